Background: an optimization exercise with open tools, aiming at small area and a short achievable clock period. Do not read the settings as production practice.
RTL that was checked went through simulation tests only; none was proved equivalent to the original.
Runs are listed by start time; runs that overlapped did not see each other's results, and the first one shown may already differ from the original design.
The series may have gaps, and a smaller design here may also do less where the tests do not look.
Only the layout flow was run in runs 2 to 5, 8 to 12, 16, 20, 21, 23 and 24; the RTL was not checked for function there.
No activity file was given, so power comes from the tool's default toggle rates.

File: flow/design.v
module float_adder(a,b,z);
input [31:0] a, b;
output  [31:0] z;
wire sign_a,sign_b;
wire [7:0] exp_a,exp_b;
wire [22:0] frac_a,frac_b;
assign sign_a = a[31];
assign sign_b = b[31];
assign exp_a = a[30:23];
assign exp_b = b[30:23];
 assign frac_a = a[22:0];
 assign frac_b = b[22:0];
 reg [7:0] smaller_exp;
 reg [23:0] norm_a, norm_b,final_a,final_b;
 reg [24:0] add_result;
 reg [7:0] final_exp;
 reg overflow;
 reg out_sign;
 assign z = {out_sign,final_exp,add_result[22:0]};
 always @(*)
 begin
         smaller_exp = (exp_a < exp_b) ? exp_a :  exp_b;
         norm_a = {1'b1,frac_a} >> (exp_b - smaller_exp);
         norm_b = {1'b1,frac_b} >> (exp_a - smaller_exp);
         final_a = (sign_a == 1) ? ~norm_a + 1 : norm_a;
         final_b = (sign_b == 1) ? ~norm_b + 1 : norm_b;
         add_result = final_a + final_b;
         final_exp= (exp_a > exp_b) ? exp_a : exp_b;	 
         overflow = (add_result[24] == 1'b1);
             if(overflow)
                out_sign = sign_a;
             else if (exp_a > exp_b)
                out_sign = sign_a;
             else if (exp_b > exp_a)
                 out_sign = sign_b;
            else 
                 out_sign = sign_a ^ sign_b ;
end
   endmodule
module fadd_top(clk, a, b, z);
input clk;
input [31:0] a, b;
output reg [31:0] z;
wire [31:0] sum;
float_adder u_add(.a(a), .b(b), .z(sum));
always @(posedge clk)
  z <= sum;
endmodule
File: flow/run.sh
#!/bin/bash
# synth_recipe.tcl (not shown) runs the flow's synth.tcl, then flattens the netlist and writes it again
# the make line also repeats each setting of config.mk as NAME=value (left out here)
make -C /OpenROAD-flow-scripts/flow DESIGN_CONFIG=/design/flow/config.mk WORK_HOME=/design/flow/orfs CLKGATE_MAP_FILE= SYNTH_SCRIPT=/design/flow/synth_recipe.tcl finish
File: flow/config.mk
export PLATFORM = sky130hd
export DESIGN_NAME = fadd_top
export DESIGN_NICKNAME = fadd_top
export VERILOG_FILES = /design/flow/design.v
export SDC_FILE = /design/flow/constraint.sdc
export NUM_CORES = 4
export LEC_CHECK = 0
export CAP_MARGIN = 20
export CORE_MARGIN = 2
export CORE_UTILIZATION = 40
export SLEW_MARGIN = 20
File: flow/constraint.sdc
create_clock -name core_clock -period 8.5 [get_ports {clk}]
set_input_delay 1.7000 -clock core_clock [delete_from_list [all_inputs] [get_ports {clk}]]
set_output_delay 1.7000 -clock core_clock [all_outputs]
set_load 0.01 [all_outputs]
==> metrics.log, run 1 <==
[metrics] total I/O pin count: 97
[metrics] critical path type: input pin to flip-flop
[metrics] result of the run: finished clean
[metrics] initial core utilization: 0.4092
[metrics] cell at the root of the clock tree: sky130_fd_sc_hd__clkbuf_16
[metrics] Core Region: 18,830 um2
[metrics] Via density: 5.794
[metrics] first-pass GRT wire length: 50,520 um
[metrics] maximum fanout along the worst path: 4
[metrics] synthesis-stage register bit count: 32
[metrics] chip width: 142.8 um
[metrics] cell type with the largest total area after synthesis: sky130_fd_sc_hd__dfxtp_1
[metrics] Mapped Nets: 1,211
[metrics] Hold Violations, Final: 0
[metrics] headroom to the max-slew limit: 0.5700
[metrics] dominant synthesized flop cell: sky130_fd_sc_hd__dfxtp_1
[metrics] placement-stage cell area: 11,580 um2
[metrics] area of all placed cells without fillers: 12,310 um2
[metrics] Die Y: 142.8 um
[metrics] share of the yosys chip area belonging to registers: 0.08313
[metrics] detailed placement HPWL: 25,610 um
[metrics] Yosys warning total: 2
[metrics] clock tree from TritonCTS: built
[metrics] Post-Synthesis Mean Instance Area: 6.987 um2
[metrics] number of slew-limit violations in the final report: 0
[metrics] die outline area: 20,390 um2
[metrics] leading registers by flop count: z x32
[metrics] maximum root-to-sink buffer count: 2
[metrics] Yosys cell types: 84
[metrics] slowest CP cell: sky130_fd_sc_hd__mux4_2
[metrics] critical path data required time: 8710 ps
[metrics] number of enable-type register cells in the synthesized netlist: 0
[metrics] DP Cell Count: 1,743
[metrics] cell types occupying the most area after synthesis: sky130_fd_sc_hd__dfxtp_1 8.3%, sky130_fd_sc_hd__ha_1 6.8%, sky130_fd_sc_hd__o21ai_0 6.4%
[metrics] number of nets in the layout: 1,618
[metrics] non-filler cells in the finished layout: 1,771
[metrics] post-synthesis instance area: 7706 um2
[metrics] fraction of registers with async set/reset: 0
[metrics] floorplan row count: 50
[metrics] final critical-path share of the clock period: 0.9697
[metrics] hold wc startpoint: b[25]
[metrics] most used standard cell by instance count after synthesis: sky130_fd_sc_hd__nand2_1
[metrics] total overflow reported by the global router: 0
[metrics] final setup fails: 0
[metrics] maximum achievable frequency: 121.3 MHz
[metrics] Sum Neg Setup Slack: 0 ps
[metrics] pin count of the biggest net entering global routing: 30
[metrics] worst hold path stage count: 3
[metrics] Hold/Removal Path Class: input pin to flip-flop
[metrics] standby leakage power: 5.405 nW
[metrics] total wire length after detailed routing: 31,980 um
[metrics] total routing usage reported by global routing: 0.3094
[metrics] flip-flop count of the largest register after layout: 32
[metrics] category of the worst setup path capture point: flip-flop
[metrics] Worst setup SP type: input pin
[metrics] Worst VDD drop: 0.0001224 V
[metrics] layout-stage area growth over the synthesis result: 59.73%
[metrics] worst slack at placement: -721.9 ps
[metrics] hold_buf cts: 0
[metrics] synthesized instance count: 1,103
[metrics] proportion of netlist area held by the largest area contributor: 0.08313
[metrics] H-Tree Depth: 2
[metrics] first element of the critical path: b[25]
[metrics] proportion of layout cells with a drive suffix above 1: 0.3441
[metrics] initial drt markers: 970
[metrics] number of remaining DRC errors: 0
[metrics] count of port buffers added during placement: 96
[metrics] via count of the first global-routing pass: 9,747
[metrics] worst hold slack: 1743 ps
[metrics] shortest period the worst path allows: 8242 ps
[metrics] antenna viol nets, final: 0
[metrics] routed wirelength normalized by instance count: 18.06 um
[metrics] maxcap violations: 0
[metrics] transition time at the pin with the least slew margin: 640.4 ps
[metrics] number of clock sinks: 32
[metrics] total vias in the final route: 10,261
[metrics] clock transition at the registers of the reported paths: 70 ps
[metrics] PnR worst setup slack: 257.9 ps
[metrics] first-pass detailed-route iteration total: 7
[metrics] largest register by flop count: z
[metrics] diode count: 0
[metrics] Worst EP arrival: 8450 ps
[metrics] routability-driven placement congestion ratio: 0.9849
[metrics] list of most frequent post-synthesis cells: 103 x sky130_fd_sc_hd__nand2_1, 99 x sky130_fd_sc_hd__o21ai_0, 98 x sky130_fd_sc_hd__nor2_1
[metrics] total CTS buffers: 5
[metrics] power per standard cell area: 268.9 nW/um2
[metrics] Critical Path Max Stage Delay: 550 ps
[metrics] initial antenna violation count: 1
-- final timing paths --
check                      endpoint  slack, ps
worst max-delay path  z[31]$_DFF_P_        260
worst min-delay path  z[25]$_DFF_P_       1740
-- stage by stage --
stage	util	power [mW]
3_5_place_dp	0.6148	2.844
5_1_grt	0.6537	3.566
4_1_cts	0.6342	3.147
6_report	0.6537	3.310
3_3_place_gp	0.6148	2.808
2_1_floorplan	-	1.636
-- power breakdown --
| group | switching, mW | total, mW | leakage [nW] | internal [mW] |
|---|---|---|---|---|
| registers | 0.0157 | 0.242 | 0.270 | 0.226 |
| clock network | 0.0789 | 0.196 | 0.0701 | 0.117 |
| logic | 1.37 | 2.87 | 5.07 | 1.51 |
-- worst max-delay path, delay by kind of cell --
kind | cells | cell delay (ps)
AO/OA/AOI/OAI | 18 | 3070
XOR/XNOR | 1 | 210
adder cells (fa/ha/maj) | 5 | 1210
buffers and inverters | 4 | 280
multiplexers | 1 | 550
AND/OR/NAND/NOR | 7 | 1410
-- cell families (layout without fill, tap and decap cells) --
kind of cell | Yosys count | count (layout) | synth area share
fa+ha+maj | 43 | 43 | 0.07079
simple gates | 366 | 366 | 0.2325
mux | 70 | 70 | 0.1150
flops | 32 | 32 | 0.08313
buf+inv | 102 | 510 | 0.05309
xor+xnor | 73 | 73 | 0.08394
compound gates | 417 | 417 | 0.3616
-- metal layers --
layer	vias up	wire length, um	track usage
li1	5033	-	-
met1	4722	14270	0.4295
met2	446	14460	0.5015
met3	60	2417	0.04359
met4	0	829	0.08442
met5	-	0	0
-- what timing repair did --
item | 4_1_cts | 5_1_grt
pin swaps | 16 | 41
endpoints found under the setup margin | 3 | 5
hold endpoints to repair | 0 | 0
resized for setup | 30 | 90
buffers inserted | 13 | 7
-- placed cells by master (no fill, tap or decap), drive strengths merged, types with 9 or more instances in the layout --
| cell | count |
|---|---|
| mux4 | 13 |
| o211ai | 16 |
| nand3 | 23 |
| nand2 | 104 |
| and3 | 15 |
| dfxtp | 32 |
| mux2 | 18 |
| a31oi | 18 |
| and2 | 13 |
| nor3 | 30 |
| o32ai | 9 |
| o31ai | 12 |
| a21oi | 67 |
| o22ai | 21 |
| mux2i | 39 |
| nor2 | 98 |
| inv | 36 |
| dlymetal6s2s | 15 |
| o2111ai | 9 |
| buf | 371 |
| a211oi | 27 |
| xor2 | 20 |
| a21boi | 13 |
| xnor2 | 53 |
| clkdlybuf4s50 | 79 |
| nand2b | 25 |
| nor2b | 18 |
| ha | 42 |
| o21ai | 111 |
| o21a | 15 |
-- cell type report --
type,instances,area [um2]
clock buffer,7,142.6
sequential,32,640.6
timing repair buffer,466,3822
inverter,36,142.6
multi-input combinational,969,7228
clock inverter,1,7.507
tap,260,325.3
fill,1727,6521
==> run 2, diff against run 1 <==
==> flow/design.v (replaced) <==
module fadd_align(a, b, x, y, cin, emax, sa, snov);
input [31:0] a, b;
output [23:0] x, y;
output cin;
output [7:0] emax;
output sa;      
output snov;    
wire [7:0] ea = a[30:23];
wire [7:0] eb = b[30:23];
wire [8:0] dab = {1'b0,ea} - {1'b0,eb};
wire b_gt = dab[8];                        
wire eq = (ea == eb);
wire [7:0] d = b_gt ? (eb - ea) : dab[7:0];
wire [22:0] fl = b_gt ? b[22:0] : a[22:0];
wire [22:0] fs = b_gt ? a[22:0] : b[22:0];
wire sl = b_gt ? b[31] : a[31];
wire ss = b_gt ? a[31] : b[31];
assign emax = b_gt ? eb : ea;
wire [23:0] S = {1'b1, fs} >> d;
wire szero = (d >= 8'd24);
assign cin = ss & ~szero;
wire [23:0] L = {1'b1, fl};
assign x = sl ? (~L + 24'd1) : L;
assign y = S ^ {24{cin}};
assign sa = a[31];
assign snov = eq ? (a[31] ^ b[31]) : sl;
endmodule
module fadd_sum(x, y, cin, emax, sa, snov, z);
input [23:0] x, y;
input cin;
input [7:0] emax;
input sa, snov;
output [31:0] z;
wire [25:0] t = {1'b0, x, cin} + {1'b0, y, cin};
wire [24:0] s = t[25:1];
assign z = {s[24] ? sa : snov, emax, s[22:0]};
endmodule
module fadd_top(clk, a, b, z);
input clk;
input [31:0] a, b;
output [31:0] z;
wire [23:0] x_d, y_d;
wire cin_d, sa_d, snov_d;
wire [7:0] emax_d;
reg [23:0] x_q, y_q;
reg cin_q, sa_q, snov_q;
reg [7:0] emax_q;
fadd_align u_align(.a(a), .b(b), .x(x_d), .y(y_d), .cin(cin_d), .emax(emax_d),
                   .sa(sa_d), .snov(snov_d));
always @(posedge clk) begin
  x_q <= x_d;
  y_q <= y_d;
  cin_q <= cin_d;
  emax_q <= emax_d;
  sa_q <= sa_d;
  snov_q <= snov_d;
end
fadd_sum u_sum(.x(x_q), .y(y_q), .cin(cin_q), .emax(emax_q), .sa(sa_q),
               .snov(snov_q), .z(z));
endmodule
==> run 2 against run 1 <==
Routed wire length fell by 47%. Synthesized cell count shrank 38%. Critical endpoint is now y_q[18]$_DFF_P_. Largest cell class unchanged. Final cell count down 47%. Still clean on timing, DRC and antenna. Sequential cell count increased by 27. Count of clock-buffer cells in the layout grew 3. Largest power group unchanged. Die area is 23% lower.
==> metrics.log, run 2 <==
[metrics] result of the run: finished clean
[metrics] Mapped Nets: 790
[metrics] first-pass GRT wire length: 26,880 um
[metrics] Sum Neg Setup Slack: 0 ps
[metrics] total routing usage reported by global routing: 0.2111
[metrics] most frequent standard cell in the layout excluding fill and tap cells: sky130_fd_sc_hd__clkdlybuf4s50_1
[metrics] sw frac: 0.4027
[metrics] category of the worst setup path capture point: flip-flop
[metrics] maximum root-to-sink buffer count: 2
[metrics] list of most frequent post-synthesis cells: 77 x sky130_fd_sc_hd__nand2_1, 59 x sky130_fd_sc_hd__dfxtp_1, 54 x sky130_fd_sc_hd__nor2_1
[metrics] initial core utilization: 0.4081
[metrics] standby leakage power: 3.000 nW
[metrics] critical path type: input pin to flip-flop
[metrics] total wire length after detailed routing: 16,860 um
[metrics] total overflow reported by the global router: 0
[metrics] pin count of the biggest net entering global routing: 65
[metrics] met3 global-route usage: 0.04407
[metrics] number of nets in the layout: 868
[metrics] combinational share of power: 0.592
[metrics] internal portion of total power: 1.007 mW
[metrics] Via density: 5.652
[metrics] number of slew-limit violations in the final report: 0
[metrics] peak-usage layer in the global routing report: met2
[metrics] share of power burned in registers: 0.213
[metrics] cell at the root of the clock tree: sky130_fd_sc_hd__clkbuf_16
[metrics] shortest period the worst path allows: 6312 ps
[metrics] post-cts sizing count: 0
[metrics] post-synthesis instance area: 5908 um2
[metrics] Clk network pwr share: 0.195
[metrics] Worst setup SP type: input pin
[metrics] synthesis-stage register bit count: 59
[metrics] total CTS buffers: 9
[metrics] diode count: 0
[metrics] most used standard cell by instance count after synthesis: sky130_fd_sc_hd__nand2_1
[metrics] fraction of registers with async set/reset: 0
[metrics] count of port buffers added during placement: 96
[metrics] Hold/Removal Path Class: input pin to flip-flop
[metrics] Yosys warning total: 1
[metrics] Critical Path Max Stage Delay: 700 ps
[metrics] share of the yosys chip area belonging to registers: 0.1999
[metrics] final setup fails: 0
[metrics] proportion of netlist area held by the largest area contributor: 0.1999
[metrics] proportion of layout cells with a drive suffix above 1: 0.07471
[metrics] dominant synthesized flop cell: sky130_fd_sc_hd__dfxtp_1
[metrics] number of clock sinks: 59
[metrics] total vias in the final route: 5,352
[metrics] Post CTS Setup Buffer Count: 0
[metrics] power per standard cell area: 236.6 nW/um2
[metrics] H-Tree Depth: 3
[metrics] clock transition at the registers of the reported paths: 50 ps
[metrics] synthesized instance count: 681
[metrics] total I/O pin count: 97
[metrics] final critical-path share of the clock period: 0.7426
[metrics] worst path cell trace: clkdlybuf4s50_1, inv_1, ha_1, nand4_1, a21o_1, nand2_2, buf_4, mux2i_1, xor2_1, o221ai_1, or3_1, clkinv_8, xnor2_1
[metrics] floorplan row count: 44
[metrics] headroom to the max-slew limit: 0.2915
[metrics] Core Region: 14,480 um2
[metrics] final design utilization: 0.4923
[metrics] net load switching power: 0.6792 mW
[metrics] Global Route met1 Usage: 0.2772
[metrics] cell type with the largest total area after synthesis: sky130_fd_sc_hd__dfxtp_1
[metrics] cell types occupying the most area after synthesis: sky130_fd_sc_hd__dfxtp_1 20%, sky130_fd_sc_hd__ha_1 8.7%, sky130_fd_sc_hd__mux2i_1 8.5%
[metrics] met2 usage: 0.3494
[metrics] transition time at the pin with the least slew margin: 1036 ps
[metrics] clock tree from TritonCTS: built
[metrics] routability-driven placement congestion ratio: 0.8738
[metrics] leading registers by flop count: x_q x24, y_q x24, emax_q x8
[metrics] routed wirelength normalized by instance count: 17.81 um
[metrics] highest-count cells in the layout ignoring fill and taps: 96 x sky130_fd_sc_hd__clkdlybuf4s50_1, 77 x sky130_fd_sc_hd__nand2_1, 59 x sky130_fd_sc_hd__dfxtp_1
[metrics] initial drt markers: 316
[metrics] Worst EP arrival: 6560 ps
[metrics] detailed placement HPWL: 13,350 um
[metrics] Worst VDD drop: 0.00007834 V
[metrics] slowest CP cell: sky130_fd_sc_hd__xor2_1
[metrics] maximum achievable frequency: 158.4 MHz
[metrics] chip width: 125.5 um
[metrics] maxcap violations: 0
[metrics] number of enable-type register cells in the synthesized netlist: 0
[metrics] critical path data required time: 8750 ps
[metrics] layout-stage area growth over the synthesis result: 20.65%
[metrics] Hold Violations, Final: 0
[metrics] RSZ-0062 raised after global routing: false
[metrics] antenna viol nets, final: 0
[metrics] via count of the first global-routing pass: 5,186
[metrics] Die Y: 125.5 um
[metrics] Yosys cell types: 75
[metrics] first-pass detailed-route iteration total: 4
[metrics] initial antenna violation count: 0
[metrics] Post-Synthesis Mean Instance Area: 8.676 um2
[metrics] maximum fanout along the worst path: 27
[metrics] die outline area: 15,760 um2
[metrics] number of remaining DRC errors: 0
[metrics] hold_buf cts: 0
==> run 2: per-layer routing <==
| metal | vias up | routed length, um |
|---|---|---|
| met1 | 2531 | 7727 |
| met5 | - | 0 |
| met4 | 0 | 370 |
| li1 | 2624 | - |
| met3 | 24 | 954 |
| met2 | 173 | 7810 |
==> run 2: path summary, 6_finish.rpt <==
check	start	endpoint	slack (ps)	depth (start not counted)
worst min-delay path	b[30]	emax_q[7]$_DFF_P_	1980	3
worst max-delay path	a[27]	y_q[18]$_DFF_P_	2190	13
==> run 2: cell families (layout without fill, tap and decap cells) <==
logic type	count (synthesis)	count (layout)	synth area share
AO/OA/AOI/OAI	149	149	0.1660
multiplexers	81	81	0.1946
adder cells (fa/ha/maj)	44	44	0.09699
buffers and inverters	62	144	0.06777
AND/OR/NAND/NOR	222	222	0.1741
flip-flops	59	59	0.1999
XOR/XNOR	64	64	0.1006
==> run 2: worst max-delay path, delay by kind of cell <==
family,cells,cell delay [ps]
simple gates,3,1280
buf+inv,4,1180
xor+xnor,2,850
compound gates,2,710
fa+ha+maj,1,460
mux,1,350
==> run 2: cell type report <==
| cell class | instances | area, um2 |
|---|---|---|
| fillers | 1397 | 7351 |
| multi-input cells | 560 | 4332 |
| flip-flops and latches | 59 | 1181 |
| repair buffers | 101 | 998.5 |
| clock buffers | 10 | 239.0 |
| well taps | 184 | 230.2 |
| inverters | 28 | 117.6 |
| clock inverters | 5 | 30.03 |
==> run 2: per-stage QoR <==
step / std cells / cell area [um2] / power (mW) / worst slack (ps) / hold slack (ps)
after floorplan: 681 / 5908 / 1.017 / 3331 / 1728
after global placement: 932 / 6854 / 1.344 / 1993 / 2301
after detailed placement: 932 / 6854 / 1.357 / 1894 / 2329
after CTS: 947 / 7123 / 1.693 / 2207 / 1977
after global routing: 947 / 7128 / 1.795 / 1882 / 2014
final: 947 / 7128 / 1.687 / 2188 / 1982
==> run 2: power by group through the flow <==
| stage | Sequential (mW) | Clock (mW) | Combinational [mW] |
|---|---|---|---|
| floorplan | 0.360 | 0 | 0.658 |
| finish | 0.359 | 0.329 | 0.998 |
| global route | 0.365 | 0.349 | 1.08 |
| CTS | 0.360 | 0.337 | 0.995 |
| detailed placement | 0.366 | 0 | 0.991 |
| global placement | 0.364 | 0 | 0.979 |
==> run 3, diff against run 2 <==
--- a/flow/config.mk
+++ b/flow/config.mk
@@ -9,3 +9,4 @@
 export CORE_MARGIN = 2
-export CORE_UTILIZATION = 40
+export CORE_UTILIZATION = 55
+export SETUP_SLACK_MARGIN = 4
 export SLEW_MARGIN = 20
==> run 3 against run 2 <==
Sequential share of layout area is 3.4 points lower. Routed wire length increased by 50%. Global-route usage increased by 14 points. Largest cell class unchanged. Still clean. Setup slack gained 1500 ps. Final cell count grew 9.0%. Clock power decreased by 3%. Critical endpoint is now z[21]. Power increased by 25%. Non-clock buffer count is 124 higher. Synthesized cell count did not move. Die area shrank 26%. Highest routed layer unchanged.
==> metrics.log, run 3 <==
[metrics] result of the run: finished clean
[metrics] Worst VDD drop: 0.0001506 V
[metrics] length of routed met2 wiring: 11,090 um
[metrics] total vias in the final route: 6,918
[metrics] placement-stage cell area: 6855 um2
[metrics] leading registers by flop count: x_q x24, y_q x24, emax_q x8
[metrics] Yosys cell types: 75
[metrics] chip width: 107.6 um
[metrics] Mapped Nets: 790
[metrics] via count of the first global-routing pass: 6,067
[metrics] floorplan row count: 37
[metrics] clock tree from TritonCTS: built
[metrics] highest-count cells in the layout ignoring fill and taps: 101 x sky130_fd_sc_hd__buf_4, 74 x sky130_fd_sc_hd__nand2_1, 63 x sky130_fd_sc_hd__clkdlybuf4s50_1
[metrics] share of the yosys chip area belonging to registers: 0.1999
[metrics] antenna viol nets, final: 0
[metrics] Top delay family on crit path: compound AO/OA/AOI/OAI gates
[metrics] die outline area: 11,590 um2
[metrics] Sum Neg Setup Slack: 0 ps
[metrics] Worst setup SP type: flip-flop
[metrics] clock transition at the registers of the reported paths: 80 ps
[metrics] number of buffers and inverters on the critical path: 3
[metrics] maximum fanout along the worst path: 2
[metrics] count of port buffers added during placement: 96
[metrics] number of nets in the layout: 999
[metrics] hold wc startpoint: b[28]
[metrics] Worst EP arrival: 3150 ps
[metrics] detailed placement HPWL: 12,750 um
[metrics] cell type with the largest total area after synthesis: sky130_fd_sc_hd__dfxtp_1
[metrics] standby leakage power: 3.769 nW
[metrics] H-Tree Depth: 3
[metrics] total overflow reported by the global router: 0
[metrics] routed wirelength normalized by instance count: 24.45 um
[metrics] cell at the root of the clock tree: sky130_fd_sc_hd__clkbuf_8
[metrics] final critical-path share of the clock period: 0.5704
[metrics] number of clock sinks: 59
[metrics] number of enable-type register cells in the synthesized netlist: 0
[metrics] transition time at the pin with the least slew margin: 872.0 ps
[metrics] proportion of netlist area held by the largest area contributor: 0.1999
[metrics] routability-driven placement congestion ratio: 0.9488
[metrics] Critical Path Max Stage Delay: 380 ps
[metrics] most used standard cell by instance count after synthesis: sky130_fd_sc_hd__nand2_1
[metrics] maximum achievable frequency: 206.3 MHz
[metrics] critical path data required time: 6800 ps
[metrics] fraction of registers with async set/reset: 0
[metrics] total wire length after detailed routing: 25,230 um
[metrics] first-pass GRT wire length: 31,880 um
[metrics] list of most frequent post-synthesis cells: 77 x sky130_fd_sc_hd__nand2_1, 59 x sky130_fd_sc_hd__dfxtp_1, 54 x sky130_fd_sc_hd__nor2_1
[metrics] hold_buf cts: 0
[metrics] total routing usage reported by global routing: 0.3541
[metrics] pin count of the biggest net entering global routing: 33
[metrics] total CTS buffers: 9
[metrics] post-synthesis instance area: 5908 um2
[metrics] first element of the critical path: x_q[0]$_DFF_P_
[metrics] synthesis-stage register bit count: 59
[metrics] Post-Synthesis Mean Instance Area: 8.676 um2
[metrics] maximum root-to-sink buffer count: 2
[metrics] dominant synthesized flop cell: sky130_fd_sc_hd__dfxtp_1
[metrics] number of remaining DRC errors: 0
[metrics] proportion of layout cells with a drive suffix above 1: 0.3899
[metrics] worst path cell trace: inv_2, fa_2, nor2b_1, o21ai_1, a21boi_1, o211ai_1, buf_4, a2111oi_4, nor3_2, o21a_1, o21bai_1, a21oi_2, xnor2_1, buf_2
[metrics] most frequent standard cell in the layout excluding fill and tap cells: sky130_fd_sc_hd__buf_4
[metrics] layout-stage area growth over the synthesis result: 52.52%
[metrics] initial antenna violation count: 0
[metrics] final setup fails: 0
[metrics] total I/O pin count: 97
[metrics] initial drt markers: 1,061
[metrics] critical path type: flip-flop to output pin
[metrics] overall power consumption: 2.108 mW
[metrics] cell types occupying the most area after synthesis: sky130_fd_sc_hd__dfxtp_1 20%, sky130_fd_sc_hd__ha_1 8.7%, sky130_fd_sc_hd__mux2i_1 8.5%
[metrics] RSZ-0062 raised after global routing: true
[metrics] initial core utilization: 0.5697
[metrics] area of all placed cells without fillers: 9011 um2
[metrics] Hold Violations, Final: 0
[metrics] synthesized instance count: 681
[metrics] power per standard cell area: 233.9 nW/um2
[metrics] Yosys warning total: 1
[metrics] worst hold slack: 1582 ps
[metrics] Via density: 6.703
[metrics] number of slew-limit violations in the final report: 0
[metrics] Hold/Removal Path Class: input pin to flip-flop
[metrics] maxcap violations: 0
[metrics] headroom to the max-slew limit: 0.4187
[metrics] first-pass detailed-route iteration total: 6
[metrics] Core Region: 10,370 um2
[metrics] DR top layer: met4
[metrics] DR WL met3: 2967 um
[metrics] category of the worst setup path capture point: output pin
[metrics] Die Y: 107.6 um
[metrics] slowest CP cell: sky130_fd_sc_hd__fa_2
[metrics] shortest period the worst path allows: 4848 ps
[metrics] routed metal-1 wire length: 8999 um
-- run 3: cell families after synthesis --
kind of cell	count (synthesis)	share of synthesized area
and+or+nand+nor	222	0.1741
AOI/OAI and AO/OA	149	0.1660
adders and majority gates	44	0.09699
xor gates and xnor gates	64	0.1006
DFF	59	0.1999
muxes	81	0.1946
buffers and inverters	62	0.06777
-- run 3: area by class of cell --
class	count	area, um2
Antenna cell	1	2.502
Multi-Input combinational cell	567	5218
Sequential cell	59	1191
Clock buffer	12	145.1
Inverter	28	132.6
Tap cell	136	170.2
Fill cell	511	1359
Timing Repair Buffer	225	2054
Clock inverter	4	97.59
-- run 3: routing by layer --
| layer | track usage | vias up |
|---|---|---|
| met5 | 0 | - |
| met4 | 0.1465 | 0 |
| met3 | 0.05145 | 215 |
| met2 | 0.5800 | 596 |
| met1 | 0.4670 | 3199 |
| li1 | - | 2908 |
-- run 3: stage by stage --
step | worst slack [ps] | cells | util
3_3_place_gp | 2032 | 884 | 0.6611
6_report | 3652 | 1032 | 0.8690
4_1_cts | 3658 | 984 | 0.7939
3_5_place_dp | 2010 | 884 | 0.6611
2_1_floorplan | 3947 | 681 | -
5_1_grt | 3513 | 1031 | 0.8687
-- run 3: tightest hold or removal path, cell delays in order --
cell,delay (ps)
sky130_fd_sc_hd__buf_6,90
sky130_fd_sc_hd__nand2_1,40
sky130_fd_sc_hd__o21ai_0,70
-- run 3: power by group --
part           internal [mW]  switching (mW)  total, mW
clock network          0.203           0.115      0.319
registers              0.339          0.0282      0.368
logic                  0.666           0.755       1.42
total                   1.21           0.899       2.11
-- run 3: timing repair --
| action | CTS | global route |
|---|---|---|
| pin swaps | 53 | 54 |
| gates cloned | 8 | 4 |
| buffers inserted | 76 | 43 |
| gates resized for setup | 182 | 138 |
| setup endpoints to repair | 66 | 52 |
-- run 3: path summary, 6_finish.rpt --
| path | to | slack, ps | cells after the start |
|---|---|---|---|
| worst max-delay path | z[21] | 3650 | 14 |
| worst min-delay path | emax_q[5]$_DFF_P_ | 1580 | 3 |
==> run 4, diff against run 3 <==
--- a/flow/config.mk
+++ b/flow/config.mk
@@ -10,3 +10,3 @@
 export CORE_UTILIZATION = 55
-export SETUP_SLACK_MARGIN = 4
+export SETUP_SLACK_MARGIN = 3
 export SLEW_MARGIN = 20
==> run 4 against run 3 <==
Clock power decreased by 21%. Final cell count decreased by 12%. Setup slack got worse by 530 ps. Global-route usage decreased by 5.6 points. Count of clock-buffer cells in the layout decreased by 3. Largest cell class unchanged. Routed wire length decreased by 31%. Area after synthesis unchanged. Fmax decreased by 9.8%.
==> metrics.log, run 4 <==
[metrics] result of the run: finished clean
[metrics] clock transition at the registers of the reported paths: 70 ps
[metrics] number of remaining DRC errors: 0
[metrics] synthesis-stage register bit count: 59
[metrics] number of clock sinks: 59
[metrics] Critical Path Max Stage Delay: 540 ps
[metrics] number of enable-type register cells in the synthesized netlist: 0
[metrics] Yosys warning total: 1
[metrics] Yosys cell types: 75
[metrics] maximum achievable frequency: 186.1 MHz
[metrics] number of nets in the layout: 881
[metrics] critical path data required time: 8720 ps
[metrics] total vias in the final route: 5,600
[metrics] highest-count cells in the layout ignoring fill and taps: 96 x sky130_fd_sc_hd__clkdlybuf4s50_1, 77 x sky130_fd_sc_hd__nand2_1, 59 x sky130_fd_sc_hd__dfxtp_1
[metrics] synthesized instance count: 681
[metrics] worst path cell trace: clkdlybuf4s50_1, ha_1, inv_1, fa_1, nand3_1, a21o_1, and2_4, mux2i_4, xor2_4, mux2i_1, o21ai_1, nand4_1, o221ai_1, mux2_1
[metrics] fraction of the mapped netlist area in compound gates: 0.1660
[metrics] Clk network pwr share: 0.151
[metrics] most used standard cell by instance count after synthesis: sky130_fd_sc_hd__nand2_1
[metrics] total overflow reported by the global router: 0
[metrics] layout-stage area growth over the synthesis result: 21.56%
[metrics] H-Tree Depth: 3
[metrics] list of most frequent post-synthesis cells: 77 x sky130_fd_sc_hd__nand2_1, 59 x sky130_fd_sc_hd__dfxtp_1, 54 x sky130_fd_sc_hd__nor2_1
[metrics] Worst VDD drop: 0.0001551 V
[metrics] initial core utilization: 0.5697
[metrics] floorplan row count: 37
[metrics] overall power consumption: 1.671 mW
[metrics] final design utilization: 0.6926
[metrics] headroom to the max-slew limit: 0.2585
[metrics] leading registers by flop count: x_q x24, y_q x24, emax_q x8
[metrics] chip width: 107.6 um
[metrics] sink of the worst hold path: emax_q[7]$_DFF_P_
[metrics] antenna viol nets, final: 0
[metrics] standby leakage power: 3.035 nW
[metrics] share of the yosys chip area belonging to registers: 0.1999
[metrics] critical path type: input pin to flip-flop
[metrics] number of slew-limit violations in the final report: 0
[metrics] cell at the root of the clock tree: sky130_fd_sc_hd__clkbuf_8
[metrics] diode count: 0
[metrics] hold_buf cts: 0
[metrics] detailed placement HPWL: 12,800 um
[metrics] Post-Synthesis Mean Instance Area: 8.676 um2
[metrics] die outline area: 11,590 um2
[metrics] total I/O pin count: 97
[metrics] cell type with the largest total area after synthesis: sky130_fd_sc_hd__dfxtp_1
[metrics] initial drt markers: 490
[metrics] sw frac: 0.4238
[metrics] fraction of registers with async set/reset: 0
[metrics] share of synthesized cell area in and, or, nand and nor gates: 0.1741
[metrics] post-synthesis share of cell area spent on xor and xnor gates: 0.1006
[metrics] routed wirelength normalized by instance count: 18.95 um
[metrics] category of the worst setup path capture point: flip-flop
[metrics] hold wc startpoint: b[30]
[metrics] Hold/Removal Path Class: input pin to flip-flop
[metrics] Mapped Nets: 790
[metrics] area share of fa/ha/maj cells after synthesis: 0.09699
[metrics] power per standard cell area: 232.6 nW/um2
[metrics] Worst EP arrival: 5600 ps
[metrics] share of power burned in registers: 0.214
[metrics] maximum fanout along the worst path: 14
[metrics] final critical-path share of the clock period: 0.6322
[metrics] proportion of netlist area held by the largest area contributor: 0.1999
[metrics] total wire length after detailed routing: 17,300 um
[metrics] largest family of logic cells by synthesized area: multiplexers
[metrics] routability-driven placement congestion ratio: 0.9194
[metrics] maximum root-to-sink buffer count: 2
[metrics] pin count of the biggest net entering global routing: 49
[metrics] worst hold path stage count: 3
[metrics] post-synthesis instance area: 5908 um2
[metrics] count of port buffers added during placement: 96
[metrics] Die Y: 107.6 um
[metrics] Hold Violations, Final: 0
[metrics] internal portion of total power: 0.9625 mW
[metrics] RSZ-0062 raised after global routing: false
[metrics] first-pass detailed-route iteration total: 7
[metrics] maxcap violations: 0
[metrics] clock tree from TritonCTS: built
[metrics] mux contribution to synthesized area: 0.1946
[metrics] shortest period the worst path allows: 5373 ps
[metrics] total CTS buffers: 9
[metrics] Worst setup SP type: input pin
[metrics] net load switching power: 0.7080 mW
[metrics] combinational share of power: 0.635
[metrics] Core Region: 10,370 um2
[metrics] proportion of layout cells with a drive suffix above 1: 0.1030
[metrics] Sum Neg Setup Slack: 0 ps
[metrics] slowest CP cell: sky130_fd_sc_hd__clkdlybuf4s50_1
[metrics] total routing usage reported by global routing: 0.2982
[metrics] final setup fails: 0
[metrics] most frequent standard cell in the layout excluding fill and tap cells: sky130_fd_sc_hd__clkdlybuf4s50_1
[metrics] first-pass GRT wire length: 26,850 um
[metrics] initial antenna violation count: 0
[metrics] transition time at the pin with the least slew margin: 1112 ps
[metrics] dominant synthesized flop cell: sky130_fd_sc_hd__dfxtp_1
[metrics] Via density: 6.134
[metrics] cell types occupying the most area after synthesis: sky130_fd_sc_hd__dfxtp_1 20%, sky130_fd_sc_hd__ha_1 8.7%, sky130_fd_sc_hd__mux2i_1 8.5%
[metrics] via count of the first global-routing pass: 5,216
run 4: cell counts after synthesis:
Identical to the previous run, type by type.
run 4: worst max-delay path: cells and delay by family:
| family | cells | cell delay [ps] |
|---|---|---|
| xor+xnor | 1 | 470 |
| buf+inv | 2 | 590 |
| compound gates | 3 | 780 |
| fa+ha+maj | 2 | 590 |
| simple gates | 3 | 540 |
| mux | 3 | 900 |
run 4: power by group through the flow:
stage	Combinational [mW]	Clock, mW	Sequential (mW)
6_report	1.06	0.252	0.358
5_1_grt	1.14	0.268	0.362
4_1_cts	1.03	0.257	0.358
3_5_place_dp	0.993	0	0.364
3_3_place_gp	0.977	0	0.362
2_1_floorplan	0.658	0	0.360
run 4: cell families (layout without fill, tap and decap cells):
kind of cell | after synthesis | in the layout
flops | 59 | 59
xor+xnor | 64 | 65
simple gates | 222 | 224
buf+inv | 62 | 154
fa+ha+maj | 44 | 44
mux | 81 | 82
compound gates | 149 | 149
run 4: layer usage:
layer  track usage  vias to the layer above  wire [um]
met4       0.09066                        0        352
met1        0.4044                     2646       7463
li1              -                     2651          -
met2        0.4852                      270       8053
met5             0                        -          0
met3       0.05145                       33       1432
run 4: final cells by class:
type                            count  area (um2)
Clock buffer                        9       123.9
Clock inverter                      7       68.82
Fill cell                         836        3188
Inverter                           28       117.6
Multi-Input combinational cell    564        4442
Sequential cell                    59        1181
Tap cell                          136       170.2
Timing Repair Buffer              110        1079
run 4: how the worst max path moves through the flow:
stage               start               to  slack (ps)  depth (start not counted)
floorplan           a[23]  x_q[18]$_DFF_P_        3330                         20
global placement    a[28]   y_q[1]$_DFF_P_        2170                         11
detailed placement  a[23]  y_q[21]$_DFF_P_        2050                         15
CTS                 a[27]   y_q[2]$_DFF_P_        3070                         14
global route        a[23]   y_q[1]$_DFF_P_        3040                         15
finish              b[23]   y_q[3]$_DFF_P_        3130                         14
run 4: what timing repair did:
action,CTS,global route
setup endpoints to repair,36,9
cloned,4,0
pin swaps,0,3
gates resized for setup,11,7
setup buffers,7,3
run 4: through the flow:
stage          cell area, um2  std cells  hold slack (ps)  setup slack, ps
2_1_floorplan            5908        681             1728             3331
3_3_place_gp             6787        883             2307             2173
3_5_place_dp             6787        883             2333             2052
4_1_cts                  7128        910             1967             3072
5_1_grt                  7182        913             1990             3036
6_report                 7182        913             1965             3127
==> run 5, diff against run 4 <==
==> flow/flow/run.sh (new file) <==
#!/bin/bash
# Standard ORFS layout (standard.sh), with the I/O port buffers made
# from small buf_2 cells instead of the default clkdlybuf4s50_1 delay cells.
set -euo pipefail
export BUFFER_PORTS_ARGS="-buffer_cell sky130_fd_sc_hd__buf_2"
bash standard.sh > standard_flow.log 2>&1
==> flow/standard.sh (new file) <==
#!/bin/bash
# synth_recipe.tcl (not shown) runs the flow's synth.tcl, then flattens the netlist and writes it again
# the make line also repeats each setting of config.mk as NAME=value (left out here)
make -C /OpenROAD-flow-scripts/flow DESIGN_CONFIG=/design/flow/config.mk WORK_HOME=/design/flow/orfs CLKGATE_MAP_FILE= SYNTH_SCRIPT=/design/flow/synth_recipe.tcl "${@:-finish}"
removed: flow/run.sh
==> run 5 against run 4 <==
Still clean on timing, DRC and antenna. Count of clock-buffer cells in the layout increased by 2. Sequential share of layout area increased by 1.5 points. Core utilization decreased by 5.9 points. Global-route usage decreased by 2.8 points. First-iteration DRC count increased by 13%. Final area decreased by 8.4%. Combinational power decreased by 14%. Via count decreased by 3.8%. Highest routed layer unchanged.
==> metrics.log, run 5 <==
[metrics] total wire length after detailed routing: 15,920 um
[metrics] number of nets in the layout: 868
[metrics] diode count: 0
[metrics] number of remaining DRC errors: 0
[metrics] headroom to the max-slew limit: 0.4247
[metrics] RSZ-0062 raised after global routing: false
[metrics] Hold/Removal Path Class: input pin to flip-flop
[metrics] post-synthesis instance area: 5908 um2
[metrics] total routing usage reported by global routing: 0.2704
[metrics] Hold Violations, Final: 0
[metrics] most frequent standard cell in the layout excluding fill and tap cells: sky130_fd_sc_hd__buf_2
[metrics] Die Y: 107.6 um
[metrics] worst hold path stage count: 1
[metrics] total vias in the final route: 5,387
[metrics] Worst setup SP type: input pin
[metrics] routability-driven placement congestion ratio: 0.9330
[metrics] DP Cell Count: 883
[metrics] synthesis-stage register bit count: 59
[metrics] via count of the first global-routing pass: 4,847
[metrics] non-filler cells in the finished layout: 900
[metrics] layout-stage area growth over the synthesis result: 11.29%
[metrics] cell at the root of the clock tree: sky130_fd_sc_hd__clkbuf_8
[metrics] Core Region: 10,370 um2
[metrics] chip width: 107.6 um
[metrics] floorplan row count: 37
[metrics] Yosys cell types: 75
[metrics] cell types occupying the most area after synthesis: sky130_fd_sc_hd__dfxtp_1 20%, sky130_fd_sc_hd__ha_1 8.7%, sky130_fd_sc_hd__mux2i_1 8.5%
[metrics] proportion of netlist area held by the largest area contributor: 0.1999
[metrics] area of combinational cells with multiple inputs: 4383 um2
[metrics] Worst EP arrival: 5510 ps
[metrics] maxcap violations: 0
[metrics] total CTS buffers: 9
[metrics] die outline area: 11,590 um2
[metrics] power per standard cell area: 235.4 nW/um2
[metrics] share of the yosys chip area belonging to registers: 0.1999
[metrics] worst slack at placement: 2341 ps
[metrics] final setup fails: 0
[metrics] Register Area: 1181 um2
[metrics] area of all placed cells without fillers: 6575 um2
[metrics] H-Tree Depth: 3
[metrics] peak-usage layer in the global routing report: met2
[metrics] transition time at the pin with the least slew margin: 844.9 ps
[metrics] Post-Synthesis Mean Instance Area: 8.676 um2
[metrics] list of most frequent post-synthesis cells: 77 x sky130_fd_sc_hd__nand2_1, 59 x sky130_fd_sc_hd__dfxtp_1, 54 x sky130_fd_sc_hd__nor2_1
[metrics] count of port buffers added during placement: 96
[metrics] number of clock sinks: 59
[metrics] Via density: 5.986
[metrics] maximum fanout along the worst path: 32
[metrics] initial antenna violation count: 0
[metrics] category of the worst setup path capture point: flip-flop
[metrics] shortest period the worst path allows: 5242 ps
[metrics] Post CTS Setup Buffer Count: 0
[metrics] Sum Neg Setup Slack: 0 ps
[metrics] highest-count cells in the layout ignoring fill and taps: 96 x sky130_fd_sc_hd__buf_2, 77 x sky130_fd_sc_hd__nand2_1, 59 x sky130_fd_sc_hd__dfxtp_1
[metrics] antenna viol nets, final: 0
[metrics] routed wirelength normalized by instance count: 17.68 um
[metrics] proportion of layout cells with a drive suffix above 1: 0.2068
[metrics] standby leakage power: 2.987 nW
[metrics] met2 usage: 0.4227
[metrics] hold_buf cts: 0
[metrics] Yosys warning total: 1
[metrics] result of the run: finished clean
[metrics] Fillers: 957
[metrics] synthesized instance count: 681
[metrics] critical path type: input pin to flip-flop
[metrics] final critical-path share of the clock period: 0.6167
[metrics] PnR worst setup slack: 3258 ps
[metrics] clock tree from TritonCTS: built
[metrics] most used standard cell by instance count after synthesis: sky130_fd_sc_hd__nand2_1
[metrics] critical path data required time: 8760 ps
[metrics] placement-stage cell area: 6311 um2
[metrics] number of slew-limit violations in the final report: 0
[metrics] maximum root-to-sink buffer count: 2
[metrics] met3 global-route usage: 0.04237
[metrics] dominant synthesized flop cell: sky130_fd_sc_hd__dfxtp_1
[metrics] pin count of the biggest net entering global routing: 65
[metrics] clock transition at the registers of the reported paths: 80 ps
[metrics] initial core utilization: 0.5697
[metrics] total overflow reported by the global router: 0
[metrics] leading registers by flop count: x_q x24, y_q x24, emax_q x8
[metrics] Global Route met1 Usage: 0.3876
[metrics] first-pass GRT wire length: 24,520 um
[metrics] number of enable-type register cells in the synthesized netlist: 0
[metrics] Mapped Nets: 790
[metrics] total I/O pin count: 97
[metrics] initial drt markers: 552
[metrics] fraction of registers with async set/reset: 0
[metrics] first-pass detailed-route iteration total: 7
[metrics] detailed placement HPWL: 12,400 um
[metrics] Worst VDD drop: 0.0001079 V
[metrics] maximum achievable frequency: 190.8 MHz
[metrics] cell type with the largest total area after synthesis: sky130_fd_sc_hd__dfxtp_1
## run 5: final timing paths
kind	start	end	slack, ps
worst min-delay path	a[31]	sa_q$_DFF_P_	1550
worst max-delay path	a[23]	y_q[12]$_DFF_P_	3260
## run 5: power by group
group	switching (mW)	total [mW]	internal (mW)
clock	0.115	0.279	0.164
sequential	0.0208	0.358	0.337
combinational	0.538	0.910	0.373
total	0.674	1.55	0.874
## run 5: logic make-up after synthesis
| kind of cell | synth area share |
|---|---|
| AND/OR/NAND/NOR | 0.1741 |
| AO/OA/AOI/OAI | 0.1660 |
| multiplexers | 0.1946 |
| XOR/XNOR | 0.1006 |
| buffers and inverters | 0.06777 |
| flip-flops | 0.1999 |
| adder cells (fa/ha/maj) | 0.09699 |
## run 5: repair_timing
item / 4_1_cts / 5_1_grt
pin swaps: 0 / 0
resized for setup: 4 / 5
setup endpoints to repair: 26 / 29
cloned: 0 / 1
## run 5: worst max-delay path, stage by stage
cell	delay (ps)
sky130_fd_sc_hd__buf_2	110
sky130_fd_sc_hd__inv_1	90
sky130_fd_sc_hd__ha_1	150
sky130_fd_sc_hd__inv_1	50
sky130_fd_sc_hd__fa_1	410
sky130_fd_sc_hd__nand3_1	120
sky130_fd_sc_hd__a21o_1	170
sky130_fd_sc_hd__and2_4	500
sky130_fd_sc_hd__mux2i_4	400
sky130_fd_sc_hd__xor2_4	620
sky130_fd_sc_hd__mux2i_1	200
sky130_fd_sc_hd__mux2i_1	360
sky130_fd_sc_hd__nand3_1	120
sky130_fd_sc_hd__a21oi_1	310
sky130_fd_sc_hd__xnor2_1	170
## run 5: stage by stage
stage	hold slack (ps)	power, mW	util
5_1_grt	1553	1.650	0.6340
3_3_place_gp	1899	1.237	0.6081
2_1_floorplan	1728	1.017	-
6_report	1548	1.548	0.6340
3_5_place_dp	1904	1.248	0.6086
4_1_cts	1540	1.533	0.6304
## run 5: final cells by class
cell class	instances	area share
timing repair buffer	100	0.07821
clock buffer	11	0.01998
clock inverter	5	0.01180
multi-input combinational	561	0.6666
sequential	59	0.1796
inverter	28	0.01789
tap	136	0.02588
## run 5: routing by layer
metal	part of all wire	wire, um
met1	0.47	7518
met2	0.44	7058
met5	0	0
met3	0.064	1026
met4	0.020	311
==> run 6, diff against run 5 <==
--- a/flow/design.v
+++ b/flow/design.v
@@ -37,2 +37,12 @@
 endmodule
+module float_adder(a, b, z);
+input [31:0] a, b;
+output [31:0] z;
+wire [23:0] x, y;
+wire cin, sa, snov;
+wire [7:0] emax;
+fadd_align u_align(.a(a), .b(b), .x(x), .y(y), .cin(cin), .emax(emax), .sa(sa),
+                   .snov(snov));
+fadd_sum u_sum(.x(x), .y(y), .cin(cin), .emax(emax), .sa(sa), .snov(snov), .z(z));
+endmodule
 module fadd_top(clk, a, b, z);
==> run 6 against run 5 <==
Die area stayed put. Synthesized cell count stayed put. Sequential power hardly changed. Final area stayed put.
==> metrics.log, run 6 <==
[metrics] met2 usage: 0.4227
[metrics] clock tree from TritonCTS: built
[metrics] fraction of registers with async set/reset: 0
[metrics] number of slew-limit violations in the final report: 0
[metrics] Post-Synthesis Mean Instance Area: 8.676 um2
[metrics] Yosys warning total: 1
[metrics] Core Region: 10,370 um2
[metrics] share of synthesized cell area in and, or, nand and nor gates: 0.1741
[metrics] met3 global-route usage: 0.04237
[metrics] routability-driven placement congestion ratio: 0.9330
[metrics] area of combinational cells with multiple inputs: 4383 um2
[metrics] total overflow reported by the global router: 0
[metrics] initial drt markers: 552
[metrics] shortest period the worst path allows: 5242 ps
[metrics] Hold/Removal Path Class: input pin to flip-flop
[metrics] first-pass detailed-route iteration total: 7
[metrics] total I/O pin count: 97
[metrics] dominant synthesized flop cell: sky130_fd_sc_hd__dfxtp_1
[metrics] Yosys cell types: 75
[metrics] count of port buffers added during placement: 96
[metrics] category of the worst setup path capture point: flip-flop
[metrics] Worst EP arrival: 5510 ps
[metrics] layout-stage area growth over the synthesis result: 11.29%
[metrics] maximum achievable frequency: 190.8 MHz
[metrics] Mapped Nets: 790
[metrics] antenna viol nets, final: 0
[metrics] result of the run: finished clean
[metrics] Fillers: 957
[metrics] floorplan row count: 37
[metrics] final critical-path share of the clock period: 0.6167
[metrics] fraction of the mapped netlist area in compound gates: 0.1660
[metrics] cell types occupying the most area after synthesis: sky130_fd_sc_hd__dfxtp_1 20%, sky130_fd_sc_hd__ha_1 8.7%, sky130_fd_sc_hd__mux2i_1 8.5%
[metrics] pin count of the biggest net entering global routing: 65
[metrics] Die Y: 107.6 um
[metrics] proportion of netlist area held by the largest area contributor: 0.1999
[metrics] Hold Violations, Final: 0
[metrics] post-synthesis instance area: 5908 um2
[metrics] headroom to the max-slew limit: 0.4247
[metrics] cell at the root of the clock tree: sky130_fd_sc_hd__clkbuf_8
[metrics] total vias in the final route: 5,387
[metrics] Sum Neg Setup Slack: 0 ps
[metrics] number of nets in the layout: 868
[metrics] initial core utilization: 0.5697
[metrics] detailed placement HPWL: 12,400 um
[metrics] RSZ-0062 raised after global routing: false
[metrics] leading registers by flop count: x_q x24, y_q x24, emax_q x8
[metrics] maxcap violations: 0
[metrics] cell type with the largest total area after synthesis: sky130_fd_sc_hd__dfxtp_1
[metrics] largest family of logic cells by synthesized area: multiplexers
[metrics] peak-usage layer in the global routing report: met2
[metrics] area share of fa/ha/maj cells after synthesis: 0.09699
[metrics] critical path type: input pin to flip-flop
[metrics] mux contribution to synthesized area: 0.1946
[metrics] routed wirelength normalized by instance count: 17.68 um
[metrics] hold_buf cts: 0
[metrics] maximum fanout along the worst path: 32
[metrics] first-pass GRT wire length: 24,520 um
[metrics] die outline area: 11,590 um2
[metrics] share of the yosys chip area belonging to registers: 0.1999
[metrics] post-synthesis share of cell area spent on xor and xnor gates: 0.1006
[metrics] total wire length after detailed routing: 15,920 um
[metrics] Worst VDD drop: 0.0001079 V
[metrics] transition time at the pin with the least slew margin: 844.9 ps
[metrics] maximum root-to-sink buffer count: 2
[metrics] via count of the first global-routing pass: 4,847
[metrics] H-Tree Depth: 3
[metrics] proportion of layout cells with a drive suffix above 1: 0.2068
[metrics] final setup fails: 0
[metrics] critical path data required time: 8760 ps
[metrics] Register Area: 1181 um2
[metrics] synthesis-stage register bit count: 59
[metrics] list of most frequent post-synthesis cells: 77 x sky130_fd_sc_hd__nand2_1, 59 x sky130_fd_sc_hd__dfxtp_1, 54 x sky130_fd_sc_hd__nor2_1
[metrics] standby leakage power: 2.987 nW
[metrics] initial antenna violation count: 0
[metrics] number of remaining DRC errors: 0
[metrics] overall power consumption: 1.548 mW
[metrics] highest-count cells in the layout ignoring fill and taps: 96 x sky130_fd_sc_hd__buf_2, 77 x sky130_fd_sc_hd__nand2_1, 59 x sky130_fd_sc_hd__dfxtp_1
[metrics] total routing usage reported by global routing: 0.2704
[metrics] synthesized instance count: 681
[metrics] power per standard cell area: 235.4 nW/um2
[metrics] Via density: 5.986
[metrics] most frequent standard cell in the layout excluding fill and tap cells: sky130_fd_sc_hd__buf_2
[metrics] number of clock sinks: 59
[metrics] number of enable-type register cells in the synthesized netlist: 0
[metrics] chip width: 107.6 um
[metrics] diode count: 0
[metrics] total CTS buffers: 9
[metrics] final design utilization: 0.6340
[metrics] Global Route met1 Usage: 0.3876
[metrics] Worst setup SP type: input pin
[metrics] most used standard cell by instance count after synthesis: sky130_fd_sc_hd__nand2_1
[metrics] clock transition at the registers of the reported paths: 80 ps
run 6: power breakdown:
part	internal [mW]	total, mW	switching [mW]
logic	0.373	0.910	0.538
clock network	0.164	0.279	0.115
registers	0.337	0.358	0.0208
total	0.874	1.55	0.674
run 6: worst paths after layout:
check             start         endpoint  slack (ps)  depth (start not counted)
hold / removal    a[31]     sa_q$_DFF_P_        1550                          1
setup / recovery  a[23]  y_q[12]$_DFF_P_        3260                         15
run 6: worst max-delay path, cell delays in order:
cell and delay (ps):
sky130_fd_sc_hd__buf_2 110, sky130_fd_sc_hd__inv_1 90, sky130_fd_sc_hd__ha_1 150, sky130_fd_sc_hd__inv_1 50, sky130_fd_sc_hd__fa_1 410, sky130_fd_sc_hd__nand3_1 120
sky130_fd_sc_hd__a21o_1 170, sky130_fd_sc_hd__and2_4 500, sky130_fd_sc_hd__mux2i_4 400, sky130_fd_sc_hd__xor2_4 620, sky130_fd_sc_hd__mux2i_1 200, sky130_fd_sc_hd__mux2i_1 360
sky130_fd_sc_hd__nand3_1 120, sky130_fd_sc_hd__a21oi_1 310, sky130_fd_sc_hd__xnor2_1 170
run 6: timing repair:
action                                  4_1_cts  5_1_grt
buffers inserted                              0        0
endpoints found under the setup margin       26       29
resized for setup                             4        5
gates cloned                                  0        1
run 6: area by class of cell:
cell class,instances,share of cell area
Sequential cell,59,0.1796
Clock buffer,11,0.01998
Clock inverter,5,0.01180
Tap cell,136,0.02588
Inverter,28,0.01789
Timing Repair Buffer,100,0.07821
Multi-Input combinational cell,561,0.6666
run 6: layer usage:
metal  part of all wire  wire length, um  up-vias
met5                  0                0        -
met4              0.020              311        0
met3              0.064             1026       20
met2               0.44             7058      200
met1               0.47             7518     2536
li1                   -                -     2631
run 6: logic make-up (layout without fill, tap and decap cells):
| family | Yosys count | after routing |
|---|---|---|
| buf+inv | 62 | 144 |
| flops | 59 | 59 |
| fa+ha+maj | 44 | 44 |
| xor+xnor | 64 | 64 |
| simple gates | 222 | 223 |
| compound gates | 149 | 149 |
| mux | 81 | 81 |
run 6: per-stage QoR:
| stage | hold WS, ps | setup slack, ps | std cells | cell area (um2) |
|---|---|---|---|---|
| 2_1_floorplan | 1728 | 3331 | 681 | 5908 |
| 3_3_place_gp | 1899 | 2185 | 883 | 6306 |
| 3_5_place_dp | 1904 | 2341 | 883 | 6311 |
| 4_1_cts | 1540 | 3020 | 899 | 6538 |
| 5_1_grt | 1553 | 3004 | 900 | 6575 |
| 6_report | 1548 | 3258 | 900 | 6575 |
==> run 7, diff against run 6 <==
--- a/flow/config.mk
+++ b/flow/config.mk
@@ -10,3 +10,3 @@
 export CORE_UTILIZATION = 55
-export SETUP_SLACK_MARGIN = 3
+export SETUP_SLACK_MARGIN = 3.5
 export SLEW_MARGIN = 20
==> run 7 against run 6 <==
Final cell count up 1.8%. Sequential power hardly changed. Power rose by 1.3%. Non-clock buffer count up 12. First-iteration DRC count down 1.6%. Critical path depth is 3 lower. Critical path type is now flip-flop to output pin.
==> metrics.log, run 7 <==
[metrics] result of the run: finished clean
[metrics] met2 usage: 0.4721
[metrics] Hold/Removal Path Class: input pin to flip-flop
[metrics] via count of the first global-routing pass: 5,153
[metrics] total vias in the final route: 5,564
[metrics] initial drt markers: 543
[metrics] total I/O pin count: 97
[metrics] Sum Neg Setup Slack: 0 ps
[metrics] Worst VDD drop: 0.0001193 V
[metrics] initial core utilization: 0.5697
[metrics] floorplan row count: 37
[metrics] RSZ-0062 raised after global routing: true
[metrics] peak-usage layer in the global routing report: met2
[metrics] Yosys warning total: 1
[metrics] worst slack at placement: 2334 ps
[metrics] first-pass GRT wire length: 26,300 um
[metrics] cell type with the largest total area after synthesis: sky130_fd_sc_hd__dfxtp_1
[metrics] net load switching power: 0.6969 mW
[metrics] cell types occupying the most area after synthesis: sky130_fd_sc_hd__dfxtp_1 20%, sky130_fd_sc_hd__ha_1 8.7%, sky130_fd_sc_hd__mux2i_1 8.5%
[metrics] number of remaining DRC errors: 0
[metrics] pin count of the biggest net entering global routing: 49
[metrics] share of power burned in registers: 0.230
[metrics] Clk network pwr share: 0.148
[metrics] maximum root-to-sink buffer count: 2
[metrics] shortest period the worst path allows: 4874 ps
[metrics] Fillers: 885
[metrics] Critical Path Max Stage Delay: 370 ps
[metrics] PnR worst setup slack: 3626 ps
[metrics] area of combinational cells with multiple inputs: 4548 um2
[metrics] total wire length after detailed routing: 16,690 um
[metrics] cell at the root of the clock tree: sky130_fd_sc_hd__clkbuf_8
[metrics] most used standard cell by instance count after synthesis: sky130_fd_sc_hd__nand2_1
[metrics] number of slew-limit violations in the final report: 0
[metrics] critical path data required time: 6800 ps
[metrics] fraction of registers with async set/reset: 0
[metrics] antenna viol nets, final: 0
[metrics] area of all placed cells without fillers: 6839 um2
[metrics] clock tree from TritonCTS: built
[metrics] placement-stage cell area: 6306 um2
[metrics] Yosys cell types: 75
[metrics] Post-Synthesis Mean Instance Area: 8.676 um2
[metrics] post-synthesis instance area: 5908 um2
[metrics] chip width: 107.6 um
[metrics] maxcap violations: 0
[metrics] maximum fanout along the worst path: 3
[metrics] internal portion of total power: 0.8715 mW
[metrics] Mapped Nets: 790
[metrics] synthesized instance count: 681
[metrics] die outline area: 11,590 um2
[metrics] slowest CP cell: sky130_fd_sc_hd__a2111oi_4
[metrics] count of port buffers added during placement: 96
[metrics] transition time at the pin with the least slew margin: 842.6 ps
[metrics] clock transition at the registers of the reported paths: 70 ps
[metrics] most frequent standard cell in the layout excluding fill and tap cells: sky130_fd_sc_hd__buf_2
[metrics] proportion of layout cells with a drive suffix above 1: 0.2478
[metrics] Die Y: 107.6 um
[metrics] first-pass detailed-route iteration total: 5
[metrics] total routing usage reported by global routing: 0.2914
[metrics] power per standard cell area: 229.3 nW/um2
[metrics] non-filler cells in the finished layout: 916
[metrics] overall power consumption: 1.568 mW
[metrics] headroom to the max-slew limit: 0.4342
[metrics] routability-driven placement congestion ratio: 0.8987
[metrics] number of nets in the layout: 883
[metrics] final critical-path share of the clock period: 0.5734
[metrics] worst path cell trace: ha_1, a21o_1, a21o_1, a2111oi_4, o211ai_1, a41oi_2, o21ai_2, a21oi_2, o21a_1, a21oi_2, mux2_2, buf_2
[metrics] Worst EP arrival: 3170 ps
[metrics] critical path type: flip-flop to output pin
[metrics] detailed placement HPWL: 12,480 um
[metrics] dominant synthesized flop cell: sky130_fd_sc_hd__dfxtp_1
[metrics] total overflow reported by the global router: 0
[metrics] sw frac: 0.4443
[metrics] combinational share of power: 0.621
[metrics] routed wirelength normalized by instance count: 18.22 um
[metrics] met3 global-route usage: 0.05327
[metrics] standby leakage power: 3.054 nW
[metrics] total CTS buffers: 9
[metrics] highest-count cells in the layout ignoring fill and taps: 96 x sky130_fd_sc_hd__buf_2, 77 x sky130_fd_sc_hd__nand2_1, 58 x sky130_fd_sc_hd__dfxtp_1
[metrics] final setup fails: 0
[metrics] Global Route met1 Usage: 0.3992
[metrics] Via density: 6.074
[metrics] H-Tree Depth: 3
[metrics] share of the yosys chip area belonging to registers: 0.1999
[metrics] synthesis-stage register bit count: 59
[metrics] DP Cell Count: 883
[metrics] leading registers by flop count: x_q x24, y_q x24, emax_q x8
[metrics] Register Area: 1182 um2
[metrics] Core Region: 10,370 um2
[metrics] layout-stage area growth over the synthesis result: 15.76%
[metrics] list of most frequent post-synthesis cells: 77 x sky130_fd_sc_hd__nand2_1, 59 x sky130_fd_sc_hd__dfxtp_1, 54 x sky130_fd_sc_hd__nor2_1
[metrics] Hold Violations, Final: 0
[metrics] maximum achievable frequency: 205.2 MHz
[metrics] initial antenna violation count: 1
[metrics] number of clock sinks: 59
[metrics] category of the worst setup path capture point: output pin
[metrics] number of enable-type register cells in the synthesized netlist: 0
[metrics] proportion of netlist area held by the largest area contributor: 0.1999
[metrics] Worst setup SP type: flip-flop
==> run 7: cell families (layout without fill, tap and decap cells) <==
family | count (synthesis) | in the layout | share of synthesized area
xor+xnor | 64 | 65 | 0.1006
buf+inv | 62 | 156 | 0.06777
simple gates | 222 | 224 | 0.1741
mux | 81 | 82 | 0.1946
flops | 59 | 59 | 0.1999
compound gates | 149 | 149 | 0.1660
fa+ha+maj | 44 | 44 | 0.09699
other cells | 0 | 1 | 0
==> run 7: per-layer routing <==
| layer | vias to the layer above | routed length, um |
|---|---|---|
| met5 | - | 0 |
| met4 | 0 | 255 |
| met3 | 24 | 1267 |
| met2 | 273 | 7699 |
| met1 | 2596 | 7470 |
| li1 | 2671 | - |
==> run 7: per-stage QoR <==
step	hold slack [ps]	utilization
final	1562	0.6595
after global routing	1549	0.6593
after CTS	1547	0.6410
after detailed placement	1908	0.6081
after global placement	1903	0.6081
after floorplan	1728	-
==> run 7: critical path: cells and delay by family (launching register included) <==
family	cells	cell delay, ps
adder cells (fa/ha/maj)	1	280
flip-flops	1	330
multiplexers	1	270
buffers and inverters	1	140
AO/OA/AOI/OAI	9	1840
==> run 7: final cells by class <==
| class | count | area share |
|---|---|---|
| flip-flops and latches | 59 | 0.1729 |
| inverters | 28 | 0.01720 |
| diodes | 1 | 0.0003659 |
| repair buffers | 112 | 0.09330 |
| well taps | 136 | 0.02488 |
| multi-input cells | 564 | 0.6650 |
| clock inverters | 4 | 0.003659 |
| clock buffers | 12 | 0.02269 |
==> run 7: power groups by stage <==
stage          sequential [mW]  clock, mW  combinational [mW]
3_5_place_dp             0.366          0               0.878
4_1_cts                  0.360      0.238               0.921
3_3_place_gp             0.363          0               0.870
5_1_grt                  0.367      0.247                1.06
6_report                 0.361      0.233               0.975
2_1_floorplan            0.360          0               0.659
==> run 7: worst paths after layout <==
path	start	end	slack [ps]	cells past startpoint
hold / removal	a[31]	sa_q$_DFF_P_	1560	1
setup / recovery	y_q[0]$_DFF_P_	z[31]	3630	12
==> run 7: repair_timing <==
action / CTS / global route
gates cloned: 4 / 0
buffers inserted: 2 / 10
pin swaps: 2 / 16
resized for setup: 17 / 21
hold buffers: 0 / 0
endpoints found under the setup margin: 40 / 32
==> run 8, diff against run 7 <==
--- a/flow/design.v
+++ b/flow/design.v
@@ -5,10 +5,24 @@
 output [7:0] emax;
-output sa;      
-output snov;    
+output sa;
+output snov;
 wire [7:0] ea = a[30:23];
 wire [7:0] eb = b[30:23];
-wire [8:0] dab = {1'b0,ea} - {1'b0,eb};
-wire b_gt = dab[8];                        
-wire eq = (ea == eb);
-wire [7:0] d = b_gt ? (eb - ea) : dab[7:0];
+wire [7:0] g0 = eb & ~ea;
+wire [7:0] e0 = ~(ea ^ eb);
+wire [3:0] g1, e1;
+wire [1:0] g2, e2;
+genvar i;
+generate for (i = 0; i < 4; i = i + 1) begin : c1
+  assign g1[i] = g0[2*i+1] | (e0[2*i+1] & g0[2*i]);
+  assign e1[i] = e0[2*i+1] & e0[2*i];
+end endgenerate
+generate for (i = 0; i < 2; i = i + 1) begin : c2
+  assign g2[i] = g1[2*i+1] | (e1[2*i+1] & g1[2*i]);
+  assign e2[i] = e1[2*i+1] & e1[2*i];
+end endgenerate
+wire b_gt = g2[1] | (e2[1] & g2[0]);
+wire eq = e2[1] & e2[0];
+wire [7:0] dab = ea - eb;
+wire [7:0] dba = eb - ea;
+wire [7:0] d = b_gt ? dba : dab;
 wire [22:0] fl = b_gt ? b[22:0] : a[22:0];
@@ -20,18 +34,106 @@
 wire szero = (d >= 8'd24);
-assign cin = ss & ~szero;
-wire [23:0] L = {1'b1, fl};
-assign x = sl ? (~L + 24'd1) : L;
-assign y = S ^ {24{cin}};
-assign sa = a[31];
+assign cin = ss;
+wire [22:0] orp;   
+assign orp[0] = fl[0];
+generate for (i = 1; i < 23; i = i + 1) begin : po
+  assign orp[i] = orp[i-1] | fl[i];
+end endgenerate
+assign x[0] = fl[0];
+assign x[22:1] = fl[22:1] ^ ({22{sl}} & orp[21:0]);
+assign x[23] = ~(sl & orp[22]);
+assign y = S ^ {24{ss}};
 assign snov = eq ? (a[31] ^ b[31]) : sl;
+assign sa = (szero & ss) ? snov : a[31];
 endmodule
 module fadd_sum(x, y, cin, emax, sa, snov, z);
-input [23:0] x, y;
-input cin;
-input [7:0] emax;
-input sa, snov;
-output [31:0] z;
-wire [25:0] t = {1'b0, x, cin} + {1'b0, y, cin};
-wire [24:0] s = t[25:1];
-assign z = {s[24] ? sa : snov, emax, s[22:0]};
+input [23:0] x, y; input cin; input [7:0] emax; input sa, snov; output [31:0] z;
+wire [24:0] g0, p0;
+assign g0 = {x & y, cin};
+assign p0 = {x ^ y, 1'b0};
+wire gg0 = g0[1] | (p0[1] & g0[0]);
+wire gg1 = g0[3] | (p0[3] & g0[2]);
+wire pp1 = p0[3] & p0[2];
+wire gg2 = g0[5] | (p0[5] & g0[4]);
+wire pp2 = p0[5] & p0[4];
+wire gg3 = g0[7] | (p0[7] & g0[6]);
+wire pp3 = p0[7] & p0[6];
+wire gg4 = g0[9] | (p0[9] & g0[8]);
+wire pp4 = p0[9] & p0[8];
+wire gg5 = g0[11] | (p0[11] & g0[10]);
+wire pp5 = p0[11] & p0[10];
+wire gg6 = g0[13] | (p0[13] & g0[12]);
+wire pp6 = p0[13] & p0[12];
+wire gg7 = g0[15] | (p0[15] & g0[14]);
+wire pp7 = p0[15] & p0[14];
+wire gg8 = g0[17] | (p0[17] & g0[16]);
+wire pp8 = p0[17] & p0[16];
+wire gg9 = g0[19] | (p0[19] & g0[18]);
+wire pp9 = p0[19] & p0[18];
+wire gg10 = g0[21] | (p0[21] & g0[20]);
+wire pp10 = p0[21] & p0[20];
+wire gg11 = g0[23] | (p0[23] & g0[22]);
+wire pp11 = p0[23] & p0[22];
+wire gg12 = gg1 | (pp1 & gg0);
+wire gg13 = gg3 | (pp3 & gg2);
+wire pp13 = pp3 & pp2;
+wire gg14 = gg5 | (pp5 & gg4);
+wire pp14 = pp5 & pp4;
+wire gg15 = gg7 | (pp7 & gg6);
+wire pp15 = pp7 & pp6;
+wire gg16 = gg9 | (pp9 & gg8);
+wire pp16 = pp9 & pp8;
+wire gg17 = gg11 | (pp11 & gg10);
+wire pp17 = pp11 & pp10;
+wire gg18 = gg13 | (pp13 & gg12);
+wire gg19 = gg15 | (pp15 & gg14);
+wire pp19 = pp15 & pp14;
+wire gg20 = gg17 | (pp17 & gg16);
+wire pp20 = pp17 & pp16;
+wire gg21 = gg19 | (pp19 & gg18);
+wire gg22 = gg20 | (pp20 & gg21);
+wire gg23 = gg14 | (pp14 & gg18);
+wire gg24 = gg16 | (pp16 & gg21);
+wire gg25 = gg2 | (pp2 & gg12);
+wire gg26 = gg4 | (pp4 & gg18);
+wire gg27 = gg6 | (pp6 & gg23);
+wire gg28 = gg8 | (pp8 & gg21);
+wire gg29 = gg10 | (pp10 & gg24);
+wire gg30 = g0[2] | (p0[2] & gg0);
+wire gg31 = g0[4] | (p0[4] & gg12);
+wire gg32 = g0[6] | (p0[6] & gg25);
+wire gg33 = g0[8] | (p0[8] & gg18);
+wire gg34 = g0[10] | (p0[10] & gg26);
+wire gg35 = g0[12] | (p0[12] & gg23);
+wire gg36 = g0[14] | (p0[14] & gg27);
+wire gg37 = g0[16] | (p0[16] & gg21);
+wire gg38 = g0[18] | (p0[18] & gg28);
+wire gg39 = g0[20] | (p0[20] & gg24);
+wire gg40 = g0[22] | (p0[22] & gg29);
+wire gg41 = g0[24] | (p0[24] & gg22);
+wire [22:0] s;
+assign s[0] = p0[1] ^ g0[0];
+assign s[1] = p0[2] ^ gg0;
+assign s[2] = p0[3] ^ gg30;
+assign s[3] = p0[4] ^ gg12;
+assign s[4] = p0[5] ^ gg31;
+assign s[5] = p0[6] ^ gg25;
+assign s[6] = p0[7] ^ gg32;
+assign s[7] = p0[8] ^ gg18;
+assign s[8] = p0[9] ^ gg33;
+assign s[9] = p0[10] ^ gg26;
+assign s[10] = p0[11] ^ gg34;
+assign s[11] = p0[12] ^ gg23;
+assign s[12] = p0[13] ^ gg35;
+assign s[13] = p0[14] ^ gg27;
+assign s[14] = p0[15] ^ gg36;
+assign s[15] = p0[16] ^ gg21;
+assign s[16] = p0[17] ^ gg37;
+assign s[17] = p0[18] ^ gg28;
+assign s[18] = p0[19] ^ gg38;
+assign s[19] = p0[20] ^ gg24;
+assign s[20] = p0[21] ^ gg39;
+assign s[21] = p0[22] ^ gg29;
+assign s[22] = p0[23] ^ gg40;
+wire s24 = gg41;
+assign z = {s24 ? sa : snov, emax, s};
 endmodule
==> run 8 against run 7 <==
Critical path type is now input pin to flip-flop. Synthesized cell count down 3.2%. Final area down 0.59%. Routed wire length down 1.7%. Final cell count down 2.8%. First-iteration DRC count down 26%. Sequential power about the same. Die area up 0.41%. Setup slack worse by 2.7 ps. Sequential cell count unchanged. Combinational power down 5.6%. Global-route usage down 0.17 points.
==> metrics.log, run 8 <==
[metrics] pin count of the biggest net entering global routing: 32
[metrics] number of slew-limit violations in the final report: 0
[metrics] Top delay family on crit path: compound AO/OA/AOI/OAI gates
[metrics] sw frac: 0.4436
[metrics] antenna viol nets, final: 0
[metrics] share of the yosys chip area belonging to registers: 0.1991
[metrics] number of enable-type register cells in the synthesized netlist: 0
[metrics] category of the worst setup path capture point: flip-flop
[metrics] H-Tree Depth: 3
[metrics] number of remaining DRC errors: 0
[metrics] Worst setup SP type: input pin
[metrics] routability-driven placement congestion ratio: 0.9825
[metrics] dominant synthesized flop cell: sky130_fd_sc_hd__dfxtp_1
[metrics] worst slack at placement: 2489 ps
[metrics] count of port buffers added during placement: 96
[metrics] power per standard cell area: 220.7 nW/um2
[metrics] internal portion of total power: 0.8348 mW
[metrics] number of nets in the layout: 868
[metrics] cell at the root of the clock tree: sky130_fd_sc_hd__clkbuf_8
[metrics] Worst VDD drop: 0.0001390 V
[metrics] Critical Path Max Stage Delay: 420 ps
[metrics] share of power burned in registers: 0.241
[metrics] routed wirelength normalized by instance count: 18.44 um
[metrics] cell types occupying the most area after synthesis: sky130_fd_sc_hd__dfxtp_1 20%, sky130_fd_sc_hd__mux2i_1 9.1%, sky130_fd_sc_hd__ha_1 8.2%
[metrics] Yosys warning total: 1
[metrics] maximum root-to-sink buffer count: 2
[metrics] Hold/Removal Path Class: input pin to flip-flop
[metrics] proportion of netlist area held by the largest area contributor: 0.1991
[metrics] Die Y: 107.9 um
[metrics] diode count: 0
[metrics] fraction of registers with async set/reset: 0
[metrics] total overflow reported by the global router: 0
[metrics] list of most frequent post-synthesis cells: 71 x sky130_fd_sc_hd__nand2_1, 59 x sky130_fd_sc_hd__dfxtp_1, 54 x sky130_fd_sc_hd__mux2i_1
[metrics] synthesized instance count: 659
[metrics] total routing usage reported by global routing: 0.2897
[metrics] headroom to the max-slew limit: 0.3826
[metrics] net load switching power: 0.6656 mW
[metrics] most frequent standard cell in the layout excluding fill and tap cells: sky130_fd_sc_hd__buf_2
[metrics] worst path cell trace: buf_2, inv_1, ha_1, and3_1, o21ai_2, o211a_4, buf_4, mux2i_4, xor2_2, buf_4, mux2_2, o31ai_1, o221ai_1, a311oi_1
[metrics] library cell appearing most often on the critical path: sky130_fd_sc_hd__buf_4
[metrics] Hold Violations, Final: 0
[metrics] first-pass GRT wire length: 26,080 um
[metrics] Mapped Nets: 777
[metrics] area of combinational cells with multiple inputs: 4551 um2
[metrics] transition time at the pin with the least slew margin: 925.1 ps
[metrics] Via density: 6.100
[metrics] maximum achievable frequency: 205.1 MHz
[metrics] Yosys cell types: 69
[metrics] Core Region: 10,420 um2
[metrics] total CTS buffers: 9
[metrics] total wire length after detailed routing: 16,420 um
[metrics] clock transition at the registers of the reported paths: 70 ps
[metrics] initial core utilization: 0.5696
[metrics] floorplan row count: 37
[metrics] standby leakage power: 3.093 nW
[metrics] layout-stage area growth over the synthesis result: 14.59%
[metrics] cell type with the largest total area after synthesis: sky130_fd_sc_hd__dfxtp_1
[metrics] Sum Neg Setup Slack: 0 ps
[metrics] slowest CP cell: sky130_fd_sc_hd__mux2_2
[metrics] final setup fails: 0
[metrics] worst hold slack: 1582 ps
[metrics] result of the run: finished clean
[metrics] maxcap violations: 0
[metrics] PnR worst setup slack: 3624 ps
[metrics] Clk network pwr share: 0.146
[metrics] combinational share of power: 0.613
[metrics] shortest period the worst path allows: 4876 ps
[metrics] number of clock sinks: 59
[metrics] total I/O pin count: 97
[metrics] die outline area: 11,630 um2
[metrics] detailed placement HPWL: 12,890 um
[metrics] highest-count cells in the layout ignoring fill and taps: 96 x sky130_fd_sc_hd__buf_2, 70 x sky130_fd_sc_hd__nand2_1, 59 x sky130_fd_sc_hd__dfxtp_1
[metrics] initial antenna violation count: 0
[metrics] first-pass detailed-route iteration total: 6
[metrics] initial drt markers: 404
[metrics] most used standard cell by instance count after synthesis: sky130_fd_sc_hd__nand2_1
[metrics] number of buffers and inverters on the critical path: 4
[metrics] final critical-path share of the clock period: 0.5737
[metrics] proportion of layout cells with a drive suffix above 1: 0.2507
[metrics] via count of the first global-routing pass: 5,165
[metrics] maximum fanout along the worst path: 25
[metrics] leading registers by flop count: x_q x24, y_q x24, emax_q x8
[metrics] critical path type: input pin to flip-flop
[metrics] critical path data required time: 8730 ps
[metrics] RSZ-0062 raised after global routing: true
[metrics] synthesis-stage register bit count: 59
[metrics] chip width: 107.9 um
[metrics] clock tree from TritonCTS: built
[metrics] Worst EP arrival: 5110 ps
[metrics] Register Area: 1181 um2
[metrics] Fillers: 889
[metrics] total vias in the final route: 5,429
[metrics] Post-Synthesis Mean Instance Area: 9.003 um2
[metrics] post-synthesis instance area: 5933 um2
run 8: changes by cell type after synthesis, sizes merged, moves of 6 or more:
| cell | delta |
|---|---|
| xnor2 | -7 |
| nand2 | -6 |
| nor2 | -8 |
| xor2 | +8 |
| fa | +11 |
| nor3 | -23 |
| o211ai | +6 |
| mux2i | +6 |
run 8: layout make-up:
type,instances,area share
clock buffers,13,0.02190
clock inverters,2,0.001840
inverters,31,0.01711
multi-input cells,536,0.6693
flip-flops and latches,59,0.1737
well taps,136,0.02503
repair buffers,113,0.09109
run 8: path summary, 6_finish.rpt:
path | startpoint | endpoint | slack (ps) | depth (start not counted)
setup / recovery | a[28] | y_q[0]$_DFF_P_ | 3620 | 14
hold / removal | a[29] | emax_q[6]$_DFF_P_ | 1580 | 3
run 8: cells by family (layout without fill, tap and decap cells):
logic type               Yosys count  after routing  share of synthesized area
adder cells (fa/ha/maj)           53             53                     0.1295
multiplexers                      90             90                     0.2128
buffers and inverters             65            159                    0.05652
AO/OA/AOI/OAI                    149            150                     0.1689
flip-flops                        59             59                     0.1991
AND/OR/NAND/NOR                  178            178                     0.1348
XOR/XNOR                          65             65                    0.09848
run 8: metal layers:
| metal | track usage | vias up | part of all wire |
|---|---|---|---|
| li1 | - | 2580 | - |
| met1 | 0.3874 | 2631 | 0.43 |
| met2 | 0.4843 | 190 | 0.48 |
| met3 | 0.04116 | 28 | 0.060 |
| met4 | 0.08883 | 0 | 0.022 |
| met5 | 0 | - | 0 |
run 8: what timing repair did:
action	CTS	global route
buffers inserted	1	7
pin swaps	4	9
endpoints found under the setup margin	46	30
gates cloned	1	0
hold buffers	0	0
resized for setup	9	21
run 8: tightest hold or removal path, stage by stage:
cell                      delay, ps
sky130_fd_sc_hd__buf_2          100
sky130_fd_sc_hd__nand2_1         40
sky130_fd_sc_hd__o21ai_0         50
run 8: per-stage QoR:
stage | total power [mW] | utilization | instance area (um2) | cells
global placement | 1.225 | 0.6199 | 6457 | 866
global route | 1.617 | 0.6527 | 6799 | 890
finish | 1.500 | 0.6527 | 6799 | 890
floorplan | 1.001 | - | 5933 | 659
detailed placement | 1.239 | 0.6199 | 6457 | 866
CTS | 1.472 | 0.6395 | 6661 | 883
run 8: power by group through the flow:
stage | Combinational, mW | Clock (mW) | Sequential, mW
after floorplan | 0.640 | 0 | 0.360
after global placement | 0.859 | 0 | 0.365
after detailed placement | 0.872 | 0 | 0.367
after CTS | 0.886 | 0.224 | 0.361
after global routing | 1.01 | 0.238 | 0.366
final | 0.920 | 0.220 | 0.361
==> run 9, diff against run 8 <==
--- a/flow/design.v
+++ b/flow/design.v
@@ -75,39 +75,63 @@
 wire pp11 = p0[23] & p0[22];
-wire gg12 = gg1 | (pp1 & gg0);
-wire gg13 = gg3 | (pp3 & gg2);
-wire pp13 = pp3 & pp2;
-wire gg14 = gg5 | (pp5 & gg4);
-wire pp14 = pp5 & pp4;
-wire gg15 = gg7 | (pp7 & gg6);
-wire pp15 = pp7 & pp6;
-wire gg16 = gg9 | (pp9 & gg8);
-wire pp16 = pp9 & pp8;
-wire gg17 = gg11 | (pp11 & gg10);
-wire pp17 = pp11 & pp10;
-wire gg18 = gg13 | (pp13 & gg12);
-wire gg19 = gg15 | (pp15 & gg14);
-wire pp19 = pp15 & pp14;
-wire gg20 = gg17 | (pp17 & gg16);
-wire pp20 = pp17 & pp16;
-wire gg21 = gg19 | (pp19 & gg18);
-wire gg22 = gg20 | (pp20 & gg21);
-wire gg23 = gg14 | (pp14 & gg18);
-wire gg24 = gg16 | (pp16 & gg21);
-wire gg25 = gg2 | (pp2 & gg12);
-wire gg26 = gg4 | (pp4 & gg18);
-wire gg27 = gg6 | (pp6 & gg23);
-wire gg28 = gg8 | (pp8 & gg21);
-wire gg29 = gg10 | (pp10 & gg24);
-wire gg30 = g0[2] | (p0[2] & gg0);
-wire gg31 = g0[4] | (p0[4] & gg12);
-wire gg32 = g0[6] | (p0[6] & gg25);
-wire gg33 = g0[8] | (p0[8] & gg18);
-wire gg34 = g0[10] | (p0[10] & gg26);
-wire gg35 = g0[12] | (p0[12] & gg23);
-wire gg36 = g0[14] | (p0[14] & gg27);
-wire gg37 = g0[16] | (p0[16] & gg21);
-wire gg38 = g0[18] | (p0[18] & gg28);
-wire gg39 = g0[20] | (p0[20] & gg24);
-wire gg40 = g0[22] | (p0[22] & gg29);
-wire gg41 = g0[24] | (p0[24] & gg22);
+wire gg12 = g0[2] | (p0[2] & gg0);
+wire gg13 = gg1 | (pp1 & gg0);
+wire gg14 = g0[6] | (p0[6] & gg2);
+wire pp14 = p0[6] & pp2;
+wire gg15 = gg3 | (pp3 & gg2);
+wire pp15 = pp3 & pp2;
+wire gg16 = g0[10] | (p0[10] & gg4);
+wire pp16 = p0[10] & pp4;
+wire gg17 = gg5 | (pp5 & gg4);
+wire pp17 = pp5 & pp4;
+wire gg18 = g0[14] | (p0[14] & gg6);
+wire pp18 = p0[14] & pp6;
+wire gg19 = gg7 | (pp7 & gg6);
+wire pp19 = pp7 & pp6;
+wire gg20 = g0[18] | (p0[18] & gg8);
+wire pp20 = p0[18] & pp8;
+wire gg21 = gg9 | (pp9 & gg8);
+wire pp21 = pp9 & pp8;
+wire gg22 = g0[22] | (p0[22] & gg10);
+wire pp22 = p0[22] & pp10;
+wire gg23 = gg11 | (pp11 & gg10);
+wire pp23 = pp11 & pp10;
+wire gg24 = g0[4] | (p0[4] & gg13);
+wire gg25 = gg2 | (pp2 & gg13);
+wire gg26 = gg14 | (pp14 & gg13);
+wire gg27 = gg15 | (pp15 & gg13);
+wire gg28 = g0[12] | (p0[12] & gg17);
+wire pp28 = p0[12] & pp17;
+wire gg29 = gg6 | (pp6 & gg17);
+wire pp29 = pp6 & pp17;
+wire gg30 = gg18 | (pp18 & gg17);
+wire pp30 = pp18 & pp17;
+wire gg31 = gg19 | (pp19 & gg17);
+wire pp31 = pp19 & pp17;
+wire gg32 = g0[20] | (p0[20] & gg21);
+wire pp32 = p0[20] & pp21;
+wire gg33 = gg10 | (pp10 & gg21);
+wire pp33 = pp10 & pp21;
+wire gg34 = gg22 | (pp22 & gg21);
+wire pp34 = pp22 & pp21;
+wire gg35 = gg23 | (pp23 & gg21);
+wire pp35 = pp23 & pp21;
+wire gg36 = g0[8] | (p0[8] & gg27);
+wire gg37 = gg4 | (pp4 & gg27);
+wire gg38 = gg16 | (pp16 & gg27);
+wire gg39 = gg17 | (pp17 & gg27);
+wire gg40 = gg28 | (pp28 & gg27);
+wire gg41 = gg29 | (pp29 & gg27);
+wire gg42 = gg30 | (pp30 & gg27);
+wire gg43 = gg31 | (pp31 & gg27);
+wire gg44 = g0[24] | (p0[24] & gg35);
+wire pp44 = p0[24] & pp35;
+wire gg45 = g0[16] | (p0[16] & gg43);
+wire gg46 = gg8 | (pp8 & gg43);
+wire gg47 = gg20 | (pp20 & gg43);
+wire gg48 = gg21 | (pp21 & gg43);
+wire gg49 = gg32 | (pp32 & gg43);
+wire gg50 = gg33 | (pp33 & gg43);
+wire gg51 = gg34 | (pp34 & gg43);
+wire gg52 = gg35 | (pp35 & gg43);
+wire gg53 = gg44 | (pp44 & gg43);
 wire [22:0] s;
@@ -115,24 +139,24 @@
 assign s[1] = p0[2] ^ gg0;
-assign s[2] = p0[3] ^ gg30;
-assign s[3] = p0[4] ^ gg12;
-assign s[4] = p0[5] ^ gg31;
+assign s[2] = p0[3] ^ gg12;
+assign s[3] = p0[4] ^ gg13;
+assign s[4] = p0[5] ^ gg24;
 assign s[5] = p0[6] ^ gg25;
-assign s[6] = p0[7] ^ gg32;
-assign s[7] = p0[8] ^ gg18;
-assign s[8] = p0[9] ^ gg33;
-assign s[9] = p0[10] ^ gg26;
-assign s[10] = p0[11] ^ gg34;
-assign s[11] = p0[12] ^ gg23;
-assign s[12] = p0[13] ^ gg35;
-assign s[13] = p0[14] ^ gg27;
-assign s[14] = p0[15] ^ gg36;
-assign s[15] = p0[16] ^ gg21;
-assign s[16] = p0[17] ^ gg37;
-assign s[17] = p0[18] ^ gg28;
-assign s[18] = p0[19] ^ gg38;
-assign s[19] = p0[20] ^ gg24;
-assign s[20] = p0[21] ^ gg39;
-assign s[21] = p0[22] ^ gg29;
-assign s[22] = p0[23] ^ gg40;
-wire s24 = gg41;
+assign s[6] = p0[7] ^ gg26;
+assign s[7] = p0[8] ^ gg27;
+assign s[8] = p0[9] ^ gg36;
+assign s[9] = p0[10] ^ gg37;
+assign s[10] = p0[11] ^ gg38;
+assign s[11] = p0[12] ^ gg39;
+assign s[12] = p0[13] ^ gg40;
+assign s[13] = p0[14] ^ gg41;
+assign s[14] = p0[15] ^ gg42;
+assign s[15] = p0[16] ^ gg43;
+assign s[16] = p0[17] ^ gg45;
+assign s[17] = p0[18] ^ gg46;
+assign s[18] = p0[19] ^ gg47;
+assign s[19] = p0[20] ^ gg48;
+assign s[20] = p0[21] ^ gg49;
+assign s[21] = p0[22] ^ gg50;
+assign s[22] = p0[23] ^ gg51;
+wire s24 = gg53;
 assign z = {s24 ? sa : snov, emax, s};
==> run 9 against run 8 <==
Still clean. Routed wire length is 3.9% lower. Sequential power is 2% lower. Area after synthesis is 4.2% lower. Final cell count is 0.22% lower. Combinational power is 2% lower. Sequential share of layout area is 0.21 points higher. Count of clock-buffer cells in the layout is 3 lower. Critical endpoint is now z[16]. Largest cell class unchanged.
==> metrics.log, run 9 <==
[metrics] first element of the critical path: y_q[1]$_DFF_P_
[metrics] initial antenna violation count: 0
[metrics] Fillers: 864
[metrics] transition time at the pin with the least slew margin: 767.3 ps
[metrics] clock transition at the registers of the reported paths: 70 ps
[metrics] result of the run: finished clean
[metrics] proportion of layout cells with a drive suffix above 1: 0.2513
[metrics] maximum achievable frequency: 205.7 MHz
[metrics] maximum fanout along the worst path: 3
[metrics] via count of the first global-routing pass: 4,916
[metrics] Core Region: 10,180 um2
[metrics] dominant synthesized flop cell: sky130_fd_sc_hd__dfxtp_1
[metrics] synthesized instance count: 651
[metrics] Hold/Removal Path Class: input pin to flip-flop
[metrics] H-Tree Depth: 3
[metrics] share of the yosys chip area belonging to registers: 0.2079
[metrics] area of combinational cells with multiple inputs: 4348 um2
[metrics] Die Y: 105.6 um
[metrics] Mapped Nets: 762
[metrics] Yosys warning total: 1
[metrics] highest-count cells in the layout ignoring fill and taps: 96 x sky130_fd_sc_hd__buf_2, 62 x sky130_fd_sc_hd__nand2_1, 59 x sky130_fd_sc_hd__dfxtp_1
[metrics] total CTS buffers: 9
[metrics] headroom to the max-slew limit: 0.4874
[metrics] Worst EP arrival: 3160 ps
[metrics] detailed placement HPWL: 11,820 um
[metrics] chip width: 105.6 um
[metrics] cell type with the largest total area after synthesis: sky130_fd_sc_hd__dfxtp_1
[metrics] maxcap violations: 0
[metrics] Via density: 6.050
[metrics] Yosys cell types: 65
[metrics] standby leakage power: 3.011 nW
[metrics] list of most frequent post-synthesis cells: 63 x sky130_fd_sc_hd__nand2_1, 59 x sky130_fd_sc_hd__dfxtp_1, 58 x sky130_fd_sc_hd__mux2i_1
[metrics] clock tree from TritonCTS: built
[metrics] Worst setup SP type: flip-flop
[metrics] first-pass detailed-route iteration total: 4
[metrics] Worst VDD drop: 0.0001246 V
[metrics] Post-Synthesis Mean Instance Area: 8.728 um2
[metrics] critical path type: flip-flop to output pin
[metrics] most used standard cell by instance count after synthesis: sky130_fd_sc_hd__nand2_1
[metrics] number of enable-type register cells in the synthesized netlist: 0
[metrics] floorplan row count: 37
[metrics] number of nets in the layout: 858
[metrics] total I/O pin count: 97
[metrics] die outline area: 11,160 um2
[metrics] RSZ-0062 raised after global routing: true
[metrics] most frequent standard cell in the layout excluding fill and tap cells: sky130_fd_sc_hd__buf_2
[metrics] cell types occupying the most area after synthesis: sky130_fd_sc_hd__dfxtp_1 21%, sky130_fd_sc_hd__mux2i_1 10%, sky130_fd_sc_hd__mux4_2 8.7%
[metrics] number of remaining DRC errors: 0
[metrics] layout-stage area growth over the synthesis result: 18.21%
[metrics] diode count: 0
[metrics] category of the worst setup path capture point: output pin
[metrics] leading registers by flop count: x_q x24, y_q x24, emax_q x8
[metrics] proportion of netlist area held by the largest area contributor: 0.2079
[metrics] total wire length after detailed routing: 15,780 um
[metrics] initial core utilization: 0.5579
[metrics] fraction of registers with async set/reset: 0
[metrics] final critical-path share of the clock period: 0.5718
[metrics] number of slew-limit violations in the final report: 0
[metrics] routability-driven placement congestion ratio: 0.9224
[metrics] total vias in the final route: 5,372
[metrics] Register Area: 1181 um2
[metrics] shortest period the worst path allows: 4861 ps
[metrics] antenna viol nets, final: 0
[metrics] critical path capture point: z[16]
[metrics] count of port buffers added during placement: 96
[metrics] cell at the root of the clock tree: sky130_fd_sc_hd__clkbuf_8
[metrics] Sum Neg Setup Slack: 0 ps
[metrics] final setup fails: 0
[metrics] routed wirelength normalized by instance count: 17.77 um
[metrics] synthesis-stage register bit count: 59
[metrics] number of clock sinks: 59
[metrics] total routing usage reported by global routing: 0.2830
[metrics] critical path data required time: 6800 ps
[metrics] first-pass GRT wire length: 24,870 um
[metrics] total overflow reported by the global router: 0
[metrics] power per standard cell area: 231.1 nW/um2
[metrics] initial drt markers: 351
[metrics] pin count of the biggest net entering global routing: 41
[metrics] maximum root-to-sink buffer count: 2
[metrics] worst hold slack: 1563 ps
[metrics] Hold Violations, Final: 0
[metrics] post-synthesis instance area: 5682 um2
## run 9: worst min path at each step
stage / slack (ps) / startpoint / depth (start not counted) / to
2_1_floorplan: 1810 / a[23] / 2 / emax_q[0]$_DFF_P_
3_3_place_gp: 1920 / b[30] / 3 / emax_q[7]$_DFF_P_
3_5_place_dp: 1930 / b[30] / 3 / emax_q[7]$_DFF_P_
4_1_cts: 1550 / a[25] / 3 / emax_q[2]$_DFF_P_
5_1_grt: 1580 / b[30] / 3 / emax_q[7]$_DFF_P_
6_report: 1560 / a[25] / 3 / emax_q[2]$_DFF_P_
## run 9: logic make-up after synthesis
logic type	Yosys count	share of synthesized area
AO/OA/AOI/OAI	145	0.1674
adder cells (fa/ha/maj)	46	0.1105
multiplexers	87	0.2041
XOR/XNOR	70	0.1105
flip-flops	59	0.2079
AND/OR/NAND/NOR	178	0.1453
buffers and inverters	66	0.05417
## run 9: repair_timing
action                     in CTS  in global routing
gates resized for setup         9                 15
gates cloned                    3                  0
hold buffers                    0                  0
pin swaps                       4                  6
buffers inserted                5                  7
setup endpoints to repair      35                 16
## run 9: area by class of cell
| cell class | instances | share of cell area |
|---|---|---|
| Timing Repair Buffer | 116 | 0.09985 |
| Inverter | 32 | 0.01788 |
| Tap cell | 136 | 0.02534 |
| Sequential cell | 59 | 0.1759 |
| Clock inverter | 6 | 0.01323 |
| Multi-Input combinational cell | 529 | 0.6474 |
| Clock buffer | 10 | 0.02049 |
## run 9: metal layers
metal | GRT usage | share of wire
met5 | 0 | 0
met2 | 0.4664 | 0.48
met1 | 0.3858 | 0.44
met4 | 0.06673 | 0.012
met3 | 0.05195 | 0.069
## run 9: worst max-delay path: stages (launching register included)
cell and delay, ps:
sky130_fd_sc_hd__dfxtp_1 400, sky130_fd_sc_hd__ha_1 250, sky130_fd_sc_hd__nor2b_1 120, sky130_fd_sc_hd__o21ai_1 170, sky130_fd_sc_hd__a21boi_1 110, sky130_fd_sc_hd__o211ai_1 390, sky130_fd_sc_hd__nand2_2 180, sky130_fd_sc_hd__a221oi_2 300
sky130_fd_sc_hd__inv_1 110, sky130_fd_sc_hd__fa_1 450, sky130_fd_sc_hd__xor2_1 180, sky130_fd_sc_hd__buf_2 150
## run 9: stage by stage
| stage | cells | worst slack, ps | power, mW | instance area [um2] | util |
|---|---|---|---|---|---|
| after global routing | 888 | 3435 | 1.655 | 6716 | 0.6595 |
| after global placement | 856 | 2703 | 1.187 | 6225 | 0.6112 |
| final | 888 | 3639 | 1.552 | 6716 | 0.6595 |
| after CTS | 881 | 3410 | 1.530 | 6608 | 0.6488 |
| after detailed placement | 857 | 2547 | 1.208 | 6252 | 0.6139 |
| after floorplan | 651 | 3980 | 0.9697 | 5682 | - |
## run 9: power by group
group	internal, mW	leakage, nW	switching [mW]
clock network	0.173	0.108	0.124
logic	0.387	2.41	0.514
registers	0.329	0.497	0.0250
==> run 10, diff against run 9 <==
--- a/flow/config.mk
+++ b/flow/config.mk
@@ -9,3 +9,3 @@
 export CORE_MARGIN = 2
-export CORE_UTILIZATION = 55
+export CORE_UTILIZATION = 70
 export SETUP_SLACK_MARGIN = 3.5
==> run 10 against run 9 <==
Power shrank 4.1%. Core utilization grew 18 points. Sequential power is essentially flat. Final cell count shrank 4.5%. Synthesized cell count is the same. Worst hold slack gained 2.9 ps. Sequential share of layout area grew 0.48 points. Critical path type is now input pin to flip-flop. Largest cell class unchanged. Largest power group unchanged.
==> metrics.log, run 10 <==
[metrics] number of enable-type register cells in the synthesized netlist: 0
[metrics] Hold/Removal Path Class: input pin to flip-flop
[metrics] number of remaining DRC errors: 0
[metrics] count of port buffers added during placement: 96
[metrics] via count of the first global-routing pass: 5,184
[metrics] area of all placed cells without fillers: 6539 um2
[metrics] result of the run: finished clean
[metrics] pin count of the biggest net entering global routing: 31
[metrics] clock transition at the registers of the reported paths: 70 ps
[metrics] cell type with the largest total area after synthesis: sky130_fd_sc_hd__dfxtp_1
[metrics] transition time at the pin with the least slew margin: 665.1 ps
[metrics] worst hold path stage count: 3
[metrics] total I/O pin count: 97
[metrics] fraction of registers with async set/reset: 0
[metrics] non-filler cells in the finished layout: 848
[metrics] antenna viol nets, final: 0
[metrics] clock tree from TritonCTS: built
[metrics] Worst setup SP type: input pin
[metrics] total vias in the final route: 5,630
[metrics] synthesis-stage register bit count: 59
[metrics] Worst EP arrival: 5110 ps
[metrics] synthesized instance count: 651
[metrics] proportion of netlist area held by the largest area contributor: 0.2079
[metrics] final setup fails: 0
[metrics] H-Tree Depth: 3
[metrics] routed wirelength normalized by instance count: 19.31 um
[metrics] headroom to the max-slew limit: 0.5544
[metrics] highest-count cells in the layout ignoring fill and taps: 96 x sky130_fd_sc_hd__buf_2, 62 x sky130_fd_sc_hd__nand2_1, 59 x sky130_fd_sc_hd__dfxtp_1
[metrics] maximum root-to-sink buffer count: 2
[metrics] Mapped Nets: 762
[metrics] Yosys cell types: 65
[metrics] Core Region: 7807 um2
[metrics] Fillers: 493
[metrics] DP Cell Count: 822
[metrics] maxcap violations: 0
[metrics] critical path data required time: 8720 ps
[metrics] final critical-path share of the clock period: 0.5750
[metrics] Worst VDD drop: 0.0001261 V
[metrics] most frequent standard cell in the layout excluding fill and tap cells: sky130_fd_sc_hd__buf_2
[metrics] Die Y: 94.09 um
[metrics] proportion of layout cells with a drive suffix above 1: 0.2440
[metrics] standby leakage power: 2.944 nW
[metrics] power per standard cell area: 227.7 nW/um2
[metrics] detailed placement HPWL: 12,310 um
[metrics] layout-stage area growth over the synthesis result: 15.08%
[metrics] Via density: 6.639
[metrics] Yosys warning total: 1
[metrics] RSZ-0062 raised after global routing: true
[metrics] hold_buf cts: 0
[metrics] cell types occupying the most area after synthesis: sky130_fd_sc_hd__dfxtp_1 21%, sky130_fd_sc_hd__mux2i_1 10%, sky130_fd_sc_hd__mux4_2 8.7%
[metrics] die outline area: 8853 um2
[metrics] maximum fanout along the worst path: 12
[metrics] cell at the root of the clock tree: sky130_fd_sc_hd__clkbuf_8
[metrics] routability-driven placement congestion ratio: 0.9585
[metrics] diode count: 0
[metrics] category of the worst setup path capture point: flip-flop
[metrics] total routing usage reported by global routing: 0.3723
[metrics] number of clock sinks: 59
[metrics] maximum achievable frequency: 204.6 MHz
[metrics] initial drt markers: 588
[metrics] Register Area: 1181 um2
[metrics] Hold Violations, Final: 0
[metrics] dominant synthesized flop cell: sky130_fd_sc_hd__dfxtp_1
[metrics] placement-stage cell area: 6175 um2
[metrics] worst slack at placement: 2516 ps
[metrics] share of the yosys chip area belonging to registers: 0.2079
[metrics] list of most frequent post-synthesis cells: 63 x sky130_fd_sc_hd__nand2_1, 59 x sky130_fd_sc_hd__dfxtp_1, 58 x sky130_fd_sc_hd__mux2i_1
[metrics] total wire length after detailed routing: 16,380 um
[metrics] initial antenna violation count: 1
[metrics] PnR worst setup slack: 3612 ps
[metrics] total overflow reported by the global router: 0
[metrics] leading registers by flop count: x_q x24, y_q x24, emax_q x8
[metrics] floorplan row count: 32
[metrics] post-synthesis instance area: 5682 um2
[metrics] number of nets in the layout: 852
[metrics] overall power consumption: 1.489 mW
[metrics] first-pass GRT wire length: 25,720 um
[metrics] Post-Synthesis Mean Instance Area: 8.728 um2
[metrics] most used standard cell by instance count after synthesis: sky130_fd_sc_hd__nand2_1
[metrics] initial core utilization: 0.7277
[metrics] first-pass detailed-route iteration total: 6
[metrics] area of combinational cells with multiple inputs: 4337 um2
[metrics] chip width: 94.09 um
[metrics] Sum Neg Setup Slack: 0 ps
[metrics] shortest period the worst path allows: 4888 ps
[metrics] total CTS buffers: 9
[metrics] critical path type: input pin to flip-flop
[metrics] number of slew-limit violations in the final report: 0
run 10: cell counts after synthesis:
Identical to the previous run, type by type.
run 10: path summary, 6_finish.rpt:
kind / startpoint / to / slack [ps]
worst max-delay path: a[24] / y_q[7]$_DFF_P_ / 3610
worst min-delay path: b[30] / emax_q[7]$_DFF_P_ / 1570
run 10: cell type report:
type | instances | area share
repair buffers | 110 | 0.09242
multi-input cells | 529 | 0.6632
flip-flops and latches | 59 | 0.1806
well taps | 102 | 0.01952
clock inverters | 7 | 0.006889
inverters | 32 | 0.01837
clock buffers | 9 | 0.01894
run 10: power breakdown:
| part | internal [mW] | leakage (nW) | switching (mW) |
|---|---|---|---|
| logic | 0.382 | 2.36 | 0.524 |
| clock network | 0.104 | 0.0887 | 0.123 |
| registers | 0.329 | 0.497 | 0.0261 |
| total | 0.816 | 2.94 | 0.673 |
run 10: timing repair:
action,CTS,global route
endpoints found under the setup margin,35,25
gates resized for setup,4,18
cloned,2,1
pin swaps,2,5
setup buffers,3,3
run 10: routing by layer:
layer | global-route usage | vias up | part of all wire
met5 | 0 | - | 0
met4 | 0.1256 | 0 | 0.037
met3 | 0.07303 | 69 | 0.092
met2 | 0.6232 | 360 | 0.48
met1 | 0.4811 | 2646 | 0.39
li1 | - | 2555 | -
run 10: kinds of logic after synthesis:
logic type	after synthesis	synth area share
mux	87	0.2041
compound gates	145	0.1674
fa+ha+maj	46	0.1105
xor+xnor	70	0.1105
simple gates	178	0.1453
buf+inv	66	0.05417
flops	59	0.2079
run 10: through the flow:
step                hold WS (ps)  utilization
finish                      1566       0.8375
global placement            1915       0.7909
detailed placement          1935       0.7909
CTS                         1564       0.8215
floorplan                   1809            -
global route                1591       0.8375
run 10: critical path: stages:
cell and delay, ps:
sky130_fd_sc_hd__buf_2 130, sky130_fd_sc_hd__inv_1 80, sky130_fd_sc_hd__ha_1 350, sky130_fd_sc_hd__a21oi_1 220, sky130_fd_sc_hd__o21a_1 330, sky130_fd_sc_hd__o211a_4 240, sky130_fd_sc_hd__mux2i_2 570, sky130_fd_sc_hd__xor2_4 460
sky130_fd_sc_hd__nand2_1 230, sky130_fd_sc_hd__or3_1 420, sky130_fd_sc_hd__a31oi_1 270, sky130_fd_sc_hd__xnor2_1 110
==> run 11, diff against run 10 <==
--- a/flow/config.mk
+++ b/flow/config.mk
@@ -9,4 +9,4 @@
 export CORE_MARGIN = 2
-export CORE_UTILIZATION = 70
-export SETUP_SLACK_MARGIN = 3.5
+export CORE_UTILIZATION = 55
+export SETUP_SLACK_MARGIN = 3.8
 export SLEW_MARGIN = 20
==> run 11 against run 10 <==
Still clean. Final cell count up 6.7%. Fmax up 3.6%. Final area up 7.5%. Sequential power about the same. First-iteration DRC count down 25%. Global-route usage down 8.4 points. Area after synthesis unchanged. Critical path type is now flip-flop to output pin. Highest routed layer unchanged.
==> metrics.log, run 11 <==
[metrics] initial core utilization: 0.5579
[metrics] worst slack at placement: 2547 ps
[metrics] clock tree from TritonCTS: built
[metrics] maximum root-to-sink buffer count: 2
[metrics] category of the worst setup path capture point: output pin
[metrics] slowest CP cell: sky130_fd_sc_hd__dfxtp_4
[metrics] layout-stage area growth over the synthesis result: 23.74%
[metrics] maximum achievable frequency: 211.9 MHz
[metrics] headroom to the max-slew limit: 0.5551
[metrics] Mapped Nets: 762
[metrics] standby leakage power: 3.130 nW
[metrics] critical path type: flip-flop to output pin
[metrics] Register Area: 1190 um2
[metrics] die outline area: 11,160 um2
[metrics] area of all placed cells without fillers: 7030 um2
[metrics] chip width: 105.6 um
[metrics] cell types occupying the most area after synthesis: sky130_fd_sc_hd__dfxtp_1 21%, sky130_fd_sc_hd__mux2i_1 10%, sky130_fd_sc_hd__mux4_2 8.7%
[metrics] routed wirelength normalized by instance count: 17.84 um
[metrics] total overflow reported by the global router: 0
[metrics] Sum Neg Setup Slack: 0 ps
[metrics] routability-driven placement congestion ratio: 0.9224
[metrics] worst path cell trace: ha_4, nor2b_4, o21ai_2, a21boi_2, o211ai_1, a211oi_2, o2111ai_1, nand3b_1, buf_6, a311o_1, o311ai_1, buf_2
[metrics] total wire length after detailed routing: 16,140 um
[metrics] Via density: 5.996
[metrics] number of clock sinks: 59
[metrics] share of the yosys chip area belonging to registers: 0.2079
[metrics] post-synthesis instance area: 5682 um2
[metrics] highest-count cells in the layout ignoring fill and taps: 94 x sky130_fd_sc_hd__buf_2, 62 x sky130_fd_sc_hd__nand2_1, 56 x sky130_fd_sc_hd__dfxtp_1
[metrics] total vias in the final route: 5,426
[metrics] most frequent standard cell in the layout excluding fill and tap cells: sky130_fd_sc_hd__buf_2
[metrics] via count of the first global-routing pass: 5,001
[metrics] area of combinational cells with multiple inputs: 4464 um2
[metrics] maxcap violations: 0
[metrics] Die Y: 105.6 um
[metrics] dominant synthesized flop cell: sky130_fd_sc_hd__dfxtp_1
[metrics] initial antenna violation count: 0
[metrics] Hold Violations, Final: 0
[metrics] Fillers: 810
[metrics] proportion of layout cells with a drive suffix above 1: 0.2991
[metrics] Core Region: 10,180 um2
[metrics] initial drt markers: 443
[metrics] Critical Path Max Stage Delay: 360 ps
[metrics] Worst VDD drop: 0.0001426 V
[metrics] number of enable-type register cells in the synthesized netlist: 0
[metrics] Hold/Removal Path Class: input pin to flip-flop
[metrics] pin count of the biggest net entering global routing: 41
[metrics] number of remaining DRC errors: 0
[metrics] non-filler cells in the finished layout: 905
[metrics] critical path data required time: 6800 ps
[metrics] cell at the root of the clock tree: sky130_fd_sc_hd__clkbuf_8
[metrics] Top delay family on crit path: compound AO/OA/AOI/OAI gates
[metrics] first element of the critical path: x_q[1]$_DFF_P_
[metrics] number of slew-limit violations in the final report: 0
[metrics] final critical-path share of the clock period: 0.5552
[metrics] number of buffers and inverters on the critical path: 2
[metrics] power per standard cell area: 236.5 nW/um2
[metrics] diode count: 0
[metrics] first-pass detailed-route iteration total: 5
[metrics] final setup fails: 0
[metrics] Yosys warning total: 1
[metrics] final design utilization: 0.6903
[metrics] RSZ-0062 raised after global routing: true
[metrics] fraction of registers with async set/reset: 0
[metrics] transition time at the pin with the least slew margin: 664.0 ps
[metrics] detailed placement HPWL: 11,820 um
[metrics] total CTS buffers: 9
[metrics] antenna viol nets, final: 0
[metrics] count of port buffers added during placement: 96
[metrics] maximum fanout along the worst path: 3
[metrics] most used standard cell by instance count after synthesis: sky130_fd_sc_hd__nand2_1
[metrics] synthesis-stage register bit count: 59
[metrics] PnR worst setup slack: 3780 ps
[metrics] Post-Synthesis Mean Instance Area: 8.728 um2
[metrics] Worst setup SP type: flip-flop
[metrics] list of most frequent post-synthesis cells: 63 x sky130_fd_sc_hd__nand2_1, 59 x sky130_fd_sc_hd__dfxtp_1, 58 x sky130_fd_sc_hd__mux2i_1
[metrics] hold wc startpoint: a[25]
[metrics] worst hold slack: 1561 ps
[metrics] number of nets in the layout: 875
[metrics] leading registers by flop count: x_q x24, y_q x24, emax_q x8
[metrics] cell type with the largest total area after synthesis: sky130_fd_sc_hd__dfxtp_1
[metrics] Yosys cell types: 65
[metrics] first-pass GRT wire length: 25,350 um
[metrics] total routing usage reported by global routing: 0.2882
[metrics] DP Cell Count: 857
[metrics] Worst EP arrival: 3020 ps
[metrics] result of the run: finished clean
[metrics] H-Tree Depth: 3
[metrics] placement-stage cell area: 6252 um2
[metrics] synthesized instance count: 651
[metrics] total I/O pin count: 97
[metrics] proportion of netlist area held by the largest area contributor: 0.2079
[metrics] shortest period the worst path allows: 4720 ps
[metrics] clock transition at the registers of the reported paths: 70 ps
[metrics] overall power consumption: 1.663 mW
[metrics] floorplan row count: 37
run 11: cell counts after synthesis:
No cell type changed its count.
run 11: logic make-up (layout without fill, tap and decap cells):
family / count (synthesis) / after routing / share of synthesized area
multiplexers: 87 / 87 / 0.2041
buffers and inverters: 66 / 181 / 0.05417
AND/OR/NAND/NOR: 178 / 178 / 0.1453
XOR/XNOR: 70 / 71 / 0.1105
adder cells (fa/ha/maj): 46 / 46 / 0.1105
flip-flops: 59 / 59 / 0.2079
AO/OA/AOI/OAI: 145 / 147 / 0.1674
run 11: where the power goes:
part | switching [mW] | total, mW | internal (mW)
combinational | 0.548 | 1.01 | 0.461
clock | 0.124 | 0.297 | 0.173
sequential | 0.0261 | 0.357 | 0.331
total | 0.698 | 1.66 | 0.965
run 11: cell type report:
class	instances	share of cell area
clock buffers	10	0.01958
flip-flops and latches	59	0.1692
well taps	136	0.02420
inverters	32	0.01708
clock inverters	6	0.01264
repair buffers	133	0.1223
multi-input cells	529	0.6350
run 11: routing by layer:
metal / share of wire / track usage
met5: 0 / 0
met4: 0.014 / 0.07801
met3: 0.061 / 0.05071
met2: 0.48 / 0.4737
met1: 0.44 / 0.3913
run 11: timing repair:
item	4_1_cts	5_1_grt
endpoints found under the hold margin	0	0
pin swaps	18	16
setup endpoints to repair	47	45
hold buffers	0	0
buffers inserted	18	10
resized for setup	35	33
gates cloned	3	1
run 11: final timing paths:
| kind | endpoint | cells after the start | slack (ps) |
|---|---|---|---|
| worst max-delay path | z[31] | 12 | 3780 |
| worst min-delay path | emax_q[2]$_DFF_P_ | 3 | 1560 |
==> run 12, diff against run 11 <==
--- a/flow/config.mk
+++ b/flow/config.mk
@@ -9,4 +9,4 @@
 export CORE_MARGIN = 2
-export CORE_UTILIZATION = 55
-export SETUP_SLACK_MARGIN = 3.8
+export CORE_UTILIZATION = 85
+export SETUP_SLACK_MARGIN = 3.5
 export SLEW_MARGIN = 20
==> run 12 against run 11 <==
The run now fails in 3_3_place_gp. Synthesized cell count unchanged. Area after synthesis unchanged.
==> metrics.log, run 12 <==
[metrics] fraction of registers with async set/reset: 0
[metrics] dominant synthesized flop cell: sky130_fd_sc_hd__dfxtp_1
[metrics] Die Y: 85.76 um
[metrics] first error: [ERROR GPL-0301] Utilization 100.210 % exceeds 100%.
[metrics] floorplan row count: 29
[metrics] synthesized instance count: 651
[metrics] count of port buffers added during placement: 96
[metrics] proportion of netlist area held by the largest area contributor: 0.2079
[metrics] chip width: 85.76 um
[metrics] number of enable-type register cells in the synthesized netlist: 0
[metrics] Yosys cell types: 65
[metrics] Post-Synthesis Mean Instance Area: 8.728 um2
[metrics] share of the yosys chip area belonging to registers: 0.2079
[metrics] list of most frequent post-synthesis cells: 63 x sky130_fd_sc_hd__nand2_1, 59 x sky130_fd_sc_hd__dfxtp_1, 58 x sky130_fd_sc_hd__mux2i_1
[metrics] cell type with the largest total area after synthesis: sky130_fd_sc_hd__dfxtp_1
[metrics] Yosys warning total: 1
[metrics] post-synthesis instance area: 5682 um2
[metrics] result of the run: did not finish
[metrics] cell types occupying the most area after synthesis: sky130_fd_sc_hd__dfxtp_1 21%, sky130_fd_sc_hd__mux2i_1 10%, sky130_fd_sc_hd__mux4_2 8.7%
[metrics] Mapped Nets: 762
[metrics] initial core utilization: 0.8847
[metrics] stage at which the flow ended: 3_3_place_gp
[metrics] most used standard cell by instance count after synthesis: sky130_fd_sc_hd__nand2_1
[metrics] synthesis-stage register bit count: 59
[metrics] total I/O pin count: 97
[run 12: cell counts after synthesis]
Identical to the previous run, type by type.
[run 12: logic make-up after synthesis]
kind of cell | count (synthesis) | synth area share
muxes | 87 | 0.2041
and+or+nand+nor | 178 | 0.1453
buffers and inverters | 66 | 0.05417
adders and majority gates | 46 | 0.1105
DFF | 59 | 0.2079
xor gates and xnor gates | 70 | 0.1105
AOI/OAI and AO/OA | 145 | 0.1674
==> run 13, diff against run 12 <==
--- a/flow/design.v
+++ b/flow/design.v
@@ -32,3 +32,10 @@
 assign emax = b_gt ? eb : ea;
-wire [23:0] S = {1'b1, fs} >> d;
+wire big = |d[7:5];
+wire [23:0] m0 = {1'b1, fs};
+wire [23:0] t0 = d[0] ? {1'd0, m0[23:1]} : m0;
+wire [23:0] t1 = d[1] ? {2'd0, t0[23:2]} : t0;
+wire [23:0] t2 = d[2] ? {4'd0, t1[23:4]} : t1;
+wire [23:0] t3 = d[3] ? {8'd0, t2[23:8]} : t2;
+wire [23:0] t4 = d[4] ? {16'd0, t3[23:16]} : t3;
+wire [23:0] S = big ? 24'd0 : t4;
 wire szero = (d >= 8'd24);
--- a/flow/config.mk
+++ b/flow/config.mk
@@ -9,3 +9,3 @@
 export CORE_MARGIN = 2
-export CORE_UTILIZATION = 85
+export CORE_UTILIZATION = 70
 export SETUP_SLACK_MARGIN = 3.5
==> run 13 against run 12 <==
Now clean on timing, DRC and antenna. Area after synthesis shrank 4.3%. Synthesized cell count fell by 5.7%.
==> metrics.log, run 13 <==
[metrics] total vias in the final route: 5,255
[metrics] leading registers by flop count: x_q x24, y_q x24, emax_q x8
[metrics] first-pass detailed-route iteration total: 6
[metrics] Register Area: 1181 um2
[metrics] list of most frequent post-synthesis cells: 61 x sky130_fd_sc_hd__nand2_1, 59 x sky130_fd_sc_hd__dfxtp_1, 56 x sky130_fd_sc_hd__mux2i_1
[metrics] synthesis-stage register bit count: 59
[metrics] PnR worst setup slack: 3519 ps
[metrics] floorplan row count: 32
[metrics] diode count: 0
[metrics] H-Tree Depth: 3
[metrics] category of the worst setup path capture point: flip-flop
[metrics] sw frac: 0.4332
[metrics] total CTS buffers: 9
[metrics] routability-driven placement congestion ratio: 0.9806
[metrics] number of slew-limit violations in the final report: 0
[metrics] dominant synthesized flop cell: sky130_fd_sc_hd__dfxtp_1
[metrics] initial antenna violation count: 0
[metrics] Mapped Nets: 725
[metrics] number of clock sinks: 59
[metrics] Sum Neg Setup Slack: 0 ps
[metrics] Fillers: 509
[metrics] Clk network pwr share: 0.174
[metrics] total routing usage reported by global routing: 0.3662
[metrics] standby leakage power: 2.851 nW
[metrics] number of remaining DRC errors: 0
[metrics] Yosys warning total: 1
[metrics] maxcap violations: 0
[metrics] detailed placement HPWL: 10,980 um
[metrics] Worst VDD drop: 0.0001434 V
[metrics] share of the yosys chip area belonging to registers: 0.2173
[metrics] total overflow reported by the global router: 0
[metrics] final design utilization: 0.8363
[metrics] total wire length after detailed routing: 15,420 um
[metrics] maximum root-to-sink buffer count: 2
[metrics] clock transition at the registers of the reported paths: 70 ps
[metrics] maximum achievable frequency: 200.8 MHz
[metrics] critical path type: input pin to flip-flop
[metrics] initial core utilization: 0.7145
[metrics] RSZ-0062 raised after global routing: true
[metrics] placement-stage cell area: 5944 um2
[metrics] worst hold path stage count: 3
[metrics] layout-stage area growth over the synthesis result: 17.06%
[metrics] result of the run: finished clean
[metrics] clock tree from TritonCTS: built
[metrics] most frequent standard cell in the layout excluding fill and tap cells: sky130_fd_sc_hd__buf_2
[metrics] Hold Violations, Final: 0
[metrics] number of nets in the layout: 816
[metrics] die outline area: 8485 um2
[metrics] cell type with the largest total area after synthesis: sky130_fd_sc_hd__dfxtp_1
[metrics] antenna viol nets, final: 0
[metrics] area of combinational cells with multiple inputs: 4175 um2
[metrics] maximum fanout along the worst path: 15
[metrics] transition time at the pin with the least slew margin: 953.5 ps
[metrics] total I/O pin count: 97
[metrics] Post-Synthesis Mean Instance Area: 8.852 um2
[metrics] power per standard cell area: 237.6 nW/um2
[metrics] Via density: 6.472
[metrics] most used standard cell by instance count after synthesis: sky130_fd_sc_hd__nand2_1
[metrics] critical path data required time: 8760 ps
[metrics] synthesized instance count: 614
[metrics] via count of the first global-routing pass: 5,120
[metrics] share of power burned in registers: 0.236
[metrics] combinational share of power: 0.590
[metrics] headroom to the max-slew limit: 0.3636
[metrics] first-pass GRT wire length: 24,500 um
[metrics] chip width: 92.12 um
[metrics] cell types occupying the most area after synthesis: sky130_fd_sc_hd__dfxtp_1 22%, sky130_fd_sc_hd__mux2i_1 10%, sky130_fd_sc_hd__mux4_2 9.9%
[metrics] worst slack at placement: 2521 ps
[metrics] internal portion of total power: 0.8568 mW
[metrics] final critical-path share of the clock period: 0.5860
[metrics] Yosys cell types: 55
[metrics] proportion of netlist area held by the largest area contributor: 0.2173
[metrics] Core Region: 7607 um2
[metrics] post-synthesis instance area: 5435 um2
[metrics] net load switching power: 0.6548 mW
[metrics] routed wirelength normalized by instance count: 18.99 um
[metrics] cell at the root of the clock tree: sky130_fd_sc_hd__clkbuf_8
[metrics] initial drt markers: 500
[metrics] highest-count cells in the layout ignoring fill and taps: 96 x sky130_fd_sc_hd__buf_2, 60 x sky130_fd_sc_hd__nand2_1, 59 x sky130_fd_sc_hd__dfxtp_1
[metrics] proportion of layout cells with a drive suffix above 1: 0.2592
[metrics] Hold/Removal Path Class: input pin to flip-flop
[metrics] final setup fails: 0
[metrics] pin count of the biggest net entering global routing: 26
[metrics] fraction of registers with async set/reset: 0
[metrics] area of all placed cells without fillers: 6362 um2
[metrics] Worst setup SP type: input pin
[metrics] Worst EP arrival: 5240 ps
[metrics] count of port buffers added during placement: 96
[metrics] number of enable-type register cells in the synthesized netlist: 0
[metrics] shortest period the worst path allows: 4981 ps
[metrics] Die Y: 92.12 um
[run 13: cell count changes after synthesis, moves of 5 or more]
cell | before | now
sky130_fd_sc_hd__nor3_1 | 26 | 16
sky130_fd_sc_hd__and2_1 | 6 | 0
sky130_fd_sc_hd__nor2b_1 | 3 | 9
sky130_fd_sc_hd__or3_1 | 3 | 9
sky130_fd_sc_hd__inv_1 | 32 | 27
[run 13: critical path, stage by stage]
cell	delay (ps)
sky130_fd_sc_hd__buf_2	130
sky130_fd_sc_hd__inv_1	90
sky130_fd_sc_hd__ha_1	350
sky130_fd_sc_hd__a21oi_1	350
sky130_fd_sc_hd__o21ai_4	150
sky130_fd_sc_hd__a21oi_4	290
sky130_fd_sc_hd__buf_4	220
sky130_fd_sc_hd__mux2i_4	610
sky130_fd_sc_hd__nand2b_1	210
sky130_fd_sc_hd__o21ai_0	210
sky130_fd_sc_hd__mux2i_1	360
sky130_fd_sc_hd__a32oi_1	110
sky130_fd_sc_hd__nor3_1	260
sky130_fd_sc_hd__xnor2_1	170
[run 13: repair_timing]
action                     4_1_cts  5_1_grt
setup endpoints to repair       48       30
pin swaps                        3        1
gates resized for setup         17        9
setup buffers                    3        4
hold endpoints to repair         0        0
hold buffers                     0        0
cloned                           3        0
[run 13: per-layer routing]
layer  up-vias  part of all wire  track usage
met5         -                 0            0
met4         0             0.025       0.1269
met3        42             0.090      0.07724
met2       342              0.50       0.6305
met1      2477              0.39       0.4560
li1       2394                 -            -
[run 13: kinds of logic after synthesis]
group,after synthesis,share of synthesized area
buffers and inverters,58,0.04972
AO/OA/AOI/OAI,125,0.1395
adder cells (fa/ha/maj),46,0.1156
multiplexers,86,0.2175
flip-flops,59,0.2173
XOR/XNOR,70,0.1142
AND/OR/NAND/NOR,170,0.1462
[run 13: layout make-up]
class / count / area share
inverters: 28 / 0.01652
flip-flops and latches: 59 / 0.1856
repair buffers: 107 / 0.09105
multi-input cells: 500 / 0.6562
well taps: 102 / 0.02006
clock buffers: 11 / 0.02222
clock inverters: 5 / 0.008260
[run 13: final timing paths]
| check | from | endpoint | slack (ps) |
|---|---|---|---|
| worst max-delay path | a[24] | y_q[1]$_DFF_P_ | 3520 |
| worst min-delay path | a[25] | emax_q[2]$_DFF_P_ | 1590 |
[run 13: power groups by stage]
stage	clock network (mW)	registers [mW]	logic, mW
detailed placement	0	0.362	0.824
global route	0.277	0.361	0.965
global placement	0	0.361	0.795
CTS	0.263	0.357	0.866
finish	0.262	0.357	0.893
floorplan	0	0.355	0.601
[run 13: per-stage QoR]
step | hold WS, ps | power (mW) | std cells
4_1_cts | 1579 | 1.486 | 808
3_3_place_gp | 1921 | 1.156 | 786
6_report | 1586 | 1.512 | 812
5_1_grt | 1583 | 1.603 | 812
3_5_place_dp | 1939 | 1.186 | 786
2_1_floorplan | 1799 | 0.9555 | 614
==> run 14, diff against run 13 <==
--- a/flow/config.mk
+++ b/flow/config.mk
@@ -9,3 +9,3 @@
 export CORE_MARGIN = 2
-export CORE_UTILIZATION = 70
+export CORE_UTILIZATION = 55
 export SETUP_SLACK_MARGIN = 3.5
==> run 14 against run 13 <==
Still clean on timing, DRC and antenna. Worst hold slack worse by 9.7 ps. Sequential share of layout area down 0.21 points. Setup slack better by 76 ps. Global-route usage shrank 9.0 points. Fmax grew 1.6%. Critical path depth shrank 2. Final cell count increased by 4.2%. Critical endpoint is now z[20]. Largest cell class unchanged.
==> metrics.log, run 14 <==
[metrics] count of port buffers added during placement: 96
[metrics] worst path cell trace: ha_4, nor2b_1, o21a_1, o21ai_2, a32oi_2, a211oi_2, nor3_4, or3_4, a211o_1, a21oi_2, xnor2_1, buf_2
[metrics] final design utilization: 0.6674
[metrics] initial core utilization: 0.5612
[metrics] maxcap violations: 0
[metrics] combinational share of power: 0.557
[metrics] leading registers by flop count: x_q x24, y_q x24, emax_q x8
[metrics] dominant synthesized flop cell: sky130_fd_sc_hd__dfxtp_1
[metrics] maximum root-to-sink buffer count: 2
[metrics] floorplan row count: 36
[metrics] Via density: 5.819
[metrics] maximum fanout along the worst path: 3
[metrics] antenna viol nets, final: 0
[metrics] Mapped Nets: 725
[metrics] highest-count cells in the layout ignoring fill and taps: 96 x sky130_fd_sc_hd__buf_2, 60 x sky130_fd_sc_hd__nand2_1, 57 x sky130_fd_sc_hd__dfxtp_1
[metrics] pin count of the biggest net entering global routing: 39
[metrics] proportion of netlist area held by the largest area contributor: 0.2173
[metrics] Post-Synthesis Mean Instance Area: 8.852 um2
[metrics] Clk network pwr share: 0.215
[metrics] Hold Violations, Final: 0
[metrics] diode count: 0
[metrics] PnR worst setup slack: 3595 ps
[metrics] list of most frequent post-synthesis cells: 61 x sky130_fd_sc_hd__nand2_1, 59 x sky130_fd_sc_hd__dfxtp_1, 56 x sky130_fd_sc_hd__mux2i_1
[metrics] Worst EP arrival: 3200 ps
[metrics] category of the worst setup path capture point: output pin
[metrics] routability-driven placement congestion ratio: 0.9462
[metrics] total CTS buffers: 9
[metrics] Yosys warning total: 1
[metrics] worst slack at placement: 2589 ps
[metrics] result of the run: finished clean
[metrics] transition time at the pin with the least slew margin: 985.5 ps
[metrics] routed wirelength normalized by instance count: 17.11 um
[metrics] critical path type: flip-flop to output pin
[metrics] final critical-path share of the clock period: 0.5770
[metrics] total overflow reported by the global router: 0
[metrics] first-pass detailed-route iteration total: 5
[metrics] slowest CP cell: sky130_fd_sc_hd__or3_4
[metrics] worst hold path stage count: 3
[metrics] number of enable-type register cells in the synthesized netlist: 0
[metrics] synthesized instance count: 614
[metrics] Hold/Removal Path Class: input pin to flip-flop
[metrics] total I/O pin count: 97
[metrics] RSZ-0062 raised after global routing: true
[metrics] most used standard cell by instance count after synthesis: sky130_fd_sc_hd__nand2_1
[metrics] standby leakage power: 2.895 nW
[metrics] most frequent standard cell in the layout excluding fill and tap cells: sky130_fd_sc_hd__buf_2
[metrics] headroom to the max-slew limit: 0.3423
[metrics] H-Tree Depth: 3
[metrics] shortest period the worst path allows: 4905 ps
[metrics] detailed placement HPWL: 10,810 um
[metrics] number of buffers and inverters on the critical path: 1
[metrics] Critical Path Max Stage Delay: 440 ps
[metrics] maximum achievable frequency: 203.9 MHz
[metrics] number of remaining DRC errors: 0
[metrics] number of clock sinks: 59
[metrics] internal portion of total power: 0.9358 mW
[metrics] number of nets in the layout: 819
[metrics] Worst VDD drop: 0.0001345 V
[metrics] DP Cell Count: 820
[metrics] critical path data required time: 6800 ps
[metrics] final setup fails: 0
[metrics] share of the yosys chip area belonging to registers: 0.2173
[metrics] fraction of registers with async set/reset: 0
[metrics] chip width: 103.4 um
[metrics] die outline area: 10,690 um2
[metrics] proportion of layout cells with a drive suffix above 1: 0.2623
[metrics] sw frac: 0.4044
[metrics] cell at the root of the clock tree: sky130_fd_sc_hd__clkbuf_8
[metrics] clock tree from TritonCTS: built
[metrics] Yosys cell types: 55
[metrics] synthesis-stage register bit count: 59
[metrics] first-pass GRT wire length: 22,460 um
[metrics] power per standard cell area: 243.1 nW/um2
[metrics] sink of the worst hold path: emax_q[7]$_DFF_P_
[metrics] net load switching power: 0.6353 mW
[metrics] hold wc startpoint: b[30]
[metrics] total routing usage reported by global routing: 0.2761
[metrics] total wire length after detailed routing: 14,480 um
[metrics] cell type with the largest total area after synthesis: sky130_fd_sc_hd__dfxtp_1
[metrics] layout-stage area growth over the synthesis result: 18.92%
[metrics] hold_buf cts: 0
[metrics] via count of the first global-routing pass: 4,608
[metrics] initial drt markers: 262
[metrics] Core Region: 9684 um2
[metrics] Top delay family on crit path: compound AO/OA/AOI/OAI gates
[metrics] cell types occupying the most area after synthesis: sky130_fd_sc_hd__dfxtp_1 22%, sky130_fd_sc_hd__mux2i_1 10%, sky130_fd_sc_hd__mux4_2 9.9%
[metrics] number of slew-limit violations in the final report: 0
[metrics] non-filler cells in the finished layout: 846
[metrics] Sum Neg Setup Slack: 0 ps
[metrics] Worst setup SP type: flip-flop
[metrics] initial antenna violation count: 0
[metrics] total vias in the final route: 4,923
[metrics] share of power burned in registers: 0.228
[metrics] clock transition at the registers of the reported paths: 70 ps
[metrics] post-synthesis instance area: 5435 um2
[metrics] Die Y: 103.4 um
## run 14: worst max-delay path by stage
stage / cells past startpoint / slack (ps) / startpoint / to
6_report: 12 / 3600 / y_q[1]$_DFF_P_ / z[20]
5_1_grt: 12 / 3460 / x_q[1]$_DFF_P_ / z[20]
2_1_floorplan: 15 / 4070 / a[28] / y_q[0]$_DFF_P_
4_1_cts: 12 / 3510 / y_q[1]$_DFF_P_ / z[20]
3_5_place_dp: 13 / 2590 / a[26] / y_q[4]$_DFF_P_
3_3_place_gp: 13 / 2610 / a[26] / y_q[4]$_DFF_P_
## run 14: power by group through the flow
stage | combinational (mW) | clock (mW) | sequential, mW
2_1_floorplan | 0.601 | 0 | 0.355
3_3_place_gp | 0.815 | 0 | 0.360
3_5_place_dp | 0.825 | 0 | 0.362
4_1_cts | 0.854 | 0.343 | 0.356
5_1_grt | 0.969 | 0.353 | 0.361
6_report | 0.876 | 0.338 | 0.357
## run 14: kinds of logic after synthesis
kind of cell / after synthesis / share of synthesized area
xor+xnor: 70 / 0.1142
fa+ha+maj: 46 / 0.1156
buf+inv: 58 / 0.04972
flops: 59 / 0.2173
mux: 86 / 0.2175
compound gates: 125 / 0.1395
simple gates: 170 / 0.1462
## run 14: per-stage QoR
| stage | hold WS (ps) | area [um2] | power (mW) |
|---|---|---|---|
| finish | 1577 | 6464 | 1.571 |
| global route | 1601 | 6464 | 1.684 |
| CTS | 1565 | 6376 | 1.553 |
| detailed placement | 1934 | 6006 | 1.186 |
| global placement | 1923 | 6006 | 1.175 |
| floorplan | 1799 | 5435 | 0.9555 |
## run 14: layout make-up
| cell class | count | area [um2] |
|---|---|---|
| multi-input combinational | 499 | 4136 |
| fill | 834 | 3221 |
| sequential | 59 | 1186 |
| timing repair buffer | 111 | 609.3 |
| tap | 133 | 166.4 |
| clock buffer | 12 | 165.2 |
| inverter | 28 | 105.1 |
| clock inverter | 4 | 95.09 |
## run 14: repair_timing
action | CTS | global route
setup endpoints to repair | 38 | 29
gates cloned | 2 | 0
buffers inserted | 5 | 2
gates resized for setup | 12 | 15
pin swaps | 3 | 11
## run 14: metal layers
metal / GRT usage / part of all wire / up-vias / wire (um)
li1: - / - / 2389 / -
met1: 0.3647 / 0.45 / 2332 / 6463
met2: 0.4610 / 0.47 / 182 / 6855
met3: 0.04099 / 0.063 / 20 / 913
met4: 0.09818 / 0.017 / 0 / 246
met5: 0 / 0 / - / 0
==> run 15, diff against run 14 <==
==> flow/flow/run.sh (replaced) <==
#!/bin/bash
# Standard ORFS layout (standard.sh), with the I/O port buffers made
# from small buf_1 cells instead of the default clkdlybuf4s50_1 delay cells.
set -euo pipefail
export BUFFER_PORTS_ARGS="-buffer_cell sky130_fd_sc_hd__buf_1"
bash standard.sh > standard_flow.log 2>&1
--- a/flow/config.mk
+++ b/flow/config.mk
@@ -9,3 +9,3 @@
 export CORE_MARGIN = 2
-export CORE_UTILIZATION = 55
+export CORE_UTILIZATION = 70
 export SETUP_SLACK_MARGIN = 3.5
==> run 15 against run 14 <==
Sequential share of layout area is 0.43 points higher. Setup slack better by 15 ps. Die area is 21% lower. Sequential power hardly changed. Highest routed layer unchanged. Via count is 6.2% higher. Worst hold slack better by 48 ps. Final cell count is 3.3% lower.
==> metrics.log, run 15 <==
[metrics] result of the run: finished clean
[metrics] hold wc startpoint: a[26]
[metrics] Post-Synthesis Mean Instance Area: 8.852 um2
[metrics] power per standard cell area: 236.4 nW/um2
[metrics] number of slew-limit violations in the final report: 0
[metrics] number of enable-type register cells in the synthesized netlist: 0
[metrics] critical path type: flip-flop to output pin
[metrics] floorplan row count: 32
[metrics] maximum achievable frequency: 204.5 MHz
[metrics] detailed placement HPWL: 10,580 um
[metrics] initial core utilization: 0.7145
[metrics] Worst setup SP type: flip-flop
[metrics] routed wirelength normalized by instance count: 19.07 um
[metrics] total CTS buffers: 9
[metrics] Sum Neg Setup Slack: 0 ps
[metrics] Hold Violations, Final: 0
[metrics] chip width: 92.12 um
[metrics] first-pass GRT wire length: 24,340 um
[metrics] number of clock sinks: 59
[metrics] Via density: 6.389
[metrics] clock transition at the registers of the reported paths: 80 ps
[metrics] total vias in the final route: 5,226
[metrics] standby leakage power: 2.617 nW
[metrics] die outline area: 8485 um2
[metrics] peak-usage layer in the global routing report: met2
[metrics] proportion of layout cells with a drive suffix above 1: 0.1341
[metrics] met3 global-route usage: 0.04191
[metrics] DP Cell Count: 786
[metrics] slowest CP cell: sky130_fd_sc_hd__fa_1
[metrics] initial antenna violation count: 0
[metrics] synthesized instance count: 614
[metrics] shortest period the worst path allows: 4890 ps
[metrics] RSZ-0062 raised after global routing: false
[metrics] dominant synthesized flop cell: sky130_fd_sc_hd__dfxtp_1
[metrics] total wire length after detailed routing: 15,600 um
[metrics] most frequent standard cell in the layout excluding fill and tap cells: sky130_fd_sc_hd__buf_1
[metrics] critical path data required time: 6800 ps
[metrics] initial drt markers: 422
[metrics] fraction of registers with async set/reset: 0
[metrics] antenna viol nets, final: 0
[metrics] first-pass detailed-route iteration total: 5
[metrics] maxcap violations: 0
[metrics] Fillers: 486
[metrics] Global Route met1 Usage: 0.4739
[metrics] maximum fanout along the worst path: 3
[metrics] final setup fails: 0
[metrics] final critical-path share of the clock period: 0.5753
[metrics] worst path cell trace: ha_1, nor2b_1, o21a_1, o21ai_2, a32oi_2, a211oi_2, nor3_2, or3_4, fa_1, xor2_1, buf_2
[metrics] number of nets in the layout: 822
[metrics] headroom to the max-slew limit: 0.4187
[metrics] Critical Path Max Stage Delay: 440 ps
[metrics] pin count of the biggest net entering global routing: 26
[metrics] list of most frequent post-synthesis cells: 61 x sky130_fd_sc_hd__nand2_1, 59 x sky130_fd_sc_hd__dfxtp_1, 56 x sky130_fd_sc_hd__mux2i_1
[metrics] transition time at the pin with the least slew margin: 870.9 ps
[metrics] proportion of netlist area held by the largest area contributor: 0.2173
[metrics] worst hold path stage count: 3
[metrics] synthesis-stage register bit count: 59
[metrics] maximum root-to-sink buffer count: 2
[metrics] count of port buffers added during placement: 96
[metrics] Hold/Removal Path Class: input pin to flip-flop
[metrics] category of the worst setup path capture point: output pin
[metrics] via count of the first global-routing pass: 5,023
[metrics] total routing usage reported by global routing: 0.3602
[metrics] Die Y: 92.12 um
[metrics] share of the yosys chip area belonging to registers: 0.2173
[metrics] highest-count cells in the layout ignoring fill and taps: 95 x sky130_fd_sc_hd__buf_1, 60 x sky130_fd_sc_hd__nand2_1, 59 x sky130_fd_sc_hd__dfxtp_1
[metrics] leading registers by flop count: x_q x24, y_q x24, emax_q x8
[metrics] cell at the root of the clock tree: sky130_fd_sc_hd__clkbuf_8
[metrics] post-synthesis instance area: 5435 um2
[metrics] diode count: 0
[metrics] Mapped Nets: 725
[metrics] layout-stage area growth over the synthesis result: 15.72%
[metrics] Worst VDD drop: 0.0001338 V
[metrics] routability-driven placement congestion ratio: 0.9248
[metrics] most used standard cell by instance count after synthesis: sky130_fd_sc_hd__nand2_1
[metrics] Yosys cell types: 55
[metrics] overall power consumption: 1.487 mW
[metrics] Core Region: 7607 um2
[metrics] sink of the worst hold path: emax_q[3]$_DFF_P_
[metrics] clock tree from TritonCTS: built
[metrics] total I/O pin count: 97
[metrics] total overflow reported by the global router: 0
[metrics] Yosys warning total: 1
[metrics] number of remaining DRC errors: 0
[metrics] cell type with the largest total area after synthesis: sky130_fd_sc_hd__dfxtp_1
[metrics] Worst EP arrival: 3190 ps
[metrics] non-filler cells in the finished layout: 818
[metrics] cell types occupying the most area after synthesis: sky130_fd_sc_hd__dfxtp_1 22%, sky130_fd_sc_hd__mux2i_1 10%, sky130_fd_sc_hd__mux4_2 9.9%
[metrics] met2 usage: 0.6189
[metrics] H-Tree Depth: 3
## run 15: layout make-up
cell class | count | area [um2] | share of cell area
timing repair buffer | 113 | 505.5 | 0.08037
inverter | 28 | 105.1 | 0.01671
tap | 102 | 127.6 | 0.02029
sequential | 59 | 1181 | 0.1878
clock buffer | 11 | 141.4 | 0.02248
multi-input combinational | 500 | 4177 | 0.6640
clock inverter | 5 | 52.55 | 0.008355
## run 15: cell families (layout without fill, tap and decap cells)
family,after synthesis,count (layout),share of synthesized area
buffers and inverters,58,157,0.04972
multiplexers,86,87,0.2175
AO/OA/AOI/OAI,125,127,0.1395
adder cells (fa/ha/maj),46,46,0.1156
AND/OR/NAND/NOR,170,170,0.1462
XOR/XNOR,70,70,0.1142
flip-flops,59,59,0.2173
## run 15: power breakdown
group          internal, mW  switching, mW  total [mW]
clock                 0.142          0.116       0.258
sequential            0.331         0.0253       0.356
combinational         0.363          0.510       0.873
total                 0.836          0.651        1.49
## run 15: worst max-delay path by stage
stage | from | endpoint | slack, ps | depth (start not counted)
2_1_floorplan | a[28] | y_q[0]$_DFF_P_ | 4070 | 15
3_3_place_gp | a[26] | y_q[0]$_DFF_P_ | 2630 | 13
3_5_place_dp | a[26] | x_q[20]$_DFF_P_ | 2480 | 13
4_1_cts | a[26] | y_q[21]$_DFF_P_ | 3360 | 13
5_1_grt | y_q[1]$_DFF_P_ | z[16] | 3490 | 11
6_report | y_q[1]$_DFF_P_ | z[16] | 3610 | 11
## run 15: through the flow
step	util	hold slack (ps)	worst slack (ps)	area (um2)
3_3_place_gp	0.7656	1944	2628	5824
4_1_cts	0.8102	1627	3358	6163
3_5_place_dp	0.7656	1971	2484	5824
2_1_floorplan	-	1799	4071	5435
5_1_grt	0.8268	1661	3486	6290
6_report	0.8268	1624	3610	6290
## run 15: per-layer routing
layer / part of all wire / up-vias / wire, um
met5: 0 / - / 0
met4: 0.023 / 0 / 365
met3: 0.070 / 39 / 1092
met2: 0.50 / 285 / 7839
met1: 0.40 / 2499 / 6299
li1: - / 2403 / -
## run 15: what timing repair did
| action | 4_1_cts | 5_1_grt |
|---|---|---|
| hold buffers | 0 | 0 |
| setup buffers | 6 | 7 |
| resized for setup | 16 | 16 |
| cloned | 3 | 0 |
| hold endpoints to repair | 0 | 0 |
| pin swaps | 4 | 3 |
| endpoints found under the setup margin | 49 | 39 |
## run 15: critical path: cells and delay by family (launching register included)
kind                       cells  cell delay [ps]
xor gates and xnor gates       1              160
adders and majority gates      2              740
AOI/OAI and AO/OA              4              790
DFF                            1              330
and+or+nand+nor                3              660
buffers and inverters          1              160
==> run 16, diff against run 15 <==
==> flow/design.v (replaced) <==
module fadd_align(a, b, x, y, cin, emax, sa, snov);
input [31:0] a, b;
output [23:0] x, y;
output cin;
output [7:0] emax;
output sa;
output snov;
wire [7:0] ea = a[30:23];
wire [7:0] eb = b[30:23];
wire [7:0] g0 = eb & ~ea;
wire [7:0] e0 = ~(ea ^ eb);
wire [3:0] g1, e1;
wire [1:0] g2, e2;
genvar i;
generate for (i = 0; i < 4; i = i + 1) begin : c1
  assign g1[i] = g0[2*i+1] | (e0[2*i+1] & g0[2*i]);
  assign e1[i] = e0[2*i+1] & e0[2*i];
end endgenerate
generate for (i = 0; i < 2; i = i + 1) begin : c2
  assign g2[i] = g1[2*i+1] | (e1[2*i+1] & g1[2*i]);
  assign e2[i] = e1[2*i+1] & e1[2*i];
end endgenerate
wire b_gt = g2[1] | (e2[1] & g2[0]);
wire eq = e2[1] & e2[0];
wire [7:0] dab = ea - eb;
wire [7:0] dba = eb - ea;
wire [7:0] d = b_gt ? dba : dab;
wire [22:0] fl = b_gt ? b[22:0] : a[22:0];
wire [22:0] fs = b_gt ? a[22:0] : b[22:0];
wire sl = b_gt ? b[31] : a[31];
wire ss = b_gt ? a[31] : b[31];
assign emax = b_gt ? eb : ea;
wire big = |d[7:5];
wire [23:0] m0 = {1'b1, fs};
wire [23:0] t0 = d[0] ? {1'd0, m0[23:1]} : m0;
wire [23:0] t1 = d[1] ? {2'd0, t0[23:2]} : t0;
wire [23:0] t2 = d[2] ? {4'd0, t1[23:4]} : t1;
wire [23:0] t3 = d[3] ? {8'd0, t2[23:8]} : t2;
wire [23:0] t4 = d[4] ? {16'd0, t3[23:16]} : t3;
wire [23:0] S = big ? 24'd0 : t4;
wire szero = (d >= 8'd24);
assign cin = ss;
wire [22:0] orp;   
assign orp[0] = fl[0];
generate for (i = 1; i < 23; i = i + 1) begin : po
  assign orp[i] = orp[i-1] | fl[i];
end endgenerate
assign x[0] = fl[0];
assign x[22:1] = fl[22:1] ^ ({22{sl}} & orp[21:0]);
assign x[23] = ~(sl & orp[22]);
assign y = S ^ {24{ss}};
assign snov = eq ? (a[31] ^ b[31]) : sl;
assign sa = (szero & ss) ? snov : a[31];
endmodule
module fadd_sum(x, y, cin, emax, sa, snov, z);
input [23:0] x, y; input cin; input [7:0] emax; input sa, snov; output [31:0] z;
wire [24:0] g0, p0;
assign g0 = {x & y, cin};
assign p0 = {x ^ y, 1'b0};
wire gg0 = g0[1] | (p0[1] & g0[0]);
wire gg1 = g0[2] | (p0[2] & g0[1]);
wire pp1 = p0[2] & p0[1];
wire gg2 = g0[3] | (p0[3] & g0[2]);
wire pp2 = p0[3] & p0[2];
wire gg3 = g0[4] | (p0[4] & g0[3]);
wire pp3 = p0[4] & p0[3];
wire gg4 = g0[5] | (p0[5] & g0[4]);
wire pp4 = p0[5] & p0[4];
wire gg5 = g0[6] | (p0[6] & g0[5]);
wire pp5 = p0[6] & p0[5];
wire gg6 = g0[7] | (p0[7] & g0[6]);
wire pp6 = p0[7] & p0[6];
wire gg7 = g0[8] | (p0[8] & g0[7]);
wire pp7 = p0[8] & p0[7];
wire gg8 = g0[9] | (p0[9] & g0[8]);
wire pp8 = p0[9] & p0[8];
wire gg9 = g0[10] | (p0[10] & g0[9]);
wire pp9 = p0[10] & p0[9];
wire gg10 = g0[11] | (p0[11] & g0[10]);
wire pp10 = p0[11] & p0[10];
wire gg11 = g0[12] | (p0[12] & g0[11]);
wire pp11 = p0[12] & p0[11];
wire gg12 = g0[13] | (p0[13] & g0[12]);
wire pp12 = p0[13] & p0[12];
wire gg13 = g0[14] | (p0[14] & g0[13]);
wire pp13 = p0[14] & p0[13];
wire gg14 = g0[15] | (p0[15] & g0[14]);
wire pp14 = p0[15] & p0[14];
wire gg15 = g0[16] | (p0[16] & g0[15]);
wire pp15 = p0[16] & p0[15];
wire gg16 = g0[17] | (p0[17] & g0[16]);
wire pp16 = p0[17] & p0[16];
wire gg17 = g0[18] | (p0[18] & g0[17]);
wire pp17 = p0[18] & p0[17];
wire gg18 = g0[19] | (p0[19] & g0[18]);
wire pp18 = p0[19] & p0[18];
wire gg19 = g0[20] | (p0[20] & g0[19]);
wire pp19 = p0[20] & p0[19];
wire gg20 = g0[21] | (p0[21] & g0[20]);
wire pp20 = p0[21] & p0[20];
wire gg21 = g0[22] | (p0[22] & g0[21]);
wire pp21 = p0[22] & p0[21];
wire gg22 = g0[23] | (p0[23] & g0[22]);
wire pp22 = p0[23] & p0[22];
wire gg23 = g0[24] | (p0[24] & g0[23]);
wire pp23 = p0[24] & p0[23];
wire gg24 = gg1 | (pp1 & g0[0]);
wire gg25 = gg2 | (pp2 & gg0);
wire gg26 = gg3 | (pp3 & gg1);
wire pp26 = pp3 & pp1;
wire gg27 = gg4 | (pp4 & gg2);
wire pp27 = pp4 & pp2;
wire gg28 = gg5 | (pp5 & gg3);
wire pp28 = pp5 & pp3;
wire gg29 = gg6 | (pp6 & gg4);
wire pp29 = pp6 & pp4;
wire gg30 = gg7 | (pp7 & gg5);
wire pp30 = pp7 & pp5;
wire gg31 = gg8 | (pp8 & gg6);
wire pp31 = pp8 & pp6;
wire gg32 = gg9 | (pp9 & gg7);
wire pp32 = pp9 & pp7;
wire gg33 = gg10 | (pp10 & gg8);
wire pp33 = pp10 & pp8;
wire gg34 = gg11 | (pp11 & gg9);
wire pp34 = pp11 & pp9;
wire gg35 = gg12 | (pp12 & gg10);
wire pp35 = pp12 & pp10;
wire gg36 = gg13 | (pp13 & gg11);
wire pp36 = pp13 & pp11;
wire gg37 = gg14 | (pp14 & gg12);
wire pp37 = pp14 & pp12;
wire gg38 = gg15 | (pp15 & gg13);
wire pp38 = pp15 & pp13;
wire gg39 = gg16 | (pp16 & gg14);
wire pp39 = pp16 & pp14;
wire gg40 = gg17 | (pp17 & gg15);
wire pp40 = pp17 & pp15;
wire gg41 = gg18 | (pp18 & gg16);
wire pp41 = pp18 & pp16;
wire gg42 = gg19 | (pp19 & gg17);
wire pp42 = pp19 & pp17;
wire gg43 = gg20 | (pp20 & gg18);
wire pp43 = pp20 & pp18;
wire gg44 = gg21 | (pp21 & gg19);
wire pp44 = pp21 & pp19;
wire gg45 = gg22 | (pp22 & gg20);
wire pp45 = pp22 & pp20;
wire gg46 = gg23 | (pp23 & gg21);
wire pp46 = pp23 & pp21;
wire gg47 = gg26 | (pp26 & g0[0]);
wire gg48 = gg27 | (pp27 & gg0);
wire gg49 = gg28 | (pp28 & gg24);
wire gg50 = gg29 | (pp29 & gg25);
wire gg51 = gg30 | (pp30 & gg26);
wire pp51 = pp30 & pp26;
wire gg52 = gg31 | (pp31 & gg27);
wire pp52 = pp31 & pp27;
wire gg53 = gg32 | (pp32 & gg28);
wire pp53 = pp32 & pp28;
wire gg54 = gg33 | (pp33 & gg29);
wire pp54 = pp33 & pp29;
wire gg55 = gg34 | (pp34 & gg30);
wire pp55 = pp34 & pp30;
wire gg56 = gg35 | (pp35 & gg31);
wire pp56 = pp35 & pp31;
wire gg57 = gg36 | (pp36 & gg32);
wire pp57 = pp36 & pp32;
wire gg58 = gg37 | (pp37 & gg33);
wire pp58 = pp37 & pp33;
wire gg59 = gg38 | (pp38 & gg34);
wire pp59 = pp38 & pp34;
wire gg60 = gg39 | (pp39 & gg35);
wire pp60 = pp39 & pp35;
wire gg61 = gg40 | (pp40 & gg36);
wire pp61 = pp40 & pp36;
wire gg62 = gg41 | (pp41 & gg37);
wire pp62 = pp41 & pp37;
wire gg63 = gg42 | (pp42 & gg38);
wire pp63 = pp42 & pp38;
wire gg64 = gg43 | (pp43 & gg39);
wire pp64 = pp43 & pp39;
wire gg65 = gg44 | (pp44 & gg40);
wire pp65 = pp44 & pp40;
wire gg66 = gg45 | (pp45 & gg41);
wire pp66 = pp45 & pp41;
wire gg67 = gg46 | (pp46 & gg42);
wire pp67 = pp46 & pp42;
wire gg68 = gg51 | (pp51 & g0[0]);
wire gg69 = gg52 | (pp52 & gg0);
wire gg70 = gg53 | (pp53 & gg24);
wire gg71 = gg54 | (pp54 & gg25);
wire gg72 = gg55 | (pp55 & gg47);
wire gg73 = gg56 | (pp56 & gg48);
wire gg74 = gg57 | (pp57 & gg49);
wire gg75 = gg58 | (pp58 & gg50);
wire gg76 = gg59 | (pp59 & gg51);
wire pp76 = pp59 & pp51;
wire gg77 = gg60 | (pp60 & gg52);
wire pp77 = pp60 & pp52;
wire gg78 = gg61 | (pp61 & gg53);
wire pp78 = pp61 & pp53;
wire gg79 = gg62 | (pp62 & gg54);
wire pp79 = pp62 & pp54;
wire gg80 = gg63 | (pp63 & gg55);
wire pp80 = pp63 & pp55;
wire gg81 = gg64 | (pp64 & gg56);
wire pp81 = pp64 & pp56;
wire gg82 = gg65 | (pp65 & gg57);
wire pp82 = pp65 & pp57;
wire gg83 = gg66 | (pp66 & gg58);
wire pp83 = pp66 & pp58;
wire gg84 = gg67 | (pp67 & gg59);
wire pp84 = pp67 & pp59;
wire gg85 = gg76 | (pp76 & g0[0]);
wire gg86 = gg77 | (pp77 & gg0);
wire gg87 = gg78 | (pp78 & gg24);
wire gg88 = gg79 | (pp79 & gg25);
wire gg89 = gg80 | (pp80 & gg47);
wire gg90 = gg81 | (pp81 & gg48);
wire gg91 = gg82 | (pp82 & gg49);
wire gg92 = gg83 | (pp83 & gg50);
wire gg93 = gg84 | (pp84 & gg68);
wire [22:0] s;
assign s[0] = p0[1] ^ g0[0];
assign s[1] = p0[2] ^ gg0;
assign s[2] = p0[3] ^ gg24;
assign s[3] = p0[4] ^ gg25;
assign s[4] = p0[5] ^ gg47;
assign s[5] = p0[6] ^ gg48;
assign s[6] = p0[7] ^ gg49;
assign s[7] = p0[8] ^ gg50;
assign s[8] = p0[9] ^ gg68;
assign s[9] = p0[10] ^ gg69;
assign s[10] = p0[11] ^ gg70;
assign s[11] = p0[12] ^ gg71;
assign s[12] = p0[13] ^ gg72;
assign s[13] = p0[14] ^ gg73;
assign s[14] = p0[15] ^ gg74;
assign s[15] = p0[16] ^ gg75;
assign s[16] = p0[17] ^ gg85;
assign s[17] = p0[18] ^ gg86;
assign s[18] = p0[19] ^ gg87;
assign s[19] = p0[20] ^ gg88;
assign s[20] = p0[21] ^ gg89;
assign s[21] = p0[22] ^ gg90;
assign s[22] = p0[23] ^ gg91;
wire s24 = gg93;
assign z = {s24 ? sa : snov, emax, s};
endmodule
module float_adder(a, b, z);
input [31:0] a, b;
output [31:0] z;
wire [23:0] x, y;
wire cin, sa, snov;
wire [7:0] emax;
fadd_align u_align(.a(a), .b(b), .x(x), .y(y), .cin(cin), .emax(emax), .sa(sa),
                   .snov(snov));
fadd_sum u_sum(.x(x), .y(y), .cin(cin), .emax(emax), .sa(sa), .snov(snov), .z(z));
endmodule
module fadd_top(clk, a, b, z);
input clk;
input [31:0] a, b;
output [31:0] z;
wire [23:0] x_d, y_d;
wire cin_d, sa_d, snov_d;
wire [7:0] emax_d;
reg [23:0] x_q, y_q;
reg cin_q, sa_q, snov_q;
reg [7:0] emax_q;
fadd_align u_align(.a(a), .b(b), .x(x_d), .y(y_d), .cin(cin_d), .emax(emax_d),
                   .sa(sa_d), .snov(snov_d));
always @(posedge clk) begin
  x_q <= x_d;
  y_q <= y_d;
  cin_q <= cin_d;
  emax_q <= emax_d;
  sa_q <= sa_d;
  snov_q <= snov_d;
end
fadd_sum u_sum(.x(x_q), .y(y_q), .cin(cin_q), .emax(emax_q), .sa(sa_q),
               .snov(snov_q), .z(z));
endmodule
--- a/flow/config.mk
+++ b/flow/config.mk
@@ -9,3 +9,3 @@
 export CORE_MARGIN = 2
-export CORE_UTILIZATION = 70
+export CORE_UTILIZATION = 55
 export SETUP_SLACK_MARGIN = 3.5
==> run 16 against run 15 <==
Final area rose by 8.2%. Largest power group unchanged. Highest routed layer unchanged. Combinational power rose by 13%. Fmax rose by 0.25%. Sequential power fell by 2%. Still clean on timing, DRC and antenna. Largest cell class unchanged. Via count rose by 4.1%.
==> metrics.log, run 16 <==
[metrics] combinational share of power: 0.608
[metrics] post-synthesis instance area: 6018 um2
[metrics] Yosys cell types: 68
[metrics] most used standard cell by instance count after synthesis: sky130_fd_sc_hd__nand2_1
[metrics] layout-stage area growth over the synthesis result: 13.04%
[metrics] non-filler cells in the finished layout: 925
[metrics] detailed placement HPWL: 12,610 um
[metrics] maximum achievable frequency: 205.0 MHz
[metrics] maximum fanout along the worst path: 4
[metrics] Mapped Nets: 799
[metrics] number of enable-type register cells in the synthesized netlist: 0
[metrics] final critical-path share of the clock period: 0.5739
[metrics] category of the worst setup path capture point: output pin
[metrics] leading registers by flop count: x_q x24, y_q x24, emax_q x8
[metrics] met3 global-route usage: 0.03195
[metrics] number of clock sinks: 59
[metrics] share of power burned in registers: 0.216
[metrics] net load switching power: 0.7096 mW
[metrics] clock transition at the registers of the reported paths: 70 ps
[metrics] result of the run: finished clean
[metrics] most frequent standard cell in the layout excluding fill and tap cells: sky130_fd_sc_hd__buf_1
[metrics] library cell appearing most often on the critical path: sky130_fd_sc_hd__a31oi_2
[metrics] Hold Violations, Final: 0
[metrics] pin count of the biggest net entering global routing: 32
[metrics] Worst VDD drop: 0.0001556 V
[metrics] critical path type: flip-flop to output pin
[metrics] fraction of registers with async set/reset: 0
[metrics] Yosys warning total: 1
[metrics] die outline area: 11,800 um2
[metrics] number of nets in the layout: 890
[metrics] proportion of layout cells with a drive suffix above 1: 0.1274
[metrics] Core Region: 10,750 um2
[metrics] Clk network pwr share: 0.176
[metrics] number of slew-limit violations in the final report: 0
[metrics] total routing usage reported by global routing: 0.2718
[metrics] list of most frequent post-synthesis cells: 69 x sky130_fd_sc_hd__nand2_1, 59 x sky130_fd_sc_hd__dfxtp_1, 56 x sky130_fd_sc_hd__xnor2_1
[metrics] maximum root-to-sink buffer count: 2
[metrics] total vias in the final route: 5,440
[metrics] transition time at the pin with the least slew margin: 896.6 ps
[metrics] synthesized instance count: 691
[metrics] critical path data required time: 6800 ps
[metrics] Top delay family on crit path: compound AO/OA/AOI/OAI gates
[metrics] proportion of netlist area held by the largest area contributor: 0.1963
[metrics] diode count: 0
[metrics] highest-count cells in the layout ignoring fill and taps: 96 x sky130_fd_sc_hd__buf_1, 69 x sky130_fd_sc_hd__nand2_1, 59 x sky130_fd_sc_hd__dfxtp_1
[metrics] floorplan row count: 38
[metrics] count of port buffers added during placement: 96
[metrics] shortest period the worst path allows: 4878 ps
[metrics] slowest CP cell: sky130_fd_sc_hd__mux2_2
[metrics] clock tree from TritonCTS: built
[metrics] routed wirelength normalized by instance count: 17.40 um
[metrics] Die Y: 108.6 um
[metrics] standby leakage power: 2.745 nW
[metrics] worst hold slack: 1571 ps
[metrics] Post-Synthesis Mean Instance Area: 8.710 um2
[metrics] Critical Path Max Stage Delay: 370 ps
[metrics] hold_buf cts: 0
[metrics] worst path cell trace: ha_1, a21o_1, a21oi_4, o21ai_0, a31oi_2, a2111o_1, a31oi_2, a211o_1, a21oi_2, mux2_2, buf_1
[metrics] first-pass GRT wire length: 24,860 um
[metrics] power per standard cell area: 237.9 nW/um2
[metrics] total CTS buffers: 9
[metrics] number of remaining DRC errors: 0
[metrics] number of buffers and inverters on the critical path: 1
[metrics] total I/O pin count: 97
[metrics] peak-usage layer in the global routing report: met2
[metrics] dominant synthesized flop cell: sky130_fd_sc_hd__dfxtp_1
[metrics] Fillers: 953
[metrics] headroom to the max-slew limit: 0.3980
[metrics] routability-driven placement congestion ratio: 0.9710
[metrics] H-Tree Depth: 3
[metrics] internal portion of total power: 0.9088 mW
[metrics] RSZ-0062 raised after global routing: true
[metrics] total wire length after detailed routing: 16,100 um
[metrics] Sum Neg Setup Slack: 0 ps
[metrics] met2 usage: 0.4661
[metrics] final setup fails: 0
[metrics] cell types occupying the most area after synthesis: sky130_fd_sc_hd__dfxtp_1 20%, sky130_fd_sc_hd__mux2i_1 9.1%, sky130_fd_sc_hd__ha_1 8.3%
[metrics] Worst setup SP type: flip-flop
[metrics] share of the yosys chip area belonging to registers: 0.1963
[metrics] total overflow reported by the global router: 0
[metrics] sw frac: 0.4385
[metrics] Worst EP arrival: 3180 ps
[metrics] initial antenna violation count: 0
[metrics] initial core utilization: 0.5601
[metrics] cell type with the largest total area after synthesis: sky130_fd_sc_hd__dfxtp_1
[metrics] maxcap violations: 0
[metrics] Via density: 5.881
[metrics] synthesis-stage register bit count: 59
[metrics] antenna viol nets, final: 0
[metrics] chip width: 108.6 um
[metrics] initial drt markers: 501
[metrics] Hold/Removal Path Class: input pin to flip-flop
[metrics] DP Cell Count: 903
[metrics] first-pass detailed-route iteration total: 5
[metrics] via count of the first global-routing pass: 5,031
[metrics] cell at the root of the clock tree: sky130_fd_sc_hd__clkbuf_8
[metrics] overall power consumption: 1.618 mW
[metrics] Global Route met1 Usage: 0.3513
run 16: cell count changes after synthesis, sizes merged, moves of 5 or more:
cell / change
a21oi: +5
nand2: +7
a31oi: +8
or3: -6
inv: +10
nand3: +10
o211ai: +9
nor3: +14
and2: +5
xor2: -7
xnor2: +8
run 16: logic make-up (layout without fill, tap and decap cells):
logic type / after synthesis / in the layout / synth area share
adders and majority gates: 43 / 43 / 0.09314
xor gates and xnor gates: 71 / 72 / 0.1046
DFF: 59 / 59 / 0.1963
and+or+nand+nor: 200 / 200 / 0.1672
muxes: 85 / 85 / 0.1925
buffers and inverters: 68 / 160 / 0.05842
AOI/OAI and AO/OA: 165 / 166 / 0.1879
run 16: cell type report:
| type | instances | area (um2) | share of cell area |
|---|---|---|---|
| clock inverters | 2 | 60.06 | 0.008828 |
| multi-input cells | 566 | 4614 | 0.6783 |
| flip-flops and latches | 59 | 1181 | 0.1736 |
| repair buffers | 109 | 478.0 | 0.07026 |
| inverters | 37 | 138.9 | 0.02042 |
| clock buffers | 12 | 155.1 | 0.02281 |
| well taps | 140 | 175.2 | 0.02575 |
run 16: power groups by stage:
stage / clock [mW] / combinational [mW] / sequential, mW
2_1_floorplan: 0 / 0.721 / 0.352
3_3_place_gp: 0 / 0.917 / 0.355
3_5_place_dp: 0 / 0.933 / 0.356
4_1_cts: 0.291 / 0.945 / 0.351
5_1_grt: 0.300 / 1.08 / 0.354
6_report: 0.285 / 0.983 / 0.350
run 16: per-layer routing:
layer  wire [um]  vias to the layer above
li1            -                     2690
met1        7177                     2545
met2        7794                      176
met3         711                       29
met4         413                        0
met5           0                        -
run 16: repair_timing:
action | CTS | global route
pin swaps | 1 | 5
buffers inserted | 0 | 6
resized for setup | 7 | 10
cloned | 1 | 1
hold endpoints to repair | 0 | 0
endpoints found under the setup margin | 33 | 35
run 16: per-stage QoR:
step | util | cell area [um2] | worst slack [ps]
floorplan | - | 6018 | 4169
finish | 0.6331 | 6803 | 3622
detailed placement | 0.5979 | 6425 | 2864
global route | 0.6331 | 6803 | 3408
global placement | 0.5979 | 6425 | 2967
CTS | 0.6223 | 6686 | 3506
run 16: final timing paths:
check | slack (ps) | startpoint | endpoint | depth (start not counted)
worst min-delay path | 1570 | b[30] | emax_q[7]$_DFF_P_ | 3
worst max-delay path | 3620 | y_q[0]$_DFF_P_ | z[31] | 11
==> run 17, diff against run 16 <==
==> flow/design.v: back to that of run 13 <==
==> run 17 against run 16 <==
Area after synthesis fell by 9.7%. Core utilization rose by 0.77 points. Die area fell by 9.3%. Final area fell by 8.8%. Sequential cell count did not move. Still clean. Critical path depth rose by 1. Setup slack got worse by 41 ps. Highest routed layer unchanged. Largest power group unchanged. Count of clock-buffer cells in the layout fell by 2.
==> metrics.log, run 17 <==
[metrics] final setup fails: 0
[metrics] maximum fanout along the worst path: 3
[metrics] synthesized instance count: 614
[metrics] non-filler cells in the finished layout: 838
[metrics] total overflow reported by the global router: 0
[metrics] number of nets in the layout: 812
[metrics] antenna viol nets, final: 0
[metrics] count of port buffers added during placement: 96
[metrics] initial antenna violation count: 0
[metrics] clock tree from TritonCTS: built
[metrics] most frequent standard cell in the layout excluding fill and tap cells: sky130_fd_sc_hd__buf_1
[metrics] critical path capture point: z[20]
[metrics] cell at the root of the clock tree: sky130_fd_sc_hd__clkbuf_8
[metrics] maximum root-to-sink buffer count: 2
[metrics] Core Region: 9684 um2
[metrics] die outline area: 10,690 um2
[metrics] critical path type: flip-flop to output pin
[metrics] diode count: 0
[metrics] RSZ-0062 raised after global routing: true
[metrics] proportion of netlist area held by the largest area contributor: 0.2173
[metrics] initial drt markers: 308
[metrics] synthesis-stage register bit count: 59
[metrics] total wire length after detailed routing: 14,050 um
[metrics] Post-Synthesis Mean Instance Area: 8.852 um2
[metrics] standby leakage power: 2.554 nW
[metrics] initial core utilization: 0.5612
[metrics] highest-count cells in the layout ignoring fill and taps: 94 x sky130_fd_sc_hd__buf_1, 60 x sky130_fd_sc_hd__nand2_1, 57 x sky130_fd_sc_hd__dfxtp_1
[metrics] first-pass detailed-route iteration total: 5
[metrics] number of enable-type register cells in the synthesized netlist: 0
[metrics] critical path data required time: 6800 ps
[metrics] internal portion of total power: 0.7906 mW
[metrics] list of most frequent post-synthesis cells: 61 x sky130_fd_sc_hd__nand2_1, 59 x sky130_fd_sc_hd__dfxtp_1, 56 x sky130_fd_sc_hd__mux2i_1
[metrics] floorplan row count: 36
[metrics] cell types occupying the most area after synthesis: sky130_fd_sc_hd__dfxtp_1 22%, sky130_fd_sc_hd__mux2i_1 10%, sky130_fd_sc_hd__mux4_2 9.9%
[metrics] total CTS buffers: 9
[metrics] proportion of layout cells with a drive suffix above 1: 0.1206
[metrics] Clk network pwr share: 0.157
[metrics] share of the yosys chip area belonging to registers: 0.2173
[metrics] number of remaining DRC errors: 0
[metrics] Hold/Removal Path Class: input pin to flip-flop
[metrics] leading registers by flop count: x_q x24, y_q x24, emax_q x8
[metrics] hold_buf cts: 0
[metrics] transition time at the pin with the least slew margin: 963.2 ps
[metrics] shortest period the worst path allows: 4919 ps
[metrics] maximum achievable frequency: 203.3 MHz
[metrics] most used standard cell by instance count after synthesis: sky130_fd_sc_hd__nand2_1
[metrics] sw frac: 0.4436
[metrics] Via density: 5.807
[metrics] Die Y: 103.4 um
[metrics] Sum Neg Setup Slack: 0 ps
[metrics] H-Tree Depth: 3
[metrics] Mapped Nets: 725
[metrics] layout-stage area growth over the synthesis result: 14.18%
[metrics] DP Cell Count: 819
[metrics] Worst setup SP type: flip-flop
[metrics] routed wirelength normalized by instance count: 16.77 um
[metrics] Worst VDD drop: 0.0001240 V
[metrics] routability-driven placement congestion ratio: 0.9079
[metrics] first element of the critical path: x_q[1]$_DFF_P_
[metrics] final critical-path share of the clock period: 0.5787
[metrics] Yosys warning total: 1
[metrics] fraction of registers with async set/reset: 0
[metrics] dominant synthesized flop cell: sky130_fd_sc_hd__dfxtp_1
[metrics] headroom to the max-slew limit: 0.3571
[metrics] result of the run: finished clean
[metrics] Worst EP arrival: 3220 ps
[metrics] total routing usage reported by global routing: 0.2688
[metrics] total vias in the final route: 4,866
[metrics] power per standard cell area: 229.0 nW/um2
[metrics] first-pass GRT wire length: 21,990 um
[metrics] chip width: 103.4 um
[metrics] cell type with the largest total area after synthesis: sky130_fd_sc_hd__dfxtp_1
[metrics] total I/O pin count: 97
[metrics] share of power burned in registers: 0.250
[metrics] via count of the first global-routing pass: 4,514
[metrics] post-synthesis instance area: 5435 um2
[metrics] net load switching power: 0.6304 mW
[metrics] number of clock sinks: 59
[metrics] Hold Violations, Final: 0
[metrics] clock transition at the registers of the reported paths: 70 ps
[metrics] category of the worst setup path capture point: output pin
[metrics] detailed placement HPWL: 10,620 um
[metrics] pin count of the biggest net entering global routing: 56
[metrics] combinational share of power: 0.593
[metrics] number of slew-limit violations in the final report: 0
[metrics] Yosys cell types: 55
[metrics] maxcap violations: 0
==> run 17: cell count changes after synthesis, sizes merged, moves of 8 or more <==
cell	delta
a31oi	-8
inv	-10
nand3	-10
nor3	-14
xnor2	-8
o211ai	-9
==> run 17: power groups by stage <==
stage	registers, mW	logic, mW	clock network, mW
6_report	0.355	0.843	0.223
5_1_grt	0.359	0.943	0.238
4_1_cts	0.354	0.820	0.227
3_5_place_dp	0.360	0.797	0
3_3_place_gp	0.359	0.786	0
2_1_floorplan	0.355	0.601	0
==> run 17: cell type report <==
cell class | instances | area, um2
Inverter | 28 | 105.1
Tap cell | 133 | 166.4
Clock inverter | 5 | 31.28
Clock buffer | 10 | 127.6
Timing Repair Buffer | 106 | 470.5
Sequential cell | 59 | 1186
Fill cell | 898 | 3478
Multi-Input combinational cell | 497 | 4119
==> run 17: cells by family (layout without fill, tap and decap cells) <==
kind of cell,Yosys count,count (layout),share of synthesized area
DFF,59,59,0.2173
muxes,86,86,0.2175
xor gates and xnor gates,70,70,0.1142
and+or+nand+nor,170,170,0.1462
adders and majority gates,46,46,0.1156
AOI/OAI and AO/OA,125,125,0.1395
buffers and inverters,58,149,0.04972
==> run 17: timing repair <==
action,CTS,global route
pin swaps,2,10
setup endpoints to repair,39,39
setup buffers,1,2
cloned,0,0
resized for setup,11,25
==> run 17: worst min path at each step <==
| stage | slack, ps | cells after the start | to | startpoint |
|---|---|---|---|---|
| floorplan | 1800 | 2 | x_q[0]$_DFF_P_ | a[0] |
| global placement | 1950 | 3 | emax_q[7]$_DFF_P_ | b[30] |
| detailed placement | 1940 | 3 | emax_q[7]$_DFF_P_ | b[30] |
| CTS | 1570 | 3 | emax_q[7]$_DFF_P_ | b[30] |
| global route | 1600 | 3 | emax_q[7]$_DFF_P_ | b[30] |
| finish | 1570 | 3 | emax_q[7]$_DFF_P_ | b[30] |
==> run 17: stage by stage <==
| step | instance area [um2] | setup slack [ps] | util | hold WS [ps] | power (mW) |
|---|---|---|---|---|---|
| floorplan | 5435 | 4071 | - | 1799 | 0.9555 |
| global placement | 5878 | 2923 | 0.6070 | 1946 | 1.145 |
| CTS | 6088 | 3490 | 0.6287 | 1565 | 1.401 |
| finish | 6206 | 3581 | 0.6408 | 1570 | 1.421 |
| detailed placement | 5878 | 2665 | 0.6070 | 1936 | 1.157 |
| global route | 6206 | 3460 | 0.6408 | 1597 | 1.540 |
==> run 17: critical path: stages, from the launching register on <==
cell and delay (ps):
sky130_fd_sc_hd__dfxtp_2 340, sky130_fd_sc_hd__ha_4 220, sky130_fd_sc_hd__nor2b_1 120, sky130_fd_sc_hd__o21a_1 200, sky130_fd_sc_hd__o21ai_2 180, sky130_fd_sc_hd__a32oi_2 160
sky130_fd_sc_hd__a211oi_2 340, sky130_fd_sc_hd__nor3_4 80, sky130_fd_sc_hd__or3_4 430, sky130_fd_sc_hd__a211o_1 330, sky130_fd_sc_hd__a21oi_2 150, sky130_fd_sc_hd__xnor2_1 140
sky130_fd_sc_hd__buf_2 160
==> run 17: routing by layer <==
layer | global-route usage | up-vias | share of wire
li1 | - | 2381 | -
met1 | 0.3541 | 2311 | 0.45
met3 | 0.04637 | 27 | 0.050
met5 | 0 | - | 0
met2 | 0.4417 | 147 | 0.48
met4 | 0.1022 | 0 | 0.023
==> run 18, diff against run 17 <==
--- a/flow/config.mk
+++ b/flow/config.mk
@@ -10,2 +10,4 @@
 export CORE_UTILIZATION = 55
+export CTS_BUF_LIST = sky130_fd_sc_hd__clkbuf_4
+export CTS_CLUSTER_SIZE = 30
 export SETUP_SLACK_MARGIN = 3.5
==> run 18 against run 17 <==
Sequential cell count stayed put. Fmax decreased by 1.8%. Sequential power about the same. Area after synthesis unchanged. Setup slack worse by 90 ps. Final cell count fell by 0.12%. Die area did not move. Critical path type unchanged. Worst hold slack got worse by 74 ps. Power down 2.8%. Combinational power up 1%. Via count fell by 0.99%.
==> metrics.log, run 18 <==
[metrics] share of power burned in registers: 0.257
[metrics] non-filler cells in the finished layout: 837
[metrics] transition time at the pin with the least slew margin: 998.5 ps
[metrics] chip width: 103.4 um
[metrics] floorplan row count: 36
[metrics] clock transition at the registers of the reported paths: 110 ps
[metrics] net load switching power: 0.6284 mW
[metrics] Hold Violations, Final: 0
[metrics] critical path data required time: 6800 ps
[metrics] Sum Neg Setup Slack: 0 ps
[metrics] fraction of registers with async set/reset: 0
[metrics] Fillers: 904
[metrics] initial antenna violation count: 0
[metrics] final critical-path share of the clock period: 0.5893
[metrics] result of the run: finished clean
[metrics] mux contribution to synthesized area: 0.2175
[metrics] Yosys cell types: 55
[metrics] worst hold slack: 1497 ps
[metrics] maximum fanout along the worst path: 3
[metrics] slowest CP cell: sky130_fd_sc_hd__or3_4
[metrics] number of nets in the layout: 811
[metrics] total I/O pin count: 97
[metrics] count of port buffers added during placement: 96
[metrics] Via density: 5.756
[metrics] Die Y: 103.4 um
[metrics] shortest period the worst path allows: 5009 ps
[metrics] share of the yosys chip area belonging to registers: 0.2173
[metrics] sw frac: 0.4547
[metrics] Clk network pwr share: 0.126
[metrics] routability-driven placement congestion ratio: 0.9079
[metrics] maximum root-to-sink buffer count: 2
[metrics] power per standard cell area: 224.1 nW/um2
[metrics] total vias in the final route: 4,818
[metrics] initial core utilization: 0.5612
[metrics] total routing usage reported by global routing: 0.2662
[metrics] Register Area: 1186 um2
[metrics] internal portion of total power: 0.7535 mW
[metrics] maxcap violations: 0
[metrics] list of most frequent post-synthesis cells: 61 x sky130_fd_sc_hd__nand2_1, 59 x sky130_fd_sc_hd__dfxtp_1, 56 x sky130_fd_sc_hd__mux2i_1
[metrics] worst path cell trace: ha_4, nor2b_1, o21a_1, o21ai_2, a32oi_2, a211oi_4, nor3_4, or3_4, a211o_1, a21oi_2, xnor2_1, buf_2
[metrics] Global Route met1 Usage: 0.3520
[metrics] DP Cell Count: 819
[metrics] area share of fa/ha/maj cells after synthesis: 0.1156
[metrics] maximum achievable frequency: 199.6 MHz
[metrics] area of combinational cells with multiple inputs: 4124 um2
[metrics] Worst EP arrival: 3310 ps
[metrics] Yosys warning total: 1
[metrics] highest-count cells in the layout ignoring fill and taps: 92 x sky130_fd_sc_hd__buf_1, 60 x sky130_fd_sc_hd__nand2_1, 57 x sky130_fd_sc_hd__dfxtp_1
[metrics] synthesis-stage register bit count: 59
[metrics] post-synthesis share of cell area spent on xor and xnor gates: 0.1142
[metrics] standby leakage power: 2.541 nW
[metrics] proportion of layout cells with a drive suffix above 1: 0.1222
[metrics] layout-stage area growth over the synthesis result: 13.44%
[metrics] peak-usage layer in the global routing report: met2
[metrics] cell types occupying the most area after synthesis: sky130_fd_sc_hd__dfxtp_1 22%, sky130_fd_sc_hd__mux2i_1 10%, sky130_fd_sc_hd__mux4_2 9.9%
[metrics] hold_buf cts: 0
[metrics] first-pass GRT wire length: 21,790 um
[metrics] RSZ-0062 raised after global routing: true
[metrics] total CTS buffers: 9
[metrics] cell at the root of the clock tree: sky130_fd_sc_hd__clkbuf_4
[metrics] total overflow reported by the global router: 0
[metrics] proportion of netlist area held by the largest area contributor: 0.2173
[metrics] Mapped Nets: 725
[metrics] pin count of the biggest net entering global routing: 56
[metrics] worst hold path stage count: 3
[metrics] diode count: 0
[metrics] total wire length after detailed routing: 14,070 um
[metrics] met2 usage: 0.4397
[metrics] number of clock sinks: 59
[metrics] H-Tree Depth: 3
[metrics] fraction of the mapped netlist area in compound gates: 0.1395
[metrics] first-pass detailed-route iteration total: 5
[metrics] headroom to the max-slew limit: 0.3336
[metrics] most used standard cell by instance count after synthesis: sky130_fd_sc_hd__nand2_1
[metrics] antenna viol nets, final: 0
[metrics] clock tree from TritonCTS: built
[metrics] Worst setup SP type: flip-flop
[metrics] critical path type: flip-flop to output pin
[metrics] Critical Path Max Stage Delay: 430 ps
[metrics] routed wirelength normalized by instance count: 16.81 um
[metrics] die outline area: 10,690 um2
[metrics] overall power consumption: 1.382 mW
[metrics] category of the worst setup path capture point: output pin
[metrics] synthesized instance count: 614
[metrics] via count of the first global-routing pass: 4,488
[metrics] most frequent standard cell in the layout excluding fill and tap cells: sky130_fd_sc_hd__buf_1
[metrics] number of remaining DRC errors: 0
[metrics] number of enable-type register cells in the synthesized netlist: 0
[metrics] met3 global-route usage: 0.04368
[metrics] number of slew-limit violations in the final report: 0
[metrics] final design utilization: 0.6367
[metrics] Worst VDD drop: 0.0001205 V
[metrics] post-synthesis instance area: 5435 um2
[metrics] leading registers by flop count: x_q x24, y_q x24, emax_q x8
[metrics] Hold/Removal Path Class: input pin to flip-flop
[metrics] share of synthesized cell area in and, or, nand and nor gates: 0.1462
[metrics] largest family of logic cells by synthesized area: multiplexers
[metrics] Post-Synthesis Mean Instance Area: 8.852 um2
[metrics] initial drt markers: 231
[metrics] Core Region: 9684 um2
[metrics] cell type with the largest total area after synthesis: sky130_fd_sc_hd__dfxtp_1
[metrics] combinational share of power: 0.617
[metrics] dominant synthesized flop cell: sky130_fd_sc_hd__dfxtp_1
[metrics] detailed placement HPWL: 10,620 um
[metrics] final setup fails: 0
## run 18: cell counts after synthesis
Identical to the previous run, type by type.
## run 18: worst paths after layout
kind	startpoint	to	slack, ps
worst max-delay path	x_q[1]$_DFF_P_	z[20]	3490
worst min-delay path	b[30]	emax_q[7]$_DFF_P_	1500
## run 18: area by class of cell
cell class,count,area share
clock buffer,10,0.01218
clock inverter,5,0.005073
inverter,28,0.01705
multi-input combinational,497,0.6688
sequential,59,0.1924
tap,133,0.02699
timing repair buffer,105,0.07752
## run 18: worst max-delay path: cells and delay by family (launching register included)
kind | cells | cell delay [ps]
AOI/OAI and AO/OA | 6 | 1340
and+or+nand+nor | 3 | 660
DFF | 1 | 350
adders and majority gates | 1 | 220
buffers and inverters | 1 | 160
xor gates and xnor gates | 1 | 140
## run 18: stage by stage
stage	worst slack (ps)	instance area [um2]
global placement	2923	5878
CTS	3444	6038
floorplan	4071	5435
detailed placement	2665	5878
finish	3491	6166
global route	3359	6166
## run 18: kinds of logic after synthesis
family	count (synthesis)
AOI/OAI and AO/OA	125
xor gates and xnor gates	70
adders and majority gates	46
and+or+nand+nor	170
DFF	59
buffers and inverters	58
muxes	86
## run 18: power by group through the flow
stage	combinational (mW)	sequential, mW	clock (mW)
6_report	0.853	0.355	0.174
5_1_grt	0.952	0.359	0.189
4_1_cts	0.822	0.354	0.180
3_5_place_dp	0.797	0.360	0
3_3_place_gp	0.786	0.359	0
2_1_floorplan	0.601	0.355	0
## run 18: per-layer routing
metal,vias to the layer above,wire length (um)
li1,2372,-
met1,2276,6397
met2,147,6660
met3,23,705
met4,0,304
met5,-,0
## run 18: timing repair
action	in CTS	in global routing
pin swaps	4	11
resized for setup	13	25
buffers inserted	1	1
setup endpoints to repair	19	38
==> run 19, diff against run 18 <==
--- a/flow/config.mk
+++ b/flow/config.mk
@@ -10,5 +10,3 @@
 export CORE_UTILIZATION = 55
-export CTS_BUF_LIST = sky130_fd_sc_hd__clkbuf_4
-export CTS_CLUSTER_SIZE = 30
-export SETUP_SLACK_MARGIN = 3.5
+export SETUP_SLACK_MARGIN = 3.8
 export SLEW_MARGIN = 20
==> run 19 against run 18 <==
Critical path type unchanged. Sequential power is essentially flat. Global-route usage increased by 1.2 points. Combinational power rose by 5.7%. Die area is the same. Sequential cell count stayed put. Via count up 2.9%. Power up 7.1%. Sequential share of layout area decreased by 0.86 points. Worst hold slack better by 80 ps. First-iteration DRC count increased by 26%. Still clean. Core utilization rose by 3.1 points. Critical path depth did not move.
==> metrics.log, run 19 <==
[metrics] category of the worst setup path capture point: output pin
[metrics] shortest period the worst path allows: 4841 ps
[metrics] placement-stage cell area: 5878 um2
[metrics] Hold/Removal Path Class: input pin to flip-flop
[metrics] most used standard cell by instance count after synthesis: sky130_fd_sc_hd__nand2_1
[metrics] Sum Neg Setup Slack: 0 ps
[metrics] leading registers by flop count: x_q x24, y_q x24, emax_q x8
[metrics] transition time at the pin with the least slew margin: 1006 ps
[metrics] total I/O pin count: 97
[metrics] maximum achievable frequency: 206.6 MHz
[metrics] Worst VDD drop: 0.0001253 V
[metrics] Core Region: 9684 um2
[metrics] Worst setup SP type: flip-flop
[metrics] Register Area: 1189 um2
[metrics] synthesized instance count: 614
[metrics] Post-Synthesis Mean Instance Area: 8.852 um2
[metrics] cell at the root of the clock tree: sky130_fd_sc_hd__clkbuf_8
[metrics] critical path data required time: 6800 ps
[metrics] result of the run: finished clean
[metrics] number of slew-limit violations in the final report: 0
[metrics] final design utilization: 0.6678
[metrics] critical path type: flip-flop to output pin
[metrics] Mapped Nets: 725
[metrics] routability-driven placement congestion ratio: 0.9079
[metrics] chip width: 103.4 um
[metrics] DP Cell Count: 819
[metrics] H-Tree Depth: 3
[metrics] Fillers: 860
[metrics] headroom to the max-slew limit: 0.3287
[metrics] highest-count cells in the layout ignoring fill and taps: 88 x sky130_fd_sc_hd__buf_1, 60 x sky130_fd_sc_hd__nand2_1, 55 x sky130_fd_sc_hd__dfxtp_1
[metrics] Top delay family on crit path: compound AO/OA/AOI/OAI gates
[metrics] area of all placed cells without fillers: 6467 um2
[metrics] initial antenna violation count: 0
[metrics] overall power consumption: 1.481 mW
[metrics] total wire length after detailed routing: 15,080 um
[metrics] sink of the worst hold path: emax_q[7]$_DFF_P_
[metrics] non-filler cells in the finished layout: 847
[metrics] number of clock sinks: 59
[metrics] antenna viol nets, final: 0
[metrics] first-pass GRT wire length: 22,760 um
[metrics] worst slack at placement: 2665 ps
[metrics] power per standard cell area: 228.9 nW/um2
[metrics] proportion of layout cells with a drive suffix above 1: 0.1639
[metrics] count of port buffers added during placement: 96
[metrics] PnR worst setup slack: 3659 ps
[metrics] maximum root-to-sink buffer count: 2
[metrics] clock tree from TritonCTS: built
[metrics] worst path cell trace: ha_4, nor2b_1, o21a_1, o21ai_2, a32oi_2, a211oi_2, nor3_2, or3_4, a211o_1, a21oi_2, xnor2_1, buf_2
[metrics] Hold Violations, Final: 0
[metrics] cell types occupying the most area after synthesis: sky130_fd_sc_hd__dfxtp_1 22%, sky130_fd_sc_hd__mux2i_1 10%, sky130_fd_sc_hd__mux4_2 9.9%
[metrics] detailed placement HPWL: 10,620 um
[metrics] via count of the first global-routing pass: 4,597
[metrics] total vias in the final route: 4,960
[metrics] hold wc startpoint: b[30]
[metrics] die outline area: 10,690 um2
[metrics] maxcap violations: 0
[metrics] first-pass detailed-route iteration total: 4
[metrics] layout-stage area growth over the synthesis result: 18.99%
[metrics] number of remaining DRC errors: 0
[metrics] total CTS buffers: 9
[metrics] worst hold slack: 1576 ps
[metrics] Yosys cell types: 55
[metrics] synthesis-stage register bit count: 59
[metrics] final critical-path share of the clock period: 0.5695
[metrics] maximum fanout along the worst path: 3
[metrics] RSZ-0062 raised after global routing: true
[metrics] floorplan row count: 36
[metrics] Worst EP arrival: 3140 ps
[metrics] Yosys warning total: 1
[metrics] fraction of registers with async set/reset: 0
[metrics] Critical Path Max Stage Delay: 410 ps
[metrics] dominant synthesized flop cell: sky130_fd_sc_hd__dfxtp_1
[metrics] final setup fails: 0
[metrics] clock transition at the registers of the reported paths: 70 ps
[metrics] routed wirelength normalized by instance count: 17.81 um
[metrics] standby leakage power: 2.653 nW
[metrics] most frequent standard cell in the layout excluding fill and tap cells: sky130_fd_sc_hd__buf_1
[metrics] proportion of netlist area held by the largest area contributor: 0.2173
[metrics] pin count of the biggest net entering global routing: 38
[metrics] initial drt markers: 290
[metrics] slowest CP cell: sky130_fd_sc_hd__or3_4
[metrics] Via density: 5.856
[metrics] number of nets in the layout: 821
[metrics] total overflow reported by the global router: 0
[metrics] hold_buf cts: 0
[metrics] cell type with the largest total area after synthesis: sky130_fd_sc_hd__dfxtp_1
[metrics] initial core utilization: 0.5612
[metrics] worst hold path stage count: 3
[metrics] diode count: 0
[metrics] number of buffers and inverters on the critical path: 1
[metrics] post-synthesis instance area: 5435 um2
[metrics] share of the yosys chip area belonging to registers: 0.2173
[metrics] total routing usage reported by global routing: 0.2778
[metrics] area of combinational cells with multiple inputs: 4225 um2
[metrics] Die Y: 103.4 um
[metrics] number of enable-type register cells in the synthesized netlist: 0
[metrics] list of most frequent post-synthesis cells: 61 x sky130_fd_sc_hd__nand2_1, 59 x sky130_fd_sc_hd__dfxtp_1, 56 x sky130_fd_sc_hd__mux2i_1
## run 19: cell counts after synthesis
Identical to the previous run, type by type.
## run 19: worst max-delay path by stage
stage / start / endpoint / slack (ps) / cells after the start
after floorplan: a[28] / y_q[0]$_DFF_P_ / 4070 / 15
after global placement: a[24] / x_q[20]$_DFF_P_ / 2920 / 14
after detailed placement: a[24] / x_q[20]$_DFF_P_ / 2660 / 14
after CTS: y_q[1]$_DFF_P_ / z[31] / 3560 / 13
after global routing: x_q[1]$_DFF_P_ / z[31] / 3520 / 13
final: x_q[1]$_DFF_P_ / z[20] / 3660 / 12
## run 19: cells by family (layout without fill, tap and decap cells)
family | Yosys count | after routing | share of synthesized area
muxes | 86 | 87 | 0.2175
and+or+nand+nor | 170 | 170 | 0.1462
buffers and inverters | 58 | 157 | 0.04972
AOI/OAI and AO/OA | 125 | 125 | 0.1395
adders and majority gates | 46 | 46 | 0.1156
DFF | 59 | 59 | 0.2173
xor gates and xnor gates | 70 | 70 | 0.1142
## run 19: cell type report
cell class,instances,share of cell area
clock buffer,10,0.01973
timing repair buffer,114,0.09634
sequential,59,0.1838
inverter,28,0.01625
clock inverter,5,0.004837
multi-input combinational,498,0.6533
tap,133,0.02573
## run 19: metal layers
layer  share of wire  global-route usage
met4           0.021             0.09615
met1            0.45              0.3714
met2            0.47              0.4625
met5               0                   0
met3           0.060             0.03763
## run 19: what timing repair did
item                                    CTS  global route
endpoints found under the setup margin   51            34
cloned                                    2             2
gates resized for setup                  38            28
setup buffers                             5             4
pin swaps                                 8            14
## run 19: where the power goes
group | internal (mW) | switching [mW] | leakage, nW
sequential | 0.332 | 0.0238 | 0.498
clock | 0.103 | 0.120 | 0.0819
combinational | 0.395 | 0.508 | 2.07
## run 19: tightest hold or removal path, cell delays in order
cell and delay [ps]:
sky130_fd_sc_hd__buf_1 90, sky130_fd_sc_hd__nand2_1 50, sky130_fd_sc_hd__o21ai_0 60
==> run 20, diff against run 19 <==
--- a/flow/design.v
+++ b/flow/design.v
@@ -1,4 +1,5 @@
-module fadd_align(a, b, x, y, cin, emax, sa, snov);
+module fadd_align(a, b, x, p, cin, emax, sa, snov);
 input [31:0] a, b;
-output [23:0] x, y;
+output [23:0] x;
+output [23:0] p;    
 output cin;
@@ -50,3 +51,3 @@
 assign x[23] = ~(sl & orp[22]);
-assign y = S ^ {24{ss}};
+assign p = S ^ x ^ {24{ss}};
 assign snov = eq ? (a[31] ^ b[31]) : sl;
@@ -54,7 +55,7 @@
 endmodule
-module fadd_sum(x, y, cin, emax, sa, snov, z);
-input [23:0] x, y; input cin; input [7:0] emax; input sa, snov; output [31:0] z;
+module fadd_sum(x, p, cin, emax, sa, snov, z);
+input [23:0] x, p; input cin; input [7:0] emax; input sa, snov; output [31:0] z;
 wire [24:0] g0, p0;
-assign g0 = {x & y, cin};
-assign p0 = {x ^ y, 1'b0};
+assign g0 = {x & ~p, cin};
+assign p0 = {p, 1'b0};
 wire gg0 = g0[1] | (p0[1] & g0[0]);
@@ -173,8 +174,8 @@
 output [31:0] z;
-wire [23:0] x, y;
+wire [23:0] x, p;
 wire cin, sa, snov;
 wire [7:0] emax;
-fadd_align u_align(.a(a), .b(b), .x(x), .y(y), .cin(cin), .emax(emax), .sa(sa),
+fadd_align u_align(.a(a), .b(b), .x(x), .p(p), .cin(cin), .emax(emax), .sa(sa),
                    .snov(snov));
-fadd_sum u_sum(.x(x), .y(y), .cin(cin), .emax(emax), .sa(sa), .snov(snov), .z(z));
+fadd_sum u_sum(.x(x), .p(p), .cin(cin), .emax(emax), .sa(sa), .snov(snov), .z(z));
 endmodule
@@ -184,9 +185,9 @@
 output [31:0] z;
-wire [23:0] x_d, y_d;
+wire [23:0] x_d, p_d;
 wire cin_d, sa_d, snov_d;
 wire [7:0] emax_d;
-reg [23:0] x_q, y_q;
+reg [23:0] x_q, p_q;
 reg cin_q, sa_q, snov_q;
 reg [7:0] emax_q;
-fadd_align u_align(.a(a), .b(b), .x(x_d), .y(y_d), .cin(cin_d), .emax(emax_d),
+fadd_align u_align(.a(a), .b(b), .x(x_d), .p(p_d), .cin(cin_d), .emax(emax_d),
                    .sa(sa_d), .snov(snov_d));
@@ -194,3 +195,3 @@
   x_q <= x_d;
-  y_q <= y_d;
+  p_q <= p_d;
   cin_q <= cin_d;
@@ -200,3 +201,3 @@
 end
-fadd_sum u_sum(.x(x_q), .y(y_q), .cin(cin_q), .emax(emax_q), .sa(sa_q),
+fadd_sum u_sum(.x(x_q), .p(p_q), .cin(cin_q), .emax(emax_q), .sa(sa_q),
                .snov(snov_q), .z(z));
--- a/flow/config.mk
+++ b/flow/config.mk
@@ -9,4 +9,4 @@
 export CORE_MARGIN = 2
-export CORE_UTILIZATION = 55
-export SETUP_SLACK_MARGIN = 3.8
+export CORE_UTILIZATION = 70
+export SETUP_SLACK_MARGIN = 3.5
 export SLEW_MARGIN = 20
==> run 20 against run 19 <==
Critical path type is now input pin to flip-flop. Core utilization increased by 14 points. Critical path depth rose by 1. Final cell count down 0.24%.
==> metrics.log, run 20 <==
[metrics] result of the run: finished clean
[metrics] routed wirelength normalized by instance count: 22.25 um
[metrics] initial antenna violation count: 0
[metrics] slowest CP cell: sky130_fd_sc_hd__mux4_2
[metrics] share of the yosys chip area belonging to registers: 0.1997
[metrics] Sum Neg Setup Slack: 0 ps
[metrics] pin count of the biggest net entering global routing: 34
[metrics] net load switching power: 0.8003 mW
[metrics] routability-driven placement congestion ratio: 0.9814
[metrics] RSZ-0062 raised after global routing: true
[metrics] clock transition at the registers of the reported paths: 70 ps
[metrics] maximum achievable frequency: 203.8 MHz
[metrics] via count of the first global-routing pass: 5,600
[metrics] count of port buffers added during placement: 96
[metrics] total routing usage reported by global routing: 0.4033
[metrics] DP Cell Count: 822
[metrics] worst hold path stage count: 3
[metrics] initial core utilization: 0.7200
[metrics] internal portion of total power: 0.9027 mW
[metrics] cell at the root of the clock tree: sky130_fd_sc_hd__clkbuf_8
[metrics] Mapped Nets: 732
[metrics] Post-Synthesis Mean Instance Area: 9.115 um2
[metrics] standby leakage power: 2.690 nW
[metrics] hold_buf cts: 0
[metrics] library cell appearing most often on the critical path: sky130_fd_sc_hd__mux2i_1
[metrics] most used standard cell by instance count after synthesis: sky130_fd_sc_hd__nand2_1
[metrics] initial drt markers: 856
[metrics] total I/O pin count: 97
[metrics] maximum root-to-sink buffer count: 2
[metrics] critical path data required time: 8770 ps
[metrics] total wire length after detailed routing: 18,810 um
[metrics] Hold/Removal Path Class: input pin to flip-flop
[metrics] synthesis-stage register bit count: 59
[metrics] Core Region: 8217 um2
[metrics] maximum fanout along the worst path: 17
[metrics] Yosys cell types: 80
[metrics] cell type with the largest total area after synthesis: sky130_fd_sc_hd__dfxtp_1
[metrics] total vias in the final route: 5,873
[metrics] non-filler cells in the finished layout: 845
[metrics] antenna viol nets, final: 0
[metrics] Critical Path Max Stage Delay: 540 ps
[metrics] Die Y: 95.93 um
[metrics] Yosys warning total: 1
[metrics] combinational share of power: 0.590
[metrics] Worst VDD drop: 0.0001119 V
[metrics] Hold Violations, Final: 0
[metrics] first-pass detailed-route iteration total: 6
[metrics] final critical-path share of the clock period: 0.5773
[metrics] post-synthesis instance area: 5916 um2
[metrics] number of nets in the layout: 818
[metrics] proportion of layout cells with a drive suffix above 1: 0.1486
[metrics] highest-count cells in the layout ignoring fill and taps: 96 x sky130_fd_sc_hd__buf_1, 69 x sky130_fd_sc_hd__nand2_1, 65 x sky130_fd_sc_hd__mux2i_1
[metrics] sw frac: 0.4699
[metrics] power per standard cell area: 256.8 nW/um2
[metrics] maxcap violations: 0
[metrics] shortest period the worst path allows: 4907 ps
[metrics] number of enable-type register cells in the synthesized netlist: 0
[metrics] Via density: 6.950
[metrics] synthesized instance count: 649
[metrics] transition time at the pin with the least slew margin: 1039 ps
[metrics] number of gates on the worst path with buffers counted: 13
[metrics] cell types occupying the most area after synthesis: sky130_fd_sc_hd__dfxtp_1 20%, sky130_fd_sc_hd__mux2i_1 11%, sky130_fd_sc_hd__xnor2_1 8.6%
[metrics] fraction of registers with async set/reset: 0
[metrics] Worst setup SP type: input pin
[metrics] critical path type: input pin to flip-flop
[metrics] leading registers by flop count: p_q x24, x_q x24, emax_q x8
[metrics] number of buffers and inverters on the critical path: 3
[metrics] floorplan row count: 33
[metrics] total overflow reported by the global router: 0
[metrics] share of power burned in registers: 0.250
[metrics] die outline area: 9203 um2
[metrics] list of most frequent post-synthesis cells: 69 x sky130_fd_sc_hd__nand2_1, 67 x sky130_fd_sc_hd__mux2i_1, 59 x sky130_fd_sc_hd__dfxtp_1
[metrics] proportion of netlist area held by the largest area contributor: 0.1997
[metrics] H-Tree Depth: 3
[metrics] number of remaining DRC errors: 0
[metrics] diode count: 0
[metrics] first-pass GRT wire length: 28,190 um
[metrics] dominant synthesized flop cell: sky130_fd_sc_hd__dfxtp_1
[metrics] final setup fails: 0
[metrics] number of slew-limit violations in the final report: 0
[metrics] total CTS buffers: 9
[metrics] Top delay family on crit path: multiplexers
[metrics] worst path cell trace: buf_1, inv_1, ha_1, a21o_1, a21o_2, a21oi_4, buf_12, mux4_2, mux2i_1, mux2i_1, a2bb2oi_1, nor3_2, xnor2_1
[metrics] most frequent standard cell in the layout excluding fill and tap cells: sky130_fd_sc_hd__buf_1
[metrics] Clk network pwr share: 0.160
[metrics] category of the worst setup path capture point: flip-flop
[metrics] layout-stage area growth over the synthesis result: 12.10%
[metrics] headroom to the max-slew limit: 0.3074
[metrics] number of clock sinks: 59
[metrics] Worst EP arrival: 5170 ps
[metrics] clock tree from TritonCTS: built
[metrics] chip width: 95.93 um
[metrics] detailed placement HPWL: 13,040 um
-- run 20: cell families after synthesis --
kind of cell	after synthesis	share of synthesized area
and+or+nand+nor	164	0.1423
AOI/OAI and AO/OA	154	0.1965
xor gates and xnor gates	96	0.1552
muxes	95	0.2102
buffers and inverters	63	0.05542
DFF	59	0.1997
adders and majority gates	18	0.04061
-- run 20: layout make-up --
cell class	instances	area (um2)
clock buffer	10	137.6
clock inverter	6	65.06
fill	515	1585
inverter	28	105.1
multi-input combinational	527	4487
sequential	59	1181
tap	105	131.4
timing repair buffer	110	524.3
-- run 20: timing repair --
item                                    in CTS  in global routing
gates resized for setup                      5                 14
setup buffers                                4                  1
endpoints found under the setup margin      25                 11
gates cloned                                 1                  1
pin swaps                                    2                  2
-- run 20: per-stage QoR --
stage	util	total power, mW	area [um2]	hold slack (ps)	worst slack (ps)
2_1_floorplan	-	1.116	5916	1809	3886
3_3_place_gp	0.7591	1.310	6237	1925	2803
3_5_place_dp	0.7591	1.351	6237	1939	2621
4_1_cts	0.7946	1.650	6529	1571	3557
5_1_grt	0.8071	1.805	6631	1601	3471
6_report	0.8071	1.703	6631	1582	3593
-- run 20: path summary, 6_finish.rpt --
path,from,endpoint,slack (ps)
hold / removal,b[30],emax_q[7]$_DFF_P_,1580
setup / recovery,a[24],p_q[12]$_DFF_P_,3590
-- run 20: layer usage --
layer,up-vias,global-route usage,share of wire
met4,0,0.2095,0.055
met1,2718,0.4534,0.35
met3,125,0.1323,0.11
li1,2555,-,-
met5,-,0,0
met2,475,0.6801,0.48
-- run 20: power by group through the flow --
stage          Combinational [mW]  Sequential, mW  Clock, mW
2_1_floorplan               0.706           0.410          0
3_3_place_gp                0.891           0.419          0
3_5_place_dp                0.925           0.426          0
4_1_cts                     0.957           0.422      0.271
5_1_grt                      1.09           0.434      0.284
6_report                     1.01           0.425      0.273
-- run 20: tightest hold or removal path: cells and delay by family --
family | cells | cell delay (ps)
simple gates | 1 | 50
buf+inv | 1 | 100
compound gates | 1 | 60
==> run 21, diff against run 20 <==
--- a/flow/config.mk
+++ b/flow/config.mk
@@ -9,3 +9,3 @@
 export CORE_MARGIN = 2
-export CORE_UTILIZATION = 70
+export CORE_UTILIZATION = 55
 export SETUP_SLACK_MARGIN = 3.5
==> run 21 against run 20 <==
Non-clock buffer count is the same. Still clean. Critical endpoint is now p_q[0]$_DFF_P_. Routed wire length shrank 12%. Via count shrank 9.3%. Highest routed layer unchanged. Largest cell class unchanged. Setup slack gained 75 ps. Sequential power shrank 2%.
==> metrics.log, run 21 <==
[metrics] via count of the first global-routing pass: 5,104
[metrics] proportion of layout cells with a drive suffix above 1: 0.1536
[metrics] total routing usage reported by global routing: 0.2858
[metrics] fraction of registers with async set/reset: 0
[metrics] hold wc startpoint: b[30]
[metrics] count of port buffers added during placement: 96
[metrics] cell type with the largest total area after synthesis: sky130_fd_sc_hd__dfxtp_1
[metrics] met2 usage: 0.4915
[metrics] Critical Path Max Stage Delay: 420 ps
[metrics] post-synthesis instance area: 5916 um2
[metrics] final setup fails: 0
[metrics] first-pass GRT wire length: 25,670 um
[metrics] final design utilization: 0.6431
[metrics] Worst setup SP type: input pin
[metrics] die outline area: 11,600 um2
[metrics] internal portion of total power: 0.8799 mW
[metrics] largest family of logic cells by synthesized area: multiplexers
[metrics] clock tree from TritonCTS: built
[metrics] maximum root-to-sink buffer count: 2
[metrics] synthesis-stage register bit count: 59
[metrics] Top delay family on crit path: compound AO/OA/AOI/OAI gates
[metrics] antenna viol nets, final: 0
[metrics] peak-usage layer in the global routing report: met2
[metrics] net load switching power: 0.7303 mW
[metrics] number of nets in the layout: 820
[metrics] number of enable-type register cells in the synthesized netlist: 0
[metrics] Yosys warning total: 1
[metrics] area of all placed cells without fillers: 6669 um2
[metrics] share of synthesized cell area in and, or, nand and nor gates: 0.1423
[metrics] transition time at the pin with the least slew margin: 1018 ps
[metrics] maximum achievable frequency: 206.9 MHz
[metrics] Mapped Nets: 732
[metrics] total wire length after detailed routing: 16,480 um
[metrics] most frequent standard cell in the layout excluding fill and tap cells: sky130_fd_sc_hd__buf_1
[metrics] combinational share of power: 0.594
[metrics] Worst EP arrival: 5060 ps
[metrics] Core Region: 10,370 um2
[metrics] share of power burned in registers: 0.259
[metrics] area of combinational cells with multiple inputs: 4521 um2
[metrics] sink of the worst hold path: emax_q[7]$_DFF_P_
[metrics] detailed placement HPWL: 12,580 um
[metrics] number of buffers and inverters on the critical path: 4
[metrics] cell types occupying the most area after synthesis: sky130_fd_sc_hd__dfxtp_1 20%, sky130_fd_sc_hd__mux2i_1 11%, sky130_fd_sc_hd__xnor2_1 8.6%
[metrics] initial antenna violation count: 0
[metrics] area share of fa/ha/maj cells after synthesis: 0.04061
[metrics] shortest period the worst path allows: 4832 ps
[metrics] first-pass detailed-route iteration total: 5
[metrics] worst path cell trace: buf_1, inv_1, ha_1, and2_1, a21oi_4, o21ai_4, buf_6, mux2i_4, xor2_2, buf_4, nand2_1, o22a_1, a211oi_2, xnor2_1
[metrics] Sum Neg Setup Slack: 0 ps
[metrics] fraction of the mapped netlist area in compound gates: 0.1965
[metrics] PnR worst setup slack: 3668 ps
[metrics] leading registers by flop count: p_q x24, x_q x24, emax_q x8
[metrics] chip width: 107.7 um
[metrics] overall power consumption: 1.610 mW
[metrics] mux contribution to synthesized area: 0.2102
[metrics] Clk network pwr share: 0.147
[metrics] Die Y: 107.7 um
[metrics] proportion of netlist area held by the largest area contributor: 0.1997
[metrics] number of gates on the worst path with buffers counted: 14
[metrics] headroom to the max-slew limit: 0.3212
[metrics] pin count of the biggest net entering global routing: 48
[metrics] maximum fanout along the worst path: 27
[metrics] critical path data required time: 8730 ps
[metrics] Post-Synthesis Mean Instance Area: 9.115 um2
[metrics] maxcap violations: 0
[metrics] Fillers: 921
[metrics] cell at the root of the clock tree: sky130_fd_sc_hd__clkbuf_8
[metrics] Via density: 6.069
[metrics] total I/O pin count: 97
[metrics] RSZ-0062 raised after global routing: false
[metrics] highest-count cells in the layout ignoring fill and taps: 95 x sky130_fd_sc_hd__buf_1, 69 x sky130_fd_sc_hd__nand2_1, 64 x sky130_fd_sc_hd__mux2i_1
[metrics] category of the worst setup path capture point: flip-flop
[metrics] sw frac: 0.4535
[metrics] share of the yosys chip area belonging to registers: 0.1997
[metrics] Yosys cell types: 80
[metrics] floorplan row count: 37
[metrics] layout-stage area growth over the synthesis result: 12.73%
[metrics] total vias in the final route: 5,329
[metrics] diode count: 0
[metrics] post-synthesis share of cell area spent on xor and xnor gates: 0.1552
[metrics] H-Tree Depth: 3
[metrics] initial drt markers: 355
[metrics] dominant synthesized flop cell: sky130_fd_sc_hd__dfxtp_1
[metrics] critical path type: input pin to flip-flop
[metrics] power per standard cell area: 241.4 nW/um2
[metrics] worst hold path stage count: 3
[metrics] met3 global-route usage: 0.06114
[metrics] most used standard cell by instance count after synthesis: sky130_fd_sc_hd__nand2_1
[metrics] number of remaining DRC errors: 0
[metrics] worst slack at placement: 2656 ps
[metrics] initial core utilization: 0.5705
[metrics] list of most frequent post-synthesis cells: 69 x sky130_fd_sc_hd__nand2_1, 67 x sky130_fd_sc_hd__mux2i_1, 59 x sky130_fd_sc_hd__dfxtp_1
[metrics] Hold/Removal Path Class: input pin to flip-flop
[metrics] final critical-path share of the clock period: 0.5685
[metrics] synthesized instance count: 649
[metrics] clock transition at the registers of the reported paths: 70 ps
[metrics] Worst VDD drop: 0.0001397 V
[metrics] routability-driven placement congestion ratio: 0.9367
[metrics] number of clock sinks: 59
[metrics] Hold Violations, Final: 0
[metrics] slowest CP cell: sky130_fd_sc_hd__ha_1
[metrics] routed wirelength normalized by instance count: 18.77 um
[metrics] Register Area: 1181 um2
[metrics] total overflow reported by the global router: 0
[metrics] standby leakage power: 2.668 nW
[metrics] result of the run: finished clean
[metrics] number of slew-limit violations in the final report: 0
[metrics] first element of the critical path: a[25]
[metrics] total CTS buffers: 9
[metrics] Global Route met1 Usage: 0.3549
[metrics] placement-stage cell area: 6289 um2
[run 21: cells by family (layout without fill, tap and decap cells)]
logic type,count (synthesis),count (layout)
buffers and inverters,63,154
AND/OR/NAND/NOR,164,164
AO/OA/AOI/OAI,154,155
XOR/XNOR,96,96
flip-flops,59,59
multiplexers,95,96
adder cells (fa/ha/maj),18,18
[run 21: repair_timing]
action	4_1_cts	5_1_grt
gates cloned	1	2
hold buffers	0	0
gates resized for setup	5	17
buffers inserted	5	1
setup endpoints to repair	25	17
pin swaps	2	1
[run 21: tightest hold or removal path: stages]
cell                      delay, ps
sky130_fd_sc_hd__buf_1           90
sky130_fd_sc_hd__nand2_1         50
sky130_fd_sc_hd__o21ai_0         60
[run 21: layout make-up]
type	instances	share of cell area
sequential	59	0.1771
multi-input combinational	529	0.6779
clock inverter	4	0.003752
inverter	28	0.01576
timing repair buffer	110	0.07674
tap	136	0.02552
clock buffer	12	0.02326
[run 21: worst max-delay path by stage]
stage	end	slack, ps
final	p_q[0]$_DFF_P_	3670
after floorplan	p_q[11]$_DFF_P_	3890
after detailed placement	p_q[22]$_DFF_P_	2660
after global routing	p_q[0]$_DFF_P_	3510
after CTS	p_q[22]$_DFF_P_	3460
after global placement	p_q[22]$_DFF_P_	2710
[run 21: metrics by stage]
step           hold slack, ps  instances
2_1_floorplan            1809        649
6_report                 1577        878
3_5_place_dp             1946        853
4_1_cts                  1561        875
5_1_grt                  1638        878
3_3_place_gp             1928        853
[run 21: power by group through the flow]
| stage | Combinational, mW | Sequential [mW] | Clock (mW) |
|---|---|---|---|
| 2_1_floorplan | 0.706 | 0.410 | 0 |
| 3_3_place_gp | 0.905 | 0.419 | 0 |
| 3_5_place_dp | 0.916 | 0.423 | 0 |
| 4_1_cts | 0.930 | 0.417 | 0.244 |
| 5_1_grt | 1.05 | 0.427 | 0.257 |
| 6_report | 0.957 | 0.418 | 0.236 |
[run 21: per-layer routing]
| layer | vias to the layer above | wire [um] |
|---|---|---|
| li1 | 2563 | - |
| met1 | 2539 | 6989 |
| met2 | 199 | 8126 |
| met3 | 28 | 998 |
| met4 | 0 | 363 |
| met5 | - | 0 |
==> run 22, diff against run 21 <==
--- a/flow/design.v
+++ b/flow/design.v
@@ -1,5 +1,4 @@
-module fadd_align(a, b, x, p, cin, emax, sa, snov);
+module fadd_align(a, b, x, y, cin, emax, sa, snov);
 input [31:0] a, b;
-output [23:0] x;
-output [23:0] p;    
+output [23:0] x, y;
 output cin;
@@ -51,3 +50,3 @@
 assign x[23] = ~(sl & orp[22]);
-assign p = S ^ x ^ {24{ss}};
+assign y = S ^ {24{ss}};
 assign snov = eq ? (a[31] ^ b[31]) : sl;
@@ -55,7 +54,7 @@
 endmodule
-module fadd_sum(x, p, cin, emax, sa, snov, z);
-input [23:0] x, p; input cin; input [7:0] emax; input sa, snov; output [31:0] z;
+module fadd_sum(x, y, cin, emax, sa, snov, z);
+input [23:0] x, y; input cin; input [7:0] emax; input sa, snov; output [31:0] z;
 wire [24:0] g0, p0;
-assign g0 = {x & ~p, cin};
-assign p0 = {p, 1'b0};
+assign g0 = {x & y, cin};
+assign p0 = {x ^ y, 1'b0};
 wire gg0 = g0[1] | (p0[1] & g0[0]);
@@ -174,8 +173,8 @@
 output [31:0] z;
-wire [23:0] x, p;
+wire [23:0] x, y;
 wire cin, sa, snov;
 wire [7:0] emax;
-fadd_align u_align(.a(a), .b(b), .x(x), .p(p), .cin(cin), .emax(emax), .sa(sa),
+fadd_align u_align(.a(a), .b(b), .x(x), .y(y), .cin(cin), .emax(emax), .sa(sa),
                    .snov(snov));
-fadd_sum u_sum(.x(x), .p(p), .cin(cin), .emax(emax), .sa(sa), .snov(snov), .z(z));
+fadd_sum u_sum(.x(x), .y(y), .cin(cin), .emax(emax), .sa(sa), .snov(snov), .z(z));
 endmodule
@@ -185,9 +184,9 @@
 output [31:0] z;
-wire [23:0] x_d, p_d;
+wire [23:0] x_d, y_d;
 wire cin_d, sa_d, snov_d;
 wire [7:0] emax_d;
-reg [23:0] x_q, p_q;
+reg [23:0] x_q, y_q;
 reg cin_q, sa_q, snov_q;
 reg [7:0] emax_q;
-fadd_align u_align(.a(a), .b(b), .x(x_d), .p(p_d), .cin(cin_d), .emax(emax_d),
+fadd_align u_align(.a(a), .b(b), .x(x_d), .y(y_d), .cin(cin_d), .emax(emax_d),
                    .sa(sa_d), .snov(snov_d));
@@ -195,3 +194,3 @@
   x_q <= x_d;
-  p_q <= p_d;
+  y_q <= y_d;
   cin_q <= cin_d;
@@ -201,3 +200,3 @@
 end
-fadd_sum u_sum(.x(x_q), .p(p_q), .cin(cin_q), .emax(emax_q), .sa(sa_q),
+fadd_sum u_sum(.x(x_q), .y(y_q), .cin(cin_q), .emax(emax_q), .sa(sa_q),
                .snov(snov_q), .z(z));
--- a/flow/config.mk
+++ b/flow/config.mk
@@ -7,2 +7,3 @@
 export LEC_CHECK = 0
+export ABC_AREA = 1
 export CAP_MARGIN = 20
==> run 22 against run 21 <==
Sequential power fell by 12%. Critical path depth up 2. Final area fell by 5.9%. Setup slack lost 27 ps. Via count rose by 2.1%. Count of clock-buffer cells in the layout shrank 1. Combinational power is 0.4% lower. Largest power group unchanged.
==> metrics.log, run 22 <==
[metrics] result of the run: finished clean
[metrics] library cell appearing most often on the critical path: sky130_fd_sc_hd__nand2_2
[metrics] maximum fanout along the worst path: 8
[metrics] Post-Synthesis Mean Instance Area: 6.764 um2
[metrics] final critical-path share of the clock period: 0.5717
[metrics] most frequent standard cell in the layout excluding fill and tap cells: sky130_fd_sc_hd__nand2_1
[metrics] hold_buf cts: 0
[metrics] sw frac: 0.4622
[metrics] highest-count cells in the layout ignoring fill and taps: 213 x sky130_fd_sc_hd__nand2_1, 94 x sky130_fd_sc_hd__buf_1, 89 x sky130_fd_sc_hd__inv_1
[metrics] number of nets in the layout: 1,006
[metrics] Hold Violations, Final: 0
[metrics] proportion of layout cells with a drive suffix above 1: 0.1167
[metrics] Fillers: 913
[metrics] maxcap violations: 0
[metrics] first element of the critical path: y_q[2]$_DFF_P_
[metrics] pin count of the biggest net entering global routing: 104
[metrics] share of power burned in registers: 0.230
[metrics] Worst VDD drop: 0.0001624 V
[metrics] floorplan row count: 36
[metrics] via count of the first global-routing pass: 4,842
[metrics] H-Tree Depth: 3
[metrics] number of slew-limit violations in the final report: 0
[metrics] routability-driven placement congestion ratio: 0.9524
[metrics] worst path cell trace: ha_4, a21oi_2, nand2_2, nand3_2, nand2_2, a21oi_4, o21bai_4, a21boi_2, o21bai_2, a21oi_2, nor2_1, nand3_1, nand2_2, a21o_4, fa_2, buf_6
[metrics] Clk network pwr share: 0.171
[metrics] maximum root-to-sink buffer count: 2
[metrics] area of all placed cells without fillers: 6277 um2
[metrics] Hold/Removal Path Class: input pin to flip-flop
[metrics] synthesized instance count: 795
[metrics] post-synthesis instance area: 5378 um2
[metrics] list of most frequent post-synthesis cells: 216 x sky130_fd_sc_hd__nand2_1, 93 x sky130_fd_sc_hd__inv_1, 80 x sky130_fd_sc_hd__o21ai_0
[metrics] number of clock sinks: 59
[metrics] Yosys warning total: 1
[metrics] Worst setup SP type: flip-flop
[metrics] Sum Neg Setup Slack: 0 ps
[metrics] clock tree from TritonCTS: built
[metrics] category of the worst setup path capture point: output pin
[metrics] Yosys cell types: 44
[metrics] proportion of netlist area held by the largest area contributor: 0.2196
[metrics] total CTS buffers: 9
[metrics] internal portion of total power: 0.8552 mW
[metrics] die outline area: 10,580 um2
[metrics] total routing usage reported by global routing: 0.2834
[metrics] placement-stage cell area: 5768 um2
[metrics] most used standard cell by instance count after synthesis: sky130_fd_sc_hd__nand2_1
[metrics] leading registers by flop count: x_q x24, y_q x24, emax_q x8
[metrics] layout-stage area growth over the synthesis result: 16.73%
[metrics] total vias in the final route: 5,440
[metrics] routed wirelength normalized by instance count: 15.13 um
[metrics] total I/O pin count: 97
[metrics] slowest CP cell: sky130_fd_sc_hd__fa_2
[metrics] number of remaining DRC errors: 0
[metrics] cell types occupying the most area after synthesis: sky130_fd_sc_hd__dfxtp_1 22%, sky130_fd_sc_hd__nand2_1 15%, sky130_fd_sc_hd__ha_1 9.1%
[metrics] headroom to the max-slew limit: 0.5151
[metrics] cell type with the largest total area after synthesis: sky130_fd_sc_hd__dfxtp_1
[metrics] count of port buffers added during placement: 96
[metrics] RSZ-0062 raised after global routing: false
[metrics] Via density: 5.266
[metrics] Mapped Nets: 906
[metrics] area of combinational cells with multiple inputs: 3797 um2
[metrics] final design utilization: 0.6512
[metrics] Core Region: 9639 um2
[metrics] initial drt markers: 241
[metrics] Top delay family on crit path: compound AO/OA/AOI/OAI gates
[metrics] Register Area: 1187 um2
[metrics] total overflow reported by the global router: 0
[metrics] Worst EP arrival: 3160 ps
[metrics] combinational share of power: 0.599
[metrics] cell at the root of the clock tree: sky130_fd_sc_hd__clkbuf_8
[metrics] number of enable-type register cells in the synthesized netlist: 0
[metrics] dominant synthesized flop cell: sky130_fd_sc_hd__dfxtp_1
[metrics] power per standard cell area: 253.3 nW/um2
[metrics] net load switching power: 0.7349 mW
[metrics] Critical Path Max Stage Delay: 580 ps
[metrics] final setup fails: 0
[metrics] detailed placement HPWL: 12,040 um
[metrics] antenna viol nets, final: 0
[metrics] standby leakage power: 2.933 nW
[metrics] worst hold slack: 1602 ps
[metrics] clock transition at the registers of the reported paths: 60 ps
[metrics] initial core utilization: 0.5579
[metrics] hold wc startpoint: b[30]
[metrics] total wire length after detailed routing: 15,630 um
[metrics] initial antenna violation count: 0
[metrics] share of the yosys chip area belonging to registers: 0.2196
[metrics] maximum achievable frequency: 205.8 MHz
[metrics] critical path data required time: 6800 ps
[metrics] shortest period the worst path allows: 4860 ps
[metrics] Die Y: 102.9 um
[metrics] synthesis-stage register bit count: 59
[metrics] chip width: 102.9 um
[metrics] critical path type: flip-flop to output pin
[metrics] diode count: 0
[metrics] transition time at the pin with the least slew margin: 724.6 ps
[metrics] first-pass GRT wire length: 23,050 um
[metrics] fraction of registers with async set/reset: 0
[metrics] first-pass detailed-route iteration total: 5
[metrics] number of buffers and inverters on the critical path: 1
## run 22: cell count changes in the layout (fill, tap and decap cells not counted), sizes merged, moves of 12 or more
cell and delta:
nand2 +161, inv +68, mux2i -60, o21ai +60
xnor2 -43, nand3 +24, ha +23, mux4 -22
nor2 +22, xor2 +17, nor3 -14, a211oi -12
## run 22: logic make-up after synthesis
kind of cell	count (synthesis)	share of synthesized area
AOI/OAI and AO/OA	150	0.1598
xor gates and xnor gates	66	0.1089
adders and majority gates	46	0.1168
buffers and inverters	131	0.1007
DFF	59	0.2196
muxes	8	0.01489
and+or+nand+nor	335	0.2792
## run 22: path summary, 6_finish.rpt
check | endpoint | slack [ps] | depth (start not counted)
max | z[15] | 3640 | 16
min | emax_q[7]$_DFF_P_ | 1600 | 3
## run 22: power groups by stage
stage,Combinational (mW),Clock [mW],Sequential [mW]
after floorplan,0.616,0,0.363
after global placement,0.812,0,0.366
after detailed placement,0.830,0,0.369
after CTS,0.880,0.276,0.364
after global routing,1.08,0.288,0.370
final,0.953,0.271,0.366
## run 22: timing repair
action	CTS	global route
endpoints found under the setup margin	44	41
cloned	0	3
hold endpoints to repair	0	0
setup buffers	9	9
pin swaps	6	15
gates resized for setup	15	22
## run 22: metal layers
layer	vias up	share of wire	global-route usage
met5	-	0	0
met4	0	0.024	0.1002
li1	2768	-	-
met3	28	0.069	0.05288
met2	206	0.47	0.4580
met1	2438	0.44	0.3789
## run 22: stage by stage
step / power [mW] / cells / setup slack (ps)
floorplan: 0.9786 / 795 / 3776
global placement: 1.178 / 996 / 2782
detailed placement: 1.198 / 996 / 2622
CTS: 1.521 / 1021 / 3524
global route: 1.734 / 1033 / 3464
finish: 1.590 / 1033 / 3640
## run 22: area by class of cell
cell class | instances | share of cell area
clock buffers | 11 | 0.02093
repair buffers | 119 | 0.08631
well taps | 133 | 0.02651
multi-input cells | 608 | 0.6049
flip-flops and latches | 59 | 0.1892
clock inverters | 5 | 0.01236
inverters | 98 | 0.05980
==> run 23, diff against run 22 <==
--- a/flow/design.v
+++ b/flow/design.v
@@ -33,4 +33,6 @@
 wire big = |d[7:5];
-wire [23:0] m0 = {1'b1, fs};
-wire [23:0] t0 = d[0] ? {1'd0, m0[23:1]} : m0;
+wire d0 = ea[0] ^ eb[0];
+wire [23:0] ma0 = d0 ? {1'b0, 1'b1, a[22:1]} : {1'b1, a[22:0]};
+wire [23:0] mb0 = d0 ? {1'b0, 1'b1, b[22:1]} : {1'b1, b[22:0]};
+wire [23:0] t0 = b_gt ? ma0 : mb0;
 wire [23:0] t1 = d[1] ? {2'd0, t0[23:2]} : t0;
==> run 23 against run 22 <==
Core utilization decreased by 0.49 points. Clock power decreased by 13%. Sequential share of layout area decreased by 0.30 points. Final area increased by 1.1%. Via count increased by 0.20%. Power decreased by 2.7%. First-iteration DRC count increased by 41%. Count of clock-buffer cells in the layout increased by 1. Die area increased by 3.8%. Global-route usage decreased by 2.7 points.
==> metrics.log, run 23 <==
[metrics] result of the run: finished clean
[metrics] maximum fanout along the worst path: 8
[metrics] Yosys cell types: 41
[metrics] chip width: 104.8 um
[metrics] first-pass GRT wire length: 22,970 um
[metrics] diode count: 0
[metrics] synthesis-stage register bit count: 59
[metrics] routability-driven placement congestion ratio: 0.9998
[metrics] Mapped Nets: 934
[metrics] Worst setup SP type: flip-flop
[metrics] H-Tree Depth: 3
[metrics] hold wc startpoint: b[25]
[metrics] detailed placement HPWL: 11,140 um
[metrics] count of port buffers added during placement: 96
[metrics] most used standard cell by instance count after synthesis: sky130_fd_sc_hd__nand2_1
[metrics] RSZ-0062 raised after global routing: true
[metrics] maxcap violations: 0
[metrics] dominant synthesized flop cell: sky130_fd_sc_hd__dfxtp_1
[metrics] hold_buf cts: 0
[metrics] initial core utilization: 0.5693
[metrics] total routing usage reported by global routing: 0.2562
[metrics] proportion of netlist area held by the largest area contributor: 0.2113
[metrics] clock tree from TritonCTS: built
[metrics] Hold Violations, Final: 0
[metrics] antenna viol nets, final: 0
[metrics] number of remaining DRC errors: 0
[metrics] total I/O pin count: 97
[metrics] Worst EP arrival: 3110 ps
[metrics] critical path type: flip-flop to output pin
[metrics] shortest period the worst path allows: 4808 ps
[metrics] highest-count cells in the layout ignoring fill and taps: 205 x sky130_fd_sc_hd__nand2_1, 94 x sky130_fd_sc_hd__buf_1, 93 x sky130_fd_sc_hd__inv_1
[metrics] total wire length after detailed routing: 14,380 um
[metrics] initial antenna violation count: 0
[metrics] first-pass detailed-route iteration total: 5
[metrics] pin count of the biggest net entering global routing: 113
[metrics] share of the yosys chip area belonging to registers: 0.2113
[metrics] layout-stage area growth over the synthesis result: 13.52%
[metrics] fraction of registers with async set/reset: 0
[metrics] Hold/Removal Path Class: input pin to flip-flop
[metrics] maximum achievable frequency: 208.0 MHz
[metrics] post-synthesis instance area: 5590 um2
[metrics] final critical-path share of the clock period: 0.5656
[metrics] maximum root-to-sink buffer count: 2
[metrics] power per standard cell area: 243.9 nW/um2
[metrics] number of nets in the layout: 1,020
[metrics] Die Y: 104.8 um
[metrics] headroom to the max-slew limit: 0.4755
[metrics] routed wirelength normalized by instance count: 13.73 um
[metrics] transition time at the pin with the least slew margin: 785.8 ps
[metrics] total CTS buffers: 9
[metrics] number of slew-limit violations in the final report: 0
[metrics] Core Region: 9819 um2
[metrics] most frequent standard cell in the layout excluding fill and tap cells: sky130_fd_sc_hd__nand2_1
[metrics] total vias in the final route: 5,451
[metrics] final setup fails: 0
[metrics] standby leakage power: 2.904 nW
[metrics] cell types occupying the most area after synthesis: sky130_fd_sc_hd__dfxtp_1 21%, sky130_fd_sc_hd__nand2_1 14%, sky130_fd_sc_hd__ha_1 8.7%
[metrics] number of clock sinks: 59
[metrics] die outline area: 10,990 um2
[metrics] synthesized instance count: 823
[metrics] leading registers by flop count: x_q x24, y_q x24, emax_q x8
[metrics] cell at the root of the clock tree: sky130_fd_sc_hd__clkbuf_8
[metrics] Worst VDD drop: 0.0001496 V
[metrics] Fillers: 945
[metrics] initial drt markers: 339
[metrics] via count of the first global-routing pass: 4,889
[metrics] total overflow reported by the global router: 0
[metrics] first element of the critical path: x_q[0]$_DFF_P_
[metrics] list of most frequent post-synthesis cells: 208 x sky130_fd_sc_hd__nand2_1, 94 x sky130_fd_sc_hd__inv_1, 80 x sky130_fd_sc_hd__o21ai_0
[metrics] number of enable-type register cells in the synthesized netlist: 0
[metrics] critical path data required time: 6800 ps
[metrics] cell type with the largest total area after synthesis: sky130_fd_sc_hd__dfxtp_1
[metrics] Post-Synthesis Mean Instance Area: 6.793 um2
[metrics] Yosys warning total: 1
[metrics] Via density: 5.206
[metrics] proportion of layout cells with a drive suffix above 1: 0.1105
[metrics] clock transition at the registers of the reported paths: 80 ps
[metrics] final design utilization: 0.6463
[metrics] category of the worst setup path capture point: output pin
[metrics] floorplan row count: 36
[metrics] Sum Neg Setup Slack: 0 ps
[run 23: cell types whose count changed after synthesis, moves of 6 or more]
cell,delta
sky130_fd_sc_hd__nand3_1,-6
sky130_fd_sc_hd__or2_2,+10
sky130_fd_sc_hd__o211ai_1,+28
sky130_fd_sc_hd__nand2_1,-8
sky130_fd_sc_hd__nor3_1,-8
[run 23: cell type report]
type	instances	area [um2]	share of cell area
clock buffers	12	155.1	0.02445
clock inverters	4	25.02	0.003943
inverters	100	375.4	0.05915
multi-input cells	626	3946	0.6218
flip-flops and latches	59	1181	0.1861
well taps	133	166.4	0.02622
repair buffers	113	496.7	0.07827
[run 23: routing by layer]
metal	vias up	share of wire	global-route usage
met3	13	0.046	0.03930
li1	2848	-	-
met4	0	0.010	0.05524
met2	142	0.45	0.4114
met5	-	0	0
met1	2448	0.49	0.3629
[run 23: through the flow]
step	worst slack [ps]	hold slack [ps]	total power [mW]	std cells	area (um2)
global route	3447	1649	1.675	1047	6346
floorplan	3776	1813	1.004	823	5590
finish	3692	1617	1.548	1047	6346
CTS	3435	1599	1.487	1037	6187
global placement	2885	1963	1.196	1017	5934
detailed placement	2743	1973	1.214	1017	5934
[run 23: cells by family after synthesis]
logic type	count (synthesis)	share of synthesized area
adders and majority gates	46	0.1124
and+or+nand+nor	326	0.2637
AOI/OAI and AO/OA	178	0.1878
muxes	8	0.01432
buffers and inverters	140	0.1072
xor gates and xnor gates	66	0.1034
DFF	59	0.2113
[run 23: repair_timing]
action	in CTS	in global routing
endpoints found under the setup margin	29	39
gates resized for setup	13	16
pin swaps	6	14
buffers inserted	4	8
gates cloned	0	2
[run 23: final timing paths]
| kind | to | slack [ps] | cells after the start |
|---|---|---|---|
| min | emax_q[2]$_DFF_P_ | 1620 | 3 |
| max | z[15] | 3690 | 18 |
[run 23: critical path, stage by stage (launching register included)]
cell,delay (ps)
sky130_fd_sc_hd__dfxtp_1,310
sky130_fd_sc_hd__inv_1,50
sky130_fd_sc_hd__fa_2,380
sky130_fd_sc_hd__inv_2,60
sky130_fd_sc_hd__nand3_1,70
sky130_fd_sc_hd__nand2_2,90
sky130_fd_sc_hd__nand3_2,60
sky130_fd_sc_hd__nand2_2,110
sky130_fd_sc_hd__a21oi_4,70
sky130_fd_sc_hd__o21bai_4,130
sky130_fd_sc_hd__a21boi_2,80
sky130_fd_sc_hd__o21bai_2,180
sky130_fd_sc_hd__a21oi_2,80
sky130_fd_sc_hd__nor2_2,150
sky130_fd_sc_hd__nand3_2,90
sky130_fd_sc_hd__nand2_2,80
sky130_fd_sc_hd__a21o_4,170
sky130_fd_sc_hd__fa_2,450
sky130_fd_sc_hd__buf_6,130
[run 23: power breakdown]
part           leakage [nW]  switching [mW]  internal (mW)
registers             0.497          0.0264          0.340
logic                  2.32           0.589          0.356
clock network        0.0884           0.115          0.121
total                  2.90           0.731          0.817
==> run 24, diff against run 23 <==
--- a/flow/config.mk
+++ b/flow/config.mk
@@ -7,3 +7,2 @@
 export LEC_CHECK = 0
-export ABC_AREA = 1
 export CAP_MARGIN = 20
==> run 24 against run 23 <==
Fmax shrank 4.6%. Largest power group unchanged. Critical path type unchanged. Routed wire length grew 6.4%. Die area grew 0.52%.
==> metrics.log, run 24 <==
[metrics] category of the worst setup path capture point: output pin
[metrics] H-Tree Depth: 3
[metrics] cell type with the largest total area after synthesis: sky130_fd_sc_hd__dfxtp_1
[metrics] number of buffers and inverters on the critical path: 2
[metrics] pin count of the biggest net entering global routing: 36
[metrics] critical path type: flip-flop to output pin
[metrics] Yosys cell types: 67
[metrics] shortest period the worst path allows: 5038 ps
[metrics] synthesis-stage register bit count: 59
[metrics] routability-driven placement congestion ratio: 0.9430
[metrics] proportion of netlist area held by the largest area contributor: 0.2102
[metrics] Mapped Nets: 745
[metrics] list of most frequent post-synthesis cells: 67 x sky130_fd_sc_hd__nand2_1, 59 x sky130_fd_sc_hd__dfxtp_1, 51 x sky130_fd_sc_hd__mux2i_1
[metrics] Post-Synthesis Mean Instance Area: 8.865 um2
[metrics] cell types occupying the most area after synthesis: sky130_fd_sc_hd__dfxtp_1 21%, sky130_fd_sc_hd__mux4_2 9.2%, sky130_fd_sc_hd__mux2i_1 9.1%
[metrics] slowest CP cell: sky130_fd_sc_hd__a2111oi_4
[metrics] headroom to the max-slew limit: 0.4124
[metrics] initial core utilization: 0.5698
[metrics] worst hold path stage count: 3
[metrics] share of the yosys chip area belonging to registers: 0.2102
[metrics] via count of the first global-routing pass: 4,989
[metrics] result of the run: finished clean
[metrics] initial drt markers: 334
[metrics] worst path cell trace: inv_2, fa_2, nor2b_2, o21ai_2, a2111oi_4, o2111ai_2, and3_4, nor4b_4, o21ai_1, a21oi_2, mux2_4, buf_6
[metrics] Worst EP arrival: 3340 ps
[metrics] total I/O pin count: 97
[metrics] Top delay family on crit path: compound AO/OA/AOI/OAI gates
[metrics] number of slew-limit violations in the final report: 0
[metrics] worst hold slack: 1569 ps
[metrics] total CTS buffers: 9
[metrics] count of port buffers added during placement: 96
[metrics] clock tree from TritonCTS: built
[metrics] Via density: 5.998
[metrics] number of enable-type register cells in the synthesized netlist: 0
[metrics] proportion of layout cells with a drive suffix above 1: 0.1374
[metrics] maxcap violations: 0
[metrics] post-synthesis instance area: 5620 um2
[metrics] Yosys warning total: 1
[metrics] hold_buf cts: 0
[metrics] hold wc startpoint: b[30]
[metrics] most used standard cell by instance count after synthesis: sky130_fd_sc_hd__nand2_1
[metrics] total routing usage reported by global routing: 0.2793
[metrics] layout-stage area growth over the synthesis result: 14.92%
[metrics] Hold/Removal Path Class: input pin to flip-flop
[metrics] number of remaining DRC errors: 0
[metrics] number of clock sinks: 59
[metrics] floorplan row count: 36
[metrics] power per standard cell area: 232.2 nW/um2
[metrics] initial antenna violation count: 0
[metrics] maximum fanout along the worst path: 2
[metrics] most frequent standard cell in the layout excluding fill and tap cells: sky130_fd_sc_hd__buf_1
[metrics] clock transition at the registers of the reported paths: 90 ps
[metrics] die outline area: 11,040 um2
[metrics] chip width: 105.1 um
[metrics] synthesized instance count: 634
[metrics] first-pass detailed-route iteration total: 5
[metrics] Hold Violations, Final: 0
[metrics] detailed placement HPWL: 11,750 um
[metrics] highest-count cells in the layout ignoring fill and taps: 95 x sky130_fd_sc_hd__buf_1, 67 x sky130_fd_sc_hd__nand2_1, 58 x sky130_fd_sc_hd__dfxtp_1
[metrics] final critical-path share of the clock period: 0.5927
[metrics] transition time at the pin with the least slew margin: 875.1 ps
[metrics] maximum root-to-sink buffer count: 2
[metrics] total vias in the final route: 5,164
[metrics] leading registers by flop count: x_q x24, y_q x24, emax_q x8
[metrics] Worst VDD drop: 0.0001555 V
[metrics] routed wirelength normalized by instance count: 17.77 um
[metrics] standby leakage power: 2.712 nW
[metrics] fraction of registers with async set/reset: 0
[metrics] total overflow reported by the global router: 0
[metrics] sink of the worst hold path: emax_q[7]$_DFF_P_
[metrics] final setup fails: 0
[metrics] Sum Neg Setup Slack: 0 ps
[metrics] Critical Path Max Stage Delay: 420 ps
[metrics] maximum achievable frequency: 198.5 MHz
[metrics] first-pass GRT wire length: 24,390 um
[metrics] dominant synthesized flop cell: sky130_fd_sc_hd__dfxtp_1
[metrics] critical path data required time: 6800 ps
[metrics] number of nets in the layout: 834
[metrics] cell at the root of the clock tree: sky130_fd_sc_hd__clkbuf_8
[metrics] diode count: 0
[metrics] Die Y: 105.1 um
[metrics] Core Region: 9864 um2
[metrics] RSZ-0062 raised after global routing: true
[metrics] antenna viol nets, final: 0
[metrics] total wire length after detailed routing: 15,300 um
[metrics] Worst setup SP type: flip-flop
run 24: cell count changes after synthesis, moves of 28 or more:
cell	previous run	this run
sky130_fd_sc_hd__xnor2_1	13	44
sky130_fd_sc_hd__mux2i_1	8	51
sky130_fd_sc_hd__o21ai_0	80	30
sky130_fd_sc_hd__inv_1	94	32
sky130_fd_sc_hd__o211ai_1	44	8
sky130_fd_sc_hd__nand2_1	208	67
sky130_fd_sc_hd__xor2_1	53	25
run 24: per-stage QoR:
step	cell area, um2	cells	total power [mW]	setup slack [ps]	util
finish	6459	861	1.500	3462	0.6547
global route	6459	861	1.608	3335	0.6547
CTS	6382	861	1.483	3469	0.6470
detailed placement	6060	840	1.202	2242	0.6143
global placement	6060	840	1.189	2394	0.6143
floorplan	5620	634	0.9842	3670	-
run 24: how the worst max path moves through the flow:
stage | depth (start not counted) | from | slack, ps | to
after CTS | 12 | cin_q$_DFF_P_ | 3470 | z[31]
after global routing | 12 | x_q[0]$_DFF_P_ | 3330 | z[31]
final | 12 | x_q[0]$_DFF_P_ | 3460 | z[31]
after detailed placement | 13 | a[24] | 2240 | y_q[19]$_DFF_P_
after global placement | 13 | a[28] | 2390 | y_q[11]$_DFF_P_
after floorplan | 13 | a[28] | 3670 | y_q[9]$_DFF_P_
run 24: cell type report:
| cell class | instances | area [um2] |
|---|---|---|
| Multi-Input combinational cell | 513 | 4319 |
| Fill cell | 839 | 3406 |
| Sequential cell | 59 | 1182 |
| Timing Repair Buffer | 107 | 478.0 |
| Tap cell | 133 | 166.4 |
| Clock buffer | 11 | 151.4 |
| Inverter | 33 | 123.9 |
| Clock inverter | 5 | 37.54 |
run 24: metal layers:
metal  vias up  share of wire  track usage
met2       171           0.48       0.4694
met5         -              0            0
met3        23          0.051      0.03681
met4         0          0.019      0.09048
met1      2480           0.45       0.3711
li1       2490              -            -
run 24: kinds of logic (layout without fill, tap and decap cells):
family | after synthesis | after routing | share of synthesized area
fa+ha+maj | 46 | 46 | 0.1118
flops | 59 | 59 | 0.2102
mux | 83 | 83 | 0.2017
buf+inv | 63 | 156 | 0.04853
simple gates | 167 | 167 | 0.1418
xor+xnor | 69 | 69 | 0.1075
compound gates | 147 | 148 | 0.1785
run 24: power by group:
part	total (mW)	internal (mW)	switching, mW
Clock	0.248	0.122	0.126
Combinational	0.893	0.361	0.532
Sequential	0.359	0.332	0.0264
Total	1.50	0.815	0.685
run 24: timing repair:
item	CTS	global route
buffers inserted	4	0
gates cloned	1	0
pin swaps	5	7
setup endpoints to repair	36	18
resized for setup	20	21
==> run 25, diff against run 24 <==
--- a/flow/design.v
+++ b/flow/design.v
@@ -33,6 +33,4 @@
 wire big = |d[7:5];
-wire d0 = ea[0] ^ eb[0];
-wire [23:0] ma0 = d0 ? {1'b0, 1'b1, a[22:1]} : {1'b1, a[22:0]};
-wire [23:0] mb0 = d0 ? {1'b0, 1'b1, b[22:1]} : {1'b1, b[22:0]};
-wire [23:0] t0 = b_gt ? ma0 : mb0;
+wire [23:0] m0 = {1'b1, fs};
+wire [23:0] t0 = d[0] ? {1'd0, m0[23:1]} : m0;
 wire [23:0] t1 = d[1] ? {2'd0, t0[23:2]} : t0;
--- a/flow/config.mk
+++ b/flow/config.mk
@@ -7,2 +7,3 @@
 export LEC_CHECK = 0
+export ABC_AREA = 1
 export CAP_MARGIN = 20
@@ -10,2 +11,4 @@
 export CORE_UTILIZATION = 55
+export CTS_BUF_LIST = sky130_fd_sc_hd__clkbuf_4
+export CTS_CLUSTER_SIZE = 30
 export SETUP_SLACK_MARGIN = 3.5
==> run 25 against run 24 <==
Still clean. Area after synthesis fell by 4.3%. First-iteration DRC count fell by 29%. Global-route usage rose by 0.62 points. Sequential cell count did not move. Routed wire length rose by 2.8%. Worst hold slack got worse by 38 ps. Final area fell by 2.4%. Core utilization fell by 0.080 points. Final cell count rose by 21%. Sequential share of layout area rose by 0.55 points. Via count rose by 6.2%. Critical path type unchanged. Largest power group unchanged.
==> metrics.log, run 25 <==
[metrics] worst path cell trace: inv_2, fa_2, inv_2, nand3_2, nand2_2, nand3_2, nand2_2, a21oi_4, o21bai_4, a21boi_2, o21bai_2, a21oi_2, nor2_1, nand3_1, nand2_2, a21o_4, fa_2, buf_6
[metrics] shortest period the worst path allows: 4953 ps
[metrics] first-pass GRT wire length: 23,220 um
[metrics] power per standard cell area: 254.9 nW/um2
[metrics] Yosys cell types: 44
[metrics] category of the worst setup path capture point: output pin
[metrics] pin count of the biggest net entering global routing: 104
[metrics] clock tree from TritonCTS: built
[metrics] mux contribution to synthesized area: 0.01489
[metrics] Worst EP arrival: 3250 ps
[metrics] floorplan row count: 36
[metrics] area of combinational cells with multiple inputs: 3795 um2
[metrics] worst hold slack: 1531 ps
[metrics] antenna viol nets, final: 0
[metrics] number of enable-type register cells in the synthesized netlist: 0
[metrics] maximum root-to-sink buffer count: 2
[metrics] number of remaining DRC errors: 0
[metrics] cell type with the largest total area after synthesis: sky130_fd_sc_hd__dfxtp_1
[metrics] Worst setup SP type: flip-flop
[metrics] share of the yosys chip area belonging to registers: 0.2196
[metrics] chip width: 102.9 um
[metrics] critical path type: flip-flop to output pin
[metrics] total overflow reported by the global router: 0
[metrics] Yosys warning total: 1
[metrics] headroom to the max-slew limit: 0.2948
[metrics] cell at the root of the clock tree: sky130_fd_sc_hd__clkbuf_4
[metrics] initial core utilization: 0.5579
[metrics] area share of fa/ha/maj cells after synthesis: 0.1168
[metrics] die outline area: 10,580 um2
[metrics] list of most frequent post-synthesis cells: 216 x sky130_fd_sc_hd__nand2_1, 93 x sky130_fd_sc_hd__inv_1, 80 x sky130_fd_sc_hd__o21ai_0
[metrics] number of nets in the layout: 1,016
[metrics] share of synthesized cell area in and, or, nand and nor gates: 0.2792
[metrics] number of slew-limit violations in the final report: 0
[metrics] leading registers by flop count: x_q x24, y_q x24, emax_q x8
[metrics] fraction of registers with async set/reset: 0
[metrics] Mapped Nets: 906
[metrics] sink of the worst hold path: emax_q[7]$_DFF_P_
[metrics] via count of the first global-routing pass: 4,867
[metrics] hold_buf cts: 0
[metrics] slowest CP cell: sky130_fd_sc_hd__fa_2
[metrics] final setup fails: 0
[metrics] most used standard cell by instance count after synthesis: sky130_fd_sc_hd__nand2_1
[metrics] routed wirelength normalized by instance count: 15.08 um
[metrics] clock transition at the registers of the reported paths: 90 ps
[metrics] Sum Neg Setup Slack: 0 ps
[metrics] Post-Synthesis Mean Instance Area: 6.764 um2
[metrics] Die Y: 102.9 um
[metrics] first-pass detailed-route iteration total: 5
[metrics] number of clock sinks: 59
[metrics] Via density: 5.257
[metrics] hold wc startpoint: b[30]
[metrics] initial drt markers: 237
[metrics] Critical Path Max Stage Delay: 450 ps
[metrics] detailed placement HPWL: 12,040 um
[metrics] post-synthesis share of cell area spent on xor and xnor gates: 0.1089
[metrics] dominant synthesized flop cell: sky130_fd_sc_hd__dfxtp_1
[metrics] Hold Violations, Final: 0
[metrics] total CTS buffers: 9
[metrics] maxcap violations: 0
[metrics] standby leakage power: 2.978 nW
[metrics] initial antenna violation count: 0
[metrics] proportion of layout cells with a drive suffix above 1: 0.1352
[metrics] post-synthesis instance area: 5378 um2
[metrics] Hold/Removal Path Class: input pin to flip-flop
[metrics] cell types occupying the most area after synthesis: sky130_fd_sc_hd__dfxtp_1 22%, sky130_fd_sc_hd__nand2_1 15%, sky130_fd_sc_hd__ha_1 9.1%
[metrics] Register Area: 1189 um2
[metrics] proportion of netlist area held by the largest area contributor: 0.2196
[metrics] Core Region: 9639 um2
[metrics] routability-driven placement congestion ratio: 0.9524
[metrics] largest family of logic cells by synthesized area: simple AND/OR/NAND/NOR gates
[metrics] final critical-path share of the clock period: 0.5827
[metrics] most frequent standard cell in the layout excluding fill and tap cells: sky130_fd_sc_hd__nand2_1
[metrics] count of port buffers added during placement: 96
[metrics] highest-count cells in the layout ignoring fill and taps: 213 x sky130_fd_sc_hd__nand2_1, 90 x sky130_fd_sc_hd__inv_1, 90 x sky130_fd_sc_hd__buf_1
[metrics] transition time at the pin with the least slew margin: 1058 ps
[metrics] total I/O pin count: 97
[metrics] H-Tree Depth: 3
[metrics] synthesized instance count: 795
[metrics] RSZ-0062 raised after global routing: true
[metrics] diode count: 0
[metrics] Fillers: 910
[metrics] total vias in the final route: 5,483
[metrics] synthesis-stage register bit count: 59
[metrics] maximum fanout along the worst path: 8
[metrics] total routing usage reported by global routing: 0.2855
[metrics] Worst VDD drop: 0.0001874 V
[metrics] worst hold path stage count: 3
[metrics] library cell appearing most often on the critical path: sky130_fd_sc_hd__nand2_2
[metrics] result of the run: finished clean
[metrics] total wire length after detailed routing: 15,730 um
[metrics] critical path data required time: 6800 ps
[metrics] layout-stage area growth over the synthesis result: 17.22%
[metrics] fraction of the mapped netlist area in compound gates: 0.1598
[metrics] maximum achievable frequency: 201.9 MHz
## run 25: worst max path at each step
stage,start,end,slack (ps),cells past startpoint
2_1_floorplan,y_q[2]$_DFF_P_,z[16],3780,17
5_1_grt,y_q[0]$_DFF_P_,z[15],3370,18
6_report,x_q[0]$_DFF_P_,z[15],3550,18
4_1_cts,cin_q$_DFF_P_,z[15],3460,18
3_3_place_gp,a[24],y_q[15]$_DFF_P_,2780,19
3_5_place_dp,a[24],y_q[15]$_DFF_P_,2620,19
## run 25: routing by layer
| metal | up-vias | wire, um | track usage |
|---|---|---|---|
| li1 | 2788 | - | - |
| met5 | - | 0 | 0 |
| met1 | 2451 | 6813 | 0.3814 |
| met4 | 0 | 304 | 0.09211 |
| met2 | 218 | 7448 | 0.4630 |
| met3 | 26 | 1159 | 0.05763 |
## run 25: through the flow
stage | instance area (um2) | worst slack [ps] | util | power, mW | std cells
finish | 6304 | 3547 | 0.6539 | 1.606 | 1043
global route | 6304 | 3367 | 0.6539 | 1.753 | 1043
CTS | 6122 | 3461 | 0.6351 | 1.516 | 1029
detailed placement | 5768 | 2622 | 0.5984 | 1.198 | 996
global placement | 5768 | 2782 | 0.5984 | 1.178 | 996
floorplan | 5378 | 3776 | - | 0.9786 | 795
## run 25: repair_timing
action	4_1_cts	5_1_grt
gates cloned	0	3
gates resized for setup	17	25
pin swaps	6	20
setup buffers	17	11
setup endpoints to repair	43	45
## run 25: area by class of cell
| cell class | count | share of cell area |
|---|---|---|
| Multi-Input combinational cell | 608 | 0.6020 |
| Sequential cell | 59 | 0.1886 |
| Timing Repair Buffer | 129 | 0.09865 |
| Inverter | 98 | 0.05895 |
| Tap cell | 133 | 0.02640 |
| Clock buffer | 11 | 0.01310 |
| Clock inverter | 5 | 0.01231 |
## run 25: power breakdown
group / internal (mW) / switching (mW)
logic: 0.400 / 0.613
registers: 0.338 / 0.0288
clock network: 0.125 / 0.101
## run 25: kinds of logic (layout without fill, tap and decap cells)
group | after synthesis | in the layout
adder cells (fa/ha/maj) | 46 | 46
multiplexers | 8 | 8
AND/OR/NAND/NOR | 335 | 338
XOR/XNOR | 66 | 66
buffers and inverters | 131 | 243
AO/OA/AOI/OAI | 150 | 150
flip-flops | 59 | 59
## run 25: worst max-delay path: cells and delay by family, from the launching register on
kind	cells	cell delay (ps)
simple gates	7	670
buf+inv	3	260
compound gates	6	760
fa+ha+maj	2	830
flops	1	340
==> run 26, diff against run 25 <==
--- a/flow/config.mk
+++ b/flow/config.mk
@@ -10,6 +10,4 @@
 export CORE_MARGIN = 2
-export CORE_UTILIZATION = 55
-export CTS_BUF_LIST = sky130_fd_sc_hd__clkbuf_4
-export CTS_CLUSTER_SIZE = 30
-export SETUP_SLACK_MARGIN = 3.5
+export CORE_UTILIZATION = 60
+export SETUP_SLACK_MARGIN = 3.6
 export SLEW_MARGIN = 20
==> run 26 against run 25 <==
Still clean. Sequential power hardly changed. First-iteration DRC count is 66% higher. Final cell count decreased by 3.3%. Core utilization up 7.1 points. Sequential share of layout area fell by 0.092 points. Critical endpoint unchanged.
==> metrics.log, run 26 <==
[metrics] result of the run: finished clean
[metrics] first-pass GRT wire length: 23,920 um
[metrics] floorplan row count: 34
[metrics] H-Tree Depth: 3
[metrics] category of the worst setup path capture point: output pin
[metrics] total I/O pin count: 97
[metrics] total routing usage reported by global routing: 0.3061
[metrics] PnR worst setup slack: 3723 ps
[metrics] transition time at the pin with the least slew margin: 1038 ps
[metrics] synthesis-stage register bit count: 59
[metrics] antenna viol nets, final: 0
[metrics] total CTS buffers: 9
[metrics] Hold/Removal Path Class: input pin to flip-flop
[metrics] worst slack at placement: 2399 ps
[metrics] number of nets in the layout: 1,007
[metrics] final critical-path share of the clock period: 0.5620
[metrics] Hold Violations, Final: 0
[metrics] standby leakage power: 2.970 nW
[metrics] overall power consumption: 1.602 mW
[metrics] clock tree from TritonCTS: built
[metrics] number of slew-limit violations in the final report: 0
[metrics] initial drt markers: 394
[metrics] highest-count cells in the layout ignoring fill and taps: 212 x sky130_fd_sc_hd__nand2_1, 91 x sky130_fd_sc_hd__inv_1, 90 x sky130_fd_sc_hd__buf_1
[metrics] chip width: 98.67 um
[metrics] die outline area: 9736 um2
[metrics] total vias in the final route: 5,573
[metrics] total wire length after detailed routing: 15,030 um
[metrics] number of clock sinks: 59
[metrics] DP Cell Count: 969
[metrics] critical path data required time: 6800 ps
[metrics] Fillers: 757
[metrics] Sum Neg Setup Slack: 0 ps
[metrics] final design utilization: 0.7248
[metrics] dominant synthesized flop cell: sky130_fd_sc_hd__dfxtp_1
[metrics] leading registers by flop count: x_q x24, y_q x24, emax_q x8
[metrics] initial core utilization: 0.6166
[metrics] Worst setup SP type: flip-flop
[metrics] maximum achievable frequency: 209.3 MHz
[metrics] via count of the first global-routing pass: 5,053
[metrics] maximum fanout along the worst path: 2
[metrics] Yosys warning total: 1
[metrics] cell types occupying the most area after synthesis: sky130_fd_sc_hd__dfxtp_1 22%, sky130_fd_sc_hd__nand2_1 15%, sky130_fd_sc_hd__ha_1 9.1%
[metrics] layout-stage area growth over the synthesis result: 17.54%
[metrics] first-pass detailed-route iteration total: 5
[metrics] post-synthesis instance area: 5378 um2
[metrics] power per standard cell area: 253.4 nW/um2
[metrics] total overflow reported by the global router: 0
[metrics] share of the yosys chip area belonging to registers: 0.2196
[metrics] most used standard cell by instance count after synthesis: sky130_fd_sc_hd__nand2_1
[metrics] maximum root-to-sink buffer count: 2
[metrics] critical path type: flip-flop to output pin
[metrics] proportion of layout cells with a drive suffix above 1: 0.1265
[metrics] proportion of netlist area held by the largest area contributor: 0.2196
[metrics] Worst EP arrival: 3080 ps
[metrics] Die Y: 98.67 um
[metrics] detailed placement HPWL: 11,240 um
[metrics] diode count: 0
[metrics] non-filler cells in the finished layout: 1,009
[metrics] RSZ-0062 raised after global routing: true
[metrics] number of enable-type register cells in the synthesized netlist: 0
[metrics] routed wirelength normalized by instance count: 14.89 um
[metrics] clock transition at the registers of the reported paths: 70 ps
[metrics] Worst VDD drop: 0.0001405 V
[metrics] Yosys cell types: 44
[metrics] maxcap violations: 0
[metrics] most frequent standard cell in the layout excluding fill and tap cells: sky130_fd_sc_hd__nand2_1
[metrics] synthesized instance count: 795
[metrics] count of port buffers added during placement: 96
[metrics] headroom to the max-slew limit: 0.3080
[metrics] Post-Synthesis Mean Instance Area: 6.764 um2
[metrics] initial antenna violation count: 0
[metrics] list of most frequent post-synthesis cells: 216 x sky130_fd_sc_hd__nand2_1, 93 x sky130_fd_sc_hd__inv_1, 80 x sky130_fd_sc_hd__o21ai_0
[metrics] routability-driven placement congestion ratio: 0.9257
[metrics] cell at the root of the clock tree: sky130_fd_sc_hd__clkbuf_8
[metrics] Via density: 5.523
[metrics] Mapped Nets: 906
[metrics] final setup fails: 0
[metrics] number of remaining DRC errors: 0
[metrics] cell type with the largest total area after synthesis: sky130_fd_sc_hd__dfxtp_1
[metrics] pin count of the biggest net entering global routing: 52
[metrics] shortest period the worst path allows: 4777 ps
[metrics] Core Region: 8721 um2
[metrics] fraction of registers with async set/reset: 0
run 26: through the flow:
stage | hold WS, ps | instance area (um2)
after CTS | 1614 | 6142
after floorplan | 1803 | 5378
after global routing | 1647 | 6321
final | 1621 | 6321
after detailed placement | 1965 | 5722
after global placement | 1955 | 5722
run 26: critical path, stage by stage, from the launching register on:
cell and delay [ps]:
sky130_fd_sc_hd__dfxtp_2 330, sky130_fd_sc_hd__ha_1 300, sky130_fd_sc_hd__nand3_1 110, sky130_fd_sc_hd__nand2_2 80, sky130_fd_sc_hd__nand3_2 70, sky130_fd_sc_hd__nand2_2 60
sky130_fd_sc_hd__a21oi_2 160, sky130_fd_sc_hd__o21bai_2 90, sky130_fd_sc_hd__a21boi_2 180, sky130_fd_sc_hd__o21bai_2 90, sky130_fd_sc_hd__a21oi_2 180, sky130_fd_sc_hd__nor2_2 80
sky130_fd_sc_hd__nand3_2 60, sky130_fd_sc_hd__nand2_2 60, sky130_fd_sc_hd__a21o_4 230, sky130_fd_sc_hd__fa_2 570, sky130_fd_sc_hd__buf_6 100
run 26: area by class of cell:
type | instances | area, um2 | share of cell area
sequential | 59 | 1186 | 0.1876
timing repair buffer | 119 | 578.1 | 0.09145
timing repair inverter | 1 | 5.005 | 0.0007918
clock inverter | 4 | 72.57 | 0.01148
clock buffer | 12 | 155.1 | 0.02454
inverter | 98 | 371.6 | 0.05879
tap | 108 | 135.1 | 0.02138
multi-input combinational | 608 | 3817 | 0.6039
run 26: final timing paths:
kind              depth (start not counted)      startpoint  slack, ps                end
hold / removal                            3           b[30]       1620  emax_q[7]$_DFF_P_
setup / recovery                         16  y_q[1]$_DFF_P_       3720              z[15]
run 26: layer usage:
metal	global-route usage	vias to the layer above	wire (um)
met5	0	-	0
met4	0.08641	0	249
met3	0.03262	21	885
met2	0.5186	230	7250
met1	0.4160	2543	6641
li1	-	2779	-
run 26: where the power goes:
group	switching, mW	internal, mW
registers	0.0275	0.338
logic	0.583	0.361
clock network	0.111	0.181
total	0.722	0.879
run 26: timing repair:
| item | in CTS | in global routing |
|---|---|---|
| gates cloned | 2 | 2 |
| hold buffers | 0 | 0 |
| pin swaps | 11 | 15 |
| gates resized for setup | 23 | 21 |
| buffers inserted | 9 | 11 |
| setup endpoints to repair | 47 | 39 |
run 26: kinds of logic (layout without fill, tap and decap cells):
| group | Yosys count | in the layout | synth area share |
|---|---|---|---|
| simple gates | 335 | 338 | 0.2792 |
| xor+xnor | 66 | 66 | 0.1089 |
| flops | 59 | 59 | 0.2196 |
| compound gates | 150 | 150 | 0.1598 |
| buf+inv | 131 | 234 | 0.1007 |
| fa+ha+maj | 46 | 46 | 0.1168 |
| mux | 8 | 8 | 0.01489 |
==> run 27, diff against run 26 <==
--- a/flow/config.mk
+++ b/flow/config.mk
@@ -11,3 +11,3 @@
 export CORE_UTILIZATION = 60
-export SETUP_SLACK_MARGIN = 3.6
+export SETUP_SLACK_MARGIN = 3.7
 export SLEW_MARGIN = 20
==> run 27 against run 26 <==
Still clean. Synthesized cell count is the same. Core utilization rose by 2.8 points. Fmax increased by 0.25%. Critical path type unchanged. Largest cell class unchanged. Largest power group unchanged. Highest routed layer unchanged.
==> metrics.log, run 27 <==
[metrics] Hold Violations, Final: 0
[metrics] most used standard cell by instance count after synthesis: sky130_fd_sc_hd__nand2_1
[metrics] number of clock sinks: 59
[metrics] initial antenna violation count: 0
[metrics] count of port buffers added during placement: 96
[metrics] cell types occupying the most area after synthesis: sky130_fd_sc_hd__dfxtp_1 22%, sky130_fd_sc_hd__nand2_1 15%, sky130_fd_sc_hd__ha_1 9.1%
[metrics] power per standard cell area: 258.6 nW/um2
[metrics] Worst setup SP type: flip-flop
[metrics] chip width: 98.67 um
[metrics] total vias in the final route: 5,651
[metrics] post-synthesis instance area: 5378 um2
[metrics] headroom to the max-slew limit: 0.3103
[metrics] Worst VDD drop: 0.0001413 V
[metrics] clock tree from TritonCTS: built
[metrics] initial drt markers: 374
[metrics] Yosys cell types: 44
[metrics] first-pass GRT wire length: 24,630 um
[metrics] initial core utilization: 0.6166
[metrics] number of nets in the layout: 1,023
[metrics] total wire length after detailed routing: 15,750 um
[metrics] diode count: 0
[metrics] Via density: 5.513
[metrics] category of the worst setup path capture point: output pin
[metrics] clock transition at the registers of the reported paths: 70 ps
[metrics] maximum achievable frequency: 209.9 MHz
[metrics] RSZ-0062 raised after global routing: true
[metrics] total I/O pin count: 97
[metrics] Register Area: 1189 um2
[metrics] area of combinational cells with multiple inputs: 3943 um2
[metrics] via count of the first global-routing pass: 5,205
[metrics] routability-driven placement congestion ratio: 0.9257
[metrics] critical path data required time: 6800 ps
[metrics] number of enable-type register cells in the synthesized netlist: 0
[metrics] number of remaining DRC errors: 0
[metrics] most frequent standard cell in the layout excluding fill and tap cells: sky130_fd_sc_hd__nand2_1
[metrics] detailed placement HPWL: 11,240 um
[metrics] proportion of netlist area held by the largest area contributor: 0.2196
[metrics] leading registers by flop count: x_q x24, y_q x24, emax_q x8
[metrics] Post-Synthesis Mean Instance Area: 6.764 um2
[metrics] result of the run: finished clean
[metrics] list of most frequent post-synthesis cells: 216 x sky130_fd_sc_hd__nand2_1, 93 x sky130_fd_sc_hd__inv_1, 80 x sky130_fd_sc_hd__o21ai_0
[metrics] standby leakage power: 3.086 nW
[metrics] Yosys warning total: 1
[metrics] Worst EP arrival: 3070 ps
[metrics] maxcap violations: 0
[metrics] fraction of registers with async set/reset: 0
[metrics] cell type with the largest total area after synthesis: sky130_fd_sc_hd__dfxtp_1
[metrics] share of the yosys chip area belonging to registers: 0.2196
[metrics] Mapped Nets: 906
[metrics] synthesized instance count: 795
[metrics] final design utilization: 0.7524
[metrics] Hold/Removal Path Class: input pin to flip-flop
[metrics] antenna viol nets, final: 0
[metrics] synthesis-stage register bit count: 59
[metrics] Sum Neg Setup Slack: 0 ps
[metrics] maximum fanout along the worst path: 3
[metrics] maximum root-to-sink buffer count: 2
[metrics] die outline area: 9736 um2
[metrics] total routing usage reported by global routing: 0.3155
[metrics] Core Region: 8721 um2
[metrics] Fillers: 690
[metrics] pin count of the biggest net entering global routing: 52
[metrics] transition time at the pin with the least slew margin: 1034 ps
[metrics] shortest period the worst path allows: 4765 ps
[metrics] first-pass detailed-route iteration total: 5
[metrics] Die Y: 98.67 um
[metrics] final setup fails: 0
[metrics] dominant synthesized flop cell: sky130_fd_sc_hd__dfxtp_1
[metrics] total overflow reported by the global router: 0
[metrics] routed wirelength normalized by instance count: 15.37 um
[metrics] final critical-path share of the clock period: 0.5606
[metrics] proportion of layout cells with a drive suffix above 1: 0.1658
[metrics] floorplan row count: 34
[metrics] number of slew-limit violations in the final report: 0
[metrics] H-Tree Depth: 3
[metrics] critical path type: flip-flop to output pin
[metrics] layout-stage area growth over the synthesis result: 22.01%
[metrics] cell at the root of the clock tree: sky130_fd_sc_hd__clkbuf_8
[metrics] total CTS buffers: 9
[metrics] highest-count cells in the layout ignoring fill and taps: 206 x sky130_fd_sc_hd__nand2_1, 88 x sky130_fd_sc_hd__inv_1, 86 x sky130_fd_sc_hd__buf_1
## run 27: stage by stage
stage | hold WS, ps | power, mW | setup WS (ps) | area, um2 | std cells
floorplan | 1803 | 0.9786 | 3776 | 5378 | 795
global placement | 1955 | 1.160 | 2583 | 5722 | 969
detailed placement | 1965 | 1.180 | 2399 | 5722 | 969
CTS | 1614 | 1.594 | 3675 | 6254 | 1010
global route | 1647 | 1.823 | 3565 | 6561 | 1025
finish | 1619 | 1.697 | 3735 | 6561 | 1025
## run 27: worst paths after layout
path                  depth (start not counted)  slack, ps      startpoint           endpoint
worst min-delay path                          3       1620           b[30]  emax_q[7]$_DFF_P_
worst max-delay path                         17       3730  x_q[2]$_DFF_P_              z[16]
## run 27: area by class of cell
cell class                      count  area share
Clock buffer                       12     0.02365
Timing Repair inverter              1   0.0007628
Inverter                           98     0.05664
Timing Repair Buffer              133      0.1053
Clock inverter                      4     0.01106
Tap cell                          108     0.02060
Sequential cell                    59      0.1812
Multi-Input combinational cell    610      0.6009
## run 27: cell families (layout without fill, tap and decap cells)
| group | after synthesis | after routing | synth area share |
|---|---|---|---|
| AND/OR/NAND/NOR | 335 | 340 | 0.2792 |
| AO/OA/AOI/OAI | 150 | 150 | 0.1598 |
| buffers and inverters | 131 | 248 | 0.1007 |
| XOR/XNOR | 66 | 66 | 0.1089 |
| flip-flops | 59 | 59 | 0.2196 |
| adder cells (fa/ha/maj) | 46 | 46 | 0.1168 |
| multiplexers | 8 | 8 | 0.01489 |
## run 27: power by group
part	leakage, nW	internal [mW]	switching [mW]
Sequential	0.497	0.338	0.0278
Clock	0.113	0.181	0.110
Combinational	2.48	0.415	0.624
Total	3.09	0.934	0.762
## run 27: routing by layer
layer  vias to the layer above  global-route usage  part of all wire
met1                      2583              0.4228              0.44
met5                         -                   0                 0
li1                       2812                   -                 -
met2                       226              0.5406              0.48
met3                        30             0.03546             0.058
met4                         0             0.08851             0.020
## run 27: worst max-delay path: stages, from the launching register on
cell,delay (ps)
sky130_fd_sc_hd__dfxtp_2,340
sky130_fd_sc_hd__ha_4,250
sky130_fd_sc_hd__a21oi_2,140
sky130_fd_sc_hd__nand2_2,80
sky130_fd_sc_hd__nand3_2,60
sky130_fd_sc_hd__nand2_2,50
sky130_fd_sc_hd__a21oi_2,150
sky130_fd_sc_hd__o21bai_2,90
sky130_fd_sc_hd__a21boi_2,190
sky130_fd_sc_hd__o21bai_2,100
sky130_fd_sc_hd__a21oi_2,180
sky130_fd_sc_hd__nor2_2,70
sky130_fd_sc_hd__nand3_2,60
sky130_fd_sc_hd__nand2_2,60
sky130_fd_sc_hd__a21o_4,220
sky130_fd_sc_hd__fa_2,340
sky130_fd_sc_hd__xor2_1,160
sky130_fd_sc_hd__buf_2,160
## run 27: repair_timing
item                                    in CTS  in global routing
hold buffers                                 0                  0
buffers inserted                            22                 12
resized for setup                           24                 59
endpoints found under the setup margin      49                 44
gates cloned                                 3                  3
pin swaps                                   16                 18
==> run 28, diff against run 27 <==
--- a/flow/config.mk
+++ b/flow/config.mk
@@ -11,3 +11,4 @@
 export CORE_UTILIZATION = 60
-export SETUP_SLACK_MARGIN = 3.7
+export GPL_TIMING_DRIVEN = 0
+export SETUP_SLACK_MARGIN = 3.6
 export SLEW_MARGIN = 20
==> run 28 against run 27 <==
Critical endpoint unchanged. Combinational power barely moved. First-iteration DRC count rose by 17%. Count of clock-buffer cells in the layout did not move. Largest power group unchanged. Worst hold slack got worse by 18 ps. Area after synthesis did not move.
==> metrics.log, run 28 <==
[metrics] Hold Violations, Final: 0
[metrics] standby leakage power: 3.016 nW
[metrics] Sum Neg Setup Slack: 0 ps
[metrics] dominant synthesized flop cell: sky130_fd_sc_hd__dfxtp_1
[metrics] category of the worst setup path capture point: output pin
[metrics] Fillers: 702
[metrics] Core Region: 8721 um2
[metrics] maxcap violations: 0
[metrics] via count of the first global-routing pass: 5,624
[metrics] initial antenna violation count: 0
[metrics] final setup fails: 0
[metrics] total routing usage reported by global routing: 0.3565
[metrics] Worst setup SP type: flip-flop
[metrics] most used standard cell by instance count after synthesis: sky130_fd_sc_hd__nand2_1
[metrics] cell types occupying the most area after synthesis: sky130_fd_sc_hd__dfxtp_1 22%, sky130_fd_sc_hd__nand2_1 15%, sky130_fd_sc_hd__ha_1 9.1%
[metrics] number of slew-limit violations in the final report: 0
[metrics] Yosys warning total: 1
[metrics] worst path cell trace: ha_4, a21oi_2, nand2_2, nand3_2, nand2_2, a21oi_4, o21bai_4, a21boi_2, o21bai_2, a21oi_2, nor2_2, nand3_2, nand2_2, a21o_1, buf_6, fa_2, xor2_1, buf_2
[metrics] pin count of the biggest net entering global routing: 11
[metrics] count of port buffers added during placement: 96
[metrics] die outline area: 9736 um2
[metrics] slowest CP cell: sky130_fd_sc_hd__fa_2
[metrics] maximum root-to-sink buffer count: 2
[metrics] final critical-path share of the clock period: 0.5968
[metrics] total overflow reported by the global router: 0
[metrics] library cell appearing most often on the critical path: sky130_fd_sc_hd__nand2_2
[metrics] shortest period the worst path allows: 5072 ps
[metrics] RSZ-0062 raised after global routing: true
[metrics] critical path type: flip-flop to output pin
[metrics] synthesized instance count: 795
[metrics] clock transition at the registers of the reported paths: 70 ps
[metrics] result of the run: finished clean
[metrics] list of most frequent post-synthesis cells: 216 x sky130_fd_sc_hd__nand2_1, 93 x sky130_fd_sc_hd__inv_1, 80 x sky130_fd_sc_hd__o21ai_0
[metrics] Hold/Removal Path Class: input pin to flip-flop
[metrics] routed wirelength normalized by instance count: 18.51 um
[metrics] number of remaining DRC errors: 0
[metrics] first-pass detailed-route iteration total: 7
[metrics] maximum achievable frequency: 197.1 MHz
[metrics] Die Y: 98.67 um
[metrics] number of enable-type register cells in the synthesized netlist: 0
[metrics] overall power consumption: 1.716 mW
[metrics] number of nets in the layout: 1,030
[metrics] chip width: 98.67 um
[metrics] total I/O pin count: 97
[metrics] antenna viol nets, final: 0
[metrics] fraction of registers with async set/reset: 0
[metrics] Critical Path Max Stage Delay: 360 ps
[metrics] transition time at the pin with the least slew margin: 797.2 ps
[metrics] Post-Synthesis Mean Instance Area: 6.764 um2
[metrics] total wire length after detailed routing: 19,100 um
[metrics] share of the yosys chip area belonging to registers: 0.2196
[metrics] maximum fanout along the worst path: 7
[metrics] hold_buf cts: 0
[metrics] clock tree from TritonCTS: built
[metrics] leading registers by flop count: x_q x24, y_q x24, emax_q x8
[metrics] Via density: 5.857
[metrics] layout-stage area growth over the synthesis result: 18.52%
[metrics] Worst VDD drop: 0.0001495 V
[metrics] Worst EP arrival: 3370 ps
[metrics] Mapped Nets: 906
[metrics] highest-count cells in the layout ignoring fill and taps: 211 x sky130_fd_sc_hd__nand2_1, 90 x sky130_fd_sc_hd__buf_1, 88 x sky130_fd_sc_hd__inv_1
[metrics] first-pass GRT wire length: 27,420 um
[metrics] synthesis-stage register bit count: 59
[metrics] total CTS buffers: 9
[metrics] floorplan row count: 34
[metrics] post-synthesis instance area: 5378 um2
[metrics] cell at the root of the clock tree: sky130_fd_sc_hd__clkbuf_8
[metrics] cell type with the largest total area after synthesis: sky130_fd_sc_hd__dfxtp_1
[metrics] power per standard cell area: 269.2 nW/um2
[metrics] routability-driven placement congestion ratio: 0.9496
[metrics] initial core utilization: 0.6166
[metrics] Yosys cell types: 44
[metrics] detailed placement HPWL: 13,310 um
[metrics] total vias in the final route: 6,044
[metrics] proportion of layout cells with a drive suffix above 1: 0.1418
[metrics] diode count: 0
[metrics] most frequent standard cell in the layout excluding fill and tap cells: sky130_fd_sc_hd__nand2_1
[metrics] headroom to the max-slew limit: 0.4629
[metrics] initial drt markers: 437
[metrics] proportion of netlist area held by the largest area contributor: 0.2196
[metrics] H-Tree Depth: 3
[metrics] number of clock sinks: 59
[metrics] critical path data required time: 6800 ps
==> run 28: cell counts after synthesis <==
No cell type changed its count.
==> run 28: layer usage <==
layer | vias up | GRT usage | part of all wire
li1 | 2816 | - | -
met1 | 2756 | 0.4351 | 0.39
met2 | 377 | 0.6342 | 0.47
met3 | 95 | 0.04965 | 0.080
met4 | 0 | 0.1380 | 0.059
met5 | - | 0 | 0
==> run 28: area by class of cell <==
class | count | area [um2] | area share
flip-flops and latches | 59 | 1189 | 0.1865
multi-input cells | 605 | 3774 | 0.5921
well taps | 108 | 135.1 | 0.02120
plain buffers | 33 | 185.2 | 0.02905
clock inverters | 4 | 47.55 | 0.007460
clock buffers | 12 | 165.2 | 0.02591
repair buffers | 113 | 506.7 | 0.07951
inverters | 98 | 371.6 | 0.05830
==> run 28: power by group <==
part | switching [mW] | internal, mW | leakage [nW]
Clock | 0.118 | 0.158 | 0.108
Sequential | 0.0316 | 0.338 | 0.497
Combinational | 0.681 | 0.389 | 2.41
Total | 0.830 | 0.886 | 3.02
==> run 28: kinds of logic (layout without fill, tap and decap cells) <==
| kind of cell | count (synthesis) | in the layout | synth area share |
|---|---|---|---|
| compound gates | 150 | 150 | 0.1598 |
| xor+xnor | 66 | 66 | 0.1089 |
| fa+ha+maj | 46 | 46 | 0.1168 |
| buf+inv | 131 | 260 | 0.1007 |
| flops | 59 | 59 | 0.2196 |
| mux | 8 | 8 | 0.01489 |
| simple gates | 335 | 335 | 0.2792 |
==> run 28: worst max-delay path: cells and delay by family (launching register included) <==
kind / cells / cell delay (ps)
and+or+nand+nor: 6 / 460
xor gates and xnor gates: 1 / 220
buffers and inverters: 2 / 330
adders and majority gates: 2 / 610
DFF: 1 / 330
AOI/OAI and AO/OA: 7 / 1090
==> run 28: final timing paths <==
check | start | endpoint | slack [ps] | depth (start not counted)
setup / recovery | x_q[2]$_DFF_P_ | z[16] | 3430 | 18
hold / removal | b[30] | emax_q[7]$_DFF_P_ | 1600 | 3
==> run 28: repair_timing <==
action | in CTS | in global routing
gates resized for setup | 29 | 34
buffers inserted | 8 | 9
pin swaps | 15 | 16
endpoints found under the setup margin | 10 | 29
hold endpoints to repair | 0 | 0
gates cloned | 0 | 0
==> run 28: per-stage QoR <==
stage               hold slack (ps)  cell area (um2)  worst slack, ps  utilization  cells
finish                         1601             6374             3428       0.7308   1032
floorplan                      1803             5378             3776            -    795
global route                   1629             6374             3313       0.7308   1032
CTS                            1600             6228             3585       0.7142   1023
detailed placement             1951             5873             3321       0.6735    999
global placement               1940             5873             3469       0.6735    999
==> run 29, diff against run 28 <==
--- a/flow/config.mk
+++ b/flow/config.mk
@@ -10,4 +10,3 @@
 export CORE_MARGIN = 2
-export CORE_UTILIZATION = 60
-export GPL_TIMING_DRIVEN = 0
+export CORE_UTILIZATION = 55
 export SETUP_SLACK_MARGIN = 3.6
==> run 29 against run 28 <==
Power fell by 0.20%. Highest routed layer unchanged. First-iteration DRC count fell by 37%. Combinational power barely moved. Routed wire length fell by 14%. Die area rose by 8.7%. Critical path type unchanged.
==> metrics.log, run 29 <==
[metrics] Die Y: 102.9 um
[metrics] standby leakage power: 3.050 nW
[metrics] proportion of layout cells with a drive suffix above 1: 0.1514
[metrics] most frequent standard cell in the layout excluding fill and tap cells: sky130_fd_sc_hd__nand2_1
[metrics] final critical-path share of the clock period: 0.5692
[metrics] routed wirelength normalized by instance count: 15.56 um
[metrics] clock transition at the registers of the reported paths: 60 ps
[metrics] post-synthesis instance area: 5378 um2
[metrics] share of synthesized cell area in and, or, nand and nor gates: 0.2792
[metrics] total routing usage reported by global routing: 0.2902
[metrics] critical path data required time: 6800 ps
[metrics] initial drt markers: 274
[metrics] total overflow reported by the global router: 0
[metrics] first-pass detailed-route iteration total: 6
[metrics] H-Tree Depth: 3
[metrics] highest-count cells in the layout ignoring fill and taps: 213 x sky130_fd_sc_hd__nand2_1, 88 x sky130_fd_sc_hd__inv_1, 85 x sky130_fd_sc_hd__buf_1
[metrics] synthesized instance count: 795
[metrics] hold wc startpoint: b[30]
[metrics] mux contribution to synthesized area: 0.01489
[metrics] pin count of the biggest net entering global routing: 53
[metrics] Yosys warning total: 1
[metrics] area share of fa/ha/maj cells after synthesis: 0.1168
[metrics] Worst setup SP type: flip-flop
[metrics] maximum achievable frequency: 206.7 MHz
[metrics] Via density: 5.256
[metrics] largest family of logic cells by synthesized area: simple AND/OR/NAND/NOR gates
[metrics] final setup fails: 0
[metrics] hold_buf cts: 0
[metrics] antenna viol nets, final: 0
[metrics] Sum Neg Setup Slack: 0 ps
[metrics] list of most frequent post-synthesis cells: 216 x sky130_fd_sc_hd__nand2_1, 93 x sky130_fd_sc_hd__inv_1, 80 x sky130_fd_sc_hd__o21ai_0
[metrics] RSZ-0062 raised after global routing: true
[metrics] Critical Path Max Stage Delay: 540 ps
[metrics] first-pass GRT wire length: 23,610 um
[metrics] library cell appearing most often on the critical path: sky130_fd_sc_hd__buf_4
[metrics] worst slack at placement: 2622 ps
[metrics] DP Cell Count: 996
[metrics] category of the worst setup path capture point: output pin
[metrics] Core Region: 9639 um2
[metrics] worst hold path stage count: 3
[metrics] critical path type: flip-flop to output pin
[metrics] layout-stage area growth over the synthesis result: 20.94%
[metrics] initial antenna violation count: 0
[metrics] chip width: 102.9 um
[metrics] cell at the root of the clock tree: sky130_fd_sc_hd__clkbuf_8
[metrics] via count of the first global-routing pass: 4,941
[metrics] shortest period the worst path allows: 4839 ps
[metrics] Yosys cell types: 44
[metrics] power per standard cell area: 263.2 nW/um2
[metrics] Worst VDD drop: 0.0001869 V
[metrics] sink of the worst hold path: emax_q[7]$_DFF_P_
[metrics] Post-Synthesis Mean Instance Area: 6.764 um2
[metrics] share of the yosys chip area belonging to registers: 0.2196
[metrics] number of remaining DRC errors: 0
[metrics] total I/O pin count: 97
[metrics] most used standard cell by instance count after synthesis: sky130_fd_sc_hd__nand2_1
[metrics] headroom to the max-slew limit: 0.5151
[metrics] dominant synthesized flop cell: sky130_fd_sc_hd__dfxtp_1
[metrics] worst path cell trace: ha_4, a21oi_2, nand2_2, buf_4, buf_4, buf_4, buf_4, buf_4, buf_4, buf_4, buf_4, buf_4, buf_4, buf_4, fa_2, buf_6
[metrics] Hold Violations, Final: 0
[metrics] maximum fanout along the worst path: 3
[metrics] total vias in the final route: 5,524
[metrics] cell type with the largest total area after synthesis: sky130_fd_sc_hd__dfxtp_1
[metrics] Hold/Removal Path Class: input pin to flip-flop
[metrics] number of slew-limit violations in the final report: 0
[metrics] cell types occupying the most area after synthesis: sky130_fd_sc_hd__dfxtp_1 22%, sky130_fd_sc_hd__nand2_1 15%, sky130_fd_sc_hd__ha_1 9.1%
[metrics] clock tree from TritonCTS: built
[metrics] non-filler cells in the finished layout: 1,051
[metrics] maximum root-to-sink buffer count: 2
[metrics] routability-driven placement congestion ratio: 0.9524
[metrics] diode count: 0
[metrics] floorplan row count: 36
[metrics] count of port buffers added during placement: 96
[metrics] die outline area: 10,580 um2
[metrics] total wire length after detailed routing: 16,350 um
[metrics] result of the run: finished clean
[metrics] overall power consumption: 1.712 mW
[metrics] slowest CP cell: sky130_fd_sc_hd__fa_2
[metrics] fraction of the mapped netlist area in compound gates: 0.1598
[metrics] total CTS buffers: 9
[metrics] number of enable-type register cells in the synthesized netlist: 0
[metrics] initial core utilization: 0.5579
[metrics] PnR worst setup slack: 3661 ps
[metrics] maxcap violations: 0
[metrics] Worst EP arrival: 3140 ps
[metrics] post-synthesis share of cell area spent on xor and xnor gates: 0.1089
[metrics] leading registers by flop count: x_q x24, y_q x24, emax_q x8
[metrics] fraction of registers with async set/reset: 0
[metrics] synthesis-stage register bit count: 59
[metrics] detailed placement HPWL: 12,040 um
[metrics] proportion of netlist area held by the largest area contributor: 0.2196
[metrics] Mapped Nets: 906
[metrics] number of clock sinks: 59
[metrics] Fillers: 877
[metrics] transition time at the pin with the least slew margin: 724.6 ps
[metrics] number of nets in the layout: 1,024
==> run 29: cell types whose count changed in the layout (fill, tap and decap cells not counted), sizes merged <==
cell / previous run / this run
clkinvlp: 2 / 5
clkbuf: 32 / 14
buf: 126 / 133
inv: 97 / 95
bufinv: 1 / 2
nand2: 227 / 230
==> run 29: worst max-delay path, delay by kind of cell (launching register included) <==
kind,cells,cell delay [ps]
buffers and inverters,12,1440
DFF,1,330
and+or+nand+nor,1,90
AOI/OAI and AO/OA,1,140
adders and majority gates,2,790
==> run 29: kinds of logic after synthesis <==
logic type                 count (synthesis)
xor gates and xnor gates                  66
AOI/OAI and AO/OA                        150
and+or+nand+nor                          335
buffers and inverters                    131
DFF                                       59
adders and majority gates                 46
muxes                                      8
==> run 29: power breakdown <==
part           total [mW]  leakage (nW)  internal [mW]  switching (mW)
Clock               0.273         0.103          0.164           0.109
Combinational        1.07          2.45          0.433           0.635
Sequential          0.370         0.497          0.338          0.0321
==> run 29: timing repair <==
| item | CTS | global route |
|---|---|---|
| resized for setup | 23 | 41 |
| gates cloned | 1 | 3 |
| setup endpoints to repair | 46 | 40 |
| setup buffers | 20 | 15 |
| pin swaps | 11 | 18 |
==> run 29: layer usage <==
metal	up-vias	track usage	wire length (um)
met4	0	0.09717	353
met5	-	0	0
met3	28	0.05220	1142
met2	201	0.4740	7889
met1	2485	0.3874	6968
li1	2810	-	-
==> run 29: layout make-up <==
cell class,count,area [um2],area share
Multi-Input combinational cell,608,3839,0.5902
Clock inverter,5,77.57,0.01193
Clock buffer,11,131.4,0.02020
Tap cell,133,166.4,0.02559
Sequential cell,59,1187,0.1826
Timing Repair inverter,1,7.507,0.001154
Inverter,98,379.1,0.05829
Timing Repair Buffer,136,715.7,0.1100
==> run 29: how the worst max path moves through the flow <==
| stage | start | end | slack (ps) |
|---|---|---|---|
| 2_1_floorplan | y_q[2]$_DFF_P_ | z[16] | 3780 |
| 3_3_place_gp | a[24] | y_q[15]$_DFF_P_ | 2780 |
| 3_5_place_dp | a[24] | y_q[15]$_DFF_P_ | 2620 |
| 4_1_cts | y_q[2]$_DFF_P_ | z[4] | 3590 |
| 5_1_grt | x_q[0]$_DFF_P_ | z[17] | 3500 |
| 6_report | x_q[2]$_DFF_P_ | z[3] | 3660 |
==> run 29: through the flow <==
step	utilization	instance area, um2	hold WS, ps
final	0.6747	6504	1598
after global routing	0.6747	6504	1625
after CTS	0.6450	6217	1588
after detailed placement	0.5984	5768	1953
after global placement	0.5984	5768	1950
after floorplan	-	5378	1803
==> run 30, diff against run 29 <==
==> flow/flow/run.sh (replaced) <==
#!/bin/bash
# The standard ORFS layout (standard.sh, synthesis unchanged), except that
# the I/O ports are buffered with small buf_1 cells instead of the default
# clkdlybuf4s50_1 delay cells. Every input and output still gets its own
# buffer. The flow's output goes to standard_flow.log, and each ORFS step
# keeps its own log under orfs/logs/.
set -euo pipefail
export BUFFER_PORTS_ARGS="-buffer_cell sky130_fd_sc_hd__buf_1"
bash standard.sh > standard_flow.log 2>&1
--- a/flow/config.mk
+++ b/flow/config.mk
@@ -10,3 +10,3 @@
 export CORE_MARGIN = 2
-export CORE_UTILIZATION = 55
+export CORE_UTILIZATION = 60
 export SETUP_SLACK_MARGIN = 3.6
==> run 30 against run 29 <==
Still clean on timing, DRC and antenna. First-iteration DRC count up 44%. Power down 6.4%. Via count up 0.89%. Combinational power down 12%. Worst hold slack better by 23 ps. Final cell count down 4.0%. Fmax up 1.3%. Non-clock buffer count down 17. Routed wire length down 8.1%. Final area down 2.8%. Highest routed layer unchanged.
==> metrics.log, run 30 <==
[metrics] most used standard cell by instance count after synthesis: sky130_fd_sc_hd__nand2_1
[metrics] leading registers by flop count: x_q x24, y_q x24, emax_q x8
[metrics] layout-stage area growth over the synthesis result: 17.54%
[metrics] final setup fails: 0
[metrics] Mapped Nets: 906
[metrics] synthesized instance count: 795
[metrics] Yosys cell types: 44
[metrics] critical path data required time: 6800 ps
[metrics] PnR worst setup slack: 3723 ps
[metrics] floorplan row count: 34
[metrics] first-pass detailed-route iteration total: 5
[metrics] H-Tree Depth: 3
[metrics] proportion of netlist area held by the largest area contributor: 0.2196
[metrics] headroom to the max-slew limit: 0.3080
[metrics] post-synthesis instance area: 5378 um2
[metrics] diode count: 0
[metrics] most frequent standard cell in the layout excluding fill and tap cells: sky130_fd_sc_hd__nand2_1
[metrics] length of routed met2 wiring: 7250 um
[metrics] total routing usage reported by global routing: 0.3061
[metrics] proportion of layout cells with a drive suffix above 1: 0.1265
[metrics] fraction of registers with async set/reset: 0
[metrics] RSZ-0062 raised after global routing: true
[metrics] Post-Synthesis Mean Instance Area: 6.764 um2
[metrics] maximum root-to-sink buffer count: 2
[metrics] result of the run: finished clean
[metrics] Hold/Removal Path Class: input pin to flip-flop
[metrics] Worst setup SP type: flip-flop
[metrics] dominant synthesized flop cell: sky130_fd_sc_hd__dfxtp_1
[metrics] DR WL met3: 885 um
[metrics] pin count of the biggest net entering global routing: 52
[metrics] Core Region: 8721 um2
[metrics] Hold Violations, Final: 0
[metrics] cell types occupying the most area after synthesis: sky130_fd_sc_hd__dfxtp_1 22%, sky130_fd_sc_hd__nand2_1 15%, sky130_fd_sc_hd__ha_1 9.1%
[metrics] routability-driven placement congestion ratio: 0.9257
[metrics] first element of the critical path: y_q[1]$_DFF_P_
[metrics] Worst VDD drop: 0.0001405 V
[metrics] DR top layer: met4
[metrics] cell at the root of the clock tree: sky130_fd_sc_hd__clkbuf_8
[metrics] number of remaining DRC errors: 0
[metrics] share of the yosys chip area belonging to registers: 0.2196
[metrics] total CTS buffers: 9
[metrics] routed wirelength normalized by instance count: 14.89 um
[metrics] clock tree from TritonCTS: built
[metrics] standby leakage power: 2.970 nW
[metrics] via count of the first global-routing pass: 5,053
[metrics] list of most frequent post-synthesis cells: 216 x sky130_fd_sc_hd__nand2_1, 93 x sky130_fd_sc_hd__inv_1, 80 x sky130_fd_sc_hd__o21ai_0
[metrics] hold_buf cts: 0
[metrics] count of port buffers added during placement: 96
[metrics] maxcap violations: 0
[metrics] transition time at the pin with the least slew margin: 1038 ps
[metrics] die outline area: 9736 um2
[metrics] worst slack at placement: 2399 ps
[metrics] routed metal-1 wire length: 6641 um
[metrics] highest-count cells in the layout ignoring fill and taps: 212 x sky130_fd_sc_hd__nand2_1, 91 x sky130_fd_sc_hd__inv_1, 90 x sky130_fd_sc_hd__buf_1
[metrics] first-pass GRT wire length: 23,920 um
[metrics] Yosys warning total: 1
[metrics] critical path capture point: z[15]
[metrics] shortest period the worst path allows: 4777 ps
[metrics] total wire length after detailed routing: 15,030 um
[metrics] initial core utilization: 0.6166
[metrics] Via density: 5.523
[metrics] chip width: 98.67 um
[metrics] power per standard cell area: 253.4 nW/um2
[metrics] number of nets in the layout: 1,007
[metrics] maximum achievable frequency: 209.3 MHz
[metrics] category of the worst setup path capture point: output pin
[metrics] number of slew-limit violations in the final report: 0
[metrics] detailed placement HPWL: 11,240 um
[metrics] total I/O pin count: 97
[metrics] initial drt markers: 394
[metrics] synthesis-stage register bit count: 59
[metrics] Worst EP arrival: 3080 ps
[metrics] antenna viol nets, final: 0
[metrics] critical path type: flip-flop to output pin
[metrics] Sum Neg Setup Slack: 0 ps
[metrics] maximum fanout along the worst path: 2
[metrics] Fillers: 757
[metrics] total overflow reported by the global router: 0
[metrics] number of enable-type register cells in the synthesized netlist: 0
[metrics] total vias in the final route: 5,573
[metrics] final critical-path share of the clock period: 0.5620
[metrics] final design utilization: 0.7248
[metrics] number of clock sinks: 59
[metrics] initial antenna violation count: 0
[metrics] clock transition at the registers of the reported paths: 70 ps
[metrics] Die Y: 98.67 um
[metrics] cell type with the largest total area after synthesis: sky130_fd_sc_hd__dfxtp_1
-- run 30: cell counts after synthesis --
No cell type changed its count.
-- run 30: power by group --
group	leakage, nW	total, mW	internal, mW	switching [mW]
logic	2.36	0.944	0.361	0.583
clock network	0.113	0.292	0.181	0.111
registers	0.497	0.366	0.338	0.0275
-- run 30: how the worst min path moves through the flow --
stage / startpoint / endpoint / cells past startpoint
floorplan: a[31] / sa_q$_DFF_P_ / 2
finish: b[30] / emax_q[7]$_DFF_P_ / 3
detailed placement: b[30] / emax_q[7]$_DFF_P_ / 3
global placement: b[30] / emax_q[7]$_DFF_P_ / 3
CTS: b[30] / emax_q[7]$_DFF_P_ / 3
global route: b[30] / emax_q[7]$_DFF_P_ / 3
-- run 30: logic make-up after synthesis --
family / after synthesis / share of synthesized area
muxes: 8 / 0.01489
AOI/OAI and AO/OA: 150 / 0.1598
and+or+nand+nor: 335 / 0.2792
adders and majority gates: 46 / 0.1168
xor gates and xnor gates: 66 / 0.1089
buffers and inverters: 131 / 0.1007
DFF: 59 / 0.2196
-- run 30: cell type report --
cell class / instances / area (um2) / area share
Sequential cell: 59 / 1186 / 0.1876
Timing Repair Buffer: 119 / 578.1 / 0.09145
Clock inverter: 4 / 72.57 / 0.01148
Multi-Input combinational cell: 608 / 3817 / 0.6039
Timing Repair inverter: 1 / 5.005 / 0.0007918
Tap cell: 108 / 135.1 / 0.02138
Inverter: 98 / 371.6 / 0.05879
Clock buffer: 12 / 155.1 / 0.02454
-- run 30: metrics by stage --
step | hold slack (ps) | total power, mW | std cells | instance area (um2)
6_report | 1621 | 1.602 | 1009 | 6321
5_1_grt | 1647 | 1.730 | 1009 | 6321
4_1_cts | 1614 | 1.551 | 996 | 6142
3_5_place_dp | 1965 | 1.180 | 969 | 5722
3_3_place_gp | 1955 | 1.160 | 969 | 5722
2_1_floorplan | 1803 | 0.9786 | 795 | 5378
-- run 30: what timing repair did --
| item | CTS | global route |
|---|---|---|
| resized for setup | 23 | 21 |
| pin swaps | 11 | 15 |
| setup buffers | 9 | 11 |
| setup endpoints to repair | 47 | 39 |
| cloned | 2 | 2 |
-- run 30: layer usage --
layer  vias up  track usage
met1      2543       0.4160
met5         -            0
met4         0      0.08641
li1       2779            -
met2       230       0.5186
met3        21      0.03262
-- run 30: critical path, cell delays in order, from the launching register on --
cell	delay, ps
sky130_fd_sc_hd__dfxtp_2	330
sky130_fd_sc_hd__ha_1	300
sky130_fd_sc_hd__nand3_1	110
sky130_fd_sc_hd__nand2_2	80
sky130_fd_sc_hd__nand3_2	70
sky130_fd_sc_hd__nand2_2	60
sky130_fd_sc_hd__a21oi_2	160
sky130_fd_sc_hd__o21bai_2	90
sky130_fd_sc_hd__a21boi_2	180
sky130_fd_sc_hd__o21bai_2	90
sky130_fd_sc_hd__a21oi_2	180
sky130_fd_sc_hd__nor2_2	80
sky130_fd_sc_hd__nand3_2	60
sky130_fd_sc_hd__nand2_2	60
sky130_fd_sc_hd__a21o_4	230
sky130_fd_sc_hd__fa_2	570
sky130_fd_sc_hd__buf_6	100
==> run 31, diff against run 30 <==
--- a/flow/config.mk
+++ b/flow/config.mk
@@ -10,3 +10,3 @@
 export CORE_MARGIN = 2
-export CORE_UTILIZATION = 60
+export CORE_UTILIZATION = 65
 export SETUP_SLACK_MARGIN = 3.6
==> run 31 against run 30 <==
Critical path type unchanged. Clock power is 11% lower. Via count is 3.6% higher. Routed wire length is 13% higher. Worst hold slack worse by 7.6 ps. Largest cell class unchanged. Die area is 7.4% lower. Global-route usage is 4.4 points higher.
==> metrics.log, run 31 <==
[metrics] Worst setup SP type: flip-flop
[metrics] most frequent standard cell in the layout excluding fill and tap cells: sky130_fd_sc_hd__nand2_1
[metrics] hold wc startpoint: b[30]
[metrics] post-synthesis instance area: 5378 um2
[metrics] Die Y: 94.96 um
[metrics] floorplan row count: 33
[metrics] antenna viol nets, final: 0
[metrics] non-filler cells in the finished layout: 1,012
[metrics] maximum achievable frequency: 198.3 MHz
[metrics] total wire length after detailed routing: 16,970 um
[metrics] maxcap violations: 0
[metrics] pin count of the biggest net entering global routing: 53
[metrics] layout-stage area growth over the synthesis result: 17.36%
[metrics] final setup fails: 0
[metrics] category of the worst setup path capture point: output pin
[metrics] count of port buffers added during placement: 96
[metrics] first-pass GRT wire length: 24,370 um
[metrics] initial drt markers: 439
[metrics] proportion of netlist area held by the largest area contributor: 0.2196
[metrics] initial antenna violation count: 0
[metrics] total CTS buffers: 9
[metrics] H-Tree Depth: 3
[metrics] list of most frequent post-synthesis cells: 216 x sky130_fd_sc_hd__nand2_1, 93 x sky130_fd_sc_hd__inv_1, 80 x sky130_fd_sc_hd__o21ai_0
[metrics] share of the yosys chip area belonging to registers: 0.2196
[metrics] final critical-path share of the clock period: 0.5934
[metrics] routed wirelength normalized by instance count: 16.77 um
[metrics] critical path type: flip-flop to output pin
[metrics] synthesis-stage register bit count: 59
[metrics] number of remaining DRC errors: 0
[metrics] detailed placement HPWL: 12,010 um
[metrics] highest-count cells in the layout ignoring fill and taps: 213 x sky130_fd_sc_hd__nand2_1, 94 x sky130_fd_sc_hd__buf_1, 90 x sky130_fd_sc_hd__inv_1
[metrics] clock tree from TritonCTS: built
[metrics] Core Region: 8134 um2
[metrics] transition time at the pin with the least slew margin: 1137 ps
[metrics] total routing usage reported by global routing: 0.3499
[metrics] cell at the root of the clock tree: sky130_fd_sc_hd__clkbuf_8
[metrics] Hold Violations, Final: 0
[metrics] placement-stage cell area: 5733 um2
[metrics] number of slew-limit violations in the final report: 0
[metrics] hold_buf cts: 0
[metrics] total vias in the final route: 5,773
[metrics] via count of the first global-routing pass: 5,280
[metrics] number of nets in the layout: 1,013
[metrics] total overflow reported by the global router: 0
[metrics] Via density: 5.705
[metrics] most used standard cell by instance count after synthesis: sky130_fd_sc_hd__nand2_1
[metrics] worst hold path stage count: 3
[metrics] cell type with the largest total area after synthesis: sky130_fd_sc_hd__dfxtp_1
[metrics] critical path data required time: 6800 ps
[metrics] cell types occupying the most area after synthesis: sky130_fd_sc_hd__dfxtp_1 22%, sky130_fd_sc_hd__nand2_1 15%, sky130_fd_sc_hd__ha_1 9.1%
[metrics] diode count: 0
[metrics] Worst EP arrival: 3340 ps
[metrics] fraction of registers with async set/reset: 0
[metrics] chip width: 94.96 um
[metrics] number of clock sinks: 59
[metrics] DP Cell Count: 968
[metrics] Worst VDD drop: 0.0001138 V
[metrics] RSZ-0062 raised after global routing: true
[metrics] sink of the worst hold path: emax_q[7]$_DFF_P_
[metrics] routability-driven placement congestion ratio: 0.9575
[metrics] Post-Synthesis Mean Instance Area: 6.764 um2
[metrics] total I/O pin count: 97
[metrics] headroom to the max-slew limit: 0.2422
[metrics] Sum Neg Setup Slack: 0 ps
[metrics] die outline area: 9016 um2
[metrics] Hold/Removal Path Class: input pin to flip-flop
[metrics] standby leakage power: 2.968 nW
[metrics] synthesized instance count: 795
[metrics] initial core utilization: 0.6611
[metrics] number of enable-type register cells in the synthesized netlist: 0
[metrics] worst slack at placement: 2611 ps
[metrics] maximum root-to-sink buffer count: 2
[metrics] Mapped Nets: 906
[metrics] proportion of layout cells with a drive suffix above 1: 0.1257
[metrics] result of the run: finished clean
[metrics] leading registers by flop count: x_q x24, y_q x24, emax_q x8
[metrics] clock transition at the registers of the reported paths: 80 ps
[metrics] Yosys warning total: 1
[metrics] power per standard cell area: 263.7 nW/um2
[metrics] area of all placed cells without fillers: 6311 um2
[metrics] dominant synthesized flop cell: sky130_fd_sc_hd__dfxtp_1
[metrics] first-pass detailed-route iteration total: 7
[metrics] maximum fanout along the worst path: 7
[metrics] shortest period the worst path allows: 5044 ps
[metrics] PnR worst setup slack: 3456 ps
[metrics] Yosys cell types: 44
==> run 31: layer usage <==
layer	wire, um	track usage	vias to the layer above
li1	-	-	2791
met1	6797	0.4293	2626
met2	8120	0.6141	303
met3	1479	0.07023	53
met4	569	0.1087	0
met5	0	0	-
==> run 31: metrics by stage <==
| step | util | hold WS, ps | power, mW |
|---|---|---|---|
| global placement | 0.7048 | 1945 | 1.166 |
| finish | 0.7759 | 1613 | 1.664 |
| detailed placement | 0.7048 | 1958 | 1.203 |
| CTS | 0.7540 | 1617 | 1.535 |
| global route | 0.7759 | 1664 | 1.780 |
| floorplan | - | 1803 | 0.9786 |
==> run 31: worst max-delay path by stage <==
stage / from / end / slack, ps / cells after the start
final: x_q[4]$_DFF_P_ / z[16] / 3460 / 15
after CTS: cin_q$_DFF_P_ / z[15] / 3620 / 18
after global routing: x_q[4]$_DFF_P_ / z[16] / 3310 / 15
after detailed placement: a[24] / y_q[15]$_DFF_P_ / 2610 / 19
after global placement: a[24] / y_q[15]$_DFF_P_ / 2700 / 19
after floorplan: y_q[2]$_DFF_P_ / z[16] / 3780 / 17
==> run 31: kinds of logic after synthesis <==
family	share of synthesized area
xor gates and xnor gates	0.1089
and+or+nand+nor	0.2792
buffers and inverters	0.1007
AOI/OAI and AO/OA	0.1598
muxes	0.01489
DFF	0.2196
adders and majority gates	0.1168
==> run 31: timing repair <==
action,in CTS,in global routing
buffers inserted,13,11
endpoints found under the setup margin,47,44
pin swaps,12,18
resized for setup,21,17
gates cloned,1,3
==> run 31: final cells by class <==
cell class | instances | area [um2]
Tap cell | 105 | 131.4
Timing Repair Buffer | 125 | 599.3
Timing Repair inverter | 1 | 5.005
Clock buffer | 10 | 137.6
Clock inverter | 6 | 65.06
Inverter | 98 | 375.4
Multi-Input combinational cell | 608 | 3814
Fill cell | 586 | 1823
Sequential cell | 59 | 1184
==> run 31: worst max-delay path, cell delays in order (launching register included) <==
cell and delay, ps:
sky130_fd_sc_hd__dfxtp_1 320, sky130_fd_sc_hd__ha_1 330, sky130_fd_sc_hd__a21oi_1 240, sky130_fd_sc_hd__nand2_2 140, sky130_fd_sc_hd__a21oi_4 170, sky130_fd_sc_hd__o21bai_4 80
sky130_fd_sc_hd__a21boi_2 210, sky130_fd_sc_hd__o21bai_2 100, sky130_fd_sc_hd__a21oi_2 160, sky130_fd_sc_hd__nor2_2 70, sky130_fd_sc_hd__nand3_2 80, sky130_fd_sc_hd__nand2_2 70
sky130_fd_sc_hd__a21o_4 240, sky130_fd_sc_hd__fa_2 340, sky130_fd_sc_hd__xor2_1 250, sky130_fd_sc_hd__buf_2 200
==> run 31: where the power goes <==
group,total [mW],internal [mW],switching (mW)
Sequential,0.367,0.337,0.0297
Clock,0.259,0.143,0.116
Combinational,1.04,0.382,0.656
Total,1.66,0.863,0.801

[re-timing with driven ports]
The results above use ideal ports. As a check the final layouts listed here were re-extracted and re-timed, cells and wires unchanged.
Step 1: set_driving_cell puts a clkbuf_16 on clk and a buf_2 on each other input, an assumption about the parent block.
Step 2 adds t to the input delays and takes it off the output delays; t is the mean of the earliest and latest rising clock arrival at the registers after step 1. Input paths then give back, and output paths get back, about the clock's delay inside the block.
a / b / c = no drivers / after step 1 / after step 2; a / b = the first two.
run | t (ns) | setup slack, ns | clock arrival spread, ns | worst register clock-pin slew, ns
run 1 | 0.334 | 0.258 / 0.281 / -0.053 | 0.016 / 0.016 | 0.07 / 0.07
run 2 | 0.370 | 2.188 / 2.203 / 1.832 | 0.009 / 0.009 | 0.06 / 0.06
run 3 | 0.378 | 3.652 / 3.614 / 3.298 | 0.020 / 0.021 | 0.08 / 0.08
run 4 | 0.379 | 3.127 / 3.111 / 2.732 | 0.020 / 0.019 | 0.08 / 0.08
run 5 | 0.383 | 3.258 / 3.261 / 2.890 | 0.018 / 0.017 | 0.08 / 0.08
run 6 | 0.383 | 3.258 / 3.261 / 2.890 | 0.018 / 0.017 | 0.08 / 0.08
run 7 | 0.380 | 3.626 / 3.591 / 3.279 | 0.014 / 0.014 | 0.07 / 0.07
run 8 | 0.370 | 3.624 / 3.626 / 3.269 | 0.016 / 0.016 | 0.07 / 0.07
run 9 | 0.390 | 3.639 / 3.604 / 3.284 | 0.010 / 0.010 | 0.08 / 0.08
run 10 | 0.385 | 3.612 / 3.601 / 3.242 | 0.010 / 0.010 | 0.08 / 0.08
run 11 | 0.391 | 3.780 / 3.746 / 3.484 | 0.011 / 0.010 | 0.08 / 0.08
run 13 | 0.378 | 3.519 / 3.525 / 3.147 | 0.014 / 0.014 | 0.08 / 0.08
run 14 | 0.378 | 3.595 / 3.560 / 3.314 | 0.008 / 0.008 | 0.07 / 0.07
run 15 | 0.364 | 3.610 / 3.579 / 3.285 | 0.017 / 0.017 | 0.08 / 0.08
run 16 | 0.384 | 3.622 / 3.583 / 3.328 | 0.015 / 0.015 | 0.07 / 0.07
run 17 | 0.391 | 3.581 / 3.546 / 3.373 | 0.011 / 0.011 | 0.08 / 0.08
run 18 | 0.456 | 3.491 / 3.459 / 3.347 | 0.019 / 0.019 | 0.12 / 0.12
run 19 | 0.389 | 3.659 / 3.624 / 3.577 | 0.010 / 0.010 | 0.07 / 0.07
run 20 | 0.388 | 3.593 / 3.606 / 3.218 | 0.018 / 0.018 | 0.08 / 0.08
run 21 | 0.386 | 3.668 / 3.683 / 3.298 | 0.014 / 0.013 | 0.08 / 0.08
run 22 | 0.380 | 3.640 / 3.607 / 3.425 | 0.010 / 0.010 | 0.07 / 0.07
run 23 | 0.377 | 3.692 / 3.656 / 3.429 | 0.020 / 0.020 | 0.08 / 0.08
run 24 | 0.389 | 3.462 / 3.428 / 3.195 | 0.023 / 0.023 | 0.09 / 0.09
run 25 | 0.446 | 3.547 / 3.516 / 3.392 | 0.014 / 0.014 | 0.10 / 0.10
run 26 | 0.372 | 3.723 / 3.689 / 3.431 | 0.011 / 0.012 | 0.07 / 0.07
run 27 | 0.373 | 3.735 / 3.700 / 3.500 | 0.012 / 0.012 | 0.07 / 0.07
run 28 | 0.373 | 3.428 / 3.392 / 3.159 | 0.015 / 0.014 | 0.08 / 0.08
run 29 | 0.385 | 3.661 / 3.628 / 3.449 | 0.009 / 0.009 | 0.07 / 0.07
run 30 | 0.372 | 3.723 / 3.689 / 3.431 | 0.011 / 0.012 | 0.07 / 0.07
run 31 | 0.365 | 3.456 / 3.421 / 3.492 | 0.011 / 0.012 | 0.08 / 0.08
Met with ideal ports but missed after step 2: setup timing in run 1. The setup slack of run 4, which loses most, moves by -0.016 ns with the drivers and by -0.395 ns with both steps.
